This design comes from an exercise in tuning for small area and a short achievable clock period on the open sky130 flow, not from production work.
At most, simulation tests tie the RTL to the original design; equivalence was not proved.
Runs are listed by start time; runs that overlapped did not see each other's results, and the first one shown may already differ from the original design.
The series may have gaps, and a smaller design here may also do less where the tests do not look.
Only the layout flow was run in runs 14, 16, 21 and 22; the RTL was not checked for function there.
No activity file was given, so power comes from the tool's default toggle rates.

===== flow/design.v =====
module EX (
    input clk,
    input rst_n,
    input en,
    input stage_ID_EX__EX_regwrite,
    input stage_ID_EX__EX_memtoreg,
    input stage_ID_EX__EX_memread,
    input stage_ID_EX__EX_memwrite,
    input stage_ID_EX__EX_alusrc,
    input [1:0] stage_ID_EX__EX_aluop,
    input stage_ID_EX__EX_regdst,
    input stage_ID_EX__EX_sys_en,
    input [31:0]stage_ID_EX__EX_rs_data,
    input [31:0]stage_ID_EX__EX_rt_data,
    input [4:0]stage_ID_EX__EX_rs_id,
    input [4:0]stage_ID_EX__EX_rt_id,
    input [4:0]stage_ID_EX__EX_rd_id,
    input [31:0]stage_ID_EX__EX_sign_ext,
    input [2:0]stage_ID_EX__EX_funct3,
    input sys__EX_done,
    output reg stage_EX_MEM__MEM_regwrite,
    output reg stage_EX_MEM__MEM_memtoreg,
    output reg stage_EX_MEM__MEM_memread,
    output reg stage_EX_MEM__MEM_memwrite,
    output reg [31:0] stage_EX_MEM__MEM_alures,
    output reg [31:0] stage_EX_MEM__MEM_store_data,
    output reg [4:0]  stage_EX_MEM__MEM_rd_id,
    output EX__HDUbr_regwrite,
    output EX__HDU_memread,
    output [4:0] EX__HDU_HDUbr_rd_id,
    output reg  EX_stall_for_sys,
    input  FU__EX_rs_wb,
    input  FU__EX_rs_mem,
    input  FU__EX_rt_wb,
    input  FU__EX_rt_mem,
    input [31:0]  WB__EX_for_help,
    input [31:0]  MEM__EX_for_help
);
localparam S0 = 0;  
localparam S1 = 1;  
wire [31:0] FMP1_out_rs;
wire [31:0] FMP1_out_rt;
wire [31:0] FMP2_out_rs;
wire [31:0] FMP2_out_rt;
wire [31:0] alu_in_rs;
wire [31:0] alu_in_rt;
reg  [31:0] alu_res;
assign FMP1_out_rs = (FU__EX_rs_wb)?WB__EX_for_help:stage_ID_EX__EX_rs_data;
assign FMP1_out_rt = (FU__EX_rt_wb)?WB__EX_for_help:stage_ID_EX__EX_rt_data;
assign FMP2_out_rs = (FU__EX_rs_mem)?MEM__EX_for_help:FMP1_out_rs;
assign FMP2_out_rt = (FU__EX_rt_mem)?MEM__EX_for_help:FMP1_out_rt;
assign alu_in_rs = FMP2_out_rs;
assign alu_in_rt = (stage_ID_EX__EX_alusrc)?stage_ID_EX__EX_sign_ext:FMP2_out_rt;
always@* begin
    case ({stage_ID_EX__EX_aluop,stage_ID_EX__EX_funct3})
        5'b00000: alu_res = alu_in_rs+alu_in_rt;
        5'b01000: alu_res = alu_in_rs+alu_in_rt;
        5'b10000: alu_res = alu_in_rs-alu_in_rt;
        5'b01001: alu_res = alu_in_rs<<alu_in_rt[4:0];
        5'b01101: alu_res = alu_in_rs>>alu_in_rt[4:0];
        5'b10101: alu_res = $signed(alu_in_rs)>>>alu_in_rt[4:0];
        5'b01100: alu_res = alu_in_rs^alu_in_rt;
        5'b01110: alu_res = alu_in_rs|alu_in_rt;
        5'b01111: alu_res = alu_in_rs&alu_in_rt;
        default: alu_res = 32'b0;   
    endcase
end
reg curr_state , next_state;
always@(posedge clk) begin
    if (!rst_n) begin
        curr_state <= 0;
    end
    else begin
        curr_state <= next_state;
    end
end
always@* begin
    next_state = curr_state;
    EX_stall_for_sys = 0;
    case(curr_state) 
        S0: begin
                if (stage_ID_EX__EX_sys_en) begin
                    next_state = S1;
                    EX_stall_for_sys = 1;
                end
        end
        S1: begin
                if(!sys__EX_done)
                    EX_stall_for_sys = 1;
                else begin
                    EX_stall_for_sys = 0;
                    next_state = S0;
                end
        end
    endcase
end
always@(posedge clk) begin
    if(!rst_n) begin
        stage_EX_MEM__MEM_regwrite <= 0;
        stage_EX_MEM__MEM_memtoreg <= 0;
        stage_EX_MEM__MEM_memread <= 0;
        stage_EX_MEM__MEM_memwrite <= 0;
        stage_EX_MEM__MEM_alures <= 0;
        stage_EX_MEM__MEM_store_data <= 0;
        stage_EX_MEM__MEM_rd_id <= 0;
    end
    else begin
        if(en) begin
            stage_EX_MEM__MEM_regwrite <= EX_stall_for_sys?0:stage_ID_EX__EX_regwrite;
            stage_EX_MEM__MEM_memtoreg <= EX_stall_for_sys?0:stage_ID_EX__EX_memtoreg;
            stage_EX_MEM__MEM_memread  <= EX_stall_for_sys?0:stage_ID_EX__EX_memread;
            stage_EX_MEM__MEM_memwrite <= EX_stall_for_sys?0:stage_ID_EX__EX_memwrite;
            stage_EX_MEM__MEM_alures   <= alu_res;
            stage_EX_MEM__MEM_store_data <= FMP2_out_rt;
            stage_EX_MEM__MEM_rd_id      <= stage_ID_EX__EX_regdst?stage_ID_EX__EX_rd_id:stage_ID_EX__EX_rt_id; 
        end
    end
end
assign EX__HDU_HDUbr_rd_id = stage_ID_EX__EX_regdst?stage_ID_EX__EX_rd_id:stage_ID_EX__EX_rt_id;
assign EX__HDU_memread = stage_ID_EX__EX_memread;
assign EX__HDUbr_regwrite = stage_ID_EX__EX_regwrite;
endmodule

===== flow/run.sh =====
#!/bin/bash
# synth_recipe.tcl (not shown) runs the flow's synth.tcl, then flattens the netlist and writes it again
# the make line also repeats each setting of config.mk as NAME=value (left out here)
make -C /OpenROAD-flow-scripts/flow DESIGN_CONFIG=/design/flow/config.mk WORK_HOME=/design/flow/orfs CLKGATE_MAP_FILE= SYNTH_SCRIPT=/design/flow/synth_recipe.tcl finish

===== flow/config.mk =====
export PLATFORM = sky130hd
export DESIGN_NAME = EX
export DESIGN_NICKNAME = EX
export VERILOG_FILES = /design/flow/design.v
export SDC_FILE = /design/flow/constraint.sdc
export NUM_CORES = 4
export LEC_CHECK = 0
export CAP_MARGIN = 20
export CORE_MARGIN = 2
export CORE_UTILIZATION = 40
export SLEW_MARGIN = 20

===== flow/constraint.sdc =====
create_clock -name core_clock -period 5.2 [get_ports {clk}]
set_input_delay 1.0400 -clock core_clock [delete_from_list [all_inputs] [get_ports {clk}]]
set_output_delay 1.0400 -clock core_clock [all_outputs]
set_load 0.01 [all_outputs]

==> run notes, run 1 <==
Status -> no timing/DRC/antenna violations
Largest stage delay, worst path -> 0.42 ns
Non-Filler Instances -> 2714
Router iterations before antenna repair -> 6
Crit Path Class -> in2reg
Worst Max-Slew Pin Slew -> 0.896 ns
Hold crit path type -> reg2reg
Hold depth -> 2
MaxCap Viol Count -> 0
Post-Route WL -> 74.7 mm
Overflow after GRT -> 0
Area delta synth->final -> 39.6%
Layout cells sized above 1 -> 0.184
RSZ-0062 raised after global routing -> true
Top-count cell post-synth -> mux2i_1
Final Hold Vio Count -> 0
Worst-skew pair later-pin latency -> 0.39 ns
Worst slew margin relative to its limit -> 0.403
Pwr Density -> 202 nW/µm²
Fin area -> 18400 µm²
R2R Setup Slk -> 3.40 ns
Leakage power -> 0.00800 µW
Worst hold endpoint -> stage_EX_MEM__MEM_alures[3]
Crit-path max FO -> 4
TNS Setup -> 0 ns
Core ar. -> 32500 µm²
Mean Syn Cell Area -> 7.29 µm²
Reg-to-Reg End -> stage_EX_MEM__MEM_alures[1]
Vias per Instance -> 6.17
FF-to-FF Start -> stage_EX_MEM__MEM_alures[1]
Worst EP arrival -> 5.30 ns
Synth Register Bits -> 74
CTS hold repair buffers -> 0
Worst Hold Slack -> 0.464 ns
# Post-CTS Setup Buffers -> 0
Initial antenna violation count -> 8
CTS max path bufs -> 2
Synth warn -> 1
Global-route wire length before repair -> 108 mm
Period utilisation layout -> 0.965
Number of enable flip-flop cells after synthesis -> 0
Main synth FF type -> dfxtp_1
Worst-path clk slew -> 0.07 ns
Synth top cells by count -> 204 x mux2i_1, 190 x nand2_1, 142 x nor2_1
Fin nets -> 2551
Synth top area share -> 0.155
Setup crit end kind -> register
Post-synthesis sequential area ratio -> 0.112
Placed instance area -> 18000 µm²
Clock Skew -> 0.00523 ns
Antenna Nets Post-Route -> 0
Via count -> 16746
Iteration-0 DRC Markers -> 1985
Rows -> 66
Hold Startpoint -> stage_EX_MEM__MEM_alures[3]
Cell Area, Synth -> 13200 µm²
Worst Path Required -> 5.48 ns
CTS Sinks -> 74
DP Wirelength -> 59.9 mm
Largest net degree at the start of global routing -> 67
Worst Reg-to-Reg Cells -> 6
Setup crit start kind -> input pin
Final min period -> 5.02 ns
DIE HEIGHT -> 186 µm
Routed len/inst -> 27.5 µm
GRT Total Usage -> 0.430
Fmax achieved -> 199 MHz
Mapped Cells -> 1813
TritonCTS clock tree -> yes
CTS Buf Count -> 9
Die span in x -> 186 µm
Worst-path cell chain -> clkdlybuf4s50_1 > mux2_4 > o221ai_4 > ha_4 > a41oi_4 > nor3_4 > o311a_1 > o21a_4 > nand2_4 > a21oi_2 > xnor2_1 > ha_1 > and4_1 > nand4_1 > nor2_1 > nand4_1 > o211ai_1 > a21oi_1 > o31a_1 > xnor2_1 > buf_4 > a21o_1
Pins over their slew limit -> 0
Root Buffer -> clkbuf_16
Main area contributors after synthesis -> mux2i_1 15%, dfxtp_1 11%, ha_1 9.2%
Number of global-route vias before repair -> 16093
Peak supply drop -> 0.170 mV
Die area -> 34500 µm²
Slowest CP cell -> clkdlybuf4s50_1
Mapped Nets -> 2106
Yosys top cell by area -> mux2i_1
Async SR Flop Fraction -> 0
Final setup viols -> 0
Port bufs -> 270
Ports -> 276
# H-tree levels -> 3
Routability cong. -> 1.08
Number of instances in the placed design -> 2689
Distinct cells, synth -> 86
Initial Util -> 0.406
# DRC -> 0
==> layout make-up <==
class | instances | area, µm²
diodes | 9 | 22.5
clock buffers | 10 | 229
clock inverters | 6 | 66.3
fillers | 3101 | 14100
inverters | 104 | 390
multi-input cells | 1508 | 10800
flip-flops and latches | 74 | 1480
well taps | 442 | 553
repair buffers | 561 | 4900
==> flip-flops by register name, summed over array words and instances, names as in the netlist <==
register	cells
stage_EX_MEM__MEM_alures	32
stage_EX_MEM__MEM_store_data	32
stage_EX_MEM__MEM_rd_id	5
curr_state	1
stage_EX_MEM__MEM_memread	1
stage_EX_MEM__MEM_memtoreg	1
stage_EX_MEM__MEM_memwrite	1
stage_EX_MEM__MEM_regwrite	1
==> how the worst max path moves through the flow <==
stage / startpoint / end / slack, ns / cells after the start
after floorplan: stage_ID_EX__EX_alusrc / stage_EX_MEM__MEM_alures[31] / -0.20 / 26
after global placement: WB__EX_for_help[4] / stage_EX_MEM__MEM_alures[31] / -0.40 / 22
after detailed placement: WB__EX_for_help[4] / stage_EX_MEM__MEM_alures[31] / -0.41 / 22
after CTS: stage_ID_EX__EX_rt_data[3] / stage_EX_MEM__MEM_alures[31] / 0.02 / 21
after global routing: WB__EX_for_help[1] / stage_EX_MEM__MEM_alures[31] / -0.05 / 22
final: WB__EX_for_help[1] / stage_EX_MEM__MEM_alures[31] / 0.18 / 22
==> cell families (layout without fill, tap and decap cells) <==
| logic type | Yosys count | in the layout | share of synthesized area |
|---|---|---|---|
| AO/OA/AOI/OAI | 569 | 569 | 0.287 |
| AND/OR/NAND/NOR | 528 | 528 | 0.186 |
| multiplexers | 257 | 257 | 0.203 |
| buffers and inverters | 231 | 681 | 0.0817 |
| adder cells (fa/ha/maj) | 98 | 98 | 0.0934 |
| flip-flops | 74 | 74 | 0.112 |
| XOR/XNOR | 56 | 56 | 0.0377 |
| other | 0 | 9 | 0 |
==> report_power, final <==
part,leakage [µW],total [µW],internal [µW],switching [µW]
sequential,0.000604,605,591,13.3
combinational,0.00726,2410,1020,1390
clock,0.000135,703,373,329
total,0.00800,3720,1980,1730
==> timing repair <==
| item | 4_1_cts | 5_1_grt |
|---|---|---|
| gates resized for setup | 1 | 26 |
| endpoints found under the setup margin | 2 | 14 |
| pin swaps | 0 | 11 |
| cloned | 0 | 0 |
==> through the flow <==
step | total power (µW) | setup WS [ns] | util
finish | 3720 | 0.180 | 0.567
global route | 3880 | -0.0481 | 0.567
CTS | 3640 | 0.0209 | 0.563
detailed placement | 2930 | -0.415 | 0.554
global placement | 2910 | -0.396 | 0.554
floorplan | 1860 | -0.198 | -
==> routing by layer <==
layer,routed length [µm],global-route usage,vias to the layer above
met5,11,0,-
met4,5400,0.280,2
met3,8300,0.0878,214
met2,31200,0.655,1081
met1,29900,0.549,7974
li1,-,-,7475
==> critical path: cells and delay by family <==
kind	cells	cell delay, ns
xor+xnor	2	0.21
compound gates	9	1.76
fa+ha+maj	2	0.51
simple gates	6	0.88
buf+inv	2	0.57
mux	1	0.30
==> cells in the final DEF (no fill, tap or decap), drive strengths merged, types with 7 or more instances in the layout <==
cell type / count
nor2b: 57
nor3: 24
a21boi: 14
o21a: 38
inv: 104
mux2: 49
a21o: 15
o22ai: 32
o211ai: 20
xor2: 8
clkbuf: 10
xnor2: 48
and2: 14
clkdlybuf4s50: 260
nand2: 191
nand2b: 36
o31ai: 14
a22oi: 37
buf: 299
mux2i: 208
a31oi: 20
o221ai: 19
a211oi: 21
ha: 97
nor2: 144
o21ai: 147
diode: 9
a221oi: 19
a21oi: 115
nand3: 23
a311oi: 7
or3: 13
dfxtp: 74
==> run 2: changes to the inputs <==
--- a/flow/config.mk
+++ b/flow/config.mk
@@ -9,3 +9,4 @@
 export CORE_MARGIN = 2
 export CORE_UTILIZATION = 40
+export GPL_TIMING_DRIVEN = 0
 export SLEW_MARGIN = 20
==> run 2 against run 1 <==
Against the previous run:
- the layout now fails its checks (setup timing)
- power barely moved
- hold slack improved by 0.021 ns
- via count rose by 3.5%
- global-route usage rose by 5.8 points
- clock skew fell by 0.0035 ns
- register-to-register slack got worse by 0.34 ns
- design area fell by 3.4%
- combinational power barely moved
- sequential power barely moved
- critical path type unchanged
- largest cell class unchanged
==> run notes, run 2 <==
Status -> failed layout checks (was no timing/DRC/antenna violations)
SO Faults -> setup timing
Async SR Flop Fraction -> 0 (unchanged)
Final Hold Vio Count -> 0 (unchanged)
Overflow after GRT -> 0 (unchanged)
Largest net degree at the start of global routing -> 18 (was 67)
Period utilisation layout -> 1.10 (was 0.965)
FF-to-FF Start -> stage_EX_MEM__MEM_alures[19] (was stage_EX_MEM__MEM_alures[1])
TritonCTS clock tree -> yes (unchanged)
Slowest CP cell -> mux2i_1 (was clkdlybuf4s50_1)
Main synth FF type -> dfxtp_1 (unchanged)
Crit path buf inv count -> 3 (was 2)
Worst Path Required -> 5.49 ns (was 5.48 ns)
Leakage power -> 0.00741 µW (was 0.00800 µW)
Post-synthesis sequential area ratio -> 0.112 (unchanged)
Fin nets -> 2425 (was 2551)
R2R Setup Slk -> 3.06 ns (was 3.40 ns)
Worst Max-Slew Pin Slew -> 1.23 ns (was 0.896 ns)
CTS hold repair buffers -> 0 (unchanged)
Iteration-0 DRC Markers -> 2752 (was 1985)
Core ar. -> 32500 µm² (unchanged)
# DRC -> 0 (unchanged)
Port bufs -> 266 (was 270)
Synth top area share -> 0.155 (unchanged)
Setup crit end kind -> register (unchanged)
Final setup viols -> 16 (was 0)
Final min period -> 5.70 ns (was 5.02 ns)
Die area -> 34500 µm² (unchanged)
Final WS setup -> -0.500 ns (was 0.180 ns)
Router iterations before antenna repair -> 6 (unchanged)
Crit Path Class -> in2reg (unchanged)
Mapped Nets -> 2106 (unchanged)
Rows -> 66 (unchanged)
Yosys top cell by area -> mux2i_1 (unchanged)
Worst-path cell chain -> buf_12 > buf_8 > buf_8 > mux2i_1 > o21ai_2 > or3_1 > o311ai_0 > o311a_1 > o21a_2 > nand2_4 > a21oi_2 > xnor2_1 > ha_2 > and4_4 > nand4_1 > nor2_2 > nand4_1 > o211ai_1 > a21oi_1 > o31a_1 > xnor2_1 > a21o_1 (was clkdlybuf4s50_1 > mux2_4 > o221ai_4 > ha_4 > a41oi_4 > nor3_4 > o311a_1 > o21a_4 > nand2_4 > a21oi_2 > xnor2_1 > ha_1 > and4_1 > nand4_1 > nor2_1 > nand4_1 > o211ai_1 > a21oi_1 > o31a_1 > xnor2_1 > buf_4 > a21o_1)
DP Wirelength -> 67.5 mm (was 59.9 mm)
Antenna Nets Post-Route -> 0 (unchanged)
MaxCap Viol Count -> 0 (unchanged)
Routed len/inst -> 33.5 µm (was 27.5 µm)
Worst-path clk slew -> 0.08 ns (was 0.07 ns)
Largest stage delay, worst path -> 0.75 ns (was 0.42 ns)
Peak supply drop -> 0.168 mV (was 0.170 mV)
Clock Skew -> 0.00169 ns (was 0.00523 ns)
CTS max path bufs -> 2 (unchanged)
Worst Reg-to-Reg Cells -> 5 (was 6)
Top flop regs -> stage_EX_MEM__MEM_alures (32), stage_EX_MEM__MEM_store_data (32), stage_EX_MEM__MEM_rd_id (5) (unchanged)
CTS Buf Count -> 9 (unchanged)
Routability cong. -> 1.05 (was 1.08)
Main area contributors after synthesis -> mux2i_1 15%, dfxtp_1 11%, ha_1 9.2% (unchanged)
Vias per Instance -> 6.71 (was 6.17)
CP delay by family, top -> compound AO/OA/AOI/OAI gates (unchanged)
Pwr Density -> 209 nW/µm² (was 202 nW/µm²)
Fmax achieved -> 175 MHz (was 199 MHz)
Via count -> 17325 (was 16746)
Distinct cells, synth -> 86 (unchanged)
Total chip power -> 3720 µW (about the same)
Layout fillers -> 3077 (was 3101)
Post-Route WL -> 86.4 mm (was 74.7 mm)
GRT Total Usage -> 0.488 (was 0.430)
Hold depth -> 2 (unchanged)
Mean Syn Cell Area -> 7.29 µm² (unchanged)
Initial antenna violation count -> 3 (was 8)
Hold Startpoint -> stage_EX_MEM__MEM_memtoreg (was stage_EX_MEM__MEM_alures[3])
Layout cells sized above 1 -> 0.134 (was 0.184)
Initial Util -> 0.406 (unchanged)
Commonest non-fill, non-tap cells in the layout -> 254 x clkdlybuf4s50_1, 196 x mux2i_1, 186 x nand2_1 (was 287 x buf_4, 260 x clkdlybuf4s50_1, 204 x mux2i_1)
Cell Area, Synth -> 13200 µm² (unchanged)
Ports -> 276 (unchanged)
Worst EP arrival -> 5.99 ns (was 5.30 ns)
Global-route wire length before repair -> 119 mm (was 108 mm)
Synth Register Bits -> 74 (unchanged)
Setup crit start kind -> input pin (unchanged)
Worst Hold Slack -> 0.485 ns (was 0.464 ns)
Hold crit path type -> reg2reg (unchanged)
Most common cell after layout, fill and taps aside -> clkdlybuf4s50_1 (was buf_4)
Worst slew margin relative to its limit -> 0.167 (was 0.403)
DIE HEIGHT -> 186 µm (unchanged)
Synth warn -> 1 (unchanged)
Number of enable flip-flop cells after synthesis -> 0 (unchanged)
Worst-skew pair later-pin latency -> 0.39 ns (about the same)
Worst hold endpoint -> stage_EX_MEM__MEM_memtoreg (was stage_EX_MEM__MEM_alures[3])
Pins over their slew limit -> 0 (unchanged)
Crit-path max FO -> 10 (was 4)
RSZ-0062 raised after global routing -> true (unchanged)
CTS Sinks -> 74 (unchanged)
Mapped Cells -> 1813 (unchanged)
Number of global-route vias before repair -> 16305 (was 16093)
Reg-to-Reg End -> stage_EX_MEM__MEM_alures[19] (was stage_EX_MEM__MEM_alures[1])
# H-tree levels -> 3 (unchanged)
Synth top cells by count -> 204 x mux2i_1, 190 x nand2_1, 142 x nor2_1 (unchanged)
Top-count cell post-synth -> mux2i_1 (unchanged)
Root Buffer -> clkbuf_16 (unchanged)
Die span in x -> 186 µm (unchanged)
Area delta synth->final -> 34.9% (was 39.6%)
-- run 2: worst register-to-register path: cells and delay by family (launching register included) --
kind	cells	cell delay, ns
and+or+nand+nor	2	0.85
AOI/OAI and AO/OA	3	0.83
DFF	1	0.32
-- run 2: routing by layer --
layer / vias to the layer above / share of wire / global-route usage
met5: - / 0.00031 / 0
met4: 4 / 0.093 / 0.360
met2: 1493 / 0.40 / 0.715
met3: 403 / 0.14 / 0.157
li1: 7246 / - / -
met1: 8179 / 0.37 / 0.596
-- run 2: layout make-up --
class | instances | area [µm²] | area share
sequential | 74 | 1480 | 0.0831
buffer | 118 | 822 | 0.0461
tap | 442 | 553 | 0.0310
timing repair buffer | 317 | 3130 | 0.175
multi-input combinational | 1508 | 11200 | 0.626
clock buffer | 9 | 225 | 0.0126
clock inverter | 7 | 60.1 | 0.00337
antenna | 3 | 7.51 | 0.000421
inverter | 104 | 398 | 0.0223
-- run 2: cell families after synthesis --
logic type | synth area share
xor+xnor | 0.0377
flops | 0.112
simple gates | 0.186
compound gates | 0.287
fa+ha+maj | 0.0934
mux | 0.203
buf+inv | 0.0817
-- run 2: what timing repair did --
action                     4_1_cts  5_1_grt
gates resized for setup        102       81
buffers inserted                25       21
gates cloned                     1        0
pin swaps                       26       37
setup endpoints to repair       29       22
-- run 2: report_power, final --
| part | leakage [µW] | internal [µW] | total [µW] | switching [µW] |
|---|---|---|---|---|
| clock network | 0.000131 | 333 | 697 | 364 |
| logic | 0.00667 | 897 | 2420 | 1520 |
| registers | 0.000604 | 591 | 605 | 14.1 |
-- run 2: worst max-delay path by stage --
| stage | depth (start not counted) | start | slack [ns] | endpoint |
|---|---|---|---|---|
| 4_1_cts | 24 | WB__EX_for_help[1] | 0.0002 | stage_EX_MEM__MEM_alures[29] |
| 6_report | 22 | FU__EX_rt_wb | -0.50 | stage_EX_MEM__MEM_alures[31] |
| 3_3_place_gp | 19 | stage_ID_EX__EX_rt_data[3] | -1.80 | stage_EX_MEM__MEM_alures[10] |
| 5_1_grt | 22 | FU__EX_rt_wb | -0.55 | stage_EX_MEM__MEM_alures[31] |
| 3_5_place_dp | 20 | stage_ID_EX__EX_rt_data[3] | -1.73 | stage_EX_MEM__MEM_alures[28] |
| 2_1_floorplan | 26 | stage_ID_EX__EX_alusrc | -0.20 | stage_EX_MEM__MEM_alures[31] |
-- run 2: per-stage QoR --
| step | util | area [µm²] | std cells | setup TNS, ns | setup WS [ns] |
|---|---|---|---|---|---|
| 2_1_floorplan | - | 13300 | 1813 | -0.423 | -0.198 |
| 3_3_place_gp | 0.507 | 16500 | 2521 | -35.81 | -1.80 |
| 3_5_place_dp | 0.509 | 16500 | 2524 | -36.14 | -1.73 |
| 4_1_cts | 0.535 | 17400 | 2561 | 0 | 0.000215 |
| 5_1_grt | 0.548 | 17800 | 2580 | -5.76 | -0.552 |
| 6_report | 0.548 | 17800 | 2582 | -4.36 | -0.500 |
==> run 3: changes to the inputs <==
==> flow/flow/run.sh (new file) <==
#!/bin/bash
# Standard layout, but buffer the ports with the smallest buffer cell.
set -o pipefail
bash standard.sh BUFFER_PORTS_ARGS="-buffer_cell sky130_fd_sc_hd__buf_1" finish > flow_standard.log 2>&1
==> flow/standard.sh (new file) <==
#!/bin/bash
# synth_recipe.tcl (not shown) runs the flow's synth.tcl, then flattens the netlist and writes it again
# the make line also repeats each setting of config.mk as NAME=value (left out here)
make -C /OpenROAD-flow-scripts/flow DESIGN_CONFIG=/design/flow/config.mk WORK_HOME=/design/flow/orfs CLKGATE_MAP_FILE= SYNTH_SCRIPT=/design/flow/synth_recipe.tcl "${@:-finish}"
removed: flow/run.sh
==> run 3 against run 2 <==
Against the previous run:
- utilization fell by 5.9 points
- sequential cell count did not move
- still fails the layout checks on setup timing
- largest cell class unchanged
- clock skew fell by 0.00051 ns
- routed wire length fell by 5.5%
- register-to-register slack got worse by 0.17 ns
- critical path depth rose by 1
- sequential share of layout area rose by 1.0 points
==> run notes, run 3 <==
Status -> failed layout checks (unchanged)
SO Faults -> setup timing (unchanged)
Worst Hold Slack -> 0.460 ns (was 0.485 ns)
Core ar. -> 32500 µm² (unchanged)
# DRC -> 0 (unchanged)
CP delay by family, top -> compound AO/OA/AOI/OAI gates (unchanged)
Router iterations before antenna repair -> 8 (was 6)
CTS Sinks -> 74 (unchanged)
RSZ-0062 raised after global routing -> true (unchanged)
Hold crit path type -> reg2reg (unchanged)
Final WS setup -> -0.00887 ns (was -0.500 ns)
Layout cells sized above 1 -> 0.125 (was 0.134)
Leakage power -> 0.00651 µW (was 0.00741 µW)
Synth top area share -> 0.155 (unchanged)
Total chip power -> 3490 µW (was 3720 µW)
Final min period -> 5.21 ns (was 5.70 ns)
Post-Route WL -> 81.6 mm (was 86.4 mm)
Main synth FF type -> dfxtp_1 (unchanged)
MaxCap Viol Count -> 0 (unchanged)
# H-tree levels -> 3 (unchanged)
DIE HEIGHT -> 186 µm (unchanged)
Placed instance area -> 14900 µm² (was 16500 µm²)
Cell Area, Synth -> 13200 µm² (unchanged)
Initial antenna violation count -> 5 (was 3)
Top-count cell post-synth -> mux2i_1 (unchanged)
Worst-path clk slew -> 0.06 ns (was 0.08 ns)
Synth Register Bits -> 74 (unchanged)
Worst-path cell chain -> buf_12 > or2_1 > buf_6 > o221ai_4 > buf_6 > buf_12 > ha_4 > a41oi_4 > nor3_4 > o311a_1 > o21a_4 > a31oi_1 > xnor2_1 > ha_4 > a21oi_4 > o21ai_2 > a211oi_2 > nand3b_1 > o21ai_2 > o221ai_2 > nor2b_2 > mux2i_1 > or3_1 (was buf_12 > buf_8 > buf_8 > mux2i_1 > o21ai_2 > or3_1 > o311ai_0 > o311a_1 > o21a_2 > nand2_4 > a21oi_2 > xnor2_1 > ha_2 > and4_4 > nand4_1 > nor2_2 > nand4_1 > o211ai_1 > a21oi_1 > o31a_1 > xnor2_1 > a21o_1)
Number of global-route vias before repair -> 15399 (was 16305)
Top flop regs -> stage_EX_MEM__MEM_alures (32), stage_EX_MEM__MEM_store_data (32), stage_EX_MEM__MEM_rd_id (5) (unchanged)
Distinct cells, synth -> 86 (unchanged)
Fmax achieved -> 192 MHz (was 175 MHz)
Worst-skew pair later-pin latency -> 0.38 ns (was 0.39 ns)
Slowest CP cell -> or3_1 (was mux2i_1)
Die span in x -> 186 µm (unchanged)
Pwr Density -> 220 nW/µm² (was 209 nW/µm²)
CTS Buf Count -> 9 (unchanged)
Ports -> 276 (unchanged)
Initial Util -> 0.406 (unchanged)
Main area contributors after synthesis -> mux2i_1 15%, dfxtp_1 11%, ha_1 9.2% (unchanged)
Fin area -> 15900 µm² (was 17800 µm²)
R2R Setup Slk -> 2.89 ns (was 3.06 ns)
Antenna Nets Post-Route -> 0 (unchanged)
Routed len/inst -> 31.6 µm (was 33.5 µm)
Clock Skew -> 0.00117 ns (was 0.00169 ns)
Mapped Cells -> 1813 (unchanged)
Routability cong. -> 1.04 (was 1.05)
Port bufs -> 266 (unchanged)
Final setup viols -> 2 (was 16)
Final Hold Vio Count -> 0 (unchanged)
Number of enable flip-flop cells after synthesis -> 0 (unchanged)
Largest stage delay, worst path -> 0.38 ns (was 0.75 ns)
Commonest non-fill, non-tap cells in the layout -> 274 x buf_1, 199 x mux2i_1, 188 x nand2_1 (was 254 x clkdlybuf4s50_1, 196 x mux2i_1, 186 x nand2_1)
Synth top cells by count -> 204 x mux2i_1, 190 x nand2_1, 142 x nor2_1 (unchanged)
DP Wirelength -> 65.8 mm (was 67.5 mm)
Worst Path Required -> 5.45 ns (was 5.49 ns)
Async SR Flop Fraction -> 0 (unchanged)
Period utilisation layout -> 1.00 (was 1.10)
Root Buffer -> clkbuf_16 (unchanged)
Setup crit end kind -> register (unchanged)
Overflow after GRT -> 0 (unchanged)
Via count -> 16802 (was 17325)
Crit path buf inv count -> 4 (was 3)
GRT Total Usage -> 0.459 (was 0.488)
Global-route wire length before repair -> 111 mm (was 119 mm)
Mean Syn Cell Area -> 7.29 µm² (unchanged)
Rows -> 66 (unchanged)
CTS max path bufs -> 2 (unchanged)
Worst slew margin relative to its limit -> 0.165 (was 0.167)
TNS Setup -> -0.0146 ns (was -4.36 ns)
CTS hold repair buffers -> 0 (unchanged)
Most common cell after layout, fill and taps aside -> buf_1 (was clkdlybuf4s50_1)
Iteration-0 DRC Markers -> 2496 (was 2752)
Pins over their slew limit -> 0 (unchanged)
TritonCTS clock tree -> yes (unchanged)
Setup crit start kind -> input pin (unchanged)
Fin nets -> 2424 (was 2425)
Synth warn -> 1 (unchanged)
Worst EP arrival -> 5.46 ns (was 5.99 ns)
Die area -> 34500 µm² (unchanged)
Worst Max-Slew Pin Slew -> 1.23 ns (about the same)
Area delta synth->final -> 20.5% (was 34.9%)
Mapped Nets -> 2106 (unchanged)
Crit-path max FO -> 8 (was 10)
Yosys top cell by area -> mux2i_1 (unchanged)
Peak supply drop -> 0.156 mV (was 0.168 mV)
Largest net degree at the start of global routing -> 16 (was 18)
Vias per Instance -> 6.50 (was 6.71)
Post-synthesis sequential area ratio -> 0.112 (unchanged)
Crit Path Class -> in2reg (unchanged)
==> run 3: worst reg2reg max path, stage by stage, from the launching register on <==
cell	delay, ns
dfxtp_1	0.31
nor2b_1	0.15
a21oi_1	0.56
o21ai_0	0.18
nor3_1	0.81
a21oi_1	0.15
==> run 3: area by class of cell <==
type                    count  area [µm²]
fillers                  3462       16600
multi-input cells        1508       11000
flip-flops and latches     74        1480
repair buffers            313        1380
plain buffers             121         768
well taps                 442         553
inverters                 104         399
clock buffers               9         225
clock inverters             7        53.8
diodes                      7        17.5
==> run 3: through the flow <==
| step | util | cells | setup slack (ns) |
|---|---|---|---|
| global route | 0.489 | 2582 | -0.128 |
| floorplan | - | 1813 | -0.198 |
| detailed placement | 0.457 | 2522 | -1.41 |
| CTS | 0.474 | 2546 | 0.00164 |
| finish | 0.489 | 2585 | -0.00887 |
| global placement | 0.456 | 2521 | -1.48 |
==> run 3: report_power, final <==
part           internal [µW]  switching (µW)
registers                591            14.2
clock network            328             325
logic                    751            1490
==> run 3: metal layers <==
metal	wire length, µm	track usage
met1	31600	0.583
met2	33300	0.683
met3	10200	0.119
met4	6530	0.304
met5	0	0
==> run 3: what timing repair did <==
item                       4_1_cts  5_1_grt
hold endpoints to repair         0        0
gates resized for setup         57       66
setup endpoints to repair       27       18
pin swaps                        9       35
buffers inserted                12       33
cloned                           1        0
==> run 3: worst paths after layout <==
kind	start	to	cells after the start
setup / recovery	stage_ID_EX__EX_alusrc	stage_EX_MEM__MEM_alures[29]	23
hold / removal	stage_EX_MEM__MEM_alures[3]	stage_EX_MEM__MEM_alures[3]	2
setup reg to reg	stage_EX_MEM__MEM_alures[19]	stage_EX_MEM__MEM_alures[19]	5
hold reg to reg	stage_EX_MEM__MEM_alures[3]	stage_EX_MEM__MEM_alures[3]	2
==> run 3: cell families (layout without fill, tap and decap cells) <==
kind of cell	after synthesis	count (layout)	share of synthesized area
buffers and inverters	231	554	0.0817
DFF	74	74	0.112
muxes	257	257	0.203
AOI/OAI and AO/OA	569	569	0.287
xor gates and xnor gates	56	56	0.0377
adders and majority gates	98	98	0.0934
other	0	7	0
and+or+nand+nor	528	528	0.186
==> run 4: changes to the inputs <==
==> flow/design.v (replaced) <==
module EX (
    input clk,
    input rst_n,
    input en,
    input stage_ID_EX__EX_regwrite,
    input stage_ID_EX__EX_memtoreg,
    input stage_ID_EX__EX_memread,
    input stage_ID_EX__EX_memwrite,
    input stage_ID_EX__EX_alusrc,
    input [1:0] stage_ID_EX__EX_aluop,
    input stage_ID_EX__EX_regdst,
    input stage_ID_EX__EX_sys_en,
    input [31:0]stage_ID_EX__EX_rs_data,
    input [31:0]stage_ID_EX__EX_rt_data,
    input [4:0]stage_ID_EX__EX_rs_id,
    input [4:0]stage_ID_EX__EX_rt_id,
    input [4:0]stage_ID_EX__EX_rd_id,
    input [31:0]stage_ID_EX__EX_sign_ext,
    input [2:0]stage_ID_EX__EX_funct3,
    input sys__EX_done,
    output reg stage_EX_MEM__MEM_regwrite,
    output reg stage_EX_MEM__MEM_memtoreg,
    output reg stage_EX_MEM__MEM_memread,
    output reg stage_EX_MEM__MEM_memwrite,
    output reg [31:0] stage_EX_MEM__MEM_alures,
    output reg [31:0] stage_EX_MEM__MEM_store_data,
    output reg [4:0]  stage_EX_MEM__MEM_rd_id,
    output EX__HDUbr_regwrite,
    output EX__HDU_memread,
    output [4:0] EX__HDU_HDUbr_rd_id,
    output EX_stall_for_sys,
    input  FU__EX_rs_wb,
    input  FU__EX_rs_mem,
    input  FU__EX_rt_wb,
    input  FU__EX_rt_mem,
    input [31:0]  WB__EX_for_help,
    input [31:0]  MEM__EX_for_help
);
wire [31:0] rs = FU__EX_rs_mem ? MEM__EX_for_help :
                 (FU__EX_rs_wb ? WB__EX_for_help : stage_ID_EX__EX_rs_data);
wire [31:0] rt = FU__EX_rt_mem ? MEM__EX_for_help :
                 (FU__EX_rt_wb ? WB__EX_for_help : stage_ID_EX__EX_rt_data);
wire [31:0] b  = stage_ID_EX__EX_alusrc ? stage_ID_EX__EX_sign_ext : rt;
wire [4:0] op = {stage_ID_EX__EX_aluop, stage_ID_EX__EX_funct3};
wire op_add = (op == 5'b00000) | (op == 5'b01000);
wire op_sub = (op == 5'b10000);
wire op_sll = (op == 5'b01001);
wire op_srl = (op == 5'b01101);
wire op_sra = (op == 5'b10101);
wire op_xor = (op == 5'b01100);
wire op_or  = (op == 5'b01110);
wire op_and = (op == 5'b01111);
wire ld   = rst_n & en;           
wire s_p  = ld & (op_add | op_sub | op_xor | op_or);
wire s_g  = ld & (op_or | op_and);
wire s_c  = ld & (op_add | op_sub);
wire s_sr = ld & (op_srl | op_sra);
wire s_sl = ld & op_sll;
wire s_h  = rst_n & ~en;          
wire        sub = stage_ID_EX__EX_aluop[1];
wire [31:0] bx  = b ^ {32{sub}};
wire [31:0] p   = rs ^ bx;
wire [31:0] g   = rs & bx;
wire [31:0] G0 = {g[31:1], g[0] | (p[0] & sub)};
wire [31:0] P0 = p;
wire [31:0] G1, P1, G2, P2, G3, P3, G4, P4, G5, P5;
genvar i;
generate
  for (i = 0; i < 32; i = i + 1) begin : up
    if (i % 2 == 1) begin : l1
      assign G1[i] = G0[i] | (P0[i] & G0[i-1]);
      assign P1[i] = P0[i] & P0[i-1];
    end else begin : l1n
      assign G1[i] = G0[i];
      assign P1[i] = P0[i];
    end
    if (i % 4 == 3) begin : l2
      assign G2[i] = G1[i] | (P1[i] & G1[i-2]);
      assign P2[i] = P1[i] & P1[i-2];
    end else begin : l2n
      assign G2[i] = G1[i];
      assign P2[i] = P1[i];
    end
    if (i % 8 == 7) begin : l3
      assign G3[i] = G2[i] | (P2[i] & G2[i-4]);
      assign P3[i] = P2[i] & P2[i-4];
    end else begin : l3n
      assign G3[i] = G2[i];
      assign P3[i] = P2[i];
    end
    if (i % 16 == 15) begin : l4
      assign G4[i] = G3[i] | (P3[i] & G3[i-8]);
      assign P4[i] = P3[i] & P3[i-8];
    end else begin : l4n
      assign G4[i] = G3[i];
      assign P4[i] = P3[i];
    end
    if (i == 31) begin : l5
      assign G5[i] = G4[i] | (P4[i] & G4[i-16]);
      assign P5[i] = P4[i] & P4[i-16];
    end else begin : l5n
      assign G5[i] = G4[i];
      assign P5[i] = P4[i];
    end
  end
endgenerate
wire [31:0] D4, D3, D2, D1;
generate
  for (i = 0; i < 32; i = i + 1) begin : dn
    if (i == 23) begin : d4
      assign D4[i] = G5[i] | (P5[i] & G5[15]);
    end else begin : d4n
      assign D4[i] = G5[i];
    end
    if (i % 8 == 3 && i > 8) begin : d3
      assign D3[i] = D4[i] | (P5[i] & D4[i-4]);
    end else begin : d3n
      assign D3[i] = D4[i];
    end
    if (i % 4 == 1 && i > 4) begin : d2
      assign D2[i] = D3[i] | (P5[i] & D3[i-2]);
    end else begin : d2n
      assign D2[i] = D3[i];
    end
    if (i % 2 == 0 && i > 1) begin : d1
      assign D1[i] = D2[i] | (P0[i] & D2[i-1]);
    end else begin : d1n
      assign D1[i] = D2[i];
    end
  end
endgenerate
wire [31:0] c = {D1[30:0], sub};
wire [31:0] al = (p & {32{s_p}}) ^ ((g & {32{s_g}}) | (c & {32{s_c}}));
wire [31:0] rs_rev;
generate
  for (i = 0; i < 32; i = i + 1) begin : rv
    assign rs_rev[i] = rs[31-i];
  end
endgenerate
wire [31:0] x    = op_sll ? rs_rev : rs;
wire        fill = op_sra & rs[31];
wire [4:0]  sh   = b[4:0];
wire [31:0] x1 = sh[0] ? {fill, x[31:1]}            : x;
wire [31:0] x2 = sh[1] ? {{2{fill}}, x1[31:2]}      : x1;
wire [31:0] x3 = sh[2] ? {{4{fill}}, x2[31:4]}      : x2;
wire [31:0] x4 = sh[3] ? {{8{fill}}, x3[31:8]}      : x3;
wire [31:0] y  = sh[4] ? {{16{fill}}, x4[31:16]}    : x4;
wire [31:0] y_rev;
generate
  for (i = 0; i < 32; i = i + 1) begin : yr
    assign y_rev[i] = y[31-i];
  end
endgenerate
wire [31:0] alu_d = al | (y & {32{s_sr}}) | (y_rev & {32{s_sl}}) |
                    (stage_EX_MEM__MEM_alures & {32{s_h}});
reg curr_state;
assign EX_stall_for_sys = curr_state ? ~sys__EX_done : stage_ID_EX__EX_sys_en;
always @(posedge clk) begin
    curr_state <= rst_n & EX_stall_for_sys;
end
wire [4:0] rd_sel = stage_ID_EX__EX_regdst ? stage_ID_EX__EX_rd_id : stage_ID_EX__EX_rt_id;
always @(posedge clk) begin
    stage_EX_MEM__MEM_alures <= alu_d;
end
always @(posedge clk) begin
    if (!rst_n) begin
        stage_EX_MEM__MEM_regwrite <= 0;
        stage_EX_MEM__MEM_memtoreg <= 0;
        stage_EX_MEM__MEM_memread <= 0;
        stage_EX_MEM__MEM_memwrite <= 0;
        stage_EX_MEM__MEM_store_data <= 0;
        stage_EX_MEM__MEM_rd_id <= 0;
    end else if (en) begin
        stage_EX_MEM__MEM_regwrite <= ~EX_stall_for_sys & stage_ID_EX__EX_regwrite;
        stage_EX_MEM__MEM_memtoreg <= ~EX_stall_for_sys & stage_ID_EX__EX_memtoreg;
        stage_EX_MEM__MEM_memread  <= ~EX_stall_for_sys & stage_ID_EX__EX_memread;
        stage_EX_MEM__MEM_memwrite <= ~EX_stall_for_sys & stage_ID_EX__EX_memwrite;
        stage_EX_MEM__MEM_store_data <= rt;
        stage_EX_MEM__MEM_rd_id      <= rd_sel;
    end
end
assign EX__HDU_HDUbr_rd_id = rd_sel;
assign EX__HDU_memread = stage_ID_EX__EX_memread;
assign EX__HDUbr_regwrite = stage_ID_EX__EX_regwrite;
endmodule
==> flow/run.sh (new file) <==
#!/bin/bash
# synth_recipe.tcl (not shown) runs the flow's synth.tcl, then flattens the netlist and writes it again
# the make line also repeats each setting of config.mk as NAME=value (left out here)
make -C /OpenROAD-flow-scripts/flow DESIGN_CONFIG=/design/flow/config.mk WORK_HOME=/design/flow/orfs CLKGATE_MAP_FILE= SYNTH_SCRIPT=/design/flow/synth_recipe.tcl finish
--- a/flow/config.mk
+++ b/flow/config.mk
@@ -9,4 +9,3 @@
 export CORE_MARGIN = 2
 export CORE_UTILIZATION = 40
-export GPL_TIMING_DRIVEN = 0
 export SLEW_MARGIN = 20
removed: flow/flow/run.sh
removed: flow/standard.sh
==> run 4 against run 3 <==
Against the previous run:
- the run now finishes clean
- utilization increased by 7.2 points
- via count decreased by 39%
- synthesized cell count decreased by 33%
- highest routed layer unchanged
==> run notes, run 4 <==
Post-synthesis sequential area ratio -> 0.163 (was 0.112)
Global-route wire length before repair -> 58.4 mm (was 111 mm)
Worst EP arrival -> 4.95 ns (was 5.46 ns)
Worst Max-Slew Pin Slew -> 1.17 ns (was 1.23 ns)
DIE HEIGHT -> 155 µm (was 186 µm)
Mapped Nets -> 1448 (was 2106)
Async SR Flop Fraction -> 0 (unchanged)
MaxCap Viol Count -> 0 (unchanged)
Reg-to-Reg End -> stage_EX_MEM__MEM_regwrite (was stage_EX_MEM__MEM_alures[19])
TNS Setup -> 0 ns (was -0.0146 ns)
Fin area -> 12600 µm² (was 15900 µm²)
CTS hold repair buffers -> 0 (unchanged)
Area delta synth->final -> 38.7% (was 20.5%)
ANT cells -> 0 (was 7)
# Post-CTS Setup Buffers -> 0 (was 12)
# DRC -> 0 (unchanged)
Fmax achieved -> 212 MHz (was 192 MHz)
Final Hold Vio Count -> 0 (unchanged)
Main synth FF type -> dfxtp_1 (unchanged)
Final setup viols -> 0 (was 2)
Cell Area, Synth -> 9070 µm² (was 13200 µm²)
Routability cong. -> 0.964 (was 1.04)
Worst slew margin relative to its limit -> 0.213 (was 0.165)
Fin nets -> 1701 (was 2424)
Number of instances in the placed design -> 1748 (was 2522)
Router iterations before antenna repair -> 5 (was 8)
Setup crit start kind -> input pin (unchanged)
Crit Path Class -> in2reg (unchanged)
Die area -> 23900 µm² (was 34500 µm²)
Port bufs -> 270 (was 266)
Period utilisation layout -> 0.906 (was 1.00)
Yosys top cell by area -> dfxtp_1 (was mux2i_1)
Rows -> 55 (was 66)
Antenna Nets Post-Route -> 0 (unchanged)
Most common cell after layout, fill and taps aside -> clkdlybuf4s50_1 (was buf_1)
Vias per Instance -> 5.84 (was 6.50)
Initial antenna violation count -> 0 (was 5)
# H-tree levels -> 3 (unchanged)
Initial Util -> 0.404 (was 0.406)
CTS Buf Count -> 9 (unchanged)
Layout cells sized above 1 -> 0.103 (was 0.125)
Status -> no timing/DRC/antenna violations (was failed layout checks)
CTS max path bufs -> 2 (unchanged)
Leakage power -> 0.00514 µW (was 0.00651 µW)
Post-Route WL -> 38.3 mm (was 81.6 mm)
Synth Register Bits -> 74 (unchanged)
Via count -> 10305 (was 16802)
Critical path endpoint -> stage_EX_MEM__MEM_alures[30] (was stage_EX_MEM__MEM_alures[29])
Setup crit end kind -> register (unchanged)
Commonest non-fill, non-tap cells in the layout -> 264 x clkdlybuf4s50_1, 176 x nand2_1, 125 x mux2i_1 (was 274 x buf_1, 199 x mux2i_1, 188 x nand2_1)
Top-count cell post-synth -> nand2_1 (was mux2i_1)
Largest net degree at the start of global routing -> 61 (was 16)
Mean Syn Cell Area -> 7.43 µm² (was 7.29 µm²)
Worst Setup SP -> FU__EX_rt_wb (was stage_ID_EX__EX_alusrc)
R2R Setup Slk -> 4.21 ns (was 2.89 ns)
Worst Reg-to-Reg Cells -> 4 (was 5)
Mapped Cells -> 1221 (was 1813)
FF-to-FF Start -> curr_state (was stage_EX_MEM__MEM_alures[19])
Clock Skew -> 0.00152 ns (was 0.00117 ns)
Core ar. -> 22400 µm² (was 32500 µm²)
Synth top area share -> 0.163 (was 0.155)
Hold crit path type -> reg2reg (unchanged)
RSZ-0062 raised after global routing -> false (was true)
Die span in x -> 155 µm (was 186 µm)
DP Wirelength -> 31.0 mm (was 65.8 mm)
GRT Total Usage -> 0.316 (was 0.459)
Worst-path clk slew -> 0.07 ns (was 0.06 ns)
Final min period -> 4.71 ns (was 5.21 ns)
Iteration-0 DRC Markers -> 800 (was 2496)
Synth top cells by count -> 176 x nand2_1, 125 x mux2i_1, 89 x a21oi_1 (was 204 x mux2i_1, 190 x nand2_1, 142 x nor2_1)
Root Buffer -> clkbuf_16 (unchanged)
Number of enable flip-flop cells after synthesis -> 0 (unchanged)
TritonCTS clock tree -> yes (unchanged)
CTS Sinks -> 74 (unchanged)
Worst Path Required -> 5.44 ns (was 5.45 ns)
Post-CTS resize count -> 0 (was 57)
Top flop regs -> stage_EX_MEM__MEM_alures (32), stage_EX_MEM__MEM_store_data (32), stage_EX_MEM__MEM_rd_id (5) (unchanged)
Main area contributors after synthesis -> dfxtp_1 16%, mux2i_1 14%, nand2_1 7.3% (was mux2i_1 15%, dfxtp_1 11%, ha_1 9.2%)
Overflow after GRT -> 0 (unchanged)
Peak supply drop -> 0.163 mV (was 0.156 mV)
Ports -> 276 (unchanged)
Distinct cells, synth -> 67 (was 86)
Number of global-route vias before repair -> 10027 (was 15399)
Synth warn -> 1 (unchanged)
Pins over their slew limit -> 0 (unchanged)
Pwr Density -> 213 nW/µm² (was 220 nW/µm²)
Worst-skew pair later-pin latency -> 0.35 ns (was 0.38 ns)
Non-Filler Instances -> 1764 (was 2585)
Crit-path max FO -> 18 (was 8)
Placed instance area -> 12200 µm² (was 14900 µm²)
Routed len/inst -> 21.7 µm (was 31.6 µm)
==> run 4: worst min-delay path by stage <==
stage	from	slack, ns	end	depth (start not counted)
floorplan	stage_EX_MEM__MEM_alures[4]	0.50	stage_EX_MEM__MEM_alures[4]	2
global placement	stage_EX_MEM__MEM_rd_id[4]	0.46	stage_EX_MEM__MEM_rd_id[4]	1
detailed placement	stage_EX_MEM__MEM_rd_id[4]	0.46	stage_EX_MEM__MEM_rd_id[4]	1
CTS	stage_EX_MEM__MEM_rd_id[4]	0.48	stage_EX_MEM__MEM_rd_id[4]	1
global route	stage_EX_MEM__MEM_rd_id[0]	0.50	stage_EX_MEM__MEM_rd_id[0]	1
finish	stage_EX_MEM__MEM_memwrite	0.48	stage_EX_MEM__MEM_memwrite	1
==> run 4: final cells by class <==
type                    count  area, µm²
clock buffers              10        239
repair buffers            331       3170
inverters                  53        199
multi-input cells        1005       7040
clock inverters             6       97.6
fillers                  2191       9850
flip-flops and latches     74       1480
well taps                 285        357
==> run 4: where the power goes <==
part	total, µW	internal [µW]	switching (µW)
clock network	732	441	291
registers	630	607	23.0
logic	1320	590	727
==> run 4: worst max-delay path, cell delays in order <==
cell and delay (ns):
buf_2 0.20, buf_12 0.21, mux2i_1 0.22, nor2_1 0.06
a21oi_1 0.18, o21ai_0 0.15, xor2_1 0.17, ha_1 0.37
a21oi_1 0.08, o21ai_0 0.39, o21ai_0 0.23, a211oi_2 0.36
o211ai_1 0.18, a211oi_1 0.40, o21ai_0 0.14, mux2_2 0.28
a211o_1 0.26
==> run 4: metal layers <==
metal | part of all wire | vias to the layer above | GRT usage
met5 | 0 | - | 0
met4 | 0.022 | 0 | 0.0842
met3 | 0.069 | 43 | 0.0530
met2 | 0.49 | 394 | 0.557
met1 | 0.42 | 4922 | 0.398
li1 | - | 4946 | -
==> run 4: logic make-up after synthesis <==
kind of cell,after synthesis,share of synthesized area
fa+ha+maj,32,0.0441
simple gates,347,0.170
mux,197,0.233
compound gates,367,0.265
buf+inv,142,0.0644
xor+xnor,62,0.0598
flops,74,0.163
==> run 4: through the flow <==
step                      hold slack, ns  worst slack (ns)   util  power [µW]
after floorplan                    0.505             0.374      -        1390
after global placement             0.457             0.249  0.546        1930
after detailed placement           0.460             0.227  0.546        1930
after CTS                          0.481             0.571  0.561        2670
after global routing               0.504             0.191  0.561        2810
final                              0.484             0.491  0.561        2680
==> run 5: changes to the inputs <==
==> flow/flow/run.sh (new file) <==
#!/bin/bash
# Standard layout, but buffer the ports with the smallest buffer cell.
set -o pipefail
bash standard.sh BUFFER_PORTS_ARGS="-buffer_cell sky130_fd_sc_hd__buf_1" finish > flow_standard.log 2>&1
==> flow/standard.sh (new file) <==
#!/bin/bash
# synth_recipe.tcl (not shown) runs the flow's synth.tcl, then flattens the netlist and writes it again
# the make line also repeats each setting of config.mk as NAME=value (left out here)
make -C /OpenROAD-flow-scripts/flow DESIGN_CONFIG=/design/flow/config.mk WORK_HOME=/design/flow/orfs CLKGATE_MAP_FILE= SYNTH_SCRIPT=/design/flow/synth_recipe.tcl "${@:-finish}"
removed: flow/run.sh
==> run 5 against run 4 <==
Against the previous run:
- critical path depth rose by 2
- first-iteration DRC count fell by 4.1%
- non-clock buffer count fell by 6
- final cell count fell by 0.34%
- routed wire length fell by 4.9%
- critical path type unchanged
- largest cell class unchanged
==> run notes, run 5 <==
Status -> no timing/DRC/antenna violations (unchanged)
Reg-to-Reg End -> stage_EX_MEM__MEM_memwrite (was stage_EX_MEM__MEM_regwrite)
Total chip power -> 2420 µW (was 2680 µW)
Overflow after GRT -> 0 (unchanged)
Worst-path cell chain -> clkbuf_2 > buf_12 > mux2i_1 > nor2_1 > a21oi_1 > o21ai_0 > xor2_1 > ha_1 > nand2_1 > o21ai_0 > buf_4 > a21oi_1 > o21ai_0 > o211ai_1 > a2111oi_0 > a211oi_1 > xnor2_1 > buf_4 > o211ai_1 (was buf_2 > buf_12 > mux2i_1 > nor2_1 > a21oi_1 > o21ai_0 > xor2_1 > ha_1 > a21oi_1 > o21ai_0 > o21ai_0 > a211oi_2 > o211ai_1 > a211oi_1 > o21ai_0 > mux2_2 > a211o_1)
Yosys top cell by area -> dfxtp_1 (unchanged)
Synth Register Bits -> 74 (unchanged)
ANT cells -> 0 (unchanged)
Root Buffer -> clkbuf_16 (unchanged)
Combinational share of power -> 0.477 (was 0.492)
Number of global-route vias before repair -> 9787 (was 10027)
Worst slew margin relative to its limit -> 0.311 (was 0.213)
Vias per Instance -> 5.83 (was 5.84)
Mapped Cells -> 1221 (unchanged)
Fmax achieved -> 216 MHz (was 212 MHz)
Post-Route WL -> 36.4 mm (was 38.3 mm)
Area of the multi-input gates -> 7040 µm² (about the same)
Worst-skew pair later-pin latency -> 0.36 ns (was 0.35 ns)
Sw Ratio -> 0.429 (was 0.389)
Synth top area share -> 0.163 (unchanged)
Die area -> 23900 µm² (unchanged)
Slowest CP cell -> a2111oi_0 (was a211oi_1)
Die span in x -> 155 µm (unchanged)
Crit Path Class -> in2reg (unchanged)
Async SR Flop Fraction -> 0 (unchanged)
Global-route wire length before repair -> 55.8 mm (was 58.4 mm)
Via count -> 10256 (was 10305)
Top-count cell post-synth -> nand2_1 (unchanged)
Commonest non-fill, non-tap cells in the layout -> 263 x buf_1, 176 x nand2_1, 125 x mux2i_1 (was 264 x clkdlybuf4s50_1, 176 x nand2_1, 125 x mux2i_1)
Mean Syn Cell Area -> 7.43 µm² (unchanged)
TritonCTS clock tree -> yes (unchanged)
Hold crit path type -> reg2reg (unchanged)
Register share of total power -> 0.260 (was 0.235)
MaxCap Viol Count -> 0 (unchanged)
Area delta synth->final -> 19.3% (was 38.7%)
Peak supply drop -> 0.168 mV (was 0.163 mV)
Worst Path Required -> 5.43 ns (was 5.44 ns)
Critical path endpoint -> stage_EX_MEM__MEM_alures[29] (was stage_EX_MEM__MEM_alures[30])
Post-CTS resize count -> 0 (unchanged)
Distinct cells, synth -> 67 (unchanged)
Antenna Nets Post-Route -> 0 (unchanged)
Layout fillers -> 2347 (was 2191)
Hold depth -> 1 (unchanged)
Final WS setup -> 0.560 ns (was 0.491 ns)
CTS Buf Count -> 9 (unchanged)
Period utilisation layout -> 0.892 (was 0.906)
Worst Reg-to-Reg Cells -> 4 (unchanged)
R2R Setup Slk -> 4.25 ns (was 4.21 ns)
Final setup viols -> 0 (unchanged)
Pre-CTS setup slack -> 0.229 ns (was 0.227 ns)
Sw Pwr -> 1040 µW (about the same)
Worst Setup SP -> FU__EX_rt_wb (unchanged)
Top flop regs -> stage_EX_MEM__MEM_alures (32), stage_EX_MEM__MEM_store_data (32), stage_EX_MEM__MEM_rd_id (5) (unchanged)
Most common cell after layout, fill and taps aside -> buf_1 (was clkdlybuf4s50_1)
Fin nets -> 1695 (was 1701)
CTS Sinks -> 74 (unchanged)
Post-synthesis sequential area ratio -> 0.163 (unchanged)
# DRC -> 0 (unchanged)
Setup crit start kind -> input pin (unchanged)
FF-to-FF Start -> curr_state (unchanged)
Cell Area, Synth -> 9070 µm² (unchanged)
GRT Total Usage -> 0.300 (was 0.316)
Worst-path clk slew -> 0.07 ns (about the same)
Synth warn -> 1 (unchanged)
TNS Setup -> 0 ns (unchanged)
Largest net degree at the start of global routing -> 56 (was 61)
# H-tree levels -> 3 (unchanged)
Initial Util -> 0.404 (unchanged)
Routed len/inst -> 20.7 µm (was 21.7 µm)
Initial antenna violation count -> 0 (unchanged)
RSZ-0062 raised after global routing -> false (unchanged)
CTS max path bufs -> 2 (unchanged)
Largest stage delay, worst path -> 0.43 ns (was 0.40 ns)
Worst EP arrival -> 4.87 ns (was 4.95 ns)
Synth top cells by count -> 176 x nand2_1, 125 x mux2i_1, 89 x a21oi_1 (unchanged)
Main area contributors after synthesis -> dfxtp_1 16%, mux2i_1 14%, nand2_1 7.3% (unchanged)
Router iterations before antenna repair -> 6 (was 5)
Crit-path max FO -> 27 (was 18)
Hold Startpoint -> stage_EX_MEM__MEM_rd_id[0] (was stage_EX_MEM__MEM_memwrite)
Number of enable flip-flop cells after synthesis -> 0 (unchanged)
Clock Skew -> 0.000575 ns (was 0.00152 ns)
Storage element area -> 1480 µm² (unchanged)
Core ar. -> 22400 µm² (unchanged)
Layout cells sized above 1 -> 0.0998 (was 0.103)
Most frequent CP cell -> o21ai_0 (unchanged)
Pwr Density -> 223 nW/µm² (was 213 nW/µm²)
Setup crit end kind -> register (unchanged)
Iteration-0 DRC Markers -> 767 (was 800)
Routability cong. -> 0.994 (was 0.964)
Mapped Nets -> 1448 (unchanged)
Leakage power -> 0.00439 µW (was 0.00514 µW)
Pins over their slew limit -> 0 (unchanged)
Final Hold Vio Count -> 0 (unchanged)
Clock Power Share -> 0.263 (was 0.273)
# Post-CTS Setup Buffers -> 0 (unchanged)
DP Wirelength -> 29.6 mm (was 31.0 mm)
DIE HEIGHT -> 155 µm (unchanged)
Rows -> 55 (unchanged)
Int Pwr -> 1380 µW (was 1640 µW)
Port bufs -> 270 (unchanged)
Final min period -> 4.64 ns (was 4.71 ns)
Worst Max-Slew Pin Slew -> 1.03 ns (was 1.17 ns)
Main synth FF type -> dfxtp_1 (unchanged)
CTS hold repair buffers -> 0 (unchanged)
Ports -> 276 (unchanged)
## run 5: cell counts after synthesis
No cell type changed its count.
## run 5: worst min-delay path by stage
stage	end	slack, ns
3_5_place_dp	stage_EX_MEM__MEM_rd_id[1]	0.46
5_1_grt	stage_EX_MEM__MEM_rd_id[0]	0.50
4_1_cts	stage_EX_MEM__MEM_rd_id[1]	0.48
6_report	stage_EX_MEM__MEM_rd_id[0]	0.47
2_1_floorplan	stage_EX_MEM__MEM_alures[4]	0.50
3_3_place_gp	stage_EX_MEM__MEM_rd_id[3]	0.46
## run 5: cell type report
cell class,count,area share
well taps,285,0.0329
flip-flops and latches,74,0.137
inverters,53,0.0184
repair buffers,325,0.135
clock inverters,7,0.00566
clock buffers,9,0.0208
multi-input cells,1005,0.650
## run 5: critical path: cells and delay by family
family                   cells  cell delay (ns)
AO/OA/AOI/OAI                9             1.84
buffers and inverters        4             0.83
XOR/XNOR                     2             0.45
adder cells (fa/ha/maj)      1             0.37
multiplexers                 1             0.21
AND/OR/NAND/NOR              2             0.14
## run 5: power groups by stage
stage | sequential, µW | clock, µW | combinational [µW]
2_1_floorplan | 657 | 0 | 729
3_3_place_gp | 642 | 0 | 1120
3_5_place_dp | 643 | 0 | 1120
4_1_cts | 630 | 646 | 1130
5_1_grt | 634 | 664 | 1250
6_report | 630 | 635 | 1150
## run 5: layer usage
metal	GRT usage	vias up	part of all wire
met5	0	-	0
li1	-	4936	-
met4	0.111	0	0.034
met2	0.515	430	0.48
met1	0.378	4826	0.42
met3	0.0482	64	0.067
## run 5: cell families after synthesis
family / share of synthesized area
AO/OA/AOI/OAI: 0.265
AND/OR/NAND/NOR: 0.170
multiplexers: 0.233
buffers and inverters: 0.0644
flip-flops: 0.163
XOR/XNOR: 0.0598
adder cells (fa/ha/maj): 0.0441
## run 5: metrics by stage
stage                     hold WS [ns]  instance area [µm²]  utilization  instances
final                            0.472                10800        0.482       1758
after global routing             0.501                10800        0.482       1758
after CTS                        0.477                10800        0.482       1758
after detailed placement         0.459                10500        0.470       1742
after global placement           0.458                10500        0.470       1742
after floorplan                  0.505                 9070            -       1221
==> run 6: changes to the inputs <==
--- a/flow/config.mk
+++ b/flow/config.mk
@@ -6,4 +6,5 @@
 export NUM_CORES = 4
 export LEC_CHECK = 0
+export ABC_AREA = 1
 export CAP_MARGIN = 20
 export CORE_MARGIN = 2
==> run 6 against run 5 <==
Against the previous run:
- still clean
- final cell count is 14% higher
- design area is 6.6% lower
- first-iteration DRC count up 61%
- via count increased by 9.1%
- area after synthesis down 4.5%
- synthesized cell count rose by 24%
- die area is 4.4% lower
- clock power up 19%
- non-clock buffer count shrank 25
- clock skew is 0.00064 ns higher
- register-to-register slack got worse by 0.11 ns
- sequential cell count unchanged
- critical endpoint is now stage_EX_MEM__MEM_alures[30]
- largest cell class unchanged
- highest routed layer unchanged
==> run notes, run 6 <==
Status -> no timing/DRC/antenna violations (unchanged)
Leakage power -> 0.00445 µW (was 0.00439 µW)
Die span in x -> 151 µm (was 155 µm)
Mapped Cells -> 1515 (was 1221)
Fin area -> 10100 µm² (was 10800 µm²)
Worst-skew pair later-pin latency -> 0.35 ns (was 0.36 ns)
Fin nets -> 1954 (was 1695)
Critical path endpoint -> stage_EX_MEM__MEM_alures[30] (was stage_EX_MEM__MEM_alures[29])
Setup crit start kind -> input pin (unchanged)
Rows -> 53 (was 55)
Hold depth -> 2 (was 1)
Non-Filler Instances -> 2007 (was 1758)
CTS Buf Count -> 9 (unchanged)
Mean Syn Cell Area -> 5.72 µm² (was 7.43 µm²)
ANT cells -> 0 (unchanged)
Crit Path Class -> in2reg (unchanged)
Antenna Nets Post-Route -> 0 (unchanged)
Pins over their slew limit -> 0 (unchanged)
Global-route wire length before repair -> 56.5 mm (was 55.8 mm)
Area delta synth->final -> 16.6% (was 19.3%)
Number of enable flip-flop cells after synthesis -> 0 (unchanged)
Post-CTS resize count -> 0 (unchanged)
Pwr Density -> 238 nW/µm² (was 223 nW/µm²)
Fmax achieved -> 225 MHz (was 216 MHz)
GRT Total Usage -> 0.326 (was 0.300)
Period utilisation layout -> 0.856 (was 0.892)
Placed instance area -> 9770 µm² (was 10500 µm²)
Reg-to-Reg End -> stage_EX_MEM__MEM_regwrite (was stage_EX_MEM__MEM_memwrite)
Hold crit path type -> reg2reg (unchanged)
Synth warn -> 1 (unchanged)
Via count -> 11186 (was 10256)
Router iterations before antenna repair -> 5 (was 6)
Vias per Instance -> 5.57 (was 5.83)
CTS max path bufs -> 2 (unchanged)
Ports -> 276 (unchanged)
Async SR Flop Fraction -> 0 (unchanged)
Yosys top cell by area -> nand2_1 (was dfxtp_1)
Clock Skew -> 0.00122 ns (was 0.000575 ns)
Routed len/inst -> 18.7 µm (was 20.7 µm)
Commonest non-fill, non-tap cells in the layout -> 523 x nand2_1, 268 x buf_1, 173 x nand3_1 (was 263 x buf_1, 176 x nand2_1, 125 x mux2i_1)
Die area -> 22900 µm² (was 23900 µm²)
Cell Area, Synth -> 8660 µm² (was 9070 µm²)
TNS Setup -> 0 ns (unchanged)
Post-synthesis sequential area ratio -> 0.171 (was 0.163)
Main area contributors after synthesis -> nand2_1 23%, dfxtp_1 17%, nand3_1 10% (was dfxtp_1 16%, mux2i_1 14%, nand2_1 7.3%)
Synth top area share -> 0.227 (was 0.163)
Port bufs -> 270 (unchanged)
Worst Path Required -> 5.41 ns (was 5.43 ns)
# DRC -> 0 (unchanged)
Number of global-route vias before repair -> 10107 (was 9787)
Final Hold Vio Count -> 0 (unchanged)
Initial Util -> 0.410 (was 0.404)
TritonCTS clock tree -> yes (unchanged)
Iteration-0 DRC Markers -> 1238 (was 767)
Synth Register Bits -> 74 (unchanged)
Worst slew margin relative to its limit -> 0.380 (was 0.311)
CTS Sinks -> 74 (unchanged)
Worst Reg-to-Reg Cells -> 4 (unchanged)
MaxCap Viol Count -> 0 (unchanged)
Post-layout util -> 0.478 (was 0.482)
Setup crit end kind -> register (unchanged)
Peak supply drop -> 0.152 mV (was 0.168 mV)
Main synth FF type -> dfxtp_1 (unchanged)
Root Buffer -> clkbuf_16 (unchanged)
# H-tree levels -> 3 (unchanged)
Worst EP arrival -> 4.66 ns (was 4.87 ns)
Worst-path clk slew -> 0.06 ns (was 0.07 ns)
Number of instances in the placed design -> 1991 (was 1742)
Top-count cell post-synth -> nand2_1 (unchanged)
DP Wirelength -> 30.3 mm (was 29.6 mm)
Overflow after GRT -> 0 (unchanged)
DIE HEIGHT -> 151 µm (was 155 µm)
FF-to-FF Start -> curr_state (unchanged)
Initial antenna violation count -> 0 (unchanged)
Post-Route WL -> 37.5 mm (was 36.4 mm)
Distinct cells, synth -> 54 (was 67)
Final setup viols -> 0 (unchanged)
Worst Setup SP -> FU__EX_rt_mem (was FU__EX_rt_wb)
Layout fillers -> 2389 (was 2347)
Routability cong. -> 1.02 (was 0.994)
Top flop regs -> stage_EX_MEM__MEM_alures (32), stage_EX_MEM__MEM_store_data (32), stage_EX_MEM__MEM_rd_id (5) (unchanged)
RSZ-0062 raised after global routing -> false (unchanged)
# Post-CTS Setup Buffers -> 0 (unchanged)
Total chip power -> 2400 µW (was 2420 µW)
Crit-path max FO -> 16 (was 27)
Final min period -> 4.45 ns (was 4.64 ns)
Mapped Nets -> 1742 (was 1448)
Layout cells sized above 1 -> 0.0525 (was 0.0998)
Core ar. -> 21200 µm² (was 22400 µm²)
Largest net degree at the start of global routing -> 39 (was 56)
R2R Setup Slk -> 4.14 ns (was 4.25 ns)
CTS hold repair buffers -> 0 (unchanged)
Synth top cells by count -> 523 x nand2_1, 173 x nand3_1, 135 x o21ai_0 (was 176 x nand2_1, 125 x mux2i_1, 89 x a21oi_1)
Most common cell after layout, fill and taps aside -> nand2_1 (was buf_1)
Worst Max-Slew Pin Slew -> 0.929 ns (was 1.03 ns)
==> run 6: changes by cell type in the layout (fill, tap and decap cells not counted), sizes merged, moves of 20 or more <==
| cell | change |
|---|---|
| mux2i | -117 |
| inv | +44 |
| nand2 | +348 |
| buf | -20 |
| o21ai | +96 |
| nand3 | +162 |
| mux2 | -68 |
| nor2b | -35 |
| a21oi | -37 |
==> run 6: how the worst min path moves through the flow <==
stage                                           startpoint                               end  slack, ns
after CTS                  stage_EX_MEM__MEM_store_data[5]   stage_EX_MEM__MEM_store_data[5]       0.46
after global placement    stage_EX_MEM__MEM_store_data[19]  stage_EX_MEM__MEM_store_data[19]       0.44
after floorplan           stage_EX_MEM__MEM_store_data[10]  stage_EX_MEM__MEM_store_data[10]       0.49
final                     stage_EX_MEM__MEM_store_data[19]  stage_EX_MEM__MEM_store_data[19]       0.46
after global routing      stage_EX_MEM__MEM_store_data[19]  stage_EX_MEM__MEM_store_data[19]       0.48
after detailed placement   stage_EX_MEM__MEM_store_data[5]   stage_EX_MEM__MEM_store_data[5]       0.45
==> run 6: logic make-up after synthesis <==
family,count (synthesis),synth area share
multiplexers,8,0.00924
flip-flops,74,0.171
AO/OA/AOI/OAI,336,0.225
buffers and inverters,201,0.104
adder cells (fa/ha/maj),32,0.0462
XOR/XNOR,45,0.0455
AND/OR/NAND/NOR,819,0.400
==> run 6: power by group <==
group	switching [µW]	total (µW)	internal (µW)
Clock	284	756	472
Combinational	700	1020	315
Sequential	23.8	631	607
==> run 6: worst max-delay path, stage by stage <==
cell	delay, ns
buf_1	0.15
clkinv_1	0.40
o21ai_0	0.61
o21ai_0	0.20
xor2_1	0.17
ha_1	0.35
a21oi_1	0.23
nor2_1	0.06
a211oi_1	0.17
nand2_1	0.19
nand2_1	0.12
nand2_1	0.17
nand2_1	0.12
nand2_1	0.10
nand2_1	0.08
nand2_1	0.08
nand2_1	0.07
nand2_1	0.06
nand2_1	0.08
nand2_1	0.06
nand2_1	0.05
nand3_1	0.09
==> run 6: layer usage <==
layer	global-route usage	vias to the layer above	share of wire
met5	0	-	0
met4	0.106	0	0.032
met3	0.0509	75	0.089
met2	0.529	555	0.45
met1	0.443	5068	0.43
li1	-	5488	-
==> run 6: cell type report <==
| type | instances | area, µm² | share of cell area |
|---|---|---|---|
| multi-input combinational | 1240 | 6310 | 0.624 |
| sequential | 74 | 1480 | 0.147 |
| timing repair buffer | 300 | 1240 | 0.123 |
| inverter | 102 | 393 | 0.0389 |
| tap | 275 | 344 | 0.0340 |
| clock buffer | 10 | 229 | 0.0227 |
| clock inverter | 6 | 113 | 0.0111 |
==> run 6: metrics by stage <==
| stage | hold slack [ns] | setup slack (ns) |
|---|---|---|
| after floorplan | 0.493 | 1.35 |
| after CTS | 0.463 | 0.904 |
| final | 0.458 | 0.750 |
| after global routing | 0.481 | 0.405 |
| after global placement | 0.439 | 0.521 |
| after detailed placement | 0.446 | 0.550 |
==> run 7: changes to the inputs <==
==> flow/flow/run.sh (replaced) <==
#!/bin/bash
# Standard layout with three changes: ports buffered with the smallest buffer,
# CTS without dummy loads, and power recovery (downsizing off-critical gates).
set -o pipefail
bash standard.sh \
  BUFFER_PORTS_ARGS="-buffer_cell sky130_fd_sc_hd__buf_1" \
  CTS_ARGS="-sink_clustering_enable -repair_clock_nets -dont_use_dummy_load" \
  RECOVER_POWER=100 \
  finish > flow_standard.log 2>&1
--- a/flow/config.mk
+++ b/flow/config.mk
@@ -7,6 +7,6 @@
 export LEC_CHECK = 0
 export ABC_AREA = 1
-export CAP_MARGIN = 20
+export CAP_MARGIN = 0
 export CORE_MARGIN = 2
 export CORE_UTILIZATION = 40
-export SLEW_MARGIN = 20
+export SLEW_MARGIN = 0
==> run 7 against run 6 <==
Against the previous run:
- the layout now fails its checks (capacitance limit, slew limit)
- combinational power is essentially flat
- highest routed layer unchanged
- routed wire length is essentially flat
- critical endpoint unchanged
- via count up 0.16%
- non-clock buffer count is the same
==> run notes, run 7 <==
Pins over their slew limit -> 56 (was 0)
Clock Skew -> 0.00108 ns (was 0.00122 ns)
GRT Total Usage -> 0.326 (about the same)
Critical path endpoint -> stage_EX_MEM__MEM_alures[30] (unchanged)
SO Faults -> capacitance limit, slew limit
CTS hold repair buffers -> 0 (unchanged)
Top flop regs -> stage_EX_MEM__MEM_alures (32), stage_EX_MEM__MEM_store_data (32), stage_EX_MEM__MEM_rd_id (5) (unchanged)
Root Buffer -> clkbuf_16 (unchanged)
Fmax achieved -> 221 MHz (was 225 MHz)
Yosys top cell by area -> nand2_1 (unchanged)
MaxCap Viol Count -> 2 (was 0)
CTS Sinks -> 74 (unchanged)
Non-Filler Instances -> 2000 (was 2007)
Worst Max-Slew Pin Slew -> 1.69 ns (was 0.929 ns)
Top-count cell post-synth -> nand2_1 (unchanged)
Synth top cells by count -> 523 x nand2_1, 173 x nand3_1, 135 x o21ai_0 (unchanged)
Pwr Density -> 220 nW/µm² (was 238 nW/µm²)
Worst-path clk slew -> 0.06 ns (about the same)
TNS Setup -> 0 ns (unchanged)
Adder-cell share of the synthesized area -> 0.0462 (unchanged)
ANT cells -> 0 (unchanged)
Port bufs -> 270 (unchanged)
Async SR Flop Fraction -> 0 (unchanged)
Main area contributors after synthesis -> nand2_1 23%, dfxtp_1 17%, nand3_1 10% (unchanged)
Overflow after GRT -> 0 (unchanged)
RSZ-0062 raised after global routing -> false (unchanged)
Final min period -> 4.53 ns (was 4.45 ns)
Synth warn -> 1 (unchanged)
Ports -> 276 (unchanged)
Worst Path Required -> 5.40 ns (was 5.41 ns)
Initial antenna violation count -> 0 (unchanged)
Antenna Nets Post-Route -> 0 (unchanged)
Largest family of logic cells by synthesized area -> simple AND/OR/NAND/NOR gates (unchanged)
Vias per Instance -> 5.60 (was 5.57)
Period utilisation layout -> 0.871 (was 0.856)
Worst-skew pair later-pin latency -> 0.35 ns (about the same)
Commonest non-fill, non-tap cells in the layout -> 523 x nand2_1, 267 x buf_1, 173 x nand3_1 (was 523 x nand2_1, 268 x buf_1, 173 x nand3_1)
Synth Area in Compound Gates -> 0.225 (unchanged)
Post-Route WL -> 37.5 mm (about the same)
CTS max path bufs -> 2 (unchanged)
Router iterations before antenna repair -> 5 (unchanged)
Hold crit path type -> reg2reg (unchanged)
Main synth FF type -> dfxtp_1 (unchanged)
Sw Pwr -> 964 µW (was 1010 µW)
Worst Hold Slack -> 0.459 ns (was 0.458 ns)
Mapped Nets -> 1742 (unchanged)
Cell Area, Synth -> 8660 µm² (unchanged)
Final setup viols -> 0 (unchanged)
Synth top area share -> 0.227 (unchanged)
Most common cell after layout, fill and taps aside -> nand2_1 (unchanged)
Combinational share of power -> 0.462 (was 0.423)
Post-synthesis sequential area ratio -> 0.171 (unchanged)
Global-route wire length before repair -> 56.4 mm (was 56.5 mm)
Clock Power Share -> 0.250 (was 0.315)
Setup crit end kind -> register (unchanged)
TritonCTS clock tree -> yes (unchanged)
# DRC -> 0 (unchanged)
Int Pwr -> 1230 µW (was 1390 µW)
Post-layout util -> 0.471 (was 0.478)
Number of global-route vias before repair -> 10086 (was 10107)
Sw Ratio -> 0.440 (was 0.419)
Post-Synth XOR/XNOR Area -> 0.0455 (unchanged)
Mean Syn Cell Area -> 5.72 µm² (unchanged)
# H-tree levels -> 3 (unchanged)
Simple-Gate Fraction of Synth Area -> 0.400 (unchanged)
Worst Setup SP -> FU__EX_rt_mem (unchanged)
Fin nets -> 1954 (unchanged)
Reg-to-Reg End -> stage_EX_MEM__MEM_regwrite (unchanged)
Layout cells sized above 1 -> 0.0458 (was 0.0525)
Worst Reg-to-Reg Cells -> 4 (unchanged)
Initial Util -> 0.410 (unchanged)
Crit-path max FO -> 37 (was 16)
Die span in x -> 151 µm (unchanged)
Largest net degree at the start of global routing -> 39 (unchanged)
Routability cong. -> 1.02 (unchanged)
Mapped Cells -> 1515 (unchanged)
Crit Path Class -> in2reg (unchanged)
CTS Buf Count -> 9 (unchanged)
Number of instances in the placed design -> 1991 (unchanged)
Core ar. -> 21200 µm² (unchanged)
Via count -> 11204 (was 11186)
Post-CTS resize count -> 0 (unchanged)
Routed len/inst -> 18.7 µm (about the same)
Final Hold Vio Count -> 0 (unchanged)
Rows -> 53 (unchanged)
FF-to-FF Start -> curr_state (unchanged)
Number of enable flip-flop cells after synthesis -> 0 (unchanged)
Synth Register Bits -> 74 (unchanged)
Status -> failed layout checks (was no timing/DRC/antenna violations)
Iteration-0 DRC Markers -> 1134 (was 1238)
Leakage power -> 0.00438 µW (was 0.00445 µW)
Multiplexer share of the synthesized area -> 0.00924 (unchanged)
Worst slew margin relative to its limit -> -0.132 (was 0.380)
Peak supply drop -> 0.152 mV (about the same)
Worst EP arrival -> 4.73 ns (was 4.66 ns)
Register share of total power -> 0.288 (was 0.263)
Area delta synth->final -> 15.0% (was 16.6%)
# Post-CTS Setup Buffers -> 0 (unchanged)
Setup crit start kind -> input pin (unchanged)
Distinct cells, synth -> 54 (unchanged)
Die area -> 22900 µm² (unchanged)
DP Wirelength -> 30.3 mm (unchanged)
R2R Setup Slk -> 4.14 ns (about the same)
DIE HEIGHT -> 151 µm (unchanged)
run 7: area by class of cell:
class | count | area, µm²
fillers | 2403 | 11200
multi-input cells | 1240 | 6290
flip-flops and latches | 74 | 1480
repair buffers | 300 | 1230
inverters | 102 | 393
well taps | 275 | 344
clock buffers | 9 | 225
run 7: through the flow:
step / setup WS, ns / power, µW / area, µm²
final: 0.673 / 2190 / 9970
after global routing: 0.238 / 2330 / 9970
after CTS: 0.897 / 2180 / 9990
after detailed placement: 0.550 / 1630 / 9770
after global placement: 0.521 / 1630 / 9770
after floorplan: 1.35 / 1300 / 8660
run 7: per-layer routing:
layer | part of all wire | global-route usage | vias to the layer above
met5 | 0 | 0 | -
met3 | 0.090 | 0.0563 | 64
met2 | 0.45 | 0.531 | 594
met1 | 0.43 | 0.439 | 5067
met4 | 0.029 | 0.0986 | 0
li1 | - | - | 5479
run 7: worst min path at each step:
stage / start / cells after the start / slack [ns] / end
after floorplan: stage_EX_MEM__MEM_store_data[10] / 2 / 0.49 / stage_EX_MEM__MEM_store_data[10]
after global placement: stage_EX_MEM__MEM_store_data[19] / 2 / 0.44 / stage_EX_MEM__MEM_store_data[19]
after detailed placement: stage_EX_MEM__MEM_store_data[5] / 2 / 0.45 / stage_EX_MEM__MEM_store_data[5]
after CTS: stage_EX_MEM__MEM_store_data[5] / 2 / 0.46 / stage_EX_MEM__MEM_store_data[5]
after global routing: stage_EX_MEM__MEM_store_data[19] / 2 / 0.48 / stage_EX_MEM__MEM_store_data[19]
final: stage_EX_MEM__MEM_store_data[19] / 2 / 0.46 / stage_EX_MEM__MEM_store_data[19]
run 7: cells by family (layout without fill, tap and decap cells):
group,after synthesis,in the layout
compound gates,336,336
xor+xnor,45,45
fa+ha+maj,32,32
buf+inv,201,411
flops,74,74
mux,8,8
simple gates,819,819
run 7: critical path, stage by stage:
cell and delay, ns:
buf_1 0.15, clkinv_1 0.39, clkbuf_1 0.38, o211ai_1 0.18, o21ai_1 0.12, nand2_1 0.08, o21ai_2 0.09, buf_4 0.27
inv_1 0.61, nand2_1 0.14, nand2_1 0.16, a21oi_1 0.10, o21ai_0 0.36, nand2_1 0.10, nand2_1 0.12, nor2_1 0.06
nor2_1 0.21, nand3_1 0.14
run 7: power by group through the flow:
stage | clock network [µW] | registers [µW] | logic [µW]
4_1_cts | 555 | 630 | 994
6_report | 546 | 631 | 1010
3_5_place_dp | 0 | 642 | 990
3_3_place_gp | 0 | 642 | 988
2_1_floorplan | 0 | 657 | 648
5_1_grt | 573 | 635 | 1120
==> run 8: changes to the inputs <==
==> flow/flow/run.sh (replaced) <==
#!/bin/bash
# Standard layout, but buffer the ports with the smallest buffer cell.
set -o pipefail
bash standard.sh BUFFER_PORTS_ARGS="-buffer_cell sky130_fd_sc_hd__buf_1" finish > flow_standard.log 2>&1
--- a/flow/config.mk
+++ b/flow/config.mk
@@ -7,6 +7,7 @@
 export LEC_CHECK = 0
 export ABC_AREA = 1
-export CAP_MARGIN = 0
+export CAP_MARGIN = 20
 export CORE_MARGIN = 2
 export CORE_UTILIZATION = 40
-export SLEW_MARGIN = 0
+export SETUP_SLACK_MARGIN = 0.6
+export SLEW_MARGIN = 20
==> run 8 against run 7 <==
Against the previous run:
- now clean on timing, DRC and antenna
- sequential power about the same
- routed wire length increased by 0.57%
- design area increased by 1.8%
- sequential cell count unchanged
- non-clock buffer count increased by 4
- register-to-register slack about the same
- clock power increased by 39%
- synthesized cell count unchanged
- fmax increased by 4.4%
- critical path type unchanged
- critical endpoint is now stage_EX_MEM__MEM_alures[31]
- largest power group unchanged
- highest routed layer unchanged
==> run notes, run 8 <==
Status -> no timing/DRC/antenna violations (was failed layout checks)
Largest net degree at the start of global routing -> 39 (unchanged)
RSZ-0062 raised after global routing -> false (unchanged)
Layout cells sized above 1 -> 0.0553 (was 0.0458)
Global-route wire length before repair -> 56.5 mm (was 56.4 mm)
Crit path buf inv count -> 3 (was 5)
CTS max path bufs -> 2 (unchanged)
Fmax achieved -> 231 MHz (was 221 MHz)
Fin area -> 10100 µm² (was 9970 µm²)
Router iterations before antenna repair -> 8 (was 5)
Largest stage delay, worst path -> 0.43 ns (was 0.61 ns)
Distinct cells, synth -> 54 (unchanged)
Worst Path Required -> 5.41 ns (was 5.40 ns)
Rows -> 53 (unchanged)
Worst Reg-to-Reg Cells -> 4 (unchanged)
Async SR Flop Fraction -> 0 (unchanged)
Area delta synth->final -> 17.1% (was 15.0%)
Worst-path clk slew -> 0.07 ns (was 0.06 ns)
TritonCTS clock tree -> yes (unchanged)
Port bufs -> 270 (unchanged)
Top flop regs -> stage_EX_MEM__MEM_alures (32), stage_EX_MEM__MEM_store_data (32), stage_EX_MEM__MEM_rd_id (5) (unchanged)
Core ar. -> 21200 µm² (unchanged)
GRT Total Usage -> 0.326 (about the same)
Worst-skew pair later-pin latency -> 0.35 ns (about the same)
Final min period -> 4.34 ns (was 4.53 ns)
MaxCap Viol Count -> 0 (was 2)
Worst Max-Slew Pin Slew -> 0.931 ns (was 1.69 ns)
Most common cell after layout, fill and taps aside -> nand2_1 (unchanged)
Number of global-route vias before repair -> 10107 (was 10086)
Worst slew margin relative to its limit -> 0.379 (was -0.132)
Final setup viols -> 0 (unchanged)
TNS Setup -> 0 ns (unchanged)
Crit Path Class -> in2reg (unchanged)
Mean Syn Cell Area -> 5.72 µm² (unchanged)
Die area -> 22900 µm² (unchanged)
Pwr Density -> 237 nW/µm² (was 220 nW/µm²)
Main synth FF type -> dfxtp_1 (unchanged)
Routability cong. -> 1.02 (unchanged)
Initial Util -> 0.410 (unchanged)
Top-count cell post-synth -> nand2_1 (unchanged)
Peak supply drop -> 0.153 mV (was 0.152 mV)
R2R Setup Slk -> 4.14 ns (about the same)
Hold crit path type -> reg2reg (unchanged)
DP Wirelength -> 30.3 mm (unchanged)
CTS Buf Count -> 9 (unchanged)
Commonest non-fill, non-tap cells in the layout -> 523 x nand2_1, 268 x buf_1, 173 x nand3_1 (was 523 x nand2_1, 267 x buf_1, 173 x nand3_1)
CP delay by family, top -> simple AND/OR/NAND/NOR gates (was buffers and inverters)
Number of enable flip-flop cells after synthesis -> 0 (unchanged)
Hold depth -> 2 (unchanged)
Vias per Instance -> 5.59 (was 5.60)
Post-synthesis sequential area ratio -> 0.171 (unchanged)
# H-tree levels -> 3 (unchanged)
# DRC -> 0 (unchanged)
Initial antenna violation count -> 0 (unchanged)
Slowest CP cell -> o21ai_0 (was inv_1)
Iteration-0 DRC Markers -> 1323 (was 1134)
Fin nets -> 1958 (was 1954)
Period utilisation layout -> 0.834 (was 0.871)
Routed len/inst -> 18.7 µm (about the same)
Placed instance area -> 9770 µm² (unchanged)
Total chip power -> 2410 µW (was 2190 µW)
Mapped Nets -> 1742 (unchanged)
Worst hold endpoint -> stage_EX_MEM__MEM_store_data[19] (unchanged)
Main area contributors after synthesis -> nand2_1 23%, dfxtp_1 17%, nand3_1 10% (unchanged)
Synth top cells by count -> 523 x nand2_1, 173 x nand3_1, 135 x o21ai_0 (unchanged)
FF-to-FF Start -> curr_state (unchanged)
Most frequent CP cell -> nand2_1 (unchanged)
Worst-path cell chain -> buf_1 > clkinvlp_4 > buf_4 > o21ai_0 > o21ai_0 > xor2_1 > ha_1 > nand2_1 > nor2_1 > a211oi_1 > nand2_1 > nand2_1 > nand2_1 > nand2_1 > nand2_1 > nand2_1 > nand2_1 > nand2_1 > nand2_1 > nand3_1 > nand2_1 > nand2_1 > nand3_1 (was buf_1 > clkinv_1 > clkbuf_1 > o211ai_1 > o21ai_1 > nand2_1 > o21ai_2 > buf_4 > inv_1 > nand2_1 > nand2_1 > a21oi_1 > o21ai_0 > nand2_1 > nand2_1 > nor2_1 > nor2_1 > nand3_1)
Setup crit end kind -> register (unchanged)
Ports -> 276 (unchanged)
Reg-to-Reg End -> stage_EX_MEM__MEM_regwrite (unchanged)
Setup crit start kind -> input pin (unchanged)
Post-Route WL -> 37.7 mm (was 37.5 mm)
Die span in x -> 151 µm (unchanged)
Worst EP arrival -> 4.55 ns (was 4.73 ns)
Crit-path max FO -> 13 (was 37)
Worst Hold Slack -> 0.459 ns (about the same)
Via count -> 11242 (was 11204)
Synth Register Bits -> 74 (unchanged)
Synth warn -> 1 (unchanged)
Root Buffer -> clkbuf_16 (unchanged)
Mapped Cells -> 1515 (unchanged)
Synth top area share -> 0.227 (unchanged)
Overflow after GRT -> 0 (unchanged)
Final Hold Vio Count -> 0 (unchanged)
Yosys top cell by area -> nand2_1 (unchanged)
Pins over their slew limit -> 0 (was 56)
DIE HEIGHT -> 151 µm (unchanged)
Clock Skew -> 0.00103 ns (was 0.00108 ns)
Cell Area, Synth -> 8660 µm² (unchanged)
Leakage power -> 0.00447 µW (was 0.00438 µW)
Hold Startpoint -> stage_EX_MEM__MEM_store_data[19] (unchanged)
Antenna Nets Post-Route -> 0 (unchanged)
CTS Sinks -> 74 (unchanged)
[run 8: cell counts after synthesis]
Identical to the previous run, type by type.
[run 8: final cells by class]
cell class              instances  area [µm²]
diodes                          1        2.50
clock buffers                  10         229
clock inverters                 6         113
fillers                      2386       11000
inverters                     102         397
multi-input cells            1240        6310
flip-flops and latches         74        1480
well taps                     275         344
repair buffers                304        1270
[run 8: repair_timing]
item,4_1_cts,5_1_grt
hold endpoints to repair,0,0
gates resized for setup,0,1
setup buffers,0,4
hold buffers,0,0
endpoints found under the setup margin,0,14
[run 8: how the worst max path moves through the flow]
stage	end	cells past startpoint	startpoint	slack (ns)
final	stage_EX_MEM__MEM_alures[31]	23	FU__EX_rt_mem	0.86
after detailed placement	stage_EX_MEM__MEM_alures[31]	22	FU__EX_rt_mem	0.55
after floorplan	stage_EX_MEM__MEM_alures[31]	21	stage_ID_EX__EX_aluop[1]	1.35
after global placement	stage_EX_MEM__MEM_alures[31]	22	FU__EX_rt_mem	0.52
after CTS	stage_EX_MEM__MEM_alures[31]	22	FU__EX_rt_mem	0.90
after global routing	stage_EX_MEM__MEM_alures[31]	23	FU__EX_rt_mem	0.59
[run 8: logic make-up (layout without fill, tap and decap cells)]
logic type                 count (synthesis)  count (layout)  share of synthesized area
and+or+nand+nor                          819             819                      0.400
AOI/OAI and AO/OA                        336             336                      0.225
buffers and inverters                    201             422                      0.104
DFF                                       74              74                      0.171
xor gates and xnor gates                  45              45                     0.0455
adders and majority gates                 32              32                     0.0462
muxes                                      8               8                    0.00924
other                                      0               1                          0
[run 8: layer usage]
layer  vias up  GRT usage  part of all wire
met3        75     0.0509             0.090
met2       571      0.529              0.45
li1       5497          -                 -
met4         0      0.106             0.031
met1      5099      0.443              0.43
met5         -          0                 0
[run 8: power by group]
part | internal [µW] | switching (µW)
Clock | 472 | 284
Combinational | 318 | 703
Sequential | 607 | 23.7
Total | 1400 | 1010
[run 8: worst reg2reg max path, delay by kind of cell, from the launching register on]
family / cells / cell delay, ns
flip-flops: 1 / 0.31
buffers and inverters: 2 / 0.19
AO/OA/AOI/OAI: 2 / 0.45
[run 8: per-stage QoR]
step                      std cells  utilization  worst slack (ns)
after floorplan                1515            -              1.35
after global placement         1991        0.462             0.521
after detailed placement       1991        0.462             0.550
after CTS                      2007        0.478             0.904
after global routing           2011        0.479             0.586
final                          2012        0.480             0.863
==> run 9: changes to the inputs <==
--- a/flow/design.v
+++ b/flow/design.v
@@ -37,8 +37,14 @@
     input [31:0]  MEM__EX_for_help
 );
-wire [31:0] rs = FU__EX_rs_mem ? MEM__EX_for_help :
-                 (FU__EX_rs_wb ? WB__EX_for_help : stage_ID_EX__EX_rs_data);
-wire [31:0] rt = FU__EX_rt_mem ? MEM__EX_for_help :
-                 (FU__EX_rt_wb ? WB__EX_for_help : stage_ID_EX__EX_rt_data);
+wire rs_m = FU__EX_rs_mem;
+wire rs_w = ~FU__EX_rs_mem & FU__EX_rs_wb;
+wire rs_d = ~FU__EX_rs_mem & ~FU__EX_rs_wb;
+wire rt_m = FU__EX_rt_mem;
+wire rt_w = ~FU__EX_rt_mem & FU__EX_rt_wb;
+wire rt_d = ~FU__EX_rt_mem & ~FU__EX_rt_wb;
+wire [31:0] rs = (MEM__EX_for_help & {32{rs_m}}) | (WB__EX_for_help & {32{rs_w}}) |
+                 (stage_ID_EX__EX_rs_data & {32{rs_d}});
+wire [31:0] rt = (MEM__EX_for_help & {32{rt_m}}) | (WB__EX_for_help & {32{rt_w}}) |
+                 (stage_ID_EX__EX_rt_data & {32{rt_d}});
 wire [31:0] b  = stage_ID_EX__EX_alusrc ? stage_ID_EX__EX_sign_ext : rt;
 wire [4:0] op = {stage_ID_EX__EX_aluop, stage_ID_EX__EX_funct3};
--- a/flow/config.mk
+++ b/flow/config.mk
@@ -10,4 +10,3 @@
 export CORE_MARGIN = 2
 export CORE_UTILIZATION = 40
-export SETUP_SLACK_MARGIN = 0.6
 export SLEW_MARGIN = 20
==> run 9 against run 8 <==
Against the previous run:
- sequential cell count did not move
- critical path type unchanged
- combinational power barely moved
- critical endpoint unchanged
- routed wire length fell by 4.4%
- non-clock buffer count fell by 15
- clock-buffer cell count fell by 1
- design area fell by 2.5%
- register-to-register slack barely moved
- final cell count fell by 1.9%
- via count fell by 3.2%
==> run notes, run 9 <==
Synth warn -> 1 (unchanged)
Top-count cell post-synth -> nand2_1 (unchanged)
Worst Max-Slew Pin Slew -> 0.915 ns (was 0.931 ns)
Setup crit start kind -> input pin (unchanged)
Initial Util -> 0.405 (was 0.410)
Number of global-route vias before repair -> 9545 (was 10107)
Fmax achieved -> 235 MHz (was 231 MHz)
Routed len/inst -> 18.2 µm (was 18.7 µm)
Area delta synth->final -> 16.5% (was 17.1%)
Global-route wire length before repair -> 53.9 mm (was 56.5 mm)
Post-CTS resize count -> 0 (unchanged)
FF-to-FF Start -> curr_state (unchanged)
Main area contributors after synthesis -> nand2_1 24%, dfxtp_1 17%, nand3_1 9.8% (was nand2_1 23%, dfxtp_1 17%, nand3_1 10%)
Peak supply drop -> 0.147 mV (was 0.153 mV)
Overflow after GRT -> 0 (unchanged)
Final setup viols -> 0 (unchanged)
Distinct cells, synth -> 56 (was 54)
Die span in x -> 150 µm (was 151 µm)
Top flop regs -> stage_EX_MEM__MEM_alures (32), stage_EX_MEM__MEM_store_data (32), stage_EX_MEM__MEM_rd_id (5) (unchanged)
Setup crit end kind -> register (unchanged)
TNS Setup -> 0 ns (unchanged)
Worst slew margin relative to its limit -> 0.386 (was 0.379)
Router iterations before antenna repair -> 7 (was 8)
Pwr Density -> 235 nW/µm² (was 237 nW/µm²)
Worst Path Required -> 5.44 ns (was 5.41 ns)
RSZ-0062 raised after global routing -> false (unchanged)
Worst-path clk slew -> 0.07 ns (about the same)
Largest net degree at the start of global routing -> 45 (was 39)
Routability cong. -> 0.986 (was 1.02)
Yosys top cell by area -> nand2_1 (unchanged)
Worst-skew pair later-pin latency -> 0.36 ns (was 0.35 ns)
Synth Register Bits -> 74 (unchanged)
Antenna Nets Post-Route -> 0 (unchanged)
Post-Route WL -> 36.0 mm (was 37.7 mm)
# DRC -> 0 (unchanged)
Layout cells sized above 1 -> 0.0495 (was 0.0553)
DP Wirelength -> 28.8 mm (was 30.3 mm)
Commonest non-fill, non-tap cells in the layout -> 549 x nand2_1, 267 x buf_1, 167 x nand3_1 (was 523 x nand2_1, 268 x buf_1, 173 x nand3_1)
Placed instance area -> 9580 µm² (was 9770 µm²)
CTS Sinks -> 74 (unchanged)
TritonCTS clock tree -> yes (unchanged)
Number of instances in the placed design -> 1955 (was 1991)
Root Buffer -> clkbuf_16 (unchanged)
Die area -> 22400 µm² (was 22900 µm²)
Post-layout util -> 0.472 (was 0.480)
# Post-CTS Setup Buffers -> 0 (unchanged)
Non-Filler Instances -> 1974 (was 2012)
Period utilisation layout -> 0.817 (was 0.834)
GRT Total Usage -> 0.312 (was 0.326)
MaxCap Viol Count -> 0 (unchanged)
Final min period -> 4.25 ns (was 4.34 ns)
Rows -> 53 (unchanged)
Worst Setup SP -> FU__EX_rt_mem (unchanged)
Ports -> 276 (unchanged)
Status -> no timing/DRC/antenna violations (unchanged)
Pins over their slew limit -> 0 (unchanged)
Mapped Nets -> 1707 (was 1742)
Crit Path Class -> in2reg (unchanged)
Async SR Flop Fraction -> 0 (unchanged)
Most common cell after layout, fill and taps aside -> nand2_1 (unchanged)
Port bufs -> 270 (unchanged)
Main synth FF type -> dfxtp_1 (unchanged)
DIE HEIGHT -> 150 µm (was 151 µm)
Mean Syn Cell Area -> 5.74 µm² (was 5.72 µm²)
Mapped Cells -> 1480 (was 1515)
Cell Area, Synth -> 8490 µm² (was 8660 µm²)
Worst EP arrival -> 4.49 ns (was 4.55 ns)
Fin area -> 9890 µm² (was 10100 µm²)
Hold Startpoint -> stage_EX_MEM__MEM_store_data[9] (was stage_EX_MEM__MEM_store_data[19])
Worst Hold Slack -> 0.460 ns (was 0.459 ns)
Number of enable flip-flop cells after synthesis -> 0 (unchanged)
Crit-path max FO -> 18 (was 13)
Clock Skew -> 0.00146 ns (was 0.00103 ns)
Final Hold Vio Count -> 0 (unchanged)
Vias per Instance -> 5.51 (was 5.59)
Post-synthesis sequential area ratio -> 0.174 (was 0.171)
CTS Buf Count -> 9 (unchanged)
Iteration-0 DRC Markers -> 1150 (was 1323)
Initial antenna violation count -> 5 (was 0)
Hold crit path type -> reg2reg (unchanged)
Via count -> 10885 (was 11242)
Synth top area share -> 0.243 (was 0.227)
Leakage power -> 0.00447 µW (about the same)
CTS max path bufs -> 2 (unchanged)
Fin nets -> 1918 (was 1958)
Synth top cells by count -> 549 x nand2_1, 167 x nand3_1, 124 x o21ai_0 (was 523 x nand2_1, 173 x nand3_1, 135 x o21ai_0)
# H-tree levels -> 3 (unchanged)
Core ar. -> 21000 µm² (was 21200 µm²)
CTS hold repair buffers -> 0 (unchanged)
-- run 9: cell count changes in the layout (fill, tap and decap cells not counted), sizes merged, moves of 16 or more --
cell	previous run	this run
nor2	80	43
inv	101	120
nand2	524	558
o21ai	207	164
buf	302	286
-- run 9: cell families after synthesis --
logic type	count (synthesis)	synth area share
buffers and inverters	207	0.103
and+or+nand+nor	812	0.407
AOI/OAI and AO/OA	301	0.211
xor gates and xnor gates	43	0.0443
DFF	74	0.174
adders and majority gates	32	0.0471
muxes	11	0.0130
-- run 9: final cells by class --
type	count	area, µm²
Multi-Input combinational cell	1199	6150
Tap cell	275	344
Antenna cell	3	7.51
Inverter	118	443
Fill cell	2446	11100
Clock buffer	9	225
Clock inverter	7	83.8
Sequential cell	74	1480
Timing Repair Buffer	289	1160
-- run 9: worst max-delay path, cell delays in order --
cell and delay, ns:
clkbuf_2 0.20, nor2_4 0.44, buf_4 0.31, nand2_1 0.07, o211ai_1 0.10, inv_1 0.07
o21ai_0 0.26, xor2_1 0.30, ha_1 0.32, inv_1 0.12, o21bai_1 0.09, a21oi_1 0.18
nor2_1 0.06, a211oi_1 0.22, nand2_2 0.13, nand2_1 0.08, nand2_1 0.07, nand2_1 0.07
nand2_1 0.07, nand3_1 0.09, nand2_1 0.06, nand2_1 0.06, nand3_1 0.06
-- run 9: final timing paths --
path / to / slack (ns) / depth (start not counted)
hold reg to reg: stage_EX_MEM__MEM_store_data[9] / 0.46 / 2
setup reg to reg: stage_EX_MEM__MEM_memwrite / 4.15 / 4
hold / removal: stage_EX_MEM__MEM_store_data[9] / 0.46 / 2
setup / recovery: stage_EX_MEM__MEM_alures[31] / 0.95 / 23
-- run 9: layer usage --
layer / routed length [µm] / up-vias / track usage
met2: 15400 / 583 / 0.466
met3: 3490 / 58 / 0.0646
met4: 881 / 4 / 0.0807
met5: 28 / - / 0
met1: 16200 / 4890 / 0.454
li1: - / 5350 / -
-- run 9: stage by stage --
step                      power, µW  setup WS (ns)
after CTS                      2300           1.03
after floorplan                1290           1.27
after global placement         1620          0.730
final                          2330          0.951
after detailed placement       1620          0.685
after global routing           2460          0.602
-- run 9: power breakdown --
group          total (µW)  internal, µW  switching, µW
combinational        1010           312            702
sequential            626           604           22.3
clock                 688           382            306
==> run 10: changes to the inputs <==
--- a/flow/config.mk
+++ b/flow/config.mk
@@ -10,3 +10,4 @@
 export CORE_MARGIN = 2
 export CORE_UTILIZATION = 40
+export SETUP_SLACK_MARGIN = 2.5
 export SLEW_MARGIN = 20
==> run 10 against run 9 <==
Against the previous run:
- still clean
- via count grew 7.0%
- clock skew down 0.00067 ns
- die area stayed put
- routed wire length rose by 12%
- sequential share of layout area is 2.4 points lower
- combinational power up 32%
- hold slack improved by 0.0019 ns
- critical path type unchanged
- largest power group unchanged
==> run notes, run 10 <==
GRT Total Usage -> 0.353 (was 0.312)
DIE HEIGHT -> 150 µm (unchanged)
CTS Sinks -> 74 (unchanged)
Most common cell after layout, fill and taps aside -> nand2_1 (unchanged)
Placed instance area -> 9670 µm² (was 9580 µm²)
Top flop regs -> stage_EX_MEM__MEM_alures (32), stage_EX_MEM__MEM_store_data (32), stage_EX_MEM__MEM_rd_id (5) (unchanged)
Mapped Nets -> 1707 (unchanged)
Top-count cell post-synth -> nand2_1 (unchanged)
Layout fillers -> 2181 (was 2446)
Pwr Density -> 224 nW/µm² (was 235 nW/µm²)
TritonCTS clock tree -> yes (unchanged)
Worst Reg-to-Reg Cells -> 4 (unchanged)
Worst-path clk slew -> 0.07 ns (about the same)
Main synth FF type -> dfxtp_1 (unchanged)
Crit Path Class -> in2reg (unchanged)
Pins over their slew limit -> 0 (unchanged)
Synth top area share -> 0.243 (unchanged)
Iteration-0 DRC Markers -> 1055 (was 1150)
CTS Buf Count -> 9 (unchanged)
R2R Setup Slk -> 4.15 ns (about the same)
Status -> no timing/DRC/antenna violations (unchanged)
Initial antenna violation count -> 0 (was 5)
Cell Area, Synth -> 8490 µm² (unchanged)
Synth top cells by count -> 549 x nand2_1, 167 x nand3_1, 124 x o21ai_0 (unchanged)
Number of instances in the placed design -> 1957 (was 1955)
Port bufs -> 270 (unchanged)
Worst slew margin relative to its limit -> 0.336 (was 0.386)
Crit-path max FO -> 13 (was 18)
MaxCap Viol Count -> 0 (unchanged)
Final setup viols -> 0 (unchanged)
CTS max path bufs -> 2 (unchanged)
Fmax achieved -> 282 MHz (was 235 MHz)
Period utilisation layout -> 0.682 (was 0.817)
# DRC -> 0 (unchanged)
Peak supply drop -> 0.143 mV (was 0.147 mV)
Worst hold endpoint -> stage_EX_MEM__MEM_store_data[5] (was stage_EX_MEM__MEM_store_data[9])
Router iterations before antenna repair -> 6 (was 7)
Core ar. -> 21000 µm² (unchanged)
Fin area -> 11800 µm² (was 9890 µm²)
# H-tree levels -> 3 (unchanged)
Vias per Instance -> 5.64 (was 5.51)
Number of global-route vias before repair -> 10690 (was 9545)
Async SR Flop Fraction -> 0 (unchanged)
Mapped Cells -> 1480 (unchanged)
Main area contributors after synthesis -> nand2_1 24%, dfxtp_1 17%, nand3_1 9.8% (unchanged)
Distinct cells, synth -> 56 (unchanged)
Worst EP arrival -> 3.78 ns (was 4.49 ns)
Root Buffer -> clkbuf_16 (unchanged)
Clock Skew -> 0.000799 ns (was 0.00146 ns)
Final Hold Vio Count -> 0 (unchanged)
Hold crit path type -> reg2reg (unchanged)
DP Wirelength -> 29.9 mm (was 28.8 mm)
Routed len/inst -> 19.6 µm (was 18.2 µm)
Leakage power -> 0.00520 µW (was 0.00447 µW)
Die area -> 22400 µm² (unchanged)
Ports -> 276 (unchanged)
Number of enable flip-flop cells after synthesis -> 0 (unchanged)
Commonest non-fill, non-tap cells in the layout -> 526 x nand2_1, 262 x buf_1, 153 x nand3_1 (was 549 x nand2_1, 267 x buf_1, 167 x nand3_1)
Pre-CTS setup slack -> 0.841 ns (was 0.685 ns)
TNS Setup -> 0 ns (unchanged)
Hold depth -> 2 (unchanged)
Worst Path Required -> 5.43 ns (was 5.44 ns)
FF-to-FF Start -> curr_state (unchanged)
Setup crit end kind -> register (unchanged)
Final WS setup -> 1.65 ns (was 0.951 ns)
Worst-skew pair later-pin latency -> 0.35 ns (was 0.36 ns)
Synth Register Bits -> 74 (unchanged)
Global-route wire length before repair -> 60.5 mm (was 53.9 mm)
Post-Route WL -> 40.5 mm (was 36.0 mm)
Antenna Nets Post-Route -> 0 (unchanged)
Largest net degree at the start of global routing -> 56 (was 45)
RSZ-0062 raised after global routing -> true (was false)
Setup crit start kind -> input pin (unchanged)
ANT cells -> 0 (was 3)
Overflow after GRT -> 0 (unchanged)
Non-Filler Instances -> 2064 (was 1974)
Hold Startpoint -> stage_EX_MEM__MEM_store_data[5] (was stage_EX_MEM__MEM_store_data[9])
Routability cong. -> 0.941 (was 0.986)
Layout cells sized above 1 -> 0.181 (was 0.0495)
Rows -> 53 (unchanged)
Mean Syn Cell Area -> 5.74 µm² (unchanged)
Reg-to-Reg End -> stage_EX_MEM__MEM_memwrite (unchanged)
Worst Max-Slew Pin Slew -> 0.993 ns (was 0.915 ns)
Fin nets -> 2011 (was 1918)
Initial Util -> 0.405 (unchanged)
Synth warn -> 1 (unchanged)
Area delta synth->final -> 38.3% (was 16.5%)
Via count -> 11650 (was 10885)
Yosys top cell by area -> nand2_1 (unchanged)
Final min period -> 3.55 ns (was 4.25 ns)
Die span in x -> 150 µm (unchanged)
Post-synthesis sequential area ratio -> 0.174 (unchanged)
Worst Hold Slack -> 0.462 ns (was 0.460 ns)
-- run 10: critical path, cell delays in order --
cell and delay (ns):
clkbuf_16 0.13, nor2_4 0.05, buf_12 0.14, buf_4 0.15
a221oi_4 0.29, o21ai_1 0.11, xor2_1 0.17, ha_1 0.33
inv_1 0.12, nor4_2 0.27, nand2_1 0.09, nand2_2 0.10
nand2_1 0.07, nand2_2 0.14, nand3_2 0.08, nand2_1 0.08
nand2_2 0.08, o21bai_4 0.17, inv_1 0.05, nand2_1 0.05
nand3_1 0.06
-- run 10: kinds of logic (layout without fill, tap and decap cells) --
| family | Yosys count | in the layout | share of synthesized area |
|---|---|---|---|
| and+or+nand+nor | 812 | 815 | 0.407 |
| xor gates and xnor gates | 43 | 43 | 0.0443 |
| buffers and inverters | 207 | 513 | 0.103 |
| AOI/OAI and AO/OA | 301 | 301 | 0.211 |
| muxes | 11 | 11 | 0.0130 |
| DFF | 74 | 74 | 0.174 |
| adders and majority gates | 32 | 32 | 0.0471 |
-- run 10: worst max-delay path by stage --
stage | startpoint | end | slack [ns] | cells after the start
after detailed placement | FU__EX_rs_mem | stage_EX_MEM__MEM_alures[14] | 0.84 | 15
after global placement | FU__EX_rs_mem | stage_EX_MEM__MEM_alures[14] | 0.84 | 15
final | FU__EX_rt_mem | stage_EX_MEM__MEM_alures[27] | 1.65 | 21
after floorplan | FU__EX_rt_mem | stage_EX_MEM__MEM_alures[31] | 1.68 | 25
after global routing | FU__EX_rt_mem | stage_EX_MEM__MEM_alures[31] | 1.45 | 22
after CTS | FU__EX_rt_mem | stage_EX_MEM__MEM_alures[31] | 1.68 | 25
-- run 10: power by group --
group          leakage (µW)  total (µW)  internal [µW]  switching, µW
clock              0.000145         684            381            303
sequential         0.000606         626            604           22.0
combinational       0.00445        1330            485            841
total               0.00520        2640           1470           1170
-- run 10: timing repair --
| action | in CTS | in global routing |
|---|---|---|
| setup buffers | 64 | 18 |
| pin swaps | 44 | 24 |
| endpoints found under the setup margin | 32 | 37 |
| gates cloned | 9 | 0 |
| hold buffers | 0 | 0 |
| gates resized for setup | 189 | 79 |
-- run 10: area by class of cell --
type | count | area, µm² | share of cell area
Tap cell | 275 | 344 | 0.0293
Clock buffer | 9 | 225 | 0.0192
Multi-Input combinational cell | 1202 | 6950 | 0.592
Clock inverter | 7 | 82.6 | 0.00703
Inverter | 118 | 503 | 0.0428
Sequential cell | 74 | 1480 | 0.126
Timing Repair Buffer | 375 | 2130 | 0.181
Timing Repair inverter | 4 | 33.8 | 0.00287
-- run 10: through the flow --
stage	utilization	power [µW]
6_report	0.561	2640
5_1_grt	0.561	2770
3_3_place_gp	0.462	1650
3_5_place_dp	0.462	1650
4_1_cts	0.541	2520
2_1_floorplan	-	1320
-- run 10: per-layer routing --
metal  vias to the layer above  wire length, µm  global-route usage
met2                       676            18000               0.558
met4                         0             1850               0.141
met1                      5308            16800               0.476
met3                       112             3820              0.0625
li1                       5554                -                   -
met5                         -                0                   0
==> run 11: changes to the inputs <==
--- a/flow/config.mk
+++ b/flow/config.mk
@@ -10,4 +10,4 @@
 export CORE_MARGIN = 2
 export CORE_UTILIZATION = 40
-export SETUP_SLACK_MARGIN = 2.5
+export SETUP_SLACK_MARGIN = 1.5
 export SLEW_MARGIN = 20
==> run 11 against run 10 <==
Against the previous run:
- critical path depth increased by 5
- still clean
- utilization fell by 5.8 points
- non-clock buffer count down 58
- clock power rose by 2%
- critical path type unchanged
- combinational power is 14% lower
- first-iteration DRC count up 4.3%
==> run notes, run 11 <==
Status -> no timing/DRC/antenna violations (unchanged)
Global-route wire length before repair -> 56.7 mm (was 60.5 mm)
Overflow after GRT -> 0 (unchanged)
Synth top area share -> 0.243 (unchanged)
Clock Skew -> 0.000455 ns (was 0.000799 ns)
Setup crit end kind -> register (unchanged)
Top flop regs -> stage_EX_MEM__MEM_alures (32), stage_EX_MEM__MEM_store_data (32), stage_EX_MEM__MEM_rd_id (5) (unchanged)
Post-Route WL -> 39.0 mm (was 40.5 mm)
Largest net degree at the start of global routing -> 43 (was 56)
Synth Register Bits -> 74 (unchanged)
Crit Path Class -> in2reg (unchanged)
Routability cong. -> 0.980 (was 0.941)
TNS Setup -> 0 ns (unchanged)
Rows -> 53 (unchanged)
Main area contributors after synthesis -> nand2_1 24%, dfxtp_1 17%, nand3_1 9.8% (unchanged)
DIE HEIGHT -> 150 µm (unchanged)
Iteration-0 DRC Markers -> 1100 (was 1055)
Port bufs -> 270 (unchanged)
Fmax achieved -> 268 MHz (was 282 MHz)
Pins over their slew limit -> 0 (unchanged)
CTS Sinks -> 74 (unchanged)
GRT Total Usage -> 0.331 (was 0.353)
Hold crit path type -> reg2reg (unchanged)
Final Hold Vio Count -> 0 (unchanged)
Initial antenna violation count -> 4 (was 0)
Synth warn -> 1 (unchanged)
Die area -> 22400 µm² (unchanged)
Fin nets -> 1949 (was 2011)
R2R Setup Slk -> 4.18 ns (was 4.15 ns)
Pwr Density -> 233 nW/µm² (was 224 nW/µm²)
Worst slew margin relative to its limit -> 0.353 (was 0.336)
Area delta synth->final -> 24.0% (was 38.3%)
Peak supply drop -> 0.130 mV (was 0.143 mV)
DP Wirelength -> 29.6 mm (was 29.9 mm)
Die span in x -> 150 µm (unchanged)
Final setup viols -> 0 (unchanged)
Main synth FF type -> dfxtp_1 (unchanged)
Initial Util -> 0.405 (unchanged)
Root Buffer -> clkbuf_16 (unchanged)
Mean Syn Cell Area -> 5.74 µm² (unchanged)
Leakage power -> 0.00471 µW (was 0.00520 µW)
TritonCTS clock tree -> yes (unchanged)
Setup crit start kind -> input pin (unchanged)
CTS max path bufs -> 2 (unchanged)
Final min period -> 3.73 ns (was 3.55 ns)
Crit-path max FO -> 6 (was 13)
# H-tree levels -> 3 (unchanged)
Cell Area, Synth -> 8490 µm² (unchanged)
Ports -> 276 (unchanged)
Routed len/inst -> 19.4 µm (was 19.6 µm)
Mapped Nets -> 1707 (unchanged)
Largest stage delay, worst path -> 0.29 ns (was 0.33 ns)
MaxCap Viol Count -> 0 (unchanged)
Async SR Flop Fraction -> 0 (unchanged)
Synth top cells by count -> 549 x nand2_1, 167 x nand3_1, 124 x o21ai_0 (unchanged)
Most frequent CP cell -> nand2_2 (was nand2_1)
Total chip power -> 2460 µW (was 2640 µW)
Router iterations before antenna repair -> 5 (was 6)
Most common cell after layout, fill and taps aside -> nand2_1 (unchanged)
# DRC -> 0 (unchanged)
Number of enable flip-flop cells after synthesis -> 0 (unchanged)
Worst Max-Slew Pin Slew -> 0.968 ns (was 0.993 ns)
Layout fillers -> 2363 (was 2181)
Core ar. -> 21000 µm² (unchanged)
Worst Path Required -> 5.44 ns (was 5.43 ns)
Worst-skew pair later-pin latency -> 0.36 ns (was 0.35 ns)
Top-count cell post-synth -> nand2_1 (unchanged)
CTS Buf Count -> 9 (unchanged)
Layout cells sized above 1 -> 0.0921 (was 0.181)
Pre-CTS setup slack -> 0.915 ns (was 0.841 ns)
Post-synthesis sequential area ratio -> 0.174 (unchanged)
Distinct cells, synth -> 56 (unchanged)
Yosys top cell by area -> nand2_1 (unchanged)
Period utilisation layout -> 0.717 (was 0.682)
RSZ-0062 raised after global routing -> true (unchanged)
Commonest non-fill, non-tap cells in the layout -> 539 x nand2_1, 265 x buf_1, 167 x nand3_1 (was 526 x nand2_1, 262 x buf_1, 153 x nand3_1)
Worst EP arrival -> 3.97 ns (was 3.78 ns)
Worst-path clk slew -> 0.08 ns (was 0.07 ns)
Final WS setup -> 1.47 ns (was 1.65 ns)
Mapped Cells -> 1480 (unchanged)
Antenna Nets Post-Route -> 0 (unchanged)
Slowest CP cell -> ha_1 (unchanged)
Via count -> 11242 (was 11650)
Post-layout util -> 0.503 (was 0.561)
Number of global-route vias before repair -> 9908 (was 10690)
Vias per Instance -> 5.61 (was 5.64)
run 11: cell counts after synthesis:
No cell type changed its count.
run 11: path summary, 6_finish.rpt:
path,from,end,cells past startpoint
worst max-delay path,FU__EX_rt_mem,stage_EX_MEM__MEM_alures[31],26
worst min-delay path,stage_EX_MEM__MEM_store_data[8],stage_EX_MEM__MEM_store_data[8],2
worst max register to register,curr_state,stage_EX_MEM__MEM_regwrite,4
worst min register to register,stage_EX_MEM__MEM_store_data[8],stage_EX_MEM__MEM_store_data[8],2
run 11: where the power goes:
group | leakage, µW | total (µW) | internal, µW | switching [µW]
clock network | 0.000149 | 695 | 381 | 314
registers | 0.000606 | 626 | 604 | 22.3
logic | 0.00396 | 1140 | 373 | 763
run 11: stage by stage:
stage / area, µm² / cells / hold slack, ns
global placement: 9610 / 1957 / 0.444
CTS: 10000 / 1977 / 0.467
global route: 10500 / 2005 / 0.484
floorplan: 8530 / 1480 / 0.492
finish: 10500 / 2005 / 0.467
detailed placement: 9610 / 1957 / 0.449
run 11: logic make-up (layout without fill, tap and decap cells):
logic type | count (synthesis) | in the layout | synth area share
AO/OA/AOI/OAI | 301 | 301 | 0.211
XOR/XNOR | 43 | 43 | 0.0443
adder cells (fa/ha/maj) | 32 | 32 | 0.0471
AND/OR/NAND/NOR | 812 | 814 | 0.407
multiplexers | 11 | 11 | 0.0130
other | 0 | 3 | 0
buffers and inverters | 207 | 452 | 0.103
flip-flops | 74 | 74 | 0.174
run 11: worst max-delay path: cells and delay by family:
kind | cells | cell delay [ns]
AOI/OAI and AO/OA | 6 | 0.89
xor gates and xnor gates | 1 | 0.19
adders and majority gates | 1 | 0.29
buffers and inverters | 3 | 0.40
and+or+nand+nor | 15 | 1.13
run 11: per-layer routing:
layer  track usage  up-vias  share of wire
met1         0.478     5138           0.44
li1              -     5424              -
met5             0        -        0.00033
met2         0.497      609           0.44
met4         0.115        2          0.035
met3        0.0546       69          0.087
run 11: what timing repair did:
| action | 4_1_cts | 5_1_grt |
|---|---|---|
| pin swaps | 4 | 30 |
| buffers inserted | 3 | 20 |
| gates cloned | 1 | 5 |
| resized for setup | 22 | 77 |
| hold buffers | 0 | 0 |
| setup endpoints to repair | 20 | 32 |
run 11: layout make-up:
type,instances,area (µm²),share of cell area
Inverter,118,463,0.0439
Timing Repair Buffer,317,1530,0.145
Clock inverter,7,83.8,0.00796
Antenna cell,3,7.51,0.000713
Multi-Input combinational cell,1201,6390,0.607
Sequential cell,74,1480,0.141
Timing Repair inverter,1,7.51,0.000713
Tap cell,275,344,0.0327
Clock buffer,9,225,0.0214
==> run 12: changes to the inputs <==
==> flow/flow/run.sh (replaced) <==
#!/bin/bash
# Standard layout with three changes: synthesis maps the logic with its own ABC
# script (flow/synth.tcl, flow/map.abc), ports are buffered with the smallest
# buffer, and CTS adds no dummy loads.
set -o pipefail
export EX_ABC_SCRIPT=$PWD/flow/map.abc
bash standard.sh \
  SYNTH_SCRIPT=$PWD/flow/synth.tcl \
  BUFFER_PORTS_ARGS="-buffer_cell sky130_fd_sc_hd__buf_1" \
  CTS_ARGS="-sink_clustering_enable -repair_clock_nets -dont_use_dummy_load" \
  finish > flow_standard.log 2>&1
==> flow/flow/map.abc (new file) <==
strash
dch
map -D 2500
topo
stime -c
buffer -c
upsize -c
dnsize -c
==> flow/flow/synth.tcl (new file) <==
proc synth {args} { yosys synth -nofsm -noshare {*}$args }
proc abc {args} {
  set i [lsearch -exact $args -script]
  if {$i >= 0} { lset args [expr {$i + 1}] $::env(EX_ABC_SCRIPT) }
  yosys abc {*}$args
}
source $::env(SCRIPTS_DIR)/synth.tcl
# left out here: clear keep_hierarchy, flatten, clean up, hide names made inside functions, write 1_2_yosys.v
==> run 12 against run 11 <==
Against the previous run:
- still clean
- first-iteration DRC count fell by 12%
- final cell count fell by 6.6%
- sequential share of layout area fell by 0.078 points
- design area rose by 0.56%
- power fell by 1.8%
- routed wire length fell by 3.9%
- register-to-register slack improved by 0.10 ns
- fmax fell by 9.6%
==> run notes, run 12 <==
Final WS setup -> 1.08 ns (was 1.47 ns)
Number of global-route vias before repair -> 9974 (was 9908)
CTS Buf Count -> 9 (unchanged)
MaxCap Viol Count -> 0 (unchanged)
Status -> no timing/DRC/antenna violations (unchanged)
Mean Syn Cell Area -> 6.02 µm² (was 5.74 µm²)
Commonest non-fill, non-tap cells in the layout -> 327 x nand2_1, 267 x buf_1, 118 x inv_1 (was 539 x nand2_1, 265 x buf_1, 167 x nand3_1)
Crit Path Class -> in2reg (unchanged)
Main synth FF type -> dfxtp_1 (unchanged)
Top flop regs -> stage_EX_MEM__MEM_alures (32), stage_EX_MEM__MEM_store_data (32), stage_EX_MEM__MEM_rd_id (5) (unchanged)
Main area contributors after synthesis -> dfxtp_1 19%, nand2_1 16%, o21ai_0 8.5% (was nand2_1 24%, dfxtp_1 17%, nand3_1 9.8%)
CP delay by family, top -> compound AO/OA/AOI/OAI gates (was simple AND/OR/NAND/NOR gates)
Vias per Instance -> 5.73 (was 5.61)
Worst EP arrival -> 4.34 ns (was 3.97 ns)
Non-Filler Instances -> 1872 (was 2005)
Async SR Flop Fraction -> 0 (unchanged)
DIE HEIGHT -> 145 µm (was 150 µm)
Cell Area, Synth -> 7980 µm² (was 8490 µm²)
Antenna Nets Post-Route -> 0 (unchanged)
Most common cell after layout, fill and taps aside -> nand2_1 (unchanged)
# H-tree levels -> 3 (unchanged)
Pins over their slew limit -> 0 (unchanged)
TritonCTS clock tree -> yes (unchanged)
Fin nets -> 1832 (was 1949)
Core ar. -> 19500 µm² (was 21000 µm²)
Synth top cells by count -> 337 x nand2_1, 136 x o21ai_0, 120 x inv_1 (was 549 x nand2_1, 167 x nand3_1, 124 x o21ai_0)
Worst Hold Slack -> 0.460 ns (was 0.467 ns)
Mapped Nets -> 1552 (was 1707)
Initial Util -> 0.408 (was 0.405)
Leakage power -> 0.00440 µW (was 0.00471 µW)
M1 WL -> 15.7 mm (was 17.0 mm)
Overflow after GRT -> 0 (unchanged)
Layout fillers -> 2061 (was 2363)
Worst Path Required -> 5.42 ns (was 5.44 ns)
Final min period -> 4.12 ns (was 3.73 ns)
CTS hold repair buffers -> 0 (unchanged)
Setup crit start kind -> input pin (unchanged)
Pwr Density -> 228 nW/µm² (was 233 nW/µm²)
Die span in x -> 145 µm (was 150 µm)
Final setup viols -> 0 (unchanged)
Setup crit end kind -> register (unchanged)
DP Wirelength -> 28.8 mm (was 29.6 mm)
Pre-CTS setup slack -> 0.356 ns (was 0.915 ns)
Met3 routed WL -> 3.47 mm (was 3.41 mm)
Area delta synth->final -> 32.8% (was 24.0%)
Period utilisation layout -> 0.793 (was 0.717)
Global-route wire length before repair -> 56.2 mm (was 56.7 mm)
Clock Skew -> 0.000298 ns (was 0.000455 ns)
Port bufs -> 270 (unchanged)
Root Buffer -> clkbuf_16 (unchanged)
CTS Sinks -> 74 (unchanged)
Total chip power -> 2410 µW (was 2460 µW)
Worst-path clk slew -> 0.06 ns (was 0.08 ns)
Worst slew margin relative to its limit -> 0.352 (was 0.353)
Top-count cell post-synth -> nand2_1 (unchanged)
Fmax achieved -> 243 MHz (was 268 MHz)
Post-Route WL -> 37.4 mm (was 39.0 mm)
Distinct cells, synth -> 49 (was 56)
Layout cells sized above 1 -> 0.143 (was 0.0921)
Crit path buf inv count -> 4 (was 3)
Worst Max-Slew Pin Slew -> 0.970 ns (was 0.968 ns)
Final Hold Vio Count -> 0 (unchanged)
Via count -> 10728 (was 11242)
Post-synthesis sequential area ratio -> 0.186 (was 0.174)
Rows -> 51 (was 53)
Slowest CP cell -> ha_1 (unchanged)
DR WL met2 -> 16.8 mm (was 17.2 mm)
Die area -> 21100 µm² (was 22400 µm²)
Number of instances in the placed design -> 1804 (was 1957)
Iteration-0 DRC Markers -> 966 (was 1100)
Synth top area share -> 0.186 (was 0.243)
Synth warn -> 1 (unchanged)
Worst-path cell chain -> buf_8 > buf_12 > bufbuf_16 > a22oi_1 > a21boi_2 > nand2_1 > o21ai_1 > xor2_1 > ha_1 > a21oi_1 > inv_1 > nand2_1 > o211ai_1 > a31oi_4 > nor2_2 > a31oi_2 > nor2_1 > a221oi_2 > a21oi_1 > a221oi_2 > o211ai_1
Worst-skew pair later-pin latency -> 0.35 ns (was 0.36 ns)
RSZ-0062 raised after global routing -> true (unchanged)
TNS Setup -> 0 ns (unchanged)
Mapped Cells -> 1325 (was 1480)
Initial antenna violation count -> 4 (unchanged)
GRT Total Usage -> 0.340 (was 0.331)
# DRC -> 0 (unchanged)
Peak supply drop -> 0.161 mV (was 0.130 mV)
Number of enable flip-flop cells after synthesis -> 0 (unchanged)
CTS max path bufs -> 2 (unchanged)
Ports -> 276 (unchanged)
Synth Register Bits -> 74 (unchanged)
Routability cong. -> 0.980 (about the same)
Top Layer Used -> met4 (was met5)
Hold crit path type -> reg2reg (unchanged)
Largest stage delay, worst path -> 0.29 ns (about the same)
Routed len/inst -> 20.0 µm (was 19.4 µm)
Crit-path max FO -> 13 (was 6)
Largest net degree at the start of global routing -> 44 (was 43)
Yosys top cell by area -> dfxtp_1 (was nand2_1)
Router iterations before antenna repair -> 5 (unchanged)
[run 12: final timing paths]
kind,cells past startpoint,from,to,slack (ns)
worst max-delay path,21,FU__EX_rt_mem,stage_EX_MEM__MEM_alures[19],1.08
worst min-delay path,2,stage_EX_MEM__MEM_store_data[26],stage_EX_MEM__MEM_store_data[26],0.46
worst min register to register,2,stage_EX_MEM__MEM_store_data[26],stage_EX_MEM__MEM_store_data[26],0.46
worst max register to register,2,stage_EX_MEM__MEM_alures[18],stage_EX_MEM__MEM_alures[18],4.28
[run 12: cells by family (layout without fill, tap and decap cells)]
family          Yosys count  count (layout)  share of synthesized area
fa+ha+maj                32              32                     0.0502
mux                       7               7                    0.00878
xor+xnor                 36              36                     0.0395
other cells               0               4                          0
compound gates          478             478                      0.366
simple gates            479             480                      0.244
buf+inv                 219             496                      0.107
flops                    74              74                      0.186
[run 12: per-layer routing]
metal / track usage / vias to the layer above
met5: 0 / -
met4: 0.147 / 0
met2: 0.537 / 616
met1: 0.446 / 4895
met3: 0.0720 / 95
li1: - / 5122
[run 12: metrics by stage]
step | instance area [µm²] | utilization
2_1_floorplan | 8060 | -
4_1_cts | 10000 | 0.514
3_5_place_dp | 9300 | 0.476
3_3_place_gp | 9300 | 0.476
6_report | 10600 | 0.543
5_1_grt | 10600 | 0.543
[run 12: what timing repair did]
item,in CTS,in global routing
setup endpoints to repair,32,32
gates resized for setup,71,99
cloned,4,2
pin swaps,26,24
setup buffers,25,24
[run 12: final cells by class]
type	instances	area (µm²)	area share
clock buffers	9	225	0.0213
repair buffers	354	1860	0.175
multi-input cells	1033	6150	0.580
repair inverters	1	5.00	0.000472
flip-flops and latches	74	1480	0.140
inverters	132	538	0.0508
well taps	265	332	0.0313
diodes	4	10.0	0.000945
[run 12: where the power goes]
part | internal [µW] | switching, µW | total [µW]
registers | 605 | 23.0 | 628
logic | 443 | 782 | 1230
clock network | 305 | 255 | 560
[run 12: worst reg2reg max path, stage by stage, from the launching register on]
cell and delay (ns):
dfxtp_1 0.33, a221oi_1 0.26, o221ai_1 0.18
==> run 13: changes to the inputs <==
--- a/flow/design.v
+++ b/flow/design.v
@@ -68,73 +68,24 @@
 wire [31:0] p   = rs ^ bx;
 wire [31:0] g   = rs & bx;
-wire [31:0] G0 = {g[31:1], g[0] | (p[0] & sub)};
-wire [31:0] P0 = p;
-wire [31:0] G1, P1, G2, P2, G3, P3, G4, P4, G5, P5;
-genvar i;
+wire [31:0] Gs [0:5];
+wire [31:0] Ps [0:5];
+assign Gs[0] = {g[31:1], g[0] | (p[0] & sub)};
+assign Ps[0] = p;
+genvar i, k;
 generate
-  for (i = 0; i < 32; i = i + 1) begin : up
-    if (i % 2 == 1) begin : l1
-      assign G1[i] = G0[i] | (P0[i] & G0[i-1]);
-      assign P1[i] = P0[i] & P0[i-1];
-    end else begin : l1n
-      assign G1[i] = G0[i];
-      assign P1[i] = P0[i];
-    end
-    if (i % 4 == 3) begin : l2
-      assign G2[i] = G1[i] | (P1[i] & G1[i-2]);
-      assign P2[i] = P1[i] & P1[i-2];
-    end else begin : l2n
-      assign G2[i] = G1[i];
-      assign P2[i] = P1[i];
-    end
-    if (i % 8 == 7) begin : l3
-      assign G3[i] = G2[i] | (P2[i] & G2[i-4]);
-      assign P3[i] = P2[i] & P2[i-4];
-    end else begin : l3n
-      assign G3[i] = G2[i];
-      assign P3[i] = P2[i];
-    end
-    if (i % 16 == 15) begin : l4
-      assign G4[i] = G3[i] | (P3[i] & G3[i-8]);
-      assign P4[i] = P3[i] & P3[i-8];
-    end else begin : l4n
-      assign G4[i] = G3[i];
-      assign P4[i] = P3[i];
-    end
-    if (i == 31) begin : l5
-      assign G5[i] = G4[i] | (P4[i] & G4[i-16]);
-      assign P5[i] = P4[i] & P4[i-16];
-    end else begin : l5n
-      assign G5[i] = G4[i];
-      assign P5[i] = P4[i];
+  for (k = 0; k < 5; k = k + 1) begin : lv
+    for (i = 0; i < 32; i = i + 1) begin : bt
+      if ((i >> k) % 2 == 1) begin : nd
+        localparam integer J = ((i >> k) << k) - 1;
+        assign Gs[k+1][i] = Gs[k][i] | (Ps[k][i] & Gs[k][J]);
+        assign Ps[k+1][i] = Ps[k][i] & Ps[k][J];
+      end else begin : pass
+        assign Gs[k+1][i] = Gs[k][i];
+        assign Ps[k+1][i] = Ps[k][i];
+      end
     end
   end
 endgenerate
-wire [31:0] D4, D3, D2, D1;
-generate
-  for (i = 0; i < 32; i = i + 1) begin : dn
-    if (i == 23) begin : d4
-      assign D4[i] = G5[i] | (P5[i] & G5[15]);
-    end else begin : d4n
-      assign D4[i] = G5[i];
-    end
-    if (i % 8 == 3 && i > 8) begin : d3
-      assign D3[i] = D4[i] | (P5[i] & D4[i-4]);
-    end else begin : d3n
-      assign D3[i] = D4[i];
-    end
-    if (i % 4 == 1 && i > 4) begin : d2
-      assign D2[i] = D3[i] | (P5[i] & D3[i-2]);
-    end else begin : d2n
-      assign D2[i] = D3[i];
-    end
-    if (i % 2 == 0 && i > 1) begin : d1
-      assign D1[i] = D2[i] | (P0[i] & D2[i-1]);
-    end else begin : d1n
-      assign D1[i] = D2[i];
-    end
-  end
-endgenerate
-wire [31:0] c = {D1[30:0], sub};
+wire [31:0] c = {Gs[5][30:0], sub};
 wire [31:0] al = (p & {32{s_p}}) ^ ((g & {32{s_g}}) | (c & {32{s_c}}));
 wire [31:0] rs_rev;
==> flow/flow/run.sh (replaced) <==
#!/bin/bash
# Standard layout, but buffer the ports with the smallest buffer cell.
set -o pipefail
bash standard.sh BUFFER_PORTS_ARGS="-buffer_cell sky130_fd_sc_hd__buf_1" finish > flow_standard.log 2>&1
--- a/flow/config.mk
+++ b/flow/config.mk
@@ -10,4 +10,4 @@
 export CORE_MARGIN = 2
 export CORE_UTILIZATION = 40
-export SETUP_SLACK_MARGIN = 1.5
+export SETUP_SLACK_MARGIN = 2.2
 export SLEW_MARGIN = 20
removed: flow/flow/map.abc
removed: flow/flow/synth.tcl
==> run 13 against run 12 <==
Against the previous run:
- critical endpoint is now stage_EX_MEM__MEM_alures[20]
- still clean on timing, DRC and antenna
- fmax increased by 18%
- routed wire length rose by 19%
- first-iteration DRC count is 17% higher
- sequential share of layout area shrank 1.9 points
- largest cell class unchanged
==> run notes, run 13 <==
Commonest non-fill, non-tap cells in the layout -> 679 x nand2_1, 264 x buf_1, 258 x nand3_1 (was 327 x nand2_1, 267 x buf_1, 118 x inv_1)
# H-tree levels -> 3 (unchanged)
CTS Buf Count -> 9 (unchanged)
Largest net degree at the start of global routing -> 43 (was 44)
Final setup viols -> 0 (unchanged)
Mean Syn Cell Area -> 5.42 µm² (was 6.02 µm²)
Worst slew margin relative to its limit -> 0.543 (was 0.352)
Placed instance area -> 10200 µm² (was 9300 µm²)
Rows -> 54 (was 51)
Worst EP arrival -> 3.72 ns (was 4.34 ns)
Post-Route WL -> 44.6 mm (was 37.4 mm)
Worst Max-Slew Pin Slew -> 0.683 ns (was 0.970 ns)
Setup crit end kind -> register (unchanged)
Synth warn -> 1 (unchanged)
Main area contributors after synthesis -> nand2_1 30%, dfxtp_1 16%, nand3_1 15% (was dfxtp_1 19%, nand2_1 16%, o21ai_0 8.5%)
Top-count cell post-synth -> nand2_1 (unchanged)
MaxCap Viol Count -> 0 (unchanged)
CTS Sinks -> 74 (unchanged)
FF-to-FF Start -> curr_state (was stage_EX_MEM__MEM_alures[18])
Hold crit path type -> reg2reg (unchanged)
Antenna Nets Post-Route -> 0 (unchanged)
Setup crit start kind -> input pin (unchanged)
Worst Path Required -> 5.44 ns (was 5.42 ns)
Core ar. -> 22000 µm² (was 19500 µm²)
Final min period -> 3.48 ns (was 4.12 ns)
Final Hold Vio Count -> 0 (unchanged)
Mapped Nets -> 1890 (was 1552)
Period utilisation layout -> 0.669 (was 0.793)
Area delta synth->final -> 36.2% (was 32.8%)
Layout cells sized above 1 -> 0.174 (was 0.143)
CP delay by family, top -> compound AO/OA/AOI/OAI gates (unchanged)
Worst-skew pair later-pin latency -> 0.36 ns (was 0.35 ns)
GRT Total Usage -> 0.361 (was 0.340)
Main synth FF type -> dfxtp_1 (unchanged)
Most common cell after layout, fill and taps aside -> nand2_1 (unchanged)
Slowest CP cell -> o31ai_2 (was ha_1)
Initial antenna violation count -> 1 (was 4)
Iteration-0 DRC Markers -> 1135 (was 966)
Clock Skew -> 0.0111 ns (was 0.000298 ns)
Fmax achieved -> 287 MHz (was 243 MHz)
Die span in x -> 154 µm (was 145 µm)
DP Wirelength -> 33.0 mm (was 28.8 mm)
Hold Startpoint -> stage_EX_MEM__MEM_store_data[16] (was stage_EX_MEM__MEM_store_data[26])
Fin nets -> 2191 (was 1832)
Fin area -> 12300 µm² (was 10600 µm²)
Async SR Flop Fraction -> 0 (unchanged)
Largest stage delay, worst path -> 0.29 ns (about the same)
Crit path buf inv count -> 3 (was 4)
Mapped Cells -> 1663 (was 1325)
Synth top area share -> 0.301 (was 0.186)
Router iterations before antenna repair -> 6 (was 5)
Status -> no timing/DRC/antenna violations (unchanged)
Peak supply drop -> 0.174 mV (was 0.161 mV)
Cell Area, Synth -> 9010 µm² (was 7980 µm²)
RSZ-0062 raised after global routing -> true (unchanged)
Ports -> 276 (unchanged)
Port bufs -> 270 (unchanged)
TritonCTS clock tree -> yes (unchanged)
TNS Setup -> 0 ns (unchanged)
Overflow after GRT -> 0 (unchanged)
Top flop regs -> stage_EX_MEM__MEM_alures (32), stage_EX_MEM__MEM_store_data (32), stage_EX_MEM__MEM_rd_id (5) (unchanged)
Initial Util -> 0.411 (was 0.408)
Root Buffer -> clkbuf_16 (unchanged)
Die area -> 23800 µm² (was 21100 µm²)
Leakage power -> 0.00600 µW (was 0.00440 µW)
Crit Path Class -> in2reg (unchanged)
Pre-CTS setup slack -> 0.795 ns (was 0.356 ns)
Pins over their slew limit -> 0 (unchanged)
Final WS setup -> 1.72 ns (was 1.08 ns)
Distinct cells, synth -> 46 (was 49)
CTS hold repair buffers -> 0 (unchanged)
DIE HEIGHT -> 154 µm (was 145 µm)
# DRC -> 0 (unchanged)
Via count -> 12702 (was 10728)
Routed len/inst -> 19.8 µm (was 20.0 µm)
Worst-path cell chain -> buf_8 > nor2_4 > buf_6 > nand2_4 > nand2_4 > a21oi_4 > o21ai_2 > xor2_1 > ha_1 > a21oi_2 > o21bai_4 > a21oi_2 > nor3_2 > o31ai_2 > nand2_4 > buf_12 > nand2_2 > nand2_1 > o21ai_0 > nand3_1 (was buf_8 > buf_12 > bufbuf_16 > a22oi_1 > a21boi_2 > nand2_1 > o21ai_1 > xor2_1 > ha_1 > a21oi_1 > inv_1 > nand2_1 > o211ai_1 > a31oi_4 > nor2_2 > a31oi_2 > nor2_1 > a221oi_2 > a21oi_1 > a221oi_2 > o211ai_1)
Post-synthesis sequential area ratio -> 0.164 (was 0.186)
Yosys top cell by area -> nand2_1 (was dfxtp_1)
Synth top cells by count -> 723 x nand2_1, 275 x nand3_1, 80 x nor2_1 (was 337 x nand2_1, 136 x o21ai_0, 120 x inv_1)
Layout fillers -> 2318 (was 2061)
Routability cong. -> 0.979 (was 0.980)
CTS max path bufs -> 2 (unchanged)
Number of global-route vias before repair -> 12068 (was 9974)
Number of enable flip-flop cells after synthesis -> 0 (unchanged)
Post-layout util -> 0.559 (was 0.543)
Crit-path max FO -> 7 (was 13)
Most frequent CP cell -> nand2_4
Synth Register Bits -> 74 (unchanged)
Pwr Density -> 224 nW/µm² (was 228 nW/µm²)
Worst Setup SP -> FU__EX_rt_wb (was FU__EX_rt_mem)
Worst-path clk slew -> 0.07 ns (was 0.06 ns)
Vias per Instance -> 5.65 (was 5.73)
Global-route wire length before repair -> 66.2 mm (was 56.2 mm)
-- run 13: layout make-up --
| class | count | area (µm²) | area share |
|---|---|---|---|
| clock buffers | 10 | 239 | 0.0195 |
| repair buffers | 377 | 2190 | 0.178 |
| well taps | 280 | 350 | 0.0285 |
| multi-input cells | 1409 | 7520 | 0.612 |
| flip-flops and latches | 74 | 1480 | 0.121 |
| diodes | 1 | 2.50 | 0.000204 |
| clock inverters | 6 | 97.6 | 0.00795 |
| repair inverters | 2 | 15.0 | 0.00122 |
| inverters | 91 | 387 | 0.0315 |
-- run 13: through the flow --
step	std cells	hold WS, ns	total power [µW]
after global routing	2249	0.473	2890
after CTS	2219	0.463	2590
after floorplan	1663	0.492	1360
after detailed placement	2155	0.447	1710
final	2250	0.462	2750
after global placement	2155	0.437	1700
-- run 13: path summary, 6_finish.rpt --
check | endpoint | slack [ns] | depth (start not counted)
worst max-delay path | stage_EX_MEM__MEM_alures[20] | 1.72 | 20
worst min-delay path | stage_EX_MEM__MEM_store_data[16] | 0.46 | 2
worst max register to register | stage_EX_MEM__MEM_memtoreg | 4.11 | 4
worst min register to register | stage_EX_MEM__MEM_store_data[16] | 0.46 | 2
-- run 13: kinds of logic after synthesis --
family / Yosys count / share of synthesized area
AO/OA/AOI/OAI: 183 / 0.114
flip-flops: 74 / 0.164
XOR/XNOR: 39 / 0.0379
AND/OR/NAND/NOR: 1153 / 0.554
adder cells (fa/ha/maj): 32 / 0.0444
buffers and inverters: 182 / 0.0851
-- run 13: per-layer routing --
| metal | wire, µm | up-vias | GRT usage | part of all wire |
|---|---|---|---|---|
| met5 | 0 | - | 0 | 0 |
| met4 | 2800 | 0 | 0.204 | 0.063 |
| met3 | 3420 | 181 | 0.0654 | 0.077 |
| met2 | 20700 | 622 | 0.607 | 0.46 |
| met1 | 17700 | 5850 | 0.433 | 0.40 |
| li1 | - | 6049 | - | - |
-- run 13: where the power goes --
| group | internal, µW | switching (µW) | leakage (µW) |
|---|---|---|---|
| combinational | 494 | 876 | 0.00523 |
| sequential | 604 | 20.1 | 0.000606 |
| clock | 442 | 315 | 0.000165 |
| total | 1540 | 1210 | 0.00600 |
-- run 13: repair_timing --
action                     4_1_cts  5_1_grt
gates resized for setup        144      124
buffers inserted                42       24
cloned                           6        5
setup endpoints to repair       32       32
pin swaps                       51       55
-- run 13: tightest hold or removal path, cell delays in order, from the launching register on --
cell and delay, ns:
dfxtp_1 0.33, nand2_1 0.05, o21ai_0 0.05
==> run 14: changes to the inputs <==
--- a/flow/design.v
+++ b/flow/design.v
@@ -47,5 +47,10 @@
 wire [31:0] rt = (MEM__EX_for_help & {32{rt_m}}) | (WB__EX_for_help & {32{rt_w}}) |
                  (stage_ID_EX__EX_rt_data & {32{rt_d}});
-wire [31:0] b  = stage_ID_EX__EX_alusrc ? stage_ID_EX__EX_sign_ext : rt;
+wire b_e = stage_ID_EX__EX_alusrc;
+wire b_m = ~stage_ID_EX__EX_alusrc & rt_m;
+wire b_w = ~stage_ID_EX__EX_alusrc & rt_w;
+wire b_d = ~stage_ID_EX__EX_alusrc & rt_d;
+wire [31:0] b  = (stage_ID_EX__EX_sign_ext & {32{b_e}}) | (MEM__EX_for_help & {32{b_m}}) |
+                 (WB__EX_for_help & {32{b_w}}) | (stage_ID_EX__EX_rt_data & {32{b_d}});
 wire [4:0] op = {stage_ID_EX__EX_aluop, stage_ID_EX__EX_funct3};
 wire op_add = (op == 5'b00000) | (op == 5'b01000);
@@ -119,4 +124,5 @@
 always @(posedge clk) begin
     stage_EX_MEM__MEM_alures <= alu_d;
+    stage_EX_MEM__MEM_store_data <= (rt & {32{ld}}) | (stage_EX_MEM__MEM_store_data & {32{s_h}});
 end
 always @(posedge clk) begin
@@ -126,5 +132,4 @@
         stage_EX_MEM__MEM_memread <= 0;
         stage_EX_MEM__MEM_memwrite <= 0;
-        stage_EX_MEM__MEM_store_data <= 0;
         stage_EX_MEM__MEM_rd_id <= 0;
     end else if (en) begin
@@ -133,5 +138,4 @@
         stage_EX_MEM__MEM_memread  <= ~EX_stall_for_sys & stage_ID_EX__EX_memread;
         stage_EX_MEM__MEM_memwrite <= ~EX_stall_for_sys & stage_ID_EX__EX_memwrite;
-        stage_EX_MEM__MEM_store_data <= rt;
         stage_EX_MEM__MEM_rd_id      <= rd_sel;
     end
--- a/flow/config.mk
+++ b/flow/config.mk
@@ -10,4 +10,4 @@
 export CORE_MARGIN = 2
 export CORE_UTILIZATION = 40
-export SETUP_SLACK_MARGIN = 2.2
+export SETUP_SLACK_MARGIN = 1.8
 export SLEW_MARGIN = 20
==> run 14 against run 13 <==
Against the previous run:
- final cell count decreased by 2.9%
- sequential share of layout area increased by 0.81 points
- first-iteration DRC count increased by 6.6%
- clock power decreased by 18%
- sequential cell count unchanged
- clock skew decreased by 0.011 ns
- combinational power decreased by 6%
- critical path depth unchanged
- sequential power about the same
- largest cell class unchanged
- largest power group unchanged
==> run notes, run 14 <==
Status -> no timing/DRC/antenna violations (unchanged)
Register share of total power -> 0.246 (was 0.227)
CTS Sinks -> 74 (unchanged)
Rows -> 54 (unchanged)
Layout fillers -> 2364 (was 2318)
Async SR Flop Fraction -> 0 (unchanged)
MaxCap Viol Count -> 0 (unchanged)
Worst Hold Slack -> 0.459 ns (was 0.462 ns)
Overflow after GRT -> 0 (unchanged)
Int Pwr -> 1380 µW (was 1540 µW)
Pins over their slew limit -> 0 (unchanged)
Die span in x -> 154 µm (about the same)
Pwr Density -> 221 nW/µm² (was 224 nW/µm²)
TNS Setup -> 0 ns (unchanged)
DIE HEIGHT -> 154 µm (about the same)
RSZ-0062 raised after global routing -> true (unchanged)
Worst Max-Slew Pin Slew -> 0.902 ns (was 0.683 ns)
Area delta synth->final -> 28.4% (was 36.2%)
Hold crit path type -> reg2reg (unchanged)
Port bufs -> 270 (unchanged)
Antenna Nets Post-Route -> 0 (unchanged)
Router iterations before antenna repair -> 6 (unchanged)
Fmax achieved -> 289 MHz (was 287 MHz)
Worst Path Required -> 5.44 ns (about the same)
Synth top cells by count -> 595 x nand2_1, 356 x nand3_1, 103 x nor2_1 (was 723 x nand2_1, 275 x nand3_1, 80 x nor2_1)
Top-count cell post-synth -> nand2_1 (unchanged)
Mapped Nets -> 1859 (was 1890)
Final setup viols -> 0 (unchanged)
Root Buffer -> clkbuf_16 (unchanged)
Final Hold Vio Count -> 0 (unchanged)
Final WS setup -> 1.74 ns (was 1.72 ns)
CTS hold repair buffers -> 0 (unchanged)
Initial antenna violation count -> 0 (was 1)
Global-route wire length before repair -> 64.3 mm (was 66.2 mm)
Layout cells sized above 1 -> 0.115 (was 0.174)
Post-synthesis sequential area ratio -> 0.165 (was 0.164)
Main synth FF type -> dfxtp_1 (unchanged)
Reg-to-Reg End -> stage_EX_MEM__MEM_regwrite (was stage_EX_MEM__MEM_memtoreg)
# H-tree levels -> 3 (unchanged)
TritonCTS clock tree -> yes (unchanged)
Post-layout util -> 0.525 (was 0.559)
Post-Route WL -> 43.3 mm (was 44.6 mm)
Worst-path clk slew -> 0.07 ns (about the same)
Crit-path max FO -> 7 (unchanged)
Pre-CTS setup slack -> 0.823 ns (was 0.795 ns)
Number of global-route vias before repair -> 11718 (was 12068)
ANT cells -> 0 (was 1)
Synth Register Bits -> 74 (unchanged)
Number of enable flip-flop cells after synthesis -> 0 (unchanged)
FF-to-FF Start -> curr_state (unchanged)
Routed len/inst -> 19.8 µm (about the same)
Mean Syn Cell Area -> 5.49 µm² (was 5.42 µm²)
Worst Reg-to-Reg Cells -> 4 (unchanged)
Sw Ratio -> 0.459 (was 0.440)
Setup crit start kind -> input pin (unchanged)
Worst-skew pair later-pin latency -> 0.36 ns (about the same)
Most common cell after layout, fill and taps aside -> nand2_1 (unchanged)
Core ar. -> 21900 µm² (was 22000 µm²)
Clock Power Share -> 0.245 (was 0.275)
Synth top area share -> 0.249 (was 0.301)
Setup crit end kind -> register (unchanged)
Fin area -> 11500 µm² (was 12300 µm²)
Worst EP arrival -> 3.70 ns (was 3.72 ns)
Main area contributors after synthesis -> nand2_1 25%, nand3_1 20%, dfxtp_1 17% (was nand2_1 30%, dfxtp_1 16%, nand3_1 15%)
Die area -> 23600 µm² (was 23800 µm²)
Distinct cells, synth -> 45 (was 46)
Combinational share of power -> 0.509 (was 0.498)
CTS Buf Count -> 9 (unchanged)
Mapped Cells -> 1632 (was 1663)
Peak supply drop -> 0.131 mV (was 0.174 mV)
DP Wirelength -> 32.0 mm (was 33.0 mm)
Hold Startpoint -> stage_EX_MEM__MEM_store_data[10] (was stage_EX_MEM__MEM_store_data[16])
CTS max path bufs -> 2 (unchanged)
Placed instance area -> 10100 µm² (was 10200 µm²)
Synth warn -> 1 (unchanged)
Iteration-0 DRC Markers -> 1210 (was 1135)
Clock Skew -> 0.000160 ns (was 0.0111 ns)
Cell Area, Synth -> 8960 µm² (was 9010 µm²)
R2R Setup Slk -> 4.17 ns (was 4.11 ns)
Worst slew margin relative to its limit -> 0.397 (was 0.543)
Initial Util -> 0.409 (was 0.411)
Yosys top cell by area -> nand2_1 (unchanged)
Worst hold endpoint -> stage_EX_MEM__MEM_store_data[10] (was stage_EX_MEM__MEM_store_data[16])
# DRC -> 0 (unchanged)
Sw Pwr -> 1170 µW (was 1210 µW)
Final min period -> 3.46 ns (was 3.48 ns)
Hold depth -> 2 (unchanged)
GRT Total Usage -> 0.345 (was 0.361)
Commonest non-fill, non-tap cells in the layout -> 579 x nand2_1, 349 x nand3_1, 264 x buf_1 (was 679 x nand2_1, 264 x buf_1, 258 x nand3_1)
Ports -> 276 (unchanged)
Top flop regs -> stage_EX_MEM__MEM_alures (32), stage_EX_MEM__MEM_store_data (32), stage_EX_MEM__MEM_rd_id (5) (unchanged)
Crit Path Class -> in2reg (unchanged)
Leakage power -> 0.00529 µW (was 0.00600 µW)
Largest net degree at the start of global routing -> 39 (was 43)
Period utilisation layout -> 0.664 (was 0.669)
Fin nets -> 2126 (was 2191)
Via count -> 12790 (was 12702)
Routability cong. -> 0.986 (was 0.979)
Vias per Instance -> 5.86 (was 5.65)
run 14: final cells by class:
class | count | area, µm² | share of cell area
clock buffer | 11 | 233 | 0.0202
sequential | 74 | 1480 | 0.129
timing repair buffer | 342 | 1790 | 0.155
inverter | 96 | 397 | 0.0345
tap | 280 | 350 | 0.0305
clock inverter | 5 | 40.0 | 0.00348
multi-input combinational | 1373 | 7190 | 0.625
timing repair inverter | 3 | 22.5 | 0.00196
run 14: cell families (layout without fill, tap and decap cells):
kind of cell,Yosys count,count (layout),share of synthesized area
compound gates,210,210,0.146
xor+xnor,36,36,0.0352
fa+ha+maj,32,32,0.0447
buf+inv,190,457,0.0880
flops,74,74,0.165
simple gates,1090,1095,0.521
run 14: worst max-delay path, stage by stage:
cell,delay (ns)
clkbuf_16,0.14
inv_8,0.05
nand2_8,0.09
clkinv_8,0.10
buf_8,0.14
a22o_1,0.19
a21oi_2,0.12
o21ai_0,0.11
xor2_1,0.25
ha_1,0.31
inv_1,0.11
o21bai_1,0.10
a21oi_2,0.19
o21bai_2,0.09
nand2_1,0.12
o21ai_4,0.09
a21oi_2,0.22
nand2_1,0.08
nand2_1,0.07
nand3_1,0.06
run 14: per-stage QoR:
step                      cells  total power, µW
after global routing       2184             2690
after detailed placement   2114             1710
after floorplan            1632             1370
after global placement     2114             1710
final                      2184             2540
after CTS                  2153             2390
run 14: power by group through the flow:
stage / sequential [µW] / combinational [µW] / clock, µW
floorplan: 653 / 720 / 0
global placement: 639 / 1070 / 0
detailed placement: 639 / 1070 / 0
CTS: 626 / 1140 / 623
global route: 631 / 1410 / 648
finish: 627 / 1290 / 624
run 14: how the worst max path moves through the flow:
stage                            from                            to  slack (ns)  cells after the start
4_1_cts        stage_ID_EX__EX_alusrc  stage_EX_MEM__MEM_alures[26]        1.79                     21
2_1_floorplan           FU__EX_rt_mem  stage_EX_MEM__MEM_alures[31]        1.64                     22
3_5_place_dp             FU__EX_rt_wb  stage_EX_MEM__MEM_alures[26]        0.82                     18
3_3_place_gp             FU__EX_rt_wb  stage_EX_MEM__MEM_alures[29]        0.83                     17
5_1_grt                 FU__EX_rt_mem  stage_EX_MEM__MEM_alures[25]        1.64                     23
6_report                FU__EX_rt_mem  stage_EX_MEM__MEM_alures[29]        1.74                     20
run 14: what timing repair did:
item	CTS	global route
setup buffers	19	25
pin swaps	17	48
cloned	4	6
setup endpoints to repair	32	32
gates resized for setup	53	111
run 14: per-layer routing:
| layer | wire (µm) | vias up | part of all wire | track usage |
|---|---|---|---|---|
| met3 | 3850 | 165 | 0.089 | 0.0629 |
| met5 | 0 | - | 0 | 0 |
| met1 | 16800 | 5892 | 0.39 | 0.424 |
| li1 | - | 6001 | - | - |
| met4 | 2630 | 0 | 0.061 | 0.180 |
| met2 | 20000 | 732 | 0.46 | 0.575 |
==> run 15: changes to the inputs <==
--- a/flow/design.v
+++ b/flow/design.v
@@ -47,10 +47,5 @@
 wire [31:0] rt = (MEM__EX_for_help & {32{rt_m}}) | (WB__EX_for_help & {32{rt_w}}) |
                  (stage_ID_EX__EX_rt_data & {32{rt_d}});
-wire b_e = stage_ID_EX__EX_alusrc;
-wire b_m = ~stage_ID_EX__EX_alusrc & rt_m;
-wire b_w = ~stage_ID_EX__EX_alusrc & rt_w;
-wire b_d = ~stage_ID_EX__EX_alusrc & rt_d;
-wire [31:0] b  = (stage_ID_EX__EX_sign_ext & {32{b_e}}) | (MEM__EX_for_help & {32{b_m}}) |
-                 (WB__EX_for_help & {32{b_w}}) | (stage_ID_EX__EX_rt_data & {32{b_d}});
+wire [31:0] b  = stage_ID_EX__EX_alusrc ? stage_ID_EX__EX_sign_ext : rt;
 wire [4:0] op = {stage_ID_EX__EX_aluop, stage_ID_EX__EX_funct3};
 wire op_add = (op == 5'b00000) | (op == 5'b01000);
@@ -124,5 +119,4 @@
 always @(posedge clk) begin
     stage_EX_MEM__MEM_alures <= alu_d;
-    stage_EX_MEM__MEM_store_data <= (rt & {32{ld}}) | (stage_EX_MEM__MEM_store_data & {32{s_h}});
 end
 always @(posedge clk) begin
@@ -132,4 +126,5 @@
         stage_EX_MEM__MEM_memread <= 0;
         stage_EX_MEM__MEM_memwrite <= 0;
+        stage_EX_MEM__MEM_store_data <= 0;
         stage_EX_MEM__MEM_rd_id <= 0;
     end else if (en) begin
@@ -138,4 +133,5 @@
         stage_EX_MEM__MEM_memread  <= ~EX_stall_for_sys & stage_ID_EX__EX_memread;
         stage_EX_MEM__MEM_memwrite <= ~EX_stall_for_sys & stage_ID_EX__EX_memwrite;
+        stage_EX_MEM__MEM_store_data <= rt;
         stage_EX_MEM__MEM_rd_id      <= rd_sel;
     end
--- a/flow/config.mk
+++ b/flow/config.mk
@@ -9,5 +9,5 @@
 export CAP_MARGIN = 20
 export CORE_MARGIN = 2
-export CORE_UTILIZATION = 40
-export SETUP_SLACK_MARGIN = 1.8
+export CORE_UTILIZATION = 55
+export SETUP_SLACK_MARGIN = 1.5
 export SLEW_MARGIN = 20
==> run 15 against run 14 <==
Against the previous run:
- critical path depth rose by 1
- design area fell by 6.4%
- largest cell class unchanged
- still clean
- non-clock buffer count fell by 31
==> run notes, run 15 <==
CTS max path bufs -> 2 (unchanged)
Sw Pwr -> 1080 µW (was 1170 µW)
MaxCap Viol Count -> 0 (unchanged)
Reg-to-Reg End -> stage_EX_MEM__MEM_memread (was stage_EX_MEM__MEM_regwrite)
Synth warn -> 1 (unchanged)
Int Pwr -> 1340 µW (was 1380 µW)
Combinational share of power -> 0.468 (was 0.509)
Rows -> 46 (was 54)
Routability cong. -> 0.986 (about the same)
Worst Reg-to-Reg Cells -> 4 (unchanged)
Antenna Nets Post-Route -> 0 (unchanged)
Post-Route WL -> 39.6 mm (was 43.3 mm)
Fin nets -> 2124 (was 2126)
Worst-skew pair later-pin latency -> 0.37 ns (was 0.36 ns)
# DRC -> 0 (unchanged)
Main synth FF type -> dfxtp_1 (unchanged)
Final min period -> 3.64 ns (was 3.46 ns)
DP Wirelength -> 30.1 mm (was 32.0 mm)
Layout fillers -> 1568 (was 2364)
Post-synthesis sequential area ratio -> 0.164 (was 0.165)
Period utilisation layout -> 0.699 (was 0.664)
Root Buffer -> clkbuf_16 (unchanged)
Top flop regs -> stage_EX_MEM__MEM_alures (32), stage_EX_MEM__MEM_store_data (32), stage_EX_MEM__MEM_rd_id (5) (unchanged)
Port bufs -> 270 (unchanged)
CTS Sinks -> 74 (unchanged)
Sw Ratio -> 0.447 (was 0.459)
Hold Startpoint -> stage_EX_MEM__MEM_store_data[5] (was stage_EX_MEM__MEM_store_data[10])
Worst-path clk slew -> 0.06 ns (was 0.07 ns)
Clock Power Share -> 0.273 (was 0.245)
# H-tree levels -> 3 (unchanged)
Cell Area, Synth -> 9010 µm² (was 8960 µm²)
Yosys top cell by area -> nand2_1 (unchanged)
Core ar. -> 15900 µm² (was 21900 µm²)
Worst EP arrival -> 3.87 ns (was 3.70 ns)
Vias per Instance -> 5.93 (was 5.86)
Ports -> 276 (unchanged)
Setup crit start kind -> input pin (unchanged)
Crit-path max FO -> 8 (was 7)
Synth top cells by count -> 723 x nand2_1, 275 x nand3_1, 80 x nor2_1 (was 595 x nand2_1, 356 x nand3_1, 103 x nor2_1)
Routed len/inst -> 18.7 µm (was 19.8 µm)
Via count -> 12578 (was 12790)
TritonCTS clock tree -> yes (unchanged)
TNS Setup -> 0 ns (unchanged)
Most common cell after layout, fill and taps aside -> nand2_1 (unchanged)
Status -> no timing/DRC/antenna violations (unchanged)
RSZ-0062 raised after global routing -> false (was true)
Final setup viols -> 0 (unchanged)
Router iterations before antenna repair -> 6 (unchanged)
Die span in x -> 132 µm (was 154 µm)
CTS Buf Count -> 9 (unchanged)
Peak supply drop -> 0.175 mV (was 0.131 mV)
Setup crit end kind -> register (unchanged)
Global-route wire length before repair -> 59.5 mm (was 64.3 mm)
Fmax achieved -> 275 MHz (was 289 MHz)
Hold crit path type -> reg2reg (unchanged)
Mapped Cells -> 1663 (was 1632)
Commonest non-fill, non-tap cells in the layout -> 720 x nand2_1, 274 x nand3_1, 264 x buf_1 (was 579 x nand2_1, 349 x nand3_1, 264 x buf_1)
Async SR Flop Fraction -> 0 (unchanged)
Hold depth -> 2 (unchanged)
Leakage power -> 0.00523 µW (was 0.00529 µW)
Top-count cell post-synth -> nand2_1 (unchanged)
Initial antenna violation count -> 2 (was 0)
Worst slew margin relative to its limit -> 0.282 (was 0.397)
Distinct cells, synth -> 46 (was 45)
Pwr Density -> 224 nW/µm² (was 221 nW/µm²)
R2R Setup Slk -> 4.10 ns (was 4.17 ns)
Worst Setup SP -> FU__EX_rt_wb (was FU__EX_rt_mem)
Initial Util -> 0.565 (was 0.409)
Synth top area share -> 0.301 (was 0.249)
Mean Syn Cell Area -> 5.42 µm² (was 5.49 µm²)
FF-to-FF Start -> curr_state (unchanged)
Area delta synth->final -> 19.4% (was 28.4%)
Total chip power -> 2420 µW (was 2540 µW)
Synth Register Bits -> 74 (unchanged)
Final Hold Vio Count -> 0 (unchanged)
Crit Path Class -> in2reg (unchanged)
Clock Skew -> 0.00750 ns (was 0.000160 ns)
Iteration-0 DRC Markers -> 1596 (was 1210)
Layout cells sized above 1 -> 0.0815 (was 0.115)
DIE HEIGHT -> 132 µm (was 154 µm)
Number of global-route vias before repair -> 11368 (was 11718)
Worst Max-Slew Pin Slew -> 1.07 ns (was 0.902 ns)
Main area contributors after synthesis -> nand2_1 30%, dfxtp_1 16%, nand3_1 15% (was nand2_1 25%, nand3_1 20%, dfxtp_1 17%)
Number of enable flip-flop cells after synthesis -> 0 (unchanged)
Pins over their slew limit -> 0 (unchanged)
Worst hold endpoint -> stage_EX_MEM__MEM_store_data[5] (was stage_EX_MEM__MEM_store_data[10])
Worst Path Required -> 5.44 ns (about the same)
Overflow after GRT -> 0 (unchanged)
Die area -> 17400 µm² (was 23600 µm²)
Register share of total power -> 0.259 (was 0.246)
Largest net degree at the start of global routing -> 58 (was 39)
Mapped Nets -> 1890 (was 1859)
GRT Total Usage -> 0.432 (was 0.345)
-- run 15: layout make-up --
| type | count | area, µm² | area share |
|---|---|---|---|
| multi-input combinational | 1410 | 6940 | 0.645 |
| inverter | 91 | 345 | 0.0321 |
| clock buffer | 11 | 233 | 0.0216 |
| antenna | 3 | 7.51 | 0.000697 |
| sequential | 74 | 1480 | 0.138 |
| tap | 216 | 270 | 0.0251 |
| clock inverter | 5 | 63.8 | 0.00593 |
| timing repair buffer | 311 | 1420 | 0.132 |
-- run 15: power groups by stage --
stage | Sequential, µW | Combinational [µW] | Clock [µW]
4_1_cts | 625 | 1050 | 654
2_1_floorplan | 651 | 692 | 0
3_3_place_gp | 637 | 1020 | 0
3_5_place_dp | 637 | 1030 | 0
5_1_grt | 629 | 1230 | 682
6_report | 626 | 1130 | 658
-- run 15: logic make-up after synthesis --
logic type                 Yosys count  share of synthesized area
xor gates and xnor gates            39                     0.0379
and+or+nand+nor                   1153                      0.554
buffers and inverters              182                     0.0851
DFF                                 74                      0.164
adders and majority gates           32                     0.0444
AOI/OAI and AO/OA                  183                      0.114
-- run 15: stage by stage --
stage	utilization	hold WS, ns	cell area [µm²]	setup WS (ns)	instances
3_3_place_gp	0.631	0.438	10100	0.782	2080
2_1_floorplan	-	0.492	9050	1.50	1663
6_report	0.675	0.456	10800	1.56	2121
4_1_cts	0.655	0.458	10400	1.51	2105
3_5_place_dp	0.631	0.443	10100	0.774	2080
5_1_grt	0.675	0.469	10800	1.46	2119
-- run 15: repair_timing --
item | CTS | global route
hold buffers | 0 | 0
hold endpoints to repair | 0 | 0
cloned | 2 | 3
setup buffers | 7 | 10
pin swaps | 3 | 14
endpoints found under the setup margin | 29 | 25
resized for setup | 10 | 59
-- run 15: critical path: stages --
cell,delay (ns)
clkbuf_4,0.18
nor2_4,0.05
buf_12,0.14
buf_4,0.14
nand2_1,0.06
nand2_1,0.07
a21oi_2,0.20
o21ai_1,0.10
xor2_1,0.16
ha_1,0.33
inv_1,0.11
o21bai_1,0.12
a21oi_2,0.20
nor3_1,0.08
o31ai_2,0.30
nand2_4,0.06
buf_4,0.18
nand2_2,0.07
nand2_1,0.06
o21ai_0,0.11
nand3_1,0.11
-- run 15: worst max-delay path by stage --
stage	endpoint	depth (start not counted)	slack (ns)
final	stage_EX_MEM__MEM_alures[18]	21	1.56
after global routing	stage_EX_MEM__MEM_alures[21]	21	1.46
after CTS	stage_EX_MEM__MEM_alures[23]	18	1.51
after detailed placement	stage_EX_MEM__MEM_alures[30]	17	0.77
after global placement	stage_EX_MEM__MEM_alures[26]	17	0.78
after floorplan	stage_EX_MEM__MEM_alures[19]	21	1.50
-- run 15: metal layers --
metal | share of wire | global-route usage | up-vias
li1 | - | - | 5910
met1 | 0.37 | 0.520 | 5586
met2 | 0.45 | 0.698 | 871
met3 | 0.12 | 0.113 | 211
met4 | 0.065 | 0.249 | 0
met5 | 0 | 0 | -
==> run 16: changes to the inputs <==
--- a/flow/design.v
+++ b/flow/design.v
@@ -47,5 +47,10 @@
 wire [31:0] rt = (MEM__EX_for_help & {32{rt_m}}) | (WB__EX_for_help & {32{rt_w}}) |
                  (stage_ID_EX__EX_rt_data & {32{rt_d}});
-wire [31:0] b  = stage_ID_EX__EX_alusrc ? stage_ID_EX__EX_sign_ext : rt;
+wire b_e = stage_ID_EX__EX_alusrc;
+wire b_m = ~stage_ID_EX__EX_alusrc & rt_m;
+wire b_w = ~stage_ID_EX__EX_alusrc & rt_w;
+wire b_d = ~stage_ID_EX__EX_alusrc & rt_d;
+wire [31:0] b  = (stage_ID_EX__EX_sign_ext & {32{b_e}}) | (MEM__EX_for_help & {32{b_m}}) |
+                 (WB__EX_for_help & {32{b_w}}) | (stage_ID_EX__EX_rt_data & {32{b_d}});
 wire [4:0] op = {stage_ID_EX__EX_aluop, stage_ID_EX__EX_funct3};
 wire op_add = (op == 5'b00000) | (op == 5'b01000);
@@ -119,4 +124,5 @@
 always @(posedge clk) begin
     stage_EX_MEM__MEM_alures <= alu_d;
+    stage_EX_MEM__MEM_store_data <= (rt & {32{ld}}) | (stage_EX_MEM__MEM_store_data & {32{s_h}});
 end
 always @(posedge clk) begin
@@ -126,5 +132,4 @@
         stage_EX_MEM__MEM_memread <= 0;
         stage_EX_MEM__MEM_memwrite <= 0;
-        stage_EX_MEM__MEM_store_data <= 0;
         stage_EX_MEM__MEM_rd_id <= 0;
     end else if (en) begin
@@ -133,5 +138,4 @@
         stage_EX_MEM__MEM_memread  <= ~EX_stall_for_sys & stage_ID_EX__EX_memread;
         stage_EX_MEM__MEM_memwrite <= ~EX_stall_for_sys & stage_ID_EX__EX_memwrite;
-        stage_EX_MEM__MEM_store_data <= rt;
         stage_EX_MEM__MEM_rd_id      <= rd_sel;
     end
--- a/flow/config.mk
+++ b/flow/config.mk
@@ -9,5 +9,5 @@
 export CAP_MARGIN = 20
 export CORE_MARGIN = 2
-export CORE_UTILIZATION = 55
+export CORE_UTILIZATION = 40
 export SETUP_SLACK_MARGIN = 1.5
 export SLEW_MARGIN = 20
==> run 16 against run 15 <==
Against the previous run:
- final cell count up 3.0%
- first-iteration DRC count shrank 15%
- sequential power barely moved
- utilization decreased by 16 points
- via count increased by 0.69%
- highest routed layer unchanged
==> run notes, run 16 <==
Multiplexer share of the synthesized area -> 0 (unchanged)
Cell Area, Synth -> 8960 µm² (was 9010 µm²)
Worst-skew pair later-pin latency -> 0.36 ns (was 0.37 ns)
Initial antenna violation count -> 0 (was 2)
Number of global-route vias before repair -> 11543 (was 11368)
Leakage power -> 0.00520 µW (was 0.00523 µW)
Pins over their slew limit -> 0 (unchanged)
Setup crit start kind -> input pin (unchanged)
Routability cong. -> 0.979 (was 0.986)
Setup crit end kind -> register (unchanged)
Final Hold Vio Count -> 0 (unchanged)
Mapped Cells -> 1632 (was 1663)
Overflow after GRT -> 0 (unchanged)
Worst-path clk slew -> 0.07 ns (was 0.06 ns)
Worst EP arrival -> 3.91 ns (was 3.87 ns)
Yosys top cell by area -> nand2_1 (unchanged)
Most common cell after layout, fill and taps aside -> nand2_1 (unchanged)
Worst Path Required -> 5.45 ns (was 5.44 ns)
Antenna Nets Post-Route -> 0 (unchanged)
Worst Reg-to-Reg Cells -> 4 (unchanged)
Via count -> 12665 (was 12578)
Synth Area in Compound Gates -> 0.146 (was 0.114)
Period utilisation layout -> 0.704 (was 0.699)
DP Wirelength -> 32.0 mm (was 30.1 mm)
Hold depth -> 1 (was 2)
Root Buffer -> clkbuf_16 (unchanged)
Vias per Instance -> 5.80 (was 5.93)
GRT Total Usage -> 0.343 (was 0.432)
Status -> no timing/DRC/antenna violations (unchanged)
Hold Startpoint -> stage_EX_MEM__MEM_regwrite (was stage_EX_MEM__MEM_store_data[5])
R2R Setup Slk -> 4.10 ns (about the same)
Worst Setup SP -> FU__EX_rt_wb (unchanged)
Synth top cells by count -> 595 x nand2_1, 356 x nand3_1, 103 x nor2_1 (was 723 x nand2_1, 275 x nand3_1, 80 x nor2_1)
Rows -> 54 (was 46)
Mapped Nets -> 1859 (was 1890)
FF-to-FF Start -> curr_state (unchanged)
Fin nets -> 2126 (was 2124)
Non-Filler Instances -> 2184 (was 2121)
TritonCTS clock tree -> yes (unchanged)
Crit Path Class -> in2reg (unchanged)
Crit-path max FO -> 7 (was 8)
Worst Max-Slew Pin Slew -> 0.812 ns (was 1.07 ns)
Post-synthesis sequential area ratio -> 0.165 (was 0.164)
# H-tree levels -> 3 (unchanged)
Port bufs -> 270 (unchanged)
TNS Setup -> 0 ns (unchanged)
CTS Sinks -> 74 (unchanged)
Iteration-0 DRC Markers -> 1359 (was 1596)
Largest net degree at the start of global routing -> 67 (was 58)
CTS Buf Count -> 9 (unchanged)
Number of enable flip-flop cells after synthesis -> 0 (unchanged)
Mean Syn Cell Area -> 5.49 µm² (was 5.42 µm²)
Number of instances in the placed design -> 2115 (was 2080)
Core ar. -> 21900 µm² (was 15900 µm²)
Global-route wire length before repair -> 63.5 mm (was 59.5 mm)
MaxCap Viol Count -> 0 (unchanged)
Synth top area share -> 0.249 (was 0.301)
Commonest non-fill, non-tap cells in the layout -> 588 x nand2_1, 355 x nand3_1, 264 x buf_1 (was 720 x nand2_1, 274 x nand3_1, 264 x buf_1)
Post-Synth XOR/XNOR Area -> 0.0352 (was 0.0379)
Final setup viols -> 0 (unchanged)
Die span in x -> 154 µm (was 132 µm)
Router iterations before antenna repair -> 8 (was 6)
Post-Route WL -> 43.2 mm (was 39.6 mm)
CTS max path bufs -> 2 (unchanged)
Async SR Flop Fraction -> 0 (unchanged)
Adder-cell share of the synthesized area -> 0.0447 (was 0.0444)
Simple-Gate Fraction of Synth Area -> 0.521 (was 0.554)
Main synth FF type -> dfxtp_1 (unchanged)
Routed len/inst -> 19.8 µm (was 18.7 µm)
Largest family of logic cells by synthesized area -> simple AND/OR/NAND/NOR gates (unchanged)
Die area -> 23600 µm² (was 17400 µm²)
Synth warn -> 1 (unchanged)
Area delta synth->final -> 26.3% (was 19.4%)
Distinct cells, synth -> 45 (was 46)
Hold crit path type -> reg2reg (unchanged)
Reg-to-Reg End -> stage_EX_MEM__MEM_memwrite (was stage_EX_MEM__MEM_memread)
RSZ-0062 raised after global routing -> true (was false)
Main area contributors after synthesis -> nand2_1 25%, nand3_1 20%, dfxtp_1 17% (was nand2_1 30%, dfxtp_1 16%, nand3_1 15%)
Final min period -> 3.66 ns (was 3.64 ns)
Layout cells sized above 1 -> 0.106 (was 0.0815)
Worst hold endpoint -> stage_EX_MEM__MEM_regwrite (was stage_EX_MEM__MEM_store_data[5])
DIE HEIGHT -> 154 µm (was 132 µm)
ANT cells -> 0 (was 3)
Top-count cell post-synth -> nand2_1 (unchanged)
Top flop regs -> stage_EX_MEM__MEM_alures (32), stage_EX_MEM__MEM_store_data (32), stage_EX_MEM__MEM_rd_id (5) (unchanged)
Worst slew margin relative to its limit -> 0.458 (was 0.282)
Ports -> 276 (unchanged)
Fmax achieved -> 273 MHz (was 275 MHz)
Initial Util -> 0.409 (was 0.565)
Pwr Density -> 232 nW/µm² (was 224 nW/µm²)
Clock Skew -> 0.00220 ns (was 0.00750 ns)
Synth Register Bits -> 74 (unchanged)
# DRC -> 0 (unchanged)
Peak supply drop -> 0.136 mV (was 0.175 mV)
run 16: worst max-delay path: stages:
cell        delay (ns)
buf_8             0.13
nand2_4           0.07
clkinvlp_4        0.10
buf_12            0.15
buf_6             0.12
a22o_1            0.19
a21oi_2           0.12
o21ai_1           0.08
xor2_1            0.15
ha_1              0.32
inv_2             0.05
nor2_1            0.11
nor2_1            0.08
nor2_1            0.13
nor2_2            0.05
buf_4             0.13
o21ai_4           0.22
nand2_2           0.09
a21oi_2           0.16
a21oi_2           0.06
nand2_1           0.10
nand2_1           0.06
nand2_2           0.11
nand2_1           0.06
run 16: worst max-delay path by stage:
stage	to	slack, ns	cells after the start
floorplan	stage_EX_MEM__MEM_alures[29]	1.50	22
global placement	stage_EX_MEM__MEM_alures[26]	0.54	18
detailed placement	stage_EX_MEM__MEM_alures[25]	0.46	18
CTS	stage_EX_MEM__MEM_alures[9]	1.48	17
global route	stage_EX_MEM__MEM_alures[30]	1.34	24
finish	stage_EX_MEM__MEM_alures[25]	1.54	24
run 16: power by group:
part | internal, µW | switching, µW | total [µW]
registers | 604 | 22.1 | 626
clock network | 382 | 317 | 699
logic | 437 | 857 | 1290
total | 1420 | 1200 | 2620
run 16: logic make-up after synthesis:
group | count (synthesis)
simple gates | 1090
compound gates | 210
buf+inv | 190
flops | 74
xor+xnor | 36
fa+ha+maj | 32
run 16: layer usage:
layer	routed length, µm	global-route usage	vias up
met3	3540	0.0524	139
met5	0	0	-
li1	-	-	5988
met2	20100	0.580	701
met4	2300	0.169	0
met1	17200	0.426	5837
run 16: final cells by class:
cell class / instances / area [µm²]
tap: 280 / 350
multi-input combinational: 1372 / 7060
inverter: 96 / 380
sequential: 74 / 1480
clock inverter: 7 / 82.6
fill: 2435 / 10600
clock buffer: 9 / 225
timing repair inverter: 1 / 7.51
timing repair buffer: 345 / 1730
run 16: per-stage QoR:
step	area [µm²]	hold slack (ns)	util	total power (µW)	setup WS (ns)
after global routing	11300	0.476	0.517	2750	1.34
after floorplan	8960	0.476	-	1360	1.50
final	11300	0.461	0.517	2620	1.54
after global placement	10100	0.438	0.463	1720	0.542
after CTS	10700	0.461	0.490	2470	1.48
after detailed placement	10100	0.444	0.463	1730	0.462
run 16: repair_timing:
item	in CTS	in global routing
gates cloned	4	4
hold buffers	0	0
setup endpoints to repair	26	24
setup buffers	19	26
gates resized for setup	30	95
pin swaps	12	37
==> run 17: changes to the inputs <==
--- a/flow/design.v
+++ b/flow/design.v
@@ -47,10 +47,5 @@
 wire [31:0] rt = (MEM__EX_for_help & {32{rt_m}}) | (WB__EX_for_help & {32{rt_w}}) |
                  (stage_ID_EX__EX_rt_data & {32{rt_d}});
-wire b_e = stage_ID_EX__EX_alusrc;
-wire b_m = ~stage_ID_EX__EX_alusrc & rt_m;
-wire b_w = ~stage_ID_EX__EX_alusrc & rt_w;
-wire b_d = ~stage_ID_EX__EX_alusrc & rt_d;
-wire [31:0] b  = (stage_ID_EX__EX_sign_ext & {32{b_e}}) | (MEM__EX_for_help & {32{b_m}}) |
-                 (WB__EX_for_help & {32{b_w}}) | (stage_ID_EX__EX_rt_data & {32{b_d}});
+wire [31:0] b  = stage_ID_EX__EX_alusrc ? stage_ID_EX__EX_sign_ext : rt;
 wire [4:0] op = {stage_ID_EX__EX_aluop, stage_ID_EX__EX_funct3};
 wire op_add = (op == 5'b00000) | (op == 5'b01000);
@@ -124,5 +119,4 @@
 always @(posedge clk) begin
     stage_EX_MEM__MEM_alures <= alu_d;
-    stage_EX_MEM__MEM_store_data <= (rt & {32{ld}}) | (stage_EX_MEM__MEM_store_data & {32{s_h}});
 end
 always @(posedge clk) begin
@@ -132,4 +126,5 @@
         stage_EX_MEM__MEM_memread <= 0;
         stage_EX_MEM__MEM_memwrite <= 0;
+        stage_EX_MEM__MEM_store_data <= 0;
         stage_EX_MEM__MEM_rd_id <= 0;
     end else if (en) begin
@@ -138,4 +133,5 @@
         stage_EX_MEM__MEM_memread  <= ~EX_stall_for_sys & stage_ID_EX__EX_memread;
         stage_EX_MEM__MEM_memwrite <= ~EX_stall_for_sys & stage_ID_EX__EX_memwrite;
+        stage_EX_MEM__MEM_store_data <= rt;
         stage_EX_MEM__MEM_rd_id      <= rd_sel;
     end
==> run 17 against run 16 <==
Against the previous run:
- routed wire length is 2.3% lower
- synthesized cell count is 1.9% higher
- die area is 0.64% higher
- clock skew is 0.0023 ns higher
- still clean on timing, DRC and antenna
- register-to-register slack better by 0.05 ns
- final cell count hardly changed
- sequential power hardly changed
- sequential cell count stayed put
- fmax is 3.0% higher
- combinational power is 11% lower
==> run notes, run 17 <==
Number of enable flip-flop cells after synthesis -> 0 (unchanged)
Synth top area share -> 0.301 (was 0.249)
RSZ-0062 raised after global routing -> false (was true)
Peak supply drop -> 0.147 mV (was 0.136 mV)
Area of the multi-input gates -> 6950 µm² (was 7060 µm²)
Fin area -> 10900 µm² (was 11300 µm²)
Status -> no timing/DRC/antenna violations (unchanged)
Main synth FF type -> dfxtp_1 (unchanged)
# H-tree levels -> 3 (unchanged)
Storage element area -> 1480 µm² (unchanged)
Initial antenna violation count -> 2 (was 0)
Top flop regs -> stage_EX_MEM__MEM_alures (32), stage_EX_MEM__MEM_store_data (32), stage_EX_MEM__MEM_rd_id (5) (unchanged)
Main area contributors after synthesis -> nand2_1 30%, dfxtp_1 16%, nand3_1 15% (was nand2_1 25%, nand3_1 20%, dfxtp_1 17%)
TNS Setup -> 0 ns (unchanged)
Clock Power Share -> 0.286 (was 0.267)
Setup crit start kind -> input pin (unchanged)
Most common cell after layout, fill and taps aside -> nand2_1 (unchanged)
Worst-skew pair later-pin latency -> 0.35 ns (was 0.36 ns)
Worst EP arrival -> 3.78 ns (was 3.91 ns)
Fin nets -> 2129 (was 2126)
TritonCTS clock tree -> yes (unchanged)
Final setup viols -> 0 (unchanged)
Yosys top cell by area -> nand2_1 (unchanged)
Layout fillers -> 2440 (was 2435)
Cell Area, Synth -> 9010 µm² (was 8960 µm²)
GRT Total Usage -> 0.342 (was 0.343)
Via count -> 12249 (was 12665)
Most frequent CP cell -> a21oi_2
Worst Path Required -> 5.43 ns (was 5.45 ns)
Period utilisation layout -> 0.683 (was 0.704)
Rows -> 54 (unchanged)
Placed instance area -> 10200 µm² (was 10100 µm²)
MaxCap Viol Count -> 0 (unchanged)
Top-count cell post-synth -> nand2_1 (unchanged)
Fmax achieved -> 282 MHz (was 273 MHz)
Setup crit end kind -> register (unchanged)
CTS max path bufs -> 2 (unchanged)
Worst Max-Slew Pin Slew -> 1.02 ns (was 0.812 ns)
Crit path buf inv count -> 3 (was 6)
Sw Pwr -> 1090 µW (was 1200 µW)
Synth Register Bits -> 74 (unchanged)
Mean Syn Cell Area -> 5.42 µm² (was 5.49 µm²)
Pins over their slew limit -> 0 (unchanged)
Worst slew margin relative to its limit -> 0.322 (was 0.458)
CP delay by family, top -> compound AO/OA/AOI/OAI gates (was simple AND/OR/NAND/NOR gates)
Global-route wire length before repair -> 63.5 mm (about the same)
CTS Buf Count -> 9 (unchanged)
Number of global-route vias before repair -> 11567 (was 11543)
CTS Sinks -> 74 (unchanged)
CTS hold repair buffers -> 0 (unchanged)
Distinct cells, synth -> 46 (was 45)
Pwr Density -> 228 nW/µm² (was 232 nW/µm²)
Synth top cells by count -> 723 x nand2_1, 275 x nand3_1, 80 x nor2_1 (was 595 x nand2_1, 356 x nand3_1, 103 x nor2_1)
Clock Skew -> 0.00454 ns (was 0.00220 ns)
Iteration-0 DRC Markers -> 1266 (was 1359)
Die area -> 23800 µm² (was 23600 µm²)
DIE HEIGHT -> 154 µm (about the same)
Worst-path clk slew -> 0.06 ns (was 0.07 ns)
Largest stage delay, worst path -> 0.30 ns (was 0.32 ns)
Routability cong. -> 0.982 (was 0.979)
Worst-path cell chain -> buf_12 > nor2_4 > buf_6 > nand2_2 > nand2_2 > a21oi_2 > o21ai_1 > xor2_1 > ha_1 > a21oi_2 > o21bai_1 > a21oi_2 > nor3_2 > o31ai_4 > buf_6 > nand2_4 > nand2_1 > nand2_1 > o21ai_0 > nand3_1 (was buf_8 > nand2_4 > clkinvlp_4 > buf_12 > buf_6 > a22o_1 > a21oi_2 > o21ai_1 > xor2_1 > ha_1 > inv_2 > nor2_1 > nor2_1 > nor2_1 > nor2_2 > buf_4 > o21ai_4 > nand2_2 > a21oi_2 > a21oi_2 > nand2_1 > nand2_1 > nand2_2 > nand2_1)
Router iterations before antenna repair -> 6 (was 8)
DP Wirelength -> 32.8 mm (was 32.0 mm)
Largest net degree at the start of global routing -> 39 (was 67)
Post-synthesis sequential area ratio -> 0.164 (was 0.165)
Combinational share of power -> 0.463 (was 0.494)
Async SR Flop Fraction -> 0 (unchanged)
Post-Route WL -> 42.2 mm (was 43.2 mm)
Vias per Instance -> 5.60 (was 5.80)
Initial Util -> 0.411 (was 0.409)
Port bufs -> 270 (unchanged)
# DRC -> 0 (unchanged)
ANT cells -> 0 (unchanged)
Slowest CP cell -> o31ai_4 (was ha_1)
Synth warn -> 1 (unchanged)
Commonest non-fill, non-tap cells in the layout -> 718 x nand2_1, 274 x nand3_1, 264 x buf_1 (was 588 x nand2_1, 355 x nand3_1, 264 x buf_1)
Final Hold Vio Count -> 0 (unchanged)
Mapped Cells -> 1663 (was 1632)
Routed len/inst -> 19.3 µm (was 19.8 µm)
Sw Ratio -> 0.437 (was 0.457)
Mapped Nets -> 1890 (was 1859)
Core ar. -> 22000 µm² (was 21900 µm²)
Root Buffer -> clkbuf_16 (unchanged)
Crit Path Class -> in2reg (unchanged)
Leakage power -> 0.00527 µW (was 0.00520 µW)
Antenna Nets Post-Route -> 0 (unchanged)
Die span in x -> 154 µm (about the same)
Register share of total power -> 0.252 (was 0.239)
Crit-path max FO -> 8 (was 7)
Overflow after GRT -> 0 (unchanged)
Area delta synth->final -> 21.1% (was 26.3%)
Int Pwr -> 1400 µW (was 1420 µW)
Ports -> 276 (unchanged)
Final min period -> 3.55 ns (was 3.66 ns)
Layout cells sized above 1 -> 0.0839 (was 0.106)
Hold crit path type -> reg2reg (unchanged)
-- run 17: cell count changes after synthesis, moves of 6 or more --
cell      before  now
a21oi_1       51   61
a22o_1        34    9
clkbuf_1      51   45
inv_1         86   78
nand2_1      595  723
nand3_1      356  275
nand3_2        2   26
nand4_1       10   19
nor2_1       103   80
-- run 17: per-stage QoR --
| stage | hold slack, ns | util | std cells | worst slack (ns) | power (µW) |
|---|---|---|---|---|---|
| global placement | 0.438 | 0.464 | 2149 | 0.985 | 1690 |
| detailed placement | 0.443 | 0.464 | 2149 | 0.938 | 1700 |
| finish | 0.460 | 0.497 | 2186 | 1.65 | 2490 |
| CTS | 0.460 | 0.481 | 2169 | 1.50 | 2410 |
| floorplan | 0.492 | - | 1663 | 1.50 | 1340 |
| global route | 0.475 | 0.497 | 2186 | 1.48 | 2630 |
-- run 17: path summary, 6_finish.rpt --
| check | startpoint | endpoint | slack (ns) | cells past startpoint |
|---|---|---|---|---|
| worst max register to register | curr_state | stage_EX_MEM__MEM_regwrite | 4.15 | 4 |
| worst min register to register | stage_EX_MEM__MEM_store_data[7] | stage_EX_MEM__MEM_store_data[7] | 0.46 | 2 |
| worst min-delay path | stage_EX_MEM__MEM_store_data[7] | stage_EX_MEM__MEM_store_data[7] | 0.46 | 2 |
| worst max-delay path | FU__EX_rt_mem | stage_EX_MEM__MEM_alures[20] | 1.65 | 20 |
-- run 17: power groups by stage --
stage | sequential, µW | combinational, µW | clock (µW)
after floorplan | 651 | 692 | 0
after global placement | 637 | 1050 | 0
after detailed placement | 638 | 1060 | 0
after CTS | 626 | 1070 | 713
after global routing | 630 | 1260 | 735
final | 626 | 1150 | 710
-- run 17: logic make-up (layout without fill, tap and decap cells) --
logic type                 after synthesis  count (layout)  share of synthesized area
and+or+nand+nor                       1153            1156                      0.554
DFF                                     74              74                      0.164
xor gates and xnor gates                39              39                     0.0379
adders and majority gates               32              32                     0.0444
AOI/OAI and AO/OA                      183             183                      0.114
buffers and inverters                  182             422                     0.0851
-- run 17: worst register-to-register path: cells and delay by family, from the launching register on --
family          cells  cell delay [ns]
compound gates      2             0.45
buf+inv             2             0.19
flops               1             0.31
-- run 17: area by class of cell --
| type | count | area share |
|---|---|---|
| multi-input combinational | 1410 | 0.637 |
| clock buffer | 11 | 0.0222 |
| clock inverter | 4 | 0.00699 |
| timing repair buffer | 316 | 0.134 |
| inverter | 91 | 0.0315 |
| sequential | 74 | 0.136 |
| tap | 280 | 0.0321 |
-- run 17: timing repair --
action	in CTS	in global routing
setup buffers	4	13
resized for setup	11	72
gates cloned	1	4
pin swaps	2	23
setup endpoints to repair	25	25
-- run 17: metal layers --
layer / share of wire / global-route usage / up-vias / wire, µm
met5: 0.00040 / 0 / - / 17
met4: 0.044 / 0.140 / 2 / 1860
met3: 0.084 / 0.0668 / 128 / 3540
met2: 0.47 / 0.591 / 585 / 19800
met1: 0.40 / 0.416 / 5609 / 16900
li1: - / - / 5925 / -
==> run 18: changes to the inputs <==
==> flow/flow/run.sh (replaced) <==
#!/bin/bash
# Standard layout with two changes: ports are buffered with the smallest
# buffer, and CTS adds no dummy loads.
set -o pipefail
bash standard.sh \
  BUFFER_PORTS_ARGS="-buffer_cell sky130_fd_sc_hd__buf_1" \
  CTS_ARGS="-sink_clustering_enable -repair_clock_nets -dont_use_dummy_load" \
  finish > flow_standard.log 2>&1
==> run 18 against run 17 <==
Against the previous run:
- routed wire length is 0.27% lower
- utilization is 0.33 points lower
- sequential share of layout area is 0.091 points higher
- clock-buffer cell count is 2 lower
- sequential power hardly changed
- via count is 0.37% lower
- critical endpoint is now stage_EX_MEM__MEM_alures[31]
- largest cell class unchanged
==> run notes, run 18 <==
Status -> no timing/DRC/antenna violations (unchanged)
TritonCTS clock tree -> yes (unchanged)
RSZ-0062 raised after global routing -> true (was false)
Synth top area share -> 0.301 (unchanged)
Layout fillers -> 2453 (was 2440)
Iteration-0 DRC Markers -> 1324 (was 1266)
Largest net degree at the start of global routing -> 39 (unchanged)
FF-to-FF Start -> curr_state (unchanged)
Main area contributors after synthesis -> nand2_1 30%, dfxtp_1 16%, nand3_1 15% (unchanged)
Worst slew margin relative to its limit -> 0.313 (was 0.322)
Worst-skew pair later-pin latency -> 0.34 ns (was 0.35 ns)
Worst Setup SP -> FU__EX_rt_mem (unchanged)
Root Buffer -> clkbuf_16 (unchanged)
Hold Startpoint -> stage_EX_MEM__MEM_store_data[7] (unchanged)
# H-tree levels -> 3 (unchanged)
Crit Path Class -> in2reg (unchanged)
Worst Max-Slew Pin Slew -> 1.03 ns (was 1.02 ns)
Routed len/inst -> 19.3 µm (about the same)
Mapped Cells -> 1663 (unchanged)
Port bufs -> 270 (unchanged)
Worst-path cell chain -> buf_12 > nor2_4 > clkbuf_4 > buf_4 > nand2_1 > nand2_1 > a21oi_1 > o21ai_0 > xor2_1 > ha_1 > nand2_1 > inv_1 > a21oi_1 > nor2_1 > nor2_1 > a21oi_1 > a21oi_1 > nand2_1 > nand2_1 > nand3_1 (was buf_12 > nor2_4 > buf_6 > nand2_2 > nand2_2 > a21oi_2 > o21ai_1 > xor2_1 > ha_1 > a21oi_2 > o21bai_1 > a21oi_2 > nor3_2 > o31ai_4 > buf_6 > nand2_4 > nand2_1 > nand2_1 > o21ai_0 > nand3_1)
TNS Setup -> 0 ns (unchanged)
Post-synthesis sequential area ratio -> 0.164 (unchanged)
Antenna Nets Post-Route -> 0 (unchanged)
Worst EP arrival -> 3.82 ns (was 3.78 ns)
Hold depth -> 2 (unchanged)
# DRC -> 0 (unchanged)
Rows -> 54 (unchanged)
Top-count cell post-synth -> nand2_1 (unchanged)
Async SR Flop Fraction -> 0 (unchanged)
Hold crit path type -> reg2reg (unchanged)
Most common cell after layout, fill and taps aside -> nand2_1 (unchanged)
Overflow after GRT -> 0 (unchanged)
Routability cong. -> 0.982 (unchanged)
Fmax achieved -> 279 MHz (was 282 MHz)
Initial Util -> 0.411 (unchanged)
Final Hold Vio Count -> 0 (unchanged)
Worst Path Required -> 5.44 ns (was 5.43 ns)
Ports -> 276 (unchanged)
Vias per Instance -> 5.59 (was 5.60)
Worst Reg-to-Reg Cells -> 4 (unchanged)
Top flop regs -> stage_EX_MEM__MEM_alures (32), stage_EX_MEM__MEM_store_data (32), stage_EX_MEM__MEM_rd_id (5) (unchanged)
Post-Route WL -> 42.1 mm (was 42.2 mm)
Pwr Density -> 214 nW/µm² (was 228 nW/µm²)
Mean Syn Cell Area -> 5.42 µm² (unchanged)
Leakage power -> 0.00524 µW (was 0.00527 µW)
Die area -> 23800 µm² (unchanged)
ANT cells -> 0 (unchanged)
Area delta synth->final -> 20.2% (was 21.1%)
Main synth FF type -> dfxtp_1 (unchanged)
Number of global-route vias before repair -> 11543 (was 11567)
Critical path depth -> 20 (unchanged)
Fin nets -> 2131 (was 2129)
Global-route wire length before repair -> 63.3 mm (was 63.5 mm)
Slowest CP cell -> ha_1 (was o31ai_4)
Via count -> 12204 (was 12249)
Final min period -> 3.58 ns (was 3.55 ns)
Largest stage delay, worst path -> 0.37 ns (was 0.30 ns)
DIE HEIGHT -> 154 µm (unchanged)
Synth warn -> 1 (unchanged)
Peak supply drop -> 0.141 mV (was 0.147 mV)
Initial antenna violation count -> 2 (unchanged)
Crit-path max FO -> 5 (was 8)
Setup crit end kind -> register (unchanged)
Die span in x -> 154 µm (unchanged)
CP delay by family, top -> simple AND/OR/NAND/NOR gates (was compound AO/OA/AOI/OAI gates)
Yosys top cell by area -> nand2_1 (unchanged)
Mapped Nets -> 1890 (unchanged)
Distinct cells, synth -> 46 (unchanged)
CTS max path bufs -> 2 (unchanged)
Clock Skew -> 0.00418 ns (was 0.00454 ns)
GRT Total Usage -> 0.342 (about the same)
Synth top cells by count -> 723 x nand2_1, 275 x nand3_1, 80 x nor2_1 (unchanged)
Cell Area, Synth -> 9010 µm² (unchanged)
Number of enable flip-flop cells after synthesis -> 0 (unchanged)
MaxCap Viol Count -> 0 (unchanged)
Period utilisation layout -> 0.689 (was 0.683)
Most frequent CP cell -> nand2_1 (was a21oi_2)
Post-layout util -> 0.494 (was 0.497)
Layout cells sized above 1 -> 0.0825 (was 0.0839)
Core ar. -> 22000 µm² (unchanged)
Worst-path clk slew -> 0.06 ns (about the same)
Commonest non-fill, non-tap cells in the layout -> 720 x nand2_1, 273 x nand3_1, 264 x buf_1 (was 718 x nand2_1, 274 x nand3_1, 264 x buf_1)
Crit path buf inv count -> 4 (was 3)
Router iterations before antenna repair -> 6 (unchanged)
Final setup viols -> 0 (unchanged)
CTS Buf Count -> 9 (unchanged)
CTS Sinks -> 74 (unchanged)
DP Wirelength -> 32.8 mm (unchanged)
CTS hold repair buffers -> 0 (unchanged)
Synth Register Bits -> 74 (unchanged)
Setup crit start kind -> input pin (unchanged)
Pins over their slew limit -> 0 (unchanged)
[run 18: cell count changes in the layout (fill, tap and decap cells not counted), sizes merged]
| cell | delta |
|---|---|
| clkinvlp | +1 |
| clkinv | -2 |
| bufinv | -2 |
| clkbuf | -1 |
| inv | -1 |
| buf | +1 |
[run 18: routing by layer]
layer | part of all wire | track usage | up-vias
met5 | 0.00040 | 0 | -
met4 | 0.044 | 0.142 | 2
met3 | 0.082 | 0.0679 | 133
met2 | 0.47 | 0.589 | 568
met1 | 0.40 | 0.415 | 5581
li1 | - | - | 5920
[run 18: metrics by stage]
step | hold WS (ns) | power [µW] | cells | worst slack (ns) | area (µm²)
after floorplan | 0.492 | 1340 | 1663 | 1.50 | 9050
after global placement | 0.438 | 1690 | 2149 | 0.985 | 10200
after detailed placement | 0.443 | 1700 | 2149 | 0.938 | 10200
after CTS | 0.459 | 2250 | 2163 | 1.50 | 10500
after global routing | 0.476 | 2470 | 2182 | 1.49 | 10800
final | 0.458 | 2320 | 2182 | 1.62 | 10800
[run 18: where the power goes]
part	internal, µW	total (µW)	switching (µW)	leakage [µW]
Clock	305	552	248	0.000111
Combinational	361	1140	783	0.00452
Sequential	604	626	21.9	0.000606
Total	1270	2320	1050	0.00524
[run 18: kinds of logic (layout without fill, tap and decap cells)]
| family | after synthesis | after routing | synth area share |
|---|---|---|---|
| buffers and inverters | 182 | 418 | 0.0851 |
| AO/OA/AOI/OAI | 183 | 183 | 0.114 |
| AND/OR/NAND/NOR | 1153 | 1156 | 0.554 |
| flip-flops | 74 | 74 | 0.164 |
| XOR/XNOR | 39 | 39 | 0.0379 |
| adder cells (fa/ha/maj) | 32 | 32 | 0.0444 |
[run 18: area by class of cell]
cell class	count	area (µm²)	share of cell area
clock buffers	9	225	0.0208
inverters	91	349	0.0322
multi-input cells	1410	6950	0.641
flip-flops and latches	74	1480	0.137
well taps	280	350	0.0323
repair buffers	318	1480	0.137
[run 18: tightest hold or removal path, stage by stage (launching register included)]
cell	delay, ns
dfxtp_1	0.32
nand2_1	0.05
o21ai_0	0.06
[run 18: what timing repair did]
action                                  4_1_cts  5_1_grt
cloned                                        1        5
buffers inserted                              4       14
endpoints found under the hold margin         0        0
resized for setup                            11       71
pin swaps                                     2       19
endpoints found under the setup margin       25       25
[run 18: final timing paths]
check	end	slack, ns
max reg2reg	stage_EX_MEM__MEM_memread	4.16
min	stage_EX_MEM__MEM_store_data[7]	0.46
max	stage_EX_MEM__MEM_alures[31]	1.62
min reg2reg	stage_EX_MEM__MEM_store_data[7]	0.46
==> run 19: changes to the inputs <==
==> flow/flow/run.sh (replaced) <==
#!/bin/bash
# Standard layout with three changes: synthesis maps the logic with its own ABC
# script (flow/synth.tcl, flow/map.abc), ports are buffered with the smallest
# buffer, and CTS adds no dummy loads.
set -o pipefail
export EX_ABC_SCRIPT=$PWD/flow/map.abc
bash standard.sh \
  SYNTH_SCRIPT=$PWD/flow/synth.tcl \
  BUFFER_PORTS_ARGS="-buffer_cell sky130_fd_sc_hd__buf_1" \
  CTS_ARGS="-sink_clustering_enable -repair_clock_nets -dont_use_dummy_load" \
  finish > flow_standard.log 2>&1
==> flow/flow/map.abc (new file) <==
strash
dch
map -B 0.9
topo
==> flow/flow/synth.tcl (new file) <==
proc synth {args} { yosys synth -nofsm -noshare {*}$args }
proc abc {args} {
  set i [lsearch -exact $args -script]
  if {$i >= 0} { lset args [expr {$i + 1}] $::env(EX_ABC_SCRIPT) }
  yosys abc {*}$args
}
source $::env(SCRIPTS_DIR)/synth.tcl
# left out here: clear keep_hierarchy, flatten, clean up, hide names made inside functions, write 1_2_yosys.v
==> run 19 against run 18 <==
Against the previous run:
- clock power rose by 3.6%
- utilization rose by 4.5 points
- via count shrank 0.49%
- still clean on timing, DRC and antenna
- fmax fell by 0.59%
- critical path type unchanged
- highest routed layer is now met4
==> run notes, run 19 <==
Worst slew margin relative to its limit -> 0.514 (was 0.313)
DP Wirelength -> 29.0 mm (was 32.8 mm)
# DRC -> 0 (unchanged)
Vias per Instance -> 5.53 (was 5.59)
Synth warn -> 1 (unchanged)
Setup crit end kind -> register (unchanged)
Mean Syn Cell Area -> 5.33 µm² (was 5.42 µm²)
FF-to-FF Start -> curr_state (unchanged)
Worst Max-Slew Pin Slew -> 0.727 ns (was 1.03 ns)
GRT Total Usage -> 0.331 (was 0.342)
Total chip power -> 2360 µW (was 2320 µW)
Number of global-route vias before repair -> 10736 (was 11543)
Hold crit path type -> reg2reg (unchanged)
Setup crit start kind -> input pin (unchanged)
Root Buffer -> clkbuf_16 (unchanged)
Simple-Gate Fraction of Synth Area -> 0.571 (was 0.554)
DIE HEIGHT -> 149 µm (was 154 µm)
Async SR Flop Fraction -> 0 (unchanged)
Most frequent CP cell -> nand2_1 (unchanged)
Number of instances in the placed design -> 2147 (was 2149)
Top flop regs -> stage_EX_MEM__MEM_alures (32), stage_EX_MEM__MEM_store_data (32), stage_EX_MEM__MEM_rd_id (5) (unchanged)
Die area -> 22200 µm² (was 23800 µm²)
Slowest CP cell -> ha_1 (unchanged)
CTS hold repair buffers -> 0 (unchanged)
MaxCap Viol Count -> 0 (unchanged)
Antenna Nets Post-Route -> 0 (unchanged)
Final min period -> 3.60 ns (was 3.58 ns)
Die span in x -> 149 µm (was 154 µm)
# H-tree levels -> 3 (unchanged)
Routed len/inst -> 17.3 µm (was 19.3 µm)
Largest family of logic cells by synthesized area -> simple AND/OR/NAND/NOR gates (unchanged)
Top-count cell post-synth -> nand2_1 (unchanged)
Global-route wire length before repair -> 57.3 mm (was 63.3 mm)
Leakage power -> 0.00502 µW (was 0.00524 µW)
Iteration-0 DRC Markers -> 1222 (was 1324)
Crit path buf inv count -> 4 (unchanged)
Synth top area share -> 0.327 (was 0.301)
Worst-path cell chain -> buf_8 > nor2_4 > buf_12 > buf_8 > nand2_1 > nand2_1 > a21oi_2 > o21ai_1 > xor2_1 > ha_1 > clkinv_1 > o21bai_1 > a221oi_4 > o21ai_4 > nand2_1 > o21ai_0 > nand2_1 > nand4_1 > nand3_2 (was buf_12 > nor2_4 > clkbuf_4 > buf_4 > nand2_1 > nand2_1 > a21oi_1 > o21ai_0 > xor2_1 > ha_1 > nand2_1 > inv_1 > a21oi_1 > nor2_1 > nor2_1 > a21oi_1 > a21oi_1 > nand2_1 > nand2_1 > nand3_1)
Status -> no timing/DRC/antenna violations (unchanged)
Synth Register Bits -> 74 (unchanged)
CTS Sinks -> 74 (unchanged)
Post-synthesis sequential area ratio -> 0.177 (was 0.164)
Main area contributors after synthesis -> nand2_1 33%, nand3_1 18%, dfxtp_1 18% (was nand2_1 30%, dfxtp_1 16%, nand3_1 15%)
Most common cell after layout, fill and taps aside -> nand2_1 (unchanged)
Reg-to-Reg End -> stage_EX_MEM__MEM_memtoreg (was stage_EX_MEM__MEM_memread)
Post-Synth XOR/XNOR Area -> 0.0407 (was 0.0379)
TNS Setup -> 0 ns (unchanged)
Number of enable flip-flop cells after synthesis -> 0 (unchanged)
Layout cells sized above 1 -> 0.0950 (was 0.0825)
Area delta synth->final -> 31.3% (was 20.2%)
Critical path depth -> 19 (was 20)
Rows -> 52 (was 54)
Commonest non-fill, non-tap cells in the layout -> 716 x nand2_1, 295 x nand3_1, 264 x buf_1 (was 720 x nand2_1, 273 x nand3_1, 264 x buf_1)
Peak supply drop -> 0.135 mV (was 0.141 mV)
Core ar. -> 20400 µm² (was 22000 µm²)
Post-Route WL -> 38.0 mm (was 42.1 mm)
Initial Util -> 0.411 (about the same)
Main synth FF type -> dfxtp_1 (unchanged)
Period utilisation layout -> 0.693 (was 0.689)
Crit Path Class -> in2reg (unchanged)
Worst EP arrival -> 3.80 ns (was 3.82 ns)
CTS Buf Count -> 9 (unchanged)
ANT cells -> 0 (unchanged)
Pwr Density -> 215 nW/µm² (was 214 nW/µm²)
Clock Skew -> 0.00132 ns (was 0.00418 ns)
Crit-path max FO -> 11 (was 5)
Port bufs -> 270 (unchanged)
Synth top cells by count -> 730 x nand2_1, 301 x nand3_1, 91 x clkinv_1, 91 x o21ai_0, 86 x nor2_1 (was 723 x nand2_1, 275 x nand3_1, 80 x nor2_1)
Via count -> 12144 (was 12204)
Distinct cells, synth -> 29 (was 46)
Final setup viols -> 0 (unchanged)
Mapped Nets -> 1801 (was 1890)
Ports -> 276 (unchanged)
Initial antenna violation count -> 0 (was 2)
Mapped Cells -> 1574 (was 1663)
CP delay by family, top -> compound AO/OA/AOI/OAI gates (was simple AND/OR/NAND/NOR gates)
Overflow after GRT -> 0 (unchanged)
Routability cong. -> 1.01 (was 0.982)
Hold Startpoint -> stage_EX_MEM__MEM_store_data[21] (was stage_EX_MEM__MEM_store_data[7])
TritonCTS clock tree -> yes (unchanged)
Adder-cell share of the synthesized area -> 0.0477 (was 0.0444)
Fmax achieved -> 278 MHz (was 279 MHz)
Hold depth -> 2 (unchanged)
Yosys top cell by area -> nand2_1 (unchanged)
Multiplexer share of the synthesized area -> 0 (unchanged)
Worst hold endpoint -> stage_EX_MEM__MEM_store_data[21] (was stage_EX_MEM__MEM_store_data[7])
Post-layout util -> 0.539 (was 0.494)
Synth Area in Compound Gates -> 0.122 (was 0.114)
RSZ-0062 raised after global routing -> true (unchanged)
Pins over their slew limit -> 0 (unchanged)
Largest stage delay, worst path -> 0.40 ns (was 0.37 ns)
Router iterations before antenna repair -> 6 (unchanged)
Worst Path Required -> 5.40 ns (was 5.44 ns)
Cell Area, Synth -> 8390 µm² (was 9010 µm²)
Worst-path clk slew -> 0.07 ns (was 0.06 ns)
Final Hold Vio Count -> 0 (unchanged)
Non-Filler Instances -> 2196 (was 2182)
Fin nets -> 2155 (was 2131)
Worst Reg-to-Reg Cells -> 4 (unchanged)
Largest net degree at the start of global routing -> 57 (was 39)
R2R Setup Slk -> 3.95 ns (was 4.16 ns)
CTS max path bufs -> 2 (unchanged)
Worst-skew pair later-pin latency -> 0.35 ns (was 0.34 ns)
==> run 19: cell count changes after synthesis, sizes merged <==
| cell | change |
|---|---|
| clkbuf | -45 |
| buf | -44 |
| inv | -87 |
| clkinv | +87 |
==> run 19: where the power goes <==
part	switching (µW)	internal, µW
Clock	266	306
Sequential	21.5	604
Combinational	762	405
Total	1050	1310
==> run 19: timing repair <==
item / in CTS / in global routing
pin swaps: 9 / 37
gates resized for setup: 39 / 70
setup endpoints to repair: 25 / 25
buffers inserted: 13 / 27
==> run 19: area by class of cell <==
| cell class | instances | area (µm²) |
|---|---|---|
| Inverter | 91 | 352 |
| Tap cell | 270 | 338 |
| Sequential cell | 74 | 1480 |
| Timing Repair Buffer | 345 | 1730 |
| Fill cell | 2202 | 9420 |
| Multi-Input combinational cell | 1407 | 6890 |
| Clock buffer | 9 | 225 |
==> run 19: cells by family (layout without fill, tap and decap cells) <==
logic type                 Yosys count  after routing
and+or+nand+nor                   1153           1153
AOI/OAI and AO/OA                  183            183
buffers and inverters               93            445
DFF                                 74             74
xor gates and xnor gates            39             39
adders and majority gates           32             32
==> run 19: worst max path at each step <==
| stage | startpoint | slack [ns] | end |
|---|---|---|---|
| floorplan | FU__EX_rt_wb | 1.49 | stage_EX_MEM__MEM_alures[16] |
| global placement | FU__EX_rt_mem | 0.57 | stage_EX_MEM__MEM_alures[20] |
| detailed placement | FU__EX_rt_mem | 0.45 | stage_EX_MEM__MEM_alures[20] |
| CTS | FU__EX_rt_mem | 1.51 | stage_EX_MEM__MEM_alures[22] |
| global route | FU__EX_rt_mem | 1.46 | stage_EX_MEM__MEM_alures[24] |
| finish | FU__EX_rt_mem | 1.60 | stage_EX_MEM__MEM_alures[30] |
==> run 19: routing by layer <==
layer,global-route usage,wire length [µm]
met1,0.420,15800
met2,0.553,17300
met3,0.0489,2900
met4,0.160,1980
met5,0,0
==> run 19: worst reg2reg max path: stages (launching register included) <==
cell and delay [ns]:
dfxtp_1 0.31, clkinv_1 0.08, o21ai_0 0.26, clkinv_1 0.23, a32o_1 0.27
==> run 19: metrics by stage <==
step | area, µm² | hold slack [ns] | worst slack [ns]
floorplan | 8480 | 0.492 | 1.49
global placement | 10100 | 0.438 | 0.568
detailed placement | 10100 | 0.444 | 0.453
CTS | 10600 | 0.459 | 1.51
global route | 11000 | 0.485 | 1.46
finish | 11000 | 0.457 | 1.60
==> run 20: changes to the inputs <==
==> flow/flow/map.abc (replaced) <==
strash
dch
map -B 0.9
topo
stime -c
buffer -c
dnsize -c
==> run 20 against run 19 <==
Against the previous run:
- still clean
- hold slack lost 0.0025 ns
- routed wire length grew 8.5%
- register-to-register slack gained 0.22 ns
- global-route usage grew 2.2 points
- clock skew shrank 0.00085 ns
- sequential share of layout area grew 0.53 points
- critical endpoint is now stage_EX_MEM__MEM_alures[21]
- largest power group unchanged
==> run notes, run 20 <==
Synth top cells by count -> 730 x nand2_1, 301 x nand3_1, 87 x o21ai_0 (was 730 x nand2_1, 301 x nand3_1, 91 x clkinv_1, 91 x o21ai_0, 86 x nor2_1)
Cell Area, Synth -> 8720 µm² (was 8390 µm²)
Setup crit start kind -> input pin (unchanged)
Post-layout util -> 0.490 (was 0.539)
# H-tree levels -> 3 (unchanged)
Number of enable flip-flop cells after synthesis -> 0 (unchanged)
# DRC -> 0 (unchanged)
CTS Sinks -> 74 (unchanged)
Setup crit end kind -> register (unchanged)
Worst-skew pair later-pin latency -> 0.34 ns (was 0.35 ns)
Async SR Flop Fraction -> 0 (unchanged)
TritonCTS clock tree -> yes (unchanged)
R2R Setup Slk -> 4.17 ns (was 3.95 ns)
Final setup viols -> 0 (unchanged)
Overflow after GRT -> 0 (unchanged)
DP Wirelength -> 32.4 mm (was 29.0 mm)
Post-Route WL -> 41.2 mm (was 38.0 mm)
Sw Pwr -> 1030 µW (was 1050 µW)
Status -> no timing/DRC/antenna violations (unchanged)
Root Buffer -> clkbuf_16 (unchanged)
Crit Path Class -> in2reg (unchanged)
Die area -> 23000 µm² (was 22200 µm²)
Peak supply drop -> 0.156 mV (was 0.135 mV)
Fmax achieved -> 273 MHz (was 278 MHz)
Die span in x -> 152 µm (was 149 µm)
Sw Ratio -> 0.450 (was 0.444)
Yosys top cell by area -> nand2_1 (unchanged)
Period utilisation layout -> 0.704 (was 0.693)
Leakage power -> 0.00509 µW (was 0.00502 µW)
CTS max path bufs -> 2 (unchanged)
Port bufs -> 270 (unchanged)
Mapped Cells -> 1663 (was 1574)
TNS Setup -> 0 ns (unchanged)
Via count -> 12132 (was 12144)
Top-count cell post-synth -> nand2_1 (unchanged)
MaxCap Viol Count -> 0 (unchanged)
DIE HEIGHT -> 152 µm (was 149 µm)
Main area contributors after synthesis -> nand2_1 31%, nand3_1 17%, dfxtp_1 17% (was nand2_1 33%, nand3_1 18%, dfxtp_1 18%)
Hold crit path type -> reg2reg (unchanged)
CTS hold repair buffers -> 0 (unchanged)
Rows -> 54 (was 52)
Non-Filler Instances -> 2177 (was 2196)
Mapped Nets -> 1890 (was 1801)
Routed len/inst -> 18.9 µm (was 17.3 µm)
Distinct cells, synth -> 35 (was 29)
Synth Register Bits -> 74 (unchanged)
Worst EP arrival -> 3.87 ns (was 3.80 ns)
Largest net degree at the start of global routing -> 57 (unchanged)
Core ar. -> 21600 µm² (was 20400 µm²)
Combinational share of power -> 0.487 (was 0.494)
Worst Reg-to-Reg Cells -> 4 (unchanged)
Pre-CTS setup slack -> 0.739 ns (was 0.453 ns)
Commonest non-fill, non-tap cells in the layout -> 722 x nand2_1, 297 x nand3_1, 264 x buf_1 (was 716 x nand2_1, 295 x nand3_1, 264 x buf_1)
Initial Util -> 0.403 (was 0.411)
Number of global-route vias before repair -> 11077 (was 10736)
Worst Path Required -> 5.41 ns (was 5.40 ns)
Clock Power Share -> 0.240 (was 0.242)
Final Hold Vio Count -> 0 (unchanged)
FF-to-FF Start -> curr_state (unchanged)
Worst hold endpoint -> stage_EX_MEM__MEM_store_data[18] (was stage_EX_MEM__MEM_store_data[21])
Top flop regs -> stage_EX_MEM__MEM_alures (32), stage_EX_MEM__MEM_store_data (32), stage_EX_MEM__MEM_rd_id (5) (unchanged)
Synth top area share -> 0.314 (was 0.327)
Final WS setup -> 1.54 ns (was 1.60 ns)
Ports -> 276 (unchanged)
Int Pwr -> 1260 µW (was 1310 µW)
CTS Buf Count -> 9 (unchanged)
Area delta synth->final -> 21.6% (was 31.3%)
Hold Startpoint -> stage_EX_MEM__MEM_store_data[18] (was stage_EX_MEM__MEM_store_data[21])
Synth warn -> 1 (unchanged)
Mean Syn Cell Area -> 5.24 µm² (was 5.33 µm²)
Initial antenna violation count -> 4 (was 0)
RSZ-0062 raised after global routing -> true (unchanged)
Worst-path clk slew -> 0.06 ns (was 0.07 ns)
Layout cells sized above 1 -> 0.0607 (was 0.0950)
Crit-path max FO -> 8 (was 11)
Hold depth -> 2 (unchanged)
Router iterations before antenna repair -> 7 (was 6)
Main synth FF type -> dfxtp_1 (unchanged)
Reg-to-Reg End -> stage_EX_MEM__MEM_regwrite (was stage_EX_MEM__MEM_memtoreg)
Routability cong. -> 0.988 (was 1.01)
Pwr Density -> 216 nW/µm² (was 215 nW/µm²)
Global-route wire length before repair -> 61.4 mm (was 57.3 mm)
GRT Total Usage -> 0.353 (was 0.331)
Worst Max-Slew Pin Slew -> 1.03 ns (was 0.727 ns)
Worst Setup SP -> FU__EX_rt_mem (unchanged)
Fin nets -> 2123 (was 2155)
Iteration-0 DRC Markers -> 1012 (was 1222)
Post-synthesis sequential area ratio -> 0.170 (was 0.177)
Number of instances in the placed design -> 2152 (was 2147)
Antenna Nets Post-Route -> 0 (unchanged)
Register share of total power -> 0.273 (was 0.265)
Clock Skew -> 0.000464 ns (was 0.00132 ns)
Worst slew margin relative to its limit -> 0.315 (was 0.514)
Pins over their slew limit -> 0 (unchanged)
Vias per Instance -> 5.57 (was 5.53)
Most common cell after layout, fill and taps aside -> nand2_1 (unchanged)
Final min period -> 3.66 ns (was 3.60 ns)
-- run 20: cell types whose count changed after synthesis, moves of 4 or more --
| cell | before | now |
|---|---|---|
| buf_1 | 0 | 6 |
| clkbuf_1 | 0 | 79 |
| inv_1 | 0 | 83 |
| o21ai_0 | 91 | 87 |
| a22o_2 | 9 | 0 |
| buf_2 | 0 | 4 |
| clkinv_1 | 91 | 5 |
| a22o_1 | 0 | 9 |
| o21ai_1 | 0 | 4 |
-- run 20: metal layers --
layer | wire length (µm) | GRT usage
met1 | 16700 | 0.436
met2 | 19300 | 0.607
met3 | 3540 | 0.0784
met4 | 1680 | 0.122
met5 | 11 | 0
-- run 20: final cells by class --
| class | count | area, µm² |
|---|---|---|
| Fill cell | 2522 | 11000 |
| Multi-Input combinational cell | 1409 | 6770 |
| Sequential cell | 74 | 1480 |
| Timing Repair Buffer | 311 | 1410 |
| Tap cell | 280 | 350 |
| Inverter | 91 | 349 |
| Clock buffer | 9 | 225 |
| Antenna cell | 3 | 7.51 |
-- run 20: worst max path at each step --
stage | to | slack [ns] | depth (start not counted)
after CTS | stage_EX_MEM__MEM_alures[16] | 1.51 | 17
after global routing | stage_EX_MEM__MEM_alures[23] | 1.45 | 18
final | stage_EX_MEM__MEM_alures[21] | 1.54 | 20
after detailed placement | stage_EX_MEM__MEM_alures[16] | 0.74 | 17
after floorplan | stage_EX_MEM__MEM_alures[23] | 1.51 | 15
after global placement | stage_EX_MEM__MEM_alures[16] | 0.76 | 17
-- run 20: kinds of logic after synthesis --
logic type,Yosys count,synth area share
simple gates,1153,0.549
compound gates,183,0.116
buf+inv,182,0.0798
flops,74,0.170
xor+xnor,39,0.0392
fa+ha+maj,32,0.0459
-- run 20: power groups by stage --
stage               clock network, µW  logic [µW]  registers (µW)
finish                            547        1110             625
global route                      568        1220             629
CTS                               548        1050             624
detailed placement                  0        1040             636
global placement                    0        1040             636
floorplan                           0         664             651
-- run 20: per-stage QoR --
step	total power [µW]	instance area [µm²]	hold slack [ns]
2_1_floorplan	1320	8770	0.492
6_report	2280	10600	0.455
4_1_cts	2220	10300	0.458
3_5_place_dp	1680	10000	0.443
5_1_grt	2420	10600	0.480
3_3_place_gp	1670	10000	0.439
-- run 20: what timing repair did --
item / in CTS / in global routing
buffers inserted: 2 / 8
pin swaps: 1 / 11
resized for setup: 12 / 61
setup endpoints to repair: 21 / 25
hold endpoints to repair: 0 / 0
cloned: 1 / 2
-- run 20: critical path: stages --
cell and delay (ns):
clkbuf_4 0.18, nor2_4 0.30, buf_6 0.16, nand2_1 0.05
nand2_1 0.05, a21oi_1 0.05, o21ai_1 0.17, xor2_1 0.25
ha_1 0.31, inv_2 0.08, o21bai_1 0.11, a21oi_2 0.20
nor3_1 0.08, o31ai_2 0.21, buf_4 0.20, nand2_4 0.11
nand2_1 0.10, nand2_1 0.05, o21ai_0 0.07, nand3_1 0.09
==> run 21: changes to the inputs <==
--- a/flow/design.v
+++ b/flow/design.v
@@ -89,18 +89,29 @@
 wire [31:0] c = {Gs[5][30:0], sub};
 wire [31:0] al = (p & {32{s_p}}) ^ ((g & {32{s_g}}) | (c & {32{s_c}}));
-wire [31:0] rs_rev;
+wire        fill   = op_sra & rs[31];
+wire        fill_n = ~fill;
+wire [4:0]  sh     = b[4:0];
+wire [4:0]  sh_n   = ~sh;
+wire        sll_n  = ~op_sll;
+wire [31:0] xd [0:5];
 generate
-  for (i = 0; i < 32; i = i + 1) begin : rv
-    assign rs_rev[i] = rs[31-i];
+  for (i = 0; i < 32; i = i + 1) begin : rvs
+    EX_aoi22 u (.a0(rs[i]), .s0(sll_n), .a1(rs[31-i]), .s1(op_sll), .y(xd[0][i]));
   end
 endgenerate
-wire [31:0] x    = op_sll ? rs_rev : rs;
-wire        fill = op_sra & rs[31];
-wire [4:0]  sh   = b[4:0];
-wire [31:0] x1 = sh[0] ? {fill, x[31:1]}            : x;
-wire [31:0] x2 = sh[1] ? {{2{fill}}, x1[31:2]}      : x1;
-wire [31:0] x3 = sh[2] ? {{4{fill}}, x2[31:4]}      : x2;
-wire [31:0] x4 = sh[3] ? {{8{fill}}, x3[31:8]}      : x3;
-wire [31:0] y  = sh[4] ? {{16{fill}}, x4[31:16]}    : x4;
+generate
+  for (k = 0; k < 5; k = k + 1) begin : st
+    for (i = 0; i < 32; i = i + 1) begin : bt
+      if (i + (1 << k) <= 31) begin : mid
+        EX_aoi22 u (.a0(xd[k][i]), .s0(sh_n[k]), .a1(xd[k][(i + (1 << k) <= 31) ? i + (1 << k) : 31]),
+                    .s1(sh[k]), .y(xd[k+1][i]));
+      end else begin : top
+        EX_aoi22 u (.a0(xd[k][i]), .s0(sh_n[k]), .a1((k % 2 == 0) ? fill_n : fill), .s1(sh[k]),
+                    .y(xd[k+1][i]));
+      end
+    end
+  end
+endgenerate
+wire [31:0] y = xd[5];
 wire [31:0] y_rev;
 generate
@@ -141,2 +152,5 @@
 assign EX__HDUbr_regwrite = stage_ID_EX__EX_regwrite;
 endmodule
+module EX_aoi22 (input a0, input s0, input a1, input s1, output y);
+  assign y = ~((a0 & s0) | (a1 & s1));
+endmodule
==> flow/flow/run.sh (replaced) <==
#!/bin/bash
# Standard layout with three changes: synthesis maps the small AND-OR-INVERT
# modules with ABC's area mapper (flow/synth.tcl, flow/leaf.abc), ports are
# buffered with the smallest buffer, and CTS adds no dummy loads.
set -o pipefail
export EX_ABC_LEAF_SCRIPT=$PWD/flow/leaf.abc
bash standard.sh \
  SYNTH_SCRIPT=$PWD/flow/synth.tcl \
  BUFFER_PORTS_ARGS="-buffer_cell sky130_fd_sc_hd__buf_1" \
  CTS_ARGS="-sink_clustering_enable -repair_clock_nets -dont_use_dummy_load" \
  finish > flow_standard.log 2>&1
==> flow/flow/leaf.abc (new file) <==
strash
dch
amap
topo
--- a/flow/flow/synth.tcl
+++ b/flow/flow/synth.tcl
@@ -2,6 +2,8 @@
 proc abc {args} {
   set i [lsearch -exact $args -script]
-  if {$i >= 0} { lset args [expr {$i + 1}] $::env(EX_ABC_SCRIPT) }
-  yosys abc {*}$args
+  set leaf $args
+  lset leaf [expr {$i + 1}] $::env(EX_ABC_LEAF_SCRIPT)
+  yosys abc {*}$leaf EX_aoi22
+  yosys abc {*}$args EX
 }
 source $::env(SCRIPTS_DIR)/synth.tcl
--- a/flow/config.mk
+++ b/flow/config.mk
@@ -12,2 +12,4 @@
 export SETUP_SLACK_MARGIN = 1.5
 export SLEW_MARGIN = 20
+export SYNTH_HIERARCHICAL = 1
+export SYNTH_MINIMUM_KEEP_SIZE = 0
removed: flow/flow/map.abc
==> run 21 against run 20 <==
Against the previous run:
- area after synthesis fell by 7.9%
- via count fell by 5.0%
- die area fell by 7.6%
- sequential power rose by 0.8%
- sequential cell count did not move
- register-to-register slack barely moved
- synthesized cell count fell by 23%
- largest power group unchanged
==> run notes, run 21 <==
Hold Startpoint -> stage_EX_MEM__MEM_store_data[7] (was stage_EX_MEM__MEM_store_data[18])
R2R Setup Slk -> 4.18 ns (was 4.17 ns)
Post-synthesis sequential area ratio -> 0.184 (was 0.170)
Worst slew margin relative to its limit -> 0.428 (was 0.315)
Largest net degree at the start of global routing -> 48 (was 57)
Top-count cell post-synth -> nand2_1 (unchanged)
Initial Util -> 0.410 (was 0.403)
Initial antenna violation count -> 1 (was 4)
Main synth FF type -> dfxtp_1 (unchanged)
Most common cell after layout, fill and taps aside -> nand2_1 (unchanged)
Critical path endpoint -> stage_EX_MEM__MEM_alures[14] (was stage_EX_MEM__MEM_alures[21])
# H-tree levels -> 3 (unchanged)
Crit-path max FO -> 11 (was 8)
Worst Max-Slew Pin Slew -> 0.857 ns (was 1.03 ns)
Peak supply drop -> 0.158 mV (was 0.156 mV)
Worst EP arrival -> 4.03 ns (was 3.87 ns)
Pwr Density -> 222 nW/µm² (was 216 nW/µm²)
Routing usage on met1 -> 0.446 (was 0.436)
Worst Path Required -> 5.49 ns (was 5.41 ns)
Grt met2 use -> 0.604 (was 0.607)
Mapped Cells -> 1283 (was 1663)
Met3 GRT Util -> 0.0542 (was 0.0784)
Antenna Nets Post-Route -> 0 (unchanged)
DP Wirelength -> 29.9 mm (was 32.4 mm)
Reg-to-Reg End -> stage_EX_MEM__MEM_memread (was stage_EX_MEM__MEM_regwrite)
Final WS setup -> 1.46 ns (was 1.54 ns)
Cell Area, Synth -> 8030 µm² (was 8720 µm²)
Pins over their slew limit -> 0 (unchanged)
Mapped Nets -> 1510 (was 1890)
Period utilisation layout -> 0.718 (was 0.704)
Vias per Instance -> 6.19 (was 5.57)
Global-route wire length before repair -> 58.7 mm (was 61.4 mm)
RSZ-0062 raised after global routing -> true (unchanged)
DIE HEIGHT -> 146 µm (was 152 µm)
Via count -> 11531 (was 12132)
Worst Reg-to-Reg Cells -> 4 (unchanged)
Ports -> 276 (unchanged)
CTS max path bufs -> 2 (unchanged)
Rows -> 51 (was 54)
CTS hold repair buffers -> 0 (unchanged)
Die span in x -> 146 µm (was 152 µm)
Layout fillers -> 2052 (was 2522)
Fin nets -> 1826 (was 2123)
Async SR Flop Fraction -> 0 (unchanged)
Commonest non-fill, non-tap cells in the layout -> 333 x nand2_1, 265 x buf_1, 119 x a22oi_1 (was 722 x nand2_1, 297 x nand3_1, 264 x buf_1)
Main area contributors after synthesis -> a22oi_1 19%, dfxtp_1 18%, nand2_1 16% (was nand2_1 31%, nand3_1 17%, dfxtp_1 17%)
Root Buffer -> clkbuf_16 (unchanged)
FF-to-FF Start -> curr_state (unchanged)
Mean Syn Cell Area -> 6.26 µm² (was 5.24 µm²)
TNS Setup -> 0 ns (unchanged)
Hold crit path type -> reg2reg (unchanged)
GRT Total Usage -> 0.355 (was 0.353)
Status -> no timing/DRC/antenna violations (unchanged)
Pre-CTS setup slack -> 0.444 ns (was 0.739 ns)
Area delta synth->final -> 39.9% (was 21.6%)
Clock Skew -> 0.00190 ns (was 0.000464 ns)
Final Hold Vio Count -> 0 (unchanged)
Final min period -> 3.74 ns (was 3.66 ns)
Area of the multi-input gates -> 6880 µm² (was 6770 µm²)
Post-Route WL -> 41.5 mm (was 41.2 mm)
Worst-path clk slew -> 0.06 ns (about the same)
Routed len/inst -> 22.3 µm (was 18.9 µm)
ANT cells -> 0 (was 3)
Layout cells sized above 1 -> 0.187 (was 0.0607)
Crit Path Class -> in2reg (unchanged)
Synth warn -> 7 (was 1)
Worst Setup SP -> FU__EX_rs_wb (was FU__EX_rt_mem)
MaxCap Viol Count -> 0 (unchanged)
Synth top area share -> 0.185 (was 0.314)
Synth Register Bits -> 74 (unchanged)
Yosys top cell by area -> a22oi_1 (was nand2_1)
Iteration-0 DRC Markers -> 1193 (was 1012)
Port bufs -> 270 (unchanged)
Setup crit start kind -> input pin (unchanged)
Number of enable flip-flop cells after synthesis -> 0 (unchanged)
CTS Sinks -> 74 (unchanged)
Storage element area -> 1480 µm² (unchanged)
TritonCTS clock tree -> yes (unchanged)
Hold depth -> 2 (unchanged)
Leakage power -> 0.00467 µW (was 0.00509 µW)
CTS Buf Count -> 9 (unchanged)
Worst-skew pair later-pin latency -> 0.34 ns (about the same)
Setup crit end kind -> register (unchanged)
Router iterations before antenna repair -> 6 (was 7)
Number of global-route vias before repair -> 10433 (was 11077)
Top flop regs -> stage_EX_MEM__MEM_alures (32), stage_EX_MEM__MEM_store_data (32), stage_EX_MEM__MEM_rd_id (5) (unchanged)
Synth top cells by count -> 348 x nand2_1, 198 x a22oi_1, 116 x inv_1 (was 730 x nand2_1, 301 x nand3_1, 87 x o21ai_0)
Die area -> 21200 µm² (was 23000 µm²)
Fmax achieved -> 268 MHz (was 273 MHz)
Core ar. -> 19600 µm² (was 21600 µm²)
Routability cong. -> 0.984 (was 0.988)
Final setup viols -> 0 (unchanged)
# DRC -> 0 (unchanged)
Distinct cells, synth -> 39 (was 35)
Overflow after GRT -> 0 (unchanged)
GR peak layer -> met2 (unchanged)
==> run 21: cell types whose count changed in the layout (fill, tap and decap cells not counted), moves of 13 or more <==
cell	change
nand2_1	-389
nand3_1	-238
a22oi_1	+117
a22oi_2	+79
buf_4	+26
inv_1	+21
a221oi_1	+18
clkinvlp_4	+13
==> run 21: what timing repair did <==
action | in CTS | in global routing
gates resized for setup | 83 | 148
pin swaps | 17 | 42
endpoints found under the setup margin | 32 | 32
gates cloned | 10 | 7
setup buffers | 17 | 35
==> run 21: cell families (layout without fill, tap and decap cells) <==
group | after synthesis | in the layout | share of synthesized area
AND/OR/NAND/NOR | 547 | 555 | 0.287
AO/OA/AOI/OAI | 423 | 423 | 0.359
buffers and inverters | 176 | 482 | 0.0863
flip-flops | 74 | 74 | 0.184
adder cells (fa/ha/maj) | 32 | 32 | 0.0498
XOR/XNOR | 31 | 31 | 0.0338
==> run 21: critical path, cell delays in order <==
cell and delay (ns):
buf_1 0.10, inv_1 0.08, nor2_1 0.16, inv_2 0.15
o211ai_1 0.60, a22oi_2 0.15, a22oi_2 0.41, a22oi_2 0.12
a22oi_1 0.31, a22oi_1 0.14, a22oi_1 0.33, inv_1 0.11
nor2_1 0.12, a221oi_1 0.07, nand3_1 0.13
==> run 21: layout make-up <==
cell class                 count  area share
timing repair buffer         347       0.159
timing repair inverter         7     0.00468
tap                          265      0.0295
inverter                     119      0.0427
clock buffer                   9      0.0200
sequential                    74       0.132
multi-input combinational   1041       0.613
==> run 21: routing by layer <==
metal  vias to the layer above  wire [µm]
met2                       689      19400
met3                       171       3610
met4                         2       2080
met5                         -         14
li1                       5250          -
met1                      5419      16400
==> run 21: worst min path at each step <==
stage / end / slack (ns)
5_1_grt: stage_EX_MEM__MEM_store_data[7] / 0.48
3_5_place_dp: stage_EX_MEM__MEM_store_data[7] / 0.44
4_1_cts: stage_EX_MEM__MEM_store_data[5] / 0.46
6_report: stage_EX_MEM__MEM_store_data[7] / 0.45
2_1_floorplan: stage_EX_MEM__MEM_store_data[30] / 0.49
3_3_place_gp: stage_EX_MEM__MEM_store_data[15] / 0.44
==> run 21: report_power, final <==
group	internal, µW	total [µW]	switching [µW]	leakage [µW]
Sequential	605	630	25.3	0.000606
Combinational	473	1320	844	0.00396
Clock	304	548	244	0.000111
Total	1380	2500	1110	0.00467
==> run 21: per-stage QoR <==
stage	utilization	cell area [µm²]	hold WS (ns)	power, µW	std cells
3_3_place_gp	0.480	9400	0.438	1670	1783
6_report	0.574	11200	0.455	2500	1862
2_1_floorplan	-	8150	0.492	1310	1283
5_1_grt	0.574	11200	0.477	2600	1862
3_5_place_dp	0.480	9400	0.443	1670	1783
4_1_cts	0.519	10200	0.458	2290	1819
==> run 21: Yosys stat by module, one instance, submodules excluded <==
module | cell area, µm² | copies in the design | cells inside | flops+latches
EX_aoi22 | 7.51 | 192 | 1 | 0
EX | 6590 | 1 | 1091 | 74
==> run 22: changes to the inputs <==
--- a/flow/design.v
+++ b/flow/design.v
@@ -43,8 +43,16 @@
 wire rt_w = ~FU__EX_rt_mem & FU__EX_rt_wb;
 wire rt_d = ~FU__EX_rt_mem & ~FU__EX_rt_wb;
-wire [31:0] rs = (MEM__EX_for_help & {32{rs_m}}) | (WB__EX_for_help & {32{rs_w}}) |
-                 (stage_ID_EX__EX_rs_data & {32{rs_d}});
-wire [31:0] rt = (MEM__EX_for_help & {32{rt_m}}) | (WB__EX_for_help & {32{rt_w}}) |
-                 (stage_ID_EX__EX_rt_data & {32{rt_d}});
+wire [31:0] rs_n, rt_n;
+genvar i;
+generate
+  for (i = 0; i < 32; i = i + 1) begin : fw
+    EX_aoi222 u_rs (.a0(MEM__EX_for_help[i]), .s0(rs_m), .a1(WB__EX_for_help[i]), .s1(rs_w),
+                    .a2(stage_ID_EX__EX_rs_data[i]), .s2(rs_d), .y(rs_n[i]));
+    EX_aoi222 u_rt (.a0(MEM__EX_for_help[i]), .s0(rt_m), .a1(WB__EX_for_help[i]), .s1(rt_w),
+                    .a2(stage_ID_EX__EX_rt_data[i]), .s2(rt_d), .y(rt_n[i]));
+  end
+endgenerate
+wire [31:0] rs = ~rs_n;
+wire [31:0] rt = ~rt_n;
 wire [31:0] b  = stage_ID_EX__EX_alusrc ? stage_ID_EX__EX_sign_ext : rt;
 wire [4:0] op = {stage_ID_EX__EX_aluop, stage_ID_EX__EX_funct3};
@@ -72,5 +80,5 @@
 assign Gs[0] = {g[31:1], g[0] | (p[0] & sub)};
 assign Ps[0] = p;
-genvar i, k;
+genvar k;
 generate
   for (k = 0; k < 5; k = k + 1) begin : lv
@@ -155,2 +163,5 @@
   assign y = ~((a0 & s0) | (a1 & s1));
 endmodule
+module EX_aoi222 (input a0, input s0, input a1, input s1, input a2, input s2, output y);
+  assign y = ~((a0 & s0) | (a1 & s1) | (a2 & s2));
+endmodule
--- a/flow/flow/synth.tcl
+++ b/flow/flow/synth.tcl
@@ -4,5 +4,5 @@
   set leaf $args
   lset leaf [expr {$i + 1}] $::env(EX_ABC_LEAF_SCRIPT)
-  yosys abc {*}$leaf EX_aoi22
+  yosys abc {*}$leaf EX_aoi22 EX_aoi222
   yosys abc {*}$args EX
 }
==> run 22 against run 21 <==
Against the previous run:
- register-to-register slack worse by 0.04 ns
- clock-buffer cell count stayed put
- largest cell class unchanged
- die area is 2.4% lower
- sequential share of layout area is 0.33 points lower
- utilization is 2.2 points higher
- sequential power is 0.6% higher
- fmax is 2.3% lower
- first-iteration DRC count is 29% higher
- global-route usage is 1.4 points lower
==> run notes, run 22 <==
Status -> no timing/DRC/antenna violations (unchanged)
CTS Buf Count -> 9 (unchanged)
Hold crit path type -> reg2reg (unchanged)
CTS hold repair buffers -> 0 (unchanged)
Fin nets -> 1734 (was 1826)
Crit-path max FO -> 8 (was 11)
Clock Skew -> 0.000117 ns (was 0.00190 ns)
Most common cell after layout, fill and taps aside -> buf_1 (was nand2_1)
Register share of total power -> 0.248 (was 0.253)
Largest net degree at the start of global routing -> 37 (was 48)
ANT cells -> 0 (unchanged)
DP Wirelength -> 26.7 mm (was 29.9 mm)
CP delay by family, top -> compound AO/OA/AOI/OAI gates (unchanged)
MaxCap Viol Count -> 0 (unchanged)
# H-tree levels -> 3 (unchanged)
Ports -> 276 (unchanged)
TritonCTS clock tree -> yes (unchanged)
Pins over their slew limit -> 0 (unchanged)
Initial antenna violation count -> 0 (was 1)
Top-count cell post-synth -> nand2_1 (unchanged)
TNS Setup -> 0 ns (unchanged)
Synth top area share -> 0.189 (was 0.185)
Main synth FF type -> dfxtp_1 (unchanged)
RSZ-0062 raised after global routing -> true (unchanged)
Mean Syn Cell Area -> 6.86 µm² (was 6.26 µm²)
Root Buffer -> clkbuf_16 (unchanged)
Final WS setup -> 1.37 ns (was 1.46 ns)
Period utilisation layout -> 0.736 (was 0.718)
Synth Register Bits -> 74 (unchanged)
Worst-path clk slew -> 0.07 ns (was 0.06 ns)
Slowest CP cell -> a22oi_2 (was o211ai_1)
Synth top cells by count -> 230 x nand2_1, 193 x a22oi_1, 127 x inv_1 (was 348 x nand2_1, 198 x a22oi_1, 116 x inv_1)
Worst slew margin relative to its limit -> 0.427 (was 0.428)
Number of enable flip-flop cells after synthesis -> 0 (unchanged)
Global-route wire length before repair -> 54.3 mm (was 58.7 mm)
Antenna Nets Post-Route -> 0 (unchanged)
Area delta synth->final -> 47.1% (was 39.9%)
Combinational share of power -> 0.540 (was 0.528)
Top flop regs -> stage_EX_MEM__MEM_alures (32), stage_EX_MEM__MEM_store_data (32), stage_EX_MEM__MEM_rd_id (5) (unchanged)
Reg-to-Reg End -> stage_EX_MEM__MEM_alures[11] (was stage_EX_MEM__MEM_memread)
Via count -> 11301 (was 11531)
# DRC -> 0 (unchanged)
Worst EP arrival -> 4.04 ns (was 4.03 ns)
Commonest non-fill, non-tap cells in the layout -> 264 x buf_1, 221 x nand2_1, 116 x inv_1 (was 333 x nand2_1, 265 x buf_1, 119 x a22oi_1)
Number of global-route vias before repair -> 10140 (was 10433)
Final setup viols -> 0 (unchanged)
Initial Util -> 0.405 (was 0.410)
Peak supply drop -> 0.166 mV (was 0.158 mV)
Layout cells sized above 1 -> 0.235 (was 0.187)
DIE HEIGHT -> 144 µm (was 146 µm)
Cell Area, Synth -> 7830 µm² (was 8030 µm²)
Final min period -> 3.83 ns (was 3.74 ns)
Iteration-0 DRC Markers -> 1540 (was 1193)
Mapped Nets -> 1369 (was 1510)
Worst Hold Slack -> 0.459 ns (was 0.455 ns)
Crit Path Class -> in2reg (unchanged)
Clock Power Share -> 0.213 (was 0.219)
Vias per Instance -> 6.38 (was 6.19)
CTS max path bufs -> 2 (unchanged)
Leakage power -> 0.00485 µW (was 0.00467 µW)
Post-Route WL -> 38.9 mm (was 41.5 mm)
Yosys top cell by area -> dfxtp_1 (was a22oi_1)
Mapped Cells -> 1142 (was 1283)
Worst hold endpoint -> stage_EX_MEM__MEM_store_data[11] (was stage_EX_MEM__MEM_store_data[7])
Synth warn -> 7 (unchanged)
Main area contributors after synthesis -> dfxtp_1 19%, a22oi_1 19%, nand2_1 11% (was a22oi_1 19%, dfxtp_1 18%, nand2_1 16%)
Worst-skew pair later-pin latency -> 0.36 ns (was 0.34 ns)
Total chip power -> 2560 µW (was 2500 µW)
CTS Sinks -> 74 (unchanged)
Crit path buf inv count -> 7 (was 4)
Routed len/inst -> 22.0 µm (was 22.3 µm)
Worst Reg-to-Reg Cells -> 2 (was 4)
Post-synthesis sequential area ratio -> 0.189 (was 0.184)
Pre-CTS setup slack -> 0.410 ns (was 0.444 ns)
Int Pwr -> 1450 µW (was 1380 µW)
Distinct cells, synth -> 44 (was 39)
Pwr Density -> 222 nW/µm² (about the same)
Hold depth -> 2 (unchanged)
Worst-path cell chain -> buf_12 > nor2_4 > buf_12 > a222oi_1 > buf_4 > o21ai_4 > clkinvlp_4 > buf_8 > buf_6 > a22oi_2 > a22oi_2 > a22oi_1 > a22oi_1 > inv_1 > nor2_2 > a221oi_2 > nand3_1 (was buf_1 > inv_1 > nor2_1 > inv_2 > o211ai_1 > a22oi_2 > a22oi_2 > a22oi_2 > a22oi_1 > a22oi_1 > a22oi_1 > inv_1 > nor2_1 > a221oi_1 > nand3_1)
Die area -> 20700 µm² (was 21200 µm²)
Sw Pwr -> 1110 µW (about the same)
FF-to-FF Start -> stage_EX_MEM__MEM_alures[11] (was curr_state)
Overflow after GRT -> 0 (unchanged)
Final Hold Vio Count -> 0 (unchanged)
Fmax achieved -> 261 MHz (was 268 MHz)
Setup crit start kind -> input pin (unchanged)
Hold Startpoint -> stage_EX_MEM__MEM_store_data[11] (was stage_EX_MEM__MEM_store_data[7])
Worst Max-Slew Pin Slew -> 0.858 ns (was 0.857 ns)
Setup crit end kind -> register (unchanged)
Largest stage delay, worst path -> 0.34 ns (was 0.60 ns)
Router iterations before antenna repair -> 11 (was 6)
Port bufs -> 270 (unchanged)
Async SR Flop Fraction -> 0 (unchanged)
Post-layout util -> 0.596 (was 0.574)
R2R Setup Slk -> 4.14 ns (was 4.18 ns)
Sw Ratio -> 0.433 (was 0.446)
Worst Path Required -> 5.42 ns (was 5.49 ns)
Core ar. -> 19300 µm² (was 19600 µm²)
Die span in x -> 144 µm (was 146 µm)
Rows -> 51 (unchanged)
Routability cong. -> 1.05 (was 0.984)
GRT Total Usage -> 0.341 (was 0.355)
[run 22: changes by cell type in the layout (fill, tap and decap cells not counted), sizes merged, moves of 13 or more]
cell    delta
a222oi    +64
nand3     -17
a21oi     -30
o21ai     -13
inv       +19
buf       +30
nand2    -113
[run 22: area by class of cell]
| cell class | count | area (µm²) |
|---|---|---|
| Clock buffer | 9 | 225 |
| Fill cell | 1847 | 7810 |
| Inverter | 135 | 537 |
| Multi-Input combinational cell | 900 | 6670 |
| Sequential cell | 74 | 1480 |
| Tap cell | 265 | 332 |
| Timing Repair Buffer | 381 | 2230 |
| Timing Repair inverter | 6 | 45.0 |
[run 22: power by group through the flow]
stage | registers [µW] | logic [µW] | clock network [µW]
6_report | 634 | 1380 | 545
5_1_grt | 637 | 1470 | 578
4_1_cts | 633 | 1120 | 555
3_5_place_dp | 642 | 1000 | 0
3_3_place_gp | 643 | 996 | 0
2_1_floorplan | 652 | 656 | 0
[run 22: how the worst max path moves through the flow]
| stage | startpoint | slack (ns) | depth (start not counted) | end |
|---|---|---|---|---|
| floorplan | FU__EX_rt_wb | 1.11 | 13 | stage_EX_MEM__MEM_alures[17] |
| global placement | FU__EX_rt_mem | 0.40 | 16 | stage_EX_MEM__MEM_alures[18] |
| detailed placement | FU__EX_rt_mem | 0.41 | 14 | stage_EX_MEM__MEM_alures[11] |
| CTS | FU__EX_rt_wb | 1.50 | 19 | stage_EX_MEM__MEM_alures[3] |
| global route | FU__EX_rt_mem | 1.23 | 17 | stage_EX_MEM__MEM_alures[18] |
| finish | FU__EX_rt_mem | 1.37 | 17 | stage_EX_MEM__MEM_alures[18] |
[run 22: kinds of logic (layout without fill, tap and decap cells)]
logic type / count (synthesis) / in the layout / share of synthesized area
DFF: 74 / 74 / 0.189
buffers and inverters: 173 / 531 / 0.0887
AOI/OAI and AO/OA: 421 / 421 / 0.399
adders and majority gates: 32 / 32 / 0.0511
and+or+nand+nor: 408 / 413 / 0.234
xor gates and xnor gates: 34 / 34 / 0.0380
[run 22: through the flow]
stage | instances | area (µm²)
final | 1770 | 11500
after global routing | 1770 | 11500
after CTS | 1719 | 10300
after detailed placement | 1668 | 9310
after global placement | 1667 | 9290
after floorplan | 1142 | 7910
[run 22: tightest hold or removal path, stage by stage, from the launching register on]
cell,delay (ns)
dfxtp_1,0.33
nand2_1,0.05
o21ai_0,0.05
[run 22: timing repair]
item | in CTS | in global routing
cloned | 10 | 10
setup buffers | 32 | 41
pin swaps | 46 | 111
endpoints found under the setup margin | 32 | 32
resized for setup | 85 | 169
[run 22: per-layer routing]
| metal | up-vias | wire length, µm | global-route usage |
|---|---|---|---|
| li1 | 5057 | - | - |
| met1 | 5227 | 14100 | 0.400 |
| met2 | 807 | 18000 | 0.580 |
| met3 | 210 | 4100 | 0.0636 |
| met4 | 0 | 2740 | 0.196 |
| met5 | - | 0 | 0 |
[run 22: Yosys stat by module (local to each module, per instance)]
module	flops+latches	cells	copies in the design
EX	74	886	1
EX_aoi22	0	1	192
EX_aoi222	0	1	64
==> run 23: changes to the inputs <==
==> flow/design.v: back to that of run 13 <==
==> flow/flow/run.sh (replaced) <==
#!/bin/bash
# Standard layout, but buffer the ports with the smallest buffer cell.
set -o pipefail
bash standard.sh BUFFER_PORTS_ARGS="-buffer_cell sky130_fd_sc_hd__buf_1" finish > flow_standard.log 2>&1
--- a/flow/config.mk
+++ b/flow/config.mk
@@ -10,6 +10,4 @@
 export CORE_MARGIN = 2
 export CORE_UTILIZATION = 40
-export SETUP_SLACK_MARGIN = 1.5
+export SETUP_SLACK_MARGIN = 1.2
 export SLEW_MARGIN = 20
-export SYNTH_HIERARCHICAL = 1
-export SYNTH_MINIMUM_KEEP_SIZE = 0
removed: flow/flow/leaf.abc
removed: flow/flow/synth.tcl
==> run 23 against run 22 <==
Against the previous run:
- still clean on timing, DRC and antenna
- combinational power down about 20%
- global-route usage down 0.43 points
- critical path type unchanged
- sequential power down 1%
- largest power group unchanged
==> run notes, run 23 <==
Status -> no timing/DRC/antenna violations (unchanged)
FF-to-FF Start -> curr_state (was stage_EX_MEM__MEM_alures[11])
Distinct cells, synth -> 46 (was 44)
Core ar. -> 22000 µm² (was 19300 µm²)
# DRC -> 0 (unchanged)
Hold Startpoint -> stage_EX_MEM__MEM_store_data[10] (was stage_EX_MEM__MEM_store_data[11])
Layout cells sized above 1 -> 0.0636 (was 0.235)
Total chip power -> 2410 µW (was 2560 µW)
GRT Total Usage -> 0.337 (was 0.341)
Overflow after GRT -> 0 (unchanged)
Reg-to-Reg End -> stage_EX_MEM__MEM_memwrite (was stage_EX_MEM__MEM_alures[11])
DIE HEIGHT -> 154 µm (was 144 µm)
Peak supply drop -> 0.113 mV (was 0.166 mV)
Ports -> 276 (unchanged)
R2R Setup Slk -> 4.16 ns (was 4.14 ns)
Initial Util -> 0.411 (was 0.405)
Commonest non-fill, non-tap cells in the layout -> 723 x nand2_1, 275 x nand3_1, 265 x buf_1 (was 264 x buf_1, 221 x nand2_1, 116 x inv_1)
Routed len/inst -> 18.8 µm (was 22.0 µm)
Worst-skew pair later-pin latency -> 0.35 ns (was 0.36 ns)
Number of global-route vias before repair -> 11391 (was 10140)
Final setup viols -> 0 (unchanged)
Leakage power -> 0.00513 µW (was 0.00485 µW)
Setup crit end kind -> register (unchanged)
Vias per Instance -> 5.55 (was 6.38)
Initial antenna violation count -> 2 (was 0)
Final Hold Vio Count -> 0 (unchanged)
Mean Syn Cell Area -> 5.42 µm² (was 6.86 µm²)
Root Buffer -> clkbuf_16 (unchanged)
MaxCap Viol Count -> 0 (unchanged)
Worst Max-Slew Pin Slew -> 1.07 ns (was 0.858 ns)
TritonCTS clock tree -> yes (unchanged)
Crit path buf inv count -> 2 (was 7)
Die span in x -> 154 µm (was 144 µm)
Slowest CP cell -> ha_1 (was a22oi_2)
Iteration-0 DRC Markers -> 1158 (was 1540)
Crit Path Class -> in2reg (unchanged)
Worst Hold Slack -> 0.458 ns (was 0.459 ns)
Synth top cells by count -> 723 x nand2_1, 275 x nand3_1, 80 x nor2_1 (was 230 x nand2_1, 193 x a22oi_1, 127 x inv_1)
Worst Reg-to-Reg Cells -> 4 (was 2)
Synth warn -> 1 (was 7)
Yosys top cell by area -> nand2_1 (was dfxtp_1)
Worst-path clk slew -> 0.07 ns (about the same)
Cell Area, Synth -> 9010 µm² (was 7830 µm²)
Synth top area share -> 0.301 (was 0.189)
Number of enable flip-flop cells after synthesis -> 0 (unchanged)
Crit-path max FO -> 24 (was 8)
Via count -> 12048 (was 11301)
Worst-path cell chain -> buf_2 > nor2_4 > buf_8 > nand2_1 > nand2_1 > a21oi_1 > o21ai_0 > xor2_1 > ha_1 > a21oi_1 > o21ai_0 > a21oi_2 > o21ai_0 > a21oi_1 > o21bai_1 > a21boi_1 > nand2_1 > o21ai_1 > nand3_1 (was buf_12 > nor2_4 > buf_12 > a222oi_1 > buf_4 > o21ai_4 > clkinvlp_4 > buf_8 > buf_6 > a22oi_2 > a22oi_2 > a22oi_1 > a22oi_1 > inv_1 > nor2_2 > a221oi_2 > nand3_1)
Synth Register Bits -> 74 (unchanged)
Clock Skew -> 0.00144 ns (was 0.000117 ns)
Post-synthesis sequential area ratio -> 0.164 (was 0.189)
Mapped Cells -> 1663 (was 1142)
Post-Route WL -> 40.8 mm (was 38.9 mm)
CTS max path bufs -> 2 (unchanged)
Setup crit start kind -> input pin (unchanged)
Worst EP arrival -> 4.01 ns (was 4.04 ns)
Post-layout util -> 0.482 (was 0.596)
CTS Sinks -> 74 (unchanged)
Number of instances in the placed design -> 2149 (was 1668)
Non-Filler Instances -> 2169 (was 1770)
Main synth FF type -> dfxtp_1 (unchanged)
Die area -> 23800 µm² (was 20700 µm²)
Port bufs -> 270 (unchanged)
CTS hold repair buffers -> 0 (unchanged)
Hold depth -> 2 (unchanged)
Pwr Density -> 228 nW/µm² (was 222 nW/µm²)
Final min period -> 3.77 ns (was 3.83 ns)
Async SR Flop Fraction -> 0 (unchanged)
Fin nets -> 2110 (was 1734)
Main area contributors after synthesis -> nand2_1 30%, dfxtp_1 16%, nand3_1 15% (was dfxtp_1 19%, a22oi_1 19%, nand2_1 11%)
Pins over their slew limit -> 0 (unchanged)
Antenna Nets Post-Route -> 0 (unchanged)
Mapped Nets -> 1890 (was 1369)
Worst slew margin relative to its limit -> 0.285 (was 0.427)
TNS Setup -> 0 ns (unchanged)
Hold crit path type -> reg2reg (unchanged)
Largest net degree at the start of global routing -> 51 (was 37)
RSZ-0062 raised after global routing -> false (was true)
Most common cell after layout, fill and taps aside -> nand2_1 (was buf_1)
CP delay by family, top -> compound AO/OA/AOI/OAI gates (unchanged)
Fmax achieved -> 265 MHz (was 261 MHz)
Top flop regs -> stage_EX_MEM__MEM_alures (32), stage_EX_MEM__MEM_store_data (32), stage_EX_MEM__MEM_rd_id (5) (unchanged)
Area delta synth->final -> 17.3% (was 47.1%)
Worst hold endpoint -> stage_EX_MEM__MEM_store_data[10] (was stage_EX_MEM__MEM_store_data[11])
Period utilisation layout -> 0.724 (was 0.736)
Global-route wire length before repair -> 62.1 mm (was 54.3 mm)
Top-count cell post-synth -> nand2_1 (unchanged)
CTS Buf Count -> 9 (unchanged)
Worst Setup SP -> FU__EX_rt_mem (unchanged)
# H-tree levels -> 3 (unchanged)
Worst Path Required -> 5.44 ns (was 5.42 ns)
Largest stage delay, worst path -> 0.38 ns (was 0.34 ns)
DP Wirelength -> 32.6 mm (was 26.7 mm)
Router iterations before antenna repair -> 6 (was 11)
Routability cong. -> 0.963 (was 1.05)
Rows -> 54 (was 51)
-- run 23: timing repair --
item,CTS,global route
setup endpoints to repair,19,22
pin swaps,0,3
gates resized for setup,3,16
buffers inserted,0,2
cloned,0,1
-- run 23: area by class of cell --
cell class,instances,area [µm²]
Inverter,91,342
Clock buffer,10,239
Antenna cell,1,2.50
Tap cell,280,350
Clock inverter,6,72.6
Fill cell,2493,11400
Multi-Input combinational cell,1408,6830
Sequential cell,74,1480
Timing Repair Buffer,299,1260
-- run 23: per-stage QoR --
step / setup WS, ns / cell area [µm²]
after floorplan: 1.21 / 9020
after global placement: 0.732 / 10200
after detailed placement: 0.679 / 10200
after CTS: 1.26 / 10500
after global routing: 1.21 / 10600
final: 1.43 / 10600
-- run 23: how the worst max path moves through the flow --
stage / slack, ns / endpoint / depth (start not counted)
detailed placement: 0.68 / stage_EX_MEM__MEM_alures[26] / 18
floorplan: 1.21 / stage_EX_MEM__MEM_alures[19] / 21
global placement: 0.73 / stage_EX_MEM__MEM_alures[26] / 18
global route: 1.21 / stage_EX_MEM__MEM_alures[23] / 19
CTS: 1.26 / stage_EX_MEM__MEM_alures[16] / 17
finish: 1.43 / stage_EX_MEM__MEM_alures[23] / 19
-- run 23: where the power goes --
part / internal (µW) / switching [µW] / total [µW]
registers: 604 / 21.4 / 625
logic: 335 / 760 / 1100
clock network: 391 / 299 / 690
-- run 23: per-layer routing --
metal / GRT usage / vias up / wire length (µm) / share of wire
met1: 0.417 / 5471 / 16800 / 0.41
met5: 0 / - / 18 / 0.00044
met3: 0.0530 / 113 / 3120 / 0.076
li1: - / 5879 / - / -
met4: 0.146 / 2 / 1740 / 0.043
met2: 0.577 / 583 / 19100 / 0.47
-- run 23: cells by family (layout without fill, tap and decap cells) --
group | after synthesis | in the layout | synth area share
flops | 74 | 74 | 0.164
simple gates | 1153 | 1154 | 0.554
other cells | 0 | 1 | 0
xor+xnor | 39 | 39 | 0.0379
compound gates | 183 | 183 | 0.114
fa+ha+maj | 32 | 32 | 0.0444
buf+inv | 182 | 406 | 0.0851
-- run 23: worst min-delay path, delay by kind of cell, from the launching register on --
| kind | cells | cell delay, ns |
|---|---|---|
| compound gates | 1 | 0.05 |
| flops | 1 | 0.33 |
| simple gates | 1 | 0.05 |
==> run 24: changes to the inputs <==
--- a/flow/config.mk
+++ b/flow/config.mk
@@ -10,4 +10,4 @@
 export CORE_MARGIN = 2
 export CORE_UTILIZATION = 40
-export SETUP_SLACK_MARGIN = 1.2
+export SETUP_SLACK_MARGIN = 1.8
 export SLEW_MARGIN = 20
==> run 24 against run 23 <==
Against the previous run:
- combinational power rose by 7%
- worst setup slack better by 0.30 ns
- first-iteration DRC count rose by 3.1%
- highest routed layer unchanged
- clock-buffer cell count grew 2
- clock skew down 0.0012 ns
- still clean
- design area grew 4.9%
- register-to-register slack hardly changed
- utilization up 2.3 points
- largest power group unchanged
- critical endpoint is now stage_EX_MEM__MEM_alures[28]
- via count increased by 1.5%
- global-route usage up 2.0 points
- sequential share of layout area down 0.65 points
==> run notes, run 24 <==
Mapped Nets -> 1890 (unchanged)
Final setup viols -> 0 (unchanged)
Leakage power -> 0.00534 µW (was 0.00513 µW)
Layout cells sized above 1 -> 0.0944 (was 0.0636)
Number of enable flip-flop cells after synthesis -> 0 (unchanged)
Top-count cell post-synth -> nand2_1 (unchanged)
Iteration-0 DRC Markers -> 1194 (was 1158)
GR peak layer -> met2 (unchanged)
Area delta synth->final -> 23.1% (was 17.3%)
Synth top area share -> 0.301 (unchanged)
Post-synthesis sequential area ratio -> 0.164 (unchanged)
Final Hold Vio Count -> 0 (unchanged)
Setup crit start kind -> input pin (unchanged)
Grt met2 use -> 0.599 (was 0.577)
Status -> no timing/DRC/antenna violations (unchanged)
Worst Reg-to-Reg Cells -> 4 (unchanged)
CTS Sinks -> 74 (unchanged)
Layout fillers -> 2444 (was 2493)
Hold depth -> 2 (unchanged)
Largest net degree at the start of global routing -> 68 (was 51)
Setup crit end kind -> register (unchanged)
Routing usage on met1 -> 0.435 (was 0.417)
Worst-path cell chain -> buf_6 > nor2_4 > buf_8 > nand2_1 > nand2_1 > a21oi_2 > o21ai_1 > xor2_1 > ha_1 > a21oi_2 > o21ai_2 > a21oi_2 > buf_4 > o21ai_4 > nand2_1 > a21oi_1 > a21oi_2 > nand2_1 > o21ai_0 > nand3_1 (was buf_2 > nor2_4 > buf_8 > nand2_1 > nand2_1 > a21oi_1 > o21ai_0 > xor2_1 > ha_1 > a21oi_1 > o21ai_0 > a21oi_2 > o21ai_0 > a21oi_1 > o21bai_1 > a21boi_1 > nand2_1 > o21ai_1 > nand3_1)
Pwr Density -> 227 nW/µm² (was 228 nW/µm²)
Placed instance area -> 10200 µm² (about the same)
Worst slew margin relative to its limit -> 0.470 (was 0.285)
Pins over their slew limit -> 0 (unchanged)
Final WS setup -> 1.74 ns (was 1.43 ns)
# DRC -> 0 (unchanged)
Die area -> 23800 µm² (unchanged)
Hold crit path type -> reg2reg (unchanged)
Worst Path Required -> 5.44 ns (about the same)
Worst-skew pair later-pin latency -> 0.35 ns (about the same)
Mean Syn Cell Area -> 5.42 µm² (unchanged)
DP Wirelength -> 32.9 mm (was 32.6 mm)
Met3 GRT Util -> 0.0815 (was 0.0530)
Rows -> 54 (unchanged)
Ports -> 276 (unchanged)
Worst-path clk slew -> 0.06 ns (was 0.07 ns)
MaxCap Viol Count -> 0 (unchanged)
Top flop regs -> stage_EX_MEM__MEM_alures (32), stage_EX_MEM__MEM_store_data (32), stage_EX_MEM__MEM_rd_id (5) (unchanged)
TritonCTS clock tree -> yes (unchanged)
Core ar. -> 22000 µm² (unchanged)
Distinct cells, synth -> 46 (unchanged)
Worst Hold Slack -> 0.458 ns (about the same)
Router iterations before antenna repair -> 6 (unchanged)
CTS hold repair buffers -> 0 (unchanged)
Clock Skew -> 0.000215 ns (was 0.00144 ns)
Global-route wire length before repair -> 65.0 mm (was 62.1 mm)
GRT Total Usage -> 0.357 (was 0.337)
Overflow after GRT -> 0 (unchanged)
Peak supply drop -> 0.146 mV (was 0.113 mV)
DIE HEIGHT -> 154 µm (unchanged)
TNS Setup -> 0 ns (unchanged)
Routed len/inst -> 19.5 µm (was 18.8 µm)
Final min period -> 3.46 ns (was 3.77 ns)
Crit-path max FO -> 12 (was 24)
Most common cell after layout, fill and taps aside -> nand2_1 (unchanged)
Synth warn -> 1 (unchanged)
Fin nets -> 2140 (was 2110)
Async SR Flop Fraction -> 0 (unchanged)
Die span in x -> 154 µm (unchanged)
Initial Util -> 0.411 (unchanged)
Commonest non-fill, non-tap cells in the layout -> 718 x nand2_1, 273 x nand3_1, 264 x buf_1 (was 723 x nand2_1, 275 x nand3_1, 265 x buf_1)
CTS max path bufs -> 2 (unchanged)
Vias per Instance -> 5.56 (was 5.55)
Worst Max-Slew Pin Slew -> 0.796 ns (was 1.07 ns)
Synth Register Bits -> 74 (unchanged)
Mapped Cells -> 1663 (unchanged)
Via count -> 12234 (was 12048)
# H-tree levels -> 3 (unchanged)
Period utilisation layout -> 0.666 (was 0.724)
Synth top cells by count -> 723 x nand2_1, 275 x nand3_1, 80 x nor2_1 (unchanged)
Crit Path Class -> in2reg (unchanged)
Cell Area, Synth -> 9010 µm² (unchanged)
Largest stage delay, worst path -> 0.32 ns (was 0.38 ns)
Fin area -> 11100 µm² (was 10600 µm²)
Number of global-route vias before repair -> 11597 (was 11391)
Port bufs -> 270 (unchanged)
Main synth FF type -> dfxtp_1 (unchanged)
Routability cong. -> 1.01 (was 0.963)
Root Buffer -> clkbuf_16 (unchanged)
CTS Buf Count -> 9 (unchanged)
RSZ-0062 raised after global routing -> true (was false)
Worst EP arrival -> 3.70 ns (was 4.01 ns)
Slowest CP cell -> ha_1 (unchanged)
Antenna Nets Post-Route -> 0 (unchanged)
Fmax achieved -> 289 MHz (was 265 MHz)
Post-Route WL -> 42.9 mm (was 40.8 mm)
Main area contributors after synthesis -> nand2_1 30%, dfxtp_1 16%, nand3_1 15% (unchanged)
Yosys top cell by area -> nand2_1 (unchanged)
Pre-CTS setup slack -> 0.570 ns (was 0.679 ns)
Initial antenna violation count -> 4 (was 2)
==> run 24: cell counts after synthesis <==
Identical to the previous run, type by type.
==> run 24: logic make-up after synthesis <==
logic type      Yosys count  share of synthesized area
compound gates          183                      0.114
xor+xnor                 39                     0.0379
fa+ha+maj                32                     0.0444
buf+inv                 182                     0.0851
flops                    74                      0.164
simple gates           1153                      0.554
==> run 24: power by group <==
| group | total, µW | switching (µW) | internal (µW) |
|---|---|---|---|
| Sequential | 625 | 21.0 | 604 |
| Clock | 713 | 290 | 423 |
| Combinational | 1180 | 798 | 381 |
| Total | 2520 | 1110 | 1410 |
==> run 24: layer usage <==
metal	vias up	part of all wire
met5	-	0.0010
met4	6	0.049
met3	134	0.085
met2	576	0.46
met1	5563	0.40
li1	5955	-
==> run 24: timing repair <==
action / 4_1_cts / 5_1_grt
buffers inserted: 22 / 9
gates cloned: 5 / 0
resized for setup: 61 / 26
endpoints found under the setup margin: 32 / 29
pin swaps: 19 / 12
==> run 24: area by class of cell <==
type	instances	area, µm²	share of cell area
multi-input cells	1412	7060	0.636
repair buffers	325	1530	0.138
flip-flops and latches	74	1480	0.134
inverters	91	353	0.0318
well taps	280	350	0.0316
clock buffers	12	236	0.0213
clock inverters	4	76.3	0.00688
diodes	1	2.50	0.000226
==> run 24: worst max-delay path, delay by kind of cell <==
family                     cells  cell delay [ns]
AOI/OAI and AO/OA              9             1.06
xor gates and xnor gates       1             0.22
adders and majority gates      1             0.32
buffers and inverters          3             0.46
and+or+nand+nor                6             0.59
==> run 24: worst paths after layout <==
| check | start | to | slack, ns |
|---|---|---|---|
| min | stage_EX_MEM__MEM_store_data[2] | stage_EX_MEM__MEM_store_data[2] | 0.46 |
| max | FU__EX_rt_wb | stage_EX_MEM__MEM_alures[28] | 1.74 |
| min reg2reg | stage_EX_MEM__MEM_store_data[2] | stage_EX_MEM__MEM_store_data[2] | 0.46 |
| max reg2reg | curr_state | stage_EX_MEM__MEM_regwrite | 4.17 |
==> run 24: per-stage QoR <==
stage	power (µW)	util	instances
floorplan	1350	-	1663
global placement	1700	0.463	2146
detailed placement	1700	0.463	2146
CTS	2470	0.498	2189
global route	2660	0.505	2198
finish	2520	0.505	2199
==> run 25: changes to the inputs <==
==> flow/flow/run.sh (replaced) <==
#!/bin/bash
# Standard layout with two changes: ports are buffered with the smallest
# buffer, and CTS adds no dummy loads and clusters up to 40 flip-flops per
# leaf buffer (this design has 74).
set -o pipefail
bash standard.sh \
  BUFFER_PORTS_ARGS="-buffer_cell sky130_fd_sc_hd__buf_1" \
  CTS_ARGS="-sink_clustering_enable -repair_clock_nets -dont_use_dummy_load -sink_clustering_size 40 -sink_clustering_max_diameter 150" \
  finish > flow_standard.log 2>&1
--- a/flow/config.mk
+++ b/flow/config.mk
@@ -10,4 +10,4 @@
 export CORE_MARGIN = 2
 export CORE_UTILIZATION = 40
-export SETUP_SLACK_MARGIN = 1.8
+export SETUP_SLACK_MARGIN = 1.5
 export SLEW_MARGIN = 20
==> run 25 against run 24 <==
Against the previous run:
- register-to-register slack barely moved
- area after synthesis stayed put
- global-route usage fell by 1.5 points
- synthesized cell count unchanged
- utilization down 1.2 points
- critical path depth is the same
- non-clock buffer count shrank 7
- sequential cell count did not move
- design area fell by 2.3%
- combinational power decreased by 3%
- clock power decreased by 23%
- critical endpoint is now stage_EX_MEM__MEM_alures[31]
- via count fell by 0.25%
==> run notes, run 25 <==
Top flop regs -> stage_EX_MEM__MEM_alures (32), stage_EX_MEM__MEM_store_data (32), stage_EX_MEM__MEM_rd_id (5) (unchanged)
Worst-skew pair later-pin latency -> 0.34 ns (was 0.35 ns)
Cell Area, Synth -> 9010 µm² (unchanged)
Hold depth -> 2 (unchanged)
Fmax achieved -> 279 MHz (was 289 MHz)
Root Buffer -> clkbuf_16 (unchanged)
Hold crit path type -> reg2reg (unchanged)
Worst Path Required -> 5.44 ns (about the same)
Final setup viols -> 0 (unchanged)
Ports -> 276 (unchanged)
Status -> no timing/DRC/antenna violations (unchanged)
Initial antenna violation count -> 2 (was 4)
Int Pwr -> 1270 µW (was 1410 µW)
Most common cell after layout, fill and taps aside -> nand2_1 (unchanged)
Worst Reg-to-Reg Cells -> 4 (unchanged)
Crit Path Class -> in2reg (unchanged)
Worst slew margin relative to its limit -> 0.313 (was 0.470)
Port bufs -> 270 (unchanged)
Routed len/inst -> 19.3 µm (was 19.5 µm)
Worst Hold Slack -> 0.458 ns (about the same)
Number of enable flip-flop cells after synthesis -> 0 (unchanged)
Commonest non-fill, non-tap cells in the layout -> 720 x nand2_1, 273 x nand3_1, 264 x buf_1 (was 718 x nand2_1, 273 x nand3_1, 264 x buf_1)
Area delta synth->final -> 20.2% (was 23.1%)
Crit-path max FO -> 5 (was 12)
Synth Register Bits -> 74 (unchanged)
Antenna Nets Post-Route -> 0 (unchanged)
Final Hold Vio Count -> 0 (unchanged)
Sw Pwr -> 1050 µW (was 1110 µW)
TNS Setup -> 0 ns (unchanged)
RSZ-0062 raised after global routing -> true (unchanged)
Leakage power -> 0.00524 µW (was 0.00534 µW)
Iteration-0 DRC Markers -> 1324 (was 1194)
Distinct cells, synth -> 46 (unchanged)
Synth top area share -> 0.301 (unchanged)
Mapped Nets -> 1890 (unchanged)
MaxCap Viol Count -> 0 (unchanged)
Worst-path clk slew -> 0.06 ns (about the same)
Setup crit start kind -> input pin (unchanged)
CTS Sinks -> 74 (unchanged)
CTS max path bufs -> 2 (unchanged)
Placed instance area -> 10200 µm² (about the same)
Synth top cells by count -> 723 x nand2_1, 275 x nand3_1, 80 x nor2_1 (unchanged)
Peak supply drop -> 0.141 mV (was 0.146 mV)
Sw Ratio -> 0.453 (was 0.441)
DP Wirelength -> 32.8 mm (was 32.9 mm)
Global-route wire length before repair -> 63.3 mm (was 65.0 mm)
Pins over their slew limit -> 0 (unchanged)
Setup crit end kind -> register (unchanged)
Via count -> 12204 (was 12234)
Main synth FF type -> dfxtp_1 (unchanged)
CTS hold repair buffers -> 0 (unchanged)
# DRC -> 0 (unchanged)
Largest net degree at the start of global routing -> 39 (was 68)
DIE HEIGHT -> 154 µm (unchanged)
Layout cells sized above 1 -> 0.0825 (was 0.0944)
Pre-CTS setup slack -> 0.938 ns (was 0.570 ns)
Initial Util -> 0.411 (unchanged)
Synth warn -> 1 (unchanged)
Final WS setup -> 1.62 ns (was 1.74 ns)
Pwr Density -> 214 nW/µm² (was 227 nW/µm²)
Top-count cell post-synth -> nand2_1 (unchanged)
Number of global-route vias before repair -> 11543 (was 11597)
Post-synthesis sequential area ratio -> 0.164 (unchanged)
Post-Route WL -> 42.1 mm (was 42.9 mm)
Main area contributors after synthesis -> nand2_1 30%, dfxtp_1 16%, nand3_1 15% (unchanged)
Clock Skew -> 0.00418 ns (was 0.000215 ns)
# H-tree levels -> 3 (unchanged)
Period utilisation layout -> 0.689 (was 0.666)
Die area -> 23800 µm² (unchanged)
GRT Total Usage -> 0.342 (was 0.357)
ANT cells -> 0 (was 1)
Router iterations before antenna repair -> 6 (unchanged)
CTS Buf Count -> 9 (unchanged)
Register share of total power -> 0.270 (was 0.248)
Rows -> 54 (unchanged)
Async SR Flop Fraction -> 0 (unchanged)
TritonCTS clock tree -> yes (unchanged)
Non-Filler Instances -> 2182 (was 2199)
Fin nets -> 2131 (was 2140)
Vias per Instance -> 5.59 (was 5.56)
Yosys top cell by area -> nand2_1 (unchanged)
Mean Syn Cell Area -> 5.42 µm² (unchanged)
Worst EP arrival -> 3.82 ns (was 3.70 ns)
Routability cong. -> 0.982 (was 1.01)
Die span in x -> 154 µm (unchanged)
Number of instances in the placed design -> 2149 (was 2146)
Overflow after GRT -> 0 (unchanged)
Combinational share of power -> 0.493 (was 0.468)
Core ar. -> 22000 µm² (unchanged)
Fin area -> 10800 µm² (was 11100 µm²)
Mapped Cells -> 1663 (unchanged)
Final min period -> 3.58 ns (was 3.46 ns)
Worst Max-Slew Pin Slew -> 1.03 ns (was 0.796 ns)
Clock Power Share -> 0.238 (was 0.283)
## run 25: timing repair
action | 4_1_cts | 5_1_grt
gates resized for setup | 11 | 71
pin swaps | 2 | 19
buffers inserted | 4 | 14
endpoints found under the setup margin | 25 | 25
cloned | 1 | 5
## run 25: cells by family (layout without fill, tap and decap cells)
group                    count (synthesis)  in the layout  synth area share
adder cells (fa/ha/maj)                 32             32            0.0444
AND/OR/NAND/NOR                       1153           1156             0.554
buffers and inverters                  182            418            0.0851
AO/OA/AOI/OAI                          183            183             0.114
flip-flops                              74             74             0.164
XOR/XNOR                                39             39            0.0379
## run 25: layer usage
metal  vias to the layer above  routed length [µm]  global-route usage
li1                       5920                   -                   -
met1                      5581               17000               0.415
met2                       568               19700               0.589
met3                       133                3450              0.0679
met4                         2                1870               0.142
met5                         -                  17                   0
## run 25: path summary, 6_finish.rpt
kind                                         from                               to  slack, ns
setup / recovery                    FU__EX_rt_mem     stage_EX_MEM__MEM_alures[31]       1.62
hold / removal    stage_EX_MEM__MEM_store_data[7]  stage_EX_MEM__MEM_store_data[7]       0.46
setup reg to reg                       curr_state        stage_EX_MEM__MEM_memread       4.16
hold reg to reg   stage_EX_MEM__MEM_store_data[7]  stage_EX_MEM__MEM_store_data[7]       0.46
## run 25: power by group through the flow
stage	Combinational, µW	Sequential (µW)	Clock, µW
finish	1140	626	552
CTS	1070	626	558
floorplan	692	651	0
global placement	1050	637	0
global route	1260	630	577
detailed placement	1060	638	0
## run 25: worst max-delay path: stages
cell	delay (ns)
buf_12	0.13
nor2_4	0.26
clkbuf_4	0.25
buf_4	0.12
nand2_1	0.04
nand2_1	0.05
a21oi_1	0.05
o21ai_0	0.27
xor2_1	0.11
ha_1	0.37
nand2_1	0.16
inv_1	0.05
a21oi_1	0.20
nor2_1	0.06
nor2_1	0.09
a21oi_1	0.07
a21oi_1	0.26
nand2_1	0.09
nand2_1	0.06
nand3_1	0.06
## run 25: per-stage QoR
step,utilization,power [µW]
floorplan,-,1340
global placement,0.464,1690
detailed placement,0.464,1700
CTS,0.477,2250
global route,0.494,2470
finish,0.494,2320
## run 25: area by class of cell
class,count,area (µm²)
Inverter,91,349
Sequential cell,74,1480
Fill cell,2453,11100
Timing Repair Buffer,318,1480
Multi-Input combinational cell,1410,6950
Tap cell,280,350
Clock buffer,9,225
==> run 26: changes to the inputs <==
==> flow/flow/run.sh (replaced) <==
#!/bin/bash
# Standard layout, but buffer the ports with the smallest buffer cell.
set -o pipefail
bash standard.sh BUFFER_PORTS_ARGS="-buffer_cell sky130_fd_sc_hd__buf_1" finish > flow_standard.log 2>&1
--- a/flow/config.mk
+++ b/flow/config.mk
@@ -6,5 +6,4 @@
 export NUM_CORES = 4
 export LEC_CHECK = 0
-export ABC_AREA = 1
 export CAP_MARGIN = 20
 export CORE_MARGIN = 2
==> run 26 against run 25 <==
Against the previous run:
- power is 16% higher
- combinational power is about 20% higher
- area after synthesis is 2.2% higher
- sequential power hardly changed
- synthesized cell count is 27% lower
- design area is 12% higher
- first-iteration DRC count is 26% lower
- still clean
- utilization is 4.4 points higher
- critical path depth is 4 lower
- largest cell class unchanged
- highest routed layer is now met4
- non-clock buffer count is 22 higher
- clock-buffer cell count stayed put
- sequential cell count stayed put
- critical endpoint is now stage_EX_MEM__MEM_alures[15]
- critical path type unchanged
==> run notes, run 26 <==
Vias per Instance -> 6.12 (was 5.59)
Distinct cells, synth -> 68 (was 46)
DP Wirelength -> 30.4 mm (was 32.8 mm)
Worst-path clk slew -> 0.08 ns (was 0.06 ns)
Final Hold Vio Count -> 0 (unchanged)
Slowest CP cell -> a222oi_1 (was ha_1)
Worst Setup SP -> FU__EX_rt_wb (was FU__EX_rt_mem)
Commonest non-fill, non-tap cells in the layout -> 263 x buf_1, 144 x nand2_1, 106 x mux2i_1 (was 720 x nand2_1, 273 x nand3_1, 264 x buf_1)
Hold Startpoint -> stage_EX_MEM__MEM_alures[10] (was stage_EX_MEM__MEM_store_data[7])
Main area contributors after synthesis -> dfxtp_1 16%, mux2i_1 16%, nand2_1 5.9% (was nand2_1 30%, dfxtp_1 16%, nand3_1 15%)
CP delay by family, top -> compound AO/OA/AOI/OAI gates (was simple AND/OR/NAND/NOR gates)
Top flop regs -> stage_EX_MEM__MEM_alures (32), stage_EX_MEM__MEM_store_data (32), stage_EX_MEM__MEM_rd_id (5) (unchanged)
Combinational share of power -> 0.507 (was 0.493)
Crit Path Class -> in2reg (unchanged)
RSZ-0062 raised after global routing -> true (unchanged)
# DRC -> 0 (unchanged)
CTS Sinks -> 74 (unchanged)
Number of global-route vias before repair -> 10051 (was 11543)
Worst Hold Slack -> 0.435 ns (was 0.458 ns)
Die area -> 24300 µm² (was 23800 µm²)
Final min period -> 4.18 ns (was 3.58 ns)
Pwr Density -> 222 nW/µm² (was 214 nW/µm²)
Routability cong. -> 0.956 (was 0.982)
Synth top area share -> 0.161 (was 0.301)
Largest stage delay, worst path -> 0.40 ns (was 0.37 ns)
Peak supply drop -> 0.151 mV (was 0.141 mV)
Port bufs -> 270 (unchanged)
Global-route wire length before repair -> 59.0 mm (was 63.3 mm)
Router iterations before antenna repair -> 6 (unchanged)
Leakage power -> 0.00472 µW (was 0.00524 µW)
Int Pwr -> 1520 µW (was 1270 µW)
Non-Filler Instances -> 1769 (was 2182)
Hold depth -> 2 (unchanged)
Synth Register Bits -> 74 (unchanged)
Clock Skew -> 0.00840 ns (was 0.00418 ns)
Via count -> 10827 (was 12204)
Post-Route WL -> 40.5 mm (was 42.1 mm)
Routed len/inst -> 22.9 µm (was 19.3 µm)
Mapped Nets -> 1445 (was 1890)
Fmax achieved -> 239 MHz (was 279 MHz)
Period utilisation layout -> 0.805 (was 0.689)
TNS Setup -> 0 ns (unchanged)
Final setup viols -> 0 (unchanged)
# H-tree levels -> 3 (unchanged)
Worst Reg-to-Reg Cells -> 4 (unchanged)
Root Buffer -> clkbuf_16 (unchanged)
Layout fillers -> 2160 (was 2453)
Main synth FF type -> dfxtp_1 (unchanged)
Antenna Nets Post-Route -> 0 (unchanged)
Yosys top cell by area -> dfxtp_1 (was nand2_1)
Fin nets -> 1706 (was 2131)
MaxCap Viol Count -> 0 (unchanged)
Final WS setup -> 1.02 ns (was 1.62 ns)
Clock Power Share -> 0.261 (was 0.238)
Fin area -> 12200 µm² (was 10800 µm²)
Worst Path Required -> 5.45 ns (was 5.44 ns)
Sw Pwr -> 1190 µW (was 1050 µW)
Async SR Flop Fraction -> 0 (unchanged)
Most common cell after layout, fill and taps aside -> buf_1 (was nand2_1)
DIE HEIGHT -> 156 µm (was 154 µm)
Mean Syn Cell Area -> 7.56 µm² (was 5.42 µm²)
Number of enable flip-flop cells after synthesis -> 0 (unchanged)
CTS max path bufs -> 2 (unchanged)
Initial antenna violation count -> 0 (was 2)
Cell Area, Synth -> 9210 µm² (was 9010 µm²)
Layout cells sized above 1 -> 0.189 (was 0.0825)
Pre-CTS setup slack -> 0.402 ns (was 0.938 ns)
Ports -> 276 (unchanged)
Iteration-0 DRC Markers -> 981 (was 1324)
Top-count cell post-synth -> mux2i_1 (was nand2_1)
Crit path buf inv count -> 3 (was 4)
Critical path depth -> 16 (was 20)
Setup crit end kind -> register (unchanged)
Overflow after GRT -> 0 (unchanged)
FF-to-FF Start -> curr_state (unchanged)
Placed instance area -> 10600 µm² (was 10200 µm²)
ANT cells -> 0 (unchanged)
Worst EP arrival -> 4.44 ns (was 3.82 ns)
Status -> no timing/DRC/antenna violations (unchanged)
Crit-path max FO -> 6 (was 5)
Initial Util -> 0.407 (was 0.411)
Setup crit start kind -> input pin (unchanged)
TritonCTS clock tree -> yes (unchanged)
Core ar. -> 22600 µm² (was 22000 µm²)
Worst-path cell chain -> clkbuf_16 > buf_6 > mux2i_1 > buf_4 > a221o_1 > xnor2_1 > ha_2 > a2111o_1 > a31oi_1 > a211oi_2 > a31o_2 > a32o_2 > a222oi_1 > xor2_1 > a221oi_2 > o21ai_2 (was buf_12 > nor2_4 > clkbuf_4 > buf_4 > nand2_1 > nand2_1 > a21oi_1 > o21ai_0 > xor2_1 > ha_1 > nand2_1 > inv_1 > a21oi_1 > nor2_1 > nor2_1 > a21oi_1 > a21oi_1 > nand2_1 > nand2_1 > nand3_1)
Synth top cells by count -> 145 x mux2i_1, 144 x nand2_1, 103 x nor2_1 (was 723 x nand2_1, 275 x nand3_1, 80 x nor2_1)
Sw Ratio -> 0.439 (was 0.453)
Mapped Cells -> 1218 (was 1663)
Hold crit path type -> reg2reg (unchanged)
Register share of total power -> 0.232 (was 0.270)
Worst slew margin relative to its limit -> 0.273 (was 0.313)
Die span in x -> 156 µm (was 154 µm)
Pins over their slew limit -> 0 (unchanged)
Synth warn -> 1 (unchanged)
Largest net degree at the start of global routing -> 65 (was 39)
GRT Total Usage -> 0.319 (was 0.342)
Worst Max-Slew Pin Slew -> 1.09 ns (was 1.03 ns)
Post-synthesis sequential area ratio -> 0.161 (was 0.164)
Rows -> 55 (was 54)
Worst-skew pair later-pin latency -> 0.37 ns (was 0.34 ns)
Area delta synth->final -> 32.1% (was 20.2%)
Number of instances in the placed design -> 1718 (was 2149)
CTS Buf Count -> 9 (unchanged)
[run 26: changes by cell type after synthesis, moves of 23 or more]
cell      delta
a221oi_1    +23
mux2_1      +24
nand3_1    -256
mux2_2      +47
nand3_2     -26
nand2_1    -579
mux2i_1    +145
nor2_1      +23
nor2b_1     +35
[run 26: worst reg2reg max path: stages (launching register included)]
cell and delay, ns:
dfxtp_1 0.35, nor2_1 0.05, a21oi_1 0.45, nor2_1 0.20, a22o_1 0.22
[run 26: layout make-up]
cell class	count	area (µm²)	area share
timing repair buffer	340	1830	0.150
clock inverter	7	82.6	0.00679
inverter	62	233	0.0191
tap	285	357	0.0293
multi-input combinational	992	7960	0.654
sequential	74	1480	0.122
clock buffer	9	225	0.0185
[run 26: worst paths after layout]
| kind | to | slack [ns] |
|---|---|---|
| setup reg to reg | stage_EX_MEM__MEM_memread | 3.83 |
| hold / removal | stage_EX_MEM__MEM_alures[10] | 0.43 |
| setup / recovery | stage_EX_MEM__MEM_alures[15] | 1.02 |
| hold reg to reg | stage_EX_MEM__MEM_alures[10] | 0.43 |
[run 26: metal layers]
metal | up-vias | track usage | share of wire
met2 | 610 | 0.540 | 0.48
met3 | 107 | 0.0592 | 0.085
met5 | - | 0 | 0
li1 | 4973 | - | -
met1 | 5137 | 0.396 | 0.39
met4 | 0 | 0.138 | 0.047
[run 26: power by group through the flow]
| stage | logic [µW] | registers (µW) | clock network, µW |
|---|---|---|---|
| floorplan | 769 | 653 | 0 |
| global placement | 1150 | 640 | 0 |
| detailed placement | 1150 | 640 | 0 |
| CTS | 1250 | 627 | 708 |
| global route | 1450 | 631 | 730 |
| finish | 1370 | 628 | 706 |
[run 26: logic make-up after synthesis]
logic type | Yosys count | share of synthesized area
buf+inv | 152 | 0.0700
fa+ha+maj | 32 | 0.0435
mux | 221 | 0.253
xor+xnor | 64 | 0.0609
simple gates | 349 | 0.168
compound gates | 326 | 0.244
flops | 74 | 0.161
[run 26: through the flow]
stage / util / power (µW)
finish: 0.537 / 2710
detailed placement: 0.467 / 1790
global placement: 0.467 / 1790
CTS: 0.511 / 2580
global route: 0.537 / 2820
floorplan: - / 1420
[run 26: timing repair]
action	CTS	global route
pin swaps	35	54
setup endpoints to repair	32	32
gates resized for setup	92	78
cloned	3	2
buffers inserted	13	17
hold buffers	0	0
==> run 27: changes to the inputs <==
--- a/flow/config.mk
+++ b/flow/config.mk
@@ -6,4 +6,5 @@
 export NUM_CORES = 4
 export LEC_CHECK = 0
+export ABC_AREA = 1
 export CAP_MARGIN = 20
 export CORE_MARGIN = 2
@@ -11,2 +12,3 @@
 export SETUP_SLACK_MARGIN = 1.5
 export SLEW_MARGIN = 20
+export TNS_END_PERCENT = 0
==> run 27 against run 26 <==
Against the previous run:
- clock-buffer cell count rose by 2
- hold slack improved by 0.025 ns
- critical path type unchanged
- combinational power fell by 16%
- first-iteration DRC count rose by 29%
- synthesized cell count rose by 37%
- largest power group unchanged
- utilization fell by 4.0 points
- final cell count rose by 24%
==> run notes, run 27 <==
Top flop regs -> stage_EX_MEM__MEM_alures (32), stage_EX_MEM__MEM_store_data (32), stage_EX_MEM__MEM_rd_id (5) (unchanged)
Worst-skew pair later-pin latency -> 0.35 ns (was 0.37 ns)
Top-count cell post-synth -> nand2_1 (was mux2i_1)
Worst Path Required -> 5.43 ns (was 5.45 ns)
Leakage power -> 0.00527 µW (was 0.00472 µW)
Antenna Nets Post-Route -> 0 (unchanged)
# DRC -> 0 (unchanged)
Area delta synth->final -> 21.1% (was 32.1%)
Synth Register Bits -> 74 (unchanged)
Hold crit path type -> reg2reg (unchanged)
TritonCTS clock tree -> yes (unchanged)
Initial antenna violation count -> 2 (was 0)
GRT Total Usage -> 0.342 (was 0.319)
Mean Syn Cell Area -> 5.42 µm² (was 7.56 µm²)
Yosys top cell by area -> nand2_1 (was dfxtp_1)
ANT cells -> 0 (unchanged)
Global-route wire length before repair -> 63.5 mm (was 59.0 mm)
Crit-path max FO -> 8 (was 6)
MaxCap Viol Count -> 0 (unchanged)
Hold depth -> 2 (unchanged)
Synth top cells by count -> 723 x nand2_1, 275 x nand3_1, 80 x nor2_1 (was 145 x mux2i_1, 144 x nand2_1, 103 x nor2_1)
Final Hold Vio Count -> 0 (unchanged)
Ports -> 276 (unchanged)
DIE HEIGHT -> 154 µm (was 156 µm)
Vias per Instance -> 5.60 (was 6.12)
Mapped Nets -> 1890 (was 1445)
Commonest non-fill, non-tap cells in the layout -> 718 x nand2_1, 274 x nand3_1, 264 x buf_1 (was 263 x buf_1, 144 x nand2_1, 106 x mux2i_1)
Post-synthesis sequential area ratio -> 0.164 (was 0.161)
Die area -> 23800 µm² (was 24300 µm²)
Routability cong. -> 0.982 (was 0.956)
CTS Buf Count -> 9 (unchanged)
RSZ-0062 raised after global routing -> false (was true)
Hold Startpoint -> stage_EX_MEM__MEM_store_data[7] (was stage_EX_MEM__MEM_alures[10])
Number of global-route vias before repair -> 11567 (was 10051)
TNS Setup -> 0 ns (unchanged)
Reg-to-Reg End -> stage_EX_MEM__MEM_regwrite (was stage_EX_MEM__MEM_memread)
CTS max path bufs -> 2 (unchanged)
Layout cells sized above 1 -> 0.0839 (was 0.189)
Worst slew margin relative to its limit -> 0.322 (was 0.273)
Crit Path Class -> in2reg (unchanged)
Setup crit start kind -> input pin (unchanged)
Worst Reg-to-Reg Cells -> 4 (unchanged)
Worst hold endpoint -> stage_EX_MEM__MEM_store_data[7] (was stage_EX_MEM__MEM_alures[10])
Core ar. -> 22000 µm² (was 22600 µm²)
Post-Route WL -> 42.2 mm (was 40.5 mm)
Die span in x -> 154 µm (was 156 µm)
Final WS setup -> 1.65 ns (was 1.02 ns)
Synth warn -> 1 (unchanged)
Peak supply drop -> 0.147 mV (was 0.151 mV)
Pre-CTS setup slack -> 0.938 ns (was 0.402 ns)
Port bufs -> 270 (unchanged)
Mapped Cells -> 1663 (was 1218)
Most common cell after layout, fill and taps aside -> nand2_1 (was buf_1)
Rows -> 54 (was 55)
Main synth FF type -> dfxtp_1 (unchanged)
FF-to-FF Start -> curr_state (unchanged)
CTS Sinks -> 74 (unchanged)
Pwr Density -> 228 nW/µm² (was 222 nW/µm²)
Setup crit end kind -> register (unchanged)
Final min period -> 3.55 ns (was 4.18 ns)
Pins over their slew limit -> 0 (unchanged)
Async SR Flop Fraction -> 0 (unchanged)
R2R Setup Slk -> 4.15 ns (was 3.83 ns)
Overflow after GRT -> 0 (unchanged)
Clock Skew -> 0.00454 ns (was 0.00840 ns)
Worst-path clk slew -> 0.06 ns (was 0.08 ns)
Fin nets -> 2129 (was 1706)
Fmax achieved -> 282 MHz (was 239 MHz)
Via count -> 12249 (was 10827)
Largest net degree at the start of global routing -> 39 (was 65)
Synth top area share -> 0.301 (was 0.161)
Status -> no timing/DRC/antenna violations (unchanged)
Routed len/inst -> 19.3 µm (was 22.9 µm)
Distinct cells, synth -> 46 (was 68)
Initial Util -> 0.411 (was 0.407)
# H-tree levels -> 3 (unchanged)
Main area contributors after synthesis -> nand2_1 30%, dfxtp_1 16%, nand3_1 15% (was dfxtp_1 16%, mux2i_1 16%, nand2_1 5.9%)
Cell Area, Synth -> 9010 µm² (was 9210 µm²)
DP Wirelength -> 32.8 mm (was 30.4 mm)
Iteration-0 DRC Markers -> 1266 (was 981)
Final setup viols -> 0 (unchanged)
Number of enable flip-flop cells after synthesis -> 0 (unchanged)
Router iterations before antenna repair -> 6 (unchanged)
Worst EP arrival -> 3.78 ns (was 4.44 ns)
Root Buffer -> clkbuf_16 (unchanged)
Worst Max-Slew Pin Slew -> 1.02 ns (was 1.09 ns)
Period utilisation layout -> 0.683 (was 0.805)
run 27: power by group:
part | leakage [µW] | internal, µW | switching (µW)
clock network | 0.000152 | 433 | 277
registers | 0.000606 | 604 | 21.9
logic | 0.00451 | 364 | 786
run 27: worst max-delay path: stages:
cell and delay, ns:
buf_12 0.12, nor2_4 0.25, buf_6 0.15, nand2_2 0.04, nand2_2 0.06, a21oi_2 0.05
o21ai_1 0.15, xor2_1 0.16, ha_1 0.29, a21oi_2 0.16, o21bai_1 0.12, a21oi_2 0.23
nor3_2 0.09, o31ai_4 0.30, buf_6 0.16, nand2_4 0.09, nand2_1 0.10, nand2_1 0.05
o21ai_0 0.06, nand3_1 0.09
run 27: layout make-up:
type	count	area, µm²
fill	2440	11000
multi-input combinational	1410	6950
sequential	74	1480
timing repair buffer	316	1460
tap	280	350
inverter	91	344
clock buffer	11	243
clock inverter	4	76.3
run 27: worst max path at each step:
stage	slack, ns	endpoint	cells after the start	startpoint
CTS	1.50	stage_EX_MEM__MEM_alures[23]	19	FU__EX_rt_wb
finish	1.65	stage_EX_MEM__MEM_alures[20]	20	FU__EX_rt_mem
global route	1.48	stage_EX_MEM__MEM_alures[23]	16	stage_ID_EX__EX_alusrc
global placement	0.99	stage_EX_MEM__MEM_alures[16]	17	stage_ID_EX__EX_alusrc
floorplan	1.50	stage_EX_MEM__MEM_alures[19]	21	FU__EX_rt_mem
detailed placement	0.94	stage_EX_MEM__MEM_alures[26]	17	stage_ID_EX__EX_alusrc
run 27: through the flow:
step	utilization	total power, µW	instance area, µm²	hold WS [ns]	cells
2_1_floorplan	-	1340	9050	0.492	1663
3_5_place_dp	0.464	1700	10200	0.443	2149
6_report	0.497	2490	10900	0.460	2186
5_1_grt	0.497	2630	10900	0.475	2186
3_3_place_gp	0.464	1690	10200	0.438	2149
4_1_cts	0.481	2410	10600	0.460	2169
run 27: repair_timing:
item                       in CTS  in global routing
setup endpoints to repair      25                 25
gates cloned                    1                  4
pin swaps                       2                 23
buffers inserted                4                 13
gates resized for setup        11                 72
hold buffers                    0                  0
run 27: cells by family after synthesis:
logic type      after synthesis  share of synthesized area
compound gates              183                      0.114
xor+xnor                     39                     0.0379
fa+ha+maj                    32                     0.0444
buf+inv                     182                     0.0851
flops                        74                      0.164
simple gates               1153                      0.554
run 27: layer usage:
metal / part of all wire / up-vias / GRT usage
met4: 0.044 / 2 / 0.140
met1: 0.40 / 5609 / 0.416
met5: 0.00040 / - / 0
li1: - / 5925 / -
met2: 0.47 / 585 / 0.591
met3: 0.084 / 128 / 0.0668
==> run 28: changes to the inputs <==
--- a/flow/config.mk
+++ b/flow/config.mk
@@ -12,3 +12,3 @@
 export SETUP_SLACK_MARGIN = 1.5
 export SLEW_MARGIN = 20
-export TNS_END_PERCENT = 0
+export TNS_END_PERCENT = 30
==> run 28 against run 27 <==
Against the previous run:
- still clean on timing, DRC and antenna
- critical path depth is the same
- design area is the same
- combinational power barely moved
- sequential power about the same
- fmax unchanged
- register-to-register slack about the same
- global-route usage stayed put
- die area stayed put
- synthesized cell count unchanged
- critical endpoint unchanged
- highest routed layer unchanged
==> run notes, run 28 <==
Status -> no timing/DRC/antenna violations (unchanged)
Routability cong. -> 0.982 (unchanged)
Setup crit end kind -> register (unchanged)
Top-count cell post-synth -> nand2_1 (unchanged)
Worst EP arrival -> 3.78 ns (about the same)
Final WS setup -> 1.65 ns (unchanged)
TritonCTS clock tree -> yes (unchanged)
DIE HEIGHT -> 154 µm (unchanged)
# H-tree levels -> 3 (unchanged)
MaxCap Viol Count -> 0 (unchanged)
Top flop regs -> stage_EX_MEM__MEM_alures (32), stage_EX_MEM__MEM_store_data (32), stage_EX_MEM__MEM_rd_id (5) (unchanged)
Cell Area, Synth -> 9010 µm² (unchanged)
Worst-skew pair later-pin latency -> 0.35 ns (about the same)
Mapped Cells -> 1663 (unchanged)
Worst slew margin relative to its limit -> 0.322 (unchanged)
FF-to-FF Start -> curr_state (unchanged)
Synth warn -> 1 (unchanged)
ANT cells -> 0 (unchanged)
TNS Setup -> 0 ns (unchanged)
GRT Total Usage -> 0.342 (unchanged)
Router iterations before antenna repair -> 6 (unchanged)
Overflow after GRT -> 0 (unchanged)
Number of enable flip-flop cells after synthesis -> 0 (unchanged)
Die area -> 23800 µm² (unchanged)
Initial Util -> 0.411 (unchanged)
Worst Path Required -> 5.43 ns (about the same)
Synth top cells by count -> 723 x nand2_1, 275 x nand3_1, 80 x nor2_1 (unchanged)
Mean Syn Cell Area -> 5.42 µm² (unchanged)
Hold Startpoint -> stage_EX_MEM__MEM_store_data[7] (unchanged)
Fin nets -> 2129 (unchanged)
Core ar. -> 22000 µm² (unchanged)
Antenna Nets Post-Route -> 0 (unchanged)
CTS max path bufs -> 2 (unchanged)
Ports -> 276 (unchanged)
Main area contributors after synthesis -> nand2_1 30%, dfxtp_1 16%, nand3_1 15% (unchanged)
Largest net degree at the start of global routing -> 39 (unchanged)
Die span in x -> 154 µm (unchanged)
Fmax achieved -> 282 MHz (unchanged)
Via count -> 12249 (unchanged)
Commonest non-fill, non-tap cells in the layout -> 718 x nand2_1, 274 x nand3_1, 264 x buf_1 (unchanged)
Synth Register Bits -> 74 (unchanged)
Reg-to-Reg End -> stage_EX_MEM__MEM_regwrite (unchanged)
DP Wirelength -> 32.8 mm (unchanged)
Most common cell after layout, fill and taps aside -> nand2_1 (unchanged)
Final Hold Vio Count -> 0 (unchanged)
Mapped Nets -> 1890 (unchanged)
CTS hold repair buffers -> 0 (unchanged)
Crit-path max FO -> 8 (unchanged)
Layout cells sized above 1 -> 0.0839 (unchanged)
Global-route wire length before repair -> 63.5 mm (unchanged)
Final setup viols -> 0 (unchanged)
Synth top area share -> 0.301 (unchanged)
Worst Hold Slack -> 0.460 ns (unchanged)
Number of global-route vias before repair -> 11567 (unchanged)
Hold depth -> 2 (unchanged)
Worst-path clk slew -> 0.06 ns (about the same)
R2R Setup Slk -> 4.15 ns (about the same)
Pwr Density -> 228 nW/µm² (unchanged)
Main synth FF type -> dfxtp_1 (unchanged)
Pre-CTS setup slack -> 0.938 ns (unchanged)
Port bufs -> 270 (unchanged)
Period utilisation layout -> 0.683 (unchanged)
CTS Sinks -> 74 (unchanged)
Clock Skew -> 0.00454 ns (unchanged)
Setup crit start kind -> input pin (unchanged)
Vias per Instance -> 5.60 (unchanged)
Pins over their slew limit -> 0 (unchanged)
Final min period -> 3.55 ns (unchanged)
Hold crit path type -> reg2reg (unchanged)
Root Buffer -> clkbuf_16 (unchanged)
Crit Path Class -> in2reg (unchanged)
# DRC -> 0 (unchanged)
Layout fillers -> 2440 (unchanged)
RSZ-0062 raised after global routing -> false (unchanged)
Area delta synth->final -> 21.1% (unchanged)
Peak supply drop -> 0.147 mV (unchanged)
Post-Route WL -> 42.2 mm (unchanged)
Worst Max-Slew Pin Slew -> 1.02 ns (unchanged)
Async SR Flop Fraction -> 0 (unchanged)
Leakage power -> 0.00527 µW (unchanged)
Post-synthesis sequential area ratio -> 0.164 (unchanged)
Iteration-0 DRC Markers -> 1266 (unchanged)
Rows -> 54 (unchanged)
Yosys top cell by area -> nand2_1 (unchanged)
Distinct cells, synth -> 46 (unchanged)
Total chip power -> 2490 µW (unchanged)
CTS Buf Count -> 9 (unchanged)
Worst Reg-to-Reg Cells -> 4 (unchanged)
Routed len/inst -> 19.3 µm (unchanged)
Worst hold endpoint -> stage_EX_MEM__MEM_store_data[7] (unchanged)
Initial antenna violation count -> 2 (unchanged)
Post-layout util -> 0.497 (unchanged)
[run 28: cell counts in the layout (fill, tap and decap cells not counted)]
No cell type changed its count.
[run 28: logic make-up after synthesis]
kind of cell,after synthesis,share of synthesized area
flops,74,0.164
fa+ha+maj,32,0.0444
xor+xnor,39,0.0379
simple gates,1153,0.554
buf+inv,182,0.0851
compound gates,183,0.114
[run 28: worst max path at each step]
stage                                start                           end  slack, ns  cells after the start
floorplan                    FU__EX_rt_mem  stage_EX_MEM__MEM_alures[19]       1.50                     21
global placement    stage_ID_EX__EX_alusrc  stage_EX_MEM__MEM_alures[16]       0.99                     17
detailed placement  stage_ID_EX__EX_alusrc  stage_EX_MEM__MEM_alures[26]       0.94                     17
CTS                           FU__EX_rt_wb  stage_EX_MEM__MEM_alures[23]       1.50                     19
global route        stage_ID_EX__EX_alusrc  stage_EX_MEM__MEM_alures[23]       1.48                     16
finish                       FU__EX_rt_mem  stage_EX_MEM__MEM_alures[20]       1.65                     20
[run 28: repair_timing]
action / CTS / global route
gates cloned: 1 / 4
setup endpoints to repair: 25 / 25
pin swaps: 2 / 23
buffers inserted: 4 / 13
gates resized for setup: 11 / 72
[run 28: stage by stage]
stage          instance area (µm²)  std cells
2_1_floorplan                 9050       1663
3_3_place_gp                 10200       2149
3_5_place_dp                 10200       2149
4_1_cts                      10600       2169
5_1_grt                      10900       2186
6_report                     10900       2186
[run 28: layout make-up]
type | instances | area [µm²] | area share
timing repair buffer | 316 | 1460 | 0.134
multi-input combinational | 1410 | 6950 | 0.637
inverter | 91 | 344 | 0.0315
tap | 280 | 350 | 0.0321
clock buffer | 11 | 243 | 0.0222
sequential | 74 | 1480 | 0.136
clock inverter | 4 | 76.3 | 0.00699
[run 28: worst max-delay path, stage by stage]
cell and delay (ns):
buf_12 0.12, nor2_4 0.25, buf_6 0.15, nand2_2 0.04
nand2_2 0.06, a21oi_2 0.05, o21ai_1 0.15, xor2_1 0.16
ha_1 0.29, a21oi_2 0.16, o21bai_1 0.12, a21oi_2 0.23
nor3_2 0.09, o31ai_4 0.30, buf_6 0.16, nand2_4 0.09
nand2_1 0.10, nand2_1 0.05, o21ai_0 0.06, nand3_1 0.09
[run 28: per-layer routing]
metal  global-route usage  wire length [µm]  vias to the layer above  share of wire
li1                     -                 -                     5925              -
met1                0.416             16900                     5609           0.40
met2                0.591             19800                      585           0.47
met3               0.0668              3540                      128          0.084
met4                0.140              1860                        2          0.044
met5                    0                17                        -        0.00040
[run 28: report_power, final]
group | internal [µW] | switching, µW | leakage (µW)
clock network | 433 | 277 | 0.000152
logic | 364 | 786 | 0.00451
registers | 604 | 21.9 | 0.000606
total | 1400 | 1090 | 0.00527

-- port drivers added, routing unchanged --
No port has a modelled driver above. Below, the same layouts with a new extraction and two added sets of constraints. Step 1 assumes that a clkbuf_16 drives the clock port and a buf_2 every other input. Step 2 adds t to the input delays and takes it off the output delays; t is the mean of the earliest and latest rising clock arrival at the registers after step 1. Input paths then give back, and output paths get back, about the clock's delay inside the block. Slacks: no drivers / after step 1 / after step 2; pairs: no drivers / after step 1.
run | t (ns) | setup WS [ns] | slew at the worst register clock pin (ns) | worst slew at a driven data input, ns | pins driven straight from the clock port
run 1 | 0.435 | 0.180 / 0.208 / -0.227 | 0.08 / 0.08 | 0.12 | 1
run 2 | 0.443 | -0.500 / -0.517 / -0.960 | 0.09 / 0.09 | 0.10 | 1
run 3 | 0.423 | -0.009 / -0.017 / -0.440 | 0.08 / 0.08 | 0.09 | 1
run 4 | 0.390 | 0.491 / 0.511 / 0.121 | 0.07 / 0.07 | 0.07 | 1
run 5 | 0.402 | 0.560 / 0.578 / 0.175 | 0.07 / 0.07 | 0.07 | 1
run 6 | 0.389 | 0.750 / 0.752 / 0.363 | 0.07 / 0.07 | 0.08 | 1
run 7 | 0.386 | 0.673 / 0.674 / 0.288 | 0.07 / 0.07 | 0.08 | 1
run 8 | 0.390 | 0.863 / 0.863 / 0.473 | 0.07 / 0.07 | 0.08 | 1
run 9 | 0.400 | 0.951 / 0.975 / 0.574 | 0.08 / 0.08 | 0.11 | 1
run 10 | 0.402 | 1.651 / 1.649 / 1.247 | 0.07 / 0.07 | 0.09 | 1
run 11 | 0.407 | 1.473 / 1.475 / 1.068 | 0.08 / 0.08 | 0.11 | 1
run 12 | 0.393 | 1.078 / 1.079 / 0.687 | 0.07 / 0.07 | 0.09 | 1
run 13 | 0.405 | 1.720 / 1.726 / 1.320 | 0.08 / 0.08 | 0.08 | 1
run 14 | 0.401 | 1.745 / 1.723 / 1.323 | 0.07 / 0.07 | 0.07 | 1
run 15 | 0.408 | 1.565 / 1.589 / 1.180 | 0.07 / 0.07 | 0.09 | 1
run 16 | 0.402 | 1.540 / 1.490 / 1.088 | 0.07 / 0.07 | 0.09 | 1
run 17 | 0.397 | 1.648 / 1.635 / 1.238 | 0.07 / 0.07 | 0.08 | 1
run 18 | 0.393 | 1.618 / 1.604 / 1.212 | 0.06 / 0.06 | 0.08 | 1
run 19 | 0.396 | 1.597 / 1.600 / 1.205 | 0.07 / 0.07 | 0.08 | 1
run 20 | 0.388 | 1.541 / 1.569 / 1.181 | 0.07 / 0.07 | 0.08 | 1
run 21 | 0.391 | 1.464 / 1.463 / 1.072 | 0.06 / 0.06 | 0.07 | 1
run 22 | 0.392 | 1.375 / 1.350 / 0.958 | 0.07 / 0.07 | 0.08 | 1
run 23 | 0.398 | 1.433 / 1.457 / 1.059 | 0.07 / 0.07 | 0.07 | 1
run 24 | 0.404 | 1.735 / 1.739 / 1.335 | 0.07 / 0.07 | 0.09 | 1
run 25 | 0.393 | 1.618 / 1.604 / 1.212 | 0.06 / 0.06 | 0.08 | 1
run 26 | 0.415 | 1.015 / 1.024 / 0.609 | 0.08 / 0.08 | 0.07 | 1
run 27 | 0.397 | 1.648 / 1.635 / 1.238 | 0.07 / 0.07 | 0.08 | 1
run 28 | 0.397 | 1.648 / 1.635 / 1.238 | 0.07 / 0.07 | 0.08 | 1
Met with ideal ports but missed after step 2: setup timing in run 1. The setup slack of run 2, which loses most, moves by -0.017 ns with the drivers and by -0.460 ns with both steps.
